Background: an optimization exercise with open tools, aiming at small area and a short achievable clock period. Do not read the settings as production practice. At most, simulation tests tie the RTL to the original design; equivalence was not proved. Order is by start time. A run may have started before the one above it ended, and the first run may already hold edits. The series may have gaps, and a smaller design here may also do less where the tests do not look. No functional check of the RTL was part of runs 7, 9, 10, 12, 15 and 16.

[design.v]
`timescale 1ns / 1ps
`default_nettype none
module Nbit_reg #(parameter n=1, r=0)
   (input  wire [n-1:0] in,
    output wire [n-1:0] out,
    input  wire         clk,
    input  wire         we,
    input  wire         gwe,
    input  wire         rst
    );
   reg [n-1:0] state;
   assign out = state;
   always @(posedge clk) 
     begin 
       if (gwe & rst) 
         state <= r;
       else if (gwe & we) 
         state <= in; 
     end
endmodule
module gp1(input wire a, b,
           output wire g, p);
   assign g = a & b;
   assign p = a | b;
endmodule
module gp4(input wire [3:0] gin, pin,
           input wire cin,
           output wire gout, pout,
           output wire [2:0] cout);
    assign pout = (& pin);
    assign cout[0] = gin[0] | pin[0] & cin;
    assign cout[1] = gin[1] | pin[1] & gin[0] | pin[1] & pin[0] & cin;
    assign cout[2] = gin[2] | pin[2] & gin[1] | pin[2] & pin[1] & gin[0] | pin[2] & pin[1] & pin[0] & cin;
    assign gout = gin[3] | pin[3] & gin[2] | pin[3] & pin[2] & gin[1] | pin[3] & pin[2] & pin[1] & gin[0];
endmodule
module cla16
  (input wire [15:0]  a, b,
   input wire         cin,
   output wire [15:0] sum);
	wire [15:0] g,p,cout;
	wire [3:0] gout;
	wire [3:0] pout;
	wire gtemp;
	genvar i; 
	for (i=0; i<16; i = i+1) begin
		gp1 f(.a(a[i]), .b(b[i]), .g(g[i]), .p(p[i]));
	end
	assign cout[0] = cin;
	gp4 h(.gin(g[3:0]), .pin(p[3:0]), .cin(cin), .gout(gout[0]), .pout(pout[0]), .cout(cout[3:1]));
	assign cout[4] = gout[0] | p[3] & p[2] & p[1] & p[0] & cin;
	gp4 h1(.gin(g[7:4]), .pin(p[7:4]), .cin(gout[0] | p[3] & p[2] & p[1] & p[0] & cin), .gout(gout[1]), .pout(pout[1]), .cout(cout[7:5]));
	assign cout[8] = gout[1] | p[7] & p[6] &p[5] & p[4] & cout[4];
	gp4 h2(.gin(g[11:8]), .pin(p[11:8]), .cin(gout[1] | p[7] & p[6] & p[5] & p[4] & cout[4]), .gout(gout[2]), .pout(pout[2]), 
.cout(cout[11:9]));
	assign cout[12] = gout[2]| p[11] & p[10] & p[9] & p[8] & cout[8];
	gp4 h3(.gin(g[15:12]), .pin(p[15:12]), .cin(gout[2] | p[11] & p[10] & p[9] & p[8] & cout[8]), .gout(gout[3]), .pout(pout[3]), 
.cout(cout[15:13]));
	assign sum = a ^ b ^ cout;
endmodule
`timescale 1ns / 1ps
`default_nettype none
module lc4_divider(input  wire [15:0] i_dividend,
                   input  wire [15:0] i_divisor,
                   output wire [15:0] o_remainder,
                   output wire [15:0] o_quotient);
      wire [15:0] temp_dividend[16:0];
      wire [15:0] temp_quotient[16:0];
      wire [15:0] temp_remainder[16:0];
      assign temp_quotient[0] = 16'd0;
      assign temp_remainder[0] = 16'd0;
      assign temp_dividend[0] = i_dividend;
      genvar i;
        for (i = 0; i < 16; i = i + 1) begin
          lc4_divider_one_iter l(.i_dividend(temp_dividend[i]),
                                 .i_divisor(i_divisor),
                                 .i_remainder(temp_remainder[i]),
                                 .i_quotient(temp_quotient[i]),
                                 .o_dividend(temp_dividend[i+1]),
                                 .o_remainder(temp_remainder[i+1]),
                                 .o_quotient(temp_quotient[i+1]));
        end
      assign o_remainder = temp_remainder[16];
      assign o_quotient = temp_quotient[16];
endmodule  
module lc4_divider_one_iter(input  wire [15:0] i_dividend,
                            input  wire [15:0] i_divisor,
                            input  wire [15:0] i_remainder,
                            input  wire [15:0] i_quotient,
                            output wire [15:0] o_dividend,
                            output wire [15:0] o_remainder,
                            output wire [15:0] o_quotient);
      wire [15:0] remainder_temp, quotient_temp, computed_remainder, computed_quotient;
      assign remainder_temp = (i_dividend >> 15 & 1'b1) | i_remainder << 1;
      assign computed_remainder = (remainder_temp < i_divisor) ? remainder_temp : remainder_temp - i_divisor;
      assign quotient_temp = i_quotient << 1;
      assign computed_quotient = (remainder_temp < i_divisor) ? quotient_temp : quotient_temp | 1'b1;
      assign o_remainder = (i_divisor == 0) ? 1'b0 : computed_remainder;
      assign o_quotient = (i_divisor == 0) ? 1'b0 : computed_quotient;
      assign o_dividend = i_dividend << 1;
endmodule
`timescale 1ns / 1ps
`default_nettype none
module cla_box(input  wire [15:0] i_insn,
               input wire [15:0]  i_pc,
               input wire [15:0]  i_r1data,
               input wire [15:0]  i_r2data,
               output wire [15:0] cla_output);
    wire [15:0] insn_4, insn_5, insn_8, insn_10, inv_rt;
    assign insn_4 = { {11{i_insn[4]}}, i_insn[4:0] }; 
    assign insn_5 = { {10{i_insn[5]}}, i_insn[5:0] }; 
    assign insn_8 = { {8{i_insn[8]}}, i_insn[8:0] }; 
    assign insn_10 = { {6{i_insn[10]}}, i_insn[10:0] }; 
    assign inv_rt = ~i_r2data;
    wire [15:0] carry_in;
    assign carry_in = i_insn[15:12] == 4'b0000 || i_insn[15:12] == 4'b0100 || i_insn[15:12] == 4'b1100 || i_insn[15:12] == 4'b1111 || 
i_insn[15:12] == 4'b0001 && i_insn[5:3] == 3'b010 ? 1'b1 : 1'b0;
    wire [15:0] cla_a_in;
    assign cla_a_in = i_insn[15:12] == 4'b0000 || i_insn[15:12] == 4'b0100 || i_insn[15:12] == 4'b1100 || i_insn[15:12] == 4'b1111 ? i_pc : 
i_r1data;
    wire [15:0] cla_b_in;
    wire [7:0] check;
    assign check[0] = i_insn[15:12] == 4'b0000 ? 1'b1 : 1'b0;  
    assign check[1] = i_insn[15:12] == 4'b0001 && i_insn[5:3] == 3'b000 ? 1'b1 : 1'b0;  
    assign check[2] = i_insn[15:12] == 4'b0001 && i_insn[5:3] == 3'b010 ? 1'b1 : 1'b0;  
    assign check[3] = i_insn[15:12] == 4'b0001 && i_insn[5] == 1'b1 ? 1'b1 : 1'b0;  
    assign check[4] = i_insn[15:12] == 4'b0100 ? 1'b1 : 1'b0;  
    assign check[5] = i_insn[15:12] == 4'b0110 || i_insn[15:12] == 4'b0111 ? 1'b1 : 1'b0;  
    assign check[6] = i_insn[15:12] == 4'b1100 ? 1'b1 : 1'b0;  
    assign check[7] = i_insn[15:12] == 4'b1111 ? 1'b1 : 1'b0;  
    wire [15:0] lev1_1, lev1_2, lev1_3, lev1_4;
    assign lev1_1 = check[0] ? insn_8 : i_r2data;
    assign lev1_2 = check[2] ? inv_rt : insn_4;
    assign lev1_3 = check[4] ? 1'b0 : insn_5;
    assign lev1_4 = check[6] ? insn_10 : 1'b0;
    wire [15:0] lev2_1, lev2_2;
    assign lev2_1 = check[0] || check[1] ? lev1_1 : lev1_2;
    assign lev2_2 = check[4] || check[5] ? lev1_3 : lev1_4;
    assign cla_b_in = check[0] || check[1] || check[2] || check[3] ? lev2_1 : lev2_2;
    cla16 cla(.a(cla_a_in), .b(cla_b_in), .cin(carry_in), .sum(cla_output));
endmodule
module lc4_alu(input  wire [15:0] i_insn,
               input wire [15:0]  i_pc,
               input wire [15:0]  i_r1data,
               input wire [15:0]  i_r2data,
               output wire [15:0] o_result);
      wire [15:0] and_o, andi_o, or_o, not_o, xor_o;
      wire [15:0] mul_o, div_o;
      wire [15:0] mod_o, sll_o, srl_o, sra_o, const_o, hiconst_o, cmp, cmpu, cmpi, cmpiu, trap_o, jsr_o;
      wire [15:0] cla_output;
      assign and_o = i_r1data & i_r2data;
      assign andi_o = i_r1data & { {11{i_insn[4]}}, i_insn[4:0] };
      assign or_o = i_r1data | i_r2data;
      assign xor_o = i_r1data ^ i_r2data;
      assign not_o = ~i_r1data;
      assign mul_o = i_r1data * i_r2data;
      lc4_divider a(.i_dividend(i_r1data), .i_divisor(i_r2data), .o_remainder(mod_o), .o_quotient(div_o));
      cla_box c(.i_insn(i_insn), .i_pc(i_pc), .i_r1data(i_r1data), .i_r2data(i_r2data), .cla_output(cla_output));
      wire signed [15:0] signed_shift;
      assign signed_shift = i_r1data;
      assign sll_o = i_r1data << i_insn[3:0];
      assign srl_o = i_r1data >> i_insn[3:0];
      assign sra_o = signed_shift >>> i_insn[3:0];
      assign const_o = { {7{i_insn[8]}}, i_insn[8:0] };
      assign hiconst_o = (i_r1data & 16'hFF) | (i_insn[7:0] << 4'h8);
      wire signed [15:0] signed_rs, signed_rt, signed_imm7;
      assign signed_rs = i_r1data;
      assign signed_rt = i_r2data;
      wire [15:0] imm7;
      assign imm7 = { {9{1'b0}}, i_insn[6:0] };
      assign signed_imm7 = { {9{i_insn[6]}}, i_insn[6:0] };
      assign cmpu = i_r1data < i_r2data ? 16'b1111111111111111 : (i_r1data > i_r2data ? 1'b1 : 1'b0);
      assign cmp = signed_rs < signed_rt ? 16'b1111111111111111 : (signed_rs > signed_rt ? 1'b1 : 1'b0);
      assign cmpiu = i_r1data < imm7 ? 16'b1111111111111111 : (i_r1data > imm7 ? 1'b1 : 1'b0);
      assign cmpi = signed_rs < signed_imm7 ? 16'b1111111111111111 : (signed_rs > signed_imm7 ? 1'b1 : 1'b0);
      assign trap_o = (16'b1000000000000000 | i_insn[7:0]);
      assign jsr_o = (i_pc & 16'b1000000000000000) | (i_insn[10:0] << 3'b100);
      wire [22:0] mux_ch;
	  assign mux_ch[0] = (i_insn[15:12] == 4'b0000 || (i_insn[15:12] == 4'b0001 && (i_insn[5:3] != 3'b001 && i_insn[5:3] != 3'b011)) || 
i_insn[15:12] == 4'b0110 || i_insn[15:12] == 4'b0111 || i_insn[15:11] == 5'b11001) ? 1'b1 : 1'b0;  
	  assign mux_ch[1] = i_insn[15:12] == 4'b0101 && i_insn[5:3] == 3'b000 ? 1'b1 : 1'b0;  
	  assign mux_ch[2] = i_insn[15:12] == 4'b0101 && i_insn[5:3] == 3'b001 ? 1'b1 : 1'b0;  
	  assign mux_ch[3] = i_insn[15:12] == 4'b0101 && i_insn[5:3] == 3'b010 ? 1'b1 : 1'b0;  
	  assign mux_ch[4] = i_insn[15:12] == 4'b0101 && i_insn[5:3] == 3'b011 ? 1'b1 : 1'b0;  
	  assign mux_ch[5] = i_insn[15:12] == 4'b0101 && i_insn[5] == 1'b1 ? 1'b1 : 1'b0;  
	  assign mux_ch[6] = i_insn[15:12] == 4'b0001 && i_insn[5:3] == 3'b001 ? 1'b1 : 1'b0;  
	  assign mux_ch[7] = i_insn[15:12] == 4'b0001 && i_insn[5:3] == 3'b011 ? 1'b1 : 1'b0;  
	  assign mux_ch[8] = i_insn[15:12] == 4'b1010 && i_insn[5:4] == 2'b00 ? 1'b1 : 1'b0;  
	  assign mux_ch[9] = i_insn[15:12] == 4'b1010 && i_insn[5:4] == 2'b01 ? 1'b1 : 1'b0;  
	  assign mux_ch[10] = i_insn[15:12] == 4'b1010 && i_insn[5:4] == 2'b10 ? 1'b1 : 1'b0;  
	  assign mux_ch[11] = i_insn[15:12] == 4'b1010 && i_insn[5:4] == 2'b11 ? 1'b1 : 1'b0;  
	  assign mux_ch[12] = i_insn[15:12] == 4'b0010 && i_insn[8:7] == 2'b00 ? 1'b1 : 1'b0;  
	  assign mux_ch[13] = i_insn[15:12] == 4'b0010 && i_insn[8:7] == 2'b01 ? 1'b1 : 1'b0;  
	  assign mux_ch[14] = i_insn[15:12] == 4'b0010 && i_insn[8:7] == 2'b10 ? 1'b1 : 1'b0;  
	  assign mux_ch[15] = i_insn[15:12] == 4'b0010 && i_insn[8:7] == 2'b11 ? 1'b1 : 1'b0;  
	  assign mux_ch[16] = i_insn[15:12] == 4'b1001 ? 1'b1 : 1'b0;  
	  assign mux_ch[17] = i_insn[15:12] == 4'b1101 ? 1'b1 : 1'b0;  
	  assign mux_ch[18] = i_insn[15:12] == 4'b1000 ? 1'b1 : 1'b0;  
	  assign mux_ch[19] = i_insn[15:11] == 5'b11000 ? 1'b1 : 1'b0;  
	  assign mux_ch[20] = i_insn[15:12] == 4'b1111 ? 1'b1 : 1'b0;  
	  assign mux_ch[21] = i_insn[15:11] == 5'b01000 ? 1'b1 : 1'b0;  
	  assign mux_ch[22] = i_insn[15:11] == 5'b01001 ? 1'b1 : 1'b0;  
	  wire [15:0] lev1_1, lev1_2, lev1_3, lev1_4, lev1_5, lev1_6, lev1_7, lev1_8, lev1_9, lev1_10, lev1_11;
      assign lev1_1 = mux_ch[0] ? cla_output : and_o;
      assign lev1_2 = mux_ch[2] ? not_o : or_o;
      assign lev1_3 = mux_ch[4] ? xor_o : andi_o;
      assign lev1_4 = mux_ch[6] ? mul_o : div_o;
      assign lev1_5 = mux_ch[8] ? sll_o : sra_o;
      assign lev1_6 = mux_ch[10] ? srl_o : mod_o;
      assign lev1_7 = mux_ch[12] ? cmp : cmpu; 
      assign lev1_8 = mux_ch[14] ? cmpi : cmpiu;
      assign lev1_9 = mux_ch[16] ? const_o : hiconst_o;
      assign lev1_10 = mux_ch[18] ? i_r1data : i_r1data;  
      assign lev1_11 = mux_ch[21] ? i_r1data : jsr_o;
      wire [15:0] lev2_1, lev2_2, lev2_3, lev2_4;
      assign lev2_1 = mux_ch[0] || mux_ch[1] ? lev1_1 : lev1_2;
      assign lev2_2 = mux_ch[4] || mux_ch[5] ? lev1_3 : lev1_4;
      assign lev2_3 = mux_ch[8] || mux_ch[9] ? lev1_5 : lev1_6;
      assign lev2_4 = mux_ch[12] || mux_ch[13] ? lev1_7 : lev1_8;
      wire [15:0] lev3_1, lev3_2;
      assign lev3_1 = mux_ch[0] || mux_ch[1] || mux_ch[2] || mux_ch[3] ? lev2_1 : lev2_2;
      assign lev3_2 = mux_ch[8] || mux_ch[9] || mux_ch[10] || mux_ch[11] ? lev2_3 : lev2_4;
      wire [15:0] final_1, final_2, final_3, final_4;
      assign final_1 = mux_ch[0] || mux_ch[1] || mux_ch[2] || mux_ch[3] || mux_ch[4] || mux_ch[5] || mux_ch[6] || mux_ch[7] ? lev3_1 : lev3_2;
      assign final_2 = mux_ch[18] || mux_ch[19] ? lev1_10 : final_1;
      assign final_3 = mux_ch[20] ? trap_o : final_2;
      assign final_4 = mux_ch[21] || mux_ch[22] ? lev1_11 : final_3;
      assign o_result = mux_ch[16] || mux_ch[17] ? lev1_9 : final_4;
endmodule
`timescale 1ns / 1ps
`default_nettype none
module lc4_decoder(input  wire [15:0] insn,                
                   output wire [ 2:0] r1sel,               
                   output wire        r1re,                
                   output wire [ 2:0] r2sel,               
                   output wire        r2re,                
                   output wire [ 2:0] wsel,                
                   output wire        regfile_we,          
                   output wire        nzp_we,              
                   output wire        select_pc_plus_one,  
                   output wire        is_load,             
                   output wire        is_store,            
                   output wire        is_branch,           
                   output wire        is_control_insn      
                   );
   wire [3:0] opcode = insn[15:12];
   assign     is_branch = (opcode == 4'b0000 & insn != 0);
   wire       is_arith = (opcode == 4'b0001);
   wire       is_add = (is_arith & (insn[5:3] == 3'b000));
   wire       is_mul = (is_arith & (insn[5:3] == 3'b001));
   wire       is_sub = (is_arith & (insn[5:3] == 3'b010));
   wire       is_div = (is_arith & (insn[5:3] == 3'b011));
   wire       is_addi = (is_arith & insn[5]);
   wire       is_compare = (opcode == 4'b0010);
   wire       is_cmp = (is_compare & (insn[8:7] == 2'b00));
   wire       is_cmpu = (is_compare & (insn[8:7] == 2'b01));
   wire       is_cmpi = (is_compare & (insn[8:7] == 2'b10));
   wire       is_cmpiu = (is_compare & (insn[8:7] == 2'b11));
   wire       is_jsr = (insn[15:11] == 5'b01001);
   wire       is_jsrr = (insn[15:11] == 5'b01000);
   wire       is_logic = (opcode == 4'b0101);
   wire       is_and = (is_logic & (insn[5:3] == 3'b000));
   wire       is_not = (is_logic & (insn[5:3] == 3'b001));
   wire       is_or = (is_logic & (insn[5:3] == 3'b010));
   wire       is_xor = (is_logic & (insn[5:3] == 3'b011));
   wire       is_andi = (is_logic & insn[5]);
   wire       is_ldr = (opcode == 4'b0110);
   wire       is_str = (opcode == 4'b0111);
   wire       is_rti = (opcode == 4'b1000);
   wire       is_const = (opcode == 4'b1001);
   wire       is_shift = (opcode == 4'b1010);
   wire       is_sll = (is_shift & (insn[5:4] == 2'b00));
   wire       is_sra = (is_shift & (insn[5:4] == 2'b01));
   wire       is_srl = (is_shift & (insn[5:4] == 2'b10));
   wire       is_mod = (is_shift & (insn[5:4] == 2'b11));
   wire       is_jmpr = (insn[15:11] == 5'b11000);
   wire       is_jmp = (insn[15:11] == 5'b11001);
   wire       is_hiconst = (opcode == 4'b1101);
   wire       is_trap = (opcode == 4'b1111);
   assign r1sel = (is_compare | is_hiconst) ? insn[11:9] :   
                  (is_rti) ? 3'd7 : insn[8:6];
   assign r1re = is_arith | 
                 is_compare | 
                 is_jsrr | 
                 is_logic | 
                 is_ldr | 
                 is_str | 
                 is_rti | 
                 is_shift | 
                 is_jmpr |
                 is_hiconst
                 ;
   assign r2sel = (is_str) ? insn[11:9] : insn[2:0];  
   assign r2re = is_add | is_mul |  is_sub | is_div |
                 is_cmp | is_cmpu |
                 is_and | is_or | is_xor |
                 is_str |
                 is_mod;
   assign wsel = (is_jsr | is_jsrr | is_trap) ? 3'd7 : insn[11:9];   
   assign regfile_we = is_arith | is_jsr | is_jsrr | is_logic | is_ldr | is_const | is_shift | is_hiconst | is_trap;
   assign nzp_we = regfile_we | is_compare;
   assign select_pc_plus_one = is_trap | is_jsrr | is_jsr;
   assign is_load = is_ldr;
   assign is_store = is_str;
   assign is_control_insn =  is_jsr | is_jsrr | is_rti | is_jmpr | is_jmp | is_trap;
endmodule
`timescale 1ns / 1ps
`default_nettype none
module lc4_regfile #(parameter n = 16)
        (input wire clk,
        input wire gwe,
        input wire rst,
        input wire [2:0] i_rs,          
        output wire [n-1:0] o_rs_data,  
        input wire [2:0] i_rt,          
        output wire [n-1:0] o_rt_data,  
        input wire [2:0] i_rd,          
        input wire [n-1:0] i_wdata,     
        input wire i_rd_we              
        );
    wire [n-1:0] r0v, r1v, r2v, r3v, r4v, r5v, r6v, r7v;
    Nbit_reg #(n) r0 (.in(i_wdata), .out(r0v), .clk(clk), .we((i_rd == 3'd0) & i_rd_we), .gwe(gwe), .rst(rst));
    Nbit_reg #(n) r1 (.in(i_wdata), .out(r1v), .clk(clk), .we((i_rd == 3'd1) & i_rd_we), .gwe(gwe), .rst(rst));
    Nbit_reg #(n) r2 (.in(i_wdata), .out(r2v), .clk(clk), .we((i_rd == 3'd2) & i_rd_we), .gwe(gwe), .rst(rst));
    Nbit_reg #(n) r3 (.in(i_wdata), .out(r3v), .clk(clk), .we((i_rd == 3'd3) & i_rd_we), .gwe(gwe), .rst(rst));
    Nbit_reg #(n) r4 (.in(i_wdata), .out(r4v), .clk(clk), .we((i_rd == 3'd4) & i_rd_we), .gwe(gwe), .rst(rst));
    Nbit_reg #(n) r5 (.in(i_wdata), .out(r5v), .clk(clk), .we((i_rd == 3'd5) & i_rd_we), .gwe(gwe), .rst(rst));
    Nbit_reg #(n) r6 (.in(i_wdata), .out(r6v), .clk(clk), .we((i_rd == 3'd6) & i_rd_we), .gwe(gwe), .rst(rst));
    Nbit_reg #(n) r7 (.in(i_wdata), .out(r7v), .clk(clk), .we((i_rd == 3'd7) & i_rd_we), .gwe(gwe), .rst(rst));
    Nbit_mux8to1 mux1 (.sel(i_rs), .ins0(r0v), .ins1(r1v), .ins2(r2v), .ins3(r3v), .ins4(r4v), .ins5(r5v), .ins6(r6v), .ins7(r7v), 
.mux_output(o_rs_data));
    Nbit_mux8to1 mux2 (.sel(i_rt), .ins0(r0v), .ins1(r1v), .ins2(r2v), .ins3(r3v), .ins4(r4v), .ins5(r5v), .ins6(r6v), .ins7(r7v), 
.mux_output(o_rt_data));
endmodule
module Nbit_mux8to1(input wire [2:0] sel,
                    input wire [15:0] ins0,
                    input wire [15:0] ins1,
                    input wire [15:0] ins2,
                    input wire [15:0] ins3,
                    input wire [15:0] ins4,
                    input wire [15:0] ins5,
                    input wire [15:0] ins6,
                    input wire [15:0] ins7,
                    output reg [15:0] mux_output); 
    always @(ins0 or ins1 or ins2 or ins3 or ins4 or ins5 or ins6 or ins7 or sel) 
        begin 
        case (sel) 
        3'b000 : mux_output = ins0; 
        3'b001 : mux_output = ins1; 
        3'b010 : mux_output = ins2; 
        3'b011 : mux_output = ins3; 
        3'b100 : mux_output = ins4; 
        3'b101 : mux_output = ins5; 
        3'b110 : mux_output = ins6; 
        3'b111 : mux_output = ins7; 
        default : mux_output = 16'bx; 
        endcase 
    end 
endmodule 
`timescale 1ns / 1ps
`default_nettype none
module lc4_processor
   (input  wire        clk,                 
    input wire         rst,  
    input wire         gwe,  
    output wire [15:0] o_cur_pc,  
    input wire [15:0]  i_cur_insn,  
    output wire [15:0] o_dmem_addr,  
    input wire [15:0]  i_cur_dmem_data,  
    output wire        o_dmem_we,  
    output wire [15:0] o_dmem_towrite,  
    output wire [1:0]  test_stall,  
    output wire [15:0] test_cur_pc,  
    output wire [15:0] test_cur_insn,  
    output wire        test_regfile_we,  
    output wire [2:0]  test_regfile_wsel,  
    output wire [15:0] test_regfile_data,  
    output wire        test_nzp_we,  
    output wire [2:0]  test_nzp_new_bits,  
    output wire        test_dmem_we,  
    output wire [15:0] test_dmem_addr,  
    output wire [15:0] test_dmem_data  
    );
   wire [15:0]   pc;       
   wire [15:0]   next_pc;  
   Nbit_reg #(16, 16'h8200) pc_reg (.in(next_pc), .out(pc), .clk(clk), .we(1'b1), .gwe(gwe), .rst(rst));
   assign o_cur_pc = pc;
   wire [2:0] r1sel, r2sel, wsel;
   wire r1we, r2we, regfile_we, nzp_we, select_pc_plus_one, is_load, is_store, is_branch, is_control_insn;
   lc4_decoder d (.insn(i_cur_insn),
                  .r1sel(r1sel),
                  .r1re(r1we),
                  .r2sel(r2sel),
                  .r2re(r2we),
                  .wsel(wsel),
                  .regfile_we(regfile_we),
                  .nzp_we(nzp_we),
                  .select_pc_plus_one(select_pc_plus_one),
                  .is_load(is_load),
                  .is_store(is_store),
                  .is_branch(is_branch),
                  .is_control_insn(is_control_insn));
   wire [15:0]   reg_insn_pc_out, reg_insn_ir_out;
   wire [2:0] reg_insn_r1sel_out, reg_insn_r2sel_out, reg_insn_wsel_out;
   wire [1:0] reg_insn_stall_out;
   wire reg_insn_we_out, reg_insn_is_load_out, reg_insn_is_store_out, reg_insn_is_branch_out, reg_insn_nzp_we_out, branch_stall;
   Nbit_reg #(16, 16'h8200) reg_insn_pc (.in(pc), .out(reg_insn_pc_out), .clk(clk), .we(1'b1), .gwe(gwe), .rst(rst));
   Nbit_reg #(16, 16'h0000) reg_insn_ir (.in(branch_stall ? 16'h0000 : i_cur_insn), .out(reg_insn_ir_out), .clk(clk), .we(1'b1), .gwe(gwe), .rst(rst));
   Nbit_reg #(3, 3'h000) reg_insn_r1sel (.in(r1sel), .out(reg_insn_r1sel_out), .clk(clk), .we(1'b1), .gwe(gwe), .rst(rst));
   Nbit_reg #(3, 3'h000) reg_insn_r2sel (.in(r2sel), .out(reg_insn_r2sel_out), .clk(clk), .we(1'b1), .gwe(gwe), .rst(rst));
   Nbit_reg #(3, 3'h000) reg_insn_wsel (.in(wsel), .out(reg_insn_wsel_out), .clk(clk), .we(1'b1), .gwe(gwe), .rst(rst));
   Nbit_reg #(1, 1'h0) reg_insn_regfile_we (.in(branch_stall ? 1'h0 : regfile_we), .out(reg_insn_we_out), .clk(clk), .we(1'b1), .gwe(gwe), .rst(rst));
   Nbit_reg #(1, 1'h0) reg_insn_nzp_we (.in(branch_stall ? 1'h0 : nzp_we), .out(reg_insn_nzp_we_out), .clk(clk), .we(1'b1), .gwe(gwe), .rst(rst));
   Nbit_reg #(1, 1'h0) reg_insn_is_load (.in(is_load), .out(reg_insn_is_load_out), .clk(clk), .we(1'b1), .gwe(gwe), .rst(rst));
   Nbit_reg #(1, 1'h0) reg_insn_is_store (.in(is_store), .out(reg_insn_is_store_out), .clk(clk), .we(1'b1), .gwe(gwe), .rst(rst));
   Nbit_reg #(1, 1'h0) reg_insn_is_branch (.in(is_branch), .out(reg_insn_is_branch_out), .clk(clk), .we(1'b1), .gwe(gwe), .rst(rst));
   Nbit_reg #(2, 2'b10) reg_insn_stall (.in(branch_stall ? 2'b10 : 2'b00), .out(reg_insn_stall_out), .clk(clk), .we(1'b1), .gwe(gwe), .rst(rst));
   wire [15:0] reg_rs_out, reg_rt_out, reg_rd_out, rs_wd_bypassed, rt_wd_bypassed, pred_cur_alu_insn;
   wire should_wx_bypass_rs, should_wx_bypass_rt, should_wd_bypass_rs, should_wd_bypass_rt;
   lc4_regfile regFile(.clk(clk),
                       .gwe(gwe),
                       .rst(rst),
                       .i_rs(reg_insn_r1sel_out),
                       .o_rs_data(reg_rs_out),
                       .i_rt(reg_insn_r2sel_out),
                       .o_rt_data(reg_rt_out),
                       .i_rd(reg_w_wsel_out),
                       .i_wdata(test_regfile_data),
                       .i_rd_we(reg_w_we_out));
   assign rs_wd_bypassed = should_wd_bypass_rs ? test_regfile_data : reg_rs_out;
   assign rt_wd_bypassed = should_wd_bypass_rt ? test_regfile_data : reg_rt_out;  
   wire [15:0]   reg_alu_pc_out, reg_alu_ir_out, reg_alu_rs_out, reg_alu_rt_out;
   wire [2:0] reg_alu_r1sel_out, reg_alu_r2sel_out, reg_alu_wsel_out;
   wire [1:0] reg_alu_stall_out;
   wire reg_alu_is_load_out, reg_alu_is_store_out, reg_alu_is_branch_out, reg_alu_we_out, reg_alu_nzp_we_out;
   Nbit_reg #(16, 16'h8200) reg_alu_pc (.in(reg_insn_pc_out), .out(reg_alu_pc_out), .clk(clk), .we(1'b1), .gwe(gwe), .rst(rst));
   Nbit_reg #(16, 16'h0000) reg_alu_ir (.in(branch_stall ? 16'h0000 : reg_insn_ir_out), .out(reg_alu_ir_out), .clk(clk), .we(1'b1), .gwe(gwe), .rst(rst));
   Nbit_reg #(16, 16'h0000) reg_alu_rs (.in(rs_wd_bypassed), .out(reg_alu_rs_out), .clk(clk), .we(1'b1), .gwe(gwe), .rst(rst));
   Nbit_reg #(16, 16'h0000) reg_alu_rt (.in(rt_wd_bypassed), .out(reg_alu_rt_out), .clk(clk), .we(1'b1), .gwe(gwe), .rst(rst));
   Nbit_reg #(3, 3'h000) reg_alu_r1sel (.in(reg_insn_r1sel_out), .out(reg_alu_r1sel_out), .clk(clk), .we(1'b1), .gwe(gwe), .rst(rst));
   Nbit_reg #(3, 3'h000) reg_alu_r2sel (.in(reg_insn_r2sel_out), .out(reg_alu_r2sel_out), .clk(clk), .we(1'b1), .gwe(gwe), .rst(rst));
   Nbit_reg #(3, 3'h000) reg_alu_wsel (.in(reg_insn_wsel_out), .out(reg_alu_wsel_out), .clk(clk), .we(1'b1), .gwe(gwe), .rst(rst));
   Nbit_reg #(1, 1'h0) reg_alu_regfile_we (.in(branch_stall ? 1'h0 : reg_insn_we_out), .out(reg_alu_we_out), .clk(clk), .we(1'b1), .gwe(gwe), .rst(rst));
   Nbit_reg #(1, 1'h0) reg_alu_nzp_we (.in(branch_stall ? 1'h0 : reg_insn_nzp_we_out), .out(reg_alu_nzp_we_out), .clk(clk), .we(1'b1), .gwe(gwe), .rst(rst));
   Nbit_reg #(1, 1'h0) reg_alu_is_load (.in(reg_insn_is_load_out), .out(reg_alu_is_load_out), .clk(clk), .we(1'b1), .gwe(gwe), .rst(rst));
   Nbit_reg #(1, 1'h0) reg_alu_is_store (.in(reg_insn_is_store_out), .out(reg_alu_is_store_out), .clk(clk), .we(1'b1), .gwe(gwe), .rst(rst));
   Nbit_reg #(1, 1'h0) reg_alu_is_branch (.in(reg_insn_is_branch_out), .out(reg_alu_is_branch_out), .clk(clk), .we(1'b1), .gwe(gwe), .rst(rst));
   Nbit_reg #(2, 2'b10) reg_alu_stall (.in(branch_stall ? 2'b10 : reg_insn_stall_out), .out(reg_alu_stall_out), .clk(clk), .we(1'b1), .gwe(gwe), .rst(rst));
  wire [15:0] alu_out, rs_mx_bypassed, rt_mx_bypassed, pred_cur_mem_insn;
  wire should_mx_bypass_rs, should_mx_bypass_rt, should_branch;
  assign rs_mx_bypassed = should_mx_bypass_rs ? reg_mem_alu_out : (should_wx_bypass_rs ? reg_w_alu_out  : reg_alu_rs_out);
  assign rt_mx_bypassed = should_mx_bypass_rt ? reg_mem_alu_out : (should_wx_bypass_rt ? reg_w_alu_out  : reg_alu_rt_out);   
  lc4_alu alu (.i_insn(reg_alu_ir_out),
               .i_pc(reg_alu_pc_out),
               .i_r1data(rs_mx_bypassed),
               .i_r2data(rt_mx_bypassed),
               .o_result(alu_out));
  wire [2:0] nzp_bypass, nzp_mem_bypass, nzp_mem_bypass_val;
  assign nzp_mem_bypass_val = $signed(reg_mem_alu_out) < $signed(16'b0) ? 3'b100 : ($signed(reg_mem_alu_out) > $signed(16'b0) ? 3'b001 : 3'b010);
  assign nzp_mem_bypass = (reg_alu_is_branch_out & reg_w_nzp_we_out) ? test_nzp_new_bits : nzp_reg_out;
  assign nzp_bypass = (reg_alu_is_branch_out & reg_mem_nzp_we_out) ? nzp_mem_bypass_val : nzp_mem_bypass;
  assign should_branch = reg_alu_is_branch_out && (reg_alu_ir_out[11] & nzp_bypass[2]) | (reg_alu_ir_out[10] & nzp_bypass[1]) | (reg_alu_ir_out[9] & nzp_bypass[0]);
  assign branch_stall = should_branch || reg_alu_ir_out[15:12] == 4'b1111 || reg_alu_ir_out[15:12] == 4'b1100 || reg_alu_ir_out[15:12] == 4'b1000 || reg_alu_ir_out[15:12] == 4'b0100;
  wire [15:0] pc_offset, pc_branch_adjust, imm9, imm11, next_pc_temp_branch, next_pc_temp_rs, next_pc_temp_rti, next_pc_temp_final;
  assign imm9 = {{7{reg_alu_ir_out[8]}}, reg_alu_ir_out[8:0]};
  assign imm11 = {{5{reg_alu_ir_out[10]}}, reg_alu_ir_out[10:0]};
  assign pc_offset = should_branch ? imm9 : (reg_alu_ir_out[15:11] == 5'b11001 ? imm11 : 16'b0);
  cla16 pc_cla_a (.a(pc_offset), .b(branch_stall ? 16'hFFFE : 1'b0), .cin(1'd0), .sum(pc_branch_adjust));
  cla16 pc_cla (.a(o_cur_pc), .b(pc_branch_adjust), .cin(1'd1), .sum(next_pc_temp_branch));
  assign next_pc_temp_rs =  (reg_alu_ir_out[15:11] == 5'b11000 || reg_alu_ir_out[15:11] == 5'b01000) ? rs_mx_bypassed : next_pc_temp_branch;
  assign next_pc_temp_rti = (reg_alu_ir_out[15:12] == 4'b1111 ||  reg_alu_ir_out[15:11] == 5'b01001) ? alu_out : next_pc_temp_rs;
  assign next_pc_temp_final = (reg_alu_ir_out[15:12] == 4'b1000) ? rs_mx_bypassed : next_pc_temp_rti;
  assign next_pc = next_pc_temp_final;
  wire [15:0]   reg_mem_pc_out, reg_mem_ir_out, reg_mem_alu_out, reg_mem_rt_out, reg_mem_rs_out;
  wire [2:0] reg_mem_r1sel_out, reg_mem_r2sel_out, reg_mem_wsel_out;
  wire [1:0] reg_mem_stall_out;
  wire reg_mem_is_load_out, reg_mem_is_store_out, reg_mem_is_branch_out, reg_mem_we_out, reg_mem_nzp_we_out;
  Nbit_reg #(16, 16'h8200) reg_mem_pc (.in(reg_alu_pc_out), .out(reg_mem_pc_out), .clk(clk), .we(1'b1), .gwe(gwe), .rst(rst));
  Nbit_reg #(16, 16'h0000) reg_mem_ir (.in(reg_alu_ir_out), .out(reg_mem_ir_out), .clk(clk), .we(1'b1), .gwe(gwe), .rst(rst));
  Nbit_reg #(16, 16'h0000) reg_mem_alu (.in(alu_out), .out(reg_mem_alu_out), .clk(clk), .we(1'b1), .gwe(gwe), .rst(rst));
  Nbit_reg #(16, 16'h0000) reg_mem_rs (.in(reg_alu_rs_out), .out(reg_mem_rs_out), .clk(clk), .we(1'b1), .gwe(gwe), .rst(rst));
  Nbit_reg #(16, 16'h0000) reg_mem_rt (.in(reg_alu_rt_out), .out(reg_mem_rt_out), .clk(clk), .we(1'b1), .gwe(gwe), .rst(rst));
  Nbit_reg #(3, 3'h000) reg_mem_r1sel (.in(reg_alu_r1sel_out), .out(reg_mem_r1sel_out), .clk(clk), .we(1'b1), .gwe(gwe), .rst(rst));
  Nbit_reg #(3, 3'h000) reg_mem_r2sel (.in(reg_alu_r2sel_out), .out(reg_mem_r2sel_out), .clk(clk), .we(1'b1), .gwe(gwe), .rst(rst));
  Nbit_reg #(3, 3'h000) reg_mem_wsel (.in(reg_alu_wsel_out), .out(reg_mem_wsel_out), .clk(clk), .we(1'b1), .gwe(gwe), .rst(rst));
  Nbit_reg #(1, 1'h0) reg_mem_nzp_we (.in(reg_alu_nzp_we_out), .out(reg_mem_nzp_we_out), .clk(clk), .we(1'b1), .gwe(gwe), .rst(rst));
  Nbit_reg #(1, 1'h0) reg_mem_regfile_we (.in(reg_alu_we_out), .out(reg_mem_we_out), .clk(clk), .we(1'b1), .gwe(gwe), .rst(rst));
  Nbit_reg #(1, 1'h0) reg_mem_is_load (.in(reg_alu_is_load_out), .out(reg_mem_is_load_out), .clk(clk), .we(1'b1), .gwe(gwe), .rst(rst));
  Nbit_reg #(1, 1'h0) reg_mem_is_store (.in(reg_alu_is_store_out), .out(reg_mem_is_store_out), .clk(clk), .we(1'b1), .gwe(gwe), .rst(rst));
  Nbit_reg #(1, 1'h0) reg_mem_is_branch (.in(reg_alu_is_branch_out), .out(reg_mem_is_branch_out), .clk(clk), .we(1'b1), .gwe(gwe), .rst(rst));
  Nbit_reg #(2, 2'b10) reg_mem_stall (.in(reg_alu_stall_out), .out(reg_mem_stall_out), .clk(clk), .we(1'b1), .gwe(gwe), .rst(rst));
  assign should_mx_bypass_rs = (reg_alu_r1sel_out == reg_mem_wsel_out && reg_mem_we_out && reg_mem_stall_out == 1'b0) ? 1'b1 : 1'b0;
  assign should_mx_bypass_rt = (reg_alu_r2sel_out == reg_mem_wsel_out && reg_mem_we_out && reg_mem_stall_out == 1'b0) ? 1'b1 : 1'b0;
  wire [15:0] temp_dmem_data; 
  assign o_dmem_we = reg_mem_ir_out[15:12] == 4'b0111 ? 1'b1 : 1'b0;
  assign o_dmem_addr = reg_mem_is_load_out || reg_mem_is_store_out ? reg_mem_alu_out : 16'b0;
  assign o_dmem_towrite = reg_mem_is_store_out ? reg_mem_rt_out : 16'b0;
  assign temp_dmem_data = reg_mem_is_load_out ? i_cur_dmem_data : (reg_mem_is_store_out ? reg_mem_rt_out : 16'b0);
  wire [15:0]   reg_w_pc_out, reg_w_ir_out, reg_w_alu_out, reg_w_data_out, reg_w_rs_out, reg_w_data_addr_out;
  wire [2:0] reg_w_r1sel_out, reg_w_r2sel_out, reg_w_wsel_out;
  wire [1:0] reg_w_stall_out;
  wire reg_w_is_load_out, reg_w_is_branch_out, reg_w_we_out, reg_w_nzp_we_out, reg_w_dmem_we_out;
  Nbit_reg #(16, 16'h8200) reg_w_pc (.in(reg_mem_pc_out), .out(reg_w_pc_out), .clk(clk), .we(1'b1), .gwe(gwe), .rst(rst));
  Nbit_reg #(16, 16'h0000) reg_w_ir (.in(reg_mem_ir_out), .out(reg_w_ir_out), .clk(clk), .we(1'b1), .gwe(gwe), .rst(rst));
  Nbit_reg #(16, 16'h0000) reg_w_rs (.in(reg_mem_rs_out), .out(reg_w_rs_out), .clk(clk), .we(1'b1), .gwe(gwe), .rst(rst));
  Nbit_reg #(16, 16'h0000) reg_w_alu (.in(reg_mem_alu_out), .out(reg_w_alu_out), .clk(clk), .we(1'b1), .gwe(gwe), .rst(rst));
  Nbit_reg #(16, 16'h0000) reg_w_data_addr (.in(o_dmem_addr), .out(reg_w_data_addr_out), .clk(clk), .we(1'b1), .gwe(gwe), .rst(rst));
  Nbit_reg #(16, 16'h0000) reg_w_data (.in(temp_dmem_data), .out(reg_w_data_out), .clk(clk), .we(1'b1), .gwe(gwe), .rst(rst));
  Nbit_reg #(3, 3'h000) reg_w_r1sel (.in(reg_mem_r1sel_out), .out(reg_w_r1sel_out), .clk(clk), .we(1'b1), .gwe(gwe), .rst(rst));
  Nbit_reg #(3, 3'h000) reg_w_r2sel (.in(reg_mem_r2sel_out), .out(reg_w_r2sel_out), .clk(clk), .we(1'b1), .gwe(gwe), .rst(rst));
  Nbit_reg #(3, 3'h000) reg_w_wsel (.in(reg_mem_wsel_out), .out(reg_w_wsel_out), .clk(clk), .we(1'b1), .gwe(gwe), .rst(rst));
  Nbit_reg #(1, 1'h0) reg_w_nzp_we (.in(reg_mem_nzp_we_out), .out(reg_w_nzp_we_out), .clk(clk), .we(1'b1), .gwe(gwe), .rst(rst));
  Nbit_reg #(1, 1'h0) reg_w_regfile_we (.in(reg_mem_we_out), .out(reg_w_we_out), .clk(clk), .we(1'b1), .gwe(gwe), .rst(rst));
  Nbit_reg #(1, 1'h0) reg_w_is_load (.in(reg_mem_is_load_out), .out(reg_w_is_load_out), .clk(clk), .we(1'b1), .gwe(gwe), .rst(rst));
  Nbit_reg #(1, 1'h0) reg_w_is_branch (.in(reg_mem_is_branch_out), .out(reg_w_is_branch_out), .clk(clk), .we(1'b1), .gwe(gwe), .rst(rst));
  Nbit_reg #(1, 1'h0) reg_w_dmem_we (.in(o_dmem_we), .out(reg_w_dmem_we_out), .clk(clk), .we(1'b1), .gwe(gwe), .rst(rst));
  Nbit_reg #(2, 2'b10) reg_w_stall (.in(reg_mem_stall_out), .out(reg_w_stall_out), .clk(clk), .we(1'b1), .gwe(gwe), .rst(rst));
  assign should_wx_bypass_rs = (reg_alu_r1sel_out == reg_w_wsel_out && reg_w_we_out && reg_w_stall_out == 1'b0) ? 1'b1 : 1'b0;
  assign should_wx_bypass_rt = (reg_alu_r2sel_out == reg_w_wsel_out && reg_w_we_out && reg_w_stall_out == 1'b0) ? 1'b1 : 1'b0;
  assign should_wd_bypass_rs = (reg_insn_r1sel_out == reg_w_wsel_out && reg_w_we_out && reg_w_stall_out == 1'b0) ? 1'b1 : 1'b0;
  assign should_wd_bypass_rt = (reg_insn_r2sel_out == reg_w_wsel_out && reg_w_we_out && reg_w_stall_out == 1'b0) ? 1'b1 : 1'b0;
  wire [15:0] pc_plus_one;  
  cla16 pc_cla0 (.a(reg_w_pc_out), .b(16'b0), .cin(1'd1), .sum(pc_plus_one));
  assign test_regfile_data = reg_w_is_load_out ? reg_w_data_out : (reg_w_ir_out[15:12] == 4'b1111 || reg_w_ir_out[15:12] == 4'b0100 ? pc_plus_one : reg_w_alu_out);
  assign test_cur_pc = reg_w_pc_out;
  assign test_cur_insn = reg_w_ir_out;
  assign test_regfile_we = reg_w_we_out;
  assign test_regfile_wsel = reg_w_wsel_out;
  assign test_nzp_we = reg_w_nzp_we_out;
  assign test_dmem_we = reg_w_dmem_we_out;
  assign test_dmem_addr = reg_w_data_addr_out;
  assign test_dmem_data = reg_w_data_out;
  assign test_stall = reg_w_stall_out;
  wire [2:0] nzp_reg_out;
  assign test_nzp_new_bits = $signed(test_regfile_data) < $signed(16'b0) ? 3'b100 : ($signed(test_regfile_data) > $signed(16'b0) ? 3'b001 : 3'b010);
  Nbit_reg #(3) nzp_reg (.in(test_nzp_new_bits), .out(nzp_reg_out), .clk(clk), .we(reg_w_nzp_we_out), .gwe(gwe), .rst(rst));
endmodule
[run.sh]
#!/bin/bash
# synth_recipe.tcl (not shown) runs the flow's synth.tcl, then flattens the netlist and writes it again
# the make line also repeats each setting of config.mk as NAME=value (left out here)
make -C /OpenROAD-flow-scripts/flow DESIGN_CONFIG=/design/flow/config.mk WORK_HOME=/design/flow/orfs CLKGATE_MAP_FILE= SYNTH_SCRIPT=/design/flow/synth_recipe.tcl finish
[config.mk]
export PLATFORM = sky130hd
export DESIGN_NAME = lc4_processor
export DESIGN_NICKNAME = lc4_processor
export VERILOG_FILES = /design/flow/design.v
export SDC_FILE = /design/flow/constraint.sdc
export NUM_CORES = 4
export LEC_CHECK = 0
export CAP_MARGIN = 20
export CORE_MARGIN = 2
export CORE_UTILIZATION = 40
export SLEW_MARGIN = 20
[constraint.sdc]
create_clock -name core_clock -period 40.0 [get_ports {clk}]
set_input_delay 8.0000 -clock core_clock [delete_from_list [all_inputs] [get_ports {clk}]]
set_output_delay 8.0000 -clock core_clock [all_outputs]
set_load 0.01 [all_outputs]
==> impl_results.md, run 1 <==
- Status: no timing/DRC/antenna violations
- Period utilization: 93.7%
- Max H-tree Level: 2
- Top_reg_cell synth: dfxtp_1
- Synthesis Warnings: 10
- Combined area of the multi-input logic cells: 0.0346 sq mm
- Share of cells above drive strength 1: 8.16%
- DPL Wire Length: 138000 microns
- Clock net sink count: 433
- Worst Setup End Kind: register
- Hold Path Class: reg -> reg
- CP arrival: 37.91 ns
- GRT Residual Overflow: 0
- Hold Buf Count CTS: 0
- Max_cap viols: 0
- Via count: 47400
- Remaining DRCs: 0
- Routed length per instance: 25.2 microns
- First-pass GRT wire length: 285000 microns
- RePlAce Congestion: 1.03
- Worst-path fanout max: 21
- Area grow syn2layout: 11.8%
- Largest net degree at the start of global routing: 146
- Io pins: 175
- Starting density of the core: 40.3%
- Maximum clock path buffer count: 3
- Root Buffer: clkbuf_16
- Final WL: 192000 microns
- Number of synthesized flops with an enable pin: 0
- Total track usage: 31.3%
- Cell variety after synth: 112
- Final std cells w/o fill: 7628
- Mapped cell area: 0.0460 sq mm
- Worst skew pair latency: 0.62 ns
- Core Region: 0.114 sq mm
- Site Rows: 124
- Total Die Area: 0.118 sq mm
- Die X-Extent: 343 microns
- Number of fill cells: 11700
- CTS tree: built
- Worst Path Buf+Inv: 9
- Max incr delay on CP: 0.58 ns
- Initial antenna violation count: 4
- Routed Antenna Nets: 0
- Sequential cell area fraction in the yosys report: 18.9%
- Crit path launch type: register
- Vias in the first global route: 44600
- Data required, critical path: 40.45 ns
- Vias per inst: 6.21
- Slowest stage cell, crit path: o31ai_1
- Crit-path leading delay family: compound AO/OA/AOI/OAI gates
- Final Hold Viols: 0
- Synth Instances: 6083
- Final setup vio count: 0
- Slew Limit Fails: 0
- Syn Area/Cell: 7.56 sq um
- FFs w/ async S/R, synth: 0%
- Register area: 0.00868 sq mm
- Pre-antenna DRT Iters: 9
- Setup TNS: 0 ns
- Final nets: 6673
- Max-Slew Margin vs Limit: 23.4%
- Fmax: 26.7 MHz
- Slew @ Worst Pin: 1.13 ns
- Worst hold slack: 0.443 ns
- Clock Skew: 0.0399 ns
- FF+latch count, synth: 433
- Min Tclk post-route: 37.46 ns
- Initial DRC Count: 5021
- Worst-path clk slew: 0.07 ns
- Port bufs: 173
- CTS buffer count: 46
- Worst Setup Path Type: reg -> reg
- Die Y: 343 microns
- Placed Cells: 7526
## cell usage after synthesis, types with 52 or more instances
cell type,instances,area (sq um)
xor2_1,81,709
nand3_1,91,455
clkbuf_1,314,1180
o2bb2ai_1,183,1600
dfxtp_1,433,8670
a21o_1,79,593
inv_1,371,1390
nor2_1,685,2570
o22ai_1,54,338
a21boi_0,52,390
nor3_1,106,531
a21oi_1,418,2090
fa_1,106,2120
mux2i_1,146,1460
a22o_1,70,613
xnor2_1,157,1380
o21ai_0,349,1750
a211oi_1,167,1250
and2_1,53,332
ha_1,456,5710
o21a_1,82,616
buf_1,63,236
a31oi_1,56,350
nand2_1,665,2500
## worst reg2reg max path, delay by kind of cell (launching register included)
kind	cells	cell delay (ns)
and+or+nand+nor	42	7.73
adders and majority gates	15	5.46
AOI/OAI and AO/OA	92	20.72
muxes	3	0.79
DFF	1	0.48
xor gates and xnor gates	2	0.35
buffers and inverters	9	1.76
## cell usage in the layout, fill, tap and decap left out, types with 31 or more instances in the layout
master	synthesis	final
ha_1	456	456
a21boi_0	52	48
nand2b_1	38	36
xor2_1	81	81
fa_1	106	106
a31oi_1	56	51
nand2_1	665	661
a221oi_1	41	41
a211oi_1	167	163
o22ai_1	54	54
dfxtp_1	433	424
and3_1	32	31
o21bai_1	36	36
nor2b_1	51	51
inv_1	371	371
o21a_1	82	80
a22o_1	70	70
o211ai_1	38	38
a21oi_1	418	409
and2_1	53	51
a21o_1	79	79
buf_4	35	196
nor2_1	685	671
o2bb2ai_1	183	183
o21ai_1	26	37
nand3_1	91	89
o21ai_0	349	324
mux4_2	31	31
nor3_1	106	99
mux2i_1	146	146
clkbuf_16	0	47
clkdlybuf4s50_1	0	171
xnor2_1	157	154
## final timing paths
path / slack (ns) / end / startpoint / depth (start not counted)
worst max register to register: 2.54 / reg_mem_alu.state[15] / reg_alu_r2sel.state[2] / 163
worst max-delay path: 2.54 / reg_mem_alu.state[15] / reg_alu_r2sel.state[2] / 163
worst min-delay path: 0.44 / reg_alu_ir.state[10] / reg_insn_ir.state[10] / 1
worst min register to register: 0.44 / reg_alu_ir.state[10] / reg_insn_ir.state[10] / 1
## metrics by stage
stage | setup WS [ns] | cell area, sq um | utilization [%]
after floorplan | 2.59 | 46000 | -
after global placement | 1.13 | 49400 | 43.3
after detailed placement | 0.825 | 49400 | 43.3
after CTS | 0.608 | 50900 | 44.6
after global routing | -0.0816 | 51400 | 45.0
final | 2.54 | 51400 | 45.0
## metal layers
layer	part of all wire (%)	routed length [microns]	track usage, %	vias to the layer above
met3	9.1	17500	5.01	557
met1	42	79900	41.9	22600
met4	6.0	11600	15.9	2
met2	43	83000	48.7	2418
li1	-	-	-	21800
met5	0.0063	12	0	-
## final cells by class
class	count	share of cell area [%]
multi-input combinational	4838	67.3
clock buffer	68	2.62
inverter	387	2.85
tap	1512	3.68
antenna	3	0.0146
timing repair buffer	370	6.28
clock inverter	17	0.373
sequential	433	16.9
## kinds of logic after synthesis
group | share of synthesized area, %
buffers and inverters | 7.10
and+or+nand+nor | 18.3
other | 0.00816
AOI/OAI and AO/OA | 28.9
DFF | 18.9
muxes | 5.17
adders and majority gates | 17.0
xor gates and xnor gates | 4.64
## timing repair
item                       in CTS  in global routing
setup buffers                   0                 14
setup endpoints to repair       0                 20
resized for setup               0                 91
Power of run 1 is not shown: default switching activity piles up to over one toggle a cycle in this logic, so the estimate is an artifact.
==> run 2: changes to the inputs <==
==> design.v (replaced) <==
`timescale 1ns / 1ps
`default_nettype none
module Nbit_reg #(parameter n=1, r=0)
   (input  wire [n-1:0] in,
    output wire [n-1:0] out,
    input  wire         clk,
    input  wire         we,
    input  wire         gwe,
    input  wire         rst
    );
   reg [n-1:0] state;
   assign out = state;
   always @(posedge clk)
     begin
       if (gwe & rst)
         state <= r;
       else if (gwe & we)
         state <= in;
     end
endmodule
module Nbit_reg_nr #(parameter n=1)
   (input  wire [n-1:0] in,
    output wire [n-1:0] out,
    input  wire         clk,
    input  wire         gwe
    );
   reg [n-1:0] state;
   assign out = state;
   always @(posedge clk)
     if (gwe)
       state <= in;
endmodule
`timescale 1ns / 1ps
`default_nettype none
`timescale 1ns / 1ps
`default_nettype none
module lc4_divider(input wire [15:0] i_dividend, input wire [15:0] i_divisor, output wire [15:0] o_remainder, output wire [15:0] o_quotient);
  wire [15:0] a = i_dividend, b = i_divisor;
  wire [17:0] b3 = {2'b0,b} + {1'b0,b,1'b0};
  wire t1 = a[14] & ~b[0];
  wire t2 = a[14] | ~b[0];
  wire t3 = a[15] & ~b[1];
  wire t4 = a[15] | ~b[1];
  wire t5 = t3 | (t4 & t2);
  wire t6 = t4 & t2;
  wire t7 = ~(b[0] ^ 1'b1);
  wire t8 = a[14] ^ t7;
  wire t9 = ~(b[1] ^ t2);
  wire t10 = a[15] ^ t9;
  wire t11 = ~|b[15:2];
  wire t12 = t11 & t5;
  wire t13 = a[15] & ~b[0];
  wire t14 = a[15] | ~b[0];
  wire t15 = t13 | (t14 & 1'b1);
  wire t16 = t14 & 1'b1;
  wire t17 = a[14] ^ ~1'b1;
  wire t18 = ~(b[0] ^ 1'b1);
  wire t19 = a[15] ^ t18;
  wire t20 = ~|b[15:1];
  wire t21 = t20 & t15;
  wire t22 = a[14] & ~b3[0];
  wire t23 = a[14] | ~b3[0];
  wire t24 = a[15] & ~b3[1];
  wire t25 = a[15] | ~b3[1];
  wire t26 = t24 | (t25 & t23);
  wire t27 = t25 & t23;
  wire t28 = ~(b3[0] ^ 1'b1);
  wire t29 = a[14] ^ t28;
  wire t30 = ~(b3[1] ^ t23);
  wire t31 = a[15] ^ t30;
  wire t32 = ~|b[15:2] & ~(b[1] | (b[0] & 1'b0));
  wire t33 = t32 & t26;
  wire t34 = t33 ? t29 : t21 ? t17 : t12 ? t8 : a[14];
  wire t35 = t33 ? t31 : t21 ? t19 : t12 ? t10 : a[15];
  wire t36 = t21;
  wire t37 = t33 | (t12 & ~t21);
  wire t38 = a[12] & ~b[0];
  wire t39 = a[12] | ~b[0];
  wire t40 = a[13] & ~b[1];
  wire t41 = a[13] | ~b[1];
  wire t42 = t34 & ~b[2];
  wire t43 = t34 | ~b[2];
  wire t44 = t35 & ~b[3];
  wire t45 = t35 | ~b[3];
  wire t46 = t40 | (t41 & t39);
  wire t47 = t41 & t39;
  wire t48 = t44 | (t45 & t42);
  wire t49 = t45 & t43;
  wire t50 = t42 | (t43 & t46);
  wire t51 = t43 & t47;
  wire t52 = t48 | (t49 & t46);
  wire t53 = t49 & t47;
  wire t54 = ~(b[0] ^ 1'b1);
  wire t55 = a[12] ^ t54;
  wire t56 = ~(b[1] ^ t39);
  wire t57 = a[13] ^ t56;
  wire t58 = ~(b[2] ^ t46);
  wire t59 = t34 ^ t58;
  wire t60 = ~(b[3] ^ t50);
  wire t61 = t35 ^ t60;
  wire t62 = ~|b[15:4];
  wire t63 = t62 & t52;
  wire t64 = a[13] & ~b[0];
  wire t65 = a[13] | ~b[0];
  wire t66 = t34 & ~b[1];
  wire t67 = t34 | ~b[1];
  wire t68 = t35 & ~b[2];
  wire t69 = t35 | ~b[2];
  wire t70 = t64 | (t65 & 1'b1);
  wire t71 = t65 & 1'b1;
  wire t72 = t68 | (t69 & t66);
  wire t73 = t69 & t67;
  wire t74 = t66 | (t67 & t70);
  wire t75 = t67 & t71;
  wire t76 = t72 | (t73 & t70);
  wire t77 = t73 & t71;
  wire t78 = a[12] ^ ~1'b1;
  wire t79 = ~(b[0] ^ 1'b1);
  wire t80 = a[13] ^ t79;
  wire t81 = ~(b[1] ^ t70);
  wire t82 = t34 ^ t81;
  wire t83 = ~(b[2] ^ t74);
  wire t84 = t35 ^ t83;
  wire t85 = ~|b[15:3];
  wire t86 = t85 & t76;
  wire t87 = a[12] & ~b3[0];
  wire t88 = a[12] | ~b3[0];
  wire t89 = a[13] & ~b3[1];
  wire t90 = a[13] | ~b3[1];
  wire t91 = t34 & ~b3[2];
  wire t92 = t34 | ~b3[2];
  wire t93 = t35 & ~b3[3];
  wire t94 = t35 | ~b3[3];
  wire t95 = t89 | (t90 & t88);
  wire t96 = t90 & t88;
  wire t97 = t93 | (t94 & t91);
  wire t98 = t94 & t92;
  wire t99 = t91 | (t92 & t95);
  wire t100 = t92 & t96;
  wire t101 = t97 | (t98 & t95);
  wire t102 = t98 & t96;
  wire t103 = ~(b3[0] ^ 1'b1);
  wire t104 = a[12] ^ t103;
  wire t105 = ~(b3[1] ^ t88);
  wire t106 = a[13] ^ t105;
  wire t107 = ~(b3[2] ^ t95);
  wire t108 = t34 ^ t107;
  wire t109 = ~(b3[3] ^ t99);
  wire t110 = t35 ^ t109;
  wire t111 = ~|b[15:4] & ~(b[3] | (b[2] & (b[1] | (b[0] & 1'b0))));
  wire t112 = t111 & t101;
  wire t113 = t112 ? t104 : t86 ? t78 : t63 ? t55 : a[12];
  wire t114 = t112 ? t106 : t86 ? t80 : t63 ? t57 : a[13];
  wire t115 = t112 ? t108 : t86 ? t82 : t63 ? t59 : t34;
  wire t116 = t112 ? t110 : t86 ? t84 : t63 ? t61 : t35;
  wire t117 = t86;
  wire t118 = t112 | (t63 & ~t86);
  wire t119 = a[10] & ~b[0];
  wire t120 = a[10] | ~b[0];
  wire t121 = a[11] & ~b[1];
  wire t122 = a[11] | ~b[1];
  wire t123 = t113 & ~b[2];
  wire t124 = t113 | ~b[2];
  wire t125 = t114 & ~b[3];
  wire t126 = t114 | ~b[3];
  wire t127 = t115 & ~b[4];
  wire t128 = t115 | ~b[4];
  wire t129 = t116 & ~b[5];
  wire t130 = t116 | ~b[5];
  wire t131 = t121 | (t122 & t120);
  wire t132 = t122 & t120;
  wire t133 = t125 | (t126 & t123);
  wire t134 = t126 & t124;
  wire t135 = t129 | (t130 & t127);
  wire t136 = t130 & t128;
  wire t137 = t123 | (t124 & t131);
  wire t138 = t124 & t132;
  wire t139 = t133 | (t134 & t131);
  wire t140 = t134 & t132;
  wire t141 = t127 | (t128 & t139);
  wire t142 = t128 & t140;
  wire t143 = t135 | (t136 & t139);
  wire t144 = t136 & t140;
  wire t145 = ~(b[0] ^ 1'b1);
  wire t146 = a[10] ^ t145;
  wire t147 = ~(b[1] ^ t120);
  wire t148 = a[11] ^ t147;
  wire t149 = ~(b[2] ^ t131);
  wire t150 = t113 ^ t149;
  wire t151 = ~(b[3] ^ t137);
  wire t152 = t114 ^ t151;
  wire t153 = ~(b[4] ^ t139);
  wire t154 = t115 ^ t153;
  wire t155 = ~(b[5] ^ t141);
  wire t156 = t116 ^ t155;
  wire t157 = ~|b[15:6];
  wire t158 = t157 & t143;
  wire t159 = a[11] & ~b[0];
  wire t160 = a[11] | ~b[0];
  wire t161 = t113 & ~b[1];
  wire t162 = t113 | ~b[1];
  wire t163 = t114 & ~b[2];
  wire t164 = t114 | ~b[2];
  wire t165 = t115 & ~b[3];
  wire t166 = t115 | ~b[3];
  wire t167 = t116 & ~b[4];
  wire t168 = t116 | ~b[4];
  wire t169 = t159 | (t160 & 1'b1);
  wire t170 = t160 & 1'b1;
  wire t171 = t163 | (t164 & t161);
  wire t172 = t164 & t162;
  wire t173 = t167 | (t168 & t165);
  wire t174 = t168 & t166;
  wire t175 = t161 | (t162 & t169);
  wire t176 = t162 & t170;
  wire t177 = t171 | (t172 & t169);
  wire t178 = t172 & t170;
  wire t179 = t165 | (t166 & t177);
  wire t180 = t166 & t178;
  wire t181 = t173 | (t174 & t177);
  wire t182 = t174 & t178;
  wire t183 = a[10] ^ ~1'b1;
  wire t184 = ~(b[0] ^ 1'b1);
  wire t185 = a[11] ^ t184;
  wire t186 = ~(b[1] ^ t169);
  wire t187 = t113 ^ t186;
  wire t188 = ~(b[2] ^ t175);
  wire t189 = t114 ^ t188;
  wire t190 = ~(b[3] ^ t177);
  wire t191 = t115 ^ t190;
  wire t192 = ~(b[4] ^ t179);
  wire t193 = t116 ^ t192;
  wire t194 = ~|b[15:5];
  wire t195 = t194 & t181;
  wire t196 = a[10] & ~b3[0];
  wire t197 = a[10] | ~b3[0];
  wire t198 = a[11] & ~b3[1];
  wire t199 = a[11] | ~b3[1];
  wire t200 = t113 & ~b3[2];
  wire t201 = t113 | ~b3[2];
  wire t202 = t114 & ~b3[3];
  wire t203 = t114 | ~b3[3];
  wire t204 = t115 & ~b3[4];
  wire t205 = t115 | ~b3[4];
  wire t206 = t116 & ~b3[5];
  wire t207 = t116 | ~b3[5];
  wire t208 = t198 | (t199 & t197);
  wire t209 = t199 & t197;
  wire t210 = t202 | (t203 & t200);
  wire t211 = t203 & t201;
  wire t212 = t206 | (t207 & t204);
  wire t213 = t207 & t205;
  wire t214 = t200 | (t201 & t208);
  wire t215 = t201 & t209;
  wire t216 = t210 | (t211 & t208);
  wire t217 = t211 & t209;
  wire t218 = t204 | (t205 & t216);
  wire t219 = t205 & t217;
  wire t220 = t212 | (t213 & t216);
  wire t221 = t213 & t217;
  wire t222 = ~(b3[0] ^ 1'b1);
  wire t223 = a[10] ^ t222;
  wire t224 = ~(b3[1] ^ t197);
  wire t225 = a[11] ^ t224;
  wire t226 = ~(b3[2] ^ t208);
  wire t227 = t113 ^ t226;
  wire t228 = ~(b3[3] ^ t214);
  wire t229 = t114 ^ t228;
  wire t230 = ~(b3[4] ^ t216);
  wire t231 = t115 ^ t230;
  wire t232 = ~(b3[5] ^ t218);
  wire t233 = t116 ^ t232;
  wire t234 = ~|b[15:6] & ~(b[5] | (b[4] & (b[3] | (b[2] & (b[1] | (b[0] & 1'b0))))));
  wire t235 = t234 & t220;
  wire t236 = t235 ? t223 : t195 ? t183 : t158 ? t146 : a[10];
  wire t237 = t235 ? t225 : t195 ? t185 : t158 ? t148 : a[11];
  wire t238 = t235 ? t227 : t195 ? t187 : t158 ? t150 : t113;
  wire t239 = t235 ? t229 : t195 ? t189 : t158 ? t152 : t114;
  wire t240 = t235 ? t231 : t195 ? t191 : t158 ? t154 : t115;
  wire t241 = t235 ? t233 : t195 ? t193 : t158 ? t156 : t116;
  wire t242 = t195;
  wire t243 = t235 | (t158 & ~t195);
  wire t244 = a[8] & ~b[0];
  wire t245 = a[8] | ~b[0];
  wire t246 = a[9] & ~b[1];
  wire t247 = a[9] | ~b[1];
  wire t248 = t236 & ~b[2];
  wire t249 = t236 | ~b[2];
  wire t250 = t237 & ~b[3];
  wire t251 = t237 | ~b[3];
  wire t252 = t238 & ~b[4];
  wire t253 = t238 | ~b[4];
  wire t254 = t239 & ~b[5];
  wire t255 = t239 | ~b[5];
  wire t256 = t240 & ~b[6];
  wire t257 = t240 | ~b[6];
  wire t258 = t241 & ~b[7];
  wire t259 = t241 | ~b[7];
  wire t260 = t246 | (t247 & t245);
  wire t261 = t247 & t245;
  wire t262 = t250 | (t251 & t248);
  wire t263 = t251 & t249;
  wire t264 = t254 | (t255 & t252);
  wire t265 = t255 & t253;
  wire t266 = t258 | (t259 & t256);
  wire t267 = t259 & t257;
  wire t268 = t248 | (t249 & t260);
  wire t269 = t249 & t261;
  wire t270 = t262 | (t263 & t260);
  wire t271 = t263 & t261;
  wire t272 = t256 | (t257 & t264);
  wire t273 = t257 & t265;
  wire t274 = t266 | (t267 & t264);
  wire t275 = t267 & t265;
  wire t276 = t252 | (t253 & t270);
  wire t277 = t253 & t271;
  wire t278 = t264 | (t265 & t270);
  wire t279 = t265 & t271;
  wire t280 = t272 | (t273 & t270);
  wire t281 = t273 & t271;
  wire t282 = t274 | (t275 & t270);
  wire t283 = t275 & t271;
  wire t284 = ~(b[0] ^ 1'b1);
  wire t285 = a[8] ^ t284;
  wire t286 = ~(b[1] ^ t245);
  wire t287 = a[9] ^ t286;
  wire t288 = ~(b[2] ^ t260);
  wire t289 = t236 ^ t288;
  wire t290 = ~(b[3] ^ t268);
  wire t291 = t237 ^ t290;
  wire t292 = ~(b[4] ^ t270);
  wire t293 = t238 ^ t292;
  wire t294 = ~(b[5] ^ t276);
  wire t295 = t239 ^ t294;
  wire t296 = ~(b[6] ^ t278);
  wire t297 = t240 ^ t296;
  wire t298 = ~(b[7] ^ t280);
  wire t299 = t241 ^ t298;
  wire t300 = ~|b[15:8];
  wire t301 = t300 & t282;
  wire t302 = a[9] & ~b[0];
  wire t303 = a[9] | ~b[0];
  wire t304 = t236 & ~b[1];
  wire t305 = t236 | ~b[1];
  wire t306 = t237 & ~b[2];
  wire t307 = t237 | ~b[2];
  wire t308 = t238 & ~b[3];
  wire t309 = t238 | ~b[3];
  wire t310 = t239 & ~b[4];
  wire t311 = t239 | ~b[4];
  wire t312 = t240 & ~b[5];
  wire t313 = t240 | ~b[5];
  wire t314 = t241 & ~b[6];
  wire t315 = t241 | ~b[6];
  wire t316 = t302 | (t303 & 1'b1);
  wire t317 = t303 & 1'b1;
  wire t318 = t306 | (t307 & t304);
  wire t319 = t307 & t305;
  wire t320 = t310 | (t311 & t308);
  wire t321 = t311 & t309;
  wire t322 = t314 | (t315 & t312);
  wire t323 = t315 & t313;
  wire t324 = t304 | (t305 & t316);
  wire t325 = t305 & t317;
  wire t326 = t318 | (t319 & t316);
  wire t327 = t319 & t317;
  wire t328 = t312 | (t313 & t320);
  wire t329 = t313 & t321;
  wire t330 = t322 | (t323 & t320);
  wire t331 = t323 & t321;
  wire t332 = t308 | (t309 & t326);
  wire t333 = t309 & t327;
  wire t334 = t320 | (t321 & t326);
  wire t335 = t321 & t327;
  wire t336 = t328 | (t329 & t326);
  wire t337 = t329 & t327;
  wire t338 = t330 | (t331 & t326);
  wire t339 = t331 & t327;
  wire t340 = a[8] ^ ~1'b1;
  wire t341 = ~(b[0] ^ 1'b1);
  wire t342 = a[9] ^ t341;
  wire t343 = ~(b[1] ^ t316);
  wire t344 = t236 ^ t343;
  wire t345 = ~(b[2] ^ t324);
  wire t346 = t237 ^ t345;
  wire t347 = ~(b[3] ^ t326);
  wire t348 = t238 ^ t347;
  wire t349 = ~(b[4] ^ t332);
  wire t350 = t239 ^ t349;
  wire t351 = ~(b[5] ^ t334);
  wire t352 = t240 ^ t351;
  wire t353 = ~(b[6] ^ t336);
  wire t354 = t241 ^ t353;
  wire t355 = ~|b[15:7];
  wire t356 = t355 & t338;
  wire t357 = a[8] & ~b3[0];
  wire t358 = a[8] | ~b3[0];
  wire t359 = a[9] & ~b3[1];
  wire t360 = a[9] | ~b3[1];
  wire t361 = t236 & ~b3[2];
  wire t362 = t236 | ~b3[2];
  wire t363 = t237 & ~b3[3];
  wire t364 = t237 | ~b3[3];
  wire t365 = t238 & ~b3[4];
  wire t366 = t238 | ~b3[4];
  wire t367 = t239 & ~b3[5];
  wire t368 = t239 | ~b3[5];
  wire t369 = t240 & ~b3[6];
  wire t370 = t240 | ~b3[6];
  wire t371 = t241 & ~b3[7];
  wire t372 = t241 | ~b3[7];
  wire t373 = t359 | (t360 & t358);
  wire t374 = t360 & t358;
  wire t375 = t363 | (t364 & t361);
  wire t376 = t364 & t362;
  wire t377 = t367 | (t368 & t365);
  wire t378 = t368 & t366;
  wire t379 = t371 | (t372 & t369);
  wire t380 = t372 & t370;
  wire t381 = t361 | (t362 & t373);
  wire t382 = t362 & t374;
  wire t383 = t375 | (t376 & t373);
  wire t384 = t376 & t374;
  wire t385 = t369 | (t370 & t377);
  wire t386 = t370 & t378;
  wire t387 = t379 | (t380 & t377);
  wire t388 = t380 & t378;
  wire t389 = t365 | (t366 & t383);
  wire t390 = t366 & t384;
  wire t391 = t377 | (t378 & t383);
  wire t392 = t378 & t384;
  wire t393 = t385 | (t386 & t383);
  wire t394 = t386 & t384;
  wire t395 = t387 | (t388 & t383);
  wire t396 = t388 & t384;
  wire t397 = ~(b3[0] ^ 1'b1);
  wire t398 = a[8] ^ t397;
  wire t399 = ~(b3[1] ^ t358);
  wire t400 = a[9] ^ t399;
  wire t401 = ~(b3[2] ^ t373);
  wire t402 = t236 ^ t401;
  wire t403 = ~(b3[3] ^ t381);
  wire t404 = t237 ^ t403;
  wire t405 = ~(b3[4] ^ t383);
  wire t406 = t238 ^ t405;
  wire t407 = ~(b3[5] ^ t389);
  wire t408 = t239 ^ t407;
  wire t409 = ~(b3[6] ^ t391);
  wire t410 = t240 ^ t409;
  wire t411 = ~(b3[7] ^ t393);
  wire t412 = t241 ^ t411;
  wire t413 = ~|b[15:8] & ~(b[7] | (b[6] & (b[5] | (b[4] & (b[3] | (b[2] & (b[1] | (b[0] & 1'b0))))))));
  wire t414 = t413 & t395;
  wire t415 = t414 ? t398 : t356 ? t340 : t301 ? t285 : a[8];
  wire t416 = t414 ? t400 : t356 ? t342 : t301 ? t287 : a[9];
  wire t417 = t414 ? t402 : t356 ? t344 : t301 ? t289 : t236;
  wire t418 = t414 ? t404 : t356 ? t346 : t301 ? t291 : t237;
  wire t419 = t414 ? t406 : t356 ? t348 : t301 ? t293 : t238;
  wire t420 = t414 ? t408 : t356 ? t350 : t301 ? t295 : t239;
  wire t421 = t414 ? t410 : t356 ? t352 : t301 ? t297 : t240;
  wire t422 = t414 ? t412 : t356 ? t354 : t301 ? t299 : t241;
  wire t423 = t356;
  wire t424 = t414 | (t301 & ~t356);
  wire t425 = a[6] & ~b[0];
  wire t426 = a[6] | ~b[0];
  wire t427 = a[7] & ~b[1];
  wire t428 = a[7] | ~b[1];
  wire t429 = t415 & ~b[2];
  wire t430 = t415 | ~b[2];
  wire t431 = t416 & ~b[3];
  wire t432 = t416 | ~b[3];
  wire t433 = t417 & ~b[4];
  wire t434 = t417 | ~b[4];
  wire t435 = t418 & ~b[5];
  wire t436 = t418 | ~b[5];
  wire t437 = t419 & ~b[6];
  wire t438 = t419 | ~b[6];
  wire t439 = t420 & ~b[7];
  wire t440 = t420 | ~b[7];
  wire t441 = t421 & ~b[8];
  wire t442 = t421 | ~b[8];
  wire t443 = t422 & ~b[9];
  wire t444 = t422 | ~b[9];
  wire t445 = t427 | (t428 & t426);
  wire t446 = t428 & t426;
  wire t447 = t431 | (t432 & t429);
  wire t448 = t432 & t430;
  wire t449 = t435 | (t436 & t433);
  wire t450 = t436 & t434;
  wire t451 = t439 | (t440 & t437);
  wire t452 = t440 & t438;
  wire t453 = t443 | (t444 & t441);
  wire t454 = t444 & t442;
  wire t455 = t429 | (t430 & t445);
  wire t456 = t430 & t446;
  wire t457 = t447 | (t448 & t445);
  wire t458 = t448 & t446;
  wire t459 = t437 | (t438 & t449);
  wire t460 = t438 & t450;
  wire t461 = t451 | (t452 & t449);
  wire t462 = t452 & t450;
  wire t463 = t433 | (t434 & t457);
  wire t464 = t434 & t458;
  wire t465 = t449 | (t450 & t457);
  wire t466 = t450 & t458;
  wire t467 = t459 | (t460 & t457);
  wire t468 = t460 & t458;
  wire t469 = t461 | (t462 & t457);
  wire t470 = t462 & t458;
  wire t471 = t441 | (t442 & t469);
  wire t472 = t442 & t470;
  wire t473 = t453 | (t454 & t469);
  wire t474 = t454 & t470;
  wire t475 = ~(b[0] ^ 1'b1);
  wire t476 = a[6] ^ t475;
  wire t477 = ~(b[1] ^ t426);
  wire t478 = a[7] ^ t477;
  wire t479 = ~(b[2] ^ t445);
  wire t480 = t415 ^ t479;
  wire t481 = ~(b[3] ^ t455);
  wire t482 = t416 ^ t481;
  wire t483 = ~(b[4] ^ t457);
  wire t484 = t417 ^ t483;
  wire t485 = ~(b[5] ^ t463);
  wire t486 = t418 ^ t485;
  wire t487 = ~(b[6] ^ t465);
  wire t488 = t419 ^ t487;
  wire t489 = ~(b[7] ^ t467);
  wire t490 = t420 ^ t489;
  wire t491 = ~(b[8] ^ t469);
  wire t492 = t421 ^ t491;
  wire t493 = ~(b[9] ^ t471);
  wire t494 = t422 ^ t493;
  wire t495 = ~|b[15:10];
  wire t496 = t495 & t473;
  wire t497 = a[7] & ~b[0];
  wire t498 = a[7] | ~b[0];
  wire t499 = t415 & ~b[1];
  wire t500 = t415 | ~b[1];
  wire t501 = t416 & ~b[2];
  wire t502 = t416 | ~b[2];
  wire t503 = t417 & ~b[3];
  wire t504 = t417 | ~b[3];
  wire t505 = t418 & ~b[4];
  wire t506 = t418 | ~b[4];
  wire t507 = t419 & ~b[5];
  wire t508 = t419 | ~b[5];
  wire t509 = t420 & ~b[6];
  wire t510 = t420 | ~b[6];
  wire t511 = t421 & ~b[7];
  wire t512 = t421 | ~b[7];
  wire t513 = t422 & ~b[8];
  wire t514 = t422 | ~b[8];
  wire t515 = t497 | (t498 & 1'b1);
  wire t516 = t498 & 1'b1;
  wire t517 = t501 | (t502 & t499);
  wire t518 = t502 & t500;
  wire t519 = t505 | (t506 & t503);
  wire t520 = t506 & t504;
  wire t521 = t509 | (t510 & t507);
  wire t522 = t510 & t508;
  wire t523 = t513 | (t514 & t511);
  wire t524 = t514 & t512;
  wire t525 = t499 | (t500 & t515);
  wire t526 = t500 & t516;
  wire t527 = t517 | (t518 & t515);
  wire t528 = t518 & t516;
  wire t529 = t507 | (t508 & t519);
  wire t530 = t508 & t520;
  wire t531 = t521 | (t522 & t519);
  wire t532 = t522 & t520;
  wire t533 = t503 | (t504 & t527);
  wire t534 = t504 & t528;
  wire t535 = t519 | (t520 & t527);
  wire t536 = t520 & t528;
  wire t537 = t529 | (t530 & t527);
  wire t538 = t530 & t528;
  wire t539 = t531 | (t532 & t527);
  wire t540 = t532 & t528;
  wire t541 = t511 | (t512 & t539);
  wire t542 = t512 & t540;
  wire t543 = t523 | (t524 & t539);
  wire t544 = t524 & t540;
  wire t545 = a[6] ^ ~1'b1;
  wire t546 = ~(b[0] ^ 1'b1);
  wire t547 = a[7] ^ t546;
  wire t548 = ~(b[1] ^ t515);
  wire t549 = t415 ^ t548;
  wire t550 = ~(b[2] ^ t525);
  wire t551 = t416 ^ t550;
  wire t552 = ~(b[3] ^ t527);
  wire t553 = t417 ^ t552;
  wire t554 = ~(b[4] ^ t533);
  wire t555 = t418 ^ t554;
  wire t556 = ~(b[5] ^ t535);
  wire t557 = t419 ^ t556;
  wire t558 = ~(b[6] ^ t537);
  wire t559 = t420 ^ t558;
  wire t560 = ~(b[7] ^ t539);
  wire t561 = t421 ^ t560;
  wire t562 = ~(b[8] ^ t541);
  wire t563 = t422 ^ t562;
  wire t564 = ~|b[15:9];
  wire t565 = t564 & t543;
  wire t566 = a[6] & ~b3[0];
  wire t567 = a[6] | ~b3[0];
  wire t568 = a[7] & ~b3[1];
  wire t569 = a[7] | ~b3[1];
  wire t570 = t415 & ~b3[2];
  wire t571 = t415 | ~b3[2];
  wire t572 = t416 & ~b3[3];
  wire t573 = t416 | ~b3[3];
  wire t574 = t417 & ~b3[4];
  wire t575 = t417 | ~b3[4];
  wire t576 = t418 & ~b3[5];
  wire t577 = t418 | ~b3[5];
  wire t578 = t419 & ~b3[6];
  wire t579 = t419 | ~b3[6];
  wire t580 = t420 & ~b3[7];
  wire t581 = t420 | ~b3[7];
  wire t582 = t421 & ~b3[8];
  wire t583 = t421 | ~b3[8];
  wire t584 = t422 & ~b3[9];
  wire t585 = t422 | ~b3[9];
  wire t586 = t568 | (t569 & t567);
  wire t587 = t569 & t567;
  wire t588 = t572 | (t573 & t570);
  wire t589 = t573 & t571;
  wire t590 = t576 | (t577 & t574);
  wire t591 = t577 & t575;
  wire t592 = t580 | (t581 & t578);
  wire t593 = t581 & t579;
  wire t594 = t584 | (t585 & t582);
  wire t595 = t585 & t583;
  wire t596 = t570 | (t571 & t586);
  wire t597 = t571 & t587;
  wire t598 = t588 | (t589 & t586);
  wire t599 = t589 & t587;
  wire t600 = t578 | (t579 & t590);
  wire t601 = t579 & t591;
  wire t602 = t592 | (t593 & t590);
  wire t603 = t593 & t591;
  wire t604 = t574 | (t575 & t598);
  wire t605 = t575 & t599;
  wire t606 = t590 | (t591 & t598);
  wire t607 = t591 & t599;
  wire t608 = t600 | (t601 & t598);
  wire t609 = t601 & t599;
  wire t610 = t602 | (t603 & t598);
  wire t611 = t603 & t599;
  wire t612 = t582 | (t583 & t610);
  wire t613 = t583 & t611;
  wire t614 = t594 | (t595 & t610);
  wire t615 = t595 & t611;
  wire t616 = ~(b3[0] ^ 1'b1);
  wire t617 = a[6] ^ t616;
  wire t618 = ~(b3[1] ^ t567);
  wire t619 = a[7] ^ t618;
  wire t620 = ~(b3[2] ^ t586);
  wire t621 = t415 ^ t620;
  wire t622 = ~(b3[3] ^ t596);
  wire t623 = t416 ^ t622;
  wire t624 = ~(b3[4] ^ t598);
  wire t625 = t417 ^ t624;
  wire t626 = ~(b3[5] ^ t604);
  wire t627 = t418 ^ t626;
  wire t628 = ~(b3[6] ^ t606);
  wire t629 = t419 ^ t628;
  wire t630 = ~(b3[7] ^ t608);
  wire t631 = t420 ^ t630;
  wire t632 = ~(b3[8] ^ t610);
  wire t633 = t421 ^ t632;
  wire t634 = ~(b3[9] ^ t612);
  wire t635 = t422 ^ t634;
  wire t636 = ~|b[15:10] & ~(b[9] | (b[8] & (b[7] | (b[6] & (b[5] | (b[4] & (b[3] | (b[2] & (b[1] | (b[0] & 1'b0))))))))));
  wire t637 = t636 & t614;
  wire t638 = t637 ? t617 : t565 ? t545 : t496 ? t476 : a[6];
  wire t639 = t637 ? t619 : t565 ? t547 : t496 ? t478 : a[7];
  wire t640 = t637 ? t621 : t565 ? t549 : t496 ? t480 : t415;
  wire t641 = t637 ? t623 : t565 ? t551 : t496 ? t482 : t416;
  wire t642 = t637 ? t625 : t565 ? t553 : t496 ? t484 : t417;
  wire t643 = t637 ? t627 : t565 ? t555 : t496 ? t486 : t418;
  wire t644 = t637 ? t629 : t565 ? t557 : t496 ? t488 : t419;
  wire t645 = t637 ? t631 : t565 ? t559 : t496 ? t490 : t420;
  wire t646 = t637 ? t633 : t565 ? t561 : t496 ? t492 : t421;
  wire t647 = t637 ? t635 : t565 ? t563 : t496 ? t494 : t422;
  wire t648 = t565;
  wire t649 = t637 | (t496 & ~t565);
  wire t650 = a[4] & ~b[0];
  wire t651 = a[4] | ~b[0];
  wire t652 = a[5] & ~b[1];
  wire t653 = a[5] | ~b[1];
  wire t654 = t638 & ~b[2];
  wire t655 = t638 | ~b[2];
  wire t656 = t639 & ~b[3];
  wire t657 = t639 | ~b[3];
  wire t658 = t640 & ~b[4];
  wire t659 = t640 | ~b[4];
  wire t660 = t641 & ~b[5];
  wire t661 = t641 | ~b[5];
  wire t662 = t642 & ~b[6];
  wire t663 = t642 | ~b[6];
  wire t664 = t643 & ~b[7];
  wire t665 = t643 | ~b[7];
  wire t666 = t644 & ~b[8];
  wire t667 = t644 | ~b[8];
  wire t668 = t645 & ~b[9];
  wire t669 = t645 | ~b[9];
  wire t670 = t646 & ~b[10];
  wire t671 = t646 | ~b[10];
  wire t672 = t647 & ~b[11];
  wire t673 = t647 | ~b[11];
  wire t674 = t652 | (t653 & t651);
  wire t675 = t653 & t651;
  wire t676 = t656 | (t657 & t654);
  wire t677 = t657 & t655;
  wire t678 = t660 | (t661 & t658);
  wire t679 = t661 & t659;
  wire t680 = t664 | (t665 & t662);
  wire t681 = t665 & t663;
  wire t682 = t668 | (t669 & t666);
  wire t683 = t669 & t667;
  wire t684 = t672 | (t673 & t670);
  wire t685 = t673 & t671;
  wire t686 = t654 | (t655 & t674);
  wire t687 = t655 & t675;
  wire t688 = t676 | (t677 & t674);
  wire t689 = t677 & t675;
  wire t690 = t662 | (t663 & t678);
  wire t691 = t663 & t679;
  wire t692 = t680 | (t681 & t678);
  wire t693 = t681 & t679;
  wire t694 = t670 | (t671 & t682);
  wire t695 = t671 & t683;
  wire t696 = t684 | (t685 & t682);
  wire t697 = t685 & t683;
  wire t698 = t658 | (t659 & t688);
  wire t699 = t659 & t689;
  wire t700 = t678 | (t679 & t688);
  wire t701 = t679 & t689;
  wire t702 = t690 | (t691 & t688);
  wire t703 = t691 & t689;
  wire t704 = t692 | (t693 & t688);
  wire t705 = t693 & t689;
  wire t706 = t666 | (t667 & t704);
  wire t707 = t667 & t705;
  wire t708 = t682 | (t683 & t704);
  wire t709 = t683 & t705;
  wire t710 = t694 | (t695 & t704);
  wire t711 = t695 & t705;
  wire t712 = t696 | (t697 & t704);
  wire t713 = t697 & t705;
  wire t714 = ~(b[0] ^ 1'b1);
  wire t715 = a[4] ^ t714;
  wire t716 = ~(b[1] ^ t651);
  wire t717 = a[5] ^ t716;
  wire t718 = ~(b[2] ^ t674);
  wire t719 = t638 ^ t718;
  wire t720 = ~(b[3] ^ t686);
  wire t721 = t639 ^ t720;
  wire t722 = ~(b[4] ^ t688);
  wire t723 = t640 ^ t722;
  wire t724 = ~(b[5] ^ t698);
  wire t725 = t641 ^ t724;
  wire t726 = ~(b[6] ^ t700);
  wire t727 = t642 ^ t726;
  wire t728 = ~(b[7] ^ t702);
  wire t729 = t643 ^ t728;
  wire t730 = ~(b[8] ^ t704);
  wire t731 = t644 ^ t730;
  wire t732 = ~(b[9] ^ t706);
  wire t733 = t645 ^ t732;
  wire t734 = ~(b[10] ^ t708);
  wire t735 = t646 ^ t734;
  wire t736 = ~(b[11] ^ t710);
  wire t737 = t647 ^ t736;
  wire t738 = ~|b[15:12];
  wire t739 = t738 & t712;
  wire t740 = a[5] & ~b[0];
  wire t741 = a[5] | ~b[0];
  wire t742 = t638 & ~b[1];
  wire t743 = t638 | ~b[1];
  wire t744 = t639 & ~b[2];
  wire t745 = t639 | ~b[2];
  wire t746 = t640 & ~b[3];
  wire t747 = t640 | ~b[3];
  wire t748 = t641 & ~b[4];
  wire t749 = t641 | ~b[4];
  wire t750 = t642 & ~b[5];
  wire t751 = t642 | ~b[5];
  wire t752 = t643 & ~b[6];
  wire t753 = t643 | ~b[6];
  wire t754 = t644 & ~b[7];
  wire t755 = t644 | ~b[7];
  wire t756 = t645 & ~b[8];
  wire t757 = t645 | ~b[8];
  wire t758 = t646 & ~b[9];
  wire t759 = t646 | ~b[9];
  wire t760 = t647 & ~b[10];
  wire t761 = t647 | ~b[10];
  wire t762 = t740 | (t741 & 1'b1);
  wire t763 = t741 & 1'b1;
  wire t764 = t744 | (t745 & t742);
  wire t765 = t745 & t743;
  wire t766 = t748 | (t749 & t746);
  wire t767 = t749 & t747;
  wire t768 = t752 | (t753 & t750);
  wire t769 = t753 & t751;
  wire t770 = t756 | (t757 & t754);
  wire t771 = t757 & t755;
  wire t772 = t760 | (t761 & t758);
  wire t773 = t761 & t759;
  wire t774 = t742 | (t743 & t762);
  wire t775 = t743 & t763;
  wire t776 = t764 | (t765 & t762);
  wire t777 = t765 & t763;
  wire t778 = t750 | (t751 & t766);
  wire t779 = t751 & t767;
  wire t780 = t768 | (t769 & t766);
  wire t781 = t769 & t767;
  wire t782 = t758 | (t759 & t770);
  wire t783 = t759 & t771;
  wire t784 = t772 | (t773 & t770);
  wire t785 = t773 & t771;
  wire t786 = t746 | (t747 & t776);
  wire t787 = t747 & t777;
  wire t788 = t766 | (t767 & t776);
  wire t789 = t767 & t777;
  wire t790 = t778 | (t779 & t776);
  wire t791 = t779 & t777;
  wire t792 = t780 | (t781 & t776);
  wire t793 = t781 & t777;
  wire t794 = t754 | (t755 & t792);
  wire t795 = t755 & t793;
  wire t796 = t770 | (t771 & t792);
  wire t797 = t771 & t793;
  wire t798 = t782 | (t783 & t792);
  wire t799 = t783 & t793;
  wire t800 = t784 | (t785 & t792);
  wire t801 = t785 & t793;
  wire t802 = a[4] ^ ~1'b1;
  wire t803 = ~(b[0] ^ 1'b1);
  wire t804 = a[5] ^ t803;
  wire t805 = ~(b[1] ^ t762);
  wire t806 = t638 ^ t805;
  wire t807 = ~(b[2] ^ t774);
  wire t808 = t639 ^ t807;
  wire t809 = ~(b[3] ^ t776);
  wire t810 = t640 ^ t809;
  wire t811 = ~(b[4] ^ t786);
  wire t812 = t641 ^ t811;
  wire t813 = ~(b[5] ^ t788);
  wire t814 = t642 ^ t813;
  wire t815 = ~(b[6] ^ t790);
  wire t816 = t643 ^ t815;
  wire t817 = ~(b[7] ^ t792);
  wire t818 = t644 ^ t817;
  wire t819 = ~(b[8] ^ t794);
  wire t820 = t645 ^ t819;
  wire t821 = ~(b[9] ^ t796);
  wire t822 = t646 ^ t821;
  wire t823 = ~(b[10] ^ t798);
  wire t824 = t647 ^ t823;
  wire t825 = ~|b[15:11];
  wire t826 = t825 & t800;
  wire t827 = a[4] & ~b3[0];
  wire t828 = a[4] | ~b3[0];
  wire t829 = a[5] & ~b3[1];
  wire t830 = a[5] | ~b3[1];
  wire t831 = t638 & ~b3[2];
  wire t832 = t638 | ~b3[2];
  wire t833 = t639 & ~b3[3];
  wire t834 = t639 | ~b3[3];
  wire t835 = t640 & ~b3[4];
  wire t836 = t640 | ~b3[4];
  wire t837 = t641 & ~b3[5];
  wire t838 = t641 | ~b3[5];
  wire t839 = t642 & ~b3[6];
  wire t840 = t642 | ~b3[6];
  wire t841 = t643 & ~b3[7];
  wire t842 = t643 | ~b3[7];
  wire t843 = t644 & ~b3[8];
  wire t844 = t644 | ~b3[8];
  wire t845 = t645 & ~b3[9];
  wire t846 = t645 | ~b3[9];
  wire t847 = t646 & ~b3[10];
  wire t848 = t646 | ~b3[10];
  wire t849 = t647 & ~b3[11];
  wire t850 = t647 | ~b3[11];
  wire t851 = t829 | (t830 & t828);
  wire t852 = t830 & t828;
  wire t853 = t833 | (t834 & t831);
  wire t854 = t834 & t832;
  wire t855 = t837 | (t838 & t835);
  wire t856 = t838 & t836;
  wire t857 = t841 | (t842 & t839);
  wire t858 = t842 & t840;
  wire t859 = t845 | (t846 & t843);
  wire t860 = t846 & t844;
  wire t861 = t849 | (t850 & t847);
  wire t862 = t850 & t848;
  wire t863 = t831 | (t832 & t851);
  wire t864 = t832 & t852;
  wire t865 = t853 | (t854 & t851);
  wire t866 = t854 & t852;
  wire t867 = t839 | (t840 & t855);
  wire t868 = t840 & t856;
  wire t869 = t857 | (t858 & t855);
  wire t870 = t858 & t856;
  wire t871 = t847 | (t848 & t859);
  wire t872 = t848 & t860;
  wire t873 = t861 | (t862 & t859);
  wire t874 = t862 & t860;
  wire t875 = t835 | (t836 & t865);
  wire t876 = t836 & t866;
  wire t877 = t855 | (t856 & t865);
  wire t878 = t856 & t866;
  wire t879 = t867 | (t868 & t865);
  wire t880 = t868 & t866;
  wire t881 = t869 | (t870 & t865);
  wire t882 = t870 & t866;
  wire t883 = t843 | (t844 & t881);
  wire t884 = t844 & t882;
  wire t885 = t859 | (t860 & t881);
  wire t886 = t860 & t882;
  wire t887 = t871 | (t872 & t881);
  wire t888 = t872 & t882;
  wire t889 = t873 | (t874 & t881);
  wire t890 = t874 & t882;
  wire t891 = ~(b3[0] ^ 1'b1);
  wire t892 = a[4] ^ t891;
  wire t893 = ~(b3[1] ^ t828);
  wire t894 = a[5] ^ t893;
  wire t895 = ~(b3[2] ^ t851);
  wire t896 = t638 ^ t895;
  wire t897 = ~(b3[3] ^ t863);
  wire t898 = t639 ^ t897;
  wire t899 = ~(b3[4] ^ t865);
  wire t900 = t640 ^ t899;
  wire t901 = ~(b3[5] ^ t875);
  wire t902 = t641 ^ t901;
  wire t903 = ~(b3[6] ^ t877);
  wire t904 = t642 ^ t903;
  wire t905 = ~(b3[7] ^ t879);
  wire t906 = t643 ^ t905;
  wire t907 = ~(b3[8] ^ t881);
  wire t908 = t644 ^ t907;
  wire t909 = ~(b3[9] ^ t883);
  wire t910 = t645 ^ t909;
  wire t911 = ~(b3[10] ^ t885);
  wire t912 = t646 ^ t911;
  wire t913 = ~(b3[11] ^ t887);
  wire t914 = t647 ^ t913;
  wire t915 = ~|b[15:12] & ~(b[11] | (b[10] & (b[9] | (b[8] & (b[7] | (b[6] & (b[5] | (b[4] & (b[3] | (b[2] & (b[1] | (b[0] & 1'b0))))))))))));
  wire t916 = t915 & t889;
  wire t917 = t916 ? t892 : t826 ? t802 : t739 ? t715 : a[4];
  wire t918 = t916 ? t894 : t826 ? t804 : t739 ? t717 : a[5];
  wire t919 = t916 ? t896 : t826 ? t806 : t739 ? t719 : t638;
  wire t920 = t916 ? t898 : t826 ? t808 : t739 ? t721 : t639;
  wire t921 = t916 ? t900 : t826 ? t810 : t739 ? t723 : t640;
  wire t922 = t916 ? t902 : t826 ? t812 : t739 ? t725 : t641;
  wire t923 = t916 ? t904 : t826 ? t814 : t739 ? t727 : t642;
  wire t924 = t916 ? t906 : t826 ? t816 : t739 ? t729 : t643;
  wire t925 = t916 ? t908 : t826 ? t818 : t739 ? t731 : t644;
  wire t926 = t916 ? t910 : t826 ? t820 : t739 ? t733 : t645;
  wire t927 = t916 ? t912 : t826 ? t822 : t739 ? t735 : t646;
  wire t928 = t916 ? t914 : t826 ? t824 : t739 ? t737 : t647;
  wire t929 = t826;
  wire t930 = t916 | (t739 & ~t826);
  wire t931 = a[2] & ~b[0];
  wire t932 = a[2] | ~b[0];
  wire t933 = a[3] & ~b[1];
  wire t934 = a[3] | ~b[1];
  wire t935 = t917 & ~b[2];
  wire t936 = t917 | ~b[2];
  wire t937 = t918 & ~b[3];
  wire t938 = t918 | ~b[3];
  wire t939 = t919 & ~b[4];
  wire t940 = t919 | ~b[4];
  wire t941 = t920 & ~b[5];
  wire t942 = t920 | ~b[5];
  wire t943 = t921 & ~b[6];
  wire t944 = t921 | ~b[6];
  wire t945 = t922 & ~b[7];
  wire t946 = t922 | ~b[7];
  wire t947 = t923 & ~b[8];
  wire t948 = t923 | ~b[8];
  wire t949 = t924 & ~b[9];
  wire t950 = t924 | ~b[9];
  wire t951 = t925 & ~b[10];
  wire t952 = t925 | ~b[10];
  wire t953 = t926 & ~b[11];
  wire t954 = t926 | ~b[11];
  wire t955 = t927 & ~b[12];
  wire t956 = t927 | ~b[12];
  wire t957 = t928 & ~b[13];
  wire t958 = t928 | ~b[13];
  wire t959 = t933 | (t934 & t932);
  wire t960 = t934 & t932;
  wire t961 = t937 | (t938 & t935);
  wire t962 = t938 & t936;
  wire t963 = t941 | (t942 & t939);
  wire t964 = t942 & t940;
  wire t965 = t945 | (t946 & t943);
  wire t966 = t946 & t944;
  wire t967 = t949 | (t950 & t947);
  wire t968 = t950 & t948;
  wire t969 = t953 | (t954 & t951);
  wire t970 = t954 & t952;
  wire t971 = t957 | (t958 & t955);
  wire t972 = t958 & t956;
  wire t973 = t935 | (t936 & t959);
  wire t974 = t936 & t960;
  wire t975 = t961 | (t962 & t959);
  wire t976 = t962 & t960;
  wire t977 = t943 | (t944 & t963);
  wire t978 = t944 & t964;
  wire t979 = t965 | (t966 & t963);
  wire t980 = t966 & t964;
  wire t981 = t951 | (t952 & t967);
  wire t982 = t952 & t968;
  wire t983 = t969 | (t970 & t967);
  wire t984 = t970 & t968;
  wire t985 = t939 | (t940 & t975);
  wire t986 = t940 & t976;
  wire t987 = t963 | (t964 & t975);
  wire t988 = t964 & t976;
  wire t989 = t977 | (t978 & t975);
  wire t990 = t978 & t976;
  wire t991 = t979 | (t980 & t975);
  wire t992 = t980 & t976;
  wire t993 = t955 | (t956 & t983);
  wire t994 = t956 & t984;
  wire t995 = t971 | (t972 & t983);
  wire t996 = t972 & t984;
  wire t997 = t947 | (t948 & t991);
  wire t998 = t948 & t992;
  wire t999 = t967 | (t968 & t991);
  wire t1000 = t968 & t992;
  wire t1001 = t981 | (t982 & t991);
  wire t1002 = t982 & t992;
  wire t1003 = t983 | (t984 & t991);
  wire t1004 = t984 & t992;
  wire t1005 = t993 | (t994 & t991);
  wire t1006 = t994 & t992;
  wire t1007 = t995 | (t996 & t991);
  wire t1008 = t996 & t992;
  wire t1009 = ~(b[0] ^ 1'b1);
  wire t1010 = a[2] ^ t1009;
  wire t1011 = ~(b[1] ^ t932);
  wire t1012 = a[3] ^ t1011;
  wire t1013 = ~(b[2] ^ t959);
  wire t1014 = t917 ^ t1013;
  wire t1015 = ~(b[3] ^ t973);
  wire t1016 = t918 ^ t1015;
  wire t1017 = ~(b[4] ^ t975);
  wire t1018 = t919 ^ t1017;
  wire t1019 = ~(b[5] ^ t985);
  wire t1020 = t920 ^ t1019;
  wire t1021 = ~(b[6] ^ t987);
  wire t1022 = t921 ^ t1021;
  wire t1023 = ~(b[7] ^ t989);
  wire t1024 = t922 ^ t1023;
  wire t1025 = ~(b[8] ^ t991);
  wire t1026 = t923 ^ t1025;
  wire t1027 = ~(b[9] ^ t997);
  wire t1028 = t924 ^ t1027;
  wire t1029 = ~(b[10] ^ t999);
  wire t1030 = t925 ^ t1029;
  wire t1031 = ~(b[11] ^ t1001);
  wire t1032 = t926 ^ t1031;
  wire t1033 = ~(b[12] ^ t1003);
  wire t1034 = t927 ^ t1033;
  wire t1035 = ~(b[13] ^ t1005);
  wire t1036 = t928 ^ t1035;
  wire t1037 = ~|b[15:14];
  wire t1038 = t1037 & t1007;
  wire t1039 = a[3] & ~b[0];
  wire t1040 = a[3] | ~b[0];
  wire t1041 = t917 & ~b[1];
  wire t1042 = t917 | ~b[1];
  wire t1043 = t918 & ~b[2];
  wire t1044 = t918 | ~b[2];
  wire t1045 = t919 & ~b[3];
  wire t1046 = t919 | ~b[3];
  wire t1047 = t920 & ~b[4];
  wire t1048 = t920 | ~b[4];
  wire t1049 = t921 & ~b[5];
  wire t1050 = t921 | ~b[5];
  wire t1051 = t922 & ~b[6];
  wire t1052 = t922 | ~b[6];
  wire t1053 = t923 & ~b[7];
  wire t1054 = t923 | ~b[7];
  wire t1055 = t924 & ~b[8];
  wire t1056 = t924 | ~b[8];
  wire t1057 = t925 & ~b[9];
  wire t1058 = t925 | ~b[9];
  wire t1059 = t926 & ~b[10];
  wire t1060 = t926 | ~b[10];
  wire t1061 = t927 & ~b[11];
  wire t1062 = t927 | ~b[11];
  wire t1063 = t928 & ~b[12];
  wire t1064 = t928 | ~b[12];
  wire t1065 = t1039 | (t1040 & 1'b1);
  wire t1066 = t1040 & 1'b1;
  wire t1067 = t1043 | (t1044 & t1041);
  wire t1068 = t1044 & t1042;
  wire t1069 = t1047 | (t1048 & t1045);
  wire t1070 = t1048 & t1046;
  wire t1071 = t1051 | (t1052 & t1049);
  wire t1072 = t1052 & t1050;
  wire t1073 = t1055 | (t1056 & t1053);
  wire t1074 = t1056 & t1054;
  wire t1075 = t1059 | (t1060 & t1057);
  wire t1076 = t1060 & t1058;
  wire t1077 = t1063 | (t1064 & t1061);
  wire t1078 = t1064 & t1062;
  wire t1079 = t1041 | (t1042 & t1065);
  wire t1080 = t1042 & t1066;
  wire t1081 = t1067 | (t1068 & t1065);
  wire t1082 = t1068 & t1066;
  wire t1083 = t1049 | (t1050 & t1069);
  wire t1084 = t1050 & t1070;
  wire t1085 = t1071 | (t1072 & t1069);
  wire t1086 = t1072 & t1070;
  wire t1087 = t1057 | (t1058 & t1073);
  wire t1088 = t1058 & t1074;
  wire t1089 = t1075 | (t1076 & t1073);
  wire t1090 = t1076 & t1074;
  wire t1091 = t1045 | (t1046 & t1081);
  wire t1092 = t1046 & t1082;
  wire t1093 = t1069 | (t1070 & t1081);
  wire t1094 = t1070 & t1082;
  wire t1095 = t1083 | (t1084 & t1081);
  wire t1096 = t1084 & t1082;
  wire t1097 = t1085 | (t1086 & t1081);
  wire t1098 = t1086 & t1082;
  wire t1099 = t1061 | (t1062 & t1089);
  wire t1100 = t1062 & t1090;
  wire t1101 = t1077 | (t1078 & t1089);
  wire t1102 = t1078 & t1090;
  wire t1103 = t1053 | (t1054 & t1097);
  wire t1104 = t1054 & t1098;
  wire t1105 = t1073 | (t1074 & t1097);
  wire t1106 = t1074 & t1098;
  wire t1107 = t1087 | (t1088 & t1097);
  wire t1108 = t1088 & t1098;
  wire t1109 = t1089 | (t1090 & t1097);
  wire t1110 = t1090 & t1098;
  wire t1111 = t1099 | (t1100 & t1097);
  wire t1112 = t1100 & t1098;
  wire t1113 = t1101 | (t1102 & t1097);
  wire t1114 = t1102 & t1098;
  wire t1115 = a[2] ^ ~1'b1;
  wire t1116 = ~(b[0] ^ 1'b1);
  wire t1117 = a[3] ^ t1116;
  wire t1118 = ~(b[1] ^ t1065);
  wire t1119 = t917 ^ t1118;
  wire t1120 = ~(b[2] ^ t1079);
  wire t1121 = t918 ^ t1120;
  wire t1122 = ~(b[3] ^ t1081);
  wire t1123 = t919 ^ t1122;
  wire t1124 = ~(b[4] ^ t1091);
  wire t1125 = t920 ^ t1124;
  wire t1126 = ~(b[5] ^ t1093);
  wire t1127 = t921 ^ t1126;
  wire t1128 = ~(b[6] ^ t1095);
  wire t1129 = t922 ^ t1128;
  wire t1130 = ~(b[7] ^ t1097);
  wire t1131 = t923 ^ t1130;
  wire t1132 = ~(b[8] ^ t1103);
  wire t1133 = t924 ^ t1132;
  wire t1134 = ~(b[9] ^ t1105);
  wire t1135 = t925 ^ t1134;
  wire t1136 = ~(b[10] ^ t1107);
  wire t1137 = t926 ^ t1136;
  wire t1138 = ~(b[11] ^ t1109);
  wire t1139 = t927 ^ t1138;
  wire t1140 = ~(b[12] ^ t1111);
  wire t1141 = t928 ^ t1140;
  wire t1142 = ~|b[15:13];
  wire t1143 = t1142 & t1113;
  wire t1144 = a[2] & ~b3[0];
  wire t1145 = a[2] | ~b3[0];
  wire t1146 = a[3] & ~b3[1];
  wire t1147 = a[3] | ~b3[1];
  wire t1148 = t917 & ~b3[2];
  wire t1149 = t917 | ~b3[2];
  wire t1150 = t918 & ~b3[3];
  wire t1151 = t918 | ~b3[3];
  wire t1152 = t919 & ~b3[4];
  wire t1153 = t919 | ~b3[4];
  wire t1154 = t920 & ~b3[5];
  wire t1155 = t920 | ~b3[5];
  wire t1156 = t921 & ~b3[6];
  wire t1157 = t921 | ~b3[6];
  wire t1158 = t922 & ~b3[7];
  wire t1159 = t922 | ~b3[7];
  wire t1160 = t923 & ~b3[8];
  wire t1161 = t923 | ~b3[8];
  wire t1162 = t924 & ~b3[9];
  wire t1163 = t924 | ~b3[9];
  wire t1164 = t925 & ~b3[10];
  wire t1165 = t925 | ~b3[10];
  wire t1166 = t926 & ~b3[11];
  wire t1167 = t926 | ~b3[11];
  wire t1168 = t927 & ~b3[12];
  wire t1169 = t927 | ~b3[12];
  wire t1170 = t928 & ~b3[13];
  wire t1171 = t928 | ~b3[13];
  wire t1172 = t1146 | (t1147 & t1145);
  wire t1173 = t1147 & t1145;
  wire t1174 = t1150 | (t1151 & t1148);
  wire t1175 = t1151 & t1149;
  wire t1176 = t1154 | (t1155 & t1152);
  wire t1177 = t1155 & t1153;
  wire t1178 = t1158 | (t1159 & t1156);
  wire t1179 = t1159 & t1157;
  wire t1180 = t1162 | (t1163 & t1160);
  wire t1181 = t1163 & t1161;
  wire t1182 = t1166 | (t1167 & t1164);
  wire t1183 = t1167 & t1165;
  wire t1184 = t1170 | (t1171 & t1168);
  wire t1185 = t1171 & t1169;
  wire t1186 = t1148 | (t1149 & t1172);
  wire t1187 = t1149 & t1173;
  wire t1188 = t1174 | (t1175 & t1172);
  wire t1189 = t1175 & t1173;
  wire t1190 = t1156 | (t1157 & t1176);
  wire t1191 = t1157 & t1177;
  wire t1192 = t1178 | (t1179 & t1176);
  wire t1193 = t1179 & t1177;
  wire t1194 = t1164 | (t1165 & t1180);
  wire t1195 = t1165 & t1181;
  wire t1196 = t1182 | (t1183 & t1180);
  wire t1197 = t1183 & t1181;
  wire t1198 = t1152 | (t1153 & t1188);
  wire t1199 = t1153 & t1189;
  wire t1200 = t1176 | (t1177 & t1188);
  wire t1201 = t1177 & t1189;
  wire t1202 = t1190 | (t1191 & t1188);
  wire t1203 = t1191 & t1189;
  wire t1204 = t1192 | (t1193 & t1188);
  wire t1205 = t1193 & t1189;
  wire t1206 = t1168 | (t1169 & t1196);
  wire t1207 = t1169 & t1197;
  wire t1208 = t1184 | (t1185 & t1196);
  wire t1209 = t1185 & t1197;
  wire t1210 = t1160 | (t1161 & t1204);
  wire t1211 = t1161 & t1205;
  wire t1212 = t1180 | (t1181 & t1204);
  wire t1213 = t1181 & t1205;
  wire t1214 = t1194 | (t1195 & t1204);
  wire t1215 = t1195 & t1205;
  wire t1216 = t1196 | (t1197 & t1204);
  wire t1217 = t1197 & t1205;
  wire t1218 = t1206 | (t1207 & t1204);
  wire t1219 = t1207 & t1205;
  wire t1220 = t1208 | (t1209 & t1204);
  wire t1221 = t1209 & t1205;
  wire t1222 = ~(b3[0] ^ 1'b1);
  wire t1223 = a[2] ^ t1222;
  wire t1224 = ~(b3[1] ^ t1145);
  wire t1225 = a[3] ^ t1224;
  wire t1226 = ~(b3[2] ^ t1172);
  wire t1227 = t917 ^ t1226;
  wire t1228 = ~(b3[3] ^ t1186);
  wire t1229 = t918 ^ t1228;
  wire t1230 = ~(b3[4] ^ t1188);
  wire t1231 = t919 ^ t1230;
  wire t1232 = ~(b3[5] ^ t1198);
  wire t1233 = t920 ^ t1232;
  wire t1234 = ~(b3[6] ^ t1200);
  wire t1235 = t921 ^ t1234;
  wire t1236 = ~(b3[7] ^ t1202);
  wire t1237 = t922 ^ t1236;
  wire t1238 = ~(b3[8] ^ t1204);
  wire t1239 = t923 ^ t1238;
  wire t1240 = ~(b3[9] ^ t1210);
  wire t1241 = t924 ^ t1240;
  wire t1242 = ~(b3[10] ^ t1212);
  wire t1243 = t925 ^ t1242;
  wire t1244 = ~(b3[11] ^ t1214);
  wire t1245 = t926 ^ t1244;
  wire t1246 = ~(b3[12] ^ t1216);
  wire t1247 = t927 ^ t1246;
  wire t1248 = ~(b3[13] ^ t1218);
  wire t1249 = t928 ^ t1248;
  wire t1250 = ~|b[15:14] & ~(b[13] | (b[12] & (b[11] | (b[10] & (b[9] | (b[8] & (b[7] | (b[6] & (b[5] | (b[4] & (b[3] | (b[2] & (b[1] | (b[0] & 1'b0))))))))))))));
  wire t1251 = t1250 & t1220;
  wire t1252 = t1251 ? t1223 : t1143 ? t1115 : t1038 ? t1010 : a[2];
  wire t1253 = t1251 ? t1225 : t1143 ? t1117 : t1038 ? t1012 : a[3];
  wire t1254 = t1251 ? t1227 : t1143 ? t1119 : t1038 ? t1014 : t917;
  wire t1255 = t1251 ? t1229 : t1143 ? t1121 : t1038 ? t1016 : t918;
  wire t1256 = t1251 ? t1231 : t1143 ? t1123 : t1038 ? t1018 : t919;
  wire t1257 = t1251 ? t1233 : t1143 ? t1125 : t1038 ? t1020 : t920;
  wire t1258 = t1251 ? t1235 : t1143 ? t1127 : t1038 ? t1022 : t921;
  wire t1259 = t1251 ? t1237 : t1143 ? t1129 : t1038 ? t1024 : t922;
  wire t1260 = t1251 ? t1239 : t1143 ? t1131 : t1038 ? t1026 : t923;
  wire t1261 = t1251 ? t1241 : t1143 ? t1133 : t1038 ? t1028 : t924;
  wire t1262 = t1251 ? t1243 : t1143 ? t1135 : t1038 ? t1030 : t925;
  wire t1263 = t1251 ? t1245 : t1143 ? t1137 : t1038 ? t1032 : t926;
  wire t1264 = t1251 ? t1247 : t1143 ? t1139 : t1038 ? t1034 : t927;
  wire t1265 = t1251 ? t1249 : t1143 ? t1141 : t1038 ? t1036 : t928;
  wire t1266 = t1143;
  wire t1267 = t1251 | (t1038 & ~t1143);
  wire t1268 = a[0] & ~b[0];
  wire t1269 = a[0] | ~b[0];
  wire t1270 = a[1] & ~b[1];
  wire t1271 = a[1] | ~b[1];
  wire t1272 = t1252 & ~b[2];
  wire t1273 = t1252 | ~b[2];
  wire t1274 = t1253 & ~b[3];
  wire t1275 = t1253 | ~b[3];
  wire t1276 = t1254 & ~b[4];
  wire t1277 = t1254 | ~b[4];
  wire t1278 = t1255 & ~b[5];
  wire t1279 = t1255 | ~b[5];
  wire t1280 = t1256 & ~b[6];
  wire t1281 = t1256 | ~b[6];
  wire t1282 = t1257 & ~b[7];
  wire t1283 = t1257 | ~b[7];
  wire t1284 = t1258 & ~b[8];
  wire t1285 = t1258 | ~b[8];
  wire t1286 = t1259 & ~b[9];
  wire t1287 = t1259 | ~b[9];
  wire t1288 = t1260 & ~b[10];
  wire t1289 = t1260 | ~b[10];
  wire t1290 = t1261 & ~b[11];
  wire t1291 = t1261 | ~b[11];
  wire t1292 = t1262 & ~b[12];
  wire t1293 = t1262 | ~b[12];
  wire t1294 = t1263 & ~b[13];
  wire t1295 = t1263 | ~b[13];
  wire t1296 = t1264 & ~b[14];
  wire t1297 = t1264 | ~b[14];
  wire t1298 = t1265 & ~b[15];
  wire t1299 = t1265 | ~b[15];
  wire t1300 = t1270 | (t1271 & t1269);
  wire t1301 = t1271 & t1269;
  wire t1302 = t1274 | (t1275 & t1272);
  wire t1303 = t1275 & t1273;
  wire t1304 = t1278 | (t1279 & t1276);
  wire t1305 = t1279 & t1277;
  wire t1306 = t1282 | (t1283 & t1280);
  wire t1307 = t1283 & t1281;
  wire t1308 = t1286 | (t1287 & t1284);
  wire t1309 = t1287 & t1285;
  wire t1310 = t1290 | (t1291 & t1288);
  wire t1311 = t1291 & t1289;
  wire t1312 = t1294 | (t1295 & t1292);
  wire t1313 = t1295 & t1293;
  wire t1314 = t1298 | (t1299 & t1296);
  wire t1315 = t1299 & t1297;
  wire t1316 = t1272 | (t1273 & t1300);
  wire t1317 = t1273 & t1301;
  wire t1318 = t1302 | (t1303 & t1300);
  wire t1319 = t1303 & t1301;
  wire t1320 = t1280 | (t1281 & t1304);
  wire t1321 = t1281 & t1305;
  wire t1322 = t1306 | (t1307 & t1304);
  wire t1323 = t1307 & t1305;
  wire t1324 = t1288 | (t1289 & t1308);
  wire t1325 = t1289 & t1309;
  wire t1326 = t1310 | (t1311 & t1308);
  wire t1327 = t1311 & t1309;
  wire t1328 = t1296 | (t1297 & t1312);
  wire t1329 = t1297 & t1313;
  wire t1330 = t1314 | (t1315 & t1312);
  wire t1331 = t1315 & t1313;
  wire t1332 = t1276 | (t1277 & t1318);
  wire t1333 = t1277 & t1319;
  wire t1334 = t1304 | (t1305 & t1318);
  wire t1335 = t1305 & t1319;
  wire t1336 = t1320 | (t1321 & t1318);
  wire t1337 = t1321 & t1319;
  wire t1338 = t1322 | (t1323 & t1318);
  wire t1339 = t1323 & t1319;
  wire t1340 = t1292 | (t1293 & t1326);
  wire t1341 = t1293 & t1327;
  wire t1342 = t1312 | (t1313 & t1326);
  wire t1343 = t1313 & t1327;
  wire t1344 = t1328 | (t1329 & t1326);
  wire t1345 = t1329 & t1327;
  wire t1346 = t1330 | (t1331 & t1326);
  wire t1347 = t1331 & t1327;
  wire t1348 = t1284 | (t1285 & t1338);
  wire t1349 = t1285 & t1339;
  wire t1350 = t1308 | (t1309 & t1338);
  wire t1351 = t1309 & t1339;
  wire t1352 = t1324 | (t1325 & t1338);
  wire t1353 = t1325 & t1339;
  wire t1354 = t1326 | (t1327 & t1338);
  wire t1355 = t1327 & t1339;
  wire t1356 = t1340 | (t1341 & t1338);
  wire t1357 = t1341 & t1339;
  wire t1358 = t1342 | (t1343 & t1338);
  wire t1359 = t1343 & t1339;
  wire t1360 = t1344 | (t1345 & t1338);
  wire t1361 = t1345 & t1339;
  wire t1362 = t1346 | (t1347 & t1338);
  wire t1363 = t1347 & t1339;
  wire t1364 = ~(b[0] ^ 1'b1);
  wire t1365 = a[0] ^ t1364;
  wire t1366 = ~(b[1] ^ t1269);
  wire t1367 = a[1] ^ t1366;
  wire t1368 = ~(b[2] ^ t1300);
  wire t1369 = t1252 ^ t1368;
  wire t1370 = ~(b[3] ^ t1316);
  wire t1371 = t1253 ^ t1370;
  wire t1372 = ~(b[4] ^ t1318);
  wire t1373 = t1254 ^ t1372;
  wire t1374 = ~(b[5] ^ t1332);
  wire t1375 = t1255 ^ t1374;
  wire t1376 = ~(b[6] ^ t1334);
  wire t1377 = t1256 ^ t1376;
  wire t1378 = ~(b[7] ^ t1336);
  wire t1379 = t1257 ^ t1378;
  wire t1380 = ~(b[8] ^ t1338);
  wire t1381 = t1258 ^ t1380;
  wire t1382 = ~(b[9] ^ t1348);
  wire t1383 = t1259 ^ t1382;
  wire t1384 = ~(b[10] ^ t1350);
  wire t1385 = t1260 ^ t1384;
  wire t1386 = ~(b[11] ^ t1352);
  wire t1387 = t1261 ^ t1386;
  wire t1388 = ~(b[12] ^ t1354);
  wire t1389 = t1262 ^ t1388;
  wire t1390 = ~(b[13] ^ t1356);
  wire t1391 = t1263 ^ t1390;
  wire t1392 = ~(b[14] ^ t1358);
  wire t1393 = t1264 ^ t1392;
  wire t1394 = ~(b[15] ^ t1360);
  wire t1395 = t1265 ^ t1394;
  wire t1396 = 1'b1;
  wire t1397 = t1396 & t1362;
  wire t1398 = a[1] & ~b[0];
  wire t1399 = a[1] | ~b[0];
  wire t1400 = t1252 & ~b[1];
  wire t1401 = t1252 | ~b[1];
  wire t1402 = t1253 & ~b[2];
  wire t1403 = t1253 | ~b[2];
  wire t1404 = t1254 & ~b[3];
  wire t1405 = t1254 | ~b[3];
  wire t1406 = t1255 & ~b[4];
  wire t1407 = t1255 | ~b[4];
  wire t1408 = t1256 & ~b[5];
  wire t1409 = t1256 | ~b[5];
  wire t1410 = t1257 & ~b[6];
  wire t1411 = t1257 | ~b[6];
  wire t1412 = t1258 & ~b[7];
  wire t1413 = t1258 | ~b[7];
  wire t1414 = t1259 & ~b[8];
  wire t1415 = t1259 | ~b[8];
  wire t1416 = t1260 & ~b[9];
  wire t1417 = t1260 | ~b[9];
  wire t1418 = t1261 & ~b[10];
  wire t1419 = t1261 | ~b[10];
  wire t1420 = t1262 & ~b[11];
  wire t1421 = t1262 | ~b[11];
  wire t1422 = t1263 & ~b[12];
  wire t1423 = t1263 | ~b[12];
  wire t1424 = t1264 & ~b[13];
  wire t1425 = t1264 | ~b[13];
  wire t1426 = t1265 & ~b[14];
  wire t1427 = t1265 | ~b[14];
  wire t1428 = t1398 | (t1399 & 1'b1);
  wire t1429 = t1399 & 1'b1;
  wire t1430 = t1402 | (t1403 & t1400);
  wire t1431 = t1403 & t1401;
  wire t1432 = t1406 | (t1407 & t1404);
  wire t1433 = t1407 & t1405;
  wire t1434 = t1410 | (t1411 & t1408);
  wire t1435 = t1411 & t1409;
  wire t1436 = t1414 | (t1415 & t1412);
  wire t1437 = t1415 & t1413;
  wire t1438 = t1418 | (t1419 & t1416);
  wire t1439 = t1419 & t1417;
  wire t1440 = t1422 | (t1423 & t1420);
  wire t1441 = t1423 & t1421;
  wire t1442 = t1426 | (t1427 & t1424);
  wire t1443 = t1427 & t1425;
  wire t1444 = t1400 | (t1401 & t1428);
  wire t1445 = t1401 & t1429;
  wire t1446 = t1430 | (t1431 & t1428);
  wire t1447 = t1431 & t1429;
  wire t1448 = t1408 | (t1409 & t1432);
  wire t1449 = t1409 & t1433;
  wire t1450 = t1434 | (t1435 & t1432);
  wire t1451 = t1435 & t1433;
  wire t1452 = t1416 | (t1417 & t1436);
  wire t1453 = t1417 & t1437;
  wire t1454 = t1438 | (t1439 & t1436);
  wire t1455 = t1439 & t1437;
  wire t1456 = t1424 | (t1425 & t1440);
  wire t1457 = t1425 & t1441;
  wire t1458 = t1442 | (t1443 & t1440);
  wire t1459 = t1443 & t1441;
  wire t1460 = t1404 | (t1405 & t1446);
  wire t1461 = t1405 & t1447;
  wire t1462 = t1432 | (t1433 & t1446);
  wire t1463 = t1433 & t1447;
  wire t1464 = t1448 | (t1449 & t1446);
  wire t1465 = t1449 & t1447;
  wire t1466 = t1450 | (t1451 & t1446);
  wire t1467 = t1451 & t1447;
  wire t1468 = t1420 | (t1421 & t1454);
  wire t1469 = t1421 & t1455;
  wire t1470 = t1440 | (t1441 & t1454);
  wire t1471 = t1441 & t1455;
  wire t1472 = t1456 | (t1457 & t1454);
  wire t1473 = t1457 & t1455;
  wire t1474 = t1458 | (t1459 & t1454);
  wire t1475 = t1459 & t1455;
  wire t1476 = t1412 | (t1413 & t1466);
  wire t1477 = t1413 & t1467;
  wire t1478 = t1436 | (t1437 & t1466);
  wire t1479 = t1437 & t1467;
  wire t1480 = t1452 | (t1453 & t1466);
  wire t1481 = t1453 & t1467;
  wire t1482 = t1454 | (t1455 & t1466);
  wire t1483 = t1455 & t1467;
  wire t1484 = t1468 | (t1469 & t1466);
  wire t1485 = t1469 & t1467;
  wire t1486 = t1470 | (t1471 & t1466);
  wire t1487 = t1471 & t1467;
  wire t1488 = t1472 | (t1473 & t1466);
  wire t1489 = t1473 & t1467;
  wire t1490 = t1474 | (t1475 & t1466);
  wire t1491 = t1475 & t1467;
  wire t1492 = a[0] ^ ~1'b1;
  wire t1493 = ~(b[0] ^ 1'b1);
  wire t1494 = a[1] ^ t1493;
  wire t1495 = ~(b[1] ^ t1428);
  wire t1496 = t1252 ^ t1495;
  wire t1497 = ~(b[2] ^ t1444);
  wire t1498 = t1253 ^ t1497;
  wire t1499 = ~(b[3] ^ t1446);
  wire t1500 = t1254 ^ t1499;
  wire t1501 = ~(b[4] ^ t1460);
  wire t1502 = t1255 ^ t1501;
  wire t1503 = ~(b[5] ^ t1462);
  wire t1504 = t1256 ^ t1503;
  wire t1505 = ~(b[6] ^ t1464);
  wire t1506 = t1257 ^ t1505;
  wire t1507 = ~(b[7] ^ t1466);
  wire t1508 = t1258 ^ t1507;
  wire t1509 = ~(b[8] ^ t1476);
  wire t1510 = t1259 ^ t1509;
  wire t1511 = ~(b[9] ^ t1478);
  wire t1512 = t1260 ^ t1511;
  wire t1513 = ~(b[10] ^ t1480);
  wire t1514 = t1261 ^ t1513;
  wire t1515 = ~(b[11] ^ t1482);
  wire t1516 = t1262 ^ t1515;
  wire t1517 = ~(b[12] ^ t1484);
  wire t1518 = t1263 ^ t1517;
  wire t1519 = ~(b[13] ^ t1486);
  wire t1520 = t1264 ^ t1519;
  wire t1521 = ~(b[14] ^ t1488);
  wire t1522 = t1265 ^ t1521;
  wire t1523 = ~|b[15:15];
  wire t1524 = t1523 & t1490;
  wire t1525 = a[0] & ~b3[0];
  wire t1526 = a[0] | ~b3[0];
  wire t1527 = a[1] & ~b3[1];
  wire t1528 = a[1] | ~b3[1];
  wire t1529 = t1252 & ~b3[2];
  wire t1530 = t1252 | ~b3[2];
  wire t1531 = t1253 & ~b3[3];
  wire t1532 = t1253 | ~b3[3];
  wire t1533 = t1254 & ~b3[4];
  wire t1534 = t1254 | ~b3[4];
  wire t1535 = t1255 & ~b3[5];
  wire t1536 = t1255 | ~b3[5];
  wire t1537 = t1256 & ~b3[6];
  wire t1538 = t1256 | ~b3[6];
  wire t1539 = t1257 & ~b3[7];
  wire t1540 = t1257 | ~b3[7];
  wire t1541 = t1258 & ~b3[8];
  wire t1542 = t1258 | ~b3[8];
  wire t1543 = t1259 & ~b3[9];
  wire t1544 = t1259 | ~b3[9];
  wire t1545 = t1260 & ~b3[10];
  wire t1546 = t1260 | ~b3[10];
  wire t1547 = t1261 & ~b3[11];
  wire t1548 = t1261 | ~b3[11];
  wire t1549 = t1262 & ~b3[12];
  wire t1550 = t1262 | ~b3[12];
  wire t1551 = t1263 & ~b3[13];
  wire t1552 = t1263 | ~b3[13];
  wire t1553 = t1264 & ~b3[14];
  wire t1554 = t1264 | ~b3[14];
  wire t1555 = t1265 & ~b3[15];
  wire t1556 = t1265 | ~b3[15];
  wire t1557 = t1527 | (t1528 & t1526);
  wire t1558 = t1528 & t1526;
  wire t1559 = t1531 | (t1532 & t1529);
  wire t1560 = t1532 & t1530;
  wire t1561 = t1535 | (t1536 & t1533);
  wire t1562 = t1536 & t1534;
  wire t1563 = t1539 | (t1540 & t1537);
  wire t1564 = t1540 & t1538;
  wire t1565 = t1543 | (t1544 & t1541);
  wire t1566 = t1544 & t1542;
  wire t1567 = t1547 | (t1548 & t1545);
  wire t1568 = t1548 & t1546;
  wire t1569 = t1551 | (t1552 & t1549);
  wire t1570 = t1552 & t1550;
  wire t1571 = t1555 | (t1556 & t1553);
  wire t1572 = t1556 & t1554;
  wire t1573 = t1529 | (t1530 & t1557);
  wire t1574 = t1530 & t1558;
  wire t1575 = t1559 | (t1560 & t1557);
  wire t1576 = t1560 & t1558;
  wire t1577 = t1537 | (t1538 & t1561);
  wire t1578 = t1538 & t1562;
  wire t1579 = t1563 | (t1564 & t1561);
  wire t1580 = t1564 & t1562;
  wire t1581 = t1545 | (t1546 & t1565);
  wire t1582 = t1546 & t1566;
  wire t1583 = t1567 | (t1568 & t1565);
  wire t1584 = t1568 & t1566;
  wire t1585 = t1553 | (t1554 & t1569);
  wire t1586 = t1554 & t1570;
  wire t1587 = t1571 | (t1572 & t1569);
  wire t1588 = t1572 & t1570;
  wire t1589 = t1533 | (t1534 & t1575);
  wire t1590 = t1534 & t1576;
  wire t1591 = t1561 | (t1562 & t1575);
  wire t1592 = t1562 & t1576;
  wire t1593 = t1577 | (t1578 & t1575);
  wire t1594 = t1578 & t1576;
  wire t1595 = t1579 | (t1580 & t1575);
  wire t1596 = t1580 & t1576;
  wire t1597 = t1549 | (t1550 & t1583);
  wire t1598 = t1550 & t1584;
  wire t1599 = t1569 | (t1570 & t1583);
  wire t1600 = t1570 & t1584;
  wire t1601 = t1585 | (t1586 & t1583);
  wire t1602 = t1586 & t1584;
  wire t1603 = t1587 | (t1588 & t1583);
  wire t1604 = t1588 & t1584;
  wire t1605 = t1541 | (t1542 & t1595);
  wire t1606 = t1542 & t1596;
  wire t1607 = t1565 | (t1566 & t1595);
  wire t1608 = t1566 & t1596;
  wire t1609 = t1581 | (t1582 & t1595);
  wire t1610 = t1582 & t1596;
  wire t1611 = t1583 | (t1584 & t1595);
  wire t1612 = t1584 & t1596;
  wire t1613 = t1597 | (t1598 & t1595);
  wire t1614 = t1598 & t1596;
  wire t1615 = t1599 | (t1600 & t1595);
  wire t1616 = t1600 & t1596;
  wire t1617 = t1601 | (t1602 & t1595);
  wire t1618 = t1602 & t1596;
  wire t1619 = t1603 | (t1604 & t1595);
  wire t1620 = t1604 & t1596;
  wire t1621 = ~(b3[0] ^ 1'b1);
  wire t1622 = a[0] ^ t1621;
  wire t1623 = ~(b3[1] ^ t1526);
  wire t1624 = a[1] ^ t1623;
  wire t1625 = ~(b3[2] ^ t1557);
  wire t1626 = t1252 ^ t1625;
  wire t1627 = ~(b3[3] ^ t1573);
  wire t1628 = t1253 ^ t1627;
  wire t1629 = ~(b3[4] ^ t1575);
  wire t1630 = t1254 ^ t1629;
  wire t1631 = ~(b3[5] ^ t1589);
  wire t1632 = t1255 ^ t1631;
  wire t1633 = ~(b3[6] ^ t1591);
  wire t1634 = t1256 ^ t1633;
  wire t1635 = ~(b3[7] ^ t1593);
  wire t1636 = t1257 ^ t1635;
  wire t1637 = ~(b3[8] ^ t1595);
  wire t1638 = t1258 ^ t1637;
  wire t1639 = ~(b3[9] ^ t1605);
  wire t1640 = t1259 ^ t1639;
  wire t1641 = ~(b3[10] ^ t1607);
  wire t1642 = t1260 ^ t1641;
  wire t1643 = ~(b3[11] ^ t1609);
  wire t1644 = t1261 ^ t1643;
  wire t1645 = ~(b3[12] ^ t1611);
  wire t1646 = t1262 ^ t1645;
  wire t1647 = ~(b3[13] ^ t1613);
  wire t1648 = t1263 ^ t1647;
  wire t1649 = ~(b3[14] ^ t1615);
  wire t1650 = t1264 ^ t1649;
  wire t1651 = ~(b3[15] ^ t1617);
  wire t1652 = t1265 ^ t1651;
  wire t1653 = 1'b1 & ~(b[15] | (b[14] & (b[13] | (b[12] & (b[11] | (b[10] & (b[9] | (b[8] & (b[7] | (b[6] & (b[5] | (b[4] & (b[3] | (b[2] & (b[1] | (b[0] & 1'b0))))))))))))))));
  wire t1654 = t1653 & t1619;
  wire t1655 = t1654 ? t1622 : t1524 ? t1492 : t1397 ? t1365 : a[0];
  wire t1656 = t1654 ? t1624 : t1524 ? t1494 : t1397 ? t1367 : a[1];
  wire t1657 = t1654 ? t1626 : t1524 ? t1496 : t1397 ? t1369 : t1252;
  wire t1658 = t1654 ? t1628 : t1524 ? t1498 : t1397 ? t1371 : t1253;
  wire t1659 = t1654 ? t1630 : t1524 ? t1500 : t1397 ? t1373 : t1254;
  wire t1660 = t1654 ? t1632 : t1524 ? t1502 : t1397 ? t1375 : t1255;
  wire t1661 = t1654 ? t1634 : t1524 ? t1504 : t1397 ? t1377 : t1256;
  wire t1662 = t1654 ? t1636 : t1524 ? t1506 : t1397 ? t1379 : t1257;
  wire t1663 = t1654 ? t1638 : t1524 ? t1508 : t1397 ? t1381 : t1258;
  wire t1664 = t1654 ? t1640 : t1524 ? t1510 : t1397 ? t1383 : t1259;
  wire t1665 = t1654 ? t1642 : t1524 ? t1512 : t1397 ? t1385 : t1260;
  wire t1666 = t1654 ? t1644 : t1524 ? t1514 : t1397 ? t1387 : t1261;
  wire t1667 = t1654 ? t1646 : t1524 ? t1516 : t1397 ? t1389 : t1262;
  wire t1668 = t1654 ? t1648 : t1524 ? t1518 : t1397 ? t1391 : t1263;
  wire t1669 = t1654 ? t1650 : t1524 ? t1520 : t1397 ? t1393 : t1264;
  wire t1670 = t1654 ? t1652 : t1524 ? t1522 : t1397 ? t1395 : t1265;
  wire t1671 = t1524;
  wire t1672 = t1654 | (t1397 & ~t1524);
  wire nz = |b;
  assign o_quotient = {t36,t37,t117,t118,t242,t243,t423,t424,t648,t649,t929,t930,t1266,t1267,t1671,t1672} & {16{nz}};
  assign o_remainder = {t1670,t1669,t1668,t1667,t1666,t1665,t1664,t1663,t1662,t1661,t1660,t1659,t1658,t1657,t1656,t1655} & {16{nz}};
endmodule
`timescale 1ns / 1ps
`default_nettype none
module lc4_alu(input  wire [15:0] i_insn,
               input  wire [15:0] i_pc,
               input  wire [15:0] i_r1data,
               input  wire [15:0] i_r2data,
               output wire [15:0] o_result,
               output wire [15:0] o_addsum);
   wire [15:0] insn = i_insn;
   wire [3:0]  op   = insn[15:12];
   wire [2:0]  sub  = insn[5:3];
   wire [15:0] rs   = i_r1data;
   wire [15:0] rt   = i_r2data;
   wire op0 = op == 4'b0000, op1 = op == 4'b0001, op2 = op == 4'b0010, op3 = op == 4'b0011;
   wire op4 = op == 4'b0100, op5 = op == 4'b0101, op6 = op == 4'b0110, op7 = op == 4'b0111;
   wire op8 = op == 4'b1000, op9 = op == 4'b1001, opA = op == 4'b1010, opB = op == 4'b1011;
   wire opC = op == 4'b1100, opD = op == 4'b1101, opE = op == 4'b1110, opF = op == 4'b1111;
   wire ar_add  = op1 & (sub == 3'b000);
   wire ar_sub  = op1 & (sub == 3'b010);
   wire ar_addi = op1 & insn[5];
   wire is_cmp  = op2 | op3 | opB | opE;        
   wire cmp_rt  = op2 & ~insn[8];               
   wire cmp_sgn = op2 & ~insn[7];               
   wire [15:0] imm7 = {{9{insn[6] & cmp_sgn}}, insn[6:0]};
   wire [15:0] cmp_b = cmp_rt ? rt : imm7;
   wire use_pc = op0 | opC;
   wire [15:0] add_a = use_pc ? i_pc : rs;
   reg  [15:0] add_b;
   reg         add_c;
   always @(*) begin
      if (op0)            begin add_b = {{7{insn[8]}}, insn[8:0]};   add_c = 1'b1; end
      else if (opC)       begin add_b = {{5{insn[10]}}, insn[10:0]}; add_c = 1'b1; end
      else if (ar_add)    begin add_b = rt;                          add_c = 1'b0; end
      else if (ar_sub)    begin add_b = ~rt;                         add_c = 1'b1; end
      else if (ar_addi)   begin add_b = {{11{insn[4]}}, insn[4:0]};  add_c = 1'b0; end
      else if (op6 | op7) begin add_b = {{10{insn[5]}}, insn[5:0]};  add_c = 1'b0; end
      else                begin add_b = ~cmp_b;                      add_c = 1'b1; end
   end
   wire [16:0] sum = {1'b0, add_a} + {1'b0, add_b} + {16'b0, add_c};
   assign o_addsum = sum[15:0];
   wire lt_u = ~sum[16];
   wire lt   = (cmp_sgn & (rs[15] ^ cmp_b[15])) ? rs[15] : lt_u;
   wire eq   = ~|sum[15:0];
   wire [15:0] cmp_o = lt ? 16'hFFFF : {15'b0, ~eq};
   wire [15:0] mul_o = rs * rt;
   wire [15:0] div_q, div_r;
   lc4_divider dv (.i_dividend(rs), .i_divisor(rt), .o_remainder(div_r), .o_quotient(div_q));
   wire is_sll = insn[5:4] == 2'b00;
   wire is_sra = insn[5:4] == 2'b01;
   wire [15:0] rs_rev;
   genvar gi;
   for (gi = 0; gi < 16; gi = gi + 1) begin : rev_in
      assign rs_rev[gi] = rs[15-gi];
   end
   wire [15:0] sh_in = is_sll ? rs_rev : rs;
   wire        fill  = is_sra & rs[15];
   wire [31:0] sh_ext = {{16{fill}}, sh_in};
   wire [15:0] sh_out = sh_ext >> insn[3:0];
   wire [15:0] sll_o;
   for (gi = 0; gi < 16; gi = gi + 1) begin : rev_out
      assign sll_o[gi] = sh_out[15-gi];
   end
   wire s_add  = op0 | (op1 & ~(sub == 3'b001) & ~(sub == 3'b011)) | op6 | op7 | (opC & insn[11]);
   wire s_mul  = op1 & (sub == 3'b001);
   wire s_div  = op1 & (sub == 3'b011);
   wire s_and  = op5 & (sub == 3'b000);
   wire s_not  = op5 & (sub == 3'b001);
   wire s_or   = op5 & (sub == 3'b010);
   wire s_xor  = op5 & (sub == 3'b011);
   wire s_andi = op5 & insn[5];
   wire s_sll  = opA & is_sll;
   wire s_sr   = opA & (insn[5:4] == 2'b01 | insn[5:4] == 2'b10);
   wire s_mod  = opA & (insn[5:4] == 2'b11);
   wire s_const = op9;
   wire s_hic  = opD;
   wire s_rs   = op8 | (opC & ~insn[11]) | (op4 & ~insn[11]);
   wire s_trap = opF;
   wire s_jsr  = op4 & insn[11];
   wire [15:0] imm5 = {{11{insn[4]}}, insn[4:0]};
   assign o_result =
        ({16{s_add}}   & sum[15:0])
      | ({16{s_mul}}   & mul_o)
      | ({16{s_div}}   & div_q)
      | ({16{s_mod}}   & div_r)
      | ({16{s_and}}   & (rs & rt))
      | ({16{s_not}}   & ~rs)
      | ({16{s_or}}    & (rs | rt))
      | ({16{s_xor}}   & (rs ^ rt))
      | ({16{s_andi}}  & (rs & imm5))
      | ({16{s_sll}}   & sll_o)
      | ({16{s_sr}}    & sh_out)
      | ({16{is_cmp}}  & cmp_o)
      | ({16{s_const}} & {{7{insn[8]}}, insn[8:0]})
      | ({16{s_hic}}   & {insn[7:0], rs[7:0]})
      | ({16{s_rs}}    & rs)
      | ({16{s_trap}}  & {8'h80, insn[7:0]})
      | ({16{s_jsr}}   & {i_pc[15], insn[10:0], 4'b0});
endmodule
`timescale 1ns / 1ps
`default_nettype none
module lc4_decoder(input  wire [15:0] insn,
                   output wire [ 2:0] r1sel,
                   output wire [ 2:0] r2sel,
                   output wire [ 2:0] wsel,
                   output wire        regfile_we,
                   output wire        nzp_we,
                   output wire        is_load,
                   output wire        is_store);
   wire [3:0] op = insn[15:12];
   assign r1sel = (op == 4'b0010 | op == 4'b1101) ? insn[11:9] :
                  (op == 4'b1000) ? 3'd7 : insn[8:6];
   assign r2sel = (op == 4'b0111) ? insn[11:9] : insn[2:0];
   assign wsel  = (op == 4'b0100 | op == 4'b1111) ? 3'd7 : insn[11:9];
   assign regfile_we = op == 4'b0001 | op == 4'b0100 | op == 4'b0101 | op == 4'b0110 |
                       op == 4'b1001 | op == 4'b1010 | op == 4'b1101 | op == 4'b1111;
   assign nzp_we = regfile_we | op == 4'b0010;
   assign is_load = op == 4'b0110;
   assign is_store = op == 4'b0111;
endmodule
`timescale 1ns / 1ps
`default_nettype none
module lc4_regfile #(parameter n = 16)
   (input  wire         clk,
    input  wire         gwe,
    input  wire         rst,
    input  wire [2:0]   i_rs,
    output wire [n-1:0] o_rs_data,
    input  wire [2:0]   i_rt,
    output wire [n-1:0] o_rt_data,
    input  wire [2:0]   i_rd,
    input  wire [n-1:0] i_wdata,
    input  wire         i_rd_we);
   wire [n-1:0] r0v, r1v, r2v, r3v, r4v, r5v, r6v, r7v;
   Nbit_reg #(n) r0 (.in(i_wdata), .out(r0v), .clk(clk), .we(i_rd_we & (i_rd == 3'd0)), .gwe(gwe), .rst(rst));
   Nbit_reg #(n) r1 (.in(i_wdata), .out(r1v), .clk(clk), .we(i_rd_we & (i_rd == 3'd1)), .gwe(gwe), .rst(rst));
   Nbit_reg #(n) r2 (.in(i_wdata), .out(r2v), .clk(clk), .we(i_rd_we & (i_rd == 3'd2)), .gwe(gwe), .rst(rst));
   Nbit_reg #(n) r3 (.in(i_wdata), .out(r3v), .clk(clk), .we(i_rd_we & (i_rd == 3'd3)), .gwe(gwe), .rst(rst));
   Nbit_reg #(n) r4 (.in(i_wdata), .out(r4v), .clk(clk), .we(i_rd_we & (i_rd == 3'd4)), .gwe(gwe), .rst(rst));
   Nbit_reg #(n) r5 (.in(i_wdata), .out(r5v), .clk(clk), .we(i_rd_we & (i_rd == 3'd5)), .gwe(gwe), .rst(rst));
   Nbit_reg #(n) r6 (.in(i_wdata), .out(r6v), .clk(clk), .we(i_rd_we & (i_rd == 3'd6)), .gwe(gwe), .rst(rst));
   Nbit_reg #(n) r7 (.in(i_wdata), .out(r7v), .clk(clk), .we(i_rd_we & (i_rd == 3'd7)), .gwe(gwe), .rst(rst));
   reg [n-1:0] rs_d, rt_d;
   always @(*) begin
      case (i_rs)
        3'd0: rs_d = r0v; 3'd1: rs_d = r1v; 3'd2: rs_d = r2v; 3'd3: rs_d = r3v;
        3'd4: rs_d = r4v; 3'd5: rs_d = r5v; 3'd6: rs_d = r6v; default: rs_d = r7v;
      endcase
      case (i_rt)
        3'd0: rt_d = r0v; 3'd1: rt_d = r1v; 3'd2: rt_d = r2v; 3'd3: rt_d = r3v;
        3'd4: rt_d = r4v; 3'd5: rt_d = r5v; 3'd6: rt_d = r6v; default: rt_d = r7v;
      endcase
   end
   assign o_rs_data = rs_d;
   assign o_rt_data = rt_d;
endmodule
`timescale 1ns / 1ps
`default_nettype none
module lc4_processor
   (input  wire        clk,
    input  wire        rst,
    input  wire        gwe,
    output wire [15:0] o_cur_pc,
    input  wire [15:0] i_cur_insn,
    output wire [15:0] o_dmem_addr,
    input  wire [15:0] i_cur_dmem_data,
    output wire        o_dmem_we,
    output wire [15:0] o_dmem_towrite,
    output wire [1:0]  test_stall,
    output wire [15:0] test_cur_pc,
    output wire [15:0] test_cur_insn,
    output wire        test_regfile_we,
    output wire [2:0]  test_regfile_wsel,
    output wire [15:0] test_regfile_data,
    output wire        test_nzp_we,
    output wire [2:0]  test_nzp_new_bits,
    output wire        test_dmem_we,
    output wire [15:0] test_dmem_addr,
    output wire [15:0] test_dmem_data);
   wire        branch_stall;
   wire [15:0] next_pc;
   wire [15:0] pc;
   Nbit_reg #(16, 16'h8200) pc_reg (.in(next_pc), .out(pc), .clk(clk), .we(1'b1), .gwe(gwe), .rst(rst));
   assign o_cur_pc = pc;
   wire [15:0] d_pc, d_raw;
   wire        d_stall;
   Nbit_reg #(16, 16'h8200) d_pc_reg    (.in(pc),           .out(d_pc),    .clk(clk), .we(1'b1), .gwe(gwe), .rst(rst));
   Nbit_reg #(16, 16'h0000) d_raw_reg   (.in(i_cur_insn),   .out(d_raw),   .clk(clk), .we(1'b1), .gwe(gwe), .rst(rst));
   Nbit_reg #(1, 1'b1)      d_stall_reg (.in(branch_stall), .out(d_stall), .clk(clk), .we(1'b1), .gwe(gwe), .rst(rst));
   wire [2:0] d_r1sel, d_r2sel;
   lc4_decoder dec_d (.insn(d_raw), .r1sel(d_r1sel), .r2sel(d_r2sel), .wsel(),
                      .regfile_we(), .nzp_we(), .is_load(), .is_store());
   wire [15:0] x_pc, x_raw;
   wire        x_stall;
   wire [2:0]  x_r1sel, x_r2sel;
   Nbit_reg #(16, 16'h8200) x_pc_reg    (.in(d_pc),                   .out(x_pc),    .clk(clk), .we(1'b1), .gwe(gwe), .rst(rst));
   Nbit_reg #(16, 16'h0000) x_raw_reg   (.in(d_raw),                  .out(x_raw),   .clk(clk), .we(1'b1), .gwe(gwe), .rst(rst));
   Nbit_reg #(1, 1'b1)      x_stall_reg (.in(branch_stall | d_stall), .out(x_stall), .clk(clk), .we(1'b1), .gwe(gwe), .rst(rst));
   Nbit_reg_nr #(3)         x_r1sel_reg (.in(d_r1sel), .out(x_r1sel), .clk(clk), .gwe(gwe));
   Nbit_reg_nr #(3)         x_r2sel_reg (.in(d_r2sel), .out(x_r2sel), .clk(clk), .gwe(gwe));
   wire [15:0] x_ir = x_stall ? 16'h0000 : x_raw;
   wire [15:0] m_pc, m_raw, m_alu, m_rt;
   wire        m_stall;
   wire [15:0] w_pc, w_raw, w_alu, w_data;
   wire        w_stall;
   wire [2:0]  m_wsel, w_wsel;
   wire        m_rfwe, m_nzpwe, m_ld, m_st, w_rfwe, w_nzpwe, w_ld, w_st;
   lc4_decoder dec_m (.insn(m_raw), .r1sel(), .r2sel(), .wsel(m_wsel),
                      .regfile_we(m_rfwe), .nzp_we(m_nzpwe), .is_load(m_ld), .is_store(m_st));
   lc4_decoder dec_w (.insn(w_raw), .r1sel(), .r2sel(), .wsel(w_wsel),
                      .regfile_we(w_rfwe), .nzp_we(w_nzpwe), .is_load(w_ld), .is_store(w_st));
   wire m_we = ~m_stall & m_rfwe;
   wire w_we = ~w_stall & w_rfwe;
   wire [15:0] rf_rs, rf_rt;
   lc4_regfile #(16) regfile (.clk(clk), .gwe(gwe), .rst(rst),
                              .i_rs(x_r1sel), .o_rs_data(rf_rs),
                              .i_rt(x_r2sel), .o_rt_data(rf_rt),
                              .i_rd(w_wsel), .i_wdata(test_regfile_data), .i_rd_we(w_we));
   wire mx_rs = m_we & (x_r1sel == m_wsel);
   wire mx_rt = m_we & (x_r2sel == m_wsel);
   wire wx_rs = w_we & (x_r1sel == w_wsel);
   wire wx_rt = w_we & (x_r2sel == w_wsel);
   wire [15:0] rs_byp = mx_rs ? m_alu : (wx_rs ? w_alu : rf_rs);
   wire [15:0] rt_byp = mx_rt ? m_alu : (wx_rt ? w_alu : rf_rt);
   wire [15:0] alu_out, alu_addsum;
   lc4_alu alu (.i_insn(x_ir), .i_pc(x_pc), .i_r1data(rs_byp), .i_r2data(rt_byp),
                .o_result(alu_out), .o_addsum(alu_addsum));
   wire [2:0] m_nzp = m_alu[15] ? 3'b100 : (|m_alu ? 3'b001 : 3'b010);
   wire [2:0] nzp_q;
   wire m_nzp_we = ~m_stall & m_nzpwe;
   wire w_nzp_we = ~w_stall & w_nzpwe;
   wire [2:0] nzp_byp = m_nzp_we ? m_nzp : (w_nzp_we ? test_nzp_new_bits : nzp_q);
   wire [3:0] x_op = x_ir[15:12];
   wire should_branch = (x_op == 4'b0000) & |(x_ir[11:9] & nzp_byp);
   wire x_ctl = x_op == 4'b1111 | x_op == 4'b1100 | x_op == 4'b1000 | x_op == 4'b0100;
   assign branch_stall = should_branch | x_ctl;
   wire [15:0] pc_inc = pc + 16'd1;
   wire x_jsr  = x_ir[15:11] == 5'b01001;
   wire x_jmp  = x_ir[15:11] == 5'b11001;
   wire x_to_rs = x_op == 4'b1000 | x_ir[15:11] == 5'b11000 | x_ir[15:11] == 5'b01000;
   assign next_pc = x_to_rs ? rs_byp :
                    (x_op == 4'b1111) ? {8'h80, x_ir[7:0]} :
                    x_jsr ? {x_pc[15], x_ir[10:0], 4'b0} :
                    (should_branch | x_jmp) ? alu_addsum : pc_inc;
   Nbit_reg #(16, 16'h8200) m_pc_reg    (.in(x_pc),    .out(m_pc),    .clk(clk), .we(1'b1), .gwe(gwe), .rst(rst));
   Nbit_reg #(16, 16'h0000) m_raw_reg   (.in(x_raw),   .out(m_raw),   .clk(clk), .we(1'b1), .gwe(gwe), .rst(rst));
   Nbit_reg #(1, 1'b1)      m_stall_reg (.in(x_stall), .out(m_stall), .clk(clk), .we(1'b1), .gwe(gwe), .rst(rst));
   Nbit_reg #(16, 16'h0000) m_alu_reg   (.in(alu_out), .out(m_alu),   .clk(clk), .we(1'b1), .gwe(gwe), .rst(rst));
   Nbit_reg_nr #(16)        m_rt_reg    (.in(rf_rt),   .out(m_rt),    .clk(clk), .gwe(gwe));
   assign o_dmem_we      = ~m_stall & m_st;
   assign o_dmem_addr    = (m_ld | m_st) ? m_alu : 16'h0000;
   assign o_dmem_towrite = m_st ? m_rt : 16'h0000;
   wire [15:0] m_data    = m_ld ? i_cur_dmem_data : (m_st ? m_rt : 16'h0000);
   Nbit_reg #(16, 16'h8200) w_pc_reg    (.in(m_pc),    .out(w_pc),    .clk(clk), .we(1'b1), .gwe(gwe), .rst(rst));
   Nbit_reg #(16, 16'h0000) w_raw_reg   (.in(m_raw),   .out(w_raw),   .clk(clk), .we(1'b1), .gwe(gwe), .rst(rst));
   Nbit_reg #(1, 1'b1)      w_stall_reg (.in(m_stall), .out(w_stall), .clk(clk), .we(1'b1), .gwe(gwe), .rst(rst));
   Nbit_reg #(16, 16'h0000) w_alu_reg   (.in(m_alu),   .out(w_alu),   .clk(clk), .we(1'b1), .gwe(gwe), .rst(rst));
   Nbit_reg #(16, 16'h0000) w_data_reg  (.in(m_data),  .out(w_data),  .clk(clk), .we(1'b1), .gwe(gwe), .rst(rst));
   wire [3:0] w_op = w_raw[15:12];
   wire w_link = ~w_stall & (w_op == 4'b1111 | w_op == 4'b0100);
   wire [15:0] w_pc_inc = w_pc + 16'd1;
   assign test_regfile_data = w_ld ? w_data : (w_link ? w_pc_inc : w_alu);
   assign test_cur_pc       = w_pc;
   assign test_cur_insn     = w_stall ? 16'h0000 : w_raw;
   assign test_regfile_we   = w_we;
   assign test_regfile_wsel = w_wsel;
   assign test_nzp_we       = w_nzp_we;
   assign test_dmem_we      = ~w_stall & w_st;
   assign test_dmem_addr    = (w_ld | w_st) ? w_alu : 16'h0000;
   assign test_dmem_data    = w_data;
   assign test_stall        = {w_stall, 1'b0};
   assign test_nzp_new_bits = test_regfile_data[15] ? 3'b100 : (|test_regfile_data ? 3'b001 : 3'b010);
   Nbit_reg #(3, 3'b000) nzp_reg (.in(test_nzp_new_bits), .out(nzp_q), .clk(clk), .we(w_nzp_we), .gwe(gwe), .rst(rst));
endmodule
--- a/config.mk
+++ b/config.mk
@@ -6,4 +6,5 @@
 export NUM_CORES = 4
 export LEC_CHECK = 0
+export ABC_AREA = 1
 export CAP_MARGIN = 20
 export CORE_MARGIN = 2
==> run 2 against run 1 <==
  * Still clean on timing, DRC and antenna
  * Hold slack improved by 0.012 ns
  * Wire length fell by 18%
  * Synthesized area fell by 20%
  * Clock skew fell by 0.022 ns
  * Die area fell by 20%
  * Synthesized cell count fell by 6.5%
  * Fmax rose by 130%
  * Sequential cell count fell by 84
  * Via count fell by 16%
  * Non-clock buffer count fell by 108
  * Critical path type unchanged
==> impl_results.md, run 2 <==
- Remaining DRCs: 0 (unchanged)
- Top cell type's share of synthesized area: 17.8% (was 18.9%)
- Vias per inst: 5.70 (was 6.21)
- Initial DRC Count: 4285 (was 5021)
- Setup TNS: 0 ns (unchanged)
- Routed length per instance: 22.7 microns (was 25.2 microns)
- Slew @ Worst Pin: 1.14 ns (was 1.13 ns)
- Pre-antenna DRT Iters: 6 (was 9)
- Status: no timing/DRC/antenna violations (unchanged)
- Synth Instances: 5685 (was 6083)
- Starting density of the core: 40.2% (was 40.3%)
- Port bufs: 173 (unchanged)
- First-pass GRT wire length: 236000 microns (was 285000 microns)
- CP arrival: 16.40 ns (was 37.91 ns)
- Worst Setup Path Type: reg -> reg (unchanged)
- Crit path launch type: register (unchanged)
- Most common library cell in the layout ignoring fill and taps: nand2_1 (was nor2_1)
- Synth cell count leaders: nand2_1, inv_1, nor2_1, o21ai_0, dfxtp_1 (was nor2_1, nand2_1, ha_1, dfxtp_1, a21oi_1)
- Top_reg_cell synth: dfxtp_1 (unchanged)
- Fmax: 62.6 MHz (was 26.7 MHz)
- Routed Antenna Nets: 0 (unchanged)
- CTS buffer count: 35 (was 46)
- Total Die Area: 0.0942 sq mm (was 0.118 sq mm)
- Cell variety after synth: 74 (was 112)
- Slowest stage cell, crit path: dfxtp_1 (was o31ai_1)
- Count leader, synth: nand2_1 (was nor2_1)
- Clock net sink count: 349 (was 433)
- Most used cell along the critical path: nand2_1
- Sequential cell area fraction in the yosys report: 19.6% (was 18.9%)
- Number of synthesized flops with an enable pin: 22 (was 0)
- Unrepaired setup endpoints after global routing: no
- Via count: 39800 (was 47400)
- Mapped cell area: 0.0367 sq mm (was 0.0460 sq mm)
- Post_cts resized: 0 (unchanged)
- Site Rows: 111 (was 124)
- Root Buffer: clkbuf_16 (unchanged)
- DPL Wire Length: 118000 microns (was 138000 microns)
- GRT Residual Overflow: 0 (unchanged)
- Worst skew pair latency: 0.55 ns (was 0.62 ns)
- Largest net degree at the start of global routing: 116 (was 146)
- Worst Reg-to-Reg Cells: 104 (was 163)
- Max_cap viols: 0 (unchanged)
- Worst Setup End Kind: register (unchanged)
- Post-CTS setup buffers: 0 (unchanged)
- Initial antenna violation count: 0 (was 4)
- Core Region: 0.0912 sq mm (was 0.114 sq mm)
- Maximum clock path buffer count: 3 (unchanged)
- Share of cells above drive strength 1: 8.74% (was 8.16%)
- Synthesis Warnings: 9 (was 10)
- Data required, critical path: 40.43 ns (was 40.45 ns)
- Max incr delay on CP: 0.86 ns (was 0.58 ns)
- CTS tree: built (unchanged)
- Worst-path clk slew: 0.07 ns (about the same)
- Most frequent cells in the layout: nand2_1, inv_1, nor2_1 (was nor2_1, nand2_1, ha_1)
- Area grow syn2layout: 10.8% (was 11.8%)
- Period utilization: 39.9% (was 93.7%)
- FF+latch count, synth: 349 (was 433)
- Max H-tree Level: 2 (unchanged)
- Vias in the first global route: 37400 (was 44600)
- Die Y: 307 microns (was 343 microns)
- Max-Slew Margin vs Limit: 23.4% (about the same)
- Synth area leaders: dfxtp_1, nand2_1, inv_1 (was dfxtp_1, ha_1, nor2_1)
- Synth area leader: dfxtp_1 (unchanged)
- Total track usage: 32.7% (was 31.3%)
- Die X-Extent: 307 microns (was 343 microns)
- Slew Limit Fails: 0 (unchanged)
- Clock Skew: 0.0178 ns (was 0.0399 ns)
- Final Hold Viols: 0 (unchanged)
- Final WL: 158000 microns (was 192000 microns)
- Hold Path Class: reg -> reg (unchanged)
- Worst-path fanout max: 21 (unchanged)
- RePlAce Congestion: 0.997 (was 1.03)
- FFs w/ async S/R, synth: 0% (unchanged)
- Io pins: 175 (unchanged)
- Hold Crit Depth: 1 (unchanged)
- Min Tclk post-route: 15.96 ns (was 37.46 ns)
- Final setup vio count: 0 (unchanged)
- Hold Buf Count CTS: 0 (unchanged)
- Syn Area/Cell: 6.45 sq um (was 7.56 sq um)
- Final nets: 6104 (was 6673)
run 2: cell types whose count changed after synthesis, sizes merged, moves of 87 or more:
cell / before / now
nand2: 665 / 1382
inv: 376 / 917
ha: 456 / 162
nand3: 91 / 380
nor2: 687 / 483
o2bb2ai: 183 / 2
clkbuf: 314 / 145
a211oi: 168 / 13
o22ai: 54 / 198
mux2i: 146 / 8
o21ai: 378 / 491
dfxtp: 433 / 327
xnor2: 157 / 52
a21oi: 421 / 334
run 2: stage by stage:
step / area (sq um) / worst slack, ns / std cells / hold WS, ns / utilization (%)
finish: 40700 / 24.04 / 6976 / 0.455 / 44.6
global route: 40700 / 22.51 / 6975 / 0.475 / 44.6
CTS: 40700 / 24.31 / 6975 / 0.459 / 44.6
detailed placement: 39500 / 24.38 / 6912 / 0.443 / 43.3
global placement: 39500 / 24.63 / 6912 / 0.436 / 43.3
floorplan: 36700 / 28.16 / 5685 / 0.429 / -
run 2: layout make-up:
type                       count  area [sq um]
clock buffer                  50          1000
tap                         1186          1480
fill                        9658         50600
sequential                   349          7210
multi-input combinational   4155         24800
antenna                        1          2.50
inverter                     960          3630
timing repair buffer         262          2400
clock inverter                13           155
run 2: cell families (layout without fill, tap and decap cells):
logic type,Yosys count,count (layout),synth area share (%)
other cells,1,2,0.0102
simple gates,2408,2408,29.6
fa+ha+maj,306,306,13.4
mux,8,8,0.218
buf+inv,1181,1285,13.0
flops,349,349,19.6
xor+xnor,150,150,3.58
compound gates,1282,1282,20.5
run 2: layer usage:
layer  vias up  track usage, %  part of all wire, %
met5         -               0                    0
met3       420            4.28                  8.9
met1     18600            43.2                   41
li1      18700               -                    -
met4         0            18.2                  6.4
met2      2020            51.6                   43
run 2: worst paths after layout:
check                         start                   to  slack (ns)
setup / recovery  w_stall_reg.state  m_alu_reg.state[13]       24.04
hold / removal    d_stall_reg.state    d_stall_reg.state        0.46
setup reg to reg  w_stall_reg.state  m_alu_reg.state[13]       24.04
hold reg to reg   d_stall_reg.state    d_stall_reg.state        0.46
run 2: worst max-delay path: cells and delay by family (launching register included):
kind | cells | cell delay (ns)
simple gates | 71 | 8.47
buf+inv | 19 | 3.29
compound gates | 12 | 2.21
fa+ha+maj | 2 | 0.95
flops | 1 | 0.86
Power of run 2 is not shown: the default activity estimate is doubtful for this run.
==> run 3: too many edits to list; what changed since run 2 <==
design.v: 1988 -> 2029 lines; modules unchanged: 4
  lc4_divider: edited, 1679 -> 1708 lines, shown in part
  lc4_alu: edited, 96 -> 96 lines
  lc4_processor: edited, 116 -> 128 lines
==> module lc4_divider, changes in run 3, first 50 of 3361 lines <==
@@ -1,4 +1,8 @@
-module lc4_divider(input wire [15:0] i_dividend, input wire [15:0] i_divisor, output wire [15:0] o_remainder, output wire [15:0] o_quotient);
-  wire [15:0] a = i_dividend, b = i_divisor;
+module lc4_divider(input wire [15:0] i_dividend, input wire [15:0] i_divisor, input wire i_mul,
+                   output wire [15:0] o_remainder, output wire [15:0] o_quotient, output wire [15:0] o_product);
+  wire [15:0] b = i_divisor;
+  wire mul = i_mul;
+  wire [15:0] a = i_dividend | {16{mul}};
+  wire [15:0] d = i_dividend;
   wire [17:0] b3 = {2'b0,b} + {1'b0,b,1'b0};
   wire t1 = a[14] & ~b[0];
@@ -12,1668 +16,1693 @@
   wire t9 = ~(b[1] ^ t2);
   wire t10 = a[15] ^ t9;
-  wire t11 = ~|b[15:2];
-  wire t12 = t11 & t5;
-  wire t13 = a[15] & ~b[0];
-  wire t14 = a[15] | ~b[0];
-  wire t15 = t13 | (t14 & 1'b1);
-  wire t16 = t14 & 1'b1;
-  wire t17 = a[14] ^ ~1'b1;
-  wire t18 = ~(b[0] ^ 1'b1);
-  wire t19 = a[15] ^ t18;
-  wire t20 = ~|b[15:1];
-  wire t21 = t20 & t15;
-  wire t22 = a[14] & ~b3[0];
-  wire t23 = a[14] | ~b3[0];
-  wire t24 = a[15] & ~b3[1];
-  wire t25 = a[15] | ~b3[1];
-  wire t26 = t24 | (t25 & t23);
-  wire t27 = t25 & t23;
-  wire t28 = ~(b3[0] ^ 1'b1);
-  wire t29 = a[14] ^ t28;
-  wire t30 = ~(b3[1] ^ t23);
-  wire t31 = a[15] ^ t30;
-  wire t32 = ~|b[15:2] & ~(b[1] | (b[0] & 1'b0));
-  wire t33 = t32 & t26;
-  wire t34 = t33 ? t29 : t21 ? t17 : t12 ? t8 : a[14];
-  wire t35 = t33 ? t31 : t21 ? t19 : t12 ? t10 : a[15];
-  wire t36 = t21;
-  wire t37 = t33 | (t12 & ~t21);
-  wire t38 = a[12] & ~b[0];
-  wire t39 = a[12] | ~b[0];
-  wire t40 = a[13] & ~b[1];
-  wire t41 = a[13] | ~b[1];
-  wire t42 = t34 & ~b[2];
-  wire t43 = t34 | ~b[2];
-  wire t44 = t35 & ~b[3];
-  wire t45 = t35 | ~b[3];
-  wire t46 = t40 | (t41 & t39);
==> module lc4_alu, changes in run 3 <==
@@ -41,7 +41,7 @@
    wire eq   = ~|sum[15:0];
    wire [15:0] cmp_o = lt ? 16'hFFFF : {15'b0, ~eq};
-   wire [15:0] mul_o = rs * rt;
-   wire [15:0] div_q, div_r;
-   lc4_divider dv (.i_dividend(rs), .i_divisor(rt), .o_remainder(div_r), .o_quotient(div_q));
+   wire [15:0] mul_o, div_q, div_r;
+   lc4_divider dv (.i_dividend(rs), .i_divisor(rt), .i_mul(op1 & (sub == 3'b001)),
+                   .o_remainder(div_r), .o_quotient(div_q), .o_product(mul_o));
    wire is_sll = insn[5:4] == 2'b00;
    wire is_sra = insn[5:4] == 2'b01;
==> module lc4_processor, changes in run 3 <==
@@ -28,5 +28,6 @@
    wire        d_stall;
    Nbit_reg #(16, 16'h8200) d_pc_reg    (.in(pc),           .out(d_pc),    .clk(clk), .we(1'b1), .gwe(gwe), .rst(rst));
-   Nbit_reg #(16, 16'h0000) d_raw_reg   (.in(i_cur_insn),   .out(d_raw),   .clk(clk), .we(1'b1), .gwe(gwe), .rst(rst));
+   Nbit_reg #(7, 7'h00)     d_rawh_reg  (.in(i_cur_insn[15:9]), .out(d_raw[15:9]), .clk(clk), .we(1'b1), .gwe(gwe), .rst(rst));
+   Nbit_reg_nr #(9)         d_rawl_reg  (.in(i_cur_insn[8:0]),  .out(d_raw[8:0]),  .clk(clk), .gwe(gwe));
    Nbit_reg #(1, 1'b1)      d_stall_reg (.in(branch_stall), .out(d_stall), .clk(clk), .we(1'b1), .gwe(gwe), .rst(rst));
    wire [2:0] d_r1sel, d_r2sel;
@@ -37,5 +38,6 @@
    wire [2:0]  x_r1sel, x_r2sel;
    Nbit_reg #(16, 16'h8200) x_pc_reg    (.in(d_pc),                   .out(x_pc),    .clk(clk), .we(1'b1), .gwe(gwe), .rst(rst));
-   Nbit_reg #(16, 16'h0000) x_raw_reg   (.in(d_raw),                  .out(x_raw),   .clk(clk), .we(1'b1), .gwe(gwe), .rst(rst));
+   Nbit_reg #(7, 7'h00)     x_rawh_reg  (.in(d_raw[15:9]), .out(x_raw[15:9]), .clk(clk), .we(1'b1), .gwe(gwe), .rst(rst));
+   Nbit_reg_nr #(9)         x_rawl_reg  (.in(d_raw[8:0]),  .out(x_raw[8:0]),  .clk(clk), .gwe(gwe));
    Nbit_reg #(1, 1'b1)      x_stall_reg (.in(branch_stall | d_stall), .out(x_stall), .clk(clk), .we(1'b1), .gwe(gwe), .rst(rst));
    Nbit_reg_nr #(3)         x_r1sel_reg (.in(d_r1sel), .out(x_r1sel), .clk(clk), .gwe(gwe));
@@ -59,8 +61,16 @@
                               .i_rt(x_r2sel), .o_rt_data(rf_rt),
                               .i_rd(w_wsel), .i_wdata(test_regfile_data), .i_rd_we(w_we));
-   wire mx_rs = m_we & (x_r1sel == m_wsel);
-   wire mx_rt = m_we & (x_r2sel == m_wsel);
-   wire wx_rs = w_we & (x_r1sel == w_wsel);
-   wire wx_rt = w_we & (x_r2sel == w_wsel);
+   wire [2:0] x_wsel;
+   wire       x_rfwe;
+   lc4_decoder dec_x (.insn(x_raw), .r1sel(), .r2sel(), .wsel(x_wsel),
+                      .regfile_we(x_rfwe), .nzp_we(), .is_load(), .is_store());
+   wire x_we = ~x_stall & x_rfwe;
+   wire mx_rs_n = x_we & (d_r1sel == x_wsel);
+   wire mx_rt_n = x_we & (d_r2sel == x_wsel);
+   wire wx_rs_n = m_we & (d_r1sel == m_wsel) & ~mx_rs_n;
+   wire wx_rt_n = m_we & (d_r2sel == m_wsel) & ~mx_rt_n;
+   wire mx_rs, mx_rt, wx_rs, wx_rt;
+   Nbit_reg #(4, 4'b0000) byp_reg (.in({mx_rs_n, mx_rt_n, wx_rs_n, wx_rt_n}), .out({mx_rs, mx_rt, wx_rs, wx_rt}),
+                                   .clk(clk), .we(1'b1), .gwe(gwe), .rst(rst));
    wire [15:0] rs_byp = mx_rs ? m_alu : (wx_rs ? w_alu : rf_rs);
    wire [15:0] rt_byp = mx_rt ? m_alu : (wx_rt ? w_alu : rf_rt);
@@ -86,5 +96,6 @@
                     (should_branch | x_jmp) ? alu_addsum : pc_inc;
    Nbit_reg #(16, 16'h8200) m_pc_reg    (.in(x_pc),    .out(m_pc),    .clk(clk), .we(1'b1), .gwe(gwe), .rst(rst));
-   Nbit_reg #(16, 16'h0000) m_raw_reg   (.in(x_raw),   .out(m_raw),   .clk(clk), .we(1'b1), .gwe(gwe), .rst(rst));
+   Nbit_reg #(7, 7'h00)     m_rawh_reg  (.in(x_raw[15:9]), .out(m_raw[15:9]), .clk(clk), .we(1'b1), .gwe(gwe), .rst(rst));
+   Nbit_reg_nr #(9)         m_rawl_reg  (.in(x_raw[8:0]),  .out(m_raw[8:0]),  .clk(clk), .gwe(gwe));
    Nbit_reg #(1, 1'b1)      m_stall_reg (.in(x_stall), .out(m_stall), .clk(clk), .we(1'b1), .gwe(gwe), .rst(rst));
    Nbit_reg #(16, 16'h0000) m_alu_reg   (.in(alu_out), .out(m_alu),   .clk(clk), .we(1'b1), .gwe(gwe), .rst(rst));
@@ -95,5 +106,6 @@
    wire [15:0] m_data    = m_ld ? i_cur_dmem_data : (m_st ? m_rt : 16'h0000);
    Nbit_reg #(16, 16'h8200) w_pc_reg    (.in(m_pc),    .out(w_pc),    .clk(clk), .we(1'b1), .gwe(gwe), .rst(rst));
-   Nbit_reg #(16, 16'h0000) w_raw_reg   (.in(m_raw),   .out(w_raw),   .clk(clk), .we(1'b1), .gwe(gwe), .rst(rst));
+   Nbit_reg #(7, 7'h00)     w_rawh_reg  (.in(m_raw[15:9]), .out(w_raw[15:9]), .clk(clk), .we(1'b1), .gwe(gwe), .rst(rst));
+   Nbit_reg_nr #(9)         w_rawl_reg  (.in(m_raw[8:0]),  .out(w_raw[8:0]),  .clk(clk), .gwe(gwe));
    Nbit_reg #(1, 1'b1)      w_stall_reg (.in(m_stall), .out(w_stall), .clk(clk), .we(1'b1), .gwe(gwe), .rst(rst));
    Nbit_reg #(16, 16'h0000) w_alu_reg   (.in(m_alu),   .out(w_alu),   .clk(clk), .we(1'b1), .gwe(gwe), .rst(rst));
==> run 3 against run 2 <==
  * Clock skew grew 0.0088 ns
  * Sequential cell count up 4
  * Still clean
  * Global-route usage is 0.15 points higher
  * Design area shrank 10%
==> impl_results.md, run 3 <==
- Status: no timing/DRC/antenna violations (unchanged)
- Post-synthesis simple-gate area fraction: 30.4% (was 29.6%)
- # diodes: 0 (was 1)
- Area grow syn2layout: 11.9% (was 10.8%)
- Crit path launch type: register (unchanged)
- Combinational family with the most area after synthesis: simple AND/OR/NAND/NOR gates (unchanged)
- CP arrival: 16.87 ns (was 16.40 ns)
- Hold Buf Count CTS: 0 (unchanged)
- Io pins: 175 (unchanged)
- Worst hold slack: 0.416 ns (was 0.455 ns)
- Syn Area/Cell: 6.26 sq um (was 6.45 sq um)
- Die Y: 290 microns (was 307 microns)
- Synth cell count leaders: nand2_1, inv_1, nor2_1, o21ai_0, nand3_1 (was nand2_1, inv_1, nor2_1, o21ai_0, dfxtp_1)
- Post-CTS setup buffers: 0 (unchanged)
- Vias per inst: 5.73 (was 5.70)
- Worst-path clk slew: 0.06 ns (was 0.07 ns)
- Synth Area in XOR/XNOR: 3.54% (was 3.58%)
- Cell variety after synth: 69 (was 74)
- Final Cell Area: 0.0366 sq mm (was 0.0407 sq mm)
- Max H-tree Level: 2 (unchanged)
- Period utilization: 41.1% (was 39.9%)
- CTS buffer count: 36 (was 35)
- Hold Crit Depth: 0 (was 1)
- Hold Path Class: reg -> reg (unchanged)
- FF-to-FF setup slack: 23.55 ns (was 24.04 ns)
- Worst-path fanout max: 21 (unchanged)
- Top_reg_cell synth: dfxtp_1 (unchanged)
- Max-Slew Margin vs Limit: 27.6% (was 23.4%)
- Via count: 36500 (was 39800)
- Synth Area in Adders: 7.82% (was 13.4%)
- Pre-antenna DRT Iters: 8 (was 6)
- Remaining DRCs: 0 (unchanged)
- Initial DRC Count: 3897 (was 4285)
- Number of synthesized flops with an enable pin: 58 (was 22)
- Min Tclk post-route: 16.45 ns (was 15.96 ns)
- Clock net sink count: 353 (was 349)
- Synth area leader: dfxtp_1 (unchanged)
- Synthesis Warnings: 12 (was 9)
- First-pass GRT wire length: 210000 microns (was 236000 microns)
- Starting density of the core: 40.5% (was 40.2%)
- Top cell type's share of synthesized area: 18.1% (was 17.8%)
- Max_cap viols: 0 (unchanged)
- Worst Reg-to-Reg Cells: 96 (was 104)
- Worst skew pair latency: 0.54 ns (was 0.55 ns)
- Worst Setup End Kind: register (unchanged)
- Total Die Area: 0.0839 sq mm (was 0.0942 sq mm)
- Slew @ Worst Pin: 1.07 ns (was 1.14 ns)
- Final nets: 5487 (was 6104)
- CTS tree: built (unchanged)
- Unrepaired setup endpoints after global routing: no (unchanged)
- Setup TNS: 0 ns (unchanged)
- Die X-Extent: 290 microns (was 307 microns)
- Sequential cell area fraction in the yosys report: 23.4% (was 19.6%)
- FF+latch count, synth: 353 (was 349)
- Mapped cell area: 0.0327 sq mm (was 0.0367 sq mm)
- Data required, critical path: 40.42 ns (was 40.43 ns)
- Synth area leaders: dfxtp_1, nand2_1, inv_1 (unchanged)
- Most frequent cells in the layout: nand2_1, inv_1, nor2_1 (unchanged)
- Final WL: 142000 microns (was 158000 microns)
- Slew Limit Fails: 0 (unchanged)
- RePlAce Congestion: 1.02 (was 0.997)
- Vias in the first global route: 33800 (was 37400)
- Area after DPL: 0.0354 sq mm (was 0.0395 sq mm)
- Total track usage: 32.8% (was 32.7%)
- Fmax: 60.8 MHz (was 62.6 MHz)
- Routed Antenna Nets: 0 (unchanged)
- Share of cells above drive strength 1: 6.60% (was 8.74%)
- FFs w/ async S/R, synth: 0% (unchanged)
- Worst slack at placement: 24.05 ns (was 24.38 ns)
- Routed length per instance: 22.3 microns (was 22.7 microns)
- Multiplexer area fraction after synthesis: 0.276% (was 0.218%)
- Slowest stage cell, crit path: a21oi_2 (was dfxtp_1)
- Most used cell along the critical path: nand2_1 (unchanged)
- Post_cts resized: 0 (unchanged)
- Max incr delay on CP: 0.75 ns (was 0.86 ns)
- Hold path endpoint: w_rawl_reg.state[3] (was d_stall_reg.state)
- Count leader, synth: nand2_1 (unchanged)
- DPL Wire Length: 107000 microns (was 118000 microns)
- Root Buffer: clkbuf_16 (unchanged)
- Synth Instances: 5217 (was 5685)
- Worst Setup Path Type: reg -> reg (unchanged)
- Final Hold Viols: 0 (unchanged)
- Port bufs: 173 (unchanged)
- Synth Area in Compound Gates: 22.2% (was 20.5%)
- Core Region: 0.0807 sq mm (was 0.0912 sq mm)
- GRT Residual Overflow: 0 (unchanged)
- Most common library cell in the layout ignoring fill and taps: nand2_1 (unchanged)
- Final setup vio count: 0 (unchanged)
- Reg2Reg Capture Point: m_alu_reg.state[0] (was m_alu_reg.state[13])
- Maximum clock path buffer count: 3 (unchanged)
- Final worst slack: 23.55 ns (was 24.04 ns)
- Site Rows: 104 (was 111)
- Clock Skew: 0.0266 ns (was 0.0178 ns)
- Largest net degree at the start of global routing: 187 (was 116)
- Number of fill cells: 8655 (was 9658)
- Initial antenna violation count: 0 (unchanged)
- Hold Path Origin: m_rawl_reg.state[3] (was d_stall_reg.state)
- R2r startpoint: x_r2sel_reg.state[1] (was w_stall_reg.state)
run 3: cell types whose count changed in the layout (fill, tap and decap cells not counted), sizes merged, moves of 33 or more:
cell,previous run,this run
nor2,483,443
inv,921,789
nand2,1382,1237
fa,144,67
o211ai,85,51
ha,162,97
o21ai,491,458
a221oi,48,9
a21oi,334,385
edfxtp,22,58
run 3: through the flow:
step,utilization (%),instances
final,45.3,6376
after floorplan,-,5217
after global routing,45.3,6376
after detailed placement,43.9,6310
after global placement,43.9,6310
after CTS,45.3,6376
run 3: worst max-delay path by stage:
stage / to / from / slack, ns
2_1_floorplan: m_alu_reg.state[9] / byp_reg.state[2] / 27.99
3_3_place_gp: m_alu_reg.state[0] / x_r2sel_reg.state[1] / 24.16
3_5_place_dp: m_alu_reg.state[0] / x_r2sel_reg.state[1] / 24.05
4_1_cts: m_alu_reg.state[0] / x_r2sel_reg.state[1] / 24.00
5_1_grt: m_alu_reg.state[0] / x_r2sel_reg.state[1] / 22.10
6_report: m_alu_reg.state[0] / x_r2sel_reg.state[1] / 23.55
run 3: cell families after synthesis:
family | Yosys count
AND/OR/NAND/NOR | 2288
AO/OA/AOI/OAI | 1250
buffers and inverters | 1020
flip-flops | 353
adder cells (fa/ha/maj) | 164
XOR/XNOR | 132
multiplexers | 9
other | 1
run 3: layout make-up:
cell class              instances  area, sq um  share of cell area (%)
multi-input cells            3844        21100                    57.6
inverters                     800         3010                    8.23
clock inverters                12         78.8                   0.216
repair buffers                253         2350                    6.42
clock buffers                  54         1080                    2.96
flip-flops and latches        353         7650                    20.9
well taps                    1060         1330                    3.63
run 3: worst max-delay path, delay by kind of cell (launching register included):
kind / cells / cell delay (ns)
compound gates: 13 / 3.56
fa+ha+maj: 2 / 0.76
flops: 1 / 0.52
buf+inv: 10 / 2.37
simple gates: 69 / 8.68
xor+xnor: 2 / 0.37
run 3: routing by layer:
metal  part of all wire, %  vias to the layer above  GRT usage, %
met4                   6.1                        0          18.0
met2                    44                     1841          52.2
met3                   8.3                      363          3.81
met5                     0                        -             0
li1                      -                    17400             -
met1                    42                    16900          43.4
Power of run 3 is not shown: the default activity estimate is doubtful for this run.
==> run 4: changes to the inputs <==
==> design.v (replaced) <==
`timescale 1ns / 1ps
`default_nettype none
module Nbit_reg #(parameter n=1, r=0)
   (input  wire [n-1:0] in,
    output wire [n-1:0] out,
    input  wire         clk,
    input  wire         we,
    input  wire         gwe,
    input  wire         rst
    );
   reg [n-1:0] state;
   assign out = state;
   always @(posedge clk)
     begin
       if (gwe & rst)
         state <= r;
       else if (gwe & we)
         state <= in;
     end
endmodule
module Nbit_reg_nr #(parameter n=1)
   (input  wire [n-1:0] in,
    output wire [n-1:0] out,
    input  wire         clk,
    input  wire         gwe
    );
   reg [n-1:0] state;
   assign out = state;
   always @(posedge clk)
     if (gwe)
       state <= in;
endmodule
`timescale 1ns / 1ps
`default_nettype none
`timescale 1ns / 1ps
`default_nettype none
module lc4_divider(input wire [15:0] i_dividend, input wire [15:0] i_divisor, input wire i_mul,
                   output wire [15:0] o_remainder, output wire [15:0] o_quotient, output wire [15:0] o_product);
  wire [15:0] b = i_divisor;
  wire mul = i_mul;
  wire [15:0] a = i_dividend | {16{mul}};
  wire [15:0] d = i_dividend;
  wire [17:0] b3 = {2'b0,b} + {1'b0,b,1'b0};
  wire t1 = a[14] & ~b[0];
  wire t2 = a[14] | ~b[0];
  wire t3 = a[15] & ~b[1];
  wire t4 = a[15] | ~b[1];
  wire t5 = t3 | (t4 & t2);
  wire t6 = t4 & t2;
  wire t7 = ~(b[0] ^ 1'b1);
  wire t8 = ~(b[1] ^ t2);
  wire t9 = ~mul & (~|b[15:2]);
  wire t10 = mul & (d[15:14] == 2'd1);
  wire t11 = (t9 & t5) | t10;
  wire t12 = a[15] & ~b[0];
  wire t13 = a[15] | ~b[0];
  wire t14 = t12 | (t13 & 1'b1);
  wire t15 = t13 & 1'b1;
  wire t16 = ~1'b1;
  wire t17 = ~(b[0] ^ 1'b1);
  wire t18 = ~mul & (~|b[15:1]);
  wire t19 = mul & (d[15:14] == 2'd2);
  wire t20 = (t18 & t14) | t19;
  wire t21 = a[14] & ~b3[0];
  wire t22 = a[14] | ~b3[0];
  wire t23 = a[15] & ~b3[1];
  wire t24 = a[15] | ~b3[1];
  wire t25 = t23 | (t24 & t22);
  wire t26 = t24 & t22;
  wire t27 = ~(b3[0] ^ 1'b1);
  wire t28 = ~(b3[1] ^ t22);
  wire t29 = ~mul & (~|b[15:2] & ~(b[1] | (b[0] & 1'b0)));
  wire t30 = mul & (d[15:14] == 2'd3);
  wire t31 = (t29 & t25) | t30;
  wire t32 = t31;
  wire t33 = t20 & ~t31;
  wire t34 = t11 & ~t20;
  wire t35 = (t32 & t27) | (t33 & t16) | (t34 & t7);
  wire t36 = a[14] ^ t35;
  wire t37 = (t32 & t28) | (t33 & t17) | (t34 & t8);
  wire t38 = a[15] ^ t37;
  wire t39 = t20;
  wire t40 = t31 | (t11 & ~t20);
  wire t41 = a[12] & ~b[0];
  wire t42 = a[12] | ~b[0];
  wire t43 = a[13] & ~b[1];
  wire t44 = a[13] | ~b[1];
  wire t45 = t36 & ~b[2];
  wire t46 = t36 | ~b[2];
  wire t47 = t38 & ~b[3];
  wire t48 = t38 | ~b[3];
  wire t49 = t43 | (t44 & t42);
  wire t50 = t44 & t42;
  wire t51 = t47 | (t48 & t45);
  wire t52 = t48 & t46;
  wire t53 = t45 | (t46 & t49);
  wire t54 = t46 & t50;
  wire t55 = t51 | (t52 & t49);
  wire t56 = t52 & t50;
  wire t57 = ~(b[0] ^ 1'b1);
  wire t58 = ~(b[1] ^ t42);
  wire t59 = ~(b[2] ^ t49);
  wire t60 = ~(b[3] ^ t53);
  wire t61 = ~mul & (~|b[15:4]);
  wire t62 = mul & (d[13:12] == 2'd1);
  wire t63 = (t61 & t55) | t62;
  wire t64 = a[13] & ~b[0];
  wire t65 = a[13] | ~b[0];
  wire t66 = t36 & ~b[1];
  wire t67 = t36 | ~b[1];
  wire t68 = t38 & ~b[2];
  wire t69 = t38 | ~b[2];
  wire t70 = t64 | (t65 & 1'b1);
  wire t71 = t65 & 1'b1;
  wire t72 = t68 | (t69 & t66);
  wire t73 = t69 & t67;
  wire t74 = t66 | (t67 & t70);
  wire t75 = t67 & t71;
  wire t76 = t72 | (t73 & t70);
  wire t77 = t73 & t71;
  wire t78 = ~1'b1;
  wire t79 = ~(b[0] ^ 1'b1);
  wire t80 = ~(b[1] ^ t70);
  wire t81 = ~(b[2] ^ t74);
  wire t82 = ~mul & (~|b[15:3]);
  wire t83 = mul & (d[13:12] == 2'd2);
  wire t84 = (t82 & t76) | t83;
  wire t85 = a[12] & ~b3[0];
  wire t86 = a[12] | ~b3[0];
  wire t87 = a[13] & ~b3[1];
  wire t88 = a[13] | ~b3[1];
  wire t89 = t36 & ~b3[2];
  wire t90 = t36 | ~b3[2];
  wire t91 = t38 & ~b3[3];
  wire t92 = t38 | ~b3[3];
  wire t93 = t87 | (t88 & t86);
  wire t94 = t88 & t86;
  wire t95 = t91 | (t92 & t89);
  wire t96 = t92 & t90;
  wire t97 = t89 | (t90 & t93);
  wire t98 = t90 & t94;
  wire t99 = t95 | (t96 & t93);
  wire t100 = t96 & t94;
  wire t101 = ~(b3[0] ^ 1'b1);
  wire t102 = ~(b3[1] ^ t86);
  wire t103 = ~(b3[2] ^ t93);
  wire t104 = ~(b3[3] ^ t97);
  wire t105 = ~mul & (~|b[15:4] & ~(b[3] | (b[2] & (b[1] | (b[0] & 1'b0)))));
  wire t106 = mul & (d[13:12] == 2'd3);
  wire t107 = (t105 & t99) | t106;
  wire t108 = t107;
  wire t109 = t84 & ~t107;
  wire t110 = t63 & ~t84;
  wire t111 = (t108 & t101) | (t109 & t78) | (t110 & t57);
  wire t112 = a[12] ^ t111;
  wire t113 = (t108 & t102) | (t109 & t79) | (t110 & t58);
  wire t114 = a[13] ^ t113;
  wire t115 = (t108 & t103) | (t109 & t80) | (t110 & t59);
  wire t116 = t36 ^ t115;
  wire t117 = (t108 & t104) | (t109 & t81) | (t110 & t60);
  wire t118 = t38 ^ t117;
  wire t119 = t84;
  wire t120 = t107 | (t63 & ~t84);
  wire t121 = a[10] & ~b[0];
  wire t122 = a[10] | ~b[0];
  wire t123 = a[11] & ~b[1];
  wire t124 = a[11] | ~b[1];
  wire t125 = t112 & ~b[2];
  wire t126 = t112 | ~b[2];
  wire t127 = t114 & ~b[3];
  wire t128 = t114 | ~b[3];
  wire t129 = t116 & ~b[4];
  wire t130 = t116 | ~b[4];
  wire t131 = t118 & ~b[5];
  wire t132 = t118 | ~b[5];
  wire t133 = t123 | (t124 & t122);
  wire t134 = t124 & t122;
  wire t135 = t127 | (t128 & t125);
  wire t136 = t128 & t126;
  wire t137 = t131 | (t132 & t129);
  wire t138 = t132 & t130;
  wire t139 = t125 | (t126 & t133);
  wire t140 = t126 & t134;
  wire t141 = t135 | (t136 & t133);
  wire t142 = t136 & t134;
  wire t143 = t129 | (t130 & t141);
  wire t144 = t130 & t142;
  wire t145 = t137 | (t138 & t141);
  wire t146 = t138 & t142;
  wire t147 = ~(b[0] ^ 1'b1);
  wire t148 = ~(b[1] ^ t122);
  wire t149 = ~(b[2] ^ t133);
  wire t150 = ~(b[3] ^ t139);
  wire t151 = ~(b[4] ^ t141);
  wire t152 = ~(b[5] ^ t143);
  wire t153 = ~mul & (~|b[15:6]);
  wire t154 = mul & (d[11:10] == 2'd1);
  wire t155 = (t153 & t145) | t154;
  wire t156 = a[11] & ~b[0];
  wire t157 = a[11] | ~b[0];
  wire t158 = t112 & ~b[1];
  wire t159 = t112 | ~b[1];
  wire t160 = t114 & ~b[2];
  wire t161 = t114 | ~b[2];
  wire t162 = t116 & ~b[3];
  wire t163 = t116 | ~b[3];
  wire t164 = t118 & ~b[4];
  wire t165 = t118 | ~b[4];
  wire t166 = t156 | (t157 & 1'b1);
  wire t167 = t157 & 1'b1;
  wire t168 = t160 | (t161 & t158);
  wire t169 = t161 & t159;
  wire t170 = t164 | (t165 & t162);
  wire t171 = t165 & t163;
  wire t172 = t158 | (t159 & t166);
  wire t173 = t159 & t167;
  wire t174 = t168 | (t169 & t166);
  wire t175 = t169 & t167;
  wire t176 = t162 | (t163 & t174);
  wire t177 = t163 & t175;
  wire t178 = t170 | (t171 & t174);
  wire t179 = t171 & t175;
  wire t180 = ~1'b1;
  wire t181 = ~(b[0] ^ 1'b1);
  wire t182 = ~(b[1] ^ t166);
  wire t183 = ~(b[2] ^ t172);
  wire t184 = ~(b[3] ^ t174);
  wire t185 = ~(b[4] ^ t176);
  wire t186 = ~mul & (~|b[15:5]);
  wire t187 = mul & (d[11:10] == 2'd2);
  wire t188 = (t186 & t178) | t187;
  wire t189 = a[10] & ~b3[0];
  wire t190 = a[10] | ~b3[0];
  wire t191 = a[11] & ~b3[1];
  wire t192 = a[11] | ~b3[1];
  wire t193 = t112 & ~b3[2];
  wire t194 = t112 | ~b3[2];
  wire t195 = t114 & ~b3[3];
  wire t196 = t114 | ~b3[3];
  wire t197 = t116 & ~b3[4];
  wire t198 = t116 | ~b3[4];
  wire t199 = t118 & ~b3[5];
  wire t200 = t118 | ~b3[5];
  wire t201 = t191 | (t192 & t190);
  wire t202 = t192 & t190;
  wire t203 = t195 | (t196 & t193);
  wire t204 = t196 & t194;
  wire t205 = t199 | (t200 & t197);
  wire t206 = t200 & t198;
  wire t207 = t193 | (t194 & t201);
  wire t208 = t194 & t202;
  wire t209 = t203 | (t204 & t201);
  wire t210 = t204 & t202;
  wire t211 = t197 | (t198 & t209);
  wire t212 = t198 & t210;
  wire t213 = t205 | (t206 & t209);
  wire t214 = t206 & t210;
  wire t215 = ~(b3[0] ^ 1'b1);
  wire t216 = ~(b3[1] ^ t190);
  wire t217 = ~(b3[2] ^ t201);
  wire t218 = ~(b3[3] ^ t207);
  wire t219 = ~(b3[4] ^ t209);
  wire t220 = ~(b3[5] ^ t211);
  wire t221 = ~mul & (~|b[15:6] & ~(b[5] | (b[4] & (b[3] | (b[2] & (b[1] | (b[0] & 1'b0)))))));
  wire t222 = mul & (d[11:10] == 2'd3);
  wire t223 = (t221 & t213) | t222;
  wire t224 = t223;
  wire t225 = t188 & ~t223;
  wire t226 = t155 & ~t188;
  wire t227 = (t224 & t215) | (t225 & t180) | (t226 & t147);
  wire t228 = a[10] ^ t227;
  wire t229 = (t224 & t216) | (t225 & t181) | (t226 & t148);
  wire t230 = a[11] ^ t229;
  wire t231 = (t224 & t217) | (t225 & t182) | (t226 & t149);
  wire t232 = t112 ^ t231;
  wire t233 = (t224 & t218) | (t225 & t183) | (t226 & t150);
  wire t234 = t114 ^ t233;
  wire t235 = (t224 & t219) | (t225 & t184) | (t226 & t151);
  wire t236 = t116 ^ t235;
  wire t237 = (t224 & t220) | (t225 & t185) | (t226 & t152);
  wire t238 = t118 ^ t237;
  wire t239 = t188;
  wire t240 = t223 | (t155 & ~t188);
  wire t241 = a[8] & ~b[0];
  wire t242 = a[8] | ~b[0];
  wire t243 = a[9] & ~b[1];
  wire t244 = a[9] | ~b[1];
  wire t245 = t228 & ~b[2];
  wire t246 = t228 | ~b[2];
  wire t247 = t230 & ~b[3];
  wire t248 = t230 | ~b[3];
  wire t249 = t232 & ~b[4];
  wire t250 = t232 | ~b[4];
  wire t251 = t234 & ~b[5];
  wire t252 = t234 | ~b[5];
  wire t253 = t236 & ~b[6];
  wire t254 = t236 | ~b[6];
  wire t255 = t238 & ~b[7];
  wire t256 = t238 | ~b[7];
  wire t257 = t243 | (t244 & t242);
  wire t258 = t244 & t242;
  wire t259 = t247 | (t248 & t245);
  wire t260 = t248 & t246;
  wire t261 = t251 | (t252 & t249);
  wire t262 = t252 & t250;
  wire t263 = t255 | (t256 & t253);
  wire t264 = t256 & t254;
  wire t265 = t245 | (t246 & t257);
  wire t266 = t246 & t258;
  wire t267 = t259 | (t260 & t257);
  wire t268 = t260 & t258;
  wire t269 = t253 | (t254 & t261);
  wire t270 = t254 & t262;
  wire t271 = t263 | (t264 & t261);
  wire t272 = t264 & t262;
  wire t273 = t249 | (t250 & t267);
  wire t274 = t250 & t268;
  wire t275 = t261 | (t262 & t267);
  wire t276 = t262 & t268;
  wire t277 = t269 | (t270 & t267);
  wire t278 = t270 & t268;
  wire t279 = t271 | (t272 & t267);
  wire t280 = t272 & t268;
  wire t281 = ~(b[0] ^ 1'b1);
  wire t282 = ~(b[1] ^ t242);
  wire t283 = ~(b[2] ^ t257);
  wire t284 = ~(b[3] ^ t265);
  wire t285 = ~(b[4] ^ t267);
  wire t286 = ~(b[5] ^ t273);
  wire t287 = ~(b[6] ^ t275);
  wire t288 = ~(b[7] ^ t277);
  wire t289 = ~mul & (~|b[15:8]);
  wire t290 = mul & (d[9:8] == 2'd1);
  wire t291 = (t289 & t279) | t290;
  wire t292 = a[9] & ~b[0];
  wire t293 = a[9] | ~b[0];
  wire t294 = t228 & ~b[1];
  wire t295 = t228 | ~b[1];
  wire t296 = t230 & ~b[2];
  wire t297 = t230 | ~b[2];
  wire t298 = t232 & ~b[3];
  wire t299 = t232 | ~b[3];
  wire t300 = t234 & ~b[4];
  wire t301 = t234 | ~b[4];
  wire t302 = t236 & ~b[5];
  wire t303 = t236 | ~b[5];
  wire t304 = t238 & ~b[6];
  wire t305 = t238 | ~b[6];
  wire t306 = t292 | (t293 & 1'b1);
  wire t307 = t293 & 1'b1;
  wire t308 = t296 | (t297 & t294);
  wire t309 = t297 & t295;
  wire t310 = t300 | (t301 & t298);
  wire t311 = t301 & t299;
  wire t312 = t304 | (t305 & t302);
  wire t313 = t305 & t303;
  wire t314 = t294 | (t295 & t306);
  wire t315 = t295 & t307;
  wire t316 = t308 | (t309 & t306);
  wire t317 = t309 & t307;
  wire t318 = t302 | (t303 & t310);
  wire t319 = t303 & t311;
  wire t320 = t312 | (t313 & t310);
  wire t321 = t313 & t311;
  wire t322 = t298 | (t299 & t316);
  wire t323 = t299 & t317;
  wire t324 = t310 | (t311 & t316);
  wire t325 = t311 & t317;
  wire t326 = t318 | (t319 & t316);
  wire t327 = t319 & t317;
  wire t328 = t320 | (t321 & t316);
  wire t329 = t321 & t317;
  wire t330 = ~1'b1;
  wire t331 = ~(b[0] ^ 1'b1);
  wire t332 = ~(b[1] ^ t306);
  wire t333 = ~(b[2] ^ t314);
  wire t334 = ~(b[3] ^ t316);
  wire t335 = ~(b[4] ^ t322);
  wire t336 = ~(b[5] ^ t324);
  wire t337 = ~(b[6] ^ t326);
  wire t338 = ~mul & (~|b[15:7]);
  wire t339 = mul & (d[9:8] == 2'd2);
  wire t340 = (t338 & t328) | t339;
  wire t341 = a[8] & ~b3[0];
  wire t342 = a[8] | ~b3[0];
  wire t343 = a[9] & ~b3[1];
  wire t344 = a[9] | ~b3[1];
  wire t345 = t228 & ~b3[2];
  wire t346 = t228 | ~b3[2];
  wire t347 = t230 & ~b3[3];
  wire t348 = t230 | ~b3[3];
  wire t349 = t232 & ~b3[4];
  wire t350 = t232 | ~b3[4];
  wire t351 = t234 & ~b3[5];
  wire t352 = t234 | ~b3[5];
  wire t353 = t236 & ~b3[6];
  wire t354 = t236 | ~b3[6];
  wire t355 = t238 & ~b3[7];
  wire t356 = t238 | ~b3[7];
  wire t357 = t343 | (t344 & t342);
  wire t358 = t344 & t342;
  wire t359 = t347 | (t348 & t345);
  wire t360 = t348 & t346;
  wire t361 = t351 | (t352 & t349);
  wire t362 = t352 & t350;
  wire t363 = t355 | (t356 & t353);
  wire t364 = t356 & t354;
  wire t365 = t345 | (t346 & t357);
  wire t366 = t346 & t358;
  wire t367 = t359 | (t360 & t357);
  wire t368 = t360 & t358;
  wire t369 = t353 | (t354 & t361);
  wire t370 = t354 & t362;
  wire t371 = t363 | (t364 & t361);
  wire t372 = t364 & t362;
  wire t373 = t349 | (t350 & t367);
  wire t374 = t350 & t368;
  wire t375 = t361 | (t362 & t367);
  wire t376 = t362 & t368;
  wire t377 = t369 | (t370 & t367);
  wire t378 = t370 & t368;
  wire t379 = t371 | (t372 & t367);
  wire t380 = t372 & t368;
  wire t381 = ~(b3[0] ^ 1'b1);
  wire t382 = ~(b3[1] ^ t342);
  wire t383 = ~(b3[2] ^ t357);
  wire t384 = ~(b3[3] ^ t365);
  wire t385 = ~(b3[4] ^ t367);
  wire t386 = ~(b3[5] ^ t373);
  wire t387 = ~(b3[6] ^ t375);
  wire t388 = ~(b3[7] ^ t377);
  wire t389 = ~mul & (~|b[15:8] & ~(b[7] | (b[6] & (b[5] | (b[4] & (b[3] | (b[2] & (b[1] | (b[0] & 1'b0)))))))));
  wire t390 = mul & (d[9:8] == 2'd3);
  wire t391 = (t389 & t379) | t390;
  wire t392 = t391;
  wire t393 = t340 & ~t391;
  wire t394 = t291 & ~t340;
  wire t395 = (t392 & t381) | (t393 & t330) | (t394 & t281);
  wire t396 = a[8] ^ t395;
  wire t397 = (t392 & t382) | (t393 & t331) | (t394 & t282);
  wire t398 = a[9] ^ t397;
  wire t399 = (t392 & t383) | (t393 & t332) | (t394 & t283);
  wire t400 = t228 ^ t399;
  wire t401 = (t392 & t384) | (t393 & t333) | (t394 & t284);
  wire t402 = t230 ^ t401;
  wire t403 = (t392 & t385) | (t393 & t334) | (t394 & t285);
  wire t404 = t232 ^ t403;
  wire t405 = (t392 & t386) | (t393 & t335) | (t394 & t286);
  wire t406 = t234 ^ t405;
  wire t407 = (t392 & t387) | (t393 & t336) | (t394 & t287);
  wire t408 = t236 ^ t407;
  wire t409 = (t392 & t388) | (t393 & t337) | (t394 & t288);
  wire t410 = t238 ^ t409;
  wire t411 = t340;
  wire t412 = t391 | (t291 & ~t340);
  wire t413 = a[6] & ~b[0];
  wire t414 = a[6] | ~b[0];
  wire t415 = a[7] & ~b[1];
  wire t416 = a[7] | ~b[1];
  wire t417 = t396 & ~b[2];
  wire t418 = t396 | ~b[2];
  wire t419 = t398 & ~b[3];
  wire t420 = t398 | ~b[3];
  wire t421 = t400 & ~b[4];
  wire t422 = t400 | ~b[4];
  wire t423 = t402 & ~b[5];
  wire t424 = t402 | ~b[5];
  wire t425 = t404 & ~b[6];
  wire t426 = t404 | ~b[6];
  wire t427 = t406 & ~b[7];
  wire t428 = t406 | ~b[7];
  wire t429 = t408 & ~b[8];
  wire t430 = t408 | ~b[8];
  wire t431 = t410 & ~b[9];
  wire t432 = t410 | ~b[9];
  wire t433 = t415 | (t416 & t414);
  wire t434 = t416 & t414;
  wire t435 = t419 | (t420 & t417);
  wire t436 = t420 & t418;
  wire t437 = t423 | (t424 & t421);
  wire t438 = t424 & t422;
  wire t439 = t427 | (t428 & t425);
  wire t440 = t428 & t426;
  wire t441 = t431 | (t432 & t429);
  wire t442 = t432 & t430;
  wire t443 = t417 | (t418 & t433);
  wire t444 = t418 & t434;
  wire t445 = t435 | (t436 & t433);
  wire t446 = t436 & t434;
  wire t447 = t425 | (t426 & t437);
  wire t448 = t426 & t438;
  wire t449 = t439 | (t440 & t437);
  wire t450 = t440 & t438;
  wire t451 = t421 | (t422 & t445);
  wire t452 = t422 & t446;
  wire t453 = t437 | (t438 & t445);
  wire t454 = t438 & t446;
  wire t455 = t447 | (t448 & t445);
  wire t456 = t448 & t446;
  wire t457 = t449 | (t450 & t445);
  wire t458 = t450 & t446;
  wire t459 = t429 | (t430 & t457);
  wire t460 = t430 & t458;
  wire t461 = t441 | (t442 & t457);
  wire t462 = t442 & t458;
  wire t463 = ~(b[0] ^ 1'b1);
  wire t464 = ~(b[1] ^ t414);
  wire t465 = ~(b[2] ^ t433);
  wire t466 = ~(b[3] ^ t443);
  wire t467 = ~(b[4] ^ t445);
  wire t468 = ~(b[5] ^ t451);
  wire t469 = ~(b[6] ^ t453);
  wire t470 = ~(b[7] ^ t455);
  wire t471 = ~(b[8] ^ t457);
  wire t472 = ~(b[9] ^ t459);
  wire t473 = ~mul & (~|b[15:10]);
  wire t474 = mul & (d[7:6] == 2'd1);
  wire t475 = (t473 & t461) | t474;
  wire t476 = a[7] & ~b[0];
  wire t477 = a[7] | ~b[0];
  wire t478 = t396 & ~b[1];
  wire t479 = t396 | ~b[1];
  wire t480 = t398 & ~b[2];
  wire t481 = t398 | ~b[2];
  wire t482 = t400 & ~b[3];
  wire t483 = t400 | ~b[3];
  wire t484 = t402 & ~b[4];
  wire t485 = t402 | ~b[4];
  wire t486 = t404 & ~b[5];
  wire t487 = t404 | ~b[5];
  wire t488 = t406 & ~b[6];
  wire t489 = t406 | ~b[6];
  wire t490 = t408 & ~b[7];
  wire t491 = t408 | ~b[7];
  wire t492 = t410 & ~b[8];
  wire t493 = t410 | ~b[8];
  wire t494 = t476 | (t477 & 1'b1);
  wire t495 = t477 & 1'b1;
  wire t496 = t480 | (t481 & t478);
  wire t497 = t481 & t479;
  wire t498 = t484 | (t485 & t482);
  wire t499 = t485 & t483;
  wire t500 = t488 | (t489 & t486);
  wire t501 = t489 & t487;
  wire t502 = t492 | (t493 & t490);
  wire t503 = t493 & t491;
  wire t504 = t478 | (t479 & t494);
  wire t505 = t479 & t495;
  wire t506 = t496 | (t497 & t494);
  wire t507 = t497 & t495;
  wire t508 = t486 | (t487 & t498);
  wire t509 = t487 & t499;
  wire t510 = t500 | (t501 & t498);
  wire t511 = t501 & t499;
  wire t512 = t482 | (t483 & t506);
  wire t513 = t483 & t507;
  wire t514 = t498 | (t499 & t506);
  wire t515 = t499 & t507;
  wire t516 = t508 | (t509 & t506);
  wire t517 = t509 & t507;
  wire t518 = t510 | (t511 & t506);
  wire t519 = t511 & t507;
  wire t520 = t490 | (t491 & t518);
  wire t521 = t491 & t519;
  wire t522 = t502 | (t503 & t518);
  wire t523 = t503 & t519;
  wire t524 = ~1'b1;
  wire t525 = ~(b[0] ^ 1'b1);
  wire t526 = ~(b[1] ^ t494);
  wire t527 = ~(b[2] ^ t504);
  wire t528 = ~(b[3] ^ t506);
  wire t529 = ~(b[4] ^ t512);
  wire t530 = ~(b[5] ^ t514);
  wire t531 = ~(b[6] ^ t516);
  wire t532 = ~(b[7] ^ t518);
  wire t533 = ~(b[8] ^ t520);
  wire t534 = ~mul & (~|b[15:9]);
  wire t535 = mul & (d[7:6] == 2'd2);
  wire t536 = (t534 & t522) | t535;
  wire t537 = a[6] & ~b3[0];
  wire t538 = a[6] | ~b3[0];
  wire t539 = a[7] & ~b3[1];
  wire t540 = a[7] | ~b3[1];
  wire t541 = t396 & ~b3[2];
  wire t542 = t396 | ~b3[2];
  wire t543 = t398 & ~b3[3];
  wire t544 = t398 | ~b3[3];
  wire t545 = t400 & ~b3[4];
  wire t546 = t400 | ~b3[4];
  wire t547 = t402 & ~b3[5];
  wire t548 = t402 | ~b3[5];
  wire t549 = t404 & ~b3[6];
  wire t550 = t404 | ~b3[6];
  wire t551 = t406 & ~b3[7];
  wire t552 = t406 | ~b3[7];
  wire t553 = t408 & ~b3[8];
  wire t554 = t408 | ~b3[8];
  wire t555 = t410 & ~b3[9];
  wire t556 = t410 | ~b3[9];
  wire t557 = t539 | (t540 & t538);
  wire t558 = t540 & t538;
  wire t559 = t543 | (t544 & t541);
  wire t560 = t544 & t542;
  wire t561 = t547 | (t548 & t545);
  wire t562 = t548 & t546;
  wire t563 = t551 | (t552 & t549);
  wire t564 = t552 & t550;
  wire t565 = t555 | (t556 & t553);
  wire t566 = t556 & t554;
  wire t567 = t541 | (t542 & t557);
  wire t568 = t542 & t558;
  wire t569 = t559 | (t560 & t557);
  wire t570 = t560 & t558;
  wire t571 = t549 | (t550 & t561);
  wire t572 = t550 & t562;
  wire t573 = t563 | (t564 & t561);
  wire t574 = t564 & t562;
  wire t575 = t545 | (t546 & t569);
  wire t576 = t546 & t570;
  wire t577 = t561 | (t562 & t569);
  wire t578 = t562 & t570;
  wire t579 = t571 | (t572 & t569);
  wire t580 = t572 & t570;
  wire t581 = t573 | (t574 & t569);
  wire t582 = t574 & t570;
  wire t583 = t553 | (t554 & t581);
  wire t584 = t554 & t582;
  wire t585 = t565 | (t566 & t581);
  wire t586 = t566 & t582;
  wire t587 = ~(b3[0] ^ 1'b1);
  wire t588 = ~(b3[1] ^ t538);
  wire t589 = ~(b3[2] ^ t557);
  wire t590 = ~(b3[3] ^ t567);
  wire t591 = ~(b3[4] ^ t569);
  wire t592 = ~(b3[5] ^ t575);
  wire t593 = ~(b3[6] ^ t577);
  wire t594 = ~(b3[7] ^ t579);
  wire t595 = ~(b3[8] ^ t581);
  wire t596 = ~(b3[9] ^ t583);
  wire t597 = ~mul & (~|b[15:10] & ~(b[9] | (b[8] & (b[7] | (b[6] & (b[5] | (b[4] & (b[3] | (b[2] & (b[1] | (b[0] & 1'b0)))))))))));
  wire t598 = mul & (d[7:6] == 2'd3);
  wire t599 = (t597 & t585) | t598;
  wire t600 = t599;
  wire t601 = t536 & ~t599;
  wire t602 = t475 & ~t536;
  wire t603 = (t600 & t587) | (t601 & t524) | (t602 & t463);
  wire t604 = a[6] ^ t603;
  wire t605 = (t600 & t588) | (t601 & t525) | (t602 & t464);
  wire t606 = a[7] ^ t605;
  wire t607 = (t600 & t589) | (t601 & t526) | (t602 & t465);
  wire t608 = t396 ^ t607;
  wire t609 = (t600 & t590) | (t601 & t527) | (t602 & t466);
  wire t610 = t398 ^ t609;
  wire t611 = (t600 & t591) | (t601 & t528) | (t602 & t467);
  wire t612 = t400 ^ t611;
  wire t613 = (t600 & t592) | (t601 & t529) | (t602 & t468);
  wire t614 = t402 ^ t613;
  wire t615 = (t600 & t593) | (t601 & t530) | (t602 & t469);
  wire t616 = t404 ^ t615;
  wire t617 = (t600 & t594) | (t601 & t531) | (t602 & t470);
  wire t618 = t406 ^ t617;
  wire t619 = (t600 & t595) | (t601 & t532) | (t602 & t471);
  wire t620 = t408 ^ t619;
  wire t621 = (t600 & t596) | (t601 & t533) | (t602 & t472);
  wire t622 = t410 ^ t621;
  wire t623 = t536;
  wire t624 = t599 | (t475 & ~t536);
  wire t625 = a[4] & ~b[0];
  wire t626 = a[4] | ~b[0];
  wire t627 = a[5] & ~b[1];
  wire t628 = a[5] | ~b[1];
  wire t629 = t604 & ~b[2];
  wire t630 = t604 | ~b[2];
  wire t631 = t606 & ~b[3];
  wire t632 = t606 | ~b[3];
  wire t633 = t608 & ~b[4];
  wire t634 = t608 | ~b[4];
  wire t635 = t610 & ~b[5];
  wire t636 = t610 | ~b[5];
  wire t637 = t612 & ~b[6];
  wire t638 = t612 | ~b[6];
  wire t639 = t614 & ~b[7];
  wire t640 = t614 | ~b[7];
  wire t641 = t616 & ~b[8];
  wire t642 = t616 | ~b[8];
  wire t643 = t618 & ~b[9];
  wire t644 = t618 | ~b[9];
  wire t645 = t620 & ~b[10];
  wire t646 = t620 | ~b[10];
  wire t647 = t622 & ~b[11];
  wire t648 = t622 | ~b[11];
  wire t649 = t627 | (t628 & t626);
  wire t650 = t628 & t626;
  wire t651 = t631 | (t632 & t629);
  wire t652 = t632 & t630;
  wire t653 = t635 | (t636 & t633);
  wire t654 = t636 & t634;
  wire t655 = t639 | (t640 & t637);
  wire t656 = t640 & t638;
  wire t657 = t643 | (t644 & t641);
  wire t658 = t644 & t642;
  wire t659 = t647 | (t648 & t645);
  wire t660 = t648 & t646;
  wire t661 = t629 | (t630 & t649);
  wire t662 = t630 & t650;
  wire t663 = t651 | (t652 & t649);
  wire t664 = t652 & t650;
  wire t665 = t637 | (t638 & t653);
  wire t666 = t638 & t654;
  wire t667 = t655 | (t656 & t653);
  wire t668 = t656 & t654;
  wire t669 = t645 | (t646 & t657);
  wire t670 = t646 & t658;
  wire t671 = t659 | (t660 & t657);
  wire t672 = t660 & t658;
  wire t673 = t633 | (t634 & t663);
  wire t674 = t634 & t664;
  wire t675 = t653 | (t654 & t663);
  wire t676 = t654 & t664;
  wire t677 = t665 | (t666 & t663);
  wire t678 = t666 & t664;
  wire t679 = t667 | (t668 & t663);
  wire t680 = t668 & t664;
  wire t681 = t641 | (t642 & t679);
  wire t682 = t642 & t680;
  wire t683 = t657 | (t658 & t679);
  wire t684 = t658 & t680;
  wire t685 = t669 | (t670 & t679);
  wire t686 = t670 & t680;
  wire t687 = t671 | (t672 & t679);
  wire t688 = t672 & t680;
  wire t689 = ~(b[0] ^ 1'b1);
  wire t690 = ~(b[1] ^ t626);
  wire t691 = ~(b[2] ^ t649);
  wire t692 = ~(b[3] ^ t661);
  wire t693 = ~(b[4] ^ t663);
  wire t694 = ~(b[5] ^ t673);
  wire t695 = ~(b[6] ^ t675);
  wire t696 = ~(b[7] ^ t677);
  wire t697 = ~(b[8] ^ t679);
  wire t698 = ~(b[9] ^ t681);
  wire t699 = ~(b[10] ^ t683);
  wire t700 = ~(b[11] ^ t685);
  wire t701 = ~mul & (~|b[15:12]);
  wire t702 = mul & (d[5:4] == 2'd1);
  wire t703 = (t701 & t687) | t702;
  wire t704 = a[5] & ~b[0];
  wire t705 = a[5] | ~b[0];
  wire t706 = t604 & ~b[1];
  wire t707 = t604 | ~b[1];
  wire t708 = t606 & ~b[2];
  wire t709 = t606 | ~b[2];
  wire t710 = t608 & ~b[3];
  wire t711 = t608 | ~b[3];
  wire t712 = t610 & ~b[4];
  wire t713 = t610 | ~b[4];
  wire t714 = t612 & ~b[5];
  wire t715 = t612 | ~b[5];
  wire t716 = t614 & ~b[6];
  wire t717 = t614 | ~b[6];
  wire t718 = t616 & ~b[7];
  wire t719 = t616 | ~b[7];
  wire t720 = t618 & ~b[8];
  wire t721 = t618 | ~b[8];
  wire t722 = t620 & ~b[9];
  wire t723 = t620 | ~b[9];
  wire t724 = t622 & ~b[10];
  wire t725 = t622 | ~b[10];
  wire t726 = t704 | (t705 & 1'b1);
  wire t727 = t705 & 1'b1;
  wire t728 = t708 | (t709 & t706);
  wire t729 = t709 & t707;
  wire t730 = t712 | (t713 & t710);
  wire t731 = t713 & t711;
  wire t732 = t716 | (t717 & t714);
  wire t733 = t717 & t715;
  wire t734 = t720 | (t721 & t718);
  wire t735 = t721 & t719;
  wire t736 = t724 | (t725 & t722);
  wire t737 = t725 & t723;
  wire t738 = t706 | (t707 & t726);
  wire t739 = t707 & t727;
  wire t740 = t728 | (t729 & t726);
  wire t741 = t729 & t727;
  wire t742 = t714 | (t715 & t730);
  wire t743 = t715 & t731;
  wire t744 = t732 | (t733 & t730);
  wire t745 = t733 & t731;
  wire t746 = t722 | (t723 & t734);
  wire t747 = t723 & t735;
  wire t748 = t736 | (t737 & t734);
  wire t749 = t737 & t735;
  wire t750 = t710 | (t711 & t740);
  wire t751 = t711 & t741;
  wire t752 = t730 | (t731 & t740);
  wire t753 = t731 & t741;
  wire t754 = t742 | (t743 & t740);
  wire t755 = t743 & t741;
  wire t756 = t744 | (t745 & t740);
  wire t757 = t745 & t741;
  wire t758 = t718 | (t719 & t756);
  wire t759 = t719 & t757;
  wire t760 = t734 | (t735 & t756);
  wire t761 = t735 & t757;
  wire t762 = t746 | (t747 & t756);
  wire t763 = t747 & t757;
  wire t764 = t748 | (t749 & t756);
  wire t765 = t749 & t757;
  wire t766 = ~1'b1;
  wire t767 = ~(b[0] ^ 1'b1);
  wire t768 = ~(b[1] ^ t726);
  wire t769 = ~(b[2] ^ t738);
  wire t770 = ~(b[3] ^ t740);
  wire t771 = ~(b[4] ^ t750);
  wire t772 = ~(b[5] ^ t752);
  wire t773 = ~(b[6] ^ t754);
  wire t774 = ~(b[7] ^ t756);
  wire t775 = ~(b[8] ^ t758);
  wire t776 = ~(b[9] ^ t760);
  wire t777 = ~(b[10] ^ t762);
  wire t778 = ~mul & (~|b[15:11]);
  wire t779 = mul & (d[5:4] == 2'd2);
  wire t780 = (t778 & t764) | t779;
  wire t781 = a[4] & ~b3[0];
  wire t782 = a[4] | ~b3[0];
  wire t783 = a[5] & ~b3[1];
  wire t784 = a[5] | ~b3[1];
  wire t785 = t604 & ~b3[2];
  wire t786 = t604 | ~b3[2];
  wire t787 = t606 & ~b3[3];
  wire t788 = t606 | ~b3[3];
  wire t789 = t608 & ~b3[4];
  wire t790 = t608 | ~b3[4];
  wire t791 = t610 & ~b3[5];
  wire t792 = t610 | ~b3[5];
  wire t793 = t612 & ~b3[6];
  wire t794 = t612 | ~b3[6];
  wire t795 = t614 & ~b3[7];
  wire t796 = t614 | ~b3[7];
  wire t797 = t616 & ~b3[8];
  wire t798 = t616 | ~b3[8];
  wire t799 = t618 & ~b3[9];
  wire t800 = t618 | ~b3[9];
  wire t801 = t620 & ~b3[10];
  wire t802 = t620 | ~b3[10];
  wire t803 = t622 & ~b3[11];
  wire t804 = t622 | ~b3[11];
  wire t805 = t783 | (t784 & t782);
  wire t806 = t784 & t782;
  wire t807 = t787 | (t788 & t785);
  wire t808 = t788 & t786;
  wire t809 = t791 | (t792 & t789);
  wire t810 = t792 & t790;
  wire t811 = t795 | (t796 & t793);
  wire t812 = t796 & t794;
  wire t813 = t799 | (t800 & t797);
  wire t814 = t800 & t798;
  wire t815 = t803 | (t804 & t801);
  wire t816 = t804 & t802;
  wire t817 = t785 | (t786 & t805);
  wire t818 = t786 & t806;
  wire t819 = t807 | (t808 & t805);
  wire t820 = t808 & t806;
  wire t821 = t793 | (t794 & t809);
  wire t822 = t794 & t810;
  wire t823 = t811 | (t812 & t809);
  wire t824 = t812 & t810;
  wire t825 = t801 | (t802 & t813);
  wire t826 = t802 & t814;
  wire t827 = t815 | (t816 & t813);
  wire t828 = t816 & t814;
  wire t829 = t789 | (t790 & t819);
  wire t830 = t790 & t820;
  wire t831 = t809 | (t810 & t819);
  wire t832 = t810 & t820;
  wire t833 = t821 | (t822 & t819);
  wire t834 = t822 & t820;
  wire t835 = t823 | (t824 & t819);
  wire t836 = t824 & t820;
  wire t837 = t797 | (t798 & t835);
  wire t838 = t798 & t836;
  wire t839 = t813 | (t814 & t835);
  wire t840 = t814 & t836;
  wire t841 = t825 | (t826 & t835);
  wire t842 = t826 & t836;
  wire t843 = t827 | (t828 & t835);
  wire t844 = t828 & t836;
  wire t845 = ~(b3[0] ^ 1'b1);
  wire t846 = ~(b3[1] ^ t782);
  wire t847 = ~(b3[2] ^ t805);
  wire t848 = ~(b3[3] ^ t817);
  wire t849 = ~(b3[4] ^ t819);
  wire t850 = ~(b3[5] ^ t829);
  wire t851 = ~(b3[6] ^ t831);
  wire t852 = ~(b3[7] ^ t833);
  wire t853 = ~(b3[8] ^ t835);
  wire t854 = ~(b3[9] ^ t837);
  wire t855 = ~(b3[10] ^ t839);
  wire t856 = ~(b3[11] ^ t841);
  wire t857 = ~mul & (~|b[15:12] & ~(b[11] | (b[10] & (b[9] | (b[8] & (b[7] | (b[6] & (b[5] | (b[4] & (b[3] | (b[2] & (b[1] | (b[0] & 1'b0)))))))))))));
  wire t858 = mul & (d[5:4] == 2'd3);
  wire t859 = (t857 & t843) | t858;
  wire t860 = t859;
  wire t861 = t780 & ~t859;
  wire t862 = t703 & ~t780;
  wire t863 = (t860 & t845) | (t861 & t766) | (t862 & t689);
  wire t864 = a[4] ^ t863;
  wire t865 = (t860 & t846) | (t861 & t767) | (t862 & t690);
  wire t866 = a[5] ^ t865;
  wire t867 = (t860 & t847) | (t861 & t768) | (t862 & t691);
  wire t868 = t604 ^ t867;
  wire t869 = (t860 & t848) | (t861 & t769) | (t862 & t692);
  wire t870 = t606 ^ t869;
  wire t871 = (t860 & t849) | (t861 & t770) | (t862 & t693);
  wire t872 = t608 ^ t871;
  wire t873 = (t860 & t850) | (t861 & t771) | (t862 & t694);
  wire t874 = t610 ^ t873;
  wire t875 = (t860 & t851) | (t861 & t772) | (t862 & t695);
  wire t876 = t612 ^ t875;
  wire t877 = (t860 & t852) | (t861 & t773) | (t862 & t696);
  wire t878 = t614 ^ t877;
  wire t879 = (t860 & t853) | (t861 & t774) | (t862 & t697);
  wire t880 = t616 ^ t879;
  wire t881 = (t860 & t854) | (t861 & t775) | (t862 & t698);
  wire t882 = t618 ^ t881;
  wire t883 = (t860 & t855) | (t861 & t776) | (t862 & t699);
  wire t884 = t620 ^ t883;
  wire t885 = (t860 & t856) | (t861 & t777) | (t862 & t700);
  wire t886 = t622 ^ t885;
  wire t887 = t780;
  wire t888 = t859 | (t703 & ~t780);
  wire t889 = a[2] & ~b[0];
  wire t890 = a[2] | ~b[0];
  wire t891 = a[3] & ~b[1];
  wire t892 = a[3] | ~b[1];
  wire t893 = t864 & ~b[2];
  wire t894 = t864 | ~b[2];
  wire t895 = t866 & ~b[3];
  wire t896 = t866 | ~b[3];
  wire t897 = t868 & ~b[4];
  wire t898 = t868 | ~b[4];
  wire t899 = t870 & ~b[5];
  wire t900 = t870 | ~b[5];
  wire t901 = t872 & ~b[6];
  wire t902 = t872 | ~b[6];
  wire t903 = t874 & ~b[7];
  wire t904 = t874 | ~b[7];
  wire t905 = t876 & ~b[8];
  wire t906 = t876 | ~b[8];
  wire t907 = t878 & ~b[9];
  wire t908 = t878 | ~b[9];
  wire t909 = t880 & ~b[10];
  wire t910 = t880 | ~b[10];
  wire t911 = t882 & ~b[11];
  wire t912 = t882 | ~b[11];
  wire t913 = t884 & ~b[12];
  wire t914 = t884 | ~b[12];
  wire t915 = t886 & ~b[13];
  wire t916 = t886 | ~b[13];
  wire t917 = t891 | (t892 & t890);
  wire t918 = t892 & t890;
  wire t919 = t895 | (t896 & t893);
  wire t920 = t896 & t894;
  wire t921 = t899 | (t900 & t897);
  wire t922 = t900 & t898;
  wire t923 = t903 | (t904 & t901);
  wire t924 = t904 & t902;
  wire t925 = t907 | (t908 & t905);
  wire t926 = t908 & t906;
  wire t927 = t911 | (t912 & t909);
  wire t928 = t912 & t910;
  wire t929 = t915 | (t916 & t913);
  wire t930 = t916 & t914;
  wire t931 = t893 | (t894 & t917);
  wire t932 = t894 & t918;
  wire t933 = t919 | (t920 & t917);
  wire t934 = t920 & t918;
  wire t935 = t901 | (t902 & t921);
  wire t936 = t902 & t922;
  wire t937 = t923 | (t924 & t921);
  wire t938 = t924 & t922;
  wire t939 = t909 | (t910 & t925);
  wire t940 = t910 & t926;
  wire t941 = t927 | (t928 & t925);
  wire t942 = t928 & t926;
  wire t943 = t897 | (t898 & t933);
  wire t944 = t898 & t934;
  wire t945 = t921 | (t922 & t933);
  wire t946 = t922 & t934;
  wire t947 = t935 | (t936 & t933);
  wire t948 = t936 & t934;
  wire t949 = t937 | (t938 & t933);
  wire t950 = t938 & t934;
  wire t951 = t913 | (t914 & t941);
  wire t952 = t914 & t942;
  wire t953 = t929 | (t930 & t941);
  wire t954 = t930 & t942;
  wire t955 = t905 | (t906 & t949);
  wire t956 = t906 & t950;
  wire t957 = t925 | (t926 & t949);
  wire t958 = t926 & t950;
  wire t959 = t939 | (t940 & t949);
  wire t960 = t940 & t950;
  wire t961 = t941 | (t942 & t949);
  wire t962 = t942 & t950;
  wire t963 = t951 | (t952 & t949);
  wire t964 = t952 & t950;
  wire t965 = t953 | (t954 & t949);
  wire t966 = t954 & t950;
  wire t967 = ~(b[0] ^ 1'b1);
  wire t968 = ~(b[1] ^ t890);
  wire t969 = ~(b[2] ^ t917);
  wire t970 = ~(b[3] ^ t931);
  wire t971 = ~(b[4] ^ t933);
  wire t972 = ~(b[5] ^ t943);
  wire t973 = ~(b[6] ^ t945);
  wire t974 = ~(b[7] ^ t947);
  wire t975 = ~(b[8] ^ t949);
  wire t976 = ~(b[9] ^ t955);
  wire t977 = ~(b[10] ^ t957);
  wire t978 = ~(b[11] ^ t959);
  wire t979 = ~(b[12] ^ t961);
  wire t980 = ~(b[13] ^ t963);
  wire t981 = ~mul & (~|b[15:14]);
  wire t982 = mul & (d[3:2] == 2'd1);
  wire t983 = (t981 & t965) | t982;
  wire t984 = a[3] & ~b[0];
  wire t985 = a[3] | ~b[0];
  wire t986 = t864 & ~b[1];
  wire t987 = t864 | ~b[1];
  wire t988 = t866 & ~b[2];
  wire t989 = t866 | ~b[2];
  wire t990 = t868 & ~b[3];
  wire t991 = t868 | ~b[3];
  wire t992 = t870 & ~b[4];
  wire t993 = t870 | ~b[4];
  wire t994 = t872 & ~b[5];
  wire t995 = t872 | ~b[5];
  wire t996 = t874 & ~b[6];
  wire t997 = t874 | ~b[6];
  wire t998 = t876 & ~b[7];
  wire t999 = t876 | ~b[7];
  wire t1000 = t878 & ~b[8];
  wire t1001 = t878 | ~b[8];
  wire t1002 = t880 & ~b[9];
  wire t1003 = t880 | ~b[9];
  wire t1004 = t882 & ~b[10];
  wire t1005 = t882 | ~b[10];
  wire t1006 = t884 & ~b[11];
  wire t1007 = t884 | ~b[11];
  wire t1008 = t886 & ~b[12];
  wire t1009 = t886 | ~b[12];
  wire t1010 = t984 | (t985 & 1'b1);
  wire t1011 = t985 & 1'b1;
  wire t1012 = t988 | (t989 & t986);
  wire t1013 = t989 & t987;
  wire t1014 = t992 | (t993 & t990);
  wire t1015 = t993 & t991;
  wire t1016 = t996 | (t997 & t994);
  wire t1017 = t997 & t995;
  wire t1018 = t1000 | (t1001 & t998);
  wire t1019 = t1001 & t999;
  wire t1020 = t1004 | (t1005 & t1002);
  wire t1021 = t1005 & t1003;
  wire t1022 = t1008 | (t1009 & t1006);
  wire t1023 = t1009 & t1007;
  wire t1024 = t986 | (t987 & t1010);
  wire t1025 = t987 & t1011;
  wire t1026 = t1012 | (t1013 & t1010);
  wire t1027 = t1013 & t1011;
  wire t1028 = t994 | (t995 & t1014);
  wire t1029 = t995 & t1015;
  wire t1030 = t1016 | (t1017 & t1014);
  wire t1031 = t1017 & t1015;
  wire t1032 = t1002 | (t1003 & t1018);
  wire t1033 = t1003 & t1019;
  wire t1034 = t1020 | (t1021 & t1018);
  wire t1035 = t1021 & t1019;
  wire t1036 = t990 | (t991 & t1026);
  wire t1037 = t991 & t1027;
  wire t1038 = t1014 | (t1015 & t1026);
  wire t1039 = t1015 & t1027;
  wire t1040 = t1028 | (t1029 & t1026);
  wire t1041 = t1029 & t1027;
  wire t1042 = t1030 | (t1031 & t1026);
  wire t1043 = t1031 & t1027;
  wire t1044 = t1006 | (t1007 & t1034);
  wire t1045 = t1007 & t1035;
  wire t1046 = t1022 | (t1023 & t1034);
  wire t1047 = t1023 & t1035;
  wire t1048 = t998 | (t999 & t1042);
  wire t1049 = t999 & t1043;
  wire t1050 = t1018 | (t1019 & t1042);
  wire t1051 = t1019 & t1043;
  wire t1052 = t1032 | (t1033 & t1042);
  wire t1053 = t1033 & t1043;
  wire t1054 = t1034 | (t1035 & t1042);
  wire t1055 = t1035 & t1043;
  wire t1056 = t1044 | (t1045 & t1042);
  wire t1057 = t1045 & t1043;
  wire t1058 = t1046 | (t1047 & t1042);
  wire t1059 = t1047 & t1043;
  wire t1060 = ~1'b1;
  wire t1061 = ~(b[0] ^ 1'b1);
  wire t1062 = ~(b[1] ^ t1010);
  wire t1063 = ~(b[2] ^ t1024);
  wire t1064 = ~(b[3] ^ t1026);
  wire t1065 = ~(b[4] ^ t1036);
  wire t1066 = ~(b[5] ^ t1038);
  wire t1067 = ~(b[6] ^ t1040);
  wire t1068 = ~(b[7] ^ t1042);
  wire t1069 = ~(b[8] ^ t1048);
  wire t1070 = ~(b[9] ^ t1050);
  wire t1071 = ~(b[10] ^ t1052);
  wire t1072 = ~(b[11] ^ t1054);
  wire t1073 = ~(b[12] ^ t1056);
  wire t1074 = ~mul & (~|b[15:13]);
  wire t1075 = mul & (d[3:2] == 2'd2);
  wire t1076 = (t1074 & t1058) | t1075;
  wire t1077 = a[2] & ~b3[0];
  wire t1078 = a[2] | ~b3[0];
  wire t1079 = a[3] & ~b3[1];
  wire t1080 = a[3] | ~b3[1];
  wire t1081 = t864 & ~b3[2];
  wire t1082 = t864 | ~b3[2];
  wire t1083 = t866 & ~b3[3];
  wire t1084 = t866 | ~b3[3];
  wire t1085 = t868 & ~b3[4];
  wire t1086 = t868 | ~b3[4];
  wire t1087 = t870 & ~b3[5];
  wire t1088 = t870 | ~b3[5];
  wire t1089 = t872 & ~b3[6];
  wire t1090 = t872 | ~b3[6];
  wire t1091 = t874 & ~b3[7];
  wire t1092 = t874 | ~b3[7];
  wire t1093 = t876 & ~b3[8];
  wire t1094 = t876 | ~b3[8];
  wire t1095 = t878 & ~b3[9];
  wire t1096 = t878 | ~b3[9];
  wire t1097 = t880 & ~b3[10];
  wire t1098 = t880 | ~b3[10];
  wire t1099 = t882 & ~b3[11];
  wire t1100 = t882 | ~b3[11];
  wire t1101 = t884 & ~b3[12];
  wire t1102 = t884 | ~b3[12];
  wire t1103 = t886 & ~b3[13];
  wire t1104 = t886 | ~b3[13];
  wire t1105 = t1079 | (t1080 & t1078);
  wire t1106 = t1080 & t1078;
  wire t1107 = t1083 | (t1084 & t1081);
  wire t1108 = t1084 & t1082;
  wire t1109 = t1087 | (t1088 & t1085);
  wire t1110 = t1088 & t1086;
  wire t1111 = t1091 | (t1092 & t1089);
  wire t1112 = t1092 & t1090;
  wire t1113 = t1095 | (t1096 & t1093);
  wire t1114 = t1096 & t1094;
  wire t1115 = t1099 | (t1100 & t1097);
  wire t1116 = t1100 & t1098;
  wire t1117 = t1103 | (t1104 & t1101);
  wire t1118 = t1104 & t1102;
  wire t1119 = t1081 | (t1082 & t1105);
  wire t1120 = t1082 & t1106;
  wire t1121 = t1107 | (t1108 & t1105);
  wire t1122 = t1108 & t1106;
  wire t1123 = t1089 | (t1090 & t1109);
  wire t1124 = t1090 & t1110;
  wire t1125 = t1111 | (t1112 & t1109);
  wire t1126 = t1112 & t1110;
  wire t1127 = t1097 | (t1098 & t1113);
  wire t1128 = t1098 & t1114;
  wire t1129 = t1115 | (t1116 & t1113);
  wire t1130 = t1116 & t1114;
  wire t1131 = t1085 | (t1086 & t1121);
  wire t1132 = t1086 & t1122;
  wire t1133 = t1109 | (t1110 & t1121);
  wire t1134 = t1110 & t1122;
  wire t1135 = t1123 | (t1124 & t1121);
  wire t1136 = t1124 & t1122;
  wire t1137 = t1125 | (t1126 & t1121);
  wire t1138 = t1126 & t1122;
  wire t1139 = t1101 | (t1102 & t1129);
  wire t1140 = t1102 & t1130;
  wire t1141 = t1117 | (t1118 & t1129);
  wire t1142 = t1118 & t1130;
  wire t1143 = t1093 | (t1094 & t1137);
  wire t1144 = t1094 & t1138;
  wire t1145 = t1113 | (t1114 & t1137);
  wire t1146 = t1114 & t1138;
  wire t1147 = t1127 | (t1128 & t1137);
  wire t1148 = t1128 & t1138;
  wire t1149 = t1129 | (t1130 & t1137);
  wire t1150 = t1130 & t1138;
  wire t1151 = t1139 | (t1140 & t1137);
  wire t1152 = t1140 & t1138;
  wire t1153 = t1141 | (t1142 & t1137);
  wire t1154 = t1142 & t1138;
  wire t1155 = ~(b3[0] ^ 1'b1);
  wire t1156 = ~(b3[1] ^ t1078);
  wire t1157 = ~(b3[2] ^ t1105);
  wire t1158 = ~(b3[3] ^ t1119);
  wire t1159 = ~(b3[4] ^ t1121);
  wire t1160 = ~(b3[5] ^ t1131);
  wire t1161 = ~(b3[6] ^ t1133);
  wire t1162 = ~(b3[7] ^ t1135);
  wire t1163 = ~(b3[8] ^ t1137);
  wire t1164 = ~(b3[9] ^ t1143);
  wire t1165 = ~(b3[10] ^ t1145);
  wire t1166 = ~(b3[11] ^ t1147);
  wire t1167 = ~(b3[12] ^ t1149);
  wire t1168 = ~(b3[13] ^ t1151);
  wire t1169 = ~mul & (~|b[15:14] & ~(b[13] | (b[12] & (b[11] | (b[10] & (b[9] | (b[8] & (b[7] | (b[6] & (b[5] | (b[4] & (b[3] | (b[2] & (b[1] | (b[0] & 1'b0)))))))))))))));
  wire t1170 = mul & (d[3:2] == 2'd3);
  wire t1171 = (t1169 & t1153) | t1170;
  wire t1172 = t1171;
  wire t1173 = t1076 & ~t1171;
  wire t1174 = t983 & ~t1076;
  wire t1175 = (t1172 & t1155) | (t1173 & t1060) | (t1174 & t967);
  wire t1176 = a[2] ^ t1175;
  wire t1177 = (t1172 & t1156) | (t1173 & t1061) | (t1174 & t968);
  wire t1178 = a[3] ^ t1177;
  wire t1179 = (t1172 & t1157) | (t1173 & t1062) | (t1174 & t969);
  wire t1180 = t864 ^ t1179;
  wire t1181 = (t1172 & t1158) | (t1173 & t1063) | (t1174 & t970);
  wire t1182 = t866 ^ t1181;
  wire t1183 = (t1172 & t1159) | (t1173 & t1064) | (t1174 & t971);
  wire t1184 = t868 ^ t1183;
  wire t1185 = (t1172 & t1160) | (t1173 & t1065) | (t1174 & t972);
  wire t1186 = t870 ^ t1185;
  wire t1187 = (t1172 & t1161) | (t1173 & t1066) | (t1174 & t973);
  wire t1188 = t872 ^ t1187;
  wire t1189 = (t1172 & t1162) | (t1173 & t1067) | (t1174 & t974);
  wire t1190 = t874 ^ t1189;
  wire t1191 = (t1172 & t1163) | (t1173 & t1068) | (t1174 & t975);
  wire t1192 = t876 ^ t1191;
  wire t1193 = (t1172 & t1164) | (t1173 & t1069) | (t1174 & t976);
  wire t1194 = t878 ^ t1193;
  wire t1195 = (t1172 & t1165) | (t1173 & t1070) | (t1174 & t977);
  wire t1196 = t880 ^ t1195;
  wire t1197 = (t1172 & t1166) | (t1173 & t1071) | (t1174 & t978);
  wire t1198 = t882 ^ t1197;
  wire t1199 = (t1172 & t1167) | (t1173 & t1072) | (t1174 & t979);
  wire t1200 = t884 ^ t1199;
  wire t1201 = (t1172 & t1168) | (t1173 & t1073) | (t1174 & t980);
  wire t1202 = t886 ^ t1201;
  wire t1203 = t1076;
  wire t1204 = t1171 | (t983 & ~t1076);
  wire t1205 = a[0] & ~b[0];
  wire t1206 = a[0] | ~b[0];
  wire t1207 = a[1] & ~b[1];
  wire t1208 = a[1] | ~b[1];
  wire t1209 = t1176 & ~b[2];
  wire t1210 = t1176 | ~b[2];
  wire t1211 = t1178 & ~b[3];
  wire t1212 = t1178 | ~b[3];
  wire t1213 = t1180 & ~b[4];
  wire t1214 = t1180 | ~b[4];
  wire t1215 = t1182 & ~b[5];
  wire t1216 = t1182 | ~b[5];
  wire t1217 = t1184 & ~b[6];
  wire t1218 = t1184 | ~b[6];
  wire t1219 = t1186 & ~b[7];
  wire t1220 = t1186 | ~b[7];
  wire t1221 = t1188 & ~b[8];
  wire t1222 = t1188 | ~b[8];
  wire t1223 = t1190 & ~b[9];
  wire t1224 = t1190 | ~b[9];
  wire t1225 = t1192 & ~b[10];
  wire t1226 = t1192 | ~b[10];
  wire t1227 = t1194 & ~b[11];
  wire t1228 = t1194 | ~b[11];
  wire t1229 = t1196 & ~b[12];
  wire t1230 = t1196 | ~b[12];
  wire t1231 = t1198 & ~b[13];
  wire t1232 = t1198 | ~b[13];
  wire t1233 = t1200 & ~b[14];
  wire t1234 = t1200 | ~b[14];
  wire t1235 = t1202 & ~b[15];
  wire t1236 = t1202 | ~b[15];
  wire t1237 = t1207 | (t1208 & t1206);
  wire t1238 = t1208 & t1206;
  wire t1239 = t1211 | (t1212 & t1209);
  wire t1240 = t1212 & t1210;
  wire t1241 = t1215 | (t1216 & t1213);
  wire t1242 = t1216 & t1214;
  wire t1243 = t1219 | (t1220 & t1217);
  wire t1244 = t1220 & t1218;
  wire t1245 = t1223 | (t1224 & t1221);
  wire t1246 = t1224 & t1222;
  wire t1247 = t1227 | (t1228 & t1225);
  wire t1248 = t1228 & t1226;
  wire t1249 = t1231 | (t1232 & t1229);
  wire t1250 = t1232 & t1230;
  wire t1251 = t1235 | (t1236 & t1233);
  wire t1252 = t1236 & t1234;
  wire t1253 = t1209 | (t1210 & t1237);
  wire t1254 = t1210 & t1238;
  wire t1255 = t1239 | (t1240 & t1237);
  wire t1256 = t1240 & t1238;
  wire t1257 = t1217 | (t1218 & t1241);
  wire t1258 = t1218 & t1242;
  wire t1259 = t1243 | (t1244 & t1241);
  wire t1260 = t1244 & t1242;
  wire t1261 = t1225 | (t1226 & t1245);
  wire t1262 = t1226 & t1246;
  wire t1263 = t1247 | (t1248 & t1245);
  wire t1264 = t1248 & t1246;
  wire t1265 = t1233 | (t1234 & t1249);
  wire t1266 = t1234 & t1250;
  wire t1267 = t1251 | (t1252 & t1249);
  wire t1268 = t1252 & t1250;
  wire t1269 = t1213 | (t1214 & t1255);
  wire t1270 = t1214 & t1256;
  wire t1271 = t1241 | (t1242 & t1255);
  wire t1272 = t1242 & t1256;
  wire t1273 = t1257 | (t1258 & t1255);
  wire t1274 = t1258 & t1256;
  wire t1275 = t1259 | (t1260 & t1255);
  wire t1276 = t1260 & t1256;
  wire t1277 = t1229 | (t1230 & t1263);
  wire t1278 = t1230 & t1264;
  wire t1279 = t1249 | (t1250 & t1263);
  wire t1280 = t1250 & t1264;
  wire t1281 = t1265 | (t1266 & t1263);
  wire t1282 = t1266 & t1264;
  wire t1283 = t1267 | (t1268 & t1263);
  wire t1284 = t1268 & t1264;
  wire t1285 = t1221 | (t1222 & t1275);
  wire t1286 = t1222 & t1276;
  wire t1287 = t1245 | (t1246 & t1275);
  wire t1288 = t1246 & t1276;
  wire t1289 = t1261 | (t1262 & t1275);
  wire t1290 = t1262 & t1276;
  wire t1291 = t1263 | (t1264 & t1275);
  wire t1292 = t1264 & t1276;
  wire t1293 = t1277 | (t1278 & t1275);
  wire t1294 = t1278 & t1276;
  wire t1295 = t1279 | (t1280 & t1275);
  wire t1296 = t1280 & t1276;
  wire t1297 = t1281 | (t1282 & t1275);
  wire t1298 = t1282 & t1276;
  wire t1299 = t1283 | (t1284 & t1275);
  wire t1300 = t1284 & t1276;
  wire t1301 = ~(b[0] ^ 1'b1);
  wire t1302 = ~(b[1] ^ t1206);
  wire t1303 = ~(b[2] ^ t1237);
  wire t1304 = ~(b[3] ^ t1253);
  wire t1305 = ~(b[4] ^ t1255);
  wire t1306 = ~(b[5] ^ t1269);
  wire t1307 = ~(b[6] ^ t1271);
  wire t1308 = ~(b[7] ^ t1273);
  wire t1309 = ~(b[8] ^ t1275);
  wire t1310 = ~(b[9] ^ t1285);
  wire t1311 = ~(b[10] ^ t1287);
  wire t1312 = ~(b[11] ^ t1289);
  wire t1313 = ~(b[12] ^ t1291);
  wire t1314 = ~(b[13] ^ t1293);
  wire t1315 = ~(b[14] ^ t1295);
  wire t1316 = ~(b[15] ^ t1297);
  wire t1317 = ~mul & (1'b1);
  wire t1318 = mul & (d[1:0] == 2'd1);
  wire t1319 = (t1317 & t1299) | t1318;
  wire t1320 = a[1] & ~b[0];
  wire t1321 = a[1] | ~b[0];
  wire t1322 = t1176 & ~b[1];
  wire t1323 = t1176 | ~b[1];
  wire t1324 = t1178 & ~b[2];
  wire t1325 = t1178 | ~b[2];
  wire t1326 = t1180 & ~b[3];
  wire t1327 = t1180 | ~b[3];
  wire t1328 = t1182 & ~b[4];
  wire t1329 = t1182 | ~b[4];
  wire t1330 = t1184 & ~b[5];
  wire t1331 = t1184 | ~b[5];
  wire t1332 = t1186 & ~b[6];
  wire t1333 = t1186 | ~b[6];
  wire t1334 = t1188 & ~b[7];
  wire t1335 = t1188 | ~b[7];
  wire t1336 = t1190 & ~b[8];
  wire t1337 = t1190 | ~b[8];
  wire t1338 = t1192 & ~b[9];
  wire t1339 = t1192 | ~b[9];
  wire t1340 = t1194 & ~b[10];
  wire t1341 = t1194 | ~b[10];
  wire t1342 = t1196 & ~b[11];
  wire t1343 = t1196 | ~b[11];
  wire t1344 = t1198 & ~b[12];
  wire t1345 = t1198 | ~b[12];
  wire t1346 = t1200 & ~b[13];
  wire t1347 = t1200 | ~b[13];
  wire t1348 = t1202 & ~b[14];
  wire t1349 = t1202 | ~b[14];
  wire t1350 = t1320 | (t1321 & 1'b1);
  wire t1351 = t1321 & 1'b1;
  wire t1352 = t1324 | (t1325 & t1322);
  wire t1353 = t1325 & t1323;
  wire t1354 = t1328 | (t1329 & t1326);
  wire t1355 = t1329 & t1327;
  wire t1356 = t1332 | (t1333 & t1330);
  wire t1357 = t1333 & t1331;
  wire t1358 = t1336 | (t1337 & t1334);
  wire t1359 = t1337 & t1335;
  wire t1360 = t1340 | (t1341 & t1338);
  wire t1361 = t1341 & t1339;
  wire t1362 = t1344 | (t1345 & t1342);
  wire t1363 = t1345 & t1343;
  wire t1364 = t1348 | (t1349 & t1346);
  wire t1365 = t1349 & t1347;
  wire t1366 = t1322 | (t1323 & t1350);
  wire t1367 = t1323 & t1351;
  wire t1368 = t1352 | (t1353 & t1350);
  wire t1369 = t1353 & t1351;
  wire t1370 = t1330 | (t1331 & t1354);
  wire t1371 = t1331 & t1355;
  wire t1372 = t1356 | (t1357 & t1354);
  wire t1373 = t1357 & t1355;
  wire t1374 = t1338 | (t1339 & t1358);
  wire t1375 = t1339 & t1359;
  wire t1376 = t1360 | (t1361 & t1358);
  wire t1377 = t1361 & t1359;
  wire t1378 = t1346 | (t1347 & t1362);
  wire t1379 = t1347 & t1363;
  wire t1380 = t1364 | (t1365 & t1362);
  wire t1381 = t1365 & t1363;
  wire t1382 = t1326 | (t1327 & t1368);
  wire t1383 = t1327 & t1369;
  wire t1384 = t1354 | (t1355 & t1368);
  wire t1385 = t1355 & t1369;
  wire t1386 = t1370 | (t1371 & t1368);
  wire t1387 = t1371 & t1369;
  wire t1388 = t1372 | (t1373 & t1368);
  wire t1389 = t1373 & t1369;
  wire t1390 = t1342 | (t1343 & t1376);
  wire t1391 = t1343 & t1377;
  wire t1392 = t1362 | (t1363 & t1376);
  wire t1393 = t1363 & t1377;
  wire t1394 = t1378 | (t1379 & t1376);
  wire t1395 = t1379 & t1377;
  wire t1396 = t1380 | (t1381 & t1376);
  wire t1397 = t1381 & t1377;
  wire t1398 = t1334 | (t1335 & t1388);
  wire t1399 = t1335 & t1389;
  wire t1400 = t1358 | (t1359 & t1388);
  wire t1401 = t1359 & t1389;
  wire t1402 = t1374 | (t1375 & t1388);
  wire t1403 = t1375 & t1389;
  wire t1404 = t1376 | (t1377 & t1388);
  wire t1405 = t1377 & t1389;
  wire t1406 = t1390 | (t1391 & t1388);
  wire t1407 = t1391 & t1389;
  wire t1408 = t1392 | (t1393 & t1388);
  wire t1409 = t1393 & t1389;
  wire t1410 = t1394 | (t1395 & t1388);
  wire t1411 = t1395 & t1389;
  wire t1412 = t1396 | (t1397 & t1388);
  wire t1413 = t1397 & t1389;
  wire t1414 = ~1'b1;
  wire t1415 = ~(b[0] ^ 1'b1);
  wire t1416 = ~(b[1] ^ t1350);
  wire t1417 = ~(b[2] ^ t1366);
  wire t1418 = ~(b[3] ^ t1368);
  wire t1419 = ~(b[4] ^ t1382);
  wire t1420 = ~(b[5] ^ t1384);
  wire t1421 = ~(b[6] ^ t1386);
  wire t1422 = ~(b[7] ^ t1388);
  wire t1423 = ~(b[8] ^ t1398);
  wire t1424 = ~(b[9] ^ t1400);
  wire t1425 = ~(b[10] ^ t1402);
  wire t1426 = ~(b[11] ^ t1404);
  wire t1427 = ~(b[12] ^ t1406);
  wire t1428 = ~(b[13] ^ t1408);
  wire t1429 = ~(b[14] ^ t1410);
  wire t1430 = ~mul & (~|b[15:15]);
  wire t1431 = mul & (d[1:0] == 2'd2);
  wire t1432 = (t1430 & t1412) | t1431;
  wire t1433 = a[0] & ~b3[0];
  wire t1434 = a[0] | ~b3[0];
  wire t1435 = a[1] & ~b3[1];
  wire t1436 = a[1] | ~b3[1];
  wire t1437 = t1176 & ~b3[2];
  wire t1438 = t1176 | ~b3[2];
  wire t1439 = t1178 & ~b3[3];
  wire t1440 = t1178 | ~b3[3];
  wire t1441 = t1180 & ~b3[4];
  wire t1442 = t1180 | ~b3[4];
  wire t1443 = t1182 & ~b3[5];
  wire t1444 = t1182 | ~b3[5];
  wire t1445 = t1184 & ~b3[6];
  wire t1446 = t1184 | ~b3[6];
  wire t1447 = t1186 & ~b3[7];
  wire t1448 = t1186 | ~b3[7];
  wire t1449 = t1188 & ~b3[8];
  wire t1450 = t1188 | ~b3[8];
  wire t1451 = t1190 & ~b3[9];
  wire t1452 = t1190 | ~b3[9];
  wire t1453 = t1192 & ~b3[10];
  wire t1454 = t1192 | ~b3[10];
  wire t1455 = t1194 & ~b3[11];
  wire t1456 = t1194 | ~b3[11];
  wire t1457 = t1196 & ~b3[12];
  wire t1458 = t1196 | ~b3[12];
  wire t1459 = t1198 & ~b3[13];
  wire t1460 = t1198 | ~b3[13];
  wire t1461 = t1200 & ~b3[14];
  wire t1462 = t1200 | ~b3[14];
  wire t1463 = t1202 & ~b3[15];
  wire t1464 = t1202 | ~b3[15];
  wire t1465 = t1435 | (t1436 & t1434);
  wire t1466 = t1436 & t1434;
  wire t1467 = t1439 | (t1440 & t1437);
  wire t1468 = t1440 & t1438;
  wire t1469 = t1443 | (t1444 & t1441);
  wire t1470 = t1444 & t1442;
  wire t1471 = t1447 | (t1448 & t1445);
  wire t1472 = t1448 & t1446;
  wire t1473 = t1451 | (t1452 & t1449);
  wire t1474 = t1452 & t1450;
  wire t1475 = t1455 | (t1456 & t1453);
  wire t1476 = t1456 & t1454;
  wire t1477 = t1459 | (t1460 & t1457);
  wire t1478 = t1460 & t1458;
  wire t1479 = t1463 | (t1464 & t1461);
  wire t1480 = t1464 & t1462;
  wire t1481 = t1437 | (t1438 & t1465);
  wire t1482 = t1438 & t1466;
  wire t1483 = t1467 | (t1468 & t1465);
  wire t1484 = t1468 & t1466;
  wire t1485 = t1445 | (t1446 & t1469);
  wire t1486 = t1446 & t1470;
  wire t1487 = t1471 | (t1472 & t1469);
  wire t1488 = t1472 & t1470;
  wire t1489 = t1453 | (t1454 & t1473);
  wire t1490 = t1454 & t1474;
  wire t1491 = t1475 | (t1476 & t1473);
  wire t1492 = t1476 & t1474;
  wire t1493 = t1461 | (t1462 & t1477);
  wire t1494 = t1462 & t1478;
  wire t1495 = t1479 | (t1480 & t1477);
  wire t1496 = t1480 & t1478;
  wire t1497 = t1441 | (t1442 & t1483);
  wire t1498 = t1442 & t1484;
  wire t1499 = t1469 | (t1470 & t1483);
  wire t1500 = t1470 & t1484;
  wire t1501 = t1485 | (t1486 & t1483);
  wire t1502 = t1486 & t1484;
  wire t1503 = t1487 | (t1488 & t1483);
  wire t1504 = t1488 & t1484;
  wire t1505 = t1457 | (t1458 & t1491);
  wire t1506 = t1458 & t1492;
  wire t1507 = t1477 | (t1478 & t1491);
  wire t1508 = t1478 & t1492;
  wire t1509 = t1493 | (t1494 & t1491);
  wire t1510 = t1494 & t1492;
  wire t1511 = t1495 | (t1496 & t1491);
  wire t1512 = t1496 & t1492;
  wire t1513 = t1449 | (t1450 & t1503);
  wire t1514 = t1450 & t1504;
  wire t1515 = t1473 | (t1474 & t1503);
  wire t1516 = t1474 & t1504;
  wire t1517 = t1489 | (t1490 & t1503);
  wire t1518 = t1490 & t1504;
  wire t1519 = t1491 | (t1492 & t1503);
  wire t1520 = t1492 & t1504;
  wire t1521 = t1505 | (t1506 & t1503);
  wire t1522 = t1506 & t1504;
  wire t1523 = t1507 | (t1508 & t1503);
  wire t1524 = t1508 & t1504;
  wire t1525 = t1509 | (t1510 & t1503);
  wire t1526 = t1510 & t1504;
  wire t1527 = t1511 | (t1512 & t1503);
  wire t1528 = t1512 & t1504;
  wire t1529 = ~(b3[0] ^ 1'b1);
  wire t1530 = ~(b3[1] ^ t1434);
  wire t1531 = ~(b3[2] ^ t1465);
  wire t1532 = ~(b3[3] ^ t1481);
  wire t1533 = ~(b3[4] ^ t1483);
  wire t1534 = ~(b3[5] ^ t1497);
  wire t1535 = ~(b3[6] ^ t1499);
  wire t1536 = ~(b3[7] ^ t1501);
  wire t1537 = ~(b3[8] ^ t1503);
  wire t1538 = ~(b3[9] ^ t1513);
  wire t1539 = ~(b3[10] ^ t1515);
  wire t1540 = ~(b3[11] ^ t1517);
  wire t1541 = ~(b3[12] ^ t1519);
  wire t1542 = ~(b3[13] ^ t1521);
  wire t1543 = ~(b3[14] ^ t1523);
  wire t1544 = ~(b3[15] ^ t1525);
  wire t1545 = ~mul & (1'b1 & ~(b[15] | (b[14] & (b[13] | (b[12] & (b[11] | (b[10] & (b[9] | (b[8] & (b[7] | (b[6] & (b[5] | (b[4] & (b[3] | (b[2] & (b[1] | (b[0] & 1'b0)))))))))))))))));
  wire t1546 = mul & (d[1:0] == 2'd3);
  wire t1547 = (t1545 & t1527) | t1546;
  wire t1548 = t1547;
  wire t1549 = t1432 & ~t1547;
  wire t1550 = t1319 & ~t1432;
  wire t1551 = (t1548 & t1529) | (t1549 & t1414) | (t1550 & t1301);
  wire t1552 = a[0] ^ t1551;
  wire t1553 = (t1548 & t1530) | (t1549 & t1415) | (t1550 & t1302);
  wire t1554 = a[1] ^ t1553;
  wire t1555 = (t1548 & t1531) | (t1549 & t1416) | (t1550 & t1303);
  wire t1556 = t1176 ^ t1555;
  wire t1557 = (t1548 & t1532) | (t1549 & t1417) | (t1550 & t1304);
  wire t1558 = t1178 ^ t1557;
  wire t1559 = (t1548 & t1533) | (t1549 & t1418) | (t1550 & t1305);
  wire t1560 = t1180 ^ t1559;
  wire t1561 = (t1548 & t1534) | (t1549 & t1419) | (t1550 & t1306);
  wire t1562 = t1182 ^ t1561;
  wire t1563 = (t1548 & t1535) | (t1549 & t1420) | (t1550 & t1307);
  wire t1564 = t1184 ^ t1563;
  wire t1565 = (t1548 & t1536) | (t1549 & t1421) | (t1550 & t1308);
  wire t1566 = t1186 ^ t1565;
  wire t1567 = (t1548 & t1537) | (t1549 & t1422) | (t1550 & t1309);
  wire t1568 = t1188 ^ t1567;
  wire t1569 = (t1548 & t1538) | (t1549 & t1423) | (t1550 & t1310);
  wire t1570 = t1190 ^ t1569;
  wire t1571 = (t1548 & t1539) | (t1549 & t1424) | (t1550 & t1311);
  wire t1572 = t1192 ^ t1571;
  wire t1573 = (t1548 & t1540) | (t1549 & t1425) | (t1550 & t1312);
  wire t1574 = t1194 ^ t1573;
  wire t1575 = (t1548 & t1541) | (t1549 & t1426) | (t1550 & t1313);
  wire t1576 = t1196 ^ t1575;
  wire t1577 = (t1548 & t1542) | (t1549 & t1427) | (t1550 & t1314);
  wire t1578 = t1198 ^ t1577;
  wire t1579 = (t1548 & t1543) | (t1549 & t1428) | (t1550 & t1315);
  wire t1580 = t1200 ^ t1579;
  wire t1581 = (t1548 & t1544) | (t1549 & t1429) | (t1550 & t1316);
  wire t1582 = t1202 ^ t1581;
  wire t1583 = t1432;
  wire t1584 = t1547 | (t1319 & ~t1432);
  wire nz = |b;
  assign o_quotient = {t39,t40,t119,t120,t239,t240,t411,t412,t623,t624,t887,t888,t1203,t1204,t1583,t1584} & {16{nz}};
  assign o_remainder = {t1582,t1580,t1578,t1576,t1574,t1572,t1570,t1568,t1566,t1564,t1562,t1560,t1558,t1556,t1554,t1552} & {16{nz}};
  assign o_product = ~{t1582,t1580,t1578,t1576,t1574,t1572,t1570,t1568,t1566,t1564,t1562,t1560,t1558,t1556,t1554,t1552};
endmodule
`timescale 1ns / 1ps
`default_nettype none
module lc4_alu(input  wire [15:0] i_insn,
               input  wire [15:0] i_pc,
               input  wire [15:0] i_r1data,
               input  wire [15:0] i_r2data,
               output wire [15:0] o_result,
               output wire [15:0] o_addsum);
   wire [15:0] insn = i_insn;
   wire [3:0]  op   = insn[15:12];
   wire [2:0]  sub  = insn[5:3];
   wire [15:0] rs   = i_r1data;
   wire [15:0] rt   = i_r2data;
   wire op0 = op == 4'b0000, op1 = op == 4'b0001, op2 = op == 4'b0010, op3 = op == 4'b0011;
   wire op4 = op == 4'b0100, op5 = op == 4'b0101, op6 = op == 4'b0110, op7 = op == 4'b0111;
   wire op8 = op == 4'b1000, op9 = op == 4'b1001, opA = op == 4'b1010, opB = op == 4'b1011;
   wire opC = op == 4'b1100, opD = op == 4'b1101, opE = op == 4'b1110, opF = op == 4'b1111;
   wire ar_add  = op1 & (sub == 3'b000);
   wire ar_sub  = op1 & (sub == 3'b010);
   wire ar_addi = op1 & insn[5];
   wire is_cmp  = op2 | op3 | opB | opE;        
   wire cmp_rt  = op2 & ~insn[8];               
   wire cmp_sgn = op2 & ~insn[7];               
   wire [15:0] imm7 = {{9{insn[6] & cmp_sgn}}, insn[6:0]};
   wire [15:0] cmp_b = cmp_rt ? rt : imm7;
   wire use_pc = op0 | opC;
   wire [15:0] add_a = use_pc ? i_pc : rs;
   reg  [15:0] add_b;
   reg         add_c;
   always @(*) begin
      if (op0)            begin add_b = {{7{insn[8]}}, insn[8:0]};   add_c = 1'b1; end
      else if (opC)       begin add_b = {{5{insn[10]}}, insn[10:0]}; add_c = 1'b1; end
      else if (ar_add)    begin add_b = rt;                          add_c = 1'b0; end
      else if (ar_sub)    begin add_b = ~rt;                         add_c = 1'b1; end
      else if (ar_addi)   begin add_b = {{11{insn[4]}}, insn[4:0]};  add_c = 1'b0; end
      else if (op6 | op7) begin add_b = {{10{insn[5]}}, insn[5:0]};  add_c = 1'b0; end
      else                begin add_b = ~cmp_b;                      add_c = 1'b1; end
   end
   wire [16:0] sum = {1'b0, add_a} + {1'b0, add_b} + {16'b0, add_c};
   assign o_addsum = sum[15:0];
   wire lt_u = ~sum[16];
   wire lt   = (cmp_sgn & (rs[15] ^ cmp_b[15])) ? rs[15] : lt_u;
   wire eq   = ~|sum[15:0];
   wire [15:0] cmp_o = lt ? 16'hFFFF : {15'b0, ~eq};
   wire [15:0] mul_o, div_q, div_r;
   lc4_divider dv (.i_dividend(rs), .i_divisor(rt), .i_mul(op1 & (sub == 3'b001)),
                   .o_remainder(div_r), .o_quotient(div_q), .o_product(mul_o));
   wire is_sll = insn[5:4] == 2'b00;
   wire is_sra = insn[5:4] == 2'b01;
   wire [15:0] rs_rev;
   genvar gi;
   for (gi = 0; gi < 16; gi = gi + 1) begin : rev_in
      assign rs_rev[gi] = rs[15-gi];
   end
   wire [15:0] sh_in = is_sll ? rs_rev : rs;
   wire        fill  = is_sra & rs[15];
   wire [31:0] sh_ext = {{16{fill}}, sh_in};
   wire [15:0] sh_out = sh_ext >> insn[3:0];
   wire [15:0] sll_o;
   for (gi = 0; gi < 16; gi = gi + 1) begin : rev_out
      assign sll_o[gi] = sh_out[15-gi];
   end
   wire s_add  = op0 | (op1 & ~(sub == 3'b001) & ~(sub == 3'b011)) | op6 | op7 | (opC & insn[11]);
   wire s_mul  = op1 & (sub == 3'b001);
   wire s_div  = op1 & (sub == 3'b011);
   wire s_and  = op5 & (sub == 3'b000);
   wire s_not  = op5 & (sub == 3'b001);
   wire s_or   = op5 & (sub == 3'b010);
   wire s_xor  = op5 & (sub == 3'b011);
   wire s_andi = op5 & insn[5];
   wire s_sll  = opA & is_sll;
   wire s_sr   = opA & (insn[5:4] == 2'b01 | insn[5:4] == 2'b10);
   wire s_mod  = opA & (insn[5:4] == 2'b11);
   wire s_const = op9;
   wire s_hic  = opD;
   wire s_rs   = op8 | (opC & ~insn[11]) | (op4 & ~insn[11]);
   wire s_trap = opF;
   wire s_jsr  = op4 & insn[11];
   wire [15:0] imm5 = {{11{insn[4]}}, insn[4:0]};
   assign o_result =
        ({16{s_add}}   & sum[15:0])
      | ({16{s_mul}}   & mul_o)
      | ({16{s_div}}   & div_q)
      | ({16{s_mod}}   & div_r)
      | ({16{s_and}}   & (rs & rt))
      | ({16{s_not}}   & ~rs)
      | ({16{s_or}}    & (rs | rt))
      | ({16{s_xor}}   & (rs ^ rt))
      | ({16{s_andi}}  & (rs & imm5))
      | ({16{s_sll}}   & sll_o)
      | ({16{s_sr}}    & sh_out)
      | ({16{is_cmp}}  & cmp_o)
      | ({16{s_const}} & {{7{insn[8]}}, insn[8:0]})
      | ({16{s_hic}}   & {insn[7:0], rs[7:0]})
      | ({16{s_rs}}    & rs)
      | ({16{s_trap}}  & {8'h80, insn[7:0]})
      | ({16{s_jsr}}   & {i_pc[15], insn[10:0], 4'b0});
endmodule
`timescale 1ns / 1ps
`default_nettype none
module lc4_decoder(input  wire [15:0] insn,
                   output wire [ 2:0] r1sel,
                   output wire [ 2:0] r2sel,
                   output wire [ 2:0] wsel,
                   output wire        regfile_we,
                   output wire        nzp_we,
                   output wire        is_load,
                   output wire        is_store);
   wire [3:0] op = insn[15:12];
   assign r1sel = (op == 4'b0010 | op == 4'b1101) ? insn[11:9] :
                  (op == 4'b1000) ? 3'd7 : insn[8:6];
   assign r2sel = (op == 4'b0111) ? insn[11:9] : insn[2:0];
   assign wsel  = (op == 4'b0100 | op == 4'b1111) ? 3'd7 : insn[11:9];
   assign regfile_we = op == 4'b0001 | op == 4'b0100 | op == 4'b0101 | op == 4'b0110 |
                       op == 4'b1001 | op == 4'b1010 | op == 4'b1101 | op == 4'b1111;
   assign nzp_we = regfile_we | op == 4'b0010;
   assign is_load = op == 4'b0110;
   assign is_store = op == 4'b0111;
endmodule
`timescale 1ns / 1ps
`default_nettype none
module lc4_regfile #(parameter n = 16)
   (input  wire         clk,
    input  wire         gwe,
    input  wire         rst,
    input  wire [2:0]   i_rs,
    output wire [n-1:0] o_rs_data,
    input  wire [2:0]   i_rt,
    output wire [n-1:0] o_rt_data,
    input  wire [2:0]   i_rd,
    input  wire [n-1:0] i_wdata,
    input  wire         i_rd_we);
   wire [n-1:0] r0v, r1v, r2v, r3v, r4v, r5v, r6v, r7v;
   Nbit_reg #(n) r0 (.in(i_wdata), .out(r0v), .clk(clk), .we(i_rd_we & (i_rd == 3'd0)), .gwe(gwe), .rst(rst));
   Nbit_reg #(n) r1 (.in(i_wdata), .out(r1v), .clk(clk), .we(i_rd_we & (i_rd == 3'd1)), .gwe(gwe), .rst(rst));
   Nbit_reg #(n) r2 (.in(i_wdata), .out(r2v), .clk(clk), .we(i_rd_we & (i_rd == 3'd2)), .gwe(gwe), .rst(rst));
   Nbit_reg #(n) r3 (.in(i_wdata), .out(r3v), .clk(clk), .we(i_rd_we & (i_rd == 3'd3)), .gwe(gwe), .rst(rst));
   Nbit_reg #(n) r4 (.in(i_wdata), .out(r4v), .clk(clk), .we(i_rd_we & (i_rd == 3'd4)), .gwe(gwe), .rst(rst));
   Nbit_reg #(n) r5 (.in(i_wdata), .out(r5v), .clk(clk), .we(i_rd_we & (i_rd == 3'd5)), .gwe(gwe), .rst(rst));
   Nbit_reg #(n) r6 (.in(i_wdata), .out(r6v), .clk(clk), .we(i_rd_we & (i_rd == 3'd6)), .gwe(gwe), .rst(rst));
   Nbit_reg #(n) r7 (.in(i_wdata), .out(r7v), .clk(clk), .we(i_rd_we & (i_rd == 3'd7)), .gwe(gwe), .rst(rst));
   reg [n-1:0] rs_d, rt_d;
   always @(*) begin
      case (i_rs)
        3'd0: rs_d = r0v; 3'd1: rs_d = r1v; 3'd2: rs_d = r2v; 3'd3: rs_d = r3v;
        3'd4: rs_d = r4v; 3'd5: rs_d = r5v; 3'd6: rs_d = r6v; default: rs_d = r7v;
      endcase
      case (i_rt)
        3'd0: rt_d = r0v; 3'd1: rt_d = r1v; 3'd2: rt_d = r2v; 3'd3: rt_d = r3v;
        3'd4: rt_d = r4v; 3'd5: rt_d = r5v; 3'd6: rt_d = r6v; default: rt_d = r7v;
      endcase
   end
   assign o_rs_data = rs_d;
   assign o_rt_data = rt_d;
endmodule
`timescale 1ns / 1ps
`default_nettype none
module lc4_processor
   (input  wire        clk,
    input  wire        rst,
    input  wire        gwe,
    output wire [15:0] o_cur_pc,
    input  wire [15:0] i_cur_insn,
    output wire [15:0] o_dmem_addr,
    input  wire [15:0] i_cur_dmem_data,
    output wire        o_dmem_we,
    output wire [15:0] o_dmem_towrite,
    output wire [1:0]  test_stall,
    output wire [15:0] test_cur_pc,
    output wire [15:0] test_cur_insn,
    output wire        test_regfile_we,
    output wire [2:0]  test_regfile_wsel,
    output wire [15:0] test_regfile_data,
    output wire        test_nzp_we,
    output wire [2:0]  test_nzp_new_bits,
    output wire        test_dmem_we,
    output wire [15:0] test_dmem_addr,
    output wire [15:0] test_dmem_data);
   wire        branch_stall;
   wire [15:0] next_pc;
   wire [15:0] pc;
   Nbit_reg #(16, 16'h8200) pc_reg (.in(next_pc), .out(pc), .clk(clk), .we(1'b1), .gwe(gwe), .rst(rst));
   assign o_cur_pc = pc;
   wire [15:0] d_pc, d_raw;
   wire        d_stall;
   Nbit_reg #(16, 16'h8200) d_pc_reg    (.in(pc),           .out(d_pc),    .clk(clk), .we(1'b1), .gwe(gwe), .rst(rst));
   Nbit_reg #(7, 7'h00)     d_rawh_reg  (.in(i_cur_insn[15:9]), .out(d_raw[15:9]), .clk(clk), .we(1'b1), .gwe(gwe), .rst(rst));
   Nbit_reg_nr #(9)         d_rawl_reg  (.in(i_cur_insn[8:0]),  .out(d_raw[8:0]),  .clk(clk), .gwe(gwe));
   Nbit_reg #(1, 1'b1)      d_stall_reg (.in(branch_stall), .out(d_stall), .clk(clk), .we(1'b1), .gwe(gwe), .rst(rst));
   wire [2:0] d_r1sel, d_r2sel;
   lc4_decoder dec_d (.insn(d_raw), .r1sel(d_r1sel), .r2sel(d_r2sel), .wsel(),
                      .regfile_we(), .nzp_we(), .is_load(), .is_store());
   wire [15:0] x_pc, x_raw;
   wire        x_stall;
   wire [2:0]  x_r1sel, x_r2sel;
   Nbit_reg #(16, 16'h8200) x_pc_reg    (.in(d_pc),                   .out(x_pc),    .clk(clk), .we(1'b1), .gwe(gwe), .rst(rst));
   Nbit_reg #(7, 7'h00)     x_rawh_reg  (.in(d_raw[15:9]), .out(x_raw[15:9]), .clk(clk), .we(1'b1), .gwe(gwe), .rst(rst));
   Nbit_reg_nr #(9)         x_rawl_reg  (.in(d_raw[8:0]),  .out(x_raw[8:0]),  .clk(clk), .gwe(gwe));
   Nbit_reg #(1, 1'b1)      x_stall_reg (.in(branch_stall | d_stall), .out(x_stall), .clk(clk), .we(1'b1), .gwe(gwe), .rst(rst));
   Nbit_reg_nr #(3)         x_r1sel_reg (.in(d_r1sel), .out(x_r1sel), .clk(clk), .gwe(gwe));
   Nbit_reg_nr #(3)         x_r2sel_reg (.in(d_r2sel), .out(x_r2sel), .clk(clk), .gwe(gwe));
   wire [15:0] x_ir = x_stall ? 16'h0000 : x_raw;
   wire [15:0] m_pc, m_raw, m_alu, m_rt;
   wire        m_stall;
   wire [15:0] w_pc, w_raw, w_alu, w_data;
   wire        w_stall;
   wire [2:0]  m_wsel, w_wsel;
   wire        m_rfwe, m_nzpwe, m_ld, m_st, w_rfwe, w_nzpwe, w_ld, w_st;
   lc4_decoder dec_m (.insn(m_raw), .r1sel(), .r2sel(), .wsel(m_wsel),
                      .regfile_we(m_rfwe), .nzp_we(m_nzpwe), .is_load(m_ld), .is_store(m_st));
   lc4_decoder dec_w (.insn(w_raw), .r1sel(), .r2sel(), .wsel(w_wsel),
                      .regfile_we(w_rfwe), .nzp_we(w_nzpwe), .is_load(w_ld), .is_store(w_st));
   wire m_we = ~m_stall & m_rfwe;
   wire w_we = ~w_stall & w_rfwe;
   wire [15:0] rf_rs, rf_rt;
   lc4_regfile #(16) regfile (.clk(clk), .gwe(gwe), .rst(rst),
                              .i_rs(x_r1sel), .o_rs_data(rf_rs),
                              .i_rt(x_r2sel), .o_rt_data(rf_rt),
                              .i_rd(w_wsel), .i_wdata(test_regfile_data), .i_rd_we(w_we));
   wire [2:0] x_wsel;
   wire       x_rfwe;
   lc4_decoder dec_x (.insn(x_raw), .r1sel(), .r2sel(), .wsel(x_wsel),
                      .regfile_we(x_rfwe), .nzp_we(), .is_load(), .is_store());
   wire x_we = ~x_stall & x_rfwe;
   wire mx_rs_n = x_we & (d_r1sel == x_wsel);
   wire mx_rt_n = x_we & (d_r2sel == x_wsel);
   wire wx_rs_n = m_we & (d_r1sel == m_wsel) & ~mx_rs_n;
   wire wx_rt_n = m_we & (d_r2sel == m_wsel) & ~mx_rt_n;
   wire mx_rs, mx_rt, wx_rs, wx_rt;
   Nbit_reg #(4, 4'b0000) byp_reg (.in({mx_rs_n, mx_rt_n, wx_rs_n, wx_rt_n}), .out({mx_rs, mx_rt, wx_rs, wx_rt}),
                                   .clk(clk), .we(1'b1), .gwe(gwe), .rst(rst));
   wire [15:0] rs_byp = mx_rs ? m_alu : (wx_rs ? w_alu : rf_rs);
   wire [15:0] rt_byp = mx_rt ? m_alu : (wx_rt ? w_alu : rf_rt);
   wire [15:0] alu_out, alu_addsum;
   lc4_alu alu (.i_insn(x_ir), .i_pc(x_pc), .i_r1data(rs_byp), .i_r2data(rt_byp),
                .o_result(alu_out), .o_addsum(alu_addsum));
   wire [2:0] m_nzp = m_alu[15] ? 3'b100 : (|m_alu ? 3'b001 : 3'b010);
   wire [2:0] nzp_q;
   wire m_nzp_we = ~m_stall & m_nzpwe;
   wire w_nzp_we = ~w_stall & w_nzpwe;
   wire [2:0] nzp_byp = m_nzp_we ? m_nzp : (w_nzp_we ? test_nzp_new_bits : nzp_q);
   wire [3:0] x_op = x_ir[15:12];
   wire should_branch = (x_op == 4'b0000) & |(x_ir[11:9] & nzp_byp);
   wire x_ctl = x_op == 4'b1111 | x_op == 4'b1100 | x_op == 4'b1000 | x_op == 4'b0100;
   assign branch_stall = should_branch | x_ctl;
   wire [15:0] pc_inc = pc + 16'd1;
   wire x_jsr  = x_ir[15:11] == 5'b01001;
   wire x_jmp  = x_ir[15:11] == 5'b11001;
   wire x_to_rs = x_op == 4'b1000 | x_ir[15:11] == 5'b11000 | x_ir[15:11] == 5'b01000;
   assign next_pc = x_to_rs ? rs_byp :
                    (x_op == 4'b1111) ? {8'h80, x_ir[7:0]} :
                    x_jsr ? {x_pc[15], x_ir[10:0], 4'b0} :
                    (should_branch | x_jmp) ? alu_addsum : pc_inc;
   Nbit_reg #(16, 16'h8200) m_pc_reg    (.in(x_pc),    .out(m_pc),    .clk(clk), .we(1'b1), .gwe(gwe), .rst(rst));
   Nbit_reg #(7, 7'h00)     m_rawh_reg  (.in(x_raw[15:9]), .out(m_raw[15:9]), .clk(clk), .we(1'b1), .gwe(gwe), .rst(rst));
   Nbit_reg_nr #(9)         m_rawl_reg  (.in(x_raw[8:0]),  .out(m_raw[8:0]),  .clk(clk), .gwe(gwe));
   Nbit_reg #(1, 1'b1)      m_stall_reg (.in(x_stall), .out(m_stall), .clk(clk), .we(1'b1), .gwe(gwe), .rst(rst));
   Nbit_reg #(16, 16'h0000) m_alu_reg   (.in(alu_out), .out(m_alu),   .clk(clk), .we(1'b1), .gwe(gwe), .rst(rst));
   Nbit_reg_nr #(16)        m_rt_reg    (.in(rf_rt),   .out(m_rt),    .clk(clk), .gwe(gwe));
   assign o_dmem_we      = ~m_stall & m_st;
   assign o_dmem_addr    = (m_ld | m_st) ? m_alu : 16'h0000;
   assign o_dmem_towrite = m_st ? m_rt : 16'h0000;
   wire [15:0] m_data    = m_ld ? i_cur_dmem_data : (m_st ? m_rt : 16'h0000);
   Nbit_reg #(16, 16'h8200) w_pc_reg    (.in(m_pc),    .out(w_pc),    .clk(clk), .we(1'b1), .gwe(gwe), .rst(rst));
   Nbit_reg #(7, 7'h00)     w_rawh_reg  (.in(m_raw[15:9]), .out(w_raw[15:9]), .clk(clk), .we(1'b1), .gwe(gwe), .rst(rst));
   Nbit_reg_nr #(9)         w_rawl_reg  (.in(m_raw[8:0]),  .out(w_raw[8:0]),  .clk(clk), .gwe(gwe));
   Nbit_reg #(1, 1'b1)      w_stall_reg (.in(m_stall), .out(w_stall), .clk(clk), .we(1'b1), .gwe(gwe), .rst(rst));
   Nbit_reg #(16, 16'h0000) w_alu_reg   (.in(m_alu),   .out(w_alu),   .clk(clk), .we(1'b1), .gwe(gwe), .rst(rst));
   Nbit_reg #(16, 16'h0000) w_data_reg  (.in(m_data),  .out(w_data),  .clk(clk), .we(1'b1), .gwe(gwe), .rst(rst));
   wire [3:0] w_op = w_raw[15:12];
   wire w_link = ~w_stall & (w_op == 4'b1111 | w_op == 4'b0100);
   wire [15:0] w_pc_inc = w_pc + 16'd1;
   assign test_regfile_data = w_ld ? w_data : (w_link ? w_pc_inc : w_alu);
   assign test_cur_pc       = w_pc;
   assign test_cur_insn     = w_stall ? 16'h0000 : w_raw;
   assign test_regfile_we   = w_we;
   assign test_regfile_wsel = w_wsel;
   assign test_nzp_we       = w_nzp_we;
   assign test_dmem_we      = ~w_stall & w_st;
   assign test_dmem_addr    = (w_ld | w_st) ? w_alu : 16'h0000;
   assign test_dmem_data    = w_data;
   assign test_stall        = {w_stall, 1'b0};
   assign test_nzp_new_bits = test_regfile_data[15] ? 3'b100 : (|test_regfile_data ? 3'b001 : 3'b010);
   Nbit_reg #(3, 3'b000) nzp_reg (.in(test_nzp_new_bits), .out(nzp_q), .clk(clk), .we(w_nzp_we), .gwe(gwe), .rst(rst));
endmodule
==> flow/run.sh (new file) <==
#!/bin/bash
set -o pipefail
cd "$(dirname "$0")/.."
export SETUP_SLACK_MARGIN=27
bash standard.sh > standard.log 2>&1
==> standard.sh (new file) <==
#!/bin/bash
# synth_recipe.tcl (not shown) runs the flow's synth.tcl, then flattens the netlist and writes it again
# the make line also repeats each setting of config.mk as NAME=value (left out here)
make -C /OpenROAD-flow-scripts/flow DESIGN_CONFIG=/design/flow/config.mk WORK_HOME=/design/flow/orfs CLKGATE_MAP_FILE= SYNTH_SCRIPT=/design/flow/synth_recipe.tcl "${@:-finish}"
removed: run.sh
==> run 4 against run 3 <==
  * Still clean on timing, DRC and antenna
  * Hold slack better by 0.0021 ns
  * Sequential share of layout area decreased by 2.7 points
  * Synthesized area is 1.3% lower
  * Register-to-register slack better by 3.5 ns
  * Via count increased by 9.3%
==> impl_results.md, run 4 <==
- Status: no timing/DRC/antenna violations (unchanged)
- Worst-path fanout max: 12 (was 21)
- Setup TNS: 0 ns (unchanged)
- Combinational family with the most area after synthesis: simple AND/OR/NAND/NOR gates (unchanged)
- Register area: 0.00765 sq mm (about the same)
- Most frequent cells in the layout: nand2_1, inv_1, nor2_1 (unchanged)
- Final WL: 156000 microns (was 142000 microns)
- RePlAce Congestion: 1.01 (was 1.02)
- Pre-antenna DRT Iters: 6 (was 8)
- Share of cells above drive strength 1: 21.7% (was 6.60%)
- Synth Area in XOR/XNOR: 4.13% (was 3.54%)
- Min Tclk post-route: 12.94 ns (was 16.45 ns)
- Core Region: 0.0802 sq mm (was 0.0807 sq mm)
- Synth area leader: dfxtp_1 (unchanged)
- Synth Area in Compound Gates: 22.0% (was 22.2%)
- Unrepaired setup endpoints after global routing: yes (was no)
- Post-synthesis simple-gate area fraction: 34.7% (was 30.4%)
- Slowest stage cell, crit path: edfxtp_1 (was a21oi_2)
- Data required, critical path: 40.45 ns (was 40.42 ns)
- Synth area leaders: dfxtp_1, nand2_1, inv_1 (unchanged)
- Max H-tree Level: 2 (unchanged)
- Die Y: 288 microns (was 290 microns)
- Final setup vio count: 0 (unchanged)
- Largest net degree at the start of global routing: 129 (was 187)
- Most common library cell in the layout ignoring fill and taps: nand2_1 (unchanged)
- CP arrival: 13.39 ns (was 16.87 ns)
- Initial DRC Count: 4207 (was 3897)
- Top cell type's share of synthesized area: 18.3% (was 18.1%)
- Syn Area/Cell: 6.13 sq um (was 6.26 sq um)
- Total track usage: 34.5% (was 32.8%)
- Synth Area in Adders: 3.33% (was 7.82%)
- Mapped cell area: 0.0322 sq mm (was 0.0327 sq mm)
- Number of fill cells: 8163 (was 8655)
- Synth cell count leaders: nand2_1, inv_1, nand3_1, nor2_1, o21ai_0 (was nand2_1, inv_1, nor2_1, o21ai_0, nand3_1)
- Remaining DRCs: 0 (unchanged)
- Routed Antenna Nets: 0 (unchanged)
- Fmax: 77.3 MHz (was 60.8 MHz)
- Combined area of the multi-input logic cells: 0.0240 sq mm (was 0.0211 sq mm)
- Site Rows: 104 (unchanged)
- CTS buffer count: 35 (was 36)
- Worst-path clk slew: 0.07 ns (was 0.06 ns)
- Clock Skew: 0.0239 ns (was 0.0266 ns)
- Sequential cell area fraction in the yosys report: 23.7% (was 23.4%)
- Io pins: 175 (unchanged)
- Root Buffer: clkbuf_16 (unchanged)
- Crit-path leading delay family: simple AND/OR/NAND/NOR gates (unchanged)
- Area grow syn2layout: 30.6% (was 11.9%)
- Number of synthesized flops with an enable pin: 58 (unchanged)
- GRT Residual Overflow: 0 (unchanged)
- Multiplexer area fraction after synthesis: 0.217% (was 0.276%)
- Via count: 39900 (was 36500)
- Hold Buf Count CTS: 0 (unchanged)
- Vias per inst: 5.95 (was 5.73)
- First-pass GRT wire length: 219000 microns (was 210000 microns)
- Max incr delay on CP: 0.59 ns (was 0.75 ns)
- Initial antenna violation count: 1 (was 0)
- Most used cell along the critical path: nand2_2 (was nand2_1)
- FF+latch count, synth: 353 (unchanged)
- Period utilization: 32.4% (was 41.1%)
- Synth Instances: 5258 (was 5217)
- Total Die Area: 0.0829 sq mm (was 0.0839 sq mm)
- DPL Wire Length: 109000 microns (was 107000 microns)
- Clock net sink count: 353 (unchanged)
- Port bufs: 173 (unchanged)
- Max-Slew Margin vs Limit: 17.2% (was 27.6%)
- Cell variety after synth: 77 (was 69)
- FFs w/ async S/R, synth: 0% (unchanged)
- Count leader, synth: nand2_1 (unchanged)
- Worst Setup Path Type: reg -> reg (unchanged)
- Slew Limit Fails: 0 (unchanged)
- Maximum clock path buffer count: 3 (unchanged)
- Vias in the first global route: 34800 (was 33800)
- Slew @ Worst Pin: 1.24 ns (was 1.07 ns)
- Worst Path Buf+Inv: 17 (was 10)
- Top_reg_cell synth: dfxtp_1 (unchanged)
- Starting density of the core: 40.2% (was 40.5%)
- Area after DPL: 0.0350 sq mm (was 0.0354 sq mm)
- Final Hold Viols: 0 (unchanged)
- Max_cap viols: 0 (unchanged)
- Synthesis Warnings: 12 (unchanged)
- Worst Setup End Kind: register (unchanged)
- Final Util: 52.5% (was 45.3%)
- CTS tree: built (unchanged)
- Hold Path Class: reg -> reg (unchanged)
- Crit path launch type: register (unchanged)
- Die X-Extent: 288 microns (was 290 microns)
- Routed length per instance: 23.3 microns (was 22.3 microns)
- Worst skew pair latency: 0.55 ns (was 0.54 ns)
- Final nets: 5738 (was 5487)
- Final Cell Area: 0.0421 sq mm (was 0.0366 sq mm)
run 4: changes by cell type after synthesis, moves of 29 or more:
cell / delta
nand3_1: +99
nand2_1: -29
inv_1: -71
xnor2_1: -41
fa_1: -64
nand4_1: +111
xor2_1: +58
run 4: per-stage QoR:
stage	hold slack, ns	instances	worst slack [ns]
2_1_floorplan	0.400	5258	28.90
3_3_place_gp	0.401	6360	24.02
3_5_place_dp	0.405	6361	23.90
4_1_cts	0.419	6488	27.01
5_1_grt	0.437	6706	26.55
6_report	0.418	6709	27.06
run 4: path summary, 6_finish.rpt:
check / from / end / slack [ns] / depth (start not counted)
worst max-delay path: x_r2sel_reg.state[0] / m_alu_reg.state[9] / 27.06 / 94
worst min-delay path: d_rawl_reg.state[5] / x_rawl_reg.state[5] / 0.42 / 0
worst max register to register: x_r2sel_reg.state[0] / m_alu_reg.state[9] / 27.06 / 94
worst min register to register: d_rawl_reg.state[5] / x_rawl_reg.state[5] / 0.42 / 0
run 4: final cells by class:
cell class,count,share of cell area [%]
clock buffers,52,2.57
clock inverters,12,0.372
inverters,748,6.90
multi-input cells,3941,56.9
well taps,1060,3.15
flip-flops and latches,353,18.2
repair buffers,540,11.9
diodes,3,0.0178
run 4: cell families after synthesis:
family                   Yosys count
adder cells (fa/ha/maj)           84
AO/OA/AOI/OAI                   1205
buffers and inverters            973
flip-flops                       353
XOR/XNOR                         150
AND/OR/NAND/NOR                 2485
other                              1
multiplexers                       7
run 4: layer usage:
| metal | global-route usage [%] | routed length [microns] | part of all wire [%] |
|---|---|---|---|
| met5 | 0 | 16 | 0.010 |
| met4 | 19.0 | 11100 | 7.1 |
| met3 | 4.42 | 14500 | 9.3 |
| met2 | 55.1 | 68600 | 44 |
| met1 | 45.1 | 61900 | 40 |
run 4: what timing repair did:
| item | in CTS | in global routing |
|---|---|---|
| pin swaps | 41 | 322 |
| resized for setup | 147 | 706 |
| gates cloned | 4 | 11 |
| setup endpoints to repair | 18 | 18 |
| setup buffers | 59 | 207 |
Power of run 4 is not shown: the default activity estimate is doubtful for this run.
==> run 5: changes to the inputs <==
==> run.sh (new file) <==
#!/bin/bash
# synth_recipe.tcl (not shown) runs the flow's synth.tcl, then flattens the netlist and writes it again
# the make line also repeats each setting of config.mk as NAME=value (left out here)
make -C /OpenROAD-flow-scripts/flow DESIGN_CONFIG=/design/flow/config.mk WORK_HOME=/design/flow/orfs CLKGATE_MAP_FILE= SYNTH_SCRIPT=/design/flow/synth_recipe.tcl finish
removed: flow/run.sh
removed: standard.sh
==> run 5 against run 4 <==
  * Synthesized area stayed put
  * Hold slack got worse by 0.0012 ns
  * First-iteration DRC count increased by 0.21%
  * Fmax down 22%
  * Clock-buffer cell count is the same
  * Cell count fell by 4.2%
  * Design area down 14%
  * Register-to-register slack worse by 3.7 ns
  * Clock skew is essentially flat
  * Sequential share of layout area up 2.9 points
  * Critical path depth is 4 lower
  * Wire length decreased by 5.7%
==> impl_results.md, run 5 <==
- Pre-antenna DRT Iters: 8 (was 6)
- Slew Limit Fails: 0 (unchanged)
- Vias per inst: 5.88 (was 5.95)
- CTS tree: built (unchanged)
- Data required, critical path: 40.45 ns (about the same)
- Die Y: 288 microns (unchanged)
- Number of synthesized flops with an enable pin: 58 (unchanged)
- Clock Skew: 0.0242 ns (was 0.0239 ns)
- Initial DRC Count: 4216 (was 4207)
- Worst-path fanout max: 29 (was 12)
- Slowest stage cell, crit path: nor3_2 (was edfxtp_1)
- Sequential cell area fraction in the yosys report: 23.7% (unchanged)
- Synthesis Warnings: 12 (unchanged)
- Final WL: 147000 microns (was 156000 microns)
- RePlAce Congestion: 1.01 (unchanged)
- Starting density of the core: 40.2% (unchanged)
- Core Region: 0.0802 sq mm (unchanged)
- Worst skew pair latency: 0.55 ns (about the same)
- Max-Slew Margin vs Limit: 14.9% (was 17.2%)
- GRT Residual Overflow: 0 (unchanged)
- Top cell type's share of synthesized area: 18.3% (unchanged)
- Max incr delay on CP: 0.81 ns (was 0.59 ns)
- Number of fill cells: 8645 (was 8163)
- Synth area leader: dfxtp_1 (unchanged)
- CTS buffer count: 35 (unchanged)
- Worst Setup End Kind: register (unchanged)
- Syn Area/Cell: 6.13 sq um (unchanged)
- Initial antenna violation count: 1 (unchanged)
- Remaining DRCs: 0 (unchanged)
- Via count: 37800 (was 39900)
- Routed length per instance: 22.9 microns (was 23.3 microns)
- Cell variety after synth: 77 (unchanged)
- Most frequent cells in the layout: nand2_1, inv_1, nand3_1 (was nand2_1, inv_1, nor2_1)
- Setup TNS: 0 ns (unchanged)
- Synth area leaders: dfxtp_1, nand2_1, inv_1 (unchanged)
- Final Hold Viols: 0 (unchanged)
- Crit path launch type: register (unchanged)
- Maximum clock path buffer count: 3 (unchanged)
- Post-CTS setup buffers: 0 (was 59)
- Fmax: 60.0 MHz (was 77.3 MHz)
- Reg2Reg Capture Point: m_alu_reg.state[9] (unchanged)
- Most common library cell in the layout ignoring fill and taps: nand2_1 (unchanged)
- FFs w/ async S/R, synth: 0% (unchanged)
- Synth Instances: 5258 (unchanged)
- Worst Reg-to-Reg Cells: 90 (was 94)
- Largest net degree at the start of global routing: 129 (unchanged)
- Root Buffer: clkbuf_16 (unchanged)
- First-pass GRT wire length: 216000 microns (was 219000 microns)
- Routed Antenna Nets: 0 (unchanged)
- FF-to-FF setup slack: 23.33 ns (was 27.06 ns)
- Io pins: 175 (unchanged)
- Max H-tree Level: 2 (unchanged)
- FF+latch count, synth: 353 (unchanged)
- Share of cells above drive strength 1: 7.58% (was 21.7%)
- Synth cell count leaders: nand2_1, inv_1, nand3_1, nor2_1, o21ai_0 (unchanged)
- Status: no timing/DRC/antenna violations (unchanged)
- CP arrival: 17.12 ns (was 13.39 ns)
- Site Rows: 104 (unchanged)
- Final setup vio count: 0 (unchanged)
- Worst-path clk slew: 0.07 ns (about the same)
- Max_cap viols: 0 (unchanged)
- Slew @ Worst Pin: 1.26 ns (was 1.24 ns)
- Mapped cell area: 0.0322 sq mm (unchanged)
- Port bufs: 173 (unchanged)
- Most used cell along the critical path: nand2_1 (was nand2_2)
- Hold Path Origin: d_rawl_reg.state[5] (unchanged)
- Hold Crit Depth: 0 (unchanged)
- Hold Path Class: reg -> reg (unchanged)
- Total Die Area: 0.0829 sq mm (unchanged)
- Clock net sink count: 353 (unchanged)
- DPL Wire Length: 109000 microns (unchanged)
- Total track usage: 34.1% (was 34.5%)
- Die X-Extent: 288 microns (unchanged)
- Count leader, synth: nand2_1 (unchanged)
- Final nets: 5458 (was 5738)
- R2r startpoint: x_r2sel_reg.state[2] (was x_r2sel_reg.state[0])
- Hold path endpoint: x_rawl_reg.state[5] (unchanged)
- Vias in the first global route: 34300 (was 34800)
- Hold Buf Count CTS: 0 (unchanged)
- Post_cts resized: 0 (was 147)
- Unrepaired setup endpoints after global routing: no (was yes)
- Top_reg_cell synth: dfxtp_1 (unchanged)
- Worst Setup Path Type: reg -> reg (unchanged)
- Min Tclk post-route: 16.67 ns (was 12.94 ns)
- Area grow syn2layout: 12.6% (was 30.6%)
- Period utilization: 41.7% (was 32.4%)
## run 5: per-stage QoR
step                      worst slack [ns]  area, sq um  utilization [%]  hold WS (ns)  instances
after detailed placement             23.90        35000             43.7         0.405       6361
after global routing                 22.15        36300             45.3         0.437       6426
after floorplan                      28.90        32200                -         0.400       5258
final                                23.33        36300             45.3         0.417       6427
after global placement               24.02        35000             43.7         0.401       6360
after CTS                            23.85        36300             45.3         0.419       6425
## run 5: how the worst max path moves through the flow
stage / start / to / slack (ns) / cells after the start
detailed placement: x_r2sel_reg.state[2] / m_alu_reg.state[2] / 23.90 / 90
global route: x_r2sel_reg.state[2] / m_alu_reg.state[12] / 22.15 / 96
floorplan: w_pc_reg.state[0] / test_nzp_new_bits[0] / 28.90 / 18
CTS: x_r2sel_reg.state[2] / m_alu_reg.state[2] / 23.85 / 90
global placement: x_r2sel_reg.state[2] / m_alu_reg.state[11] / 24.02 / 90
finish: x_r2sel_reg.state[2] / m_alu_reg.state[9] / 23.33 / 90
## run 5: kinds of logic (layout without fill, tap and decap cells)
group                      Yosys count  in the layout  synth area share, %
other                                1              2               0.0116
DFF                                353            353                 23.7
muxes                                7              7                0.217
xor gates and xnor gates           150            150                 4.13
AOI/OAI and AO/OA                 1205           1205                 22.0
adders and majority gates           84             84                 3.33
buffers and inverters              973           1081                 11.9
and+or+nand+nor                   2485           2485                 34.7
## run 5: area by class of cell
class,count,area (sq um),share of cell area [%]
well taps,1060,1330,3.65
inverters,748,2810,7.75
repair buffers,269,2460,6.77
clock inverters,12,156,0.431
flip-flops and latches,353,7650,21.1
clock buffers,52,1080,2.99
diodes,1,2.50,0.00689
multi-input cells,3932,20800,57.3
## run 5: worst max-delay path: cells and delay by family (launching register included)
| family | cells | cell delay (ns) |
|---|---|---|
| XOR/XNOR | 1 | 0.75 |
| adder cells (fa/ha/maj) | 1 | 0.21 |
| AO/OA/AOI/OAI | 9 | 2.28 |
| AND/OR/NAND/NOR | 69 | 10.03 |
| buffers and inverters | 10 | 2.51 |
| flip-flops | 1 | 0.66 |
## run 5: metal layers
| layer | vias to the layer above | share of wire (%) | GRT usage [%] |
|---|---|---|---|
| met1 | 17500 | 41 | 45.1 |
| met2 | 2064 | 44 | 54.3 |
| met4 | 2 | 5.8 | 17.8 |
| li1 | 17900 | - | - |
| met5 | - | 0.012 | 0 |
| met3 | 400 | 9.1 | 4.11 |
Power of run 5 is not shown: the default activity estimate is doubtful for this run.
==> run 6: changes to the inputs <==
==> flow/run.sh (new file) <==
#!/bin/bash
set -eo pipefail
cd "$(dirname "$0")/.."
SETUP_SLACK_MARGIN=27 bash standard.sh cts > standard_cts.log 2>&1
bash standard.sh > standard.log 2>&1
==> standard.sh (new file) <==
#!/bin/bash
# synth_recipe.tcl (not shown) runs the flow's synth.tcl, then flattens the netlist and writes it again
# the make line also repeats each setting of config.mk as NAME=value (left out here)
make -C /OpenROAD-flow-scripts/flow DESIGN_CONFIG=/design/flow/config.mk WORK_HOME=/design/flow/orfs CLKGATE_MAP_FILE= SYNTH_SCRIPT=/design/flow/synth_recipe.tcl "${@:-finish}"
removed: run.sh
==> run 6 against run 5 <==
  * Synthesized cell count unchanged
  * Critical path depth up 8
  * Sequential cell count did not move
  * Non-clock buffer count increased by 58
  * Global-route usage up 0.47 points
  * Wire length grew 1.2%
  * Die area unchanged
  * Sequential share of layout area down 0.64 points
  * Critical endpoint is now m_alu_reg.state[11]
  * Largest cell class unchanged
==> impl_results.md, run 6 <==
- FFs w/ async S/R, synth: 0% (unchanged)
- Remaining DRCs: 0 (unchanged)
- Area grow syn2layout: 16.2% (was 12.6%)
- Crit path launch type: register (unchanged)
- Met2 wire len: 65400 microns (was 64300 microns)
- Hold Buf Count CTS: 0 (unchanged)
- Synth area leaders: dfxtp_1, nand2_1, inv_1 (unchanged)
- Routed length per instance: 23.0 microns (was 22.9 microns)
- Synth Instances: 5258 (unchanged)
- Worst Setup Path Type: reg -> reg (unchanged)
- CTS tree: built (unchanged)
- Final worst slack: 26.63 ns (was 23.33 ns)
- Met3 routed WL: 13200 microns (was 13400 microns)
- Clock Skew: 0.0222 ns (was 0.0242 ns)
- Top_reg_cell synth: dfxtp_1 (unchanged)
- First-pass GRT wire length: 219000 microns (was 216000 microns)
- Synthesis Warnings: 12 (unchanged)
- DPL Wire Length: 109000 microns (unchanged)
- Site Rows: 104 (unchanged)
- M1 WL: 61300 microns (was 60700 microns)
- Slowest stage cell, crit path: edfxtp_1 (was nor3_2)
- Final Cell Area: 0.0374 sq mm (was 0.0363 sq mm)
- Max incr delay on CP: 0.48 ns (was 0.81 ns)
- Final nets: 5520 (was 5458)
- Synth Area in Compound Gates: 22.0% (unchanged)
- Synth area leader: dfxtp_1 (unchanged)
- Routed Antenna Nets: 0 (unchanged)
- Most common library cell in the layout ignoring fill and taps: nand2_1 (unchanged)
- Vias per inst: 5.88 (about the same)
- Setup TNS: 0 ns (unchanged)
- Io pins: 175 (unchanged)
- Maximum clock path buffer count: 3 (unchanged)
- Root Buffer: clkbuf_16 (unchanged)
- Initial DRC Count: 4121 (was 4216)
- Number of fill cells: 8594 (was 8645)
- Most frequent cells in the layout: nand2_1, inv_1, nand3_1 (unchanged)
- Slew Limit Fails: 0 (unchanged)
- Sequential cell area fraction in the yosys report: 23.7% (unchanged)
- Synth Area in XOR/XNOR: 4.13% (unchanged)
- Number of synthesized flops with an enable pin: 58 (unchanged)
- Via count: 38200 (was 37800)
- Max_cap viols: 0 (unchanged)
- Total Die Area: 0.0829 sq mm (unchanged)
- Vias in the first global route: 34800 (was 34300)
- Unrepaired setup endpoints after global routing: no (unchanged)
- Cell variety after synth: 77 (unchanged)
- Pre-antenna DRT Iters: 7 (was 8)
- Top cell type's share of synthesized area: 18.3% (unchanged)
- Post-synthesis simple-gate area fraction: 34.7% (unchanged)
- RePlAce Congestion: 1.01 (unchanged)
- Multiplexer area fraction after synthesis: 0.217% (unchanged)
- Slew @ Worst Pin: 1.20 ns (was 1.26 ns)
- Worst-path fanout max: 28 (was 29)
- Core Region: 0.0802 sq mm (unchanged)
- Crit-path leading delay family: simple AND/OR/NAND/NOR gates (unchanged)
- Fmax: 74.8 MHz (was 60.0 MHz)
- Area after DPL: 0.0350 sq mm (unchanged)
- Period utilization: 33.4% (was 41.7%)
- GRT Residual Overflow: 0 (unchanged)
- Count leader, synth: nand2_1 (unchanged)
- Worst slack at placement: 23.90 ns (unchanged)
- Clock net sink count: 353 (unchanged)
- Status: no timing/DRC/antenna violations (unchanged)
- Combinational family with the most area after synthesis: simple AND/OR/NAND/NOR gates (unchanged)
- Worst-path clk slew: 0.07 ns (about the same)
- Worst skew pair latency: 0.55 ns (about the same)
- Worst Path Buf+Inv: 10 (unchanged)
- Synth Area in Adders: 3.33% (unchanged)
- Max H-tree Level: 2 (unchanged)
- Port bufs: 173 (unchanged)
- Share of cells above drive strength 1: 10.1% (was 7.58%)
- Largest net degree at the start of global routing: 129 (unchanged)
- Final WL: 149000 microns (was 147000 microns)
- Hold Path Class: reg -> reg (unchanged)
- Data required, critical path: 40.45 ns (about the same)
- FF+latch count, synth: 353 (unchanged)
- Starting density of the core: 40.2% (unchanged)
- Synth cell count leaders: nand2_1, inv_1, nand3_1, nor2_1, o21ai_0 (unchanged)
- Initial antenna violation count: 2 (was 1)
- Max-Slew Margin vs Limit: 19.0% (was 14.9%)
- Die X-Extent: 288 microns (unchanged)
- Final Util: 46.7% (was 45.3%)
- Die Y: 288 microns (unchanged)
- Final setup vio count: 0 (unchanged)
- CP arrival: 13.82 ns (was 17.12 ns)
- Worst Setup End Kind: register (unchanged)
- CTS buffer count: 35 (unchanged)
- Syn Area/Cell: 6.13 sq um (unchanged)
- Top Layer Used: met5 (unchanged)
- Mapped cell area: 0.0322 sq mm (unchanged)
- Min Tclk post-route: 13.37 ns (was 16.67 ns)
- Total track usage: 34.5% (was 34.1%)
- Final Hold Viols: 0 (unchanged)
- Most used cell along the critical path: nand2_1 (unchanged)
[run 6: cell counts after synthesis]
No cell type changed its count.
[run 6: logic make-up (layout without fill, tap and decap cells)]
group / count (synthesis) / in the layout
muxes: 7 / 7
adders and majority gates: 84 / 84
buffers and inverters: 973 / 1139
xor gates and xnor gates: 150 / 150
and+or+nand+nor: 2485 / 2489
AOI/OAI and AO/OA: 1205 / 1205
other: 1 / 2
DFF: 353 / 353
[run 6: worst paths after layout]
| check | slack, ns | start | depth (start not counted) | end |
|---|---|---|---|---|
| min reg2reg | 0.42 | d_rawl_reg.state[5] | 0 | x_rawl_reg.state[5] |
| max reg2reg | 26.63 | x_r2sel_reg.state[0] | 98 | m_alu_reg.state[11] |
| min | 0.42 | d_rawl_reg.state[5] | 0 | x_rawl_reg.state[5] |
| max | 26.63 | x_r2sel_reg.state[0] | 98 | m_alu_reg.state[11] |
[run 6: through the flow]
| stage | hold WS (ns) | std cells |
|---|---|---|
| 2_1_floorplan | 0.400 | 5258 |
| 3_3_place_gp | 0.401 | 6360 |
| 3_5_place_dp | 0.405 | 6361 |
| 4_1_cts | 0.419 | 6488 |
| 5_1_grt | 0.437 | 6488 |
| 6_report | 0.418 | 6489 |
[run 6: layer usage]
metal  vias up  GRT usage, %
li1      18000             -
met1     17800          45.1
met2      1980          55.1
met3       405          4.42
met4         4          19.0
met5         -             0
[run 6: what timing repair did]
action / in CTS / in global routing
buffers inserted: 59 / 0
gates resized for setup: 147 / 0
setup endpoints to repair: 18 / 0
[run 6: final cells by class]
cell class / instances / area (sq um) / share of cell area, %
Antenna cell: 1 / 2.50 / 0.00668
Clock buffer: 52 / 1080 / 2.89
Clock inverter: 12 / 156 / 0.418
Inverter: 748 / 2830 / 7.56
Multi-Input combinational cell: 3936 / 21300 / 57.0
Sequential cell: 353 / 7650 / 20.4
Tap cell: 1060 / 1330 / 3.54
Timing Repair Buffer: 327 / 3040 / 8.12
[run 6: worst register-to-register path: cells and delay by family, from the launching register on]
kind	cells	cell delay, ns
simple gates	79	9.61
compound gates	8	1.54
buf+inv	10	1.47
fa+ha+maj	1	0.20
flops	1	0.48
Power of run 6 is not shown: the default activity estimate is doubtful for this run.
==> run 7: changes to the inputs <==
--- a/design.v
+++ b/design.v
@@ -1825,11 +1825,8 @@
    wire [15:0] x_pc, x_raw;
    wire        x_stall;
-   wire [2:0]  x_r1sel, x_r2sel;
    Nbit_reg #(16, 16'h8200) x_pc_reg    (.in(d_pc),                   .out(x_pc),    .clk(clk), .we(1'b1), .gwe(gwe), .rst(rst));
    Nbit_reg #(7, 7'h00)     x_rawh_reg  (.in(d_raw[15:9]), .out(x_raw[15:9]), .clk(clk), .we(1'b1), .gwe(gwe), .rst(rst));
    Nbit_reg_nr #(9)         x_rawl_reg  (.in(d_raw[8:0]),  .out(x_raw[8:0]),  .clk(clk), .gwe(gwe));
    Nbit_reg #(1, 1'b1)      x_stall_reg (.in(branch_stall | d_stall), .out(x_stall), .clk(clk), .we(1'b1), .gwe(gwe), .rst(rst));
-   Nbit_reg_nr #(3)         x_r1sel_reg (.in(d_r1sel), .out(x_r1sel), .clk(clk), .gwe(gwe));
-   Nbit_reg_nr #(3)         x_r2sel_reg (.in(d_r2sel), .out(x_r2sel), .clk(clk), .gwe(gwe));
    wire [15:0] x_ir = x_stall ? 16'h0000 : x_raw;
    wire [15:0] m_pc, m_raw, m_alu, m_rt;
@@ -1847,7 +1844,12 @@
    wire [15:0] rf_rs, rf_rt;
    lc4_regfile #(16) regfile (.clk(clk), .gwe(gwe), .rst(rst),
-                              .i_rs(x_r1sel), .o_rs_data(rf_rs),
-                              .i_rt(x_r2sel), .o_rt_data(rf_rt),
+                              .i_rs(d_r1sel), .o_rs_data(rf_rs),
+                              .i_rt(d_r2sel), .o_rt_data(rf_rt),
                               .i_rd(w_wsel), .i_wdata(test_regfile_data), .i_rd_we(w_we));
+   wire [15:0] d_rs = (w_we & (d_r1sel == w_wsel)) ? test_regfile_data : rf_rs;
+   wire [15:0] d_rt = (w_we & (d_r2sel == w_wsel)) ? test_regfile_data : rf_rt;
+   wire [15:0] x_rs, x_rt;
+   Nbit_reg_nr #(16) x_rs_reg (.in(d_rs), .out(x_rs), .clk(clk), .gwe(gwe));
+   Nbit_reg_nr #(16) x_rt_reg (.in(d_rt), .out(x_rt), .clk(clk), .gwe(gwe));
    wire [2:0] x_wsel;
    wire       x_rfwe;
@@ -1862,6 +1864,6 @@
    Nbit_reg #(4, 4'b0000) byp_reg (.in({mx_rs_n, mx_rt_n, wx_rs_n, wx_rt_n}), .out({mx_rs, mx_rt, wx_rs, wx_rt}),
                                    .clk(clk), .we(1'b1), .gwe(gwe), .rst(rst));
-   wire [15:0] rs_byp = mx_rs ? m_alu : (wx_rs ? w_alu : rf_rs);
-   wire [15:0] rt_byp = mx_rt ? m_alu : (wx_rt ? w_alu : rf_rt);
+   wire [15:0] rs_byp = mx_rs ? m_alu : (wx_rs ? w_alu : x_rs);
+   wire [15:0] rt_byp = mx_rt ? m_alu : (wx_rt ? w_alu : x_rt);
    wire [15:0] alu_out, alu_addsum;
    lc4_alu alu (.i_insn(x_ir), .i_pc(x_pc), .i_r1data(rs_byp), .i_r2data(rt_byp),
@@ -1889,5 +1891,5 @@
    Nbit_reg #(1, 1'b1)      m_stall_reg (.in(x_stall), .out(m_stall), .clk(clk), .we(1'b1), .gwe(gwe), .rst(rst));
    Nbit_reg #(16, 16'h0000) m_alu_reg   (.in(alu_out), .out(m_alu),   .clk(clk), .we(1'b1), .gwe(gwe), .rst(rst));
-   Nbit_reg_nr #(16)        m_rt_reg    (.in(rf_rt),   .out(m_rt),    .clk(clk), .gwe(gwe));
+   Nbit_reg_nr #(16)        m_rt_reg    (.in(x_rt),    .out(m_rt),    .clk(clk), .gwe(gwe));
    assign o_dmem_we      = ~m_stall & m_st;
    assign o_dmem_addr    = (m_ld | m_st) ? m_alu : 16'h0000;
==> run 7 against run 6 <==
  * Still clean
  * Synthesized cell count rose by 1.1%
  * Sequential share of layout area rose by 1.9 points
  * Via count rose by 1.8%
  * Wire length rose by 1.2%
  * Die area rose by 2.6%
==> impl_results.md, run 7 <==
- Slew Limit Fails: 0 (unchanged)
- Slew @ Worst Pin: 1.20 ns (about the same)
- Worst-path fanout max: 24 (was 28)
- Worst Setup End Kind: register (unchanged)
- Crit path launch type: register (unchanged)
- Largest net degree at the start of global routing: 96 (was 129)
- Most frequent cells in the layout: nand2_1, inv_1, nand3_1 (unchanged)
- Status: no timing/DRC/antenna violations (unchanged)
- Top cell type's share of synthesized area: 17.9% (was 18.3%)
- Min Tclk post-route: 13.36 ns (was 13.37 ns)
- Period utilization: 33.4% (about the same)
- Slowest stage cell, crit path: dfxtp_1 (was edfxtp_1)
- RePlAce Congestion: 1.03 (was 1.01)
- Area grow syn2layout: 14.1% (was 16.2%)
- FF+latch count, synth: 379 (was 353)
- Reg2Reg Capture Point: m_alu_reg.state[4] (was m_alu_reg.state[11])
- CTS tree: built (unchanged)
- Count leader, synth: nand2_1 (unchanged)
- Max-Slew Margin vs Limit: 17.9% (was 19.0%)
- Port bufs: 173 (unchanged)
- Root Buffer: clkbuf_16 (unchanged)
- Worst Setup Path Type: reg -> reg (unchanged)
- Routed Antenna Nets: 0 (unchanged)
- Crit-path leading delay family: simple AND/OR/NAND/NOR gates (unchanged)
- Clock Skew: 0.0181 ns (was 0.0222 ns)
- Final Util: 46.0% (was 46.7%)
- Mapped cell area: 0.0331 sq mm (was 0.0322 sq mm)
- Final Hold Viols: 0 (unchanged)
- Unrepaired setup endpoints after global routing: no (unchanged)
- Vias per inst: 5.94 (was 5.88)
- GRT Residual Overflow: 0 (unchanged)
- Syn Area/Cell: 6.22 sq um (was 6.13 sq um)
- Max H-tree Level: 2 (unchanged)
- Final setup vio count: 0 (unchanged)
- Vias in the first global route: 35300 (was 34800)
- Hold Buf Count CTS: 0 (unchanged)
- Worst-path clk slew: 0.07 ns (about the same)
- Synth area leader: dfxtp_1 (unchanged)
- Crit path launch: byp_reg.state[2] (was x_r2sel_reg.state[0])
- DPL Wire Length: 111000 microns (was 109000 microns)
- CP arrival: 13.81 ns (was 13.82 ns)
- Initial antenna violation count: 3 (was 2)
- Die Y: 291 microns (was 288 microns)
- Io pins: 175 (unchanged)
- Most common library cell in the layout ignoring fill and taps: nand2_1 (unchanged)
- Combined area of the multi-input logic cells: 0.0210 sq mm (was 0.0213 sq mm)
- Synth cell count leaders: nand2_1, inv_1, nand3_1, o21ai_0, nor2_1 (was nand2_1, inv_1, nand3_1, nor2_1, o21ai_0)
- Remaining DRCs: 0 (unchanged)
- Hold Path Class: reg -> reg (unchanged)
- Via count: 38800 (was 38200)
- Site Rows: 105 (was 104)
- R2r startpoint: byp_reg.state[2] (was x_r2sel_reg.state[0])
- Number of synthesized flops with an enable pin: 84 (was 58)
- FF-to-FF setup slack: 26.64 ns (was 26.63 ns)
- Data required, critical path: 40.45 ns (about the same)
- Starting density of the core: 40.3% (was 40.2%)
- CTS buffer count: 38 (was 35)
- Core Region: 0.0820 sq mm (was 0.0802 sq mm)
- Synthesis Warnings: 11 (was 12)
- Routed length per instance: 23.1 microns (was 23.0 microns)
- CP Capture Point: m_alu_reg.state[4] (was m_alu_reg.state[11])
- Synth area leaders: dfxtp_1, nand2_1, inv_1 (unchanged)
- Worst Path Buf+Inv: 10 (unchanged)
- Die X-Extent: 291 microns (was 288 microns)
- Final nets: 5555 (was 5520)
- Setup TNS: 0 ns (unchanged)
- Register area: 0.00843 sq mm (was 0.00765 sq mm)
- Fmax: 74.8 MHz (about the same)
- Max_cap viols: 0 (unchanged)
- Total Die Area: 0.0850 sq mm (was 0.0829 sq mm)
- Total track usage: 34.1% (was 34.5%)
- Sequential cell area fraction in the yosys report: 25.5% (was 23.7%)
- Most used cell along the critical path: nand2_1 (unchanged)
- First-pass GRT wire length: 223000 microns (was 219000 microns)
- Synth Instances: 5315 (was 5258)
- Max incr delay on CP: 0.36 ns (was 0.48 ns)
- Share of cells above drive strength 1: 8.07% (was 10.1%)
- Cell variety after synth: 75 (was 77)
- Final WL: 151000 microns (was 149000 microns)
- Clock net sink count: 379 (was 353)
- FFs w/ async S/R, synth: 0% (unchanged)
- Worst skew pair latency: 0.55 ns (about the same)
- Stages on worst setup path: 93 (was 98)
- Worst Reg-to-Reg Cells: 93 (was 98)
- Maximum clock path buffer count: 3 (unchanged)
- Number of fill cells: 8796 (was 8594)
- Pre-antenna DRT Iters: 6 (was 7)
- Initial DRC Count: 4538 (was 4121)
- Top_reg_cell synth: dfxtp_1 (unchanged)
-- run 7: cell count changes after synthesis, moves of 12 or more --
cell,previous run,this run
edfxtp_1,58,84
o22ai_1,176,155
inv_2,50,33
a221oi_1,2,44
o211ai_1,36,72
o21ai_0,392,449
nand4_1,150,135
a21oi_1,343,310
nand2_1,1143,1221
nor2_1,455,429
nor4_1,27,15
-- run 7: metrics by stage --
stage / cells / setup slack (ns) / hold WS, ns / cell area (sq um)
after floorplan: 5315 / 29.11 / 0.400 / 33100
after global placement: 6443 / 25.30 / 0.401 / 36100
after detailed placement: 6444 / 25.07 / 0.405 / 36100
after CTS: 6533 / 27.05 / 0.416 / 37700
after global routing: 6533 / 25.30 / 0.429 / 37700
final: 6534 / 26.64 / 0.414 / 37700
-- run 7: how the worst min path moves through the flow --
stage / slack [ns] / startpoint / end / depth (start not counted)
floorplan: 0.40 / m_rawl_reg.state[0] / w_rawl_reg.state[0] / 0
global placement: 0.40 / m_rawl_reg.state[4] / w_rawl_reg.state[4] / 0
detailed placement: 0.41 / d_rawl_reg.state[4] / x_rawl_reg.state[4] / 0
CTS: 0.42 / m_rawl_reg.state[2] / w_rawl_reg.state[2] / 0
global route: 0.43 / d_rawl_reg.state[5] / x_rawl_reg.state[5] / 0
finish: 0.41 / m_rawl_reg.state[2] / w_rawl_reg.state[2] / 0
-- run 7: cell type report --
cell class                      count  share of cell area, %
Antenna cell                        1                0.00663
Clock buffer                       47                   2.75
Clock inverter                     20                  0.474
Inverter                          740                   7.46
Multi-Input combinational cell   3968                   55.8
Sequential cell                   379                   22.3
Tap cell                         1070                   3.55
Timing Repair Buffer              309                   7.61
-- run 7: what timing repair did --
item / 4_1_cts / 5_1_grt
gates resized for setup: 48 / 0
endpoints found under the setup margin: 18 / 0
buffers inserted: 22 / 0
-- run 7: logic make-up (layout without fill, tap and decap cells) --
logic type | count (synthesis) | after routing | synth area share, %
compound gates | 1248 | 1248 | 22.4
xor+xnor | 142 | 142 | 3.88
fa+ha+maj | 84 | 84 | 3.25
buf+inv | 968 | 1116 | 11.5
flops | 379 | 379 | 25.5
mux | 6 | 6 | 0.182
other cells | 1 | 2 | 0.0113
simple gates | 2487 | 2487 | 33.3
-- run 7: routing by layer --
| metal | vias to the layer above | wire length (microns) | track usage, % |
|---|---|---|---|
| met5 | - | 23 | 0 |
| met1 | 18100 | 62500 | 45.7 |
| met2 | 2161 | 65000 | 52.9 |
| met4 | 4 | 8760 | 17.3 |
| met3 | 416 | 14500 | 5.43 |
| li1 | 18200 | - | - |
Power of run 7 is not shown: the default activity estimate is doubtful for this run.
==> run 8: changes to the inputs <==
==> design.v: back to that of run 4 <==
==> flow/run.sh (replaced) <==
#!/bin/bash
set -eo pipefail
cd "$(dirname "$0")/.."
export BUFFER_PORTS_ARGS="-buffer_cell sky130_fd_sc_hd__buf_1"
SETUP_SLACK_MARGIN=29 bash standard.sh cts > standard_cts.log 2>&1
bash standard.sh > standard.log 2>&1
--- a/config.mk
+++ b/config.mk
@@ -10,3 +10,4 @@
 export CORE_MARGIN = 2
 export CORE_UTILIZATION = 40
+export CTS_BUF_LIST = sky130_fd_sc_hd__clkbuf_8
 export SLEW_MARGIN = 20
==> run 8 against run 7 <==
  * Still clean on timing, DRC and antenna
  * Global-route usage up 1.9 points
  * Core utilization up 3.8 points
  * Wire length up 2.5%
  * Non-clock buffer count up 208
==> impl_results.md, run 8 <==
- Status: no timing/DRC/antenna violations (unchanged)
- Hold Path Class: reg -> reg (unchanged)
- Post-synthesis simple-gate area fraction: 34.7% (was 33.3%)
- Area after DPL: 0.0340 sq mm (was 0.0361 sq mm)
- Site Rows: 104 (was 105)
- Multiplexer area fraction after synthesis: 0.217% (was 0.182%)
- Most frequent cells in the layout: nand2_1, inv_1, nor2_1 (was nand2_1, inv_1, nand3_1)
- Largest net degree at the start of global routing: 151 (was 96)
- Worst-path clk slew: 0.07 ns (about the same)
- Number of fill cells: 8355 (was 8796)
- Io pins: 175 (unchanged)
- Max_cap viols: 0 (unchanged)
- Max incr delay on CP: 0.55 ns (was 0.36 ns)
- Slew @ Worst Pin: 1.13 ns (was 1.20 ns)
- Final setup vio count: 0 (unchanged)
- Remaining DRCs: 0 (unchanged)
- Routed Antenna Nets: 0 (unchanged)
- Max-Slew Margin vs Limit: 24.2% (was 17.9%)
- Area grow syn2layout: 23.8% (was 14.1%)
- Synth area leader: dfxtp_1 (unchanged)
- Min Tclk post-route: 12.72 ns (was 13.36 ns)
- Via count: 39700 (was 38800)
- DPL Wire Length: 109000 microns (was 111000 microns)
- Final Hold Viols: 0 (unchanged)
- Pre-antenna DRT Iters: 8 (was 6)
- Synth Area in XOR/XNOR: 4.13% (was 3.88%)
- Sequential cell area fraction in the yosys report: 23.7% (was 25.5%)
- Initial DRC Count: 4681 (was 4538)
- Combinational family with the most area after synthesis: simple AND/OR/NAND/NOR gates (unchanged)
- Core Region: 0.0802 sq mm (was 0.0820 sq mm)
- Top cell type's share of synthesized area: 18.3% (was 17.9%)
- Starting density of the core: 40.2% (was 40.3%)
- Worst skew pair latency: 0.65 ns (was 0.55 ns)
- Port bufs: 173 (unchanged)
- Total Die Area: 0.0829 sq mm (was 0.0850 sq mm)
- FF-to-FF setup slack: 27.28 ns (was 26.64 ns)
- Initial antenna violation count: 7 (was 3)
- Worst Path Buf+Inv: 14 (was 10)
- Synth cell count leaders: nand2_1, inv_1, nand3_1, nor2_1, o21ai_0 (was nand2_1, inv_1, nand3_1, o21ai_0, nor2_1)
- Die X-Extent: 288 microns (was 291 microns)
- Maximum clock path buffer count: 3 (unchanged)
- Slew Limit Fails: 0 (unchanged)
- Mapped cell area: 0.0322 sq mm (was 0.0331 sq mm)
- Max H-tree Level: 2 (unchanged)
- Routed length per instance: 23.0 microns (was 23.1 microns)
- Count leader, synth: nand2_1 (unchanged)
- Synth Area in Adders: 3.33% (was 3.25%)
- Worst Setup End Kind: register (unchanged)
- FFs w/ async S/R, synth: 0% (unchanged)
- Synthesis Warnings: 12 (was 11)
- Worst-path fanout max: 11 (was 24)
- Top_reg_cell synth: dfxtp_1 (unchanged)
- Synth Area in Compound Gates: 22.0% (was 22.4%)
- Hold Buf Count CTS: 0 (unchanged)
- Total track usage: 36.0% (was 34.1%)
- Synth area leaders: dfxtp_1, nand2_1, inv_1 (unchanged)
- Slowest stage cell, crit path: edfxtp_1 (was dfxtp_1)
- Data required, critical path: 40.53 ns (was 40.45 ns)
- Crit-path leading delay family: simple AND/OR/NAND/NOR gates (unchanged)
- First-pass GRT wire length: 229000 microns (was 223000 microns)
- CTS buffer count: 54 (was 38)
- GRT Residual Overflow: 0 (unchanged)
- Clock net sink count: 353 (was 379)
- Final nets: 5732 (was 5555)
- Fmax: 78.6 MHz (was 74.8 MHz)
- Crit path launch type: register (unchanged)
- Period utilization: 31.8% (was 33.4%)
- Root Buffer: clkbuf_8 (was clkbuf_16)
- Share of cells above drive strength 1: 19.1% (was 8.07%)
- Worst Setup Path Type: reg -> reg (unchanged)
- Number of synthesized flops with an enable pin: 58 (was 84)
- Setup TNS: 0 ns (unchanged)
- Final WL: 155000 microns (was 151000 microns)
- Most common library cell in the layout ignoring fill and taps: nand2_1 (unchanged)
- Most used cell along the critical path: nand2_1 (unchanged)
- Cell variety after synth: 77 (was 75)
- CP arrival: 13.25 ns (was 13.81 ns)
- Unrepaired setup endpoints after global routing: no (unchanged)
- RePlAce Congestion: 1.03 (about the same)
- Syn Area/Cell: 6.13 sq um (was 6.22 sq um)
- Final Cell Area: 0.0399 sq mm (was 0.0377 sq mm)
- Vias in the first global route: 37100 (was 35300)
- Die Y: 288 microns (was 291 microns)
- Synth Instances: 5258 (was 5315)
- FF+latch count, synth: 353 (was 379)
- CTS tree: built (unchanged)
- Clock Skew: 0.0325 ns (was 0.0181 ns)
- Vias per inst: 5.91 (was 5.94)
==> run 8: cell types whose count changed after synthesis, sizes merged, moves of 27 or more <==
cell and delta:
o21ai -48, a221oi -42, o211ai -36, nor2 +27, nand2 -75, a21oi +41
==> run 8: worst paths after layout <==
path / start / cells after the start / to
setup / recovery: x_r2sel_reg.state[0] / 92 / m_alu_reg.state[13]
hold / removal: d_rawl_reg.state[5] / 0 / x_rawl_reg.state[5]
setup reg to reg: x_r2sel_reg.state[0] / 92 / m_alu_reg.state[13]
hold reg to reg: d_rawl_reg.state[5] / 0 / x_rawl_reg.state[5]
==> run 8: cells by family after synthesis <==
logic type,count (synthesis)
AND/OR/NAND/NOR,2485
AO/OA/AOI/OAI,1205
buffers and inverters,973
flip-flops,353
XOR/XNOR,150
adder cells (fa/ha/maj),84
multiplexers,7
other,1
==> run 8: stage by stage <==
stage                     instances  utilization, %  setup WS (ns)  hold WS [ns]
after CTS                      6714            49.8          27.89         0.414
after detailed placement       6361            42.4          24.32         0.405
final                          6716            49.8          27.28         0.413
after global routing           6715            49.8          26.08         0.424
after floorplan                5258               -          29.00         0.400
after global placement         6361            42.4          24.40         0.401
==> run 8: worst reg2reg max path: cells and delay by family (launching register included) <==
family | cells | cell delay (ns)
adders and majority gates | 1 | 0.18
buffers and inverters | 14 | 1.93
AOI/OAI and AO/OA | 14 | 2.64
DFF | 1 | 0.55
and+or+nand+nor | 63 | 7.24
==> run 8: layout make-up <==
type                            instances  area, sq um  area share, %
Multi-Input combinational cell       3939        23000           57.7
Sequential cell                       353         7650           19.2
Timing Repair Buffer                  517         3840           9.62
Inverter                              748         2890           7.23
Tap cell                             1060         1330           3.32
Clock buffer                           61          840           2.10
Clock inverter                         36          307          0.768
Antenna cell                            2         5.00         0.0125
==> run 8: repair_timing <==
| item | CTS | global route |
|---|---|---|
| setup endpoints to repair | 109 | 0 |
| gates resized for setup | 632 | 0 |
| setup buffers | 244 | 0 |
==> run 8: routing by layer <==
metal  track usage, %  vias to the layer above  routed length [microns]
li1                 -                    18500                        -
met3             5.93                      648                    14200
met1             44.9                    18300                    61000
met2             56.8                     2231                    66600
met5                0                        -                       61
met4             24.9                        8                    12700
Power of run 8 is not shown: the default activity estimate is doubtful for this run.
==> run 9: changes to the inputs <==
--- a/design.v
+++ b/design.v
@@ -1675,25 +1675,15 @@
    wire eq   = ~|sum[15:0];
    wire [15:0] cmp_o = lt ? 16'hFFFF : {15'b0, ~eq};
-   wire [15:0] mul_o, div_q, div_r;
-   lc4_divider dv (.i_dividend(rs), .i_divisor(rt), .i_mul(op1 & (sub == 3'b001)),
-                   .o_remainder(div_r), .o_quotient(div_q), .o_product(mul_o));
    wire is_sll = insn[5:4] == 2'b00;
    wire is_sra = insn[5:4] == 2'b01;
-   wire [15:0] rs_rev;
-   genvar gi;
-   for (gi = 0; gi < 16; gi = gi + 1) begin : rev_in
-      assign rs_rev[gi] = rs[15-gi];
-   end
-   wire [15:0] sh_in = is_sll ? rs_rev : rs;
-   wire        fill  = is_sra & rs[15];
-   wire [31:0] sh_ext = {{16{fill}}, sh_in};
-   wire [15:0] sh_out = sh_ext >> insn[3:0];
-   wire [15:0] sll_o;
-   for (gi = 0; gi < 16; gi = gi + 1) begin : rev_out
-      assign sll_o[gi] = sh_out[15-gi];
-   end
+   wire sra_neg = opA & is_sra & rs[15];
+   wire [15:0] mul_o, div_q, div_r;
+   lc4_divider dv (.i_dividend(rs ^ {16{sra_neg}}), .i_divisor(rt),
+                   .i_mul((op1 & (sub == 3'b001)) | (opA & is_sll)),
+                   .o_remainder(div_r), .o_quotient(div_q), .o_product(mul_o));
    wire s_add  = op0 | (op1 & ~(sub == 3'b001) & ~(sub == 3'b011)) | op6 | op7 | (opC & insn[11]);
-   wire s_mul  = op1 & (sub == 3'b001);
-   wire s_div  = op1 & (sub == 3'b011);
+   wire s_mul  = (op1 & (sub == 3'b001)) | (opA & is_sll);
+   wire s_div  = (op1 & (sub == 3'b011)) | (opA & (insn[5:4] == 2'b10)) | (opA & is_sra & ~rs[15]);
+   wire s_ndiv = sra_neg;
    wire s_and  = op5 & (sub == 3'b000);
    wire s_not  = op5 & (sub == 3'b001);
@@ -1701,6 +1691,4 @@
    wire s_xor  = op5 & (sub == 3'b011);
    wire s_andi = op5 & insn[5];
-   wire s_sll  = opA & is_sll;
-   wire s_sr   = opA & (insn[5:4] == 2'b01 | insn[5:4] == 2'b10);
    wire s_mod  = opA & (insn[5:4] == 2'b11);
    wire s_const = op9;
@@ -1714,4 +1702,5 @@
       | ({16{s_mul}}   & mul_o)
       | ({16{s_div}}   & div_q)
+      | ({16{s_ndiv}}  & ~div_q)
       | ({16{s_mod}}   & div_r)
       | ({16{s_and}}   & (rs & rt))
@@ -1720,6 +1709,4 @@
       | ({16{s_xor}}   & (rs ^ rt))
       | ({16{s_andi}}  & (rs & imm5))
-      | ({16{s_sll}}   & sll_o)
-      | ({16{s_sr}}    & sh_out)
       | ({16{is_cmp}}  & cmp_o)
       | ({16{s_const}} & {{7{insn[8]}}, insn[8:0]})
@@ -1863,5 +1850,7 @@
                                    .clk(clk), .we(1'b1), .gwe(gwe), .rst(rst));
    wire [15:0] rs_byp = mx_rs ? m_alu : (wx_rs ? w_alu : rf_rs);
-   wire [15:0] rt_byp = mx_rt ? m_alu : (wx_rt ? w_alu : rf_rt);
+   wire x_shift = x_ir[15:12] == 4'b1010 & x_ir[5:4] != 2'b11;
+   wire [15:0] sh_onehot = 16'd1 << x_ir[3:0];
+   wire [15:0] rt_byp = x_shift ? sh_onehot : (mx_rt ? m_alu : (wx_rt ? w_alu : rf_rt));
    wire [15:0] alu_out, alu_addsum;
    lc4_alu alu (.i_insn(x_ir), .i_pc(x_pc), .i_r1data(rs_byp), .i_r2data(rt_byp),
@@ -1902,6 +1891,5 @@
    wire [3:0] w_op = w_raw[15:12];
    wire w_link = ~w_stall & (w_op == 4'b1111 | w_op == 4'b0100);
-   wire [15:0] w_pc_inc = w_pc + 16'd1;
-   assign test_regfile_data = w_ld ? w_data : (w_link ? w_pc_inc : w_alu);
+   assign test_regfile_data = w_ld ? w_data : (w_link ? m_pc : w_alu);
    assign test_cur_pc       = w_pc;
    assign test_cur_insn     = w_stall ? 16'h0000 : w_raw;
==> flow/run.sh (replaced) <==
#!/bin/bash
set -eo pipefail
cd "$(dirname "$0")/.."
export BUFFER_PORTS_ARGS="-buffer_cell sky130_fd_sc_hd__buf_1"
SETUP_SLACK_MARGIN=27 bash standard.sh cts > standard_cts.log 2>&1
bash standard.sh > standard.log 2>&1
==> run 9 against run 8 <==
  * Via count decreased by 2.9%
  * Critical path depth increased by 12
  * Design area is 6.0% lower
  * Worst setup slack lost 1.0 ns
  * Synthesized area is 2.8% lower
  * Clock-buffer cell count rose by 5
  * Non-clock buffer count shrank 62
  * Synthesized cell count down 2.4%
  * Sequential share of layout area increased by 1.2 points
  * Hold slack better by 0.0063 ns
==> impl_results.md, run 9 <==
- Status: no timing/DRC/antenna violations (unchanged)
- Worst Setup End Kind: register (unchanged)
- Slew Limit Fails: 0 (unchanged)
- Synth area leaders: dfxtp_1, nand2_1, nand3_1 (was dfxtp_1, nand2_1, inv_1)
- Top_reg_cell synth: dfxtp_1 (unchanged)
- Worst-path fanout max: 27 (was 11)
- Synth cell count leaders: nand2_1, inv_1, nand3_1, nor2_1, o21ai_0 (unchanged)
- Max-Slew Margin vs Limit: 17.5% (was 24.2%)
- Hold Path Class: reg -> reg (unchanged)
- First-pass GRT wire length: 221000 microns (was 229000 microns)
- Max H-tree Level: 2 (unchanged)
- Via count: 38500 (was 39700)
- DPL Wire Length: 107000 microns (was 109000 microns)
- Die Y: 284 microns (was 288 microns)
- FF+latch count, synth: 353 (unchanged)
- Initial DRC Count: 4935 (was 4681)
- Mapped cell area: 0.0313 sq mm (was 0.0322 sq mm)
- Most common library cell in the layout ignoring fill and taps: nand2_1 (unchanged)
- Routed length per instance: 22.9 microns (was 23.0 microns)
- Sequential cell area fraction in the yosys report: 24.4% (was 23.7%)
- Share of cells above drive strength 1: 14.7% (was 19.1%)
- CTS tree: built (unchanged)
- Io pins: 175 (unchanged)
- Synthesis Warnings: 12 (unchanged)
- Initial antenna violation count: 2 (was 7)
- Count leader, synth: nand2_1 (unchanged)
- Min Tclk post-route: 13.76 ns (was 12.72 ns)
- Core Region: 0.0775 sq mm (was 0.0802 sq mm)
- Worst Setup Path Type: reg -> reg (unchanged)
- Setup TNS: 0 ns (unchanged)
- Total Die Area: 0.0806 sq mm (was 0.0829 sq mm)
- Routed Antenna Nets: 0 (unchanged)
- Number of synthesized flops with an enable pin: 58 (unchanged)
- Port bufs: 173 (unchanged)
- Fmax: 72.7 MHz (was 78.6 MHz)
- Syn Area/Cell: 6.10 sq um (was 6.13 sq um)
- Vias in the first global route: 35400 (was 37100)
- Max_cap viols: 0 (unchanged)
- Die X-Extent: 284 microns (was 288 microns)
- Final setup vio count: 0 (unchanged)
- Synth area leader: dfxtp_1 (unchanged)
- Total track usage: 35.4% (was 36.0%)
- Final WL: 149000 microns (was 155000 microns)
- Clock net sink count: 353 (unchanged)
- GRT Residual Overflow: 0 (unchanged)
- Slew @ Worst Pin: 1.23 ns (was 1.13 ns)
- Period utilization: 34.4% (was 31.8%)
- CTS buffer count: 56 (was 54)
- Largest net degree at the start of global routing: 121 (was 151)
- Data required, critical path: 40.54 ns (was 40.53 ns)
- Max incr delay on CP: 0.45 ns (was 0.55 ns)
- Top cell type's share of synthesized area: 18.9% (was 18.3%)
- RePlAce Congestion: 1.02 (was 1.03)
- Vias per inst: 5.90 (was 5.91)
- Cell variety after synth: 70 (was 77)
- Clock Skew: 0.0529 ns (was 0.0325 ns)
- Starting density of the core: 40.4% (was 40.2%)
- Slowest stage cell, crit path: edfxtp_1 (unchanged)
- Root Buffer: clkbuf_8 (unchanged)
- Most used cell along the critical path: nand2_1 (unchanged)
- Site Rows: 102 (was 104)
- CP arrival: 14.31 ns (was 13.25 ns)
- Worst skew pair latency: 0.69 ns (was 0.65 ns)
- Area grow syn2layout: 19.7% (was 23.8%)
- Unrepaired setup endpoints after global routing: no (unchanged)
- Synth Instances: 5134 (was 5258)
- Final Hold Viols: 0 (unchanged)
- Crit path launch type: register (unchanged)
- Final nets: 5554 (was 5732)
- Remaining DRCs: 0 (unchanged)
- Maximum clock path buffer count: 3 (unchanged)
- Most frequent cells in the layout: nand2_1, inv_1, nand3_1 (was nand2_1, inv_1, nor2_1)
- FFs w/ async S/R, synth: 0% (unchanged)
- Pre-antenna DRT Iters: 6 (was 8)
- Worst-path clk slew: 0.07 ns (about the same)
-- run 9: changes by cell type after synthesis, sizes merged, moves of 10 or more --
cell    change
o211ai     +49
nand3      +19
nand2      +23
a221oi     +24
nand4      -36
a21oi      -62
nor3       -11
a22oi      -13
o22ai      -33
o21ai      -23
or2        -10
-- run 9: worst paths after layout --
path                        startpoint             endpoint  slack (ns)  cells past startpoint
hold / removal     m_rawl_reg.state[7]  w_rawl_reg.state[7]        0.42                      0
setup / recovery  x_r2sel_reg.state[1]   m_alu_reg.state[4]       26.24                    104
hold reg to reg    m_rawl_reg.state[7]  w_rawl_reg.state[7]        0.42                      0
setup reg to reg  x_r2sel_reg.state[1]   m_alu_reg.state[4]       26.24                    104
-- run 9: what timing repair did --
item,4_1_cts,5_1_grt
setup buffers,198,0
gates resized for setup,371,0
endpoints found under the hold margin,0,0
endpoints found under the setup margin,16,0
hold buffers,0,0
-- run 9: layout make-up --
class	count	area, sq um
Antenna cell	3	7.51
Clock buffer	66	908
Clock inverter	37	239
Fill cell	8200	40000
Inverter	747	2930
Multi-Input combinational cell	3826	21300
Sequential cell	353	7650
Tap cell	1040	1300
Timing Repair Buffer	455	3220
-- run 9: layer usage --
metal	share of wire (%)	GRT usage [%]	vias up
met2	44	55.8	2339
met4	6.8	21.3	0
li1	-	-	17900
met5	0	0	-
met3	9.9	5.10	511
met1	40	45.8	17800
-- run 9: worst max-delay path: cells and delay by family, from the launching register on --
kind,cells,cell delay (ns)
AND/OR/NAND/NOR,75,8.34
buffers and inverters,14,1.99
adder cells (fa/ha/maj),1,0.17
AO/OA/AOI/OAI,13,2.41
XOR/XNOR,1,0.17
flip-flops,1,0.45
-- run 9: logic make-up (layout without fill, tap and decap cells) --
kind of cell | count (synthesis) | count (layout) | synth area share, %
compound gates | 1126 | 1128 | 21.5
xor+xnor | 148 | 148 | 4.34
fa+ha+maj | 80 | 80 | 3.27
buf+inv | 963 | 1305 | 12.0
flops | 353 | 353 | 24.4
other cells | 1 | 4 | 0.0120
simple gates | 2463 | 2469 | 34.5
-- run 9: through the flow --
stage	setup WS, ns	util, %	std cells	hold slack, ns	instance area [sq um]
5_1_grt	25.19	48.4	6525	0.426	37500
6_report	26.24	48.4	6527	0.420	37500
3_3_place_gp	23.41	42.6	6209	0.401	33000
3_5_place_dp	23.21	42.6	6209	0.406	33000
2_1_floorplan	28.33	-	5134	0.400	31300
4_1_cts	26.96	48.4	6523	0.421	37500
Power of run 9 is not shown: the default activity estimate is doubtful for this run.
==> run 10: changes to the inputs <==
--- a/config.mk
+++ b/config.mk
@@ -9,5 +9,5 @@
 export CAP_MARGIN = 20
 export CORE_MARGIN = 2
-export CORE_UTILIZATION = 40
+export CORE_UTILIZATION = 55
 export CTS_BUF_LIST = sky130_fd_sc_hd__clkbuf_8
 export SLEW_MARGIN = 20
==> run 10 against run 9 <==
  * Still clean on timing, DRC and antenna
  * Clock-buffer cell count unchanged
  * Sequential share of layout area is 0.54 points higher
  * Non-clock buffer count fell by 27
  * Cell count fell by 4.9%
  * Clock skew decreased by 0.026 ns
  * Core utilization up 16 points
  * Critical path depth up 3
  * Sequential cell count is the same
  * Hold slack improved by 0.0020 ns
  * Fmax grew 0.74%
  * Design area decreased by 2.6%
  * First-iteration DRC count increased by 1.3%
  * Critical path type unchanged
==> impl_results.md, run 10 <==
- Core Region: 0.0564 sq mm (was 0.0775 sq mm)
- Synthesis Warnings: 12 (unchanged)
- Via count: 38800 (was 38500)
- Largest net degree at the start of global routing: 122 (was 121)
- Reg2Reg Capture Point: m_alu_reg.state[15] (was m_alu_reg.state[4])
- Port bufs: 173 (unchanged)
- Die Y: 243 microns (was 284 microns)
- Worst-path fanout max: 24 (was 27)
- Slew Limit Fails: 0 (unchanged)
- CTS tree: built (unchanged)
- Count leader, synth: nand2_1 (unchanged)
- Vias per inst: 6.25 (was 5.90)
- Clock Skew: 0.0272 ns (was 0.0529 ns)
- Worst skew pair latency: 0.62 ns (was 0.69 ns)
- Most frequent cells in the layout: nand2_1, inv_1, nand3_1 (unchanged)
- Cell variety after synth: 70 (unchanged)
- Worst Path Buf+Inv: 18 (was 14)
- Data required, critical path: 40.51 ns (was 40.54 ns)
- Sequential cell area fraction in the yosys report: 24.4% (unchanged)
- Synth cell count leaders: nand2_1, inv_1, nand3_1, nor2_1, o21ai_0 (unchanged)
- Site Rows: 87 (was 102)
- Number of synthesized flops with an enable pin: 58 (unchanged)
- Starting density of the core: 55.6% (was 40.4%)
- Number of fill cells: 5421 (was 8200)
- Top_reg_cell synth: dfxtp_1 (unchanged)
- Setup TNS: 0 ns (unchanged)
- Slowest stage cell, crit path: edfxtp_1 (unchanged)
- Worst-path clk slew: 0.07 ns (about the same)
- DPL Wire Length: 102000 microns (was 107000 microns)
- FF-to-FF setup slack: 26.34 ns (was 26.24 ns)
- Hold Path Origin: d_rawl_reg.state[3] (was m_rawl_reg.state[7])
- Final Hold Viols: 0 (unchanged)
- Synth area leaders: dfxtp_1, nand2_1, nand3_1 (unchanged)
- Final nets: 5522 (was 5554)
- Unrepaired setup endpoints after global routing: no (unchanged)
- Max_cap viols: 0 (unchanged)
- Worst Reg-to-Reg Cells: 107 (was 104)
- Crit-path leading delay family: simple AND/OR/NAND/NOR gates (unchanged)
- Initial antenna violation count: 3 (was 2)
- Initial DRC Count: 5001 (was 4935)
- Register area: 0.00765 sq mm (unchanged)
- Vias in the first global route: 35700 (was 35400)
- Final setup vio count: 0 (unchanged)
- Mapped cell area: 0.0313 sq mm (unchanged)
- Period utilization: 34.1% (was 34.4%)
- Total track usage: 45.9% (was 35.4%)
- Synth Instances: 5134 (unchanged)
- Routed Antenna Nets: 0 (unchanged)
- Worst Setup Path Type: reg -> reg (unchanged)
- RePlAce Congestion: 1.05 (was 1.02)
- Max H-tree Level: 2 (unchanged)
- Most used cell along the critical path: nand2_1 (unchanged)
- Synth area leader: dfxtp_1 (unchanged)
- Worst Setup End Kind: register (unchanged)
- Fmax: 73.2 MHz (was 72.7 MHz)
- Min Tclk post-route: 13.66 ns (was 13.76 ns)
- FFs w/ async S/R, synth: 0% (unchanged)
- Clock net sink count: 353 (unchanged)
- Final WL: 141000 microns (was 149000 microns)
- R2r startpoint: x_r2sel_reg.state[0] (was x_r2sel_reg.state[1])
- FF+latch count, synth: 353 (unchanged)
- Syn Area/Cell: 6.10 sq um (unchanged)
- First-pass GRT wire length: 211000 microns (was 221000 microns)
- Share of cells above drive strength 1: 13.2% (was 14.7%)
- Area grow syn2layout: 16.6% (was 19.7%)
- Hold Buf Count CTS: 0 (unchanged)
- Status: no timing/DRC/antenna violations (unchanged)
- Combined area of the multi-input logic cells: 0.0211 sq mm (was 0.0213 sq mm)
- Crit path launch: x_r2sel_reg.state[0] (was x_r2sel_reg.state[1])
- Maximum clock path buffer count: 3 (unchanged)
- Crit path launch type: register (unchanged)
- Die X-Extent: 243 microns (was 284 microns)
- Most common library cell in the layout ignoring fill and taps: nand2_1 (unchanged)
- CTS buffer count: 52 (was 56)
- Remaining DRCs: 0 (unchanged)
- CP arrival: 14.17 ns (was 14.31 ns)
- Max incr delay on CP: 0.48 ns (was 0.45 ns)
- Root Buffer: clkbuf_8 (unchanged)
- Io pins: 175 (unchanged)
- Hold Path Class: reg -> reg (unchanged)
- Total Die Area: 0.0589 sq mm (was 0.0806 sq mm)
- Top cell type's share of synthesized area: 18.9% (unchanged)
- GRT Residual Overflow: 0 (unchanged)
- Pre-antenna DRT Iters: 7 (was 6)
- Routed length per instance: 22.7 microns (was 22.9 microns)
- Slew @ Worst Pin: 1.27 ns (was 1.23 ns)
- CP Capture Point: m_alu_reg.state[15] (was m_alu_reg.state[4])
- Stages on worst setup path: 107 (was 104)
- Max-Slew Margin vs Limit: 15.0% (was 17.5%)
run 10: cell counts after synthesis:
No cell type changed its count.
run 10: logic make-up (layout without fill, tap and decap cells):
group	after synthesis	after routing	synth area share, %
simple gates	2463	2466	34.5
xor+xnor	148	148	4.34
fa+ha+maj	80	80	3.27
compound gates	1126	1128	21.5
buf+inv	963	1274	12.0
flops	353	353	24.4
other cells	1	5	0.0120
run 10: worst min-delay path by stage:
stage | to | slack [ns] | cells after the start
after global routing | x_rawl_reg.state[3] | 0.43 | 0
after floorplan | w_rawl_reg.state[0] | 0.40 | 0
after detailed placement | x_rawl_reg.state[3] | 0.41 | 0
final | x_rawl_reg.state[3] | 0.42 | 0
after CTS | x_rawl_reg.state[3] | 0.42 | 0
after global placement | x_rawl_reg.state[3] | 0.40 | 0
run 10: metrics by stage:
stage                     setup WS (ns)  area, sq um  hold WS, ns  std cells  utilization [%]
after global routing              25.20        36500        0.426       6207             64.8
after detailed placement          22.88        32600        0.405       5927             57.9
final                             26.34        36500        0.422       6210             64.8
after floorplan                   28.33        31300        0.400       5134                -
after global placement            23.17        32600        0.400       5927             57.9
after CTS                         27.00        36500        0.422       6206             64.7
run 10: layer usage:
| metal | global-route usage [%] | wire, microns |
|---|---|---|
| met3 | 9.13 | 16500 |
| met1 | 56.1 | 51900 |
| met2 | 71.3 | 60100 |
| met4 | 35.1 | 12500 |
| met5 | 0 | 0 |
run 10: what timing repair did:
action / 4_1_cts / 5_1_grt
resized for setup: 305 / 0
setup buffers: 172 / 0
setup endpoints to repair: 16 / 0
run 10: final cells by class:
| class | instances | share of cell area (%) |
|---|---|---|
| clock buffers | 66 | 2.49 |
| well taps | 756 | 2.59 |
| repair inverters | 2 | 0.0377 |
| inverters | 747 | 7.93 |
| repair buffers | 428 | 7.90 |
| diodes | 4 | 0.0274 |
| multi-input cells | 3823 | 57.7 |
| flip-flops and latches | 353 | 20.9 |
| clock inverters | 31 | 0.432 |
Power of run 10 is not shown: the default activity estimate is doubtful for this run.
==> run 11: changes to the inputs <==
==> design.v: back to that of run 4 <==
--- a/config.mk
+++ b/config.mk
@@ -9,5 +9,5 @@
 export CAP_MARGIN = 20
 export CORE_MARGIN = 2
-export CORE_UTILIZATION = 55
+export CORE_UTILIZATION = 40
 export CTS_BUF_LIST = sky130_fd_sc_hd__clkbuf_8
 export SLEW_MARGIN = 20
==> run 11 against run 10 <==
  * Fmax grew 1.9%
  * Clock skew rose by 0.028 ns
  * Highest routed layer is now met5
  * Synthesized area rose by 2.9%
  * Clock-buffer cell count decreased by 3
  * Critical endpoint is now m_alu_reg.state[13]
  * Still clean on timing, DRC and antenna
  * Largest cell class unchanged
==> impl_results.md, run 11 <==
- FFs w/ async S/R, synth: 0% (unchanged)
- Total Die Area: 0.0829 sq mm (was 0.0589 sq mm)
- FF-to-FF setup slack: 26.60 ns (was 26.34 ns)
- Worst Path Buf+Inv: 10 (was 18)
- Area grow syn2layout: 12.3% (was 16.6%)
- Final setup vio count: 0 (unchanged)
- Pre-antenna DRT Iters: 8 (was 7)
- Period utilization: 33.5% (was 34.1%)
- Clock net sink count: 353 (unchanged)
- Setup TNS: 0 ns (unchanged)
- Clock Skew: 0.0547 ns (was 0.0272 ns)
- Fmax: 74.6 MHz (was 73.2 MHz)
- Via count: 38200 (was 38800)
- Routed length per instance: 22.6 microns (was 22.7 microns)
- Io pins: 175 (unchanged)
- Hold path endpoint: x_rawl_reg.state[3] (unchanged)
- CP arrival: 13.90 ns (was 14.17 ns)
- Cell variety after synth: 77 (was 70)
- Total track usage: 34.6% (was 45.9%)
- Starting density of the core: 40.2% (was 55.6%)
- Final WL: 148000 microns (was 141000 microns)
- Initial DRC Count: 4424 (was 5001)
- Most used cell along the critical path: nand2_1 (unchanged)
- Die Y: 288 microns (was 243 microns)
- Share of cells above drive strength 1: 10.2% (was 13.2%)
- Synth Instances: 5258 (was 5134)
- Port bufs: 173 (unchanged)
- Synthesis Warnings: 12 (unchanged)
- Worst skew pair latency: 0.65 ns (was 0.62 ns)
- Number of synthesized flops with an enable pin: 58 (unchanged)
- Remaining DRCs: 0 (unchanged)
- FF+latch count, synth: 353 (unchanged)
- Min Tclk post-route: 13.40 ns (was 13.66 ns)
- Vias per inst: 5.84 (was 6.25)
- Top_reg_cell synth: dfxtp_1 (unchanged)
- DPL Wire Length: 109000 microns (was 102000 microns)
- Hold Buf Count CTS: 0 (unchanged)
- R2r startpoint: x_r2sel_reg.state[0] (unchanged)
- RePlAce Congestion: 1.02 (was 1.05)
- Worst-path clk slew: 0.06 ns (was 0.07 ns)
- Root Buffer: clkbuf_8 (unchanged)
- Hold Crit Depth: 0 (unchanged)
- Max_cap viols: 0 (unchanged)
- CTS tree: built (unchanged)
- Reg2Reg Capture Point: m_alu_reg.state[13] (was m_alu_reg.state[15])
- Synth area leaders: dfxtp_1, nand2_1, inv_1 (was dfxtp_1, nand2_1, nand3_1)
- Max H-tree Level: 2 (unchanged)
- Hold Path Origin: d_rawl_reg.state[3] (unchanged)
- Routed Antenna Nets: 0 (unchanged)
- Vias in the first global route: 35200 (was 35700)
- Most common library cell in the layout ignoring fill and taps: nand2_1 (unchanged)
- Synth Area in Adders: 3.33% (was 3.27%)
- Synth cell count leaders: nand2_1, inv_1, nand3_1, nor2_1, o21ai_0 (unchanged)
- Max-Slew Margin vs Limit: 17.6% (was 15.0%)
- First-pass GRT wire length: 220000 microns (was 211000 microns)
- Top cell type's share of synthesized area: 18.3% (was 18.9%)
- Final nets: 5549 (was 5522)
- Die X-Extent: 288 microns (was 243 microns)
- Site Rows: 104 (was 87)
- Multiplexer area fraction after synthesis: 0.217% (was 0%)
- Most frequent cells in the layout: nand2_1, inv_1, nand3_1 (unchanged)
- Post-synthesis simple-gate area fraction: 34.7% (was 34.5%)
- Maximum clock path buffer count: 3 (unchanged)
- Mapped cell area: 0.0322 sq mm (was 0.0313 sq mm)
- Worst Setup Path Type: reg -> reg (unchanged)
- Count leader, synth: nand2_1 (unchanged)
- GRT Residual Overflow: 0 (unchanged)
- Core Region: 0.0802 sq mm (was 0.0564 sq mm)
- Crit path launch type: register (unchanged)
- Worst Setup End Kind: register (unchanged)
- Synth Area in Compound Gates: 22.0% (was 21.5%)
- Synth area leader: dfxtp_1 (unchanged)
- Largest net degree at the start of global routing: 110 (was 122)
- Max incr delay on CP: 0.45 ns (was 0.48 ns)
- Slew Limit Fails: 0 (unchanged)
- Hold Path Class: reg -> reg (unchanged)
- Slew @ Worst Pin: 1.20 ns (was 1.27 ns)
- Unrepaired setup endpoints after global routing: no (unchanged)
- Slowest stage cell, crit path: edfxtp_1 (unchanged)
- Status: no timing/DRC/antenna violations (unchanged)
- Worst-path fanout max: 13 (was 24)
- Synth Area in XOR/XNOR: 4.13% (was 4.34%)
- Initial antenna violation count: 2 (was 3)
- Syn Area/Cell: 6.13 sq um (was 6.10 sq um)
- Combinational family with the most area after synthesis: simple AND/OR/NAND/NOR gates (unchanged)
- Final Hold Viols: 0 (unchanged)
- Data required, critical path: 40.50 ns (was 40.51 ns)
- Crit-path leading delay family: simple AND/OR/NAND/NOR gates (unchanged)
- CTS buffer count: 54 (was 52)
- Worst Reg-to-Reg Cells: 102 (was 107)
- Sequential cell area fraction in the yosys report: 23.7% (was 24.4%)
## run 11: cell count changes in the layout (fill, tap and decap cells not counted), sizes merged, moves of 24 or more
| cell | before | now |
|---|---|---|
| o22ai | 143 | 176 |
| o211ai | 85 | 36 |
| a221oi | 26 | 2 |
| buf | 426 | 335 |
| a21oi | 316 | 378 |
| nand4 | 118 | 154 |
## run 11: metal layers
metal | vias to the layer above | wire length (microns) | GRT usage [%]
met3 | 470 | 13000 | 4.26
met5 | - | 14 | 0
met4 | 2 | 9960 | 20.5
li1 | 18100 | - | -
met1 | 17600 | 60700 | 45.2
met2 | 2018 | 64100 | 54.5
## run 11: cell type report
type | count | area, sq um
multi-input cells | 3936 | 21300
diodes | 1 | 2.50
repair buffers | 337 | 1990
clock buffers | 63 | 867
clock inverters | 33 | 225
fillers | 8744 | 44000
well taps | 1060 | 1330
inverters | 748 | 2840
flip-flops and latches | 353 | 7650
## run 11: kinds of logic after synthesis
family | count (synthesis)
muxes | 7
adders and majority gates | 84
buffers and inverters | 973
and+or+nand+nor | 2485
xor gates and xnor gates | 150
AOI/OAI and AO/OA | 1205
DFF | 353
other | 1
## run 11: per-stage QoR
| stage | utilization [%] | hold slack, ns | instances | worst slack [ns] | instance area, sq um |
|---|---|---|---|---|---|
| floorplan | - | 0.400 | 5258 | 28.90 | 32200 |
| global placement | 42.4 | 0.401 | 6364 | 23.82 | 34000 |
| detailed placement | 42.4 | 0.405 | 6365 | 23.68 | 34000 |
| CTS | 45.1 | 0.407 | 6529 | 26.96 | 36200 |
| global route | 45.2 | 0.425 | 6531 | 25.33 | 36200 |
| finish | 45.2 | 0.406 | 6531 | 26.60 | 36200 |
## run 11: worst max-delay path by stage
stage	start	slack, ns	endpoint	depth (start not counted)
after detailed placement	x_r2sel_reg.state[2]	23.68	m_alu_reg.state[13]	90
after global routing	x_r2sel_reg.state[0]	25.33	m_alu_reg.state[10]	104
after floorplan	w_pc_reg.state[0]	28.90	test_nzp_new_bits[0]	18
after CTS	x_r2sel_reg.state[1]	26.96	m_alu_reg.state[13]	103
after global placement	x_r2sel_reg.state[1]	23.82	m_alu_reg.state[13]	90
final	x_r2sel_reg.state[0]	26.60	m_alu_reg.state[13]	102
## run 11: worst reg2reg max path: cells and delay by family (launching register included)
kind            cells  cell delay [ns]
flops               1             0.45
simple gates       83             9.91
compound gates      8             1.51
buf+inv            10             1.11
fa+ha+maj           1             0.25
## run 11: repair_timing
item / in CTS / in global routing
gates resized for setup: 129 / 0
endpoints found under the hold margin: 0 / 0
setup buffers: 64 / 0
endpoints found under the setup margin: 17 / 0
Power of run 11 is not shown: the default activity estimate is doubtful for this run.
==> run 12: changes to the inputs <==
--- a/design.v
+++ b/design.v
@@ -1675,25 +1675,15 @@
    wire eq   = ~|sum[15:0];
    wire [15:0] cmp_o = lt ? 16'hFFFF : {15'b0, ~eq};
-   wire [15:0] mul_o, div_q, div_r;
-   lc4_divider dv (.i_dividend(rs), .i_divisor(rt), .i_mul(op1 & (sub == 3'b001)),
-                   .o_remainder(div_r), .o_quotient(div_q), .o_product(mul_o));
    wire is_sll = insn[5:4] == 2'b00;
    wire is_sra = insn[5:4] == 2'b01;
-   wire [15:0] rs_rev;
-   genvar gi;
-   for (gi = 0; gi < 16; gi = gi + 1) begin : rev_in
-      assign rs_rev[gi] = rs[15-gi];
-   end
-   wire [15:0] sh_in = is_sll ? rs_rev : rs;
-   wire        fill  = is_sra & rs[15];
-   wire [31:0] sh_ext = {{16{fill}}, sh_in};
-   wire [15:0] sh_out = sh_ext >> insn[3:0];
-   wire [15:0] sll_o;
-   for (gi = 0; gi < 16; gi = gi + 1) begin : rev_out
-      assign sll_o[gi] = sh_out[15-gi];
-   end
+   wire sra_neg = opA & is_sra & rs[15];
+   wire [15:0] mul_o, div_q, div_r;
+   lc4_divider dv (.i_dividend(rs ^ {16{sra_neg}}), .i_divisor(rt),
+                   .i_mul((op1 & (sub == 3'b001)) | (opA & is_sll)),
+                   .o_remainder(div_r), .o_quotient(div_q), .o_product(mul_o));
    wire s_add  = op0 | (op1 & ~(sub == 3'b001) & ~(sub == 3'b011)) | op6 | op7 | (opC & insn[11]);
-   wire s_mul  = op1 & (sub == 3'b001);
-   wire s_div  = op1 & (sub == 3'b011);
+   wire s_mul  = (op1 & (sub == 3'b001)) | (opA & is_sll);
+   wire s_div  = (op1 & (sub == 3'b011)) | (opA & (insn[5:4] == 2'b10)) | (opA & is_sra & ~rs[15]);
+   wire s_ndiv = sra_neg;
    wire s_and  = op5 & (sub == 3'b000);
    wire s_not  = op5 & (sub == 3'b001);
@@ -1701,6 +1691,4 @@
    wire s_xor  = op5 & (sub == 3'b011);
    wire s_andi = op5 & insn[5];
-   wire s_sll  = opA & is_sll;
-   wire s_sr   = opA & (insn[5:4] == 2'b01 | insn[5:4] == 2'b10);
    wire s_mod  = opA & (insn[5:4] == 2'b11);
    wire s_const = op9;
@@ -1714,4 +1702,5 @@
       | ({16{s_mul}}   & mul_o)
       | ({16{s_div}}   & div_q)
+      | ({16{s_ndiv}}  & ~div_q)
       | ({16{s_mod}}   & div_r)
       | ({16{s_and}}   & (rs & rt))
@@ -1720,6 +1709,4 @@
       | ({16{s_xor}}   & (rs ^ rt))
       | ({16{s_andi}}  & (rs & imm5))
-      | ({16{s_sll}}   & sll_o)
-      | ({16{s_sr}}    & sh_out)
       | ({16{is_cmp}}  & cmp_o)
       | ({16{s_const}} & {{7{insn[8]}}, insn[8:0]})
@@ -1825,11 +1812,8 @@
    wire [15:0] x_pc, x_raw;
    wire        x_stall;
-   wire [2:0]  x_r1sel, x_r2sel;
    Nbit_reg #(16, 16'h8200) x_pc_reg    (.in(d_pc),                   .out(x_pc),    .clk(clk), .we(1'b1), .gwe(gwe), .rst(rst));
    Nbit_reg #(7, 7'h00)     x_rawh_reg  (.in(d_raw[15:9]), .out(x_raw[15:9]), .clk(clk), .we(1'b1), .gwe(gwe), .rst(rst));
    Nbit_reg_nr #(9)         x_rawl_reg  (.in(d_raw[8:0]),  .out(x_raw[8:0]),  .clk(clk), .gwe(gwe));
    Nbit_reg #(1, 1'b1)      x_stall_reg (.in(branch_stall | d_stall), .out(x_stall), .clk(clk), .we(1'b1), .gwe(gwe), .rst(rst));
-   Nbit_reg_nr #(3)         x_r1sel_reg (.in(d_r1sel), .out(x_r1sel), .clk(clk), .gwe(gwe));
-   Nbit_reg_nr #(3)         x_r2sel_reg (.in(d_r2sel), .out(x_r2sel), .clk(clk), .gwe(gwe));
    wire [15:0] x_ir = x_stall ? 16'h0000 : x_raw;
    wire [15:0] m_pc, m_raw, m_alu, m_rt;
@@ -1847,7 +1831,12 @@
    wire [15:0] rf_rs, rf_rt;
    lc4_regfile #(16) regfile (.clk(clk), .gwe(gwe), .rst(rst),
-                              .i_rs(x_r1sel), .o_rs_data(rf_rs),
-                              .i_rt(x_r2sel), .o_rt_data(rf_rt),
+                              .i_rs(d_r1sel), .o_rs_data(rf_rs),
+                              .i_rt(d_r2sel), .o_rt_data(rf_rt),
                               .i_rd(w_wsel), .i_wdata(test_regfile_data), .i_rd_we(w_we));
+   wire [15:0] d_rs = (w_we & (d_r1sel == w_wsel)) ? test_regfile_data : rf_rs;
+   wire [15:0] d_rt = (w_we & (d_r2sel == w_wsel)) ? test_regfile_data : rf_rt;
+   wire [15:0] x_rs, x_rt;
+   Nbit_reg_nr #(16) x_rs_reg (.in(d_rs), .out(x_rs), .clk(clk), .gwe(gwe));
+   Nbit_reg_nr #(16) x_rt_reg (.in(d_rt), .out(x_rt), .clk(clk), .gwe(gwe));
    wire [2:0] x_wsel;
    wire       x_rfwe;
@@ -1862,6 +1851,8 @@
    Nbit_reg #(4, 4'b0000) byp_reg (.in({mx_rs_n, mx_rt_n, wx_rs_n, wx_rt_n}), .out({mx_rs, mx_rt, wx_rs, wx_rt}),
                                    .clk(clk), .we(1'b1), .gwe(gwe), .rst(rst));
-   wire [15:0] rs_byp = mx_rs ? m_alu : (wx_rs ? w_alu : rf_rs);
-   wire [15:0] rt_byp = mx_rt ? m_alu : (wx_rt ? w_alu : rf_rt);
+   wire [15:0] rs_byp = mx_rs ? m_alu : (wx_rs ? w_alu : x_rs);
+   wire x_shift = x_ir[15:12] == 4'b1010 & x_ir[5:4] != 2'b11;
+   wire [15:0] sh_onehot = 16'd1 << x_ir[3:0];
+   wire [15:0] rt_byp = x_shift ? sh_onehot : (mx_rt ? m_alu : (wx_rt ? w_alu : x_rt));
    wire [15:0] alu_out, alu_addsum;
    lc4_alu alu (.i_insn(x_ir), .i_pc(x_pc), .i_r1data(rs_byp), .i_r2data(rt_byp),
@@ -1889,5 +1880,5 @@
    Nbit_reg #(1, 1'b1)      m_stall_reg (.in(x_stall), .out(m_stall), .clk(clk), .we(1'b1), .gwe(gwe), .rst(rst));
    Nbit_reg #(16, 16'h0000) m_alu_reg   (.in(alu_out), .out(m_alu),   .clk(clk), .we(1'b1), .gwe(gwe), .rst(rst));
-   Nbit_reg_nr #(16)        m_rt_reg    (.in(rf_rt),   .out(m_rt),    .clk(clk), .gwe(gwe));
+   Nbit_reg_nr #(16)        m_rt_reg    (.in(x_rt),    .out(m_rt),    .clk(clk), .gwe(gwe));
    assign o_dmem_we      = ~m_stall & m_st;
    assign o_dmem_addr    = (m_ld | m_st) ? m_alu : 16'h0000;
@@ -1902,6 +1893,5 @@
    wire [3:0] w_op = w_raw[15:12];
    wire w_link = ~w_stall & (w_op == 4'b1111 | w_op == 4'b0100);
-   wire [15:0] w_pc_inc = w_pc + 16'd1;
-   assign test_regfile_data = w_ld ? w_data : (w_link ? w_pc_inc : w_alu);
+   assign test_regfile_data = w_ld ? w_data : (w_link ? m_pc : w_alu);
    assign test_cur_pc       = w_pc;
    assign test_cur_insn     = w_stall ? 16'h0000 : w_raw;
--- a/config.mk
+++ b/config.mk
@@ -9,5 +9,5 @@
 export CAP_MARGIN = 20
 export CORE_MARGIN = 2
-export CORE_UTILIZATION = 40
+export CORE_UTILIZATION = 55
 export CTS_BUF_LIST = sky130_fd_sc_hd__clkbuf_8
 export SLEW_MARGIN = 20
==> run 12 against run 11 <==
  * Still clean on timing, DRC and antenna
  * Highest routed layer is now met4
  * Wire length shrank 5.5%
  * Non-clock buffer count shrank 27
  * Synthesized area grew 2.1%
  * Clock-buffer cell count grew 5
  * Sequential cell count grew 26
==> impl_results.md, run 12 <==
- Hold Path Origin: m_rawl_reg.state[0] (was d_rawl_reg.state[3])
- Total Die Area: 0.0618 sq mm (was 0.0829 sq mm)
- Port bufs: 173 (unchanged)
- Fmax: 73.8 MHz (was 74.6 MHz)
- FF-to-FF setup slack: 26.44 ns (was 26.60 ns)
- Status: no timing/DRC/antenna violations (unchanged)
- Die X-Extent: 249 microns (was 288 microns)
- Slowest stage cell, crit path: edfxtp_1 (unchanged)
- DPL Wire Length: 101000 microns (was 109000 microns)
- Count leader, synth: nand2_1 (unchanged)
- Reg2Reg Capture Point: m_alu_reg.state[3] (was m_alu_reg.state[13])
- Data required, critical path: 40.53 ns (was 40.50 ns)
- RePlAce Congestion: 1.03 (was 1.02)
- Root Buffer: clkbuf_8 (unchanged)
- Final setup vio count: 0 (unchanged)
- Worst Setup Path Type: reg -> reg (unchanged)
- Unrepaired setup endpoints after global routing: no (unchanged)
- CTS tree: built (unchanged)
- Final WL: 140000 microns (was 148000 microns)
- Mapped cell area: 0.0329 sq mm (was 0.0322 sq mm)
- Max-Slew Margin vs Limit: 20.7% (was 17.6%)
- Core Region: 0.0590 sq mm (was 0.0802 sq mm)
- Hold Path Class: reg -> reg (unchanged)
- Maximum clock path buffer count: 3 (unchanged)
- Final nets: 5452 (was 5549)
- Pre-antenna DRT Iters: 7 (was 8)
- Hold Crit Depth: 0 (unchanged)
- Worst hold slack: 0.412 ns (was 0.406 ns)
- Synth area leaders: dfxtp_1, nand2_1, edfxtp_1 (was dfxtp_1, nand2_1, inv_1)
- Min Tclk post-route: 13.56 ns (was 13.40 ns)
- Vias in the first global route: 35200 (about the same)
- Combined area of the multi-input logic cells: 0.0211 sq mm (was 0.0213 sq mm)
- Cell variety after synth: 73 (was 77)
- Clock Skew: 0.0592 ns (was 0.0547 ns)
- Slew Limit Fails: 0 (unchanged)
- Crit path launch type: register (unchanged)
- Most frequent cells in the layout: nand2_1, inv_1, nand3_1 (unchanged)
- Worst skew pair latency: 0.67 ns (was 0.65 ns)
- Hold Buf Count CTS: 0 (unchanged)
- Routed Antenna Nets: 0 (unchanged)
- Routed length per instance: 22.7 microns (was 22.6 microns)
- CTS buffer count: 57 (was 54)
- Worst-path fanout max: 23 (was 13)
- GRT Residual Overflow: 0 (unchanged)
- Top_reg_cell synth: dfxtp_1 (unchanged)
- Most common library cell in the layout ignoring fill and taps: nand2_1 (unchanged)
- Slew @ Worst Pin: 1.18 ns (was 1.20 ns)
- Max H-tree Level: 2 (unchanged)
- Hold path endpoint: w_rawl_reg.state[0] (was x_rawl_reg.state[3])
- Share of cells above drive strength 1: 9.69% (was 10.2%)
- Period utilization: 33.9% (was 33.5%)
- FF+latch count, synth: 379 (was 353)
- Register area: 0.00843 sq mm (was 0.00765 sq mm)
- Area grow syn2layout: 10.3% (was 12.3%)
- Synth area leader: dfxtp_1 (unchanged)
- Final Hold Viols: 0 (unchanged)
- Die Y: 249 microns (was 288 microns)
- Setup TNS: 0 ns (unchanged)
- Number of synthesized flops with an enable pin: 84 (was 58)
- Worst Reg-to-Reg Cells: 99 (was 102)
- Max_cap viols: 0 (unchanged)
- Site Rows: 89 (was 104)
- Max incr delay on CP: 0.56 ns (was 0.45 ns)
- Worst-path clk slew: 0.07 ns (was 0.06 ns)
- First-pass GRT wire length: 209000 microns (was 220000 microns)
- R2r startpoint: x_rawl_reg.state[4] (was x_r2sel_reg.state[0])
- Synth Instances: 5181 (was 5258)
- Syn Area/Cell: 6.35 sq um (was 6.13 sq um)
- Total track usage: 43.1% (was 34.6%)
- Remaining DRCs: 0 (unchanged)
- Number of fill cells: 5872 (was 8744)
- Via count: 38400 (was 38200)
- CP arrival: 14.08 ns (was 13.90 ns)
- Top cell type's share of synthesized area: 18.0% (was 18.3%)
- Largest net degree at the start of global routing: 129 (was 110)
- Synth cell count leaders: nand2_1, inv_1, nand3_1, nor2_1, o21ai_0 (unchanged)
- Initial antenna violation count: 2 (unchanged)
- Initial DRC Count: 4905 (was 4424)
- Io pins: 175 (unchanged)
- Most used cell along the critical path: nand2_1 (unchanged)
- Vias per inst: 6.24 (was 5.84)
- Worst Setup End Kind: register (unchanged)
- Sequential cell area fraction in the yosys report: 25.6% (was 23.7%)
- FFs w/ async S/R, synth: 0% (unchanged)
- Clock net sink count: 379 (was 353)
- Starting density of the core: 55.7% (was 40.2%)
- Synthesis Warnings: 11 (was 12)
[run 12: changes by cell type after synthesis, sizes merged, moves of 17 or more]
cell	change
a211oi	-17
a21oi	-60
a221oi	+38
edfxtp	+26
inv	-40
nand2	+88
nand3	+17
nand4	-29
nor2	-56
o211ai	+33
o21ai	-22
o22ai	-39
[run 12: worst max path at each step]
stage,start,slack (ns),endpoint
floorplan,x_stall_reg.state,28.72,m_alu_reg.state[10]
global placement,x_stall_reg.state,24.34,m_alu_reg.state[14]
detailed placement,x_stall_reg.state,24.16,m_alu_reg.state[12]
CTS,x_rawl_reg.state[4],27.01,m_alu_reg.state[12]
global route,x_stall_reg.state,25.39,m_alu_reg.state[14]
finish,x_rawl_reg.state[4],26.44,m_alu_reg.state[3]
[run 12: kinds of logic (layout without fill, tap and decap cells)]
family,Yosys count,in the layout,synth area share (%)
AOI/OAI and AO/OA,1156,1157,21.3
xor gates and xnor gates,145,145,3.98
adders and majority gates,80,80,3.11
buffers and inverters,933,1134,11.7
DFF,379,379,25.6
other,1,2,0.0114
and+or+nand+nor,2487,2489,34.2
[run 12: what timing repair did]
| action | CTS | global route |
|---|---|---|
| setup endpoints to repair | 16 | 0 |
| buffers inserted | 38 | 0 |
| gates resized for setup | 84 | 0 |
[run 12: critical path, delay by kind of cell (launching register included)]
family                     cells  cell delay, ns
buffers and inverters         10            1.16
AOI/OAI and AO/OA              7            1.55
adders and majority gates      1            0.24
and+or+nand+nor               81            9.84
DFF                            1            0.56
[run 12: area by class of cell]
class	instances	area share, %
Multi-Input combinational cell	3872	58.1
Clock buffer	68	2.58
Sequential cell	379	23.2
Clock inverter	39	0.845
Tap cell	773	2.67
Antenna cell	1	0.00690
Inverter	716	7.50
Timing Repair Buffer	310	5.01
Timing Repair inverter	1	0.0207
[run 12: metal layers]
layer | GRT usage [%] | part of all wire (%) | wire [microns]
met1 | 55.1 | 39 | 54100
met2 | 66.7 | 43 | 59600
met3 | 7.11 | 11 | 15000
met4 | 29.2 | 7.8 | 11000
met5 | 0 | 0 | 0
[run 12: through the flow]
stage          instances  setup slack (ns)  utilization (%)  area [sq um]
3_3_place_gp        6009             24.34             58.1         34300
3_5_place_dp        6009             24.16             58.1         34300
2_1_floorplan       5181             28.72                -         32900
5_1_grt             6159             25.39             61.5         36300
6_report            6159             26.44             61.5         36300
4_1_cts             6158             27.01             61.5         36300
Power of run 12 is not shown: the default activity estimate is doubtful for this run.
==> run 13: changes to the inputs <==
==> design.v: back to that of run 4 <==
==> run 13 against run 12 <==
  * Clock skew decreased by 0.017 ns
  * Still clean
  * Largest cell class unchanged
  * Highest routed layer unchanged
  * Via count increased by 1.6%
  * Design area decreased by 1.3%
  * Clock-buffer cell count decreased by 3
==> impl_results.md, run 13 <==
- Sequential cell area fraction in the yosys report: 23.7% (was 25.6%)
- Count leader, synth: nand2_1 (unchanged)
- Most frequent cells in the layout: nand2_1, inv_1, nand3_1 (unchanged)
- Maximum clock path buffer count: 3 (unchanged)
- Routed length per instance: 22.9 microns (was 22.7 microns)
- Crit-path leading delay family: simple AND/OR/NAND/NOR gates (unchanged)
- Worst-path clk slew: 0.08 ns (was 0.07 ns)
- Final setup vio count: 0 (unchanged)
- Most used cell along the critical path: nand2_1 (unchanged)
- Worst Setup Path Type: reg -> reg (unchanged)
- Synth Instances: 5258 (was 5181)
- Port bufs: 173 (unchanged)
- Reg2Reg Capture Point: m_alu_reg.state[15] (was m_alu_reg.state[3])
- Pre-antenna DRT Iters: 10 (was 7)
- Unrepaired setup endpoints after global routing: no (unchanged)
- First-pass GRT wire length: 212000 microns (was 209000 microns)
- Data required, critical path: 40.51 ns (was 40.53 ns)
- Worst-path fanout max: 29 (was 23)
- Slew Limit Fails: 0 (unchanged)
- Final Hold Viols: 0 (unchanged)
- CTS buffer count: 51 (was 57)
- Hold Buf Count CTS: 0 (unchanged)
- Total track usage: 45.4% (was 43.1%)
- Root Buffer: clkbuf_8 (unchanged)
- Slowest stage cell, crit path: edfxtp_1 (unchanged)
- Fmax: 73.7 MHz (was 73.8 MHz)
- Worst Setup End Kind: register (unchanged)
- Remaining DRCs: 0 (unchanged)
- Synth area leader: dfxtp_1 (unchanged)
- Vias per inst: 6.26 (was 6.24)
- Starting density of the core: 55.7% (about the same)
- GRT Residual Overflow: 0 (unchanged)
- Site Rows: 88 (was 89)
- Stages on worst setup path: 96 (was 99)
- Total Die Area: 0.0605 sq mm (was 0.0618 sq mm)
- Die Y: 246 microns (was 249 microns)
- Die X-Extent: 246 microns (was 249 microns)
- Crit path launch: x_r2sel_reg.state[2] (was x_rawl_reg.state[4])
- Synth cell count leaders: nand2_1, inv_1, nand3_1, nor2_1, o21ai_0 (unchanged)
- Via count: 39000 (was 38400)
- Crit path launch type: register (unchanged)
- Max_cap viols: 0 (unchanged)
- Slew @ Worst Pin: 1.26 ns (was 1.18 ns)
- R2r startpoint: x_r2sel_reg.state[2] (was x_rawl_reg.state[4])
- Initial antenna violation count: 1 (was 2)
- Setup TNS: 0 ns (unchanged)
- Clock net sink count: 353 (was 379)
- Core Region: 0.0578 sq mm (was 0.0590 sq mm)
- Most common library cell in the layout ignoring fill and taps: nand2_1 (unchanged)
- Top cell type's share of synthesized area: 18.3% (was 18.0%)
- Final WL: 143000 microns (was 140000 microns)
- Final nets: 5540 (was 5452)
- CP arrival: 14.08 ns (about the same)
- FF+latch count, synth: 353 (was 379)
- Cell variety after synth: 77 (was 73)
- Min Tclk post-route: 13.56 ns (about the same)
- Synthesis Warnings: 12 (was 11)
- Synth area leaders: dfxtp_1, nand2_1, inv_1 (was dfxtp_1, nand2_1, edfxtp_1)
- Mapped cell area: 0.0322 sq mm (was 0.0329 sq mm)
- Syn Area/Cell: 6.13 sq um (was 6.35 sq um)
- Max H-tree Level: 2 (unchanged)
- RePlAce Congestion: 1.08 (was 1.03)
- FF-to-FF setup slack: 26.44 ns (about the same)
- Hold Path Class: reg -> reg (unchanged)
- Status: no timing/DRC/antenna violations (unchanged)
- Clock Skew: 0.0422 ns (was 0.0592 ns)
- Max-Slew Margin vs Limit: 15.2% (was 20.7%)
- Largest net degree at the start of global routing: 164 (was 129)
- Share of cells above drive strength 1: 10.3% (was 9.69%)
- Worst Reg-to-Reg Cells: 96 (was 99)
- Worst skew pair latency: 0.63 ns (was 0.67 ns)
- Number of synthesized flops with an enable pin: 58 (was 84)
- Worst Path Buf+Inv: 14 (was 10)
- DPL Wire Length: 104000 microns (was 101000 microns)
- Vias in the first global route: 35200 (about the same)
- Area grow syn2layout: 11.1% (was 10.3%)
- Top_reg_cell synth: dfxtp_1 (unchanged)
- FFs w/ async S/R, synth: 0% (unchanged)
- Routed Antenna Nets: 0 (unchanged)
- CP Capture Point: m_alu_reg.state[15] (was m_alu_reg.state[3])
- Period utilization: 33.9% (about the same)
- Initial DRC Count: 5259 (was 4905)
- Max incr delay on CP: 0.44 ns (was 0.56 ns)
- Io pins: 175 (unchanged)
- CTS tree: built (unchanged)
-- run 13: cell types whose count changed after synthesis, sizes merged, moves of 22 or more --
| cell | before | now |
|---|---|---|
| o211ai | 69 | 36 |
| nand2 | 1307 | 1219 |
| a21oi | 317 | 377 |
| nand4 | 125 | 154 |
| a221oi | 40 | 2 |
| o22ai | 137 | 176 |
| nor2 | 411 | 467 |
| edfxtp | 84 | 58 |
| o21ai | 416 | 438 |
| inv | 688 | 728 |
-- run 13: how the worst min path moves through the flow --
stage / from / to / slack, ns / cells past startpoint
floorplan: m_rawl_reg.state[0] / w_rawl_reg.state[0] / 0.40 / 0
global placement: m_rawl_reg.state[2] / w_rawl_reg.state[2] / 0.40 / 0
detailed placement: m_rawl_reg.state[8] / w_rawl_reg.state[8] / 0.41 / 0
CTS: m_rawl_reg.state[8] / w_rawl_reg.state[8] / 0.42 / 0
global route: d_rawl_reg.state[3] / x_rawl_reg.state[3] / 0.43 / 0
finish: m_rawl_reg.state[8] / w_rawl_reg.state[8] / 0.42 / 0
-- run 13: layout make-up --
cell class                      instances  area [sq um]
Antenna cell                            1          2.50
Clock buffer                           65           895
Clock inverter                         30           159
Fill cell                            5786         22000
Inverter                              748          2830
Multi-Input combinational cell       3936         21300
Sequential cell                       353          7650
Tap cell                              765           957
Timing Repair Buffer                  331          1980
-- run 13: per-layer routing --
layer	global-route usage, %	part of all wire, %	vias up	routed length (microns)
li1	-	-	18000	-
met1	56.7	37	17700	53300
met2	70.1	42	2633	60500
met3	9.32	12	599	17400
met4	31.2	7.9	0	11300
met5	0	0	-	0
-- run 13: through the flow --
| step | hold slack [ns] | utilization [%] | setup WS [ns] | instance area, sq um | instances |
|---|---|---|---|---|---|
| 6_report | 0.420 | 61.9 | 26.44 | 35800 | 6229 |
| 5_1_grt | 0.426 | 61.9 | 25.41 | 35800 | 6229 |
| 4_1_cts | 0.421 | 61.9 | 26.99 | 35800 | 6227 |
| 3_5_place_dp | 0.406 | 58.0 | 24.53 | 33500 | 6057 |
| 3_3_place_gp | 0.402 | 58.0 | 24.58 | 33500 | 6057 |
| 2_1_floorplan | 0.400 | - | 28.90 | 32200 | 5258 |
-- run 13: cells by family (layout without fill, tap and decap cells) --
| family | after synthesis | count (layout) | share of synthesized area, % |
|---|---|---|---|
| AO/OA/AOI/OAI | 1205 | 1207 | 22.0 |
| XOR/XNOR | 150 | 150 | 4.13 |
| adder cells (fa/ha/maj) | 84 | 84 | 3.33 |
| buffers and inverters | 973 | 1174 | 11.9 |
| flip-flops | 353 | 353 | 23.7 |
| multiplexers | 7 | 7 | 0.217 |
| other | 1 | 2 | 0.0116 |
| AND/OR/NAND/NOR | 2485 | 2487 | 34.7 |
-- run 13: worst register-to-register path: cells and delay by family (launching register included) --
kind / cells / cell delay [ns]
compound gates: 13 / 2.66
simple gates: 67 / 7.66
buf+inv: 14 / 2.21
xor+xnor: 1 / 0.24
flops: 1 / 0.44
fa+ha+maj: 1 / 0.23
-- run 13: what timing repair did --
action | CTS | global route
gates resized for setup | 134 | 0
endpoints found under the setup margin | 18 | 0
setup buffers | 71 | 0
Power of run 13 is not shown: the default activity estimate is doubtful for this run.
==> run 14: changes to the inputs <==
--- a/config.mk
+++ b/config.mk
@@ -9,5 +9,6 @@
 export CAP_MARGIN = 20
 export CORE_MARGIN = 2
-export CORE_UTILIZATION = 55
+export CORE_UTILIZATION = 40
 export CTS_BUF_LIST = sky130_fd_sc_hd__clkbuf_8
 export SLEW_MARGIN = 20
+export TNS_END_PERCENT = 5
==> run 14 against run 13 <==
  * Sequential cell count stayed put
  * Design area is 0.22% higher
  * Non-clock buffer count is 14 lower
  * Cell count is 4.5% higher
  * Wire length is 3.6% higher
  * First-iteration DRC count is 19% lower
  * Via count is 2.2% lower
==> impl_results.md, run 14 <==
- Worst-path clk slew: 0.07 ns (was 0.08 ns)
- Total track usage: 34.5% (was 45.4%)
- Largest net degree at the start of global routing: 110 (was 164)
- Reg2Reg Capture Point: m_alu_reg.state[7] (was m_alu_reg.state[15])
- Vias per inst: 5.86 (was 6.26)
- Slew Limit Fails: 0 (unchanged)
- Io pins: 175 (unchanged)
- Maximum clock path buffer count: 3 (unchanged)
- Crit path launch type: register (unchanged)
- Pre-antenna DRT Iters: 6 (was 10)
- Number of synthesized flops with an enable pin: 58 (unchanged)
- GR peak layer: met2 (unchanged)
- Max incr delay on CP: 0.51 ns (was 0.44 ns)
- Via count: 38200 (was 39000)
- Max-Slew Margin vs Limit: 18.9% (was 15.2%)
- First-pass GRT wire length: 219000 microns (was 212000 microns)
- Synth area leaders: dfxtp_1, nand2_1, inv_1 (unchanged)
- R2r startpoint: x_r2sel_reg.state[1] (was x_r2sel_reg.state[2])
- Hold Path Class: reg -> reg (unchanged)
- RePlAce Congestion: 1.02 (was 1.08)
- Core Region: 0.0802 sq mm (was 0.0578 sq mm)
- Unrepaired setup endpoints after global routing: no (unchanged)
- Slew @ Worst Pin: 1.22 ns (was 1.26 ns)
- Synth cell count leaders: nand2_1, inv_1, nand3_1, nor2_1, o21ai_0 (unchanged)
- CP arrival: 14.32 ns (was 14.08 ns)
- Mapped cell area: 0.0322 sq mm (unchanged)
- Setup TNS: 0 ns (unchanged)
- Data required, critical path: 40.49 ns (was 40.51 ns)
- CTS tree: built (unchanged)
- Synth Instances: 5258 (unchanged)
- Period utilization: 34.6% (was 33.9%)
- Share of cells above drive strength 1: 9.60% (was 10.3%)
- Worst Reg-to-Reg Cells: 102 (was 96)
- Met1 usage in global routing: 44.9% (was 56.7%)
- Die Y: 288 microns (was 246 microns)
- GRT met2 Usage: 54.5% (was 70.1%)
- Routed Antenna Nets: 0 (unchanged)
- DPL Wire Length: 109000 microns (was 104000 microns)
- Worst skew pair latency: 0.64 ns (was 0.63 ns)
- Synthesis Warnings: 12 (unchanged)
- Clock Skew: 0.0560 ns (was 0.0422 ns)
- Fmax: 72.3 MHz (was 73.7 MHz)
- Root Buffer: clkbuf_8 (unchanged)
- Final setup vio count: 0 (unchanged)
- Initial antenna violation count: 2 (was 1)
- Slowest stage cell, crit path: edfxtp_1 (unchanged)
- Final WL: 148000 microns (was 143000 microns)
- Worst Setup End Kind: register (unchanged)
- Max H-tree Level: 2 (unchanged)
- Clock net sink count: 353 (unchanged)
- Site Rows: 104 (was 88)
- FF+latch count, synth: 353 (unchanged)
- Sequential cell area fraction in the yosys report: 23.7% (unchanged)
- Port bufs: 173 (unchanged)
- Syn Area/Cell: 6.13 sq um (unchanged)
- GRT Residual Overflow: 0 (unchanged)
- Most common library cell in the layout ignoring fill and taps: nand2_1 (unchanged)
- Hold Crit Depth: 0 (unchanged)
- Top cell type's share of synthesized area: 18.3% (unchanged)
- Worst-path fanout max: 29 (unchanged)
- Final Hold Viols: 0 (unchanged)
- Total Die Area: 0.0829 sq mm (was 0.0605 sq mm)
- Max_cap viols: 0 (unchanged)
- Count leader, synth: nand2_1 (unchanged)
- Worst Setup Path Type: reg -> reg (unchanged)
- Status: no timing/DRC/antenna violations (unchanged)
- Initial DRC Count: 4254 (was 5259)
- Area grow syn2layout: 11.3% (was 11.1%)
- CTS buffer count: 54 (was 51)
- Synth area leader: dfxtp_1 (unchanged)
- Hold Buf Count CTS: 0 (unchanged)
- Starting density of the core: 40.2% (was 55.7%)
- Remaining DRCs: 0 (unchanged)
- Hold Path Origin: d_rawl_reg.state[3] (was m_rawl_reg.state[8])
- Met3 usage: 4.60% (was 9.32%)
- Vias in the first global route: 35000 (was 35200)
- Most used cell along the critical path: nand2_1 (unchanged)
- Top_reg_cell synth: dfxtp_1 (unchanged)
- Die X-Extent: 288 microns (was 246 microns)
- Cell variety after synth: 77 (unchanged)
- Final nets: 5528 (was 5540)
- Min Tclk post-route: 13.83 ns (was 13.56 ns)
- Most frequent cells in the layout: nand2_1, inv_1, nand3_1 (unchanged)
- FF-to-FF setup slack: 26.17 ns (was 26.44 ns)
- FFs w/ async S/R, synth: 0% (unchanged)
- Routed length per instance: 22.7 microns (was 22.9 microns)
- Hold path endpoint: x_rawl_reg.state[3] (was w_rawl_reg.state[8])
## run 14: cell counts after synthesis
Identical to the previous run, type by type.
## run 14: stage by stage
stage          cells  worst slack, ns  cell area [sq um]  hold slack [ns]  utilization, %
3_3_place_gp    6364            23.82              34000            0.401            42.4
4_1_cts         6508            26.57              35900            0.407            44.7
3_5_place_dp    6365            23.68              34000            0.405            42.4
6_report        6511            26.17              35900            0.408            44.8
5_1_grt         6510            24.88              35900            0.425            44.8
2_1_floorplan   5258            28.90              32200            0.400               -
## run 14: worst max-delay path, delay by kind of cell (launching register included)
family / cells / cell delay (ns)
compound gates: 9 / 1.76
fa+ha+maj: 1 / 0.21
buf+inv: 13 / 1.76
flops: 1 / 0.51
simple gates: 79 / 9.34
## run 14: how the worst max path moves through the flow
| stage | startpoint | endpoint | cells past startpoint |
|---|---|---|---|
| 2_1_floorplan | w_pc_reg.state[0] | test_nzp_new_bits[0] | 18 |
| 3_3_place_gp | x_r2sel_reg.state[1] | m_alu_reg.state[13] | 90 |
| 3_5_place_dp | x_r2sel_reg.state[2] | m_alu_reg.state[13] | 90 |
| 4_1_cts | x_r2sel_reg.state[1] | m_alu_reg.state[13] | 98 |
| 5_1_grt | x_r2sel_reg.state[1] | m_alu_reg.state[7] | 102 |
| 6_report | x_r2sel_reg.state[1] | m_alu_reg.state[7] | 102 |
## run 14: cell families (layout without fill, tap and decap cells)
| kind of cell | after synthesis | count (layout) | synth area share, % |
|---|---|---|---|
| other | 1 | 3 | 0.0116 |
| AND/OR/NAND/NOR | 2485 | 2487 | 34.7 |
| buffers and inverters | 973 | 1161 | 11.9 |
| flip-flops | 353 | 353 | 23.7 |
| adder cells (fa/ha/maj) | 84 | 84 | 3.33 |
| AO/OA/AOI/OAI | 1205 | 1206 | 22.0 |
| multiplexers | 7 | 7 | 0.217 |
| XOR/XNOR | 150 | 150 | 4.13 |
## run 14: final cells by class
type	count	area (sq um)
Multi-Input combinational cell	3935	21200
Antenna cell	2	5.00
Clock buffer	63	867
Timing Repair Buffer	317	1800
Inverter	748	2830
Tap cell	1060	1330
Sequential cell	353	7650
Clock inverter	33	225
Fill cell	8771	44300
## run 14: per-layer routing
layer,vias to the layer above,share of wire [%],wire length [microns]
met3,478,8.9,13100
met5,-,0.011,16
met2,2018,43,64000
li1,18000,-,-
met4,2,6.6,9710
met1,17700,41,60800
## run 14: timing repair
| item | 4_1_cts | 5_1_grt |
|---|---|---|
| buffers inserted | 44 | 0 |
| resized for setup | 93 | 0 |
| endpoints found under the setup margin | 17 | 0 |
Power of run 14 is not shown: the default activity estimate is doubtful for this run.
==> run 15: changes to the inputs <==
==> design.v: back to that of run 9 <==
==> flow/run.sh (replaced) <==
#!/bin/bash
set -eo pipefail
cd "$(dirname "$0")/.."
export BUFFER_PORTS_ARGS="-buffer_cell sky130_fd_sc_hd__buf_1"
SETUP_SLACK_MARGIN=26 bash standard.sh cts > standard_cts.log 2>&1
bash standard.sh > standard.log 2>&1
--- a/config.mk
+++ b/config.mk
@@ -12,3 +12,2 @@
 export CTS_BUF_LIST = sky130_fd_sc_hd__clkbuf_8
 export SLEW_MARGIN = 20
-export TNS_END_PERCENT = 5
==> run 15 against run 14 <==
  * Clock skew increased by 0.00060 ns
  * Critical path depth increased by 15
  * Sequential cell count unchanged
  * Die area decreased by 2.8%
  * Hold slack improved by 0.011 ns
  * Worst setup slack got worse by 0.65 ns
  * Core utilization increased by 0.79 points
  * Register-to-register slack got worse by 0.65 ns
  * Via count decreased by 1.7%
  * Wire length decreased by 1.9%
  * Sequential share of layout area increased by 0.36 points
  * Critical endpoint is now m_alu_reg.state[9]
==> impl_results.md, run 15 <==
- Number of synthesized flops with an enable pin: 58 (unchanged)
- Site Rows: 102 (was 104)
- Root Buffer: clkbuf_8 (unchanged)
- Vias per inst: 5.88 (was 5.86)
- Status: no timing/DRC/antenna violations (unchanged)
- Cell variety after synth: 70 (was 77)
- Worst skew pair latency: 0.69 ns (was 0.64 ns)
- Fmax: 69.1 MHz (was 72.3 MHz)
- DPL Wire Length: 107000 microns (was 109000 microns)
- Routed Antenna Nets: 0 (unchanged)
- Total Die Area: 0.0806 sq mm (was 0.0829 sq mm)
- Remaining DRCs: 0 (unchanged)
- Most used cell along the critical path: nand2_1 (unchanged)
- Top cell type's share of synthesized area: 18.9% (was 18.3%)
- Area grow syn2layout: 12.7% (was 11.3%)
- CTS buffer count: 56 (was 54)
- Worst-path fanout max: 22 (was 29)
- Max incr delay on CP: 0.55 ns (was 0.51 ns)
- GRT Residual Overflow: 0 (unchanged)
- Starting density of the core: 40.4% (was 40.2%)
- Slew Limit Fails: 0 (unchanged)
- Combined area of the multi-input logic cells: 0.0204 sq mm (was 0.0212 sq mm)
- Synth Instances: 5134 (was 5258)
- Reg2Reg Capture Point: m_alu_reg.state[9] (was m_alu_reg.state[7])
- Max H-tree Level: 2 (unchanged)
- Max_cap viols: 0 (unchanged)
- Total track usage: 34.3% (was 34.5%)
- First-pass GRT wire length: 214000 microns (was 219000 microns)
- Placed Cells: 6209 (was 6365)
- Count leader, synth: nand2_1 (unchanged)
- Worst Setup End Kind: register (unchanged)
- Clock net sink count: 353 (unchanged)
- Crit path launch type: register (unchanged)
- Initial antenna violation count: 1 (was 2)
- Worst Setup Path Type: reg -> reg (unchanged)
- Most frequent cells in the layout: nand2_1, inv_1, nand3_1 (unchanged)
- Final nets: 5417 (was 5528)
- Pre-antenna DRT Iters: 7 (was 6)
- Final setup vio count: 0 (unchanged)
- Worst Reg-to-Reg Cells: 117 (was 102)
- Mapped cell area: 0.0313 sq mm (was 0.0322 sq mm)
- Synth area leader: dfxtp_1 (unchanged)
- Sequential cell area fraction in the yosys report: 24.4% (was 23.7%)
- FFs w/ async S/R, synth: 0% (unchanged)
- Maximum clock path buffer count: 3 (unchanged)
- Slowest stage cell, crit path: edfxtp_1 (unchanged)
- Synth cell count leaders: nand2_1, inv_1, nand3_1, nor2_1, o21ai_0 (unchanged)
- Syn Area/Cell: 6.10 sq um (was 6.13 sq um)
- Hold Path Origin: m_rawl_reg.state[1] (was d_rawl_reg.state[3])
- Io pins: 175 (unchanged)
- Most common library cell in the layout ignoring fill and taps: nand2_1 (unchanged)
- Setup TNS: 0 ns (unchanged)
- Synth area leaders: dfxtp_1, nand2_1, nand3_1 (was dfxtp_1, nand2_1, inv_1)
- Slew @ Worst Pin: 1.22 ns (about the same)
- Hold path endpoint: w_rawl_reg.state[1] (was x_rawl_reg.state[3])
- Period utilization: 36.2% (was 34.6%)
- FF-to-FF setup slack: 25.52 ns (was 26.17 ns)
- Final Hold Viols: 0 (unchanged)
- Unrepaired setup endpoints after global routing: no (unchanged)
- Worst-path clk slew: 0.07 ns (about the same)
- Via count: 37500 (was 38200)
- Clock Skew: 0.0566 ns (was 0.0560 ns)
- Number of fill cells: 8353 (was 8771)
- Register area: 0.00765 sq mm (unchanged)
- Final std cells w/o fill: 6388 (was 6511)
- Hold Buf Count CTS: 0 (unchanged)
- Core Region: 0.0775 sq mm (was 0.0802 sq mm)
- Port bufs: 173 (unchanged)
- Vias in the first global route: 34000 (was 35000)
- Die Y: 284 microns (was 288 microns)
- Min Tclk post-route: 14.48 ns (was 13.83 ns)
- R2r startpoint: x_r2sel_reg.state[0] (was x_r2sel_reg.state[1])
- Synthesis Warnings: 12 (unchanged)
- Initial DRC Count: 4818 (was 4254)
- Top_reg_cell synth: dfxtp_1 (unchanged)
- Die X-Extent: 284 microns (was 288 microns)
- Final Util: 45.6% (was 44.8%)
- CTS tree: built (unchanged)
- Share of cells above drive strength 1: 9.56% (was 9.60%)
- Hold Crit Depth: 0 (unchanged)
- Data required, critical path: 40.53 ns (was 40.49 ns)
- Hold Path Class: reg -> reg (unchanged)
- CP arrival: 15.01 ns (was 14.32 ns)
- Largest net degree at the start of global routing: 121 (was 110)
- Final WL: 145000 microns (was 148000 microns)
- FF+latch count, synth: 353 (unchanged)
- Routed length per instance: 22.7 microns (about the same)
- Max-Slew Margin vs Limit: 18.0% (was 18.9%)
- RePlAce Congestion: 1.02 (about the same)
## run 15: cell count changes in the layout (fill, tap and decap cells not counted), sizes merged, moves of 9 or more
cell	previous run	this run
a221oi	2	26
nand3	507	526
nand4	154	118
or2	16	6
o22ai	176	143
nor3	49	38
a21oi	378	315
o21ai	438	417
nand2	1221	1243
a22oi	24	11
a2111oi	17	26
o211ai	36	85
## run 15: worst max-delay path, delay by kind of cell (launching register included)
kind | cells | cell delay, ns
simple gates | 96 | 10.62
buf+inv | 14 | 1.92
compound gates | 6 | 0.96
flops | 1 | 0.55
fa+ha+maj | 1 | 0.21
## run 15: worst max path at each step
stage	from	end	slack, ns	depth (start not counted)
3_5_place_dp	x_r2sel_reg.state[2]	m_alu_reg.state[15]	23.21	99
5_1_grt	x_r2sel_reg.state[0]	m_alu_reg.state[15]	24.16	109
2_1_floorplan	x_r2sel_reg.state[1]	m_alu_reg.state[0]	28.33	90
4_1_cts	x_r2sel_reg.state[0]	m_alu_reg.state[15]	26.00	113
3_3_place_gp	x_r2sel_reg.state[2]	m_alu_reg.state[15]	23.41	101
6_report	x_r2sel_reg.state[0]	m_alu_reg.state[9]	25.52	117
## run 15: what timing repair did
action,in CTS,in global routing
gates resized for setup,121,0
setup buffers,71,0
endpoints found under the setup margin,16,0
## run 15: per-layer routing
metal,wire length [microns],up-vias,global-route usage (%)
met5,0,-,0
met4,8740,0,18.3
met3,13900,432,5.12
met2,63200,2213,54.1
met1,58900,17300,45.0
li1,-,17500,-
## run 15: final cells by class
class                   instances  share of cell area (%)
flip-flops and latches        353                    21.7
diodes                          1                 0.00709
multi-input cells            3821                    57.8
repair buffers                323                    5.41
clock buffers                  66                    2.57
clock inverters                37                   0.677
inverters                     747                    8.19
well taps                    1040                    3.69
## run 15: kinds of logic (layout without fill, tap and decap cells)
| group | count (synthesis) | in the layout | synth area share [%] |
|---|---|---|---|
| adder cells (fa/ha/maj) | 80 | 80 | 3.27 |
| AND/OR/NAND/NOR | 2463 | 2464 | 34.5 |
| other | 1 | 2 | 0.0120 |
| XOR/XNOR | 148 | 148 | 4.34 |
| buffers and inverters | 963 | 1173 | 12.0 |
| AO/OA/AOI/OAI | 1126 | 1128 | 21.5 |
| flip-flops | 353 | 353 | 24.4 |
## run 15: stage by stage
stage               worst slack [ns]  cell area (sq um)  hold slack (ns)
floorplan                      28.33              31300            0.400
CTS                            26.00              35300            0.421
detailed placement             23.21              33000            0.406
global route                   24.16              35300            0.426
global placement               23.41              33000            0.401
finish                         25.52              35300            0.418
Power of run 15 is not shown: the default activity estimate is doubtful for this run.
==> run 16: changes to the inputs <==
--- a/design.v
+++ b/design.v
@@ -1675,15 +1675,25 @@
    wire eq   = ~|sum[15:0];
    wire [15:0] cmp_o = lt ? 16'hFFFF : {15'b0, ~eq};
-   wire is_sll = insn[5:4] == 2'b00;
-   wire is_sra = insn[5:4] == 2'b01;
-   wire sra_neg = opA & is_sra & rs[15];
    wire [15:0] mul_o, div_q, div_r;
-   lc4_divider dv (.i_dividend(rs ^ {16{sra_neg}}), .i_divisor(rt),
-                   .i_mul((op1 & (sub == 3'b001)) | (opA & is_sll)),
+   lc4_divider dv (.i_dividend(rs), .i_divisor(rt), .i_mul(op1 & (sub == 3'b001)),
                    .o_remainder(div_r), .o_quotient(div_q), .o_product(mul_o));
+   wire is_sll = insn[5:4] == 2'b00;
+   wire is_sra = insn[5:4] == 2'b01;
+   wire [15:0] rs_rev;
+   genvar gi;
+   for (gi = 0; gi < 16; gi = gi + 1) begin : rev_in
+      assign rs_rev[gi] = rs[15-gi];
+   end
+   wire [15:0] sh_in = is_sll ? rs_rev : rs;
+   wire        fill  = is_sra & rs[15];
+   wire [31:0] sh_ext = {{16{fill}}, sh_in};
+   wire [15:0] sh_out = sh_ext >> insn[3:0];
+   wire [15:0] sll_o;
+   for (gi = 0; gi < 16; gi = gi + 1) begin : rev_out
+      assign sll_o[gi] = sh_out[15-gi];
+   end
    wire s_add  = op0 | (op1 & ~(sub == 3'b001) & ~(sub == 3'b011)) | op6 | op7 | (opC & insn[11]);
-   wire s_mul  = (op1 & (sub == 3'b001)) | (opA & is_sll);
-   wire s_div  = (op1 & (sub == 3'b011)) | (opA & (insn[5:4] == 2'b10)) | (opA & is_sra & ~rs[15]);
-   wire s_ndiv = sra_neg;
+   wire s_mul  = op1 & (sub == 3'b001);
+   wire s_div  = op1 & (sub == 3'b011);
    wire s_and  = op5 & (sub == 3'b000);
    wire s_not  = op5 & (sub == 3'b001);
@@ -1691,4 +1701,6 @@
    wire s_xor  = op5 & (sub == 3'b011);
    wire s_andi = op5 & insn[5];
+   wire s_sll  = opA & is_sll;
+   wire s_sr   = opA & (insn[5:4] == 2'b01 | insn[5:4] == 2'b10);
    wire s_mod  = opA & (insn[5:4] == 2'b11);
    wire s_const = op9;
@@ -1702,5 +1714,4 @@
       | ({16{s_mul}}   & mul_o)
       | ({16{s_div}}   & div_q)
-      | ({16{s_ndiv}}  & ~div_q)
       | ({16{s_mod}}   & div_r)
       | ({16{s_and}}   & (rs & rt))
@@ -1709,4 +1720,6 @@
       | ({16{s_xor}}   & (rs ^ rt))
       | ({16{s_andi}}  & (rs & imm5))
+      | ({16{s_sll}}   & sll_o)
+      | ({16{s_sr}}    & sh_out)
       | ({16{is_cmp}}  & cmp_o)
       | ({16{s_const}} & {{7{insn[8]}}, insn[8:0]})
@@ -1850,7 +1863,5 @@
                                    .clk(clk), .we(1'b1), .gwe(gwe), .rst(rst));
    wire [15:0] rs_byp = mx_rs ? m_alu : (wx_rs ? w_alu : rf_rs);
-   wire x_shift = x_ir[15:12] == 4'b1010 & x_ir[5:4] != 2'b11;
-   wire [15:0] sh_onehot = 16'd1 << x_ir[3:0];
-   wire [15:0] rt_byp = x_shift ? sh_onehot : (mx_rt ? m_alu : (wx_rt ? w_alu : rf_rt));
+   wire [15:0] rt_byp = mx_rt ? m_alu : (wx_rt ? w_alu : rf_rt);
    wire [15:0] alu_out, alu_addsum;
    lc4_alu alu (.i_insn(x_ir), .i_pc(x_pc), .i_r1data(rs_byp), .i_r2data(rt_byp),
==> flow/run.sh (replaced) <==
#!/bin/bash
set -eo pipefail
cd "$(dirname "$0")/.."
export BUFFER_PORTS_ARGS="-buffer_cell sky130_fd_sc_hd__buf_1"
SETUP_SLACK_MARGIN=27.3 bash standard.sh cts > standard_cts.log 2>&1
bash standard.sh > standard.log 2>&1
==> run 16 against run 15 <==
  * Critical endpoint is now m_alu_reg.state[13]
  * Critical path type unchanged
  * Fmax rose by 8.6%
  * Synthesized cell count rose by 1.4%
  * Synthesized area rose by 2.4%
  * Global-route usage rose by 0.79 points
  * Critical path depth fell by 20
  * Clock skew rose by 0.015 ns
  * First-iteration DRC count fell by 1.9%
  * Cell count rose by 2.8%
==> impl_results.md, run 16 <==
- Status: no timing/DRC/antenna violations (unchanged)
- Most used cell along the critical path: nand2_1 (unchanged)
- Remaining DRCs: 0 (unchanged)
- Synth cell count leaders: nand2_1, inv_1, nand3_1, nor2_1, o21ai_0 (unchanged)
- Worst Setup End Kind: register (unchanged)
- Synth Instances: 5207 (was 5134)
- Final Util: 47.4% (was 45.6%)
- Fmax: 75.0 MHz (was 69.1 MHz)
- Synth area leader: dfxtp_1 (unchanged)
- Syn Area/Cell: 6.16 sq um (was 6.10 sq um)
- Routed Antenna Nets: 0 (unchanged)
- Number of fill cells: 8331 (was 8353)
- Worst Setup Path Type: reg -> reg (unchanged)
- Max_cap viols: 0 (unchanged)
- Top_reg_cell synth: dfxtp_1 (unchanged)
- Placed Cells: 6296 (was 6209)
- Routed length per instance: 22.8 microns (was 22.7 microns)
- Area grow syn2layout: 17.0% (was 12.7%)
- Crit path launch type: register (unchanged)
- Slew Limit Fails: 0 (unchanged)
- Synth area leaders: dfxtp_1, nand2_1, inv_1 (was dfxtp_1, nand2_1, nand3_1)
- Clock Skew: 0.0714 ns (was 0.0566 ns)
- Synthesis Warnings: 12 (unchanged)
- Io pins: 175 (unchanged)
- Hold Path Class: reg -> reg (unchanged)
- Max incr delay on CP: 0.67 ns (was 0.55 ns)
- Number of synthesized flops with an enable pin: 58 (unchanged)
- Min Tclk post-route: 13.33 ns (was 14.48 ns)
- Vias in the first global route: 36300 (was 34000)
- Via count: 39000 (was 37500)
- Final nets: 5589 (was 5417)
- Slew @ Worst Pin: 1.17 ns (was 1.22 ns)
- Clock net sink count: 353 (unchanged)
- Final WL: 150000 microns (was 145000 microns)
- Most common library cell in the layout ignoring fill and taps: nand2_1 (unchanged)
- FF+latch count, synth: 353 (unchanged)
- Pre-antenna DRT Iters: 8 (was 7)
- GRT Residual Overflow: 0 (unchanged)
- Most frequent cells in the layout: nand2_1, inv_1, nor2_1 (was nand2_1, inv_1, nand3_1)
- FFs w/ async S/R, synth: 0% (unchanged)
- Starting density of the core: 40.5% (was 40.4%)
- DPL Wire Length: 108000 microns (was 107000 microns)
- Die X-Extent: 287 microns (was 284 microns)
- Largest net degree at the start of global routing: 100 (was 121)
- CTS buffer count: 58 (was 56)
- Setup TNS: 0 ns (unchanged)
- Total track usage: 35.1% (was 34.3%)
- Crit path launch: x_r2sel_reg.state[1] (was x_r2sel_reg.state[0])
- Mapped cell area: 0.0321 sq mm (was 0.0313 sq mm)
- Worst hold slack: 0.413 ns (was 0.418 ns)
- Initial DRC Count: 4728 (was 4818)
- Site Rows: 103 (was 102)
- Worst Reg-to-Reg Cells: 97 (was 117)
- Final setup vio count: 0 (unchanged)
- CP arrival: 13.87 ns (was 15.01 ns)
- Cell variety after synth: 79 (was 70)
- R2r startpoint: x_r2sel_reg.state[1] (was x_r2sel_reg.state[0])
- Top cell type's share of synthesized area: 18.4% (was 18.9%)
- CTS tree: built (unchanged)
- Final std cells w/o fill: 6566 (was 6388)
- Maximum clock path buffer count: 3 (unchanged)
- Initial antenna violation count: 5 (was 1)
- Worst-path clk slew: 0.06 ns (was 0.07 ns)
- Period utilization: 33.3% (was 36.2%)
- Worst skew pair latency: 0.70 ns (was 0.69 ns)
- Count leader, synth: nand2_1 (unchanged)
- Max-Slew Margin vs Limit: 19.8% (was 18.0%)
- Data required, critical path: 40.54 ns (was 40.53 ns)
- Unrepaired setup endpoints after global routing: no (unchanged)
- Slowest stage cell, crit path: o211ai_1 (was edfxtp_1)
- Worst-path fanout max: 9 (was 22)
- Total Die Area: 0.0824 sq mm (was 0.0806 sq mm)
- Final Hold Viols: 0 (unchanged)
- Max H-tree Level: 2 (unchanged)
- Hold Buf Count CTS: 0 (unchanged)
- Vias per inst: 5.94 (was 5.88)
- Die Y: 287 microns (was 284 microns)
- RePlAce Congestion: 1.03 (was 1.02)
- Hold Crit Depth: 0 (unchanged)
- Hold Path Origin: m_rawl_reg.state[3] (was m_rawl_reg.state[1])
- Sequential cell area fraction in the yosys report: 23.8% (was 24.4%)
- Root Buffer: clkbuf_8 (unchanged)
- Port bufs: 173 (unchanged)
- Core Region: 0.0791 sq mm (was 0.0775 sq mm)
- Share of cells above drive strength 1: 13.7% (was 9.56%)
- First-pass GRT wire length: 223000 microns (was 214000 microns)
-- run 16: changes by cell type after synthesis, sizes merged, moves of 8 or more --
cell / delta
o22ai: +16
or2: +13
o21ai: +48
nand4: +30
a211oi: +15
nand3: -25
a21oi: +46
inv: -36
o211ai: -20
xor2: -11
a221oi: -16
clkinv: +8
a2111oi: -12
-- run 16: worst max-delay path, delay by kind of cell, from the launching register on --
family,cells,cell delay [ns]
AOI/OAI and AO/OA,10,2.40
xor gates and xnor gates,2,0.57
adders and majority gates,1,0.23
buffers and inverters,18,2.26
DFF,1,0.56
and+or+nand+nor,66,7.16
-- run 16: cell type report --
cell class	count	area [sq um]	area share, %
Sequential cell	353	7650	20.4
Timing Repair Buffer	422	2900	7.73
Tap cell	1050	1310	3.50
Antenna cell	3	7.51	0.0200
Inverter	719	2750	7.33
Clock buffer	69	950	2.53
Clock inverter	33	211	0.563
Multi-Input combinational cell	3917	21700	57.9
-- run 16: layer usage --
| metal | global-route usage (%) | part of all wire, % |
|---|---|---|
| met5 | 0 | 0.023 |
| met4 | 19.8 | 6.6 |
| met3 | 5.94 | 9.8 |
| met2 | 55.9 | 44 |
| met1 | 44.8 | 40 |
-- run 16: kinds of logic after synthesis --
family / synth area share (%)
xor+xnor: 3.86
mux: 0.187
fa+ha+maj: 3.31
other cells: 0.0117
flops: 23.8
buf+inv: 11.7
compound gates: 22.5
simple gates: 34.6
-- run 16: what timing repair did --
| item | CTS | global route |
|---|---|---|
| setup endpoints to repair | 16 | 0 |
| resized for setup | 307 | 0 |
| setup buffers | 161 | 0 |
-- run 16: worst paths after layout --
kind	to	slack [ns]
worst min-delay path	w_rawl_reg.state[3]	0.41
worst max register to register	m_alu_reg.state[13]	26.67
worst min register to register	w_rawl_reg.state[3]	0.41
worst max-delay path	m_alu_reg.state[13]	26.67
-- run 16: stage by stage --
step	cell area, sq um	setup slack, ns
6_report	37500	26.67
5_1_grt	37500	25.53
4_1_cts	37500	27.29
3_5_place_dp	33700	24.18
3_3_place_gp	33700	24.38
2_1_floorplan	32100	28.92
Power of run 16 is not shown: the default activity estimate is doubtful for this run.
==> run 17: changes to the inputs <==
--- a/design.v
+++ b/design.v
@@ -1902,5 +1902,6 @@
    wire [3:0] w_op = w_raw[15:12];
    wire w_link = ~w_stall & (w_op == 4'b1111 | w_op == 4'b0100);
-   assign test_regfile_data = w_ld ? w_data : (w_link ? m_pc : w_alu);
+   wire [15:0] w_pc_inc = w_pc + 16'd1;
+   assign test_regfile_data = w_ld ? w_data : (w_link ? w_pc_inc : w_alu);
    assign test_cur_pc       = w_pc;
    assign test_cur_insn     = w_stall ? 16'h0000 : w_raw;
==> flow/run.sh (replaced) <==
#!/bin/bash
set -eo pipefail
cd "$(dirname "$0")/.."
export BUFFER_PORTS_ARGS="-buffer_cell sky130_fd_sc_hd__buf_1"
SETUP_SLACK_MARGIN=27.6 bash standard.sh cts > standard_cts.log 2>&1
bash standard.sh > standard.log 2>&1
--- a/config.mk
+++ b/config.mk
@@ -10,4 +10,4 @@
 export CORE_MARGIN = 2
 export CORE_UTILIZATION = 40
-export CTS_BUF_LIST = sky130_fd_sc_hd__clkbuf_8
+export CTS_BUF_LIST = sky130_fd_sc_hd__clkbuf_4
 export SLEW_MARGIN = 20
==> run 17 against run 16 <==
  * Still clean on timing, DRC and antenna
  * Non-clock buffer count fell by 5
  * Synthesized cell count rose by 0.98%
  * Fmax rose by 3.2%
  * Clock-buffer cell count rose by 64
  * Sequential share of layout area fell by 0.086 points
  * Critical path depth did not move
  * Sequential cell count did not move
  * Cell count rose by 1.6%
  * Hold slack got worse by 0.0087 ns
  * Design area rose by 0.42%
  * Global-route usage rose by 0.44 points
  * Critical path type unchanged
  * Highest routed layer is now met4
==> impl_results.md, run 17 <==
- Cell variety after synth: 77 (was 79)
- Remaining DRCs: 0 (unchanged)
- Slowest stage cell, crit path: edfxtp_1 (was o211ai_1)
- Maximum clock path buffer count: 3 (unchanged)
- Final nets: 5664 (was 5589)
- Crit-path leading delay family: simple AND/OR/NAND/NOR gates (unchanged)
- Core Region: 0.0802 sq mm (was 0.0791 sq mm)
- Largest net degree at the start of global routing: 110 (was 100)
- Vias per inst: 5.86 (was 5.94)
- Via count: 39100 (was 39000)
- Setup TNS: 0 ns (unchanged)
- Max incr delay on CP: 0.36 ns (was 0.67 ns)
- Total track usage: 35.5% (was 35.1%)
- Synthesis Warnings: 12 (unchanged)
- FF+latch count, synth: 353 (unchanged)
- Period utilization: 32.3% (was 33.3%)
- Min Tclk post-route: 12.92 ns (was 13.33 ns)
- Data required, critical path: 40.64 ns (was 40.54 ns)
- Worst-path clk slew: 0.07 ns (was 0.06 ns)
- Slew @ Worst Pin: 1.16 ns (was 1.17 ns)
- Site Rows: 104 (was 103)
- FFs w/ async S/R, synth: 0% (unchanged)
- Initial antenna violation count: 1 (was 5)
- DPL Wire Length: 109000 microns (was 108000 microns)
- Starting density of the core: 40.2% (was 40.5%)
- Synth Instances: 5258 (was 5207)
- Pre-antenna DRT Iters: 8 (unchanged)
- Worst Path Buf+Inv: 14 (was 18)
- Status: no timing/DRC/antenna violations (unchanged)
- Hold Path Class: reg -> reg (unchanged)
- Routed Antenna Nets: 0 (unchanged)
- Unrepaired setup endpoints after global routing: no (unchanged)
- Final WL: 152000 microns (was 150000 microns)
- Clock net sink count: 353 (unchanged)
- Max_cap viols: 0 (unchanged)
- Sequential cell area fraction in the yosys report: 23.7% (was 23.8%)
- Synth cell count leaders: nand2_1, inv_1, nand3_1, nor2_1, o21ai_0 (unchanged)
- Synth area leader: dfxtp_1 (unchanged)
- Number of synthesized flops with an enable pin: 58 (unchanged)
- Placed Cells: 6365 (was 6296)
- Most frequent cells in the layout: nand2_1, inv_1, nand3_1 (was nand2_1, inv_1, nor2_1)
- CP arrival: 13.56 ns (was 13.87 ns)
- Final std cells w/o fill: 6671 (was 6566)
- Max-Slew Margin vs Limit: 22.1% (was 19.8%)
- Die Y: 288 microns (was 287 microns)
- Crit path launch type: register (unchanged)
- Count leader, synth: nand2_1 (unchanged)
- Total Die Area: 0.0829 sq mm (was 0.0824 sq mm)
- Mapped cell area: 0.0322 sq mm (was 0.0321 sq mm)
- Share of cells above drive strength 1: 14.7% (was 13.7%)
- Synth area leaders: dfxtp_1, nand2_1, inv_1 (unchanged)
- CTS buffer count: 85 (was 58)
- Most common library cell in the layout ignoring fill and taps: nand2_1 (unchanged)
- Slew Limit Fails: 0 (unchanged)
- Most used cell along the critical path: nand2_1 (unchanged)
- Hold Buf Count CTS: 0 (unchanged)
- Final Util: 47.0% (was 47.4%)
- Vias in the first global route: 36400 (was 36300)
- Worst Setup End Kind: register (unchanged)
- First-pass GRT wire length: 225000 microns (was 223000 microns)
- Max H-tree Level: 3 (was 2)
- Port bufs: 173 (unchanged)
- Root Buffer: clkbuf_4 (was clkbuf_8)
- Worst skew pair latency: 0.82 ns (was 0.70 ns)
- GRT Residual Overflow: 0 (unchanged)
- CTS tree: built (unchanged)
- Routed length per instance: 22.8 microns (about the same)
- Final Hold Viols: 0 (unchanged)
- Initial DRC Count: 4579 (was 4728)
- Top cell type's share of synthesized area: 18.3% (was 18.4%)
- Worst-path fanout max: 28 (was 9)
- Syn Area/Cell: 6.13 sq um (was 6.16 sq um)
- RePlAce Congestion: 1.02 (was 1.03)
- Fmax: 77.4 MHz (was 75.0 MHz)
- Die X-Extent: 288 microns (was 287 microns)
- Clock Skew: 0.0846 ns (was 0.0714 ns)
- Top_reg_cell synth: dfxtp_1 (unchanged)
- Final setup vio count: 0 (unchanged)
- Io pins: 175 (unchanged)
- Area grow syn2layout: 17.0% (about the same)
- Worst Setup Path Type: reg -> reg (unchanged)
[run 17: cell count changes after synthesis, sizes merged, moves of 9 or more]
cell / delta
a22oi: +9
xor2: +16
o22ai: +17
nor3: +10
a21oi: +16
o2111ai: +9
o211ai: -29
inv: +29
o21ai: -25
nand2: -22
[run 17: area by class of cell]
class / instances / area [sq um]
fillers: 8659 / 42500
multi-input cells: 3940 / 22000
flip-flops and latches: 353 / 7650
inverters: 748 / 2850
repair buffers: 417 / 2730
well taps: 1060 / 1330
clock buffers: 133 / 998
clock inverters: 18 / 141
diodes: 2 / 5.00
[run 17: repair_timing]
item	in CTS	in global routing
gates resized for setup	320	0
endpoints found under the hold margin	0	0
setup buffers	142	0
endpoints found under the setup margin	18	0
[run 17: through the flow]
stage / hold slack (ns) / instance area [sq um] / setup slack [ns]
final: 0.404 / 37700 / 27.08
after global placement: 0.401 / 34000 / 23.82
after floorplan: 0.400 / 32200 / 28.90
after CTS: 0.405 / 37700 / 27.58
after detailed placement: 0.405 / 34000 / 23.68
after global routing: 0.418 / 37700 / 25.95
[run 17: cells by family after synthesis]
group,after synthesis,share of synthesized area (%)
and+or+nand+nor,2485,34.7
AOI/OAI and AO/OA,1205,22.0
buffers and inverters,973,11.9
DFF,353,23.7
xor gates and xnor gates,150,4.13
adders and majority gates,84,3.33
muxes,7,0.217
other,1,0.0116
[run 17: layer usage]
metal | vias to the layer above | share of wire (%) | GRT usage (%)
li1 | 18300 | - | -
met1 | 18000 | 40 | 45.6
met2 | 2278 | 43 | 55.6
met3 | 515 | 9.7 | 5.33
met4 | 0 | 6.9 | 22.8
met5 | - | 0 | 0
[run 17: worst register-to-register path, delay by kind of cell (launching register included)]
kind | cells | cell delay [ns]
compound gates | 10 | 1.65
fa+ha+maj | 1 | 0.17
buf+inv | 14 | 1.73
flops | 1 | 0.36
simple gates | 72 | 8.84
[run 17: final timing paths]
| kind | from | endpoint | slack [ns] | depth (start not counted) |
|---|---|---|---|---|
| setup / recovery | x_r2sel_reg.state[1] | m_alu_reg.state[2] | 27.08 | 97 |
| hold / removal | m_rawl_reg.state[3] | w_rawl_reg.state[3] | 0.40 | 0 |
| setup reg to reg | x_r2sel_reg.state[1] | m_alu_reg.state[2] | 27.08 | 97 |
| hold reg to reg | m_rawl_reg.state[3] | w_rawl_reg.state[3] | 0.40 | 0 |
Power of run 17 is not shown: the default activity estimate is doubtful for this run.
==> run 18: changes to the inputs <==
--- a/config.mk
+++ b/config.mk
@@ -10,4 +10,4 @@
 export CORE_MARGIN = 2
 export CORE_UTILIZATION = 40
-export CTS_BUF_LIST = sky130_fd_sc_hd__clkbuf_4
+export CTS_BUF_LIST = sky130_fd_sc_hd__clkbuf_8
 export SLEW_MARGIN = 20
==> run 18 against run 17 <==
  * Still clean
  * Design area is 0.24% lower
  * Global-route usage is 0.42 points lower
  * Sequential share of layout area hardly changed
  * First-iteration DRC count is 7.7% lower
  * Core utilization is 0.11 points lower
  * Critical endpoint is now m_alu_reg.state[13]
==> impl_results.md, run 18 <==
- Final WL: 150000 microns (was 152000 microns)
- Synth cell count leaders: nand2_1, inv_1, nand3_1, nor2_1, o21ai_0 (unchanged)
- Worst-path fanout max: 28 (unchanged)
- Initial antenna violation count: 1 (unchanged)
- FFs w/ async S/R, synth: 0% (unchanged)
- Multiplexer area fraction after synthesis: 0.217% (unchanged)
- Max-Slew Margin vs Limit: 19.8% (was 22.1%)
- Max_cap viols: 0 (unchanged)
- Synth Area in Compound Gates: 22.0% (unchanged)
- Most frequent cells in the layout: nand2_1, inv_1, nor2_1 (was nand2_1, inv_1, nand3_1)
- Data required, critical path: 40.49 ns (was 40.64 ns)
- Worst Setup End Kind: register (unchanged)
- Worst slack at placement: 23.68 ns (unchanged)
- Hold Path Class: reg -> reg (unchanged)
- CTS tree: built (unchanged)
- DPL Wire Length: 109000 microns (unchanged)
- Cell variety after synth: 77 (unchanged)
- Crit-path leading delay family: simple AND/OR/NAND/NOR gates (unchanged)
- Combinational family with the most area after synthesis: simple AND/OR/NAND/NOR gates (unchanged)
- GRT Residual Overflow: 0 (unchanged)
- Total Die Area: 0.0829 sq mm (unchanged)
- Top cell type's share of synthesized area: 18.3% (unchanged)
- CP arrival: 13.36 ns (was 13.56 ns)
- Synth area leader: dfxtp_1 (unchanged)
- Final Hold Viols: 0 (unchanged)
- Via count: 38700 (was 39100)
- Worst Path Buf+Inv: 12 (was 14)
- Vias in the first global route: 36200 (was 36400)
- Crit path launch type: register (unchanged)
- FF+latch count, synth: 353 (unchanged)
- Number of fill cells: 8651 (was 8659)
- Hold Buf Count CTS: 0 (unchanged)
- Post-synthesis simple-gate area fraction: 34.7% (unchanged)
- Core Region: 0.0802 sq mm (unchanged)
- Die X-Extent: 288 microns (unchanged)
- Unrepaired setup endpoints after global routing: no (unchanged)
- First-pass GRT wire length: 223000 microns (was 225000 microns)
- Setup TNS: 0 ns (unchanged)
- Die Y: 288 microns (unchanged)
- Fmax: 77.7 MHz (was 77.4 MHz)
- Final nets: 5635 (was 5664)
- Initial DRC Count: 4228 (was 4579)
- Root Buffer: clkbuf_8 (was clkbuf_4)
- Final worst slack: 27.13 ns (was 27.08 ns)
- Remaining DRCs: 0 (unchanged)
- Share of cells above drive strength 1: 13.8% (was 14.7%)
- Maximum clock path buffer count: 3 (unchanged)
- Clock net sink count: 353 (unchanged)
- Synth Area in Adders: 3.33% (unchanged)
- Synth Instances: 5258 (unchanged)
- Io pins: 175 (unchanged)
- Sequential cell area fraction in the yosys report: 23.7% (unchanged)
- Combined area of the multi-input logic cells: 0.0219 sq mm (was 0.0220 sq mm)
- Syn Area/Cell: 6.13 sq um (unchanged)
- Worst Setup Path Type: reg -> reg (unchanged)
- Max incr delay on CP: 0.45 ns (was 0.36 ns)
- Number of synthesized flops with an enable pin: 58 (unchanged)
- Max H-tree Level: 2 (was 3)
- Largest net degree at the start of global routing: 110 (unchanged)
- Area grow syn2layout: 16.7% (was 17.0%)
- Count leader, synth: nand2_1 (unchanged)
- Period utilization: 32.2% (was 32.3%)
- Final setup vio count: 0 (unchanged)
- Routed Antenna Nets: 0 (unchanged)
- Most common library cell in the layout ignoring fill and taps: nand2_1 (unchanged)
- Synthesis Warnings: 12 (unchanged)
- Site Rows: 104 (unchanged)
- Starting density of the core: 40.2% (unchanged)
- Top_reg_cell synth: dfxtp_1 (unchanged)
- Most used cell along the critical path: nand2_1 (unchanged)
- Worst-path clk slew: 0.06 ns (was 0.07 ns)
- Port bufs: 173 (unchanged)
- RePlAce Congestion: 1.02 (unchanged)
- Synth area leaders: dfxtp_1, nand2_1, inv_1 (unchanged)
- Slowest stage cell, crit path: edfxtp_1 (unchanged)
- Min Tclk post-route: 12.87 ns (was 12.92 ns)
- Worst skew pair latency: 0.64 ns (was 0.82 ns)
- CTS buffer count: 54 (was 85)
- Slew Limit Fails: 0 (unchanged)
- Register area: 0.00765 sq mm (unchanged)
- Status: no timing/DRC/antenna violations (unchanged)
- Synth Area in XOR/XNOR: 4.13% (unchanged)
- Mapped cell area: 0.0322 sq mm (unchanged)
- Total track usage: 35.1% (was 35.5%)
- Vias per inst: 5.86 (about the same)
- Pre-antenna DRT Iters: 6 (was 8)
- Slew @ Worst Pin: 1.17 ns (was 1.16 ns)
- Routed length per instance: 22.7 microns (was 22.8 microns)
- Clock Skew: 0.0566 ns (was 0.0846 ns)
==> run 18: changes by cell type in the layout (fill, tap and decap cells not counted), sizes merged <==
| cell | previous run | this run |
|---|---|---|
| bufbuf | 1 | 0 |
| bufinv | 2 | 3 |
| buf | 415 | 420 |
| inv | 726 | 749 |
| clkinvlp | 4 | 3 |
| clkinv | 34 | 26 |
| nand2 | 1226 | 1224 |
| clkbuf | 134 | 64 |
| diode | 2 | 1 |
==> run 18: final timing paths <==
kind / cells past startpoint / slack [ns] / from / to
max: 100 / 27.13 / x_r2sel_reg.state[0] / m_alu_reg.state[13]
min: 0 / 0.41 / d_rawl_reg.state[3] / x_rawl_reg.state[3]
max reg2reg: 100 / 27.13 / x_r2sel_reg.state[0] / m_alu_reg.state[13]
min reg2reg: 0 / 0.41 / d_rawl_reg.state[3] / x_rawl_reg.state[3]
==> run 18: through the flow <==
stage / util, % / cells / area (sq um) / hold WS, ns
after CTS: 46.9 / 6616 / 37600 / 0.407
after detailed placement: 42.4 / 6365 / 34000 / 0.405
after floorplan: - / 5258 / 32200 / 0.400
after global placement: 42.4 / 6364 / 34000 / 0.401
after global routing: 46.9 / 6617 / 37600 / 0.425
final: 46.9 / 6617 / 37600 / 0.408
==> run 18: routing by layer <==
metal	vias to the layer above	part of all wire, %	global-route usage [%]
li1	18300	-	-
met1	17900	41	45.2
met2	2111	43	55.4
met3	529	8.7	4.60
met4	0	7.1	22.0
met5	-	0	0
==> run 18: area by class of cell <==
cell class | instances | area share (%)
Multi-Input combinational cell | 3938 | 58.4
Sequential cell | 353 | 20.3
Inverter | 748 | 7.58
Timing Repair Buffer | 421 | 7.26
Tap cell | 1060 | 3.53
Clock buffer | 63 | 2.31
Clock inverter | 33 | 0.599
Antenna cell | 1 | 0.00666
==> run 18: logic make-up (layout without fill, tap and decap cells) <==
kind of cell,Yosys count,in the layout
buffers and inverters,973,1265
XOR/XNOR,150,150
AO/OA/AOI/OAI,1205,1206
AND/OR/NAND/NOR,2485,2490
multiplexers,7,7
adder cells (fa/ha/maj),84,84
other,1,2
flip-flops,353,353
==> run 18: repair_timing <==
item / in CTS / in global routing
setup endpoints to repair: 18 / 0
setup buffers: 148 / 0
resized for setup: 315 / 0
==> run 18: worst reg2reg max path: cells and delay by family, from the launching register on <==
kind / cells / cell delay [ns]
flops: 1 / 0.45
buf+inv: 12 / 1.54
simple gates: 75 / 8.25
compound gates: 12 / 2.30
fa+ha+maj: 1 / 0.17
Power of run 18 is not shown: the default activity estimate is doubtful for this run.
==> run 19: changes to the inputs <==
--- a/design.v
+++ b/design.v
@@ -1825,11 +1825,8 @@
    wire [15:0] x_pc, x_raw;
    wire        x_stall;
-   wire [2:0]  x_r1sel, x_r2sel;
    Nbit_reg #(16, 16'h8200) x_pc_reg    (.in(d_pc),                   .out(x_pc),    .clk(clk), .we(1'b1), .gwe(gwe), .rst(rst));
    Nbit_reg #(7, 7'h00)     x_rawh_reg  (.in(d_raw[15:9]), .out(x_raw[15:9]), .clk(clk), .we(1'b1), .gwe(gwe), .rst(rst));
    Nbit_reg_nr #(9)         x_rawl_reg  (.in(d_raw[8:0]),  .out(x_raw[8:0]),  .clk(clk), .gwe(gwe));
    Nbit_reg #(1, 1'b1)      x_stall_reg (.in(branch_stall | d_stall), .out(x_stall), .clk(clk), .we(1'b1), .gwe(gwe), .rst(rst));
-   Nbit_reg_nr #(3)         x_r1sel_reg (.in(d_r1sel), .out(x_r1sel), .clk(clk), .gwe(gwe));
-   Nbit_reg_nr #(3)         x_r2sel_reg (.in(d_r2sel), .out(x_r2sel), .clk(clk), .gwe(gwe));
    wire [15:0] x_ir = x_stall ? 16'h0000 : x_raw;
    wire [15:0] m_pc, m_raw, m_alu, m_rt;
@@ -1847,7 +1844,12 @@
    wire [15:0] rf_rs, rf_rt;
    lc4_regfile #(16) regfile (.clk(clk), .gwe(gwe), .rst(rst),
-                              .i_rs(x_r1sel), .o_rs_data(rf_rs),
-                              .i_rt(x_r2sel), .o_rt_data(rf_rt),
+                              .i_rs(d_r1sel), .o_rs_data(rf_rs),
+                              .i_rt(d_r2sel), .o_rt_data(rf_rt),
                               .i_rd(w_wsel), .i_wdata(test_regfile_data), .i_rd_we(w_we));
+   wire [15:0] d_rs = (w_we & (d_r1sel == w_wsel)) ? test_regfile_data : rf_rs;
+   wire [15:0] d_rt = (w_we & (d_r2sel == w_wsel)) ? test_regfile_data : rf_rt;
+   wire [15:0] x_rs, x_rt;
+   Nbit_reg_nr #(16) x_rs_reg (.in(d_rs), .out(x_rs), .clk(clk), .gwe(gwe));
+   Nbit_reg_nr #(16) x_rt_reg (.in(d_rt), .out(x_rt), .clk(clk), .gwe(gwe));
    wire [2:0] x_wsel;
    wire       x_rfwe;
@@ -1862,6 +1864,6 @@
    Nbit_reg #(4, 4'b0000) byp_reg (.in({mx_rs_n, mx_rt_n, wx_rs_n, wx_rt_n}), .out({mx_rs, mx_rt, wx_rs, wx_rt}),
                                    .clk(clk), .we(1'b1), .gwe(gwe), .rst(rst));
-   wire [15:0] rs_byp = mx_rs ? m_alu : (wx_rs ? w_alu : rf_rs);
-   wire [15:0] rt_byp = mx_rt ? m_alu : (wx_rt ? w_alu : rf_rt);
+   wire [15:0] rs_byp = mx_rs ? m_alu : (wx_rs ? w_alu : x_rs);
+   wire [15:0] rt_byp = mx_rt ? m_alu : (wx_rt ? w_alu : x_rt);
    wire [15:0] alu_out, alu_addsum;
    lc4_alu alu (.i_insn(x_ir), .i_pc(x_pc), .i_r1data(rs_byp), .i_r2data(rt_byp),
@@ -1889,5 +1891,5 @@
    Nbit_reg #(1, 1'b1)      m_stall_reg (.in(x_stall), .out(m_stall), .clk(clk), .we(1'b1), .gwe(gwe), .rst(rst));
    Nbit_reg #(16, 16'h0000) m_alu_reg   (.in(alu_out), .out(m_alu),   .clk(clk), .we(1'b1), .gwe(gwe), .rst(rst));
-   Nbit_reg_nr #(16)        m_rt_reg    (.in(rf_rt),   .out(m_rt),    .clk(clk), .gwe(gwe));
+   Nbit_reg_nr #(16)        m_rt_reg    (.in(x_rt),    .out(m_rt),    .clk(clk), .gwe(gwe));
    assign o_dmem_we      = ~m_stall & m_st;
    assign o_dmem_addr    = (m_ld | m_st) ? m_alu : 16'h0000;
@@ -1902,6 +1904,5 @@
    wire [3:0] w_op = w_raw[15:12];
    wire w_link = ~w_stall & (w_op == 4'b1111 | w_op == 4'b0100);
-   wire [15:0] w_pc_inc = w_pc + 16'd1;
-   assign test_regfile_data = w_ld ? w_data : (w_link ? w_pc_inc : w_alu);
+   assign test_regfile_data = w_ld ? w_data : (w_link ? m_pc : w_alu);
    assign test_cur_pc       = w_pc;
    assign test_cur_insn     = w_stall ? 16'h0000 : w_raw;
==> flow/run.sh (replaced) <==
#!/bin/bash
set -eo pipefail
cd "$(dirname "$0")/.."
export BUFFER_PORTS_ARGS="-buffer_cell sky130_fd_sc_hd__buf_1"
SETUP_SLACK_MARGIN=28.7 bash standard.sh cts > standard_cts.log 2>&1
bash standard.sh > standard.log 2>&1
==> run 19 against run 18 <==
  * Critical path depth shrank 5
  * First-iteration DRC count grew 15%
  * Hold slack gained 0.012 ns
  * Synthesized area grew 1.2%
  * Critical path type unchanged
  * Highest routed layer is now met5
  * Register-to-register slack gained 1.1 ns
  * Clock skew shrank 0.035 ns
  * Design area grew 4.5%
  * Via count grew 2.3%
  * Critical endpoint is now m_alu_reg.state[2]
  * Sequential share of layout area grew 1.1 points
  * Clock-buffer cell count grew 10
  * Core utilization grew 1.9 points
==> impl_results.md, run 19 <==
- Status: no timing/DRC/antenna violations (unchanged)
- CTS tree: built (unchanged)
- Synth area leaders: dfxtp_1, nand2_1, edfxtp_1 (was dfxtp_1, nand2_1, inv_1)
- Routed length per instance: 23.1 microns (was 22.7 microns)
- Clock net sink count: 379 (was 353)
- RePlAce Congestion: 1.03 (was 1.02)
- Synth Area in XOR/XNOR: 3.79% (was 4.13%)
- Clock Skew: 0.0220 ns (was 0.0566 ns)
- Synth cell count leaders: nand2_1, inv_1, o21ai_0, nand3_1, nor2_1 (was nand2_1, inv_1, nand3_1, nor2_1, o21ai_0)
- Synth area leader: dfxtp_1 (unchanged)
- Crit path launch type: register (unchanged)
- Period utilization: 29.5% (was 32.2%)
- CP arrival: 12.35 ns (was 13.36 ns)
- Unrepaired setup endpoints after global routing: no (unchanged)
- First-pass GRT wire length: 227000 microns (was 223000 microns)
- Via count: 39600 (was 38700)
- Setup TNS: 0 ns (unchanged)
- Mapped cell area: 0.0326 sq mm (was 0.0322 sq mm)
- Top_reg_cell synth: dfxtp_1 (unchanged)
- Most common library cell in the layout ignoring fill and taps: nand2_1 (unchanged)
- Core Region: 0.0805 sq mm (was 0.0802 sq mm)
- Total Die Area: 0.0838 sq mm (was 0.0829 sq mm)
- FF+latch count, synth: 379 (was 353)
- Max H-tree Level: 2 (unchanged)
- Worst-path clk slew: 0.07 ns (was 0.06 ns)
- Min Tclk post-route: 11.81 ns (was 12.87 ns)
- Area after DPL: 0.0345 sq mm (was 0.0340 sq mm)
- Initial antenna violation count: 2 (was 1)
- Vias in the first global route: 36700 (was 36200)
- Starting density of the core: 40.5% (was 40.2%)
- Sequential cell area fraction in the yosys report: 25.9% (was 23.7%)
- Max incr delay on CP: 0.42 ns (was 0.45 ns)
- Site Rows: 104 (unchanged)
- Initial DRC Count: 4872 (was 4228)
- Pre-antenna DRT Iters: 6 (unchanged)
- Hold Path Class: reg -> reg (unchanged)
- DPL Wire Length: 107000 microns (was 109000 microns)
- Remaining DRCs: 0 (unchanged)
- Most frequent cells in the layout: nand2_1, inv_1, o21ai_0 (was nand2_1, inv_1, nor2_1)
- GRT Residual Overflow: 0 (unchanged)
- Final Hold Viols: 0 (unchanged)
- Cell variety after synth: 75 (was 77)
- Synth Instances: 5198 (was 5258)
- Final nets: 5632 (was 5635)
- Slew Limit Fails: 0 (unchanged)
- Count leader, synth: nand2_1 (unchanged)
- Final setup vio count: 0 (unchanged)
- Data required, critical path: 40.54 ns (was 40.49 ns)
- Synthesis Warnings: 11 (was 12)
- Synth Area in Compound Gates: 23.1% (was 22.0%)
- Largest net degree at the start of global routing: 111 (was 110)
- Number of synthesized flops with an enable pin: 84 (was 58)
- Port bufs: 173 (unchanged)
- Worst hold slack: 0.420 ns (was 0.408 ns)
- Worst Setup Path Type: reg -> reg (unchanged)
- Final Cell Area: 0.0393 sq mm (was 0.0376 sq mm)
- FFs w/ async S/R, synth: 0% (unchanged)
- Syn Area/Cell: 6.27 sq um (was 6.13 sq um)
- Top cell type's share of synthesized area: 18.1% (was 18.3%)
- Combinational family with the most area after synthesis: simple AND/OR/NAND/NOR gates (unchanged)
- Root Buffer: clkbuf_8 (unchanged)
- Area grow syn2layout: 20.5% (was 16.7%)
- Number of fill cells: 8259 (was 8651)
- Final WL: 153000 microns (was 150000 microns)
- Worst skew pair latency: 0.65 ns (was 0.64 ns)
- Io pins: 175 (unchanged)
- Post-synthesis simple-gate area fraction: 33.1% (was 34.7%)
- Max-Slew Margin vs Limit: 23.9% (was 19.8%)
- Slew @ Worst Pin: 1.13 ns (was 1.17 ns)
- Slowest stage cell, crit path: dfxtp_1 (was edfxtp_1)
- Multiplexer area fraction after synthesis: 0.184% (was 0.217%)
- CTS buffer count: 57 (was 54)
- Fmax: 84.7 MHz (was 77.7 MHz)
- Die X-Extent: 289 microns (was 288 microns)
- Placed Cells: 6311 (was 6365)
- Routed Antenna Nets: 0 (unchanged)
- Synth Area in Adders: 3.25% (was 3.33%)
- Die Y: 289 microns (was 288 microns)
- Worst-path fanout max: 7 (was 28)
- Final std cells w/o fill: 6621 (was 6617)
- Maximum clock path buffer count: 3 (unchanged)
- Max_cap viols: 0 (unchanged)
- Share of cells above drive strength 1: 15.1% (was 13.8%)
- Worst Setup End Kind: register (unchanged)
- Total track usage: 35.4% (was 35.1%)
- Most used cell along the critical path: nand2_1 (unchanged)
- Vias per inst: 5.98 (was 5.86)
-- run 19: metal layers --
layer,GRT usage (%),vias to the layer above,part of all wire (%)
met3,6.75,496,11
met1,46.4,18400,40
li1,-,18300,-
met4,20.3,2,6.4
met2,54.3,2445,42
met5,0,-,0.010
-- run 19: path summary, 6_finish.rpt --
check | to | cells after the start | slack, ns | start
setup / recovery | m_alu_reg.state[2] | 95 | 28.19 | m_alu_reg.state[9]
hold reg to reg | w_rawl_reg.state[1] | 0 | 0.42 | m_rawl_reg.state[1]
setup reg to reg | m_alu_reg.state[2] | 95 | 28.19 | m_alu_reg.state[9]
hold / removal | w_rawl_reg.state[1] | 0 | 0.42 | m_rawl_reg.state[1]
-- run 19: kinds of logic (layout without fill, tap and decap cells) --
family                   after synthesis  in the layout
flip-flops                           379            379
multiplexers                           6              6
AO/OA/AOI/OAI                       1258           1259
adder cells (fa/ha/maj)               83             83
AND/OR/NAND/NOR                     2439           2444
XOR/XNOR                             138            138
other                                  1              2
buffers and inverters                894           1250
-- run 19: repair_timing --
action | in CTS | in global routing
endpoints found under the hold margin | 0 | 0
resized for setup | 405 | 0
setup endpoints to repair | 41 | 0
hold buffers | 0 | 0
buffers inserted | 185 | 0
-- run 19: layout make-up --
class	count	area [sq um]	share of cell area, %
multi-input cells	3931	22000	56.1
flip-flops and latches	379	8440	21.5
repair buffers	481	3640	9.26
inverters	664	2580	6.57
well taps	1060	1330	3.38
clock buffers	73	1000	2.56
clock inverters	32	273	0.694
diodes	1	2.50	0.00637
-- run 19: critical path: cells and delay by family (launching register included) --
kind | cells | cell delay [ns]
adder cells (fa/ha/maj) | 1 | 0.23
flip-flops | 1 | 0.42
buffers and inverters | 12 | 1.40
AND/OR/NAND/NOR | 74 | 7.81
AO/OA/AOI/OAI | 8 | 1.79
-- run 19: metrics by stage --
step	setup WS [ns]	util, %
2_1_floorplan	29.24	-
3_3_place_gp	25.40	42.9
3_5_place_dp	25.37	42.9
4_1_cts	28.70	48.7
5_1_grt	27.06	48.8
6_report	28.19	48.8
Power of run 19 is not shown: the default activity estimate is doubtful for this run.
==> run 20: changes to the inputs <==
==> flow/run.sh (replaced) <==
#!/bin/bash
set -eo pipefail
cd "$(dirname "$0")/.."
export BUFFER_PORTS_ARGS="-buffer_cell sky130_fd_sc_hd__buf_1"
SETUP_SLACK_MARGIN=28 bash standard.sh cts > standard_cts.log 2>&1
bash standard.sh > standard.log 2>&1
==> run 20 against run 19 <==
  * Still clean
  * Synthesized area did not move
  * Register-to-register slack got worse by 0.57 ns
  * Core utilization fell by 2.6 points
  * Cell count fell by 1.8%
  * Global-route usage fell by 1.2 points
  * Wire length fell by 3.3%
  * First-iteration DRC count fell by 4.6%
  * Die area did not move
  * Design area fell by 5.2%
  * Synthesized cell count did not move
  * Highest routed layer is now met4
==> impl_results.md, run 20 <==
- Status: no timing/DRC/antenna violations (unchanged)
- Share of cells above drive strength 1: 10.6% (was 15.1%)
- Port bufs: 173 (unchanged)
- Worst Reg-to-Reg Cells: 90 (was 95)
- CTS tree: built (unchanged)
- DPL Wire Length: 107000 microns (unchanged)
- Slowest stage cell, crit path: dfxtp_4 (was dfxtp_1)
- GRT met2 Usage: 53.1% (was 54.3%)
- Reg2Reg Capture Point: m_alu_reg.state[3] (was m_alu_reg.state[2])
- Vias in the first global route: 35600 (was 36700)
- Top_reg_cell synth: dfxtp_1 (unchanged)
- Most common library cell in the layout ignoring fill and taps: nand2_1 (unchanged)
- Clock net sink count: 379 (unchanged)
- Final WL: 148000 microns (was 153000 microns)
- Die Y: 289 microns (unchanged)
- RePlAce Congestion: 1.03 (unchanged)
- Site Rows: 104 (unchanged)
- Final Hold Viols: 0 (unchanged)
- Die X-Extent: 289 microns (unchanged)
- Placed Cells: 6311 (unchanged)
- Root Buffer: clkbuf_8 (unchanged)
- Clock Skew: 0.0255 ns (was 0.0220 ns)
- Worst Path Buf+Inv: 8 (was 12)
- First-pass GRT wire length: 220000 microns (was 227000 microns)
- CTS buffer count: 57 (unchanged)
- Unrepaired setup endpoints after global routing: no (unchanged)
- Worst-path fanout max: 43 (was 7)
- Top cell type's share of synthesized area: 18.1% (unchanged)
- GR peak layer: met2 (unchanged)
- Count leader, synth: nand2_1 (unchanged)
- Worst skew pair latency: 0.65 ns (about the same)
- Slew @ Worst Pin: 1.14 ns (was 1.13 ns)
- Io pins: 175 (unchanged)
- Crit path launch type: register (unchanged)
- Largest net degree at the start of global routing: 111 (unchanged)
- Pre-antenna DRT Iters: 9 (was 6)
- Syn Area/Cell: 6.27 sq um (unchanged)
- Mapped cell area: 0.0326 sq mm (unchanged)
- Number of synthesized flops with an enable pin: 84 (unchanged)
- Met1 usage in global routing: 45.3% (was 46.4%)
- Worst-path clk slew: 0.07 ns (about the same)
- Max incr delay on CP: 0.45 ns (was 0.42 ns)
- Setup TNS: 0 ns (unchanged)
- Fmax: 80.8 MHz (was 84.7 MHz)
- Synth area leaders: dfxtp_1, nand2_1, edfxtp_1 (unchanged)
- R2r startpoint: byp_reg.state[0] (was m_alu_reg.state[9])
- Slew Limit Fails: 0 (unchanged)
- CP Capture Point: m_alu_reg.state[3] (was m_alu_reg.state[2])
- Core Region: 0.0805 sq mm (unchanged)
- CP arrival: 12.92 ns (was 12.35 ns)
- Worst Setup End Kind: register (unchanged)
- Initial DRC Count: 4647 (was 4872)
- Synth area leader: dfxtp_1 (unchanged)
- Total Die Area: 0.0838 sq mm (unchanged)
- FF-to-FF setup slack: 27.62 ns (was 28.19 ns)
- FFs w/ async S/R, synth: 0% (unchanged)
- Routed length per instance: 22.8 microns (was 23.1 microns)
- Max-Slew Margin vs Limit: 23.6% (was 23.9%)
- Stages on worst setup path: 90 (was 95)
- Vias per inst: 5.97 (was 5.98)
- Via count: 38800 (was 39600)
- Crit-path leading delay family: simple AND/OR/NAND/NOR gates (unchanged)
- Initial antenna violation count: 2 (unchanged)
- Most frequent cells in the layout: nand2_1, inv_1, o21ai_0 (unchanged)
- Remaining DRCs: 0 (unchanged)
- Starting density of the core: 40.5% (unchanged)
- Hold Buf Count CTS: 0 (unchanged)
- Sequential cell area fraction in the yosys report: 25.9% (unchanged)
- Worst Setup Path Type: reg -> reg (unchanged)
- Number of fill cells: 8425 (was 8259)
- Final std cells w/o fill: 6499 (was 6621)
- Area grow syn2layout: 14.2% (was 20.5%)
- Crit path launch: byp_reg.state[0] (was m_alu_reg.state[9])
- Synth cell count leaders: nand2_1, inv_1, o21ai_0, nand3_1, nor2_1 (unchanged)
- Data required, critical path: 40.54 ns (about the same)
- Most used cell along the critical path: nand2_1 (unchanged)
- Max_cap viols: 0 (unchanged)
- Maximum clock path buffer count: 3 (unchanged)
- Final nets: 5510 (was 5632)
- Routed Antenna Nets: 0 (unchanged)
- Synth Instances: 5198 (unchanged)
- Synthesis Warnings: 11 (unchanged)
- Final setup vio count: 0 (unchanged)
- GRT Residual Overflow: 0 (unchanged)
- Max H-tree Level: 2 (unchanged)
- Cell variety after synth: 75 (unchanged)
- Min Tclk post-route: 12.38 ns (was 11.81 ns)
- Met3 usage: 5.87% (was 6.75%)
- Total track usage: 34.2% (was 35.4%)
- FF+latch count, synth: 379 (unchanged)
- Period utilization: 30.9% (was 29.5%)
- Hold Path Class: reg -> reg (unchanged)
-- run 20: cell counts after synthesis --
Identical to the previous run, type by type.
-- run 20: through the flow --
stage / util [%] / setup slack, ns / hold WS [ns] / cell area [sq um]
after floorplan: - / 29.24 / 0.400 / 32600
after global placement: 42.9 / 25.40 / 0.401 / 34500
after detailed placement: 42.9 / 25.37 / 0.405 / 34500
after CTS: 46.2 / 28.01 / 0.419 / 37200
after global routing: 46.2 / 26.19 / 0.427 / 37200
final: 46.2 / 27.62 / 0.419 / 37200
-- run 20: layout make-up --
class	instances	area, sq um	share of cell area, %
Inverter	664	2540	6.82
Tap cell	1060	1330	3.56
Clock inverter	32	273	0.733
Multi-Input combinational cell	3927	21200	57.0
Sequential cell	379	8430	22.7
Clock buffer	73	1000	2.70
Antenna cell	1	2.50	0.00672
Timing Repair Buffer	363	2430	6.53
-- run 20: worst min-delay path by stage --
stage / cells after the start / endpoint / startpoint / slack, ns
global route: 0 / w_rawl_reg.state[3] / m_rawl_reg.state[3] / 0.43
floorplan: 0 / w_rawl_reg.state[0] / m_rawl_reg.state[0] / 0.40
detailed placement: 0 / w_rawl_reg.state[8] / m_rawl_reg.state[8] / 0.40
global placement: 0 / w_rawl_reg.state[4] / m_rawl_reg.state[4] / 0.40
finish: 0 / w_rawl_reg.state[1] / m_rawl_reg.state[1] / 0.42
CTS: 0 / x_rawl_reg.state[5] / d_rawl_reg.state[5] / 0.42
-- run 20: what timing repair did --
action / CTS / global route
resized for setup: 153 / 0
buffers inserted: 75 / 0
setup endpoints to repair: 17 / 0
-- run 20: layer usage --
layer / wire (microns) / vias up / share of wire (%)
met1: 60700 / 18100 / 41
met2: 63400 / 2222 / 43
li1: - / 18000 / -
met3: 15000 / 444 / 10
met5: 0 / - / 0
met4: 8750 / 0 / 5.9
-- run 20: cells by family (layout without fill, tap and decap cells) --
logic type / after synthesis / count (layout) / share of synthesized area (%)
other: 1 / 2 / 0.0115
adder cells (fa/ha/maj): 83 / 83 / 3.25
AO/OA/AOI/OAI: 1258 / 1259 / 23.1
multiplexers: 6 / 6 / 0.184
AND/OR/NAND/NOR: 2439 / 2440 / 33.1
buffers and inverters: 894 / 1132 / 10.7
XOR/XNOR: 138 / 138 / 3.79
flip-flops: 379 / 379 / 25.9
Power of run 20 is not shown: the default activity estimate is doubtful for this run.
==> run 21: changes to the inputs <==
==> flow/run.sh (replaced) <==
#!/bin/bash
set -eo pipefail
cd "$(dirname "$0")/.."
export BUFFER_PORTS_ARGS="-buffer_cell sky130_fd_sc_hd__buf_1"
SETUP_SLACK_MARGIN=28 bash standard.sh cts > standard_cts.log 2>&1
SETUP_SLACK_MARGIN=27.5 bash standard.sh > standard.log 2>&1
==> run 21 against run 20 <==
  * Still clean
  * Hold slack hardly changed
  * Cell count is 1.9% higher
  * Via count is 1.9% higher
  * Clock-buffer cell count stayed put
  * Highest routed layer unchanged
==> impl_results.md, run 21 <==
- Clock Skew: 0.0239 ns (was 0.0255 ns)
- Final worst slack: 27.90 ns (was 27.62 ns)
- Most common library cell in the layout ignoring fill and taps: nand2_1 (unchanged)
- Data required, critical path: 32.00 ns (was 40.54 ns)
- Site Rows: 104 (unchanged)
- Placed Cells: 6311 (unchanged)
- Pre-antenna DRT Iters: 7 (was 9)
- Slew @ Worst Pin: 1.20 ns (was 1.14 ns)
- Initial DRC Count: 5006 (was 4647)
- Met2 wire len: 65000 microns (was 63400 microns)
- Max_cap viols: 0 (unchanged)
- Post-synthesis simple-gate area fraction: 33.1% (unchanged)
- GRT Residual Overflow: 0 (unchanged)
- Top cell type's share of synthesized area: 18.1% (unchanged)
- Worst skew pair latency: 0.65 ns (about the same)
- DPL Wire Length: 107000 microns (unchanged)
- Min Tclk post-route: 12.10 ns (was 12.38 ns)
- Vias in the first global route: 35600 (unchanged)
- Remaining DRCs: 0 (unchanged)
- Io pins: 175 (unchanged)
- Final Util: 48.8% (was 46.2%)
- Number of fill cells: 8269 (was 8425)
- Synth Area in Adders: 3.25% (unchanged)
- Initial antenna violation count: 2 (unchanged)
- Share of cells above drive strength 1: 16.0% (was 10.6%)
- RePlAce Congestion: 1.03 (unchanged)
- FF+latch count, synth: 379 (unchanged)
- Most frequent cells in the layout: nand2_1, inv_1, o21ai_0 (unchanged)
- Maximum clock path buffer count: 3 (unchanged)
- Worst-path clk slew: 0.06 ns (was 0.07 ns)
- Setup TNS: 0 ns (unchanged)
- Slew Limit Fails: 0 (unchanged)
- Port bufs: 173 (unchanged)
- Total Die Area: 0.0838 sq mm (unchanged)
- Final Hold Viols: 0 (unchanged)
- Synthesis Warnings: 11 (unchanged)
- Register area: 0.00844 sq mm (was 0.00843 sq mm)
- Routed length per instance: 22.9 microns (was 22.8 microns)
- Period utilization: 30.3% (was 30.9%)
- Max-Slew Margin vs Limit: 19.9% (was 23.6%)
- Routed Antenna Nets: 0 (unchanged)
- Number of synthesized flops with an enable pin: 84 (unchanged)
- Worst slack at placement: 25.37 ns (unchanged)
- Final nets: 5636 (was 5510)
- CTS buffer count: 57 (unchanged)
- Final std cells w/o fill: 6625 (was 6499)
- Starting density of the core: 40.5% (unchanged)
- Synth Instances: 5198 (unchanged)
- Final setup vio count: 0 (unchanged)
- Area grow syn2layout: 20.5% (was 14.2%)
- Cell variety after synth: 75 (unchanged)
- M1 WL: 61600 microns (was 60700 microns)
- Via count: 39500 (was 38800)
- Final WL: 152000 microns (was 148000 microns)
- Synth Area in Compound Gates: 23.1% (unchanged)
- Worst Setup Path Type: reg -> out (was reg -> reg)
- Worst-path fanout max: 32 (was 43)
- CP arrival: 4.10 ns (was 12.92 ns)
- Worst Setup End Kind: output port (was register)
- Largest net degree at the start of global routing: 111 (unchanged)
- Count leader, synth: nand2_1 (unchanged)
- Syn Area/Cell: 6.27 sq um (unchanged)
- Unrepaired setup endpoints after global routing: yes (was no)
- FFs w/ async S/R, synth: 0% (unchanged)
- First-pass GRT wire length: 220000 microns (unchanged)
- Die X-Extent: 289 microns (unchanged)
- Clock net sink count: 379 (unchanged)
- Fmax: 82.6 MHz (was 80.8 MHz)
- Mapped cell area: 0.0326 sq mm (unchanged)
- Synth area leader: dfxtp_1 (unchanged)
- Hold Path Class: reg -> reg (unchanged)
- Top_reg_cell synth: dfxtp_1 (unchanged)
- Max H-tree Level: 2 (unchanged)
- Combinational family with the most area after synthesis: simple AND/OR/NAND/NOR gates (unchanged)
- Status: no timing/DRC/antenna violations (unchanged)
- Die Y: 289 microns (unchanged)
- Root Buffer: clkbuf_8 (unchanged)
- Total track usage: 34.2% (unchanged)
- Combined area of the multi-input logic cells: 0.0222 sq mm (was 0.0212 sq mm)
- Crit path launch type: register (unchanged)
- Top Layer Used: met4 (unchanged)
- Synth area leaders: dfxtp_1, nand2_1, edfxtp_1 (unchanged)
- Sequential cell area fraction in the yosys report: 25.9% (unchanged)
- Hold Buf Count CTS: 0 (unchanged)
- Vias per inst: 5.97 (about the same)
- Synth cell count leaders: nand2_1, inv_1, o21ai_0, nand3_1, nor2_1 (unchanged)
- Met3 routed WL: 15700 microns (was 15000 microns)
- Core Region: 0.0805 sq mm (unchanged)
- Synth Area in XOR/XNOR: 3.79% (unchanged)
- Multiplexer area fraction after synthesis: 0.184% (unchanged)
- CTS tree: built (unchanged)
[run 21: cell count changes in the layout (fill, tap and decap cells not counted), sizes merged]
cell / previous run / this run
buf: 358 / 472
clkinv: 43 / 42
clkbuf: 74 / 78
clkinvlp: 5 / 6
nand2: 1290 / 1298
[run 21: cell type report]
type,count,share of cell area [%]
timing repair buffer,481,8.83
inverter,664,6.51
antenna,1,0.00637
tap,1060,3.38
clock inverter,32,0.694
sequential,379,21.5
multi-input combinational,3935,56.6
clock buffer,73,2.56
[run 21: critical path, cell delays in order, from the launching register on]
cell and delay (ns):
dfxtp_1 0.39, inv_1 0.10, nor3_1 0.27, a31oi_1 0.13, nor2_2 0.10, buf_4 0.34, nand2_1 0.24, o211ai_1 0.17
o21ai_0 0.32, nor4_1 0.52, nand4_1 0.41, inv_1 0.18, nor2_1 0.13, buf_1 0.16
[run 21: routing by layer]
layer	GRT usage [%]	vias up
met5	0	-
li1	-	18300
met3	5.87	509
met2	53.1	2298
met1	45.3	18400
met4	18.5	0
[run 21: worst paths after layout]
check,start,end,slack [ns],cells past startpoint
setup / recovery,w_rawh_reg.state[6],test_nzp_new_bits[0],27.90,13
hold / removal,d_rawl_reg.state[5],x_rawl_reg.state[5],0.42,0
setup reg to reg,byp_reg.state[0],m_alu_reg.state[10],27.99,98
hold reg to reg,d_rawl_reg.state[5],x_rawl_reg.state[5],0.42,0
[run 21: repair_timing]
item	CTS	global route
gates cloned	6	12
resized for setup	153	280
setup endpoints to repair	17	16
pin swaps	38	138
setup buffers	75	114
[run 21: kinds of logic after synthesis]
kind of cell    after synthesis
compound gates             1258
xor+xnor                    138
fa+ha+maj                    83
buf+inv                     894
flops                       379
mux                           6
other cells                   1
simple gates               2439
[run 21: per-stage QoR]
step / hold slack [ns] / cell area [sq um]
floorplan: 0.400 / 32600
global placement: 0.401 / 34500
detailed placement: 0.405 / 34500
CTS: 0.419 / 37200
global route: 0.427 / 39300
finish: 0.420 / 39300
Power of run 21 is not shown: the default activity estimate is doubtful for this run.
==> run 22: changes to the inputs <==
==> flow/run.sh (replaced) <==
#!/bin/bash
set -eo pipefail
cd "$(dirname "$0")/.."
export BUFFER_PORTS_ARGS="-buffer_cell sky130_fd_sc_hd__buf_1"
SETUP_SLACK_MARGIN=28 bash standard.sh cts > standard_cts.log 2>&1
bash standard.sh > standard.log 2>&1
--- a/config.mk
+++ b/config.mk
@@ -9,5 +9,7 @@
 export CAP_MARGIN = 20
 export CORE_MARGIN = 2
-export CORE_UTILIZATION = 40
+export CORE_UTILIZATION = 50
 export CTS_BUF_LIST = sky130_fd_sc_hd__clkbuf_8
+export CTS_CLUSTER_SIZE = 20
+export PLACE_DENSITY = 0.7
 export SLEW_MARGIN = 20
==> run 22 against run 21 <==
  * Still clean
  * Non-clock buffer count is 153 lower
  * Cell count is 5.5% lower
  * Synthesized area stayed put
  * Sequential share of layout area is 1.7 points higher
  * Sequential cell count stayed put
  * Register-to-register slack worse by 0.47 ns
  * Synthesized cell count stayed put
  * First-iteration DRC count is 1.7% lower
  * Global-route usage is 6.0 points higher
  * Worst setup slack worse by 0.37 ns
  * Largest cell class unchanged
==> impl_results.md, run 22 <==
- Worst Setup Path Type: reg -> reg (was reg -> out)
- Unrepaired setup endpoints after global routing: no (was yes)
- Via count: 38900 (was 39500)
- Final Cell Area: 0.0364 sq mm (was 0.0393 sq mm)
- Sequential cell area fraction in the yosys report: 25.9% (unchanged)
- Total track usage: 40.3% (was 34.2%)
- Max_cap viols: 0 (unchanged)
- Synth Area in Compound Gates: 23.1% (unchanged)
- Largest net degree at the start of global routing: 129 (was 111)
- Final nets: 5474 (was 5636)
- Slew Limit Fails: 0 (unchanged)
- Synthesis Warnings: 11 (unchanged)
- Synth cell count leaders: nand2_1, inv_1, o21ai_0, nand3_1, nor2_1 (unchanged)
- Period utilization: 31.2% (was 30.3%)
- Initial antenna violation count: 4 (was 2)
- Pre-antenna DRT Iters: 6 (was 7)
- Slew @ Worst Pin: 1.21 ns (was 1.20 ns)
- Share of cells above drive strength 1: 9.50% (was 16.0%)
- Status: no timing/DRC/antenna violations (unchanged)
- Core Region: 0.0645 sq mm (was 0.0805 sq mm)
- Syn Area/Cell: 6.27 sq um (unchanged)
- Placed Cells: 6096 (was 6311)
- CTS tree: built (unchanged)
- Worst skew pair latency: 0.66 ns (was 0.65 ns)
- Remaining DRCs: 0 (unchanged)
- Data required, critical path: 40.56 ns (was 32.00 ns)
- Number of synthesized flops with an enable pin: 84 (unchanged)
- Worst-path clk slew: 0.08 ns (was 0.06 ns)
- Site Rows: 93 (was 104)
- Area grow syn2layout: 11.5% (was 20.5%)
- Final Hold Viols: 0 (unchanged)
- Worst Path Buf+Inv: 15 (was 4)
- Hold Path Class: reg -> reg (unchanged)
- DPL Wire Length: 103000 microns (was 107000 microns)
- First-pass GRT wire length: 209000 microns (was 220000 microns)
- Slowest stage cell, crit path: dfxtp_4 (was nor4_1)
- M1 WL: 55300 microns (was 61600 microns)
- Number of fill cells: 6514 (was 8269)
- Fmax: 80.2 MHz (was 82.6 MHz)
- Maximum clock path buffer count: 3 (unchanged)
- Crit path launch type: register (unchanged)
- Setup TNS: 0 ns (unchanged)
- Starting density of the core: 50.6% (was 40.5%)
- Routed Antenna Nets: 0 (unchanged)
- Max H-tree Level: 2 (unchanged)
- Initial DRC Count: 4922 (was 5006)
- Count leader, synth: nand2_1 (unchanged)
- Final std cells w/o fill: 6260 (was 6625)
- Synth Area in Adders: 3.25% (unchanged)
- Most common library cell in the layout ignoring fill and taps: nand2_1 (unchanged)
- Worst Setup End Kind: register (was output port)
- Most used cell along the critical path: nand2_1 (was inv_1)
- GRT Residual Overflow: 0 (unchanged)
- Mapped cell area: 0.0326 sq mm (unchanged)
- FFs w/ async S/R, synth: 0% (unchanged)
- Post-synthesis simple-gate area fraction: 33.1% (unchanged)
- Port bufs: 173 (unchanged)
- Top_reg_cell synth: dfxtp_1 (unchanged)
- Met3 routed WL: 16100 microns (was 15700 microns)
- Die X-Extent: 259 microns (was 289 microns)
- Synth area leaders: dfxtp_1, nand2_1, edfxtp_1 (unchanged)
- Crit-path leading delay family: simple AND/OR/NAND/NOR gates (unchanged)
- Min Tclk post-route: 12.48 ns (was 12.10 ns)
- Clock Skew: 0.0266 ns (was 0.0239 ns)
- Top cell type's share of synthesized area: 18.1% (unchanged)
- Total Die Area: 0.0673 sq mm (was 0.0838 sq mm)
- Combinational family with the most area after synthesis: simple AND/OR/NAND/NOR gates (unchanged)
- Top Layer Used: met5 (was met4)
- RePlAce Congestion: 1.04 (was 1.03)
- CP arrival: 13.03 ns (was 4.10 ns)
- Clock net sink count: 379 (unchanged)
- Routed length per instance: 22.6 microns (was 22.9 microns)
- Synth Area in XOR/XNOR: 3.79% (unchanged)
- Vias per inst: 6.21 (was 5.97)
- Final WL: 141000 microns (was 152000 microns)
- Worst hold slack: 0.419 ns (was 0.420 ns)
- Cell variety after synth: 75 (unchanged)
- CTS buffer count: 55 (was 57)
- Die Y: 259 microns (was 289 microns)
- Root Buffer: clkbuf_8 (unchanged)
- Worst-path fanout max: 30 (was 32)
- Synth area leader: dfxtp_1 (unchanged)
- Final setup vio count: 0 (unchanged)
- Io pins: 175 (unchanged)
- Max incr delay on CP: 0.40 ns (was 0.52 ns)
- Multiplexer area fraction after synthesis: 0.184% (unchanged)
- Area after DPL: 0.0342 sq mm (was 0.0345 sq mm)
- Synth Instances: 5198 (unchanged)
- FF+latch count, synth: 379 (unchanged)
- Vias in the first global route: 35100 (was 35600)
- Met2 wire len: 59100 microns (was 65000 microns)
- Max-Slew Margin vs Limit: 18.5% (was 19.9%)
- Most frequent cells in the layout: nand2_1, inv_1, o21ai_0 (unchanged)
run 22: cell counts after synthesis:
No cell type changed its count.
run 22: final timing paths:
kind	start	slack (ns)	cells after the start	endpoint
worst max-delay path	byp_reg.state[2]	27.52	93	m_alu_reg.state[9]
worst min-delay path	m_rawl_reg.state[0]	0.42	0	w_rawl_reg.state[0]
worst max register to register	byp_reg.state[2]	27.52	93	m_alu_reg.state[9]
worst min register to register	m_rawl_reg.state[0]	0.42	0	w_rawl_reg.state[0]
run 22: layout make-up:
type                            instances  area [sq um]  area share, %
Clock buffer                           67           922           2.54
Tap cell                              855          1070           2.94
Multi-Input combinational cell       3927         21100           58.0
Clock inverter                         35           163          0.447
Timing Repair inverter                  1          7.51         0.0206
Sequential cell                       379          8440           23.2
Inverter                              664          2550           7.02
Timing Repair Buffer                  328          2110           5.79
Antenna cell                            4          10.0         0.0275
run 22: cell families after synthesis:
logic type / count (synthesis)
other: 1
buffers and inverters: 894
flip-flops: 379
AO/OA/AOI/OAI: 1258
adder cells (fa/ha/maj): 83
multiplexers: 6
XOR/XNOR: 138
AND/OR/NAND/NOR: 2439
run 22: metrics by stage:
step	setup slack, ns	util [%]
after global placement	25.65	53.0
after floorplan	29.24	-
final	27.52	56.4
after detailed placement	25.45	53.0
after global routing	26.42	56.4
after CTS	28.00	56.4
run 22: per-layer routing:
layer	vias to the layer above	global-route usage, %
met3	558	7.98
met2	2579	60.5
met4	4	27.1
met5	-	0
li1	17900	-
met1	17800	52.2
run 22: timing repair:
item	4_1_cts	5_1_grt
hold buffers	0	0
setup endpoints to repair	16	0
gates resized for setup	132	0
buffers inserted	54	0
hold endpoints to repair	0	0
Power of run 22 is not shown: the default activity estimate is doubtful for this run.
==> run 23: changes to the inputs <==
--- a/config.mk
+++ b/config.mk
@@ -11,5 +11,4 @@
 export CORE_UTILIZATION = 50
 export CTS_BUF_LIST = sky130_fd_sc_hd__clkbuf_8
-export CTS_CLUSTER_SIZE = 20
 export PLACE_DENSITY = 0.7
 export SLEW_MARGIN = 20
==> run 23 against run 22 <==
  * Cell count stayed put
  * Non-clock buffer count did not move
  * First-iteration DRC count is the same
  * Still clean
  * Critical path type unchanged
==> impl_results.md, run 23 <==
- Hold Buf Count CTS: 0 (unchanged)
- Maximum clock path buffer count: 3 (unchanged)
- Vias per inst: 6.21 (unchanged)
- GRT Residual Overflow: 0 (unchanged)
- Most common library cell in the layout ignoring fill and taps: nand2_1 (unchanged)
- Routed Antenna Nets: 0 (unchanged)
- Synth cell count leaders: nand2_1, inv_1, o21ai_0, nand3_1, nor2_1 (unchanged)
- Core Region: 0.0645 sq mm (unchanged)
- Register area: 0.00844 sq mm (unchanged)
- DPL Wire Length: 103000 microns (unchanged)
- Hold Path Class: reg -> reg (unchanged)
- Final Hold Viols: 0 (unchanged)
- Max_cap viols: 0 (unchanged)
- Max incr delay on CP: 0.40 ns (about the same)
- Period utilization: 31.2% (unchanged)
- Via count: 38900 (unchanged)
- Number of synthesized flops with an enable pin: 84 (unchanged)
- Synth Instances: 5198 (unchanged)
- Count leader, synth: nand2_1 (unchanged)
- Worst-path clk slew: 0.08 ns (about the same)
- First-pass GRT wire length: 209000 microns (unchanged)
- CTS buffer count: 55 (unchanged)
- Cell variety after synth: 75 (unchanged)
- Clock net sink count: 379 (unchanged)
- Worst skew pair latency: 0.66 ns (about the same)
- Most used cell along the critical path: nand2_1 (unchanged)
- Initial antenna violation count: 4 (unchanged)
- Worst Setup Path Type: reg -> reg (unchanged)
- Synthesis Warnings: 11 (unchanged)
- Site Rows: 93 (unchanged)
- Share of cells above drive strength 1: 9.50% (unchanged)
- Worst Setup End Kind: register (unchanged)
- Initial DRC Count: 4922 (unchanged)
- Largest net degree at the start of global routing: 129 (unchanged)
- Synth area leaders: dfxtp_1, nand2_1, edfxtp_1 (unchanged)
- Die Y: 259 microns (unchanged)
- Worst-path fanout max: 30 (unchanged)
- Sequential cell area fraction in the yosys report: 25.9% (unchanged)
- Port bufs: 173 (unchanged)
- Root Buffer: clkbuf_8 (unchanged)
- Status: no timing/DRC/antenna violations (unchanged)
- Slowest stage cell, crit path: dfxtp_4 (unchanged)
- Remaining DRCs: 0 (unchanged)
- CTS tree: built (unchanged)
- Synth area leader: dfxtp_1 (unchanged)
- Vias in the first global route: 35100 (unchanged)
- Final setup vio count: 0 (unchanged)
- CP arrival: 13.03 ns (about the same)
- Area grow syn2layout: 11.5% (unchanged)
- Crit path launch type: register (unchanged)
- Die X-Extent: 259 microns (unchanged)
- Io pins: 175 (unchanged)
- Clock Skew: 0.0266 ns (unchanged)
- Final WL: 141000 microns (unchanged)
- Max-Slew Margin vs Limit: 18.5% (unchanged)
- Combined area of the multi-input logic cells: 0.0211 sq mm (unchanged)
- Fmax: 80.2 MHz (unchanged)
- RePlAce Congestion: 1.04 (unchanged)
- Setup TNS: 0 ns (unchanged)
- Unrepaired setup endpoints after global routing: no (unchanged)
- Most frequent cells in the layout: nand2_1, inv_1, o21ai_0 (unchanged)
- FF+latch count, synth: 379 (unchanged)
- Slew Limit Fails: 0 (unchanged)
- Slew @ Worst Pin: 1.21 ns (unchanged)
- Mapped cell area: 0.0326 sq mm (unchanged)
- Syn Area/Cell: 6.27 sq um (unchanged)
- FFs w/ async S/R, synth: 0% (unchanged)
- Starting density of the core: 50.6% (unchanged)
- Data required, critical path: 40.56 ns (about the same)
- Routed length per instance: 22.6 microns (unchanged)
- Total Die Area: 0.0673 sq mm (unchanged)
- Max H-tree Level: 2 (unchanged)
- Min Tclk post-route: 12.48 ns (unchanged)
- Top cell type's share of synthesized area: 18.1% (unchanged)
- Total track usage: 40.3% (unchanged)
- Number of fill cells: 6514 (unchanged)
- Final nets: 5474 (unchanged)
- Top_reg_cell synth: dfxtp_1 (unchanged)
- Pre-antenna DRT Iters: 6 (unchanged)
[run 23: final cells by class]
type,count,area share [%]
repair inverters,1,0.0206
flip-flops and latches,379,23.2
clock buffers,67,2.54
clock inverters,35,0.447
repair buffers,328,5.79
inverters,664,7.02
diodes,4,0.0275
multi-input cells,3927,58.0
well taps,855,2.94
[run 23: what timing repair did]
action / CTS / global route
endpoints found under the setup margin: 16 / 0
gates resized for setup: 132 / 0
setup buffers: 54 / 0
[run 23: path summary, 6_finish.rpt]
check	cells past startpoint	slack, ns	to	startpoint
setup / recovery	93	27.52	m_alu_reg.state[9]	byp_reg.state[2]
hold / removal	0	0.42	w_rawl_reg.state[0]	m_rawl_reg.state[0]
setup reg to reg	93	27.52	m_alu_reg.state[9]	byp_reg.state[2]
hold reg to reg	0	0.42	w_rawl_reg.state[0]	m_rawl_reg.state[0]
[run 23: through the flow]
| stage | instance area (sq um) | hold slack, ns | cells | worst slack [ns] | utilization, % |
|---|---|---|---|---|---|
| 2_1_floorplan | 32600 | 0.400 | 5198 | 29.24 | - |
| 3_3_place_gp | 34200 | 0.402 | 6096 | 25.65 | 53.0 |
| 3_5_place_dp | 34200 | 0.405 | 6096 | 25.45 | 53.0 |
| 4_1_cts | 36300 | 0.417 | 6256 | 28.00 | 56.4 |
| 5_1_grt | 36400 | 0.431 | 6257 | 26.42 | 56.4 |
| 6_report | 36400 | 0.419 | 6260 | 27.52 | 56.4 |
[run 23: kinds of logic after synthesis]
| family | share of synthesized area (%) |
|---|---|
| XOR/XNOR | 3.79 |
| AO/OA/AOI/OAI | 23.1 |
| adder cells (fa/ha/maj) | 3.25 |
| flip-flops | 25.9 |
| other | 0.0115 |
| multiplexers | 0.184 |
| AND/OR/NAND/NOR | 33.1 |
| buffers and inverters | 10.7 |
[run 23: routing by layer]
layer | vias up | global-route usage [%] | routed length, microns
met5 | - | 0 | 24
met4 | 4 | 27.1 | 10500
met3 | 558 | 7.98 | 16100
met2 | 2579 | 60.5 | 59100
met1 | 17800 | 52.2 | 55300
li1 | 17900 | - | -
[run 23: worst max-delay path, delay by kind of cell, from the launching register on]
family | cells | cell delay (ns)
AO/OA/AOI/OAI | 10 | 2.10
adder cells (fa/ha/maj) | 1 | 0.23
AND/OR/NAND/NOR | 67 | 7.39
flip-flops | 1 | 0.40
buffers and inverters | 15 | 2.20
Power of run 23 is not shown: the default activity estimate is doubtful for this run.

-- static timing again, ports no longer ideal --
In the flow no input, the clock included, has a driving cell. The finished layouts below were timed again as built, in two steps.
Step 1 (the two cells are an assumption about what drives the block):
set clk [get_ports {clk}]
set_driving_cell -lib_cell sky130_fd_sc_hd__clkbuf_16 $clk
set_driving_cell -lib_cell sky130_fd_sc_hd__buf_2 [delete_from_list [all_inputs] $clk]
Step 2 also shifts input and output timing later by t, the mid clock arrival at the registers, as if the neighbouring blocks saw the same clock.
Slacks: ideal ports / drivers / drivers and shift; pairs: ideal ports / drivers.
run | t, ns | setup slack, ns | latest minus earliest clock arrival (ns)
run 1 | 0.665 | 2.536 / 2.536 / 2.536 | 0.040 / 0.040
run 2 | 0.597 | 24.036 / 24.036 / 24.036 | 0.020 / 0.019
run 3 | 0.595 | 23.547 / 23.547 / 23.547 | 0.028 / 0.028
run 4 | 0.596 | 27.058 / 27.058 / 27.058 | 0.024 / 0.024
run 5 | 0.594 | 23.326 / 23.326 / 23.326 | 0.025 / 0.024
run 6 | 0.593 | 26.634 / 26.634 / 26.634 | 0.022 / 0.023
run 7 | 0.611 | 26.638 / 26.638 / 26.638 | 0.019 / 0.019
run 8 | 0.680 | 27.280 / 27.280 / 27.280 | 0.038 / 0.038
run 9 | 0.722 | 26.239 / 26.239 / 26.239 | 0.053 / 0.053
run 10 | 0.650 | 26.340 / 26.340 / 26.340 | 0.029 / 0.030
run 11 | 0.677 | 26.595 / 26.595 / 26.595 | 0.055 / 0.055
run 12 | 0.696 | 26.443 / 26.443 / 26.443 | 0.060 / 0.059
run 13 | 0.661 | 26.436 / 26.436 / 26.436 | 0.043 / 0.043
run 14 | 0.671 | 26.170 / 26.170 / 26.170 | 0.056 / 0.056
run 15 | 0.722 | 25.524 / 25.524 / 25.524 | 0.057 / 0.057
run 16 | 0.718 | 26.670 / 26.670 / 26.670 | 0.071 / 0.072
run 17 | 0.831 | 27.077 / 27.077 / 27.077 | 0.086 / 0.086
run 18 | 0.672 | 27.134 / 27.134 / 27.134 | 0.057 / 0.057
run 19 | 0.696 | 28.192 / 28.192 / 28.192 | 0.023 / 0.022
run 20 | 0.700 | 27.623 / 27.623 / 27.623 | 0.026 / 0.027
run 21 | 0.696 | 27.897 / 27.834 / 27.990 | 0.024 / 0.024
run 22 | 0.702 | 27.524 / 27.524 / 27.524 | 0.029 / 0.028
run 23 | 0.702 | 27.524 / 27.524 / 27.524 | 0.029 / 0.028
After both steps setup and hold are still met in every run listed.
